This is an optimization exercise on Yosys and OpenROAD, whose aim is small area, not a production implementation. Function was checked by simulation only, so behaviour that the tests miss may differ from the original. Order is by start time. A run may have started before the one above it ended, and the first run may already hold edits. The series may have gaps, and a smaller design here may also do less where the tests do not look.

File: run.sh
#!/bin/bash
# synth_recipe.tcl (not shown) runs the flow's synth.tcl, then flattens the netlist and writes it again
# the make line also repeats each setting of config.mk as NAME=value (left out here)
make -C /OpenROAD-flow-scripts/flow DESIGN_CONFIG=/design/flow/config.mk WORK_HOME=/design/flow/orfs CLKGATE_MAP_FILE= SYNTH_SCRIPT=/design/flow/synth_recipe.tcl finish
File: config.mk
export PLATFORM = sky130hd
export DESIGN_NAME = Top_FFT
export DESIGN_NICKNAME = Top_FFT
export VERILOG_FILES = /design/flow/design.v
export SDC_FILE = /design/flow/constraint.sdc
export NUM_CORES = 4
export LEC_CHECK = 0
export CAP_MARGIN = 20
export CORE_MARGIN = 2
export CORE_UTILIZATION = 40
export SLEW_MARGIN = 20
File: constraint.sdc
create_clock -name core_clock -period 12.0 [get_ports {clk}]
set_input_delay 2.4000 -clock core_clock [delete_from_list [all_inputs] [get_ports {clk}]]
set_output_delay 2.4000 -clock core_clock [all_outputs]
set_load 0.01 [all_outputs]
File: design.v
module delay_unit #(parameter DATA_WIDTH=32 )
(
input clk,
input reset,
input  [DATA_WIDTH-1:0] in_data,
output reg  [DATA_WIDTH-1:0] out_data
);
always @ (posedge clk, negedge reset )begin
  if(!reset) begin
    out_data<='b0;
  end
  else begin
    out_data<= in_data;
  end
end
endmodule
module Memory_Shifter 
#(parameter MEMORY_DEPTH=8 ,DATA_WIDTH=16)
 (input    [DATA_WIDTH-1:0]    data_in_r, data_in_i,
 input      clk,
 input      rst,
 output   [DATA_WIDTH-1:0] data_out_r, data_out_i
);
    genvar i ;
wire [DATA_WIDTH-1:0] out_data_r [0:MEMORY_DEPTH-1];
wire [DATA_WIDTH-1:0] out_data_i [0:MEMORY_DEPTH-1];
    generate 
        for(i=0;i<(MEMORY_DEPTH);i=i+1)begin :for_loop
            if(i==0) begin
               delay_unit #(.DATA_WIDTH(DATA_WIDTH)) u0_r   (.clk(clk),.reset(rst), .in_data(data_in_r), .out_data(out_data_r[i]) );
               delay_unit #(.DATA_WIDTH(DATA_WIDTH)) u0_i   (.clk(clk),.reset(rst), .in_data(data_in_i), .out_data(out_data_i[i]) );
            end
            else  begin
                delay_unit #(.DATA_WIDTH(DATA_WIDTH)) u1_r  (.clk(clk),.reset(rst), .in_data(out_data_r[i-1]), .out_data(out_data_r[i]) );
                delay_unit #(.DATA_WIDTH(DATA_WIDTH)) u1_i  (.clk(clk),.reset(rst), .in_data(out_data_i[i-1]), .out_data(out_data_i[i]) );
            end
        end
    endgenerate
    assign data_out_r = out_data_r[MEMORY_DEPTH-1];
    assign data_out_i = out_data_i[MEMORY_DEPTH-1];
endmodule
module Complex_MUX2x1 #(
    parameter DATA_WIDTH = 18
) (
    input       wire                          sel,
    input       wire      [DATA_WIDTH-1:0]    in0_r, in0_i,
    input       wire      [DATA_WIDTH-1:0]    in1_r, in1_i,
    output      wire      [DATA_WIDTH-1:0]    out_r, out_i
);
assign out_r = sel?in1_r:in0_r;
assign out_i = sel?in1_i:in0_i;
endmodule
module Butterfly #(
    parameter   DATA_WIDTH = 18
) (
    input   wire                                          en,  
    input   wire    signed        [DATA_WIDTH-1:0]        in1_r, in1_i,
    input   wire    signed        [DATA_WIDTH-1:0]        in2_r, in2_i,
    output  wire    signed        [DATA_WIDTH-1:0]        sum_out_r, sum_out_i,
    output  wire    signed        [DATA_WIDTH-1:0]        diff_out_r, diff_out_i
);
    assign sum_out_r = en? in1_r + in2_r:'b0;
    assign sum_out_i = en? in1_i + in2_i:'b0;
    assign diff_out_r = en? in1_r - in2_r:'b0;
    assign diff_out_i = en? in1_i - in2_i:'b0;
endmodule
module Multiplier #(
    parameter DATA_WIDTH = 16
) (
    input wire signed [DATA_WIDTH-1:0] in1, in2,
    output wire signed [2*DATA_WIDTH-1:0] out
);
  assign out = in1*in2;
endmodule
module Complex_Multiplier_fft #(
    parameter INTEGER_SIZE = 8,
                FRACT_SIZE = 8
) (
    input   wire                                             clk, rst,
    input   wire    signed  [INTEGER_SIZE+FRACT_SIZE-1:0]    in1_r,in1_i,
    input   wire    signed  [INTEGER_SIZE+FRACT_SIZE-1:0]    in2_r,in2_i,
    output  wire    signed  [INTEGER_SIZE+FRACT_SIZE-1:0]    out_r,out_i
);
localparam DATA_WIDTH = INTEGER_SIZE+FRACT_SIZE ;
wire signed [2*DATA_WIDTH-1:0] prod1, prod2, prod3, prod4;
wire signed [2*DATA_WIDTH-1:0] prod1_seq, prod2_seq, prod3_seq, prod4_seq;
wire signed [DATA_WIDTH-1:0]   temp1, temp2,temp3,temp4;
assign temp1=prod1_seq>>FRACT_SIZE;
assign temp2=prod2_seq>>FRACT_SIZE;
assign temp3=prod3_seq>>FRACT_SIZE;
assign temp4=prod4_seq>>FRACT_SIZE;
assign out_r = (temp1 - temp2);
assign out_i = (temp3 + temp4);
Multiplier #(.DATA_WIDTH(DATA_WIDTH)) M0 (.in1(in1_r), .in2(in2_r), .out(prod1));
Multiplier #(.DATA_WIDTH(DATA_WIDTH)) M1 (.in1(in1_i), .in2(in2_i), .out(prod2));
Multiplier #(.DATA_WIDTH(DATA_WIDTH)) M2 (.in1(in1_r), .in2(in2_i), .out(prod3));
Multiplier #(.DATA_WIDTH(DATA_WIDTH)) M3 (.in1(in2_r), .in2(in1_i), .out(prod4));
delay_unit #(.DATA_WIDTH(2*DATA_WIDTH)) D1 (.clk(clk), .reset(rst), .in_data(prod1), .out_data(prod1_seq));
delay_unit #(.DATA_WIDTH(2*DATA_WIDTH)) D2 (.clk(clk), .reset(rst), .in_data(prod2), .out_data(prod2_seq));
delay_unit #(.DATA_WIDTH(2*DATA_WIDTH)) D3 (.clk(clk), .reset(rst), .in_data(prod3), .out_data(prod3_seq));
delay_unit #(.DATA_WIDTH(2*DATA_WIDTH)) D4 (.clk(clk), .reset(rst), .in_data(prod4), .out_data(prod4_seq));
endmodule
module Constant_Multiplier_fft #(
    parameter INTEGER_SIZE = 6,
                FRACT_SIZE = 12,
                NFFT=64
) (
    input   wire            [5:0]               address,
    input   wire                                             clk, rst,
    input   wire    signed  [INTEGER_SIZE+FRACT_SIZE-1:0]    in1_r,in1_i,
    output  wire    signed  [INTEGER_SIZE+FRACT_SIZE-1:0]    out_r,out_i
);
localparam DATA_WIDTH = INTEGER_SIZE+FRACT_SIZE ;
reg signed  [INTEGER_SIZE+FRACT_SIZE-1:0]    in2_r,in2_i;
wire signed [2*DATA_WIDTH-1:0]               prod1, prod2, prod3, prod4;
wire signed [2*DATA_WIDTH-1:0]               prod1_seq, prod2_seq, prod3_seq, prod4_seq;
always @(*) begin
	case (address) 
	'd0 : begin
	in2_r= 'b000010000000000; 
	in2_i= 'b000000000000000;
	end
	'd1 : begin
	in2_r= 'b000001011010100; 
	in2_i= 'b111110100101100;
	end
	'd2 : begin
	in2_r= 'b000000000000000;
	in2_i= 'b111110000000000;
	end
	'd3 : begin
	in2_r= 'b111110100101100;
	in2_i= 'b111110100101100;
	end
	default:begin
	in2_r='b0;
	in2_i='b0;
	end
	endcase
end
wire signed [DATA_WIDTH-1:0]   temp1, temp2,temp3,temp4;
assign temp1=prod1_seq>>FRACT_SIZE;
assign temp2=prod2_seq>>FRACT_SIZE;
assign temp3=prod3_seq>>FRACT_SIZE;
assign temp4=prod4_seq>>FRACT_SIZE;
assign out_r = (temp1 - temp2);
assign out_i = (temp3 + temp4);
Multiplier #(.DATA_WIDTH(DATA_WIDTH)) M0 (.in1(in1_r), .in2(in2_r), .out(prod1));
Multiplier #(.DATA_WIDTH(DATA_WIDTH)) M1 (.in1(in1_i), .in2(in2_i), .out(prod2));
Multiplier #(.DATA_WIDTH(DATA_WIDTH)) M2 (.in1(in1_r), .in2(in2_i), .out(prod3));
Multiplier #(.DATA_WIDTH(DATA_WIDTH)) M3 (.in1(in2_r), .in2(in1_i), .out(prod4));
delay_unit #(.DATA_WIDTH(2*DATA_WIDTH)) D1 (.clk(clk), .reset(rst), .in_data(prod1), .out_data(prod1_seq));
delay_unit #(.DATA_WIDTH(2*DATA_WIDTH)) D2 (.clk(clk), .reset(rst), .in_data(prod2), .out_data(prod2_seq));
delay_unit #(.DATA_WIDTH(2*DATA_WIDTH)) D3 (.clk(clk), .reset(rst), .in_data(prod3), .out_data(prod3_seq));
delay_unit #(.DATA_WIDTH(2*DATA_WIDTH)) D4 (.clk(clk), .reset(rst), .in_data(prod4), .out_data(prod4_seq));
endmodule
module Trivial_multiplier_fft #( parameter INTEGER_SIZE = 6,FRACT_SIZE = 12, NFFT=64 )
(
    input   wire            [5:0]               address,
    input   wire                                             clk, rst,
    input   wire    signed  [INTEGER_SIZE+FRACT_SIZE-1:0]    in1_r,in1_i,
    output  wire    signed  [INTEGER_SIZE+FRACT_SIZE-1:0]    out_r,out_i
);
localparam DATA_WIDTH = INTEGER_SIZE+FRACT_SIZE ;
wire signed [DATA_WIDTH-1:0]   out_r_comb, out_i_comb;
assign out_r_comb = !address ? in1_r : in1_i;
assign out_i_comb = !address ? in1_i : -in1_r;
delay_unit #(.DATA_WIDTH(DATA_WIDTH)) D5_r (.clk(clk), .reset(rst), .in_data(out_r_comb), .out_data(out_r));
delay_unit #(.DATA_WIDTH(DATA_WIDTH)) D5_i (.clk(clk), .reset(rst), .in_data(out_i_comb), .out_data(out_i));
endmodule
module Twiddle_Factor_fft_3rd_stage # (parameter NFFT = 64, DATA_WIDTH = 18 )
(
    input   wire            [5:0]        address,
    output  reg    signed   [DATA_WIDTH-1:0  ]        data_real, data_imag 
);
reg signed  [DATA_WIDTH-1:0]    ROM_imag    [(NFFT/4) - 1:0];
reg signed  [DATA_WIDTH-1:0]    ROM_real    [(NFFT/4) - 1:0];
integer i;
always @(*) begin
    for ( i = 0 ; i < 16 ; i = i + 1 ) begin
        ROM_real [i] = 'b0;
        ROM_imag [i] = 'b0;
    end
		ROM_real[0]  =	 'b000010000000000;  
		ROM_real[1]  =	 'b000001111111011;  
		ROM_real[2]  =	 'b000001111101100;    
		ROM_real[3]  =	 'b000001111010011;    
		ROM_real[4]  =	 'b000001110110010;    
		ROM_real[5]  =	 'b000001110000111;    
		ROM_real[6]  =	 'b000001101010011;    
		ROM_real[7]  =	 'b000001100010111;    
		ROM_real[8]  =	 'b000001011010100;    
		ROM_real[9]  =	 'b000001010001001;    
		ROM_real[10]  =	 'b000001000111000;    
		ROM_real[11]  =	 'b000000111100010;    
		ROM_real[12]  =	 'b000000110000111;    
		ROM_real[13]  =	 'b000000100101001;    
		ROM_real[14]  =	 'b000000011000111;    
		ROM_real[15]  =	 'b000000001100100;    
		ROM_imag[0]      =  'b000000000000000;
		ROM_imag[1]	     =  'b111111110011011;	 
		ROM_imag[2]	     =  'b111111100111000; 		
		ROM_imag[3]	     =  'b111111011010110; 		
		ROM_imag[4]      =  'b111111001111000; 		
		ROM_imag[5]      =	'b111111000011101; 		
		ROM_imag[6]	     =  'b111110111000111; 		
		ROM_imag[7]	     =  'b111110101110110; 		
		ROM_imag[8]	     =	'b111110100101011; 		
		ROM_imag[9]	     =  'b111110011101000; 		
		ROM_imag[10]	 =	'b111110010101100; 		
		ROM_imag[11]	 =	'b111110001111000; 		
		ROM_imag[12]	 =	'b111110001001101; 		
		ROM_imag[13]     =  'b111110000101100; 		
		ROM_imag[14]	 =	'b111110000010011; 		
		ROM_imag[15]	 =	'b111110000000100; 	
	case(address)
        'd9,'d36,'d18: begin
		data_real = ROM_real[4];
		data_imag = ROM_imag[4];
		end 
        'd10,'d20: begin
		data_real = ROM_real[8];
		data_imag = ROM_imag[8];
		end
        'd11,'d22,'d26,'d52: begin
		data_real = ROM_real[12];
		data_imag = ROM_imag[12];
		end
        'd12: begin
		data_real = ROM_imag[0];
		data_imag = -ROM_real[0]; 
	      end
        'd13,'d44: begin
		data_real = ROM_imag[4];
		data_imag = -ROM_real[4];
		end
        'd14,'d28: begin
		data_real = ROM_imag[8];
		data_imag = -ROM_real[8];
		end
        'd15,'d60: begin
		data_real = ROM_imag[12];
		data_imag = -ROM_real[12];
		end
        'd17 , 'd34 : begin
		data_real = ROM_real[2];
		data_imag = ROM_imag[2];
		end
        'd19,'d38,'d25,'d50: begin
		data_real = ROM_real[6];
		data_imag = ROM_imag[6];
		end
        'd21,'d42: begin
		data_real = ROM_real[10];
		data_imag = ROM_imag[10];
		end
        'd23,'d58: begin
		data_real = ROM_real[14];
		data_imag = ROM_imag[14];
		end
        'd27 ,'d54: begin
		data_real = ROM_imag[2];
		data_imag = -ROM_real[2];
		end
        'd29,'d46: begin
		data_real = ROM_imag[14];
		data_imag = -ROM_real[14];
		end
        'd30: begin
		data_real = -ROM_real[4];   
		data_imag = -ROM_imag[4];
		end
        'd31,'d62: begin
		data_real = -ROM_real[10];  
		data_imag = -ROM_imag[10];
		end
        'd33: begin
		data_real = ROM_real[1];
		data_imag = ROM_imag[1];
		end
        'd35,'d49: begin
		data_real = ROM_real[3];
		data_imag = ROM_imag[3];
		end
        'd37,'d41: begin
		data_real = ROM_real[5];
		data_imag = ROM_imag[5];
		end
        'd39,'d57: begin
		data_real = ROM_real[7];
		data_imag = ROM_imag[7];
		end
        'd43,'d53: begin
		data_real = ROM_real[15];
		data_imag = ROM_imag[15];
		end
        'd45: begin
		data_real = ROM_imag[9];
		data_imag = -ROM_real[9];
		end
        'd47,'d61: begin
		data_real = -ROM_real[3];  
		data_imag = -ROM_imag[3];
		end
        'd51: begin
		data_real = ROM_real[9];
		data_imag = ROM_imag[9];
		end
        'd55,'d59:begin
		data_real =  ROM_imag[5];
		data_imag = -ROM_real[5];
		end
        'd63: begin
		data_real = -ROM_imag[1];
		data_imag =  ROM_real[1];
	      end
        default: begin
		data_real = ROM_real[0];
		data_imag = ROM_imag[0];
		end
      endcase
end
endmodule
module Address_gen_1st_fft #( parameter   STAGE_NO = 1,NFFT = 64 )
(
    input       wire                        clk, rst,
    input       wire                        Twiddle_active,
    output      reg [5:0]      Twiddle_address  
);
localparam  IDLE = 0,
            ADDRESS_GEN = 1;
reg [5:0] counter, counter_seq;
reg                  current_state, next_state;
always @(posedge clk or negedge rst) begin
    if(!rst) begin
        counter_seq <= 'b0;
        current_state <= IDLE;
    end
    else begin
        counter_seq <= counter;
        current_state <= next_state;
    end
end
always @(*) begin
       next_state = IDLE;
       Twiddle_address = 'b0;
       counter = 'b0;
       case (current_state)
           IDLE:begin
                Twiddle_address = 'b0;
                counter = 'b0;
                    if(Twiddle_active == 1'b1) begin
                        next_state = ADDRESS_GEN;
                    end
                    else begin
                        next_state = IDLE;
                    end
                end
           ADDRESS_GEN:begin
                    counter = counter_seq + 1'b1;
		            Twiddle_address=counter_seq[4]*counter_seq[5];  
                    if(counter_seq == NFFT-1)begin  
                    next_state = IDLE;
                    end
                    else begin
                    next_state = ADDRESS_GEN;
                    end
                        end
        endcase
end
endmodule
module Address_gen_2nd_fft #( parameter   STAGE_NO = 2,NFFT = 64 )
(
    input       wire                        clk, rst,
    input       wire                        Twiddle_active,
    output      reg  [5:0]     Twiddle_address  
);
localparam  IDLE = 0,
            ADDRESS_GEN = 1;
reg [5:0] counter, counter_seq     ;
reg                  current_state, next_state;
always @(posedge clk or negedge rst) begin
    if(!rst) begin
        counter_seq <= 'b0;
        current_state <= IDLE;
    end
    else begin
        counter_seq <= counter;
        current_state <= next_state;
    end
end
always @(*) begin
       next_state = IDLE;
       Twiddle_address = 'b0;
       counter = 'b0;
       case (current_state)
          IDLE:begin
                   Twiddle_address = 'b0;
                    counter = 'b0;
                    if(Twiddle_active == 1'b1) begin
                        next_state = ADDRESS_GEN;
                    end
                    else begin
                        next_state = IDLE;
                    end
                end
            ADDRESS_GEN:begin
                counter = counter_seq + 1'b1;
        		       Twiddle_address=counter_seq[3]*{counter_seq[4],counter_seq[5]};  
                        if(counter_seq == NFFT-1)begin  
                            next_state = IDLE;
                            end
                        else begin
                            next_state = ADDRESS_GEN;
                            end
                        end
        endcase
end
endmodule
module Address_gen_3rd_fft #( parameter  STAGE_NO = 3, NFFT = 64 )
(
    input       wire                        clk, rst,
    input       wire                        Twiddle_active,
    output      reg  [5:0]     Twiddle_address  
);
localparam  IDLE = 0,
            ADDRESS_GEN = 1;
reg [5:0] counter, counter_seq     ;
reg                    current_state, next_state;
always @(posedge clk or negedge rst) begin
    if(!rst) begin
        counter_seq <= 'b0;
        current_state <= IDLE;
    end
    else begin
        counter_seq <= counter;
        current_state <= next_state;
    end
end
always @(*) begin
    next_state = IDLE;
    Twiddle_address = 'b0;
    counter = 'b0;
    case (current_state)
        IDLE:begin
            Twiddle_address = 'b0;
            counter = 'b0;
            if(Twiddle_active == 1'b1) begin
                next_state = ADDRESS_GEN;
            end
            else begin
                next_state = IDLE;
            end
        end
        ADDRESS_GEN: begin
            counter = counter_seq + 1'b1;
            Twiddle_address = counter_seq;
            if(counter_seq == NFFT-1)begin  
                next_state = IDLE;
                end
            else begin
                next_state = ADDRESS_GEN;
                end
            end
    endcase
end
endmodule
module Address_gen_4th_fft #(parameter   STAGE_NO = 4, NFFT = 64 )
(
    input       wire                        clk, rst,
    input       wire                        Twiddle_active,
    output      reg  [5:0]     Twiddle_address   
);
localparam  IDLE = 0,
            ADDRESS_GEN = 1;
reg [5:0] counter, counter_seq     ;
reg                    current_state, next_state;
always @(posedge clk or negedge rst) begin
    if(!rst) begin
        counter_seq <= 'b0;
        current_state <= IDLE;
    end
    else begin
        counter_seq <= counter;
        current_state <= next_state;
    end
end
always @(*) begin
       next_state = IDLE;
       Twiddle_address = 'b0;
       counter = 'b0;
       case (current_state)
         IDLE:begin
            Twiddle_address = 'b0;
            counter = 'b0;
            if(Twiddle_active == 1'b1) begin
                next_state = ADDRESS_GEN;
            end
            else begin
                next_state = IDLE;
            end
        end
         ADDRESS_GEN:begin
                counter = counter_seq + 1'b1;
                Twiddle_address=counter_seq[1]*counter_seq[2];  
                if(counter_seq == NFFT-1)begin  
                    next_state = IDLE;
                    end
                else  begin
                      next_state = ADDRESS_GEN;
                      end
                    end
       endcase
end
endmodule
module Address_gen_5th_fft #(parameter   STAGE_NO = 5, NFFT = 64 )
(
    input       wire                        clk, rst,
    input       wire                        Twiddle_active,
    output      reg  [5:0]                  Twiddle_address
);
localparam  IDLE = 0,
            ADDRESS_GEN = 1;
reg [5:0] counter, counter_seq     ;
reg                    current_state, next_state;
always @(posedge clk or negedge rst) begin
    if(!rst) begin
        counter_seq <= 'b0;
        current_state <= IDLE;
    end
    else begin
        counter_seq <= counter;
        current_state <= next_state;
    end
end
always @(*) begin
       next_state = IDLE;
       Twiddle_address = 'b0;
       counter = 'b0;
       case (current_state)
            IDLE:begin
                Twiddle_address = 'b0;
                counter = 'b0;
                if(Twiddle_active == 1'b1) begin
                    next_state = ADDRESS_GEN;
                end
                else begin
                    next_state = IDLE;
                     end
                end
            ADDRESS_GEN: begin
                counter = counter_seq + 1'b1;
                Twiddle_address=counter_seq[0]*{counter_seq[1],counter_seq[2]};  
                if(counter_seq == NFFT-1)  
                    next_state = IDLE;
                else
                    next_state = ADDRESS_GEN;
            end
    endcase
end
endmodule
module MUX1_Control_unit #(parameter   NFFT = 64, STAGE_NO = 1 )
 (
    input   wire    clk, rst,
    input   wire    start_conv,
    output  reg     sel1   
);                
localparam  IDLE    = 0,
            INACTIVE = 1,
            ACTIVE = 2;
reg [$clog2(NFFT)-STAGE_NO:0] counter, counter_seq;      
reg [STAGE_NO:0]  end_control_counter;                   
reg [STAGE_NO:0]  end_control_counter_seq; 
reg end_control;                                         
reg [1:0] current_state, next_state;                    
always@(posedge clk or negedge rst) begin
    if(!rst) begin
        current_state <= 'b0;
        counter_seq <= 'b0;
        end_control_counter_seq <='b0;
    end
    else begin
        current_state <= next_state;
        counter_seq <= counter;
        end_control_counter_seq <= end_control_counter;
    end
end
always @(*) begin
    sel1         = 1'b0;
    end_control = 1'b1;
    counter     = 'b0;
    end_control_counter = 'b0;
    next_state  = IDLE;
    case (current_state)
        IDLE: begin
            sel1         = 1'b0;
            end_control = 1'b1;
            counter     = 'b0;
            end_control_counter = 'b0;
            if(start_conv) begin
                next_state = INACTIVE;
                end_control_counter = end_control_counter_seq + 1'b1;
                counter     = 'b0;
            end
            else begin
                next_state = IDLE;
                end_control_counter = end_control_counter_seq;
            end
        end
        INACTIVE: begin
            sel1         = 1'b0;
            end_control = 1'b0;
            if(counter_seq == 2**($clog2(NFFT)-STAGE_NO)-1) begin
                if(end_control_counter_seq == 2**(STAGE_NO-1)+1) begin
                    next_state = IDLE;
                    counter = 'b0;
                    end_control_counter = 'b0;
                end
                else begin
                    next_state  = ACTIVE;
                    sel1         = 1'b1;
                    counter = 'b0;
                    end_control_counter = end_control_counter_seq;
                end
            end
            else begin
                counter     = counter_seq + 1'b1;
                next_state  = INACTIVE;
                end_control_counter = end_control_counter_seq;
            end
        end
        ACTIVE: begin
            sel1         = 1'b1;
            end_control = 1'b0;
            if(counter_seq == 2**($clog2(NFFT)-STAGE_NO)-1) begin
                counter = 'b0;
                next_state = INACTIVE;
                sel1         = 1'b0;
                end_control_counter = end_control_counter_seq + 1'b1;
            end
            else begin
                counter     = counter_seq + 1'b1;
                next_state = ACTIVE;
                end_control_counter = end_control_counter_seq;
            end
        end
        default: begin
            sel1         = 1'b0;
            end_control = 1'b1;
            counter     = 'b0;
            end_control_counter = 'b0;
            next_state  = IDLE;
        end
    endcase
end
endmodule
module FFT_1st_stage #(
    parameter   INTEGER_SIZE = 6,
                FRACT_SIZE = 12,
                STAGE_NO = 1,
                NFFT = 64
) (
    input       wire                                             clk, rst,
    input       wire                                             start_conv,
    input       wire    signed  [INTEGER_SIZE+FRACT_SIZE-1:0]    serial_in_r, serial_in_i,
    output      wire    signed  [INTEGER_SIZE+FRACT_SIZE-1:0]    serial_out_r, serial_out_i
);
localparam DATA_WIDTH = INTEGER_SIZE+FRACT_SIZE ;
wire signed [DATA_WIDTH-1:0]        BUF_in_r, BUF_in_i;      
wire signed [DATA_WIDTH-1:0]        BUF_out_r, BUF_out_i;    
wire signed [DATA_WIDTH-1:0]        BFLY_out1_r, BFLY_out1_i;    
wire signed [DATA_WIDTH-1:0]        BFLY_out2_r, BFLY_out2_i;    
wire signed [DATA_WIDTH-1:0]        MUL_r_buf_in, MUL_r_buf_out;
wire signed [DATA_WIDTH-1:0]        MUL_i_buf_in, MUL_i_buf_out;
wire signed [DATA_WIDTH-1:0]        TF_r_buf_out, TF_i_buf_out;
wire signed [DATA_WIDTH-1:0]        MUX2_in0_r, MUX2_in0_i;
wire signed [DATA_WIDTH-1:0]        MUX2_in1_r, MUX2_in1_i;
wire                                sel1, sel2                 ;
wire        [5:0]      Twiddle_address;
Complex_MUX2x1 #(.DATA_WIDTH(DATA_WIDTH)) MUX1 (
    .sel(sel1),
    .in0_r(serial_in_r), 
    .in0_i(serial_in_i),
    .in1_r(BFLY_out2_r),
    .in1_i(BFLY_out2_i),
    .out_r(BUF_in_r),
    .out_i(BUF_in_i)
    );
Memory_Shifter #(   .DATA_WIDTH(DATA_WIDTH), 
                    .MEMORY_DEPTH(2**($clog2(NFFT)-STAGE_NO))) MS1 (  
    .clk(clk),
    .rst(rst),
    .data_in_r(BUF_in_r),
    .data_in_i(BUF_in_i),
    .data_out_r(BUF_out_r),
    .data_out_i(BUF_out_i)
);
Butterfly #(.DATA_WIDTH(DATA_WIDTH)) BF1 (
    .en(sel1),
    .in1_r(BUF_out_r),
    .in1_i(BUF_out_i),
    .in2_r(serial_in_r),
    .in2_i(serial_in_i),
    .sum_out_r(BFLY_out1_r),
    .sum_out_i(BFLY_out1_i),
    .diff_out_r(BFLY_out2_r),
    .diff_out_i(BFLY_out2_i)
);
delay_unit #(.DATA_WIDTH(1)) DU_SEL1_MUX2 (
    .clk(clk),
    .reset(rst),
    .in_data(sel1),
    .out_data(sel2)
);
Complex_MUX2x1 #(.DATA_WIDTH(DATA_WIDTH)) MUX2 (
    .sel(sel2),
    .in0_r(MUX2_in0_r),
    .in0_i(MUX2_in0_i),
    .in1_r(MUX2_in1_r),
    .in1_i(MUX2_in1_i),
    .out_r(MUL_r_buf_in),
    .out_i(MUL_i_buf_in)
);
delay_unit #(.DATA_WIDTH(DATA_WIDTH)) DU_MUX2_MUL_r (
    .clk(clk),
    .reset(rst),
    .in_data(MUL_r_buf_in),
    .out_data(MUL_r_buf_out)
);
delay_unit #(.DATA_WIDTH(DATA_WIDTH)) DU_MUX2_MUL_i (
    .clk(clk),
    .reset(rst),
    .in_data(MUL_i_buf_in),
    .out_data(MUL_i_buf_out)
);
MUX1_Control_unit #(.NFFT(NFFT), .STAGE_NO(STAGE_NO)) CU1 (
    .clk(clk),
    .rst(rst),
    .start_conv(start_conv),
    .sel1(sel1)
);
Address_gen_1st_fft #(.STAGE_NO(STAGE_NO), .NFFT(NFFT)) CU4 (
    .clk(clk),
    .rst(rst),
    .Twiddle_active(sel2),
    .Twiddle_address(Twiddle_address)
);
Trivial_multiplier_fft #(.INTEGER_SIZE(INTEGER_SIZE), .FRACT_SIZE(FRACT_SIZE)) MUL1 (
    .clk(clk),
    .rst(rst),
    .address(Twiddle_address),
    .in1_r(MUL_r_buf_out),
    .in1_i(MUL_i_buf_out),
    .out_r(serial_out_r),
    .out_i(serial_out_i)
);
delay_unit #(.DATA_WIDTH(DATA_WIDTH)) DU1_MS_r (
    .clk(clk),
    .reset(rst),
    .in_data(BUF_out_r),
    .out_data(MUX2_in0_r)
);
delay_unit #(.DATA_WIDTH(DATA_WIDTH)) DU1_MS_i (
    .clk(clk),
    .reset(rst),
    .in_data(BUF_out_i),
    .out_data(MUX2_in0_i)
);
delay_unit #(.DATA_WIDTH(DATA_WIDTH)) DU1_BF_r (
    .clk(clk),
    .reset(rst),
    .in_data(BFLY_out1_r),
    .out_data(MUX2_in1_r)
);
delay_unit #(.DATA_WIDTH(DATA_WIDTH)) DU1_BF_i (
    .clk(clk),
    .reset(rst),
    .in_data(BFLY_out1_i),
    .out_data(MUX2_in1_i)
);
endmodule
module FFT_2nd_stage #(
    parameter   INTEGER_SIZE = 6,
                FRACT_SIZE = 12,
                STAGE_NO = 1,
                NFFT = 64
) (
    input       wire                                             clk, rst,
    input       wire                                             start_conv,
    input       wire    signed  [INTEGER_SIZE+FRACT_SIZE-1:0]    serial_in_r, serial_in_i,
    output      wire    signed  [INTEGER_SIZE+FRACT_SIZE-1:0]    serial_out_r, serial_out_i
);
localparam DATA_WIDTH = INTEGER_SIZE+FRACT_SIZE ;
wire signed [DATA_WIDTH-1:0]        BUF_in_r, BUF_in_i;      
wire signed [DATA_WIDTH-1:0]        BUF_out_r, BUF_out_i;    
wire signed [DATA_WIDTH-1:0]        BFLY_out1_r, BFLY_out1_i;    
wire signed [DATA_WIDTH-1:0]        BFLY_out2_r, BFLY_out2_i;    
wire signed [DATA_WIDTH-1:0]        MUL_r_buf_in, MUL_r_buf_out;
wire signed [DATA_WIDTH-1:0]        MUL_i_buf_in, MUL_i_buf_out;
wire signed [DATA_WIDTH-1:0]        TF_r_buf_out, TF_i_buf_out;
wire signed [DATA_WIDTH-1:0]        MUX2_in0_r, MUX2_in0_i;
wire signed [DATA_WIDTH-1:0]        MUX2_in1_r, MUX2_in1_i;
wire                                sel1, sel2  ;
wire        [5:0]      Twiddle_address;
Complex_MUX2x1 #(.DATA_WIDTH(DATA_WIDTH)) MUX1 (
    .sel(sel1),
    .in0_r(serial_in_r), 
    .in0_i(serial_in_i),
    .in1_r(BFLY_out2_r),
    .in1_i(BFLY_out2_i),
    .out_r(BUF_in_r),
    .out_i(BUF_in_i)
    );
Memory_Shifter #(   .DATA_WIDTH(DATA_WIDTH), 
                    .MEMORY_DEPTH(2**($clog2(NFFT)-STAGE_NO))) MS1 (  
    .clk(clk),
    .rst(rst),
    .data_in_r(BUF_in_r),
    .data_in_i(BUF_in_i),
    .data_out_r(BUF_out_r),
    .data_out_i(BUF_out_i)
);
Butterfly #(.DATA_WIDTH(DATA_WIDTH)) BF1 (
    .en(sel1),
    .in1_r(BUF_out_r),
    .in1_i(BUF_out_i),
    .in2_r(serial_in_r),
    .in2_i(serial_in_i),
    .sum_out_r(BFLY_out1_r),
    .sum_out_i(BFLY_out1_i),
    .diff_out_r(BFLY_out2_r),
    .diff_out_i(BFLY_out2_i)
);
delay_unit #(.DATA_WIDTH(1)) DU_SEL1_MUX2 (
    .clk(clk),
    .reset(rst),
    .in_data(sel1),
    .out_data(sel2)
);
Complex_MUX2x1 #(.DATA_WIDTH(DATA_WIDTH)) MUX2 (
    .sel(sel2),
    .in0_r(MUX2_in0_r),
    .in0_i(MUX2_in0_i),
    .in1_r(MUX2_in1_r),
    .in1_i(MUX2_in1_i),
    .out_r(MUL_r_buf_in),
    .out_i(MUL_i_buf_in)
);
delay_unit #(.DATA_WIDTH(DATA_WIDTH)) DU_MUX2_MUL_r (
    .clk(clk),
    .reset(rst),
    .in_data(MUL_r_buf_in),
    .out_data(MUL_r_buf_out)
);
delay_unit #(.DATA_WIDTH(DATA_WIDTH)) DU_MUX2_MUL_i (
    .clk(clk),
    .reset(rst),
    .in_data(MUL_i_buf_in),
    .out_data(MUL_i_buf_out)
);
MUX1_Control_unit #(.NFFT(NFFT), .STAGE_NO(STAGE_NO)) CU1 (
    .clk(clk),
    .rst(rst),
    .start_conv(start_conv),
    .sel1(sel1)
);
Address_gen_2nd_fft #(.STAGE_NO(STAGE_NO), .NFFT(NFFT)) CU4 (
    .clk(clk),
    .rst(rst),
    .Twiddle_active(sel2),
    .Twiddle_address(Twiddle_address)
);
Constant_Multiplier_fft #(.INTEGER_SIZE(INTEGER_SIZE), .FRACT_SIZE(FRACT_SIZE)) MUL1 (
    .clk(clk),
    .rst(rst),
    .address(Twiddle_address),
    .in1_r(MUL_r_buf_out),
    .in1_i(MUL_i_buf_out),
    .out_r(serial_out_r),
    .out_i(serial_out_i)
);
delay_unit #(.DATA_WIDTH(DATA_WIDTH)) DU1_MS_r (
    .clk(clk),
    .reset(rst),
    .in_data(BUF_out_r),
    .out_data(MUX2_in0_r)
);
delay_unit #(.DATA_WIDTH(DATA_WIDTH)) DU1_MS_i (
    .clk(clk),
    .reset(rst),
    .in_data(BUF_out_i),
    .out_data(MUX2_in0_i)
);
delay_unit #(.DATA_WIDTH(DATA_WIDTH)) DU1_BF_r (
    .clk(clk),
    .reset(rst),
    .in_data(BFLY_out1_r),
    .out_data(MUX2_in1_r)
);
delay_unit #(.DATA_WIDTH(DATA_WIDTH)) DU1_BF_i (
    .clk(clk),
    .reset(rst),
    .in_data(BFLY_out1_i),
    .out_data(MUX2_in1_i)
);
endmodule
module FFT_3rd_stage #(
    parameter   INTEGER_SIZE = 6,
                FRACT_SIZE = 12,
                STAGE_NO = 1,
                NFFT = 64
) (
    input       wire                                             clk, rst,
    input       wire                                             start_conv,
    input       wire    signed  [INTEGER_SIZE+FRACT_SIZE-1:0]    serial_in_r, serial_in_i,
    output      wire    signed  [INTEGER_SIZE+FRACT_SIZE-1:0]    serial_out_r, serial_out_i
);
localparam DATA_WIDTH = INTEGER_SIZE+FRACT_SIZE ;
wire signed [DATA_WIDTH-1:0]        BUF_in_r, BUF_in_i;      
wire signed [DATA_WIDTH-1:0]        BUF_out_r, BUF_out_i;    
wire signed [DATA_WIDTH-1:0]        BFLY_out1_r, BFLY_out1_i;    
wire signed [DATA_WIDTH-1:0]        BFLY_out2_r, BFLY_out2_i;    
wire signed [DATA_WIDTH-1:0]        MUL_r_buf_in, MUL_r_buf_out;
wire signed [DATA_WIDTH-1:0]        MUL_i_buf_in, MUL_i_buf_out;
wire signed [DATA_WIDTH-1:0]        TF_r_buf_out, TF_i_buf_out;
wire signed [DATA_WIDTH-1:0]        MUX2_in0_r, MUX2_in0_i;
wire signed [DATA_WIDTH-1:0]        MUX2_in1_r, MUX2_in1_i;
wire                                sel1, sel2                  ;
wire        [5:0]      Twiddle_address;
Complex_MUX2x1 #(.DATA_WIDTH(DATA_WIDTH)) MUX1 (
    .sel(sel1),
    .in0_r(serial_in_r), 
    .in0_i(serial_in_i),
    .in1_r(BFLY_out2_r),
    .in1_i(BFLY_out2_i),
    .out_r(BUF_in_r),
    .out_i(BUF_in_i)
    );
Memory_Shifter #(   .DATA_WIDTH(DATA_WIDTH), 
                    .MEMORY_DEPTH(2**($clog2(NFFT)-STAGE_NO))) MS1 (  
    .clk(clk),
    .rst(rst),
    .data_in_r(BUF_in_r),
    .data_in_i(BUF_in_i),
    .data_out_r(BUF_out_r),
    .data_out_i(BUF_out_i)
);
Butterfly #(.DATA_WIDTH(DATA_WIDTH)) BF1 (
    .en(sel1),
    .in1_r(BUF_out_r),
    .in1_i(BUF_out_i),
    .in2_r(serial_in_r),
    .in2_i(serial_in_i),
    .sum_out_r(BFLY_out1_r),
    .sum_out_i(BFLY_out1_i),
    .diff_out_r(BFLY_out2_r),
    .diff_out_i(BFLY_out2_i)
);
delay_unit #(.DATA_WIDTH(1)) DU_SEL1_MUX2 (
    .clk(clk),
    .reset(rst),
    .in_data(sel1),
    .out_data(sel2)
);
Complex_MUX2x1 #(.DATA_WIDTH(DATA_WIDTH)) MUX2 (
    .sel(sel2),
    .in0_r(MUX2_in0_r),
    .in0_i(MUX2_in0_i),
    .in1_r(MUX2_in1_r),
    .in1_i(MUX2_in1_i),
    .out_r(MUL_r_buf_in),
    .out_i(MUL_i_buf_in)
);
delay_unit #(.DATA_WIDTH(DATA_WIDTH)) DU_MUX2_MUL_r (
    .clk(clk),
    .reset(rst),
    .in_data(MUL_r_buf_in),
    .out_data(MUL_r_buf_out)
);
delay_unit #(.DATA_WIDTH(DATA_WIDTH)) DU_MUX2_MUL_i (
    .clk(clk),
    .reset(rst),
    .in_data(MUL_i_buf_in),
    .out_data(MUL_i_buf_out)
);
MUX1_Control_unit #(.NFFT(NFFT), .STAGE_NO(STAGE_NO)) CU1 (
    .clk(clk),
    .rst(rst),
    .start_conv(start_conv),
    .sel1(sel1)
);
Address_gen_3rd_fft #(.STAGE_NO(STAGE_NO), .NFFT(NFFT)) CU4 (
    .clk(clk),
    .rst(rst),
    .Twiddle_active(sel2),
    .Twiddle_address(Twiddle_address)
);
Twiddle_Factor_fft_3rd_stage #(.NFFT(NFFT), .DATA_WIDTH(DATA_WIDTH)) TF1 (
    .address(Twiddle_address),
    .data_real(TF_r_buf_out),
    .data_imag(TF_i_buf_out)
);
Complex_Multiplier_fft #(.INTEGER_SIZE(INTEGER_SIZE), .FRACT_SIZE(FRACT_SIZE)) MUL1 (
    .clk(clk),
    .rst(rst),
    .in1_r(MUL_r_buf_out),
    .in1_i(MUL_i_buf_out),
    .in2_r(TF_r_buf_out),
    .in2_i(TF_i_buf_out),
    .out_r(serial_out_r),
    .out_i(serial_out_i)
);
delay_unit #(.DATA_WIDTH(DATA_WIDTH)) DU1_MS_r (
    .clk(clk),
    .reset(rst),
    .in_data(BUF_out_r),
    .out_data(MUX2_in0_r)
);
delay_unit #(.DATA_WIDTH(DATA_WIDTH)) DU1_MS_i (
    .clk(clk),
    .reset(rst),
    .in_data(BUF_out_i),
    .out_data(MUX2_in0_i)
);
delay_unit #(.DATA_WIDTH(DATA_WIDTH)) DU1_BF_r (
    .clk(clk),
    .reset(rst),
    .in_data(BFLY_out1_r),
    .out_data(MUX2_in1_r)
);
delay_unit #(.DATA_WIDTH(DATA_WIDTH)) DU1_BF_i (
    .clk(clk),
    .reset(rst),
    .in_data(BFLY_out1_i),
    .out_data(MUX2_in1_i)
);
endmodule
module FFT_4th_stage #(
    parameter   INTEGER_SIZE = 6,
                FRACT_SIZE = 12,
                STAGE_NO = 1,
                NFFT = 64
) (
    input       wire                                             clk, rst,
    input       wire                                             start_conv,
    input       wire    signed  [INTEGER_SIZE+FRACT_SIZE-1:0]    serial_in_r, serial_in_i,
    output      wire    signed  [INTEGER_SIZE+FRACT_SIZE-1:0]    serial_out_r, serial_out_i
);
localparam DATA_WIDTH = INTEGER_SIZE+FRACT_SIZE ;
wire signed [DATA_WIDTH-1:0]        BUF_in_r, BUF_in_i;      
wire signed [DATA_WIDTH-1:0]        BUF_out_r, BUF_out_i;    
wire signed [DATA_WIDTH-1:0]        BFLY_out1_r, BFLY_out1_i;    
wire signed [DATA_WIDTH-1:0]        BFLY_out2_r, BFLY_out2_i;    
wire signed [DATA_WIDTH-1:0]        MUL_r_buf_in, MUL_r_buf_out;
wire signed [DATA_WIDTH-1:0]        MUL_i_buf_in, MUL_i_buf_out;
wire signed [DATA_WIDTH-1:0]        TF_r_buf_out, TF_i_buf_out;
wire signed [DATA_WIDTH-1:0]        MUX2_in0_r, MUX2_in0_i;
wire signed [DATA_WIDTH-1:0]        MUX2_in1_r, MUX2_in1_i;
wire                                sel1, sel2  ;
wire        [5:0]      Twiddle_address;
Complex_MUX2x1 #(.DATA_WIDTH(DATA_WIDTH)) MUX1 (
    .sel(sel1),
    .in0_r(serial_in_r), 
    .in0_i(serial_in_i),
    .in1_r(BFLY_out2_r),
    .in1_i(BFLY_out2_i),
    .out_r(BUF_in_r),
    .out_i(BUF_in_i)
    );
Memory_Shifter #(   .DATA_WIDTH(DATA_WIDTH), 
                    .MEMORY_DEPTH(2**($clog2(NFFT)-STAGE_NO))) MS1 (  
    .clk(clk),
    .rst(rst),
    .data_in_r(BUF_in_r),
    .data_in_i(BUF_in_i),
    .data_out_r(BUF_out_r),
    .data_out_i(BUF_out_i)
);
Butterfly #(.DATA_WIDTH(DATA_WIDTH)) BF1 (
    .en(sel1),
    .in1_r(BUF_out_r),
    .in1_i(BUF_out_i),
    .in2_r(serial_in_r),
    .in2_i(serial_in_i),
    .sum_out_r(BFLY_out1_r),
    .sum_out_i(BFLY_out1_i),
    .diff_out_r(BFLY_out2_r),
    .diff_out_i(BFLY_out2_i)
);
delay_unit #(.DATA_WIDTH(1)) DU_SEL1_MUX2 (
    .clk(clk),
    .reset(rst),
    .in_data(sel1),
    .out_data(sel2)
);
Complex_MUX2x1 #(.DATA_WIDTH(DATA_WIDTH)) MUX2 (
    .sel(sel2),
    .in0_r(MUX2_in0_r),
    .in0_i(MUX2_in0_i),
    .in1_r(MUX2_in1_r),
    .in1_i(MUX2_in1_i),
    .out_r(MUL_r_buf_in),
    .out_i(MUL_i_buf_in)
);
delay_unit #(.DATA_WIDTH(DATA_WIDTH)) DU_MUX2_MUL_r (
    .clk(clk),
    .reset(rst),
    .in_data(MUL_r_buf_in),
    .out_data(MUL_r_buf_out)
);
delay_unit #(.DATA_WIDTH(DATA_WIDTH)) DU_MUX2_MUL_i (
    .clk(clk),
    .reset(rst),
    .in_data(MUL_i_buf_in),
    .out_data(MUL_i_buf_out)
);
MUX1_Control_unit #(.NFFT(NFFT), .STAGE_NO(STAGE_NO)) CU1 (
    .clk(clk),
    .rst(rst),
    .start_conv(start_conv),
    .sel1(sel1)
);
Address_gen_4th_fft #(.STAGE_NO(STAGE_NO), .NFFT(NFFT)) CU4 (
    .clk(clk),
    .rst(rst),
    .Twiddle_active(sel2),
    .Twiddle_address(Twiddle_address)
);
Trivial_multiplier_fft #(.INTEGER_SIZE(INTEGER_SIZE), .FRACT_SIZE(FRACT_SIZE)) MUL1 (
    .clk(clk),
    .rst(rst),
    .address(Twiddle_address),
    .in1_r(MUL_r_buf_out),
    .in1_i(MUL_i_buf_out),
    .out_r(serial_out_r),
    .out_i(serial_out_i)
);
delay_unit #(.DATA_WIDTH(DATA_WIDTH)) DU1_MS_r (
    .clk(clk),
    .reset(rst),
    .in_data(BUF_out_r),
    .out_data(MUX2_in0_r)
);
delay_unit #(.DATA_WIDTH(DATA_WIDTH)) DU1_MS_i (
    .clk(clk),
    .reset(rst),
    .in_data(BUF_out_i),
    .out_data(MUX2_in0_i)
);
delay_unit #(.DATA_WIDTH(DATA_WIDTH)) DU1_BF_r (
    .clk(clk),
    .reset(rst),
    .in_data(BFLY_out1_r),
    .out_data(MUX2_in1_r)
);
delay_unit #(.DATA_WIDTH(DATA_WIDTH)) DU1_BF_i (
    .clk(clk),
    .reset(rst),
    .in_data(BFLY_out1_i),
    .out_data(MUX2_in1_i)
);
endmodule
module FFT_5th_stage #(
    parameter   INTEGER_SIZE = 6,
                FRACT_SIZE = 12,
                STAGE_NO = 1,
                NFFT = 64
) (
    input       wire                                             clk, rst,
    input       wire                                             start_conv,
    input       wire    signed  [INTEGER_SIZE+FRACT_SIZE-1:0]    serial_in_r, serial_in_i,
    output      wire    signed  [INTEGER_SIZE+FRACT_SIZE-1:0]    serial_out_r, serial_out_i
);
localparam DATA_WIDTH = INTEGER_SIZE+FRACT_SIZE ;
wire signed [DATA_WIDTH-1:0]        BUF_in_r, BUF_in_i;      
wire signed [DATA_WIDTH-1:0]        BUF_out_r, BUF_out_i;    
wire signed [DATA_WIDTH-1:0]        BFLY_out1_r, BFLY_out1_i;    
wire signed [DATA_WIDTH-1:0]        BFLY_out2_r, BFLY_out2_i;    
wire signed [DATA_WIDTH-1:0]        MUL_r_buf_in, MUL_r_buf_out;
wire signed [DATA_WIDTH-1:0]        MUL_i_buf_in, MUL_i_buf_out;
wire signed [DATA_WIDTH-1:0]        TF_r_buf_out, TF_i_buf_out;
wire signed [DATA_WIDTH-1:0]        MUX2_in0_r, MUX2_in0_i;
wire signed [DATA_WIDTH-1:0]        MUX2_in1_r, MUX2_in1_i;
wire                                sel1, sel2  ;
wire        [5:0]      Twiddle_address;
Complex_MUX2x1 #(.DATA_WIDTH(DATA_WIDTH)) MUX1 (
    .sel(sel1),
    .in0_r(serial_in_r), 
    .in0_i(serial_in_i),
    .in1_r(BFLY_out2_r),
    .in1_i(BFLY_out2_i),
    .out_r(BUF_in_r),
    .out_i(BUF_in_i)
    );
Memory_Shifter #(   .DATA_WIDTH(DATA_WIDTH), 
                    .MEMORY_DEPTH(2**($clog2(NFFT)-STAGE_NO))) MS1 (  
    .clk(clk),
    .rst(rst),
    .data_in_r(BUF_in_r),
    .data_in_i(BUF_in_i),
    .data_out_r(BUF_out_r),
    .data_out_i(BUF_out_i)
);
Butterfly #(.DATA_WIDTH(DATA_WIDTH)) BF1 (
    .en(sel1),
    .in1_r(BUF_out_r),
    .in1_i(BUF_out_i),
    .in2_r(serial_in_r),
    .in2_i(serial_in_i),
    .sum_out_r(BFLY_out1_r),
    .sum_out_i(BFLY_out1_i),
    .diff_out_r(BFLY_out2_r),
    .diff_out_i(BFLY_out2_i)
);
delay_unit #(.DATA_WIDTH(1)) DU_SEL1_MUX2 (
    .clk(clk),
    .reset(rst),
    .in_data(sel1),
    .out_data(sel2)
);
Complex_MUX2x1 #(.DATA_WIDTH(DATA_WIDTH)) MUX2 (
    .sel(sel2),
    .in0_r(MUX2_in0_r),
    .in0_i(MUX2_in0_i),
    .in1_r(MUX2_in1_r),
    .in1_i(MUX2_in1_i),
    .out_r(MUL_r_buf_in),
    .out_i(MUL_i_buf_in)
);
delay_unit #(.DATA_WIDTH(DATA_WIDTH)) DU_MUX2_MUL_r (
    .clk(clk),
    .reset(rst),
    .in_data(MUL_r_buf_in),
    .out_data(MUL_r_buf_out)
);
delay_unit #(.DATA_WIDTH(DATA_WIDTH)) DU_MUX2_MUL_i (
    .clk(clk),
    .reset(rst),
    .in_data(MUL_i_buf_in),
    .out_data(MUL_i_buf_out)
);
MUX1_Control_unit #(.NFFT(NFFT), .STAGE_NO(STAGE_NO)) CU1 (
    .clk(clk),
    .rst(rst),
    .start_conv(start_conv),
    .sel1(sel1)
);
Address_gen_5th_fft #(.STAGE_NO(STAGE_NO), .NFFT(NFFT)) CU4 (
    .clk(clk),
    .rst(rst),
    .Twiddle_active(sel2),
    .Twiddle_address(Twiddle_address)
);
Constant_Multiplier_fft #(.INTEGER_SIZE(INTEGER_SIZE), .FRACT_SIZE(FRACT_SIZE)) MUL1 (
    .clk(clk),
    .rst(rst),
    .address(Twiddle_address),
    .in1_r(MUL_r_buf_out),
    .in1_i(MUL_i_buf_out),
    .out_r(serial_out_r),
    .out_i(serial_out_i)
);
delay_unit #(.DATA_WIDTH(DATA_WIDTH)) DU1_MS_r (
    .clk(clk),
    .reset(rst),
    .in_data(BUF_out_r),
    .out_data(MUX2_in0_r)
);
delay_unit #(.DATA_WIDTH(DATA_WIDTH)) DU1_MS_i (
    .clk(clk),
    .reset(rst),
    .in_data(BUF_out_i),
    .out_data(MUX2_in0_i)
);
delay_unit #(.DATA_WIDTH(DATA_WIDTH)) DU1_BF_r (
    .clk(clk),
    .reset(rst),
    .in_data(BFLY_out1_r),
    .out_data(MUX2_in1_r)
);
delay_unit #(.DATA_WIDTH(DATA_WIDTH)) DU1_BF_i (
    .clk(clk),
    .reset(rst),
    .in_data(BFLY_out1_i),
    .out_data(MUX2_in1_i)
);
endmodule
module FFT_6th_stage #(
    parameter   INTEGER_SIZE = 6,
                FRACT_SIZE = 12,
                STAGE_NO = 1,
                NFFT = 64
) (
    input       wire                                             clk, rst,
    input       wire                                             start_conv,
    input       wire    signed  [INTEGER_SIZE+FRACT_SIZE-1:0]    serial_in_r, serial_in_i,
    output      wire    signed  [INTEGER_SIZE+FRACT_SIZE-1:0]    serial_out_r, serial_out_i
);
localparam DATA_WIDTH = INTEGER_SIZE+FRACT_SIZE ;
wire signed [DATA_WIDTH-1:0]        BUF_in_r, BUF_in_i;      
wire signed [DATA_WIDTH-1:0]        BUF_out_r, BUF_out_i;    
wire signed [DATA_WIDTH-1:0]        BFLY_out1_r, BFLY_out1_i;    
wire signed [DATA_WIDTH-1:0]        BFLY_out2_r, BFLY_out2_i;    
wire signed [DATA_WIDTH-1:0]        MUL_r_buf_in, MUL_r_buf_out;
wire signed [DATA_WIDTH-1:0]        MUL_i_buf_in, MUL_i_buf_out;
wire signed [DATA_WIDTH-1:0]        TF_r_buf_out, TF_i_buf_out;
wire signed [DATA_WIDTH-1:0]        MUX2_in0_r, MUX2_in0_i;
wire signed [DATA_WIDTH-1:0]        MUX2_in1_r, MUX2_in1_i;
wire                                sel1, sel2               ;
Complex_MUX2x1 #(.DATA_WIDTH(DATA_WIDTH)) MUX1 (
    .sel(sel1),
    .in0_r(serial_in_r), 
    .in0_i(serial_in_i),
    .in1_r(BFLY_out2_r),
    .in1_i(BFLY_out2_i),
    .out_r(BUF_in_r),
    .out_i(BUF_in_i)
    );
Memory_Shifter #(   .DATA_WIDTH(DATA_WIDTH), 
                    .MEMORY_DEPTH(2**($clog2(NFFT)-STAGE_NO))) MS1 ( 
    .clk(clk),
    .rst(rst),
    .data_in_r(BUF_in_r),
    .data_in_i(BUF_in_i),
    .data_out_r(BUF_out_r),
    .data_out_i(BUF_out_i)
);
Butterfly #(.DATA_WIDTH(DATA_WIDTH)) BF1 (
    .en(sel1),
    .in1_r(BUF_out_r),
    .in1_i(BUF_out_i),
    .in2_r(serial_in_r), 
    .in2_i(serial_in_i), 
    .sum_out_r(BFLY_out1_r),
    .sum_out_i(BFLY_out1_i),
    .diff_out_r(BFLY_out2_r),
    .diff_out_i(BFLY_out2_i)
);
delay_unit #(.DATA_WIDTH(1)) DU_SEL1_MUX2 (
    .clk(clk),
    .reset(rst),
    .in_data(sel1),
    .out_data(sel2)
);
Complex_MUX2x1 #(.DATA_WIDTH(DATA_WIDTH)) MUX2 (
    .sel(sel2),
    .in0_r(MUX2_in0_r),
    .in0_i(MUX2_in0_i),
    .in1_r(MUX2_in1_r),
    .in1_i(MUX2_in1_i),
    .out_r(MUL_r_buf_in),
    .out_i(MUL_i_buf_in)
);
delay_unit #(.DATA_WIDTH(DATA_WIDTH)) DU_MUX2_MUL_r (
    .clk(clk),
    .reset(rst),
    .in_data(MUL_r_buf_in),
    .out_data(MUL_r_buf_out)  
);
delay_unit #(.DATA_WIDTH(DATA_WIDTH)) DU_MUX2_MUL_i (
    .clk(clk),
    .reset(rst),
    .in_data(MUL_i_buf_in),
    .out_data(MUL_i_buf_out)  
);
delay_unit #(.DATA_WIDTH(DATA_WIDTH)) last_delay_r (
    .clk(clk),
    .reset(rst),
    .in_data(MUL_r_buf_out),
    .out_data(serial_out_r)  
);
delay_unit #(.DATA_WIDTH(DATA_WIDTH)) last_delay_i (
    .clk(clk),
    .reset(rst),
    .in_data(MUL_i_buf_out),
    .out_data(serial_out_i)  
);
MUX1_Control_unit #(.NFFT(NFFT), .STAGE_NO(STAGE_NO)) CU1 (
    .clk(clk),
    .rst(rst),
    .start_conv(start_conv),
    .sel1(sel1)
);
delay_unit #(.DATA_WIDTH(DATA_WIDTH)) DU1_MS_r (
    .clk(clk),
    .reset(rst),
    .in_data(BUF_out_r),
    .out_data(MUX2_in0_r)
);
delay_unit #(.DATA_WIDTH(DATA_WIDTH)) DU1_MS_i (
    .clk(clk),
    .reset(rst),
    .in_data(BUF_out_i),
    .out_data(MUX2_in0_i)
);
delay_unit #(.DATA_WIDTH(DATA_WIDTH)) DU1_BF_r (
    .clk(clk),
    .reset(rst),
    .in_data(BFLY_out1_r),
    .out_data(MUX2_in1_r)
);
delay_unit #(.DATA_WIDTH(DATA_WIDTH)) DU1_BF_i (
    .clk(clk),
    .reset(rst),
    .in_data(BFLY_out1_i),
    .out_data(MUX2_in1_i)
);
endmodule
module Top_controller_fft #( parameter   NFFT = 64 )
(
    input   wire                    clk, rst,
    input   wire                    start_FFT,
    output  reg  [$clog2(NFFT)-1:0] start_stage,
    output  reg                     end_FFT, data_valid
);
    localparam  IDLE = 0,
                STAGE_OPERATION = 1,
                DATA_VALID = 3;
reg [$clog2(NFFT)-1:0] counter1, counter1_seq;   
reg [$clog2(NFFT)-1:0] counter_limit, counter_limit_seq;  
reg [$clog2(NFFT)-1:0] start_stage_seq;
reg [1:0]              current_state, next_state;
always @(posedge clk or negedge rst) begin
    if(!rst) begin
        counter1_seq <= 'b0;
        counter_limit_seq <= 'b0;
        current_state <= 2'b0;
        start_stage_seq <= 'b0;
    end
    else begin
        counter1_seq <= counter1;
        counter_limit_seq <= counter_limit;
        current_state <= next_state;
        start_stage_seq <= start_stage;
    end
end
always @(*) begin
    counter1 = 'b0;
    counter_limit = 'b0;
    next_state = IDLE;
    start_stage = 'b0;
    end_FFT = 1'b0;
    data_valid = 1'b0;
    case (current_state)
        IDLE: begin
            if(start_FFT) begin
                next_state = STAGE_OPERATION;
                start_stage = 'b1;
                counter1 = 'b0;
                counter_limit = NFFT>>1;
            end
            else begin
                next_state = IDLE;
                start_stage = 'b0;
                counter1 = 'b0;
                counter_limit = 'b0;
            end
        end 
        STAGE_OPERATION: begin
            counter_limit = counter_limit_seq;
            start_stage = start_stage_seq;
            if(counter1_seq == counter_limit_seq+2) begin
                if(start_stage[$clog2(NFFT)-1] == 1) begin  
                    next_state = DATA_VALID;
                    start_stage = 'b0;
                    counter1 = 'b0;
                    counter_limit = NFFT-1;
                    end_FFT = 1'b1;
                    data_valid = 1'b1;
                end
                else begin  
                    next_state = STAGE_OPERATION;
                    start_stage = start_stage_seq<<1;
                    counter1 = 'b0;
                    counter_limit = counter_limit_seq>>1;
                    end_FFT = 1'b0;
                end
            end
            else begin
                next_state = STAGE_OPERATION;
                counter1 = counter1_seq + 1'b1;
            end
        end
        DATA_VALID: begin
            counter_limit = counter_limit_seq;
            data_valid = 1'b1;
            if(counter1_seq == counter_limit_seq) begin  
                next_state = IDLE;
                counter1 = 'b0;
                data_valid = 1'b0;
            end
            else begin  
                next_state = DATA_VALID;
                counter1 = counter1_seq +1'b1;
            end
        end
    endcase
end
endmodule
module Top_FFT #(
    parameter   INTEGER_SIZE = 5,
                FRACT_SIZE = 10,
                NFFT = 64
) (
    input       wire                                             clk, rst,
    input       wire                                             start_FFT,
    input       wire    signed  [INTEGER_SIZE+FRACT_SIZE-1:0]    serial_in_r, serial_in_i,
    output      wire    signed  [INTEGER_SIZE+FRACT_SIZE-1:0]    serial_out_r, serial_out_i,
    output      wire                                             end_FFT, data_valid_FFT
);
localparam DATA_WIDTH = INTEGER_SIZE+FRACT_SIZE ;
wire    [$clog2(NFFT)-1:0]        start_stages;
wire    [DATA_WIDTH-1:0]        stage2_in_r, stage2_in_i;
wire    [DATA_WIDTH-1:0]        stage3_in_r, stage3_in_i;
wire    [DATA_WIDTH-1:0]        stage4_in_r, stage4_in_i;
wire    [DATA_WIDTH-1:0]        stage5_in_r, stage5_in_i;
wire    [DATA_WIDTH-1:0]        stage6_in_r, stage6_in_i;
wire    [DATA_WIDTH-1:0]        stage7_in_r, stage7_in_i;
FFT_1st_stage #(.INTEGER_SIZE(INTEGER_SIZE), .FRACT_SIZE(FRACT_SIZE), .STAGE_NO(1), .NFFT(NFFT)) ST1 (
    .clk(clk),
    .rst(rst),
    .start_conv(start_stages[0]),
    .serial_in_r(serial_in_r),
    .serial_in_i(serial_in_i),
    .serial_out_r(stage2_in_r),
    .serial_out_i(stage2_in_i)
);
FFT_2nd_stage #(.INTEGER_SIZE(INTEGER_SIZE), .FRACT_SIZE(FRACT_SIZE), .STAGE_NO(2), .NFFT(NFFT)) ST2 (
    .clk(clk),
    .rst(rst),
    .start_conv(start_stages[1]),
    .serial_in_r(stage2_in_r),
    .serial_in_i(stage2_in_i),
    .serial_out_r(stage3_in_r),
    .serial_out_i(stage3_in_i)
);
FFT_3rd_stage #(.INTEGER_SIZE(INTEGER_SIZE), .FRACT_SIZE(FRACT_SIZE), .STAGE_NO(3), .NFFT(NFFT)) ST3 (
    .clk(clk),
    .rst(rst),
    .start_conv(start_stages[2]),
    .serial_in_r(stage3_in_r),
    .serial_in_i(stage3_in_i),
    .serial_out_r(stage4_in_r),
    .serial_out_i(stage4_in_i)
);
FFT_4th_stage #(.INTEGER_SIZE(INTEGER_SIZE), .FRACT_SIZE(FRACT_SIZE), .STAGE_NO(4), .NFFT(NFFT)) ST4 (
    .clk(clk),
    .rst(rst),
    .start_conv(start_stages[3]),
    .serial_in_r(stage4_in_r),
    .serial_in_i(stage4_in_i),
    .serial_out_r(stage5_in_r),
    .serial_out_i(stage5_in_i)
);
FFT_5th_stage #(.INTEGER_SIZE(INTEGER_SIZE), .FRACT_SIZE(FRACT_SIZE), .STAGE_NO(5), .NFFT(NFFT)) ST5 (
    .clk(clk),
    .rst(rst),
    .start_conv(start_stages[4]),
    .serial_in_r(stage5_in_r),
    .serial_in_i(stage5_in_i),
    .serial_out_r(stage6_in_r),
    .serial_out_i(stage6_in_i)
);
FFT_6th_stage #(.INTEGER_SIZE(INTEGER_SIZE), .FRACT_SIZE(FRACT_SIZE), .STAGE_NO(6), .NFFT(NFFT)) ST6 (
    .clk(clk),
    .rst(rst),
    .start_conv(start_stages[5]),
    .serial_in_r(stage6_in_r),
    .serial_in_i(stage6_in_i),
    .serial_out_r(serial_out_r),
    .serial_out_i(serial_out_i)
);
Top_controller_fft #(.NFFT(NFFT)) TOP_CONT1 (
    .clk(clk),
    .rst(rst),
    .start_FFT(start_FFT),
    .start_stage(start_stages),
    .end_FFT(end_FFT),
    .data_valid(data_valid_FFT)
);
endmodule
==> results of run 1 <==
## worst min-delay path by stage
stage | endpoint | startpoint | depth (start not counted)
after detailed placement | ST1.MS1.for_loop[10].genblk1.u1_r.out_data[0]$_DFF_PN0_ | ST1.MS1.for_loop[9].genblk1.u1_r.out_data[0]$_DFF_PN0_ | 0
after floorplan | ST1.MS1.for_loop[10].genblk1.u1_i.out_data[0]$_DFF_PN0_ | ST1.MS1.for_loop[9].genblk1.u1_i.out_data[0]$_DFF_PN0_ | 0
after CTS | ST2.MS1.for_loop[3].genblk1.u1_i.out_data[0]$_DFF_PN0_ | ST2.MS1.for_loop[2].genblk1.u1_i.out_data[0]$_DFF_PN0_ | 0
after global placement | ST2.MS1.for_loop[11].genblk1.u1_i.out_data[2]$_DFF_PN0_ | ST2.MS1.for_loop[10].genblk1.u1_i.out_data[2]$_DFF_PN0_ | 0
after global routing | ST2.MS1.for_loop[3].genblk1.u1_i.out_data[0]$_DFF_PN0_ | ST2.MS1.for_loop[2].genblk1.u1_i.out_data[0]$_DFF_PN0_ | 0
final | ST2.MS1.for_loop[3].genblk1.u1_i.out_data[0]$_DFF_PN0_ | ST2.MS1.for_loop[2].genblk1.u1_i.out_data[0]$_DFF_PN0_ | 0
## area by class of cell
type                    instances  share of cell area, %
inverters                    2605                  5.417
repair buffers                181                 0.9490
diodes                          7               0.009705
multi-input cells            8082                  45.05
clock inverters               133                  1.086
flip-flops and latches       2820                  39.10
well taps                    5428                  3.763
clock buffers                 400                  4.631
## through the flow
step | std cells | setup WS (ns) | utilization [%] | hold WS [ns]
finish | 19660 | 3.167 | 44.48 | 0.3040
global route | 19650 | 2.521 | 44.48 | 0.3073
CTS | 19650 | 3.167 | 44.45 | 0.3017
detailed placement | 19110 | 3.224 | 41.91 | 0.3347
global placement | 19110 | 3.182 | 41.91 | 0.3313
floorplan | 13840 | 4.118 | - | 0.3312
## logic make-up (layout without fill, tap and decap cells)
| logic type | Yosys count | in the layout | synth area share [%] |
|---|---|---|---|
| AOI/OAI and AO/OA | 1329 | 1329 | 5.241 |
| xor gates and xnor gates | 695 | 695 | 3.740 |
| adders and majority gates | 3017 | 3017 | 30.65 |
| buffers and inverters | 2934 | 3319 | 6.825 |
| DFF | 2820 | 2820 | 43.31 |
| muxes | 249 | 249 | 1.705 |
| other | 2 | 11 | 0.004609 |
| and+or+nand+nor | 2788 | 2788 | 8.528 |
## routing by layer
metal | routed length, um | vias up | GRT usage, %
li1 | - | 43300 | -
met1 | 142400 | 46340 | 21.30
met2 | 167300 | 1279 | 29.26
met3 | 9536 | 536 | 1.693
met4 | 12440 | 0 | 5.563
met5 | 0 | - | 0
## cell usage in the layout, fill, tap and decap left out, types with 63 or more instances in the layout
master / n
and2_1: 429
inv_1: 2600
buf_4: 104
xnor2_1: 498
o21ai_0: 331
xor2_1: 196
clkbuf_16: 297
dfrtp_1: 2818
o21a_1: 71
a21oi_1: 361
nor2b_1: 273
o21bai_1: 85
ha_1: 1390
nor2_1: 552
nand3_1: 87
clkdlybuf4s50_1: 63
mux2_2: 228
nand2_1: 819
nor3_1: 171
nand2b_1: 129
a21o_1: 96
fa_1: 1624
## sequential cells by signal (all words and copies together) (netlist names), 45 cells and up
signal	cells
ST1.MS1.for_loop.genblk1.u1_r.out_data	465
ST4.MS1.for_loop.genblk1.u1_r.out_data	45
ST2.MS1.for_loop.genblk1.u1_i.out_data	225
ST2.MS1.for_loop.genblk1.u1_r.out_data	225
ST3.MS1.for_loop.genblk1.u1_r.out_data	105
ST4.MS1.for_loop.genblk1.u1_i.out_data	45
ST3.MS1.for_loop.genblk1.u1_i.out_data	105
ST1.MS1.for_loop.genblk1.u1_i.out_data	465
==> impl_metrics.json, run 1 <==
{
  "critPathMaxStageDelay_ns": 0.89,
  "cp_num_buf_inv": 7,
  "io_pins": 65,
  "insertion_delay_ns": 0.95,
  "regToRegSetupSlack_ns": 3.17,
  "synth_top_area_cell": "dfrtp_1",
  "cts_resized": 0,
  "drv_slew": 0,
  "regArea_sq_mm": 0.07057,
  "grt_max_degree": 200,
  "dr.pass1.iters": 5,
  "cts_max_path_buffers": 4,
  "rsz0062_at_grt": "no",
  "cap_violations": 0,
  "synthDistinctLibCells": 102,
  "final_nets": 17040,
  "yosysTopAreaCellShare_pct": 43.31,
  "grt_pass1_wl_um": 546100,
  "critPathTopFamily": "adder cells",
  "grt_overflow": 0,
  "synth_seq_area_share_pct": 43.31,
  "cp_max_fo": 40,
  "reg2reg_depth": 30,
  "synthTopCellsByArea": "dfrtp_1 (43%), fa_1 (20%), ha_1 (11%), inv_1 (6.0%), xnor2_1 (2.7%)",
  "ys_async_sr_fraction_pct": 100.0,
  "r2r_start": "ST3.CU4.counter_seq[3]$_DFF_PN0_",
  "start_util_pct": 40.15,
  "drcViolationCount": 0,
  "status": "complete, no violations",
  "synth_seq_cells": 2820,
  "postRouteAntennaNets": 0,
  "synth_edf_count": 0,
  "drive_gt1_share_pct": 6.575,
  "crit_path_frequent_cell": "fa_1",
  "yosys_warnings": 25,
  "cp.required_ns": 12.76,
  "area_growth_pct": 10.77,
  "tns_ns": 0,
  "skew_ns": 0.06218,
  "crit_path_top_delay_cell": "dfrtp_1",
  "io_buffers": 64,
  "rows": 234,
  "vias": 91460,
  "yosys_most_used_dff": "dfrtp_1",
  "num-fill-cells": 37470,
  "clock-sinks": 2820,
  "crit_type": "reg2reg",
  "netlist_instances": 13830,
  "crit_cells": 30,
  "fin_crit_sh_pct": 73.60,
  "critPathLaunch": "ST3.CU4.counter_seq[3]$_DFF_PN0_",
  "grtUsageTotal_pct": 16.58,
  "fin_area_sq_mm": 0.1805,
  "cts_root_buffer": "clkbuf_16",
  "yosysMostFrequentCell": "dfrtp_1",
  "place_congestion": 0.8601,
  "multi_input_area_sq_mm": 0.08131,
  "cts_tree": "built",
  "cts.clk_slew.worst_paths_ns": 0.06,
  "max_freq_mhz": 113.2,
  "holdBufCountCts": 0,
  "endpoint": "ST3.MUL1.D2.out_data[24]$_DFF_PN0_",
  "placed_area_sq_mm": 0.1701,
  "wl_um": 331600,
  "hold_viol_final": 0,
  "maxSlewHeadroom_pct": 28.02,
  "core_sq_mm": 0.4058,
  "endpoint_kind": "register",
  "vias_per_cell": 4.653,
  "period_needed_ns": 8.833,
  "dp_hpwl_um": 249000,
  "die_height_um": 642.2,
  "hp-class": "reg2reg",
  "avgSynthCellArea_sq_um": 11.78,
  "post-cts-setup-buffers": 0,
  "arrival_ns": 9.60,
  "htree_levels": 5,
  "die_w_um": 642.2,
  "drtIter0Drc": 4634,
  "rr_endpoint": "ST3.MUL1.D2.out_data[24]$_DFF_PN0_",
  "wl_per_cell_um": 16.87,
  "syn_area_sq_mm": 0.1629,
  "antenna_found_initial": 8,
  "cts_buffers": 297,
  "dieArea_sq_mm": 0.4125,
  "synth_common_cells": "dfrtp_1 (2820), inv_1 (2601), fa_1 (1624)",
  "startpoint_type": "register",
  "tightest_slew_ns": 1.080,
  "grt_pass1_vias": 98680,
  "setup-violations-final": 0
}
Power of run 1 is not shown: the default activity estimate is doubtful for this run.
## Run 2: large edit since run 1, in outline
design.v: 1581 -> 1625 lines; modules unchanged: 0
  delay_unit: edited, 16 -> 18 lines
  Butterfly: edited, 14 -> 22 lines
  rca: new, 17 lines
  rinc: new, 15 lines
  Complex_Multiplier_fft: edited, 28 -> 1355 lines, shown in part
  Constant_Multiplier_fft: edited, 54 -> 24 lines
  x181: new, 15 lines
  Trivial_multiplier_fft: edited, 14 -> 10 lines
  Twiddle_Factor_fft_3rd_stage: edited, 153 -> 73 lines
  Top_controller_fft: edited, 91 -> 15 lines
  Top_FFT: edited, 82 -> 61 lines, not shown
  removed: Memory_Shifter, Complex_MUX2x1, Multiplier, Address_gen_1st_fft, Address_gen_2nd_fft, Address_gen_3rd_fft, Address_gen_4th_fft, Address_gen_5th_fft, MUX1_Control_unit, FFT_1st_stage, FFT_2nd_stage, FFT_3rd_stage, FFT_4th_stage, FFT_5th_stage, FFT_6th_stage
==> module delay_unit as of run 2 <==
module delay_unit #(parameter W = 30, N = 1) (
    input  wire         clk,
    input  wire [W-1:0] d,
    output wire [W-1:0] q
);
generate
    if (N == 0) begin : g_wire
        assign q = d;
    end else begin : g_reg
        reg [W*N-1:0] sr;
        always @(posedge clk) begin
            if (N == 1) sr <= d;
            else        sr <= {sr, d};
        end
        assign q = sr[W*N-1 -: W];
    end
endgenerate
endmodule
==> module Butterfly as of run 2 <==
module Butterfly #(parameter D = 32) (
    input  wire        clk,
    input  wire        sel,
    input  wire [14:0] in_r, in_i,
    output wire [14:0] out_r, out_i
);
reg  [30*D-1:0] sr;
wire [14:0] f_r = sr[30*D-1 -: 15];
wire [14:0] f_i = sr[30*D-16 -: 15];
wire [14:0] sum_r, sum_i, diff_r, diff_i;
rca #(.W(15)) A_SR (.a(f_r), .b(in_r),  .ci(1'b0), .s(sum_r),  .co());
rca #(.W(15)) A_SI (.a(f_i), .b(in_i),  .ci(1'b0), .s(sum_i),  .co());
rca #(.W(15)) A_DR (.a(f_r), .b(~in_r), .ci(1'b1), .s(diff_r), .co());
rca #(.W(15)) A_DI (.a(f_i), .b(~in_i), .ci(1'b1), .s(diff_i), .co());
wire [29:0] fin = sel ? {diff_r, diff_i} : {in_r, in_i};
always @(posedge clk) begin
    if (D == 1) sr <= fin;
    else        sr <= {sr, fin};
end
assign out_r = sel ? sum_r : f_r;
assign out_i = sel ? sum_i : f_i;
endmodule
==> module rca as of run 2 <==
module rca #(parameter W = 15) (
    input  wire [W-1:0] a, b,
    input  wire         ci,
    output wire [W-1:0] s,
    output wire         co
);
wire [W:0] c;
assign c[0] = ci;
genvar k;
generate
    for (k = 0; k < W; k = k + 1) begin : g_bit
        assign s[k]   = a[k] ^ b[k] ^ c[k];
        assign c[k+1] = (a[k] & b[k]) | (a[k] & c[k]) | (b[k] & c[k]);
    end
endgenerate
assign co = c[W];
endmodule
==> module rinc as of run 2 <==
module rinc #(parameter W = 15) (
    input  wire [W-1:0] a,
    input  wire         ci,
    output wire [W-1:0] s
);
wire [W:0] c;
assign c[0] = ci;
genvar k;
generate
    for (k = 0; k < W; k = k + 1) begin : g_bit
        assign s[k]   = a[k] ^ c[k];
        assign c[k+1] = a[k] & c[k];
    end
endgenerate
endmodule
==> module Complex_Multiplier_fft, changes in run 2, first 32 of 1382 lines <==
@@ -1,28 +1,1355 @@
-module Complex_Multiplier_fft #(
-    parameter INTEGER_SIZE = 8,
-                FRACT_SIZE = 8
-) (
-    input   wire                                             clk, rst,
-    input   wire    signed  [INTEGER_SIZE+FRACT_SIZE-1:0]    in1_r,in1_i,
-    input   wire    signed  [INTEGER_SIZE+FRACT_SIZE-1:0]    in2_r,in2_i,
-    output  wire    signed  [INTEGER_SIZE+FRACT_SIZE-1:0]    out_r,out_i
+module Complex_Multiplier_fft (
+    input  wire [11:0] cr, ci,
+    input  wire [14:0] in_r, in_i,
+    output wire [14:0] out_r, out_i
 );
-localparam DATA_WIDTH = INTEGER_SIZE+FRACT_SIZE ;
-wire signed [2*DATA_WIDTH-1:0] prod1, prod2, prod3, prod4;
-wire signed [2*DATA_WIDTH-1:0] prod1_seq, prod2_seq, prod3_seq, prod4_seq;
-wire signed [DATA_WIDTH-1:0]   temp1, temp2,temp3,temp4;
-assign temp1=prod1_seq>>FRACT_SIZE;
-assign temp2=prod2_seq>>FRACT_SIZE;
-assign temp3=prod3_seq>>FRACT_SIZE;
-assign temp4=prod4_seq>>FRACT_SIZE;
-assign out_r = (temp1 - temp2);
-assign out_i = (temp3 + temp4);
-Multiplier #(.DATA_WIDTH(DATA_WIDTH)) M0 (.in1(in1_r), .in2(in2_r), .out(prod1));
-Multiplier #(.DATA_WIDTH(DATA_WIDTH)) M1 (.in1(in1_i), .in2(in2_i), .out(prod2));
-Multiplier #(.DATA_WIDTH(DATA_WIDTH)) M2 (.in1(in1_r), .in2(in2_i), .out(prod3));
-Multiplier #(.DATA_WIDTH(DATA_WIDTH)) M3 (.in1(in2_r), .in2(in1_i), .out(prod4));
-delay_unit #(.DATA_WIDTH(2*DATA_WIDTH)) D1 (.clk(clk), .reset(rst), .in_data(prod1), .out_data(prod1_seq));
-delay_unit #(.DATA_WIDTH(2*DATA_WIDTH)) D2 (.clk(clk), .reset(rst), .in_data(prod2), .out_data(prod2_seq));
-delay_unit #(.DATA_WIDTH(2*DATA_WIDTH)) D3 (.clk(clk), .reset(rst), .in_data(prod3), .out_data(prod3_seq));
-delay_unit #(.DATA_WIDTH(2*DATA_WIDTH)) D4 (.clk(clk), .reset(rst), .in_data(prod4), .out_data(prod4_seq));
==> module Constant_Multiplier_fft as of run 2 <==
module Constant_Multiplier_fft (
    input  wire [1:0]  addr,
    input  wire [14:0] in_r, in_i,
    output wire [14:0] out_r, out_i
);
wire [14:0] Pa, Pb, Na;
x181 MA (.x(in_r), .p(Pa));
x181 MB (.x(in_i), .p(Pb));
wire za = ~|in_r[7:0];
wire zb = ~|in_i[7:0];
rinc #(.W(15)) NA (.a(~Pa), .ci(za), .s(Na));
reg  [14:0] xr, yr, xi, yi;
reg         cr, ci;
always @(*) begin
    case (addr)
        2'd0:    begin xr = in_r; yr = 15'd0; cr = 1'b0; xi = in_i;  yi = 15'd0; ci = 1'b0; end
        2'd1:    begin xr = Pa;   yr = Pb;    cr = ~zb;  xi = Na;    yi = Pb;    ci = 1'b0; end
        2'd2:    begin xr = in_i; yr = 15'd0; cr = 1'b0; xi = ~in_r; yi = 15'd0; ci = 1'b1; end
        default: begin xr = Na;   yr = Pb;    cr = ~zb;  xi = Na;    yi = ~Pb;   ci = zb;   end
    endcase
end
rca #(.W(15)) AR (.a(xr), .b(yr), .ci(cr), .s(out_r), .co());
rca #(.W(15)) AI (.a(xi), .b(yi), .ci(ci), .s(out_i), .co());
endmodule
==> module x181 as of run 2 <==
module x181 (
    input  wire [14:0] x,
    output wire [14:0] p
);
wire [18:0] x9;      
wire [20:0] x45;     
wire [22:0] y;       
assign x9[2:0] = x[2:0];
rca #(.W(16)) A1 (.a({x[14], x[14:0]}), .b({{4{x[14]}}, x[14:3]}), .ci(1'b0), .s(x9[18:3]), .co());
assign x45[1:0] = x9[1:0];
rca #(.W(19)) A2 (.a(x9[18:0]), .b({{2{x9[18]}}, x9[18:2]}), .ci(1'b0), .s(x45[20:2]), .co());
assign y[1:0] = x[1:0];
rca #(.W(21)) A3 (.a(x45[20:0]), .b({{8{x[14]}}, x[14:2]}), .ci(1'b0), .s(y[22:2]), .co());
assign p = y[22:8];
endmodule
==> module Trivial_multiplier_fft as of run 2 <==
module Trivial_multiplier_fft (
    input  wire        rot,
    input  wire [14:0] in_r, in_i,
    output wire [14:0] out_r, out_i
);
wire [14:0] neg_r;
rinc #(.W(15)) NEG (.a(~in_r), .ci(1'b1), .s(neg_r));
assign out_r = rot ? in_i : in_r;
assign out_i = rot ? neg_r : in_i;
endmodule
==> module Twiddle_Factor_fft_3rd_stage as of run 2 <==
module Twiddle_Factor_fft_3rd_stage (
    input  wire [5:0]  addr,
    output reg  [11:0] tr, ti
);
always @(*) begin
    case (addr)
      6'd0: begin tr = 12'd1024; ti = 12'd0; end
      6'd1: begin tr = 12'd1024; ti = 12'd0; end
      6'd2: begin tr = 12'd1024; ti = 12'd0; end
      6'd3: begin tr = 12'd1024; ti = 12'd0; end
      6'd4: begin tr = 12'd1024; ti = 12'd0; end
      6'd5: begin tr = 12'd1024; ti = 12'd0; end
      6'd6: begin tr = 12'd1024; ti = 12'd0; end
      6'd7: begin tr = 12'd1024; ti = 12'd0; end
      6'd8: begin tr = 12'd1024; ti = 12'd0; end
      6'd9: begin tr = 12'd946; ti = 12'd3704; end
      6'd10: begin tr = 12'd724; ti = 12'd3371; end
      6'd11: begin tr = 12'd391; ti = 12'd3149; end
      6'd12: begin tr = 12'd0; ti = 12'd3072; end
      6'd13: begin tr = 12'd3704; ti = 12'd3150; end
      6'd14: begin tr = 12'd3371; ti = 12'd3372; end
      6'd15: begin tr = 12'd3149; ti = 12'd3705; end
      6'd16: begin tr = 12'd1024; ti = 12'd0; end
      6'd17: begin tr = 12'd1004; ti = 12'd3896; end
      6'd18: begin tr = 12'd946; ti = 12'd3704; end
      6'd19: begin tr = 12'd851; ti = 12'd3527; end
      6'd20: begin tr = 12'd724; ti = 12'd3371; end
      6'd21: begin tr = 12'd568; ti = 12'd3244; end
      6'd22: begin tr = 12'd391; ti = 12'd3149; end
      6'd23: begin tr = 12'd199; ti = 12'd3091; end
      6'd24: begin tr = 12'd1024; ti = 12'd0; end
      6'd25: begin tr = 12'd851; ti = 12'd3527; end
      6'd26: begin tr = 12'd391; ti = 12'd3149; end
      6'd27: begin tr = 12'd3896; ti = 12'd3092; end
      6'd28: begin tr = 12'd3371; ti = 12'd3372; end
      6'd29: begin tr = 12'd3091; ti = 12'd3897; end
      6'd30: begin tr = 12'd3150; ti = 12'd392; end
      6'd31: begin tr = 12'd3528; ti = 12'd852; end
      6'd32: begin tr = 12'd1024; ti = 12'd0; end
      6'd33: begin tr = 12'd1019; ti = 12'd3995; end
      6'd34: begin tr = 12'd1004; ti = 12'd3896; end
      6'd35: begin tr = 12'd979; ti = 12'd3798; end
      6'd36: begin tr = 12'd946; ti = 12'd3704; end
      6'd37: begin tr = 12'd903; ti = 12'd3613; end
      6'd38: begin tr = 12'd851; ti = 12'd3527; end
      6'd39: begin tr = 12'd791; ti = 12'd3446; end
      6'd40: begin tr = 12'd1024; ti = 12'd0; end
      6'd41: begin tr = 12'd903; ti = 12'd3613; end
      6'd42: begin tr = 12'd568; ti = 12'd3244; end
      6'd43: begin tr = 12'd100; ti = 12'd3076; end
      6'd44: begin tr = 12'd3704; ti = 12'd3150; end
      6'd45: begin tr = 12'd3304; ti = 12'd3447; end
      6'd46: begin tr = 12'd3091; ti = 12'd3897; end
      6'd47: begin tr = 12'd3117; ti = 12'd298; end
      6'd48: begin tr = 12'd1024; ti = 12'd0; end
      6'd49: begin tr = 12'd979; ti = 12'd3798; end
      6'd50: begin tr = 12'd851; ti = 12'd3527; end
      6'd51: begin tr = 12'd649; ti = 12'd3304; end
      6'd52: begin tr = 12'd391; ti = 12'd3149; end
      6'd53: begin tr = 12'd100; ti = 12'd3076; end
      6'd54: begin tr = 12'd3896; ti = 12'd3092; end
      6'd55: begin tr = 12'd3613; ti = 12'd3193; end
      6'd56: begin tr = 12'd1024; ti = 12'd0; end
      6'd57: begin tr = 12'd791; ti = 12'd3446; end
      6'd58: begin tr = 12'd199; ti = 12'd3091; end
      6'd59: begin tr = 12'd3613; ti = 12'd3193; end
      6'd60: begin tr = 12'd3149; ti = 12'd3705; end
      6'd61: begin tr = 12'd3117; ti = 12'd298; end
      6'd62: begin tr = 12'd3528; ti = 12'd852; end
      6'd63: begin tr = 12'd101; ti = 12'd1019; end
    endcase
end
endmodule
==> module Top_controller_fft as of run 2 <==
module Top_controller_fft (
    input  wire       clk, rst,
    input  wire       start_FFT,
    output reg  [7:0] t,
    output wire       end_FFT, data_valid
);
always @(posedge clk or negedge rst) begin
    if (!rst)                  t <= 8'd0;
    else if (t == 8'd0)        t <= {7'd0, start_FFT};
    else if (t == 8'd145)      t <= 8'd0;
    else                       t <= t + 8'd1;
end
assign end_FFT    = (t == 8'd81);
assign data_valid = (t >= 8'd81) && (t <= 8'd144);
endmodule
--- a/config.mk
+++ b/config.mk
@@ -8,4 +8,7 @@
 export CAP_MARGIN = 20
 export CORE_MARGIN = 2
-export CORE_UTILIZATION = 40
+export CORE_UTILIZATION = 60
+export CTS_CLUSTER_DIAMETER = 100
+export CTS_CLUSTER_SIZE = 30
+export PLACE_DENSITY = 0.72
 export SLEW_MARGIN = 20
==> impl_metrics.json, run 2 <==
{
  "status": "complete, no violations",
  "post-cts-setup-buffers": 0,
  "synth_seq_area_share_pct": 52.25,
  "cp_num_buf_inv": 3,
  "critPathLaunch": "R5A.g_reg.sr[15]$_DFF_P_",
  "syn_area_sq_mm": 0.09436,
  "final_common_cell": "dfxtp_1",
  "tns_ns": 0,
  "grt_pass1_wl_um": 310700,
  "cts.clk_slew.worst_paths_ns": 0.12,
  "synth_top_area_cell": "dfxtp_1",
  "dp_hpwl_um": 136300,
  "vias_per_cell": 5.557,
  "io_pins": 65,
  "die_w_um": 400.6,
  "synth_edf_count": 0,
  "crit_type": "reg2reg",
  "dr.pass1.iters": 9,
  "skew_ns": 0.1024,
  "dieArea_sq_mm": 0.1605,
  "grtUsageTotal_pct": 24.53,
  "crit_path_frequent_cell": "fa_1",
  "grt_pass1_vias": 55580,
  "critPathMaxStageDelay_ns": 0.55,
  "yosysMostFrequentCell": "dfxtp_1",
  "drtIter0Drc": 4872,
  "rsz0062_at_grt": "no",
  "clock-sinks": 2461,
  "area_growth_pct": 4.792,
  "wl_um": 195900,
  "insertion_delay_ns": 0.81,
  "final_nets": 8932,
  "yosys_most_used_dff": "dfxtp_1",
  "cts_max_path_buffers": 3,
  "netlist_instances": 8175,
  "hp-class": "reg2reg",
  "core_sq_mm": 0.1562,
  "min-delay-start": "R3B.g_reg.sr[17]$_DFF_P_",
  "reg.largest.list": "ST1.sr: 960 flops, ST2.sr: 480 flops, ST3.sr: 240 flops",
  "grt_overflow": 0,
  "antennaDiodeCount": 0,
  "synth_common_cells": "dfxtp_1 (2453), fa_1 (809), inv_1 (770)",
  "vias": 55240,
  "synth_seq_cells": 2461,
  "cp_max_fo": 5,
  "yosys_warnings": 13,
  "drcViolationCount": 0,
  "r2r_start": "R5A.g_reg.sr[15]$_DFF_P_",
  "maxSlewHeadroom_pct": 23.50,
  "drive_gt1_share_pct": 5.873,
  "cts_tree": "built",
  "wl_met2_um": 92280,
  "start_util_pct": 60.41,
  "num-fill-cells": 11970,
  "largest_reg_flops": 960,
  "top_register": "ST1.sr",
  "grt_max_degree": 102,
  "tightest_slew_ns": 1.142,
  "hold_viol_final": 0,
  "cts_resized": 0,
  "place_congestion": 0.9053,
  "htree_levels": 3,
  "fin_crit_sh_pct": 88.99,
  "rows": 145,
  "synthDistinctLibCells": 78,
  "yosysTopAreaCellShare_pct": 52.04,
  "synthTopCellsByArea": "dfxtp_1 (52%), fa_1 (17%), inv_1 (3.1%), ha_1 (2.9%), a21oi_1 (2.3%)",
  "arrival_ns": 11.36,
  "cts_buffers": 94,
  "period_needed_ns": 10.68,
  "drv_slew": 0,
  "ys_async_sr_fraction_pct": 0.3251,
  "setup-violations-final": 0,
  "max_freq_mhz": 93.65,
  "startpoint_type": "register",
  "antenna_found_initial": 7,
  "cap_violations": 0,
  "postRouteAntennaNets": 0,
  "endpoint_kind": "register",
  "cts_root_buffer": "clkbuf_16",
  "wl_per_cell_um": 19.70,
  "critPathTopFamily": "adder cells",
  "final_cell_mix": "dfxtp_1 (2432), fa_1 (809), inv_1 (769)",
  "die_height_um": 400.6,
  "wl_met3_um": 13830,
  "cp.required_ns": 12.68,
  "io_buffers": 64,
  "highest_layer": "met5",
  "holdBufCountCts": 0,
  "crit_path_top_delay_cell": "fa_1",
  "avgSynthCellArea_sq_um": 11.54,
  "wirelength_met1_um": 82260
}
==> run 2: cell types whose count changed in the layout (fill, tap and decap cells not counted), moves of 166 or more <==
cell       previous run  this run
dfrtp_1            2818         5
dfxtp_1               0      2432
inv_1              2600       769
ha_1               1390       217
fa_1               1624       809
and2_1              429        24
xnor2_1             498       108
nand2_1             819       544
clkbuf_16           297        94
nor2b_1             273        94
o22ai_1              14       180
==> run 2: metal layers <==
| layer | track usage (%) | up-vias |
|---|---|---|
| met5 | 0 | - |
| met4 | 8.905 | 6 |
| met3 | 4.016 | 469 |
| met2 | 40.45 | 1981 |
| met1 | 32.83 | 26920 |
| li1 | - | 25860 |
==> run 2: worst paths after layout <==
path / endpoint / slack (ns) / depth (start not counted)
setup / recovery: R5B.g_reg.sr[29]$_DFF_P_ / 1.32 / 27
hold / removal: R3B.g_reg.sr[47]$_DFF_P_ / 0.27 / 0
setup reg to reg: R5B.g_reg.sr[29]$_DFF_P_ / 1.32 / 27
hold reg to reg: R3B.g_reg.sr[47]$_DFF_P_ / 0.27 / 0
max in group asynchronous: CTRL.t[5]$_DFF_PN0_ / 9.75 / 1
min in group asynchronous: CTRL.t[1]$_DFF_PN0_ / 1.96 / 1
==> run 2: kinds of logic (layout without fill, tap and decap cells) <==
logic type | Yosys count | count (layout) | synth area share (%)
buf+inv | 1349 | 1058 | 5.557
flops | 2461 | 2461 | 52.25
compound gates | 1471 | 1471 | 9.664
simple gates | 1249 | 1249 | 5.719
xor+xnor | 179 | 179 | 1.689
fa+ha+maj | 1175 | 1175 | 21.64
mux | 291 | 291 | 3.474
==> run 2: final cells by class <==
class                           instances  area, sq um  share of cell area [%]
Tap cell                             2058         2575                   2.604
Timing Repair Buffer                  172         1451                   1.468
Inverter                              775         2909                   2.942
Clock inverter                         14        317.8                  0.3214
Clock buffer                           97         2384                   2.410
Multi-Input combinational cell       4365        39900                   40.35
Sequential cell                      2461        49350                   49.91
==> run 2: worst register-to-register path, delay by kind of cell, from the launching register on <==
kind / cells / cell delay [ns]
fa+ha+maj: 21 / 9.16
mux: 1 / 0.50
flops: 1 / 0.44
xor+xnor: 2 / 0.32
buf+inv: 3 / 0.17
==> run 2: metrics by stage <==
step	hold slack (ns)	area [sq um]	setup slack [ns]	cells	utilization (%)
floorplan	0.3096	94360	1.782	8175	-
global placement	0.3095	96170	1.453	9831	61.57
detailed placement	0.3121	96170	1.314	9831	61.57
CTS	0.2545	98880	1.234	9942	63.30
global route	0.2657	98880	0.8637	9942	63.30
finish	0.2676	98880	1.322	9942	63.30
Power of run 2 is not shown: the default activity estimate is doubtful for this run.
==> inputs of run 3 (changes only) <==
--- a/config.mk
+++ b/config.mk
@@ -8,7 +8,4 @@
 export CAP_MARGIN = 20
 export CORE_MARGIN = 2
-export CORE_UTILIZATION = 60
-export CTS_CLUSTER_DIAMETER = 100
-export CTS_CLUSTER_SIZE = 30
-export PLACE_DENSITY = 0.72
+export CORE_UTILIZATION = 40
 export SLEW_MARGIN = 20
==> impl_metrics.json, run 3 <==
{
  "cts_resized": 0,
  "yosys_most_used_dff": "dfxtp_1",
  "dr.pass1.iters": 7,
  "startpoint_type": "register",
  "io_pins": 65,
  "skew_ns": 0.1053,
  "r2r_start": "R5A.g_reg.sr[15]$_DFF_P_",
  "synth_top_area_cell": "dfxtp_1",
  "vias_per_cell": 4.874,
  "reg.largest.list": "ST1.sr: 960 flops, ST2.sr: 480 flops, ST3.sr: 240 flops",
  "cts.clk_slew.worst_paths_ns": 0.07,
  "min-delay-start": "ST2.sr[214]$_DFF_P_",
  "cts_buffers": 213,
  "critPathTopFamily": "adder cells",
  "core_sq_mm": 0.2350,
  "multi_input_area_sq_mm": 0.03990,
  "syn_area_sq_mm": 0.09436,
  "endpoint": "R5B.g_reg.sr[29]$_DFF_P_",
  "timing.hold.ws_ns": 0.2697,
  "post-cts-setup-buffers": 0,
  "top_register": "ST1.sr",
  "grt_overflow": 0,
  "max_freq_mhz": 94.89,
  "crit_path_frequent_cell": "fa_1",
  "cp_max_fo": 5,
  "place_congestion": 0.8747,
  "wl_per_cell_um": 17.44,
  "start_util_pct": 40.16,
  "io_buffers": 64,
  "regArea_sq_mm": 0.04934,
  "synth_common_cells": "dfxtp_1 (2453), fa_1 (809), inv_1 (770)",
  "cts_tree": "built",
  "fin_area_sq_mm": 0.1053,
  "grt_pass1_wl_um": 316800,
  "num-fill-cells": 21320,
  "netlist_instances": 8175,
  "drive_gt1_share_pct": 8.872,
  "rr_endpoint": "R5B.g_reg.sr[29]$_DFF_P_",
  "grtUsageTotal_pct": 16.61,
  "cap_violations": 0,
  "final_nets": 9066,
  "setup-violations-final": 0,
  "tightest_slew_ns": 1.020,
  "grt_max_degree": 103,
  "place_ws_ns": 1.403,
  "hold_viol_final": 0,
  "rows": 178,
  "status": "complete, no violations",
  "clock-sinks": 2461,
  "synthDistinctLibCells": 78,
  "fin_crit_sh_pct": 87.82,
  "synth_seq_cells": 2461,
  "antenna_found_initial": 3,
  "hold_depth": 0,
  "hp-class": "reg2reg",
  "regToRegSetupSlack_ns": 1.46,
  "dp_hpwl_um": 135500,
  "cp_num_buf_inv": 3,
  "maxSlewHeadroom_pct": 31.72,
  "synth_edf_count": 0,
  "dieArea_sq_mm": 0.2398,
  "area_growth_pct": 11.62,
  "synth_seq_area_share_pct": 52.25,
  "holdBufCountCts": 0,
  "die_w_um": 489.7,
  "final_common_cell": "dfxtp_1",
  "final_cell_mix": "dfxtp_1 (2436), fa_1 (809), inv_1 (769)",
  "yosysTopAreaCellShare_pct": 52.04,
  "arrival_ns": 11.28,
  "die_height_um": 489.7,
  "drv_slew": 0,
  "vias": 55240,
  "endpoint_kind": "register",
  "critPathMaxStageDelay_ns": 0.57,
  "setup_ws_ns": 1.462,
  "yosysMostFrequentCell": "dfxtp_1",
  "placed_area_sq_mm": 0.09766,
  "yosys_warnings": 13,
  "period_needed_ns": 10.54,
  "wl_um": 197700,
  "crit_type": "reg2reg",
  "reg2reg_depth": 27,
  "rsz0062_at_grt": "no",
  "drtIter0Drc": 3596,
  "htree_levels": 4,
  "largest_reg_flops": 960,
  "insertion_delay_ns": 0.88,
  "critPathLaunch": "R5A.g_reg.sr[15]$_DFF_P_",
  "synthTopCellsByArea": "dfxtp_1 (52%), fa_1 (17%), inv_1 (3.1%), ha_1 (2.9%), a21oi_1 (2.3%)",
  "cts_max_path_buffers": 3,
  "postRouteAntennaNets": 0,
  "crit_cells": 27,
  "drcViolationCount": 0,
  "grt_pass1_vias": 56610,
  "ys_async_sr_fraction_pct": 0.3251,
  "crit_path_top_delay_cell": "fa_1",
  "cp.required_ns": 12.74,
  "cts_root_buffer": "clkbuf_16",
  "tns_ns": 0,
  "avgSynthCellArea_sq_um": 11.54
}
[run 3: final cells by class]
cell class,count,area share [%]
Clock inverter,111,1.582
Sequential cell,2461,46.85
Tap cell,3150,3.742
Antenna cell,2,0.004752
Multi-Input combinational cell,4365,37.89
Timing Repair Buffer,187,1.485
Inverter,775,2.762
Clock buffer,284,5.685
[run 3: how the worst min path moves through the flow]
stage / endpoint / slack, ns
5_1_grt: ST3.sr[113]$_DFF_P_ / 0.28
3_5_place_dp: ST1.sr[100]$_DFF_P_ / 0.31
2_1_floorplan: R3B.g_reg.sr[30]$_DFF_P_ / 0.31
4_1_cts: ST2.sr[244]$_DFF_P_ / 0.27
6_report: ST2.sr[244]$_DFF_P_ / 0.27
3_3_place_gp: ST4.sr[32]$_DFF_P_ / 0.31
[run 3: cells by family (layout without fill, tap and decap cells)]
kind of cell,count (synthesis),after routing,share of synthesized area (%)
flip-flops,2461,2461,52.25
adder cells (fa/ha/maj),1175,1175,21.64
AND/OR/NAND/NOR,1249,1249,5.719
XOR/XNOR,179,179,1.689
multiplexers,291,291,3.474
buffers and inverters,1349,1357,5.557
AO/OA/AOI/OAI,1471,1471,9.664
other,0,2,0
[run 3: layer usage]
layer,vias to the layer above,global-route usage [%],share of wire [%]
met3,383,2.525,5.3
met4,4,6.115,3.0
li1,26280,-,-
met5,-,0,0.0096
met1,27040,21.85,44
met2,1534,27.69,47
[run 3: worst register-to-register path: cells and delay by family (launching register included)]
kind       cells  cell delay (ns)
xor+xnor       2             0.33
fa+ha+maj     21             9.04
buf+inv        3             0.17
flops          1             0.42
mux            1             0.48
[run 3: stage by stage]
stage               std cells  util (%)
floorplan                8175         -
CTS                     11330     44.82
global placement        10940     41.57
detailed placement      10940     41.57
global route            11330     44.82
finish                  11340     44.82
Power of run 3 is not shown: the default activity estimate is doubtful for this run.
==> inputs of run 4 (changes only) <==
--- a/design.v
+++ b/design.v
@@ -27,6 +27,6 @@
 wire [14:0] f_i = sr[30*D-16 -: 15];
 wire [14:0] sum_r, sum_i, diff_r, diff_i;
-rca #(.W(15)) A_SR (.a(f_r), .b(in_r),  .ci(1'b0), .s(sum_r),  .co());
-rca #(.W(15)) A_SI (.a(f_i), .b(in_i),  .ci(1'b0), .s(sum_i),  .co());
+rca #(.W(15)) A_SR (.a(f_r), .b(in_r & {15{sel}}), .ci(1'b0), .s(sum_r), .co());
+rca #(.W(15)) A_SI (.a(f_i), .b(in_i & {15{sel}}), .ci(1'b0), .s(sum_i), .co());
 rca #(.W(15)) A_DR (.a(f_r), .b(~in_r), .ci(1'b1), .s(diff_r), .co());
 rca #(.W(15)) A_DI (.a(f_i), .b(~in_i), .ci(1'b1), .s(diff_i), .co());
@@ -36,6 +36,6 @@
     else        sr <= {sr, fin};
 end
-assign out_r = sel ? sum_r : f_r;
-assign out_i = sel ? sum_i : f_i;
+assign out_r = sum_r;
+assign out_i = sum_i;
 endmodule
 module rca #(parameter W = 15) (
--- a/config.mk
+++ b/config.mk
@@ -6,6 +6,10 @@
 export NUM_CORES = 4
 export LEC_CHECK = 0
+export ABC_AREA = 1
 export CAP_MARGIN = 20
 export CORE_MARGIN = 2
-export CORE_UTILIZATION = 40
+export CORE_UTILIZATION = 60
+export CTS_CLUSTER_DIAMETER = 100
+export CTS_CLUSTER_SIZE = 30
+export PLACE_DENSITY = 0.72
 export SLEW_MARGIN = 20
==> impl_metrics.json, run 4 <==
{
  "status": "complete, no violations",
  "core_sq_mm": 0.1452,
  "yosys_warnings": 13,
  "timing.hold.ws_ns": 0.2689,
  "final_nets": 8417,
  "synth_seq_cells": 2461,
  "yosys_most_used_dff": "dfxtp_1",
  "antennaDiodeCount": 0,
  "ys_async_sr_fraction_pct": 0.3251,
  "cts_resized": 0,
  "reg.largest.list": "ST1.sr: 960 flops, ST2.sr: 480 flops, ST3.sr: 240 flops",
  "rows": 140,
  "startpoint_type": "register",
  "place_congestion": 0.9586,
  "crit_type": "reg2reg",
  "crit_path_top_delay_cell": "fa_1",
  "final_cell_mix": "dfxtp_1 (2452), inv_1 (1057), fa_1 (809)",
  "rsz0062_at_grt": "no",
  "dieArea_sq_mm": 0.1488,
  "drv_slew": 0,
  "cts_buffers": 93,
  "post-cts-setup-buffers": 0,
  "critPathMaxStageDelay_ns": 0.56,
  "top_register": "ST1.sr",
  "synthDistinctLibCells": 55,
  "postRouteAntennaNets": 0,
  "skew_ns": 0.07903,
  "antenna_found_initial": 3,
  "clock-sinks": 2461,
  "arrival_ns": 11.05,
  "grt_overflow": 0,
  "wl_um": 179400,
  "drtIter0Drc": 3546,
  "final_common_cell": "dfxtp_1",
  "drcViolationCount": 0,
  "synth_seq_area_share_pct": 56.38,
  "tightest_slew_ns": 1.192,
  "cts_tree": "built",
  "cts.clk_slew.worst_paths_ns": 0.11,
  "netlist_instances": 7410,
  "die_height_um": 385.8,
  "fin_crit_sh_pct": 86.62,
  "area_growth_pct": 5.679,
  "num-fill-cells": 11040,
  "yosysTopAreaCellShare_pct": 56.15,
  "cp.required_ns": 12.65,
  "grt_pass1_vias": 49870,
  "fin_util_pct": 63.65,
  "synthTopCellsByArea": "dfxtp_1 (56%), fa_1 (19%), inv_1 (4.5%), xor2_1 (3.5%), nand2_1 (3.2%)",
  "wl_per_cell_um": 19.32,
  "dpl.cell_count": 9176,
  "cts_root_buffer": "clkbuf_16",
  "drive_gt1_share_pct": 3.447,
  "holdBufCountCts": 0,
  "avgSynthCellArea_sq_um": 11.80,
  "synth_common_cells": "dfxtp_1 (2453), inv_1 (1057), fa_1 (809)",
  "maxSlewHeadroom_pct": 20.20,
  "die_w_um": 385.8,
  "synth_top_area_cell": "dfxtp_1",
  "max_freq_mhz": 96.21,
  "insertion_delay_ns": 0.78,
  "tns_ns": 0,
  "yosysMostFrequentCell": "dfxtp_1",
  "endpoint_kind": "register",
  "grt_pass1_wl_um": 282600,
  "dr.pass1.iters": 6,
  "largest_reg_flops": 960,
  "io_buffers": 64,
  "cap_violations": 0,
  "hp-class": "reg2reg",
  "setup-violations-final": 0,
  "cts_max_path_buffers": 3,
  "vias": 48280,
  "syn_area_sq_mm": 0.08746,
  "io_pins": 65,
  "period_needed_ns": 10.39,
  "start_util_pct": 60.23,
  "grt_max_degree": 72,
  "dp_hpwl_um": 127300,
  "vias_per_cell": 5.200,
  "fin_cells": 9285,
  "synth_edf_count": 0,
  "crit_path_frequent_cell": "fa_1",
  "htree_levels": 3,
  "cp_max_fo": 5,
  "grtUsageTotal_pct": 24.68,
  "hold_viol_final": 0
}
==> run 4: cell count changes in the layout (fill, tap and decap cells not counted), moves of 62 or more <==
| cell | change |
|---|---|
| mux2_2 | -152 |
| nor2b_1 | -95 |
| a22oi_1 | -122 |
| nor2_1 | -106 |
| clkbuf_16 | -120 |
| inv_1 | +288 |
| o22ai_1 | +132 |
| maj3_1 | -137 |
| a221oi_1 | -73 |
| mux2i_1 | -125 |
| a21oi_1 | -331 |
| xor2_1 | +280 |
| xnor2_1 | -62 |
| nand2_1 | +193 |
==> run 4: logic make-up after synthesis <==
logic type | after synthesis | synth area share, %
buffers and inverters | 1387 | 6.270
DFF | 2461 | 56.38
xor gates and xnor gates | 392 | 3.934
AOI/OAI and AO/OA | 947 | 6.259
adders and majority gates | 1030 | 21.68
and+or+nand+nor | 1193 | 5.479
==> run 4: area by class of cell <==
class	instances	area, sq um	area share, %
clock inverter	14	275.3	0.2978
sequential	2461	49310	53.35
multi-input combinational	3562	32730	35.41
clock buffer	95	2335	2.526
inverter	1084	4074	4.408
timing repair buffer	152	1301	1.408
tap	1917	2399	2.595
==> run 4: per-layer routing <==
metal	GRT usage (%)	part of all wire, %	up-vias
met4	10.66	4.7	0
li1	-	-	22680
met1	33.90	43	23500
met2	39.12	46	1630
met5	0	0	-
met3	3.865	6.5	475
==> run 4: final timing paths <==
path / from / end / slack [ns] / depth (start not counted)
max in group asynchronous: rst / CTRL.t[0]$_DFF_PN0_ / 9.74 / 1
setup reg to reg: R2A.g_reg.sr[18]$_DFF_P_ / R2B.g_reg.sr[29]$_DFF_P_ / 1.61 / 30
hold / removal: ST2.sr[328]$_DFF_P_ / ST2.sr[358]$_DFF_P_ / 0.27 / 0
hold reg to reg: ST2.sr[328]$_DFF_P_ / ST2.sr[358]$_DFF_P_ / 0.27 / 0
min in group asynchronous: rst / CTRL.t[6]$_DFF_PN0_ / 1.96 / 1
setup / recovery: R2A.g_reg.sr[18]$_DFF_P_ / R2B.g_reg.sr[29]$_DFF_P_ / 1.61 / 30
==> run 4: worst max-delay path: cells and delay by family, from the launching register on <==
kind / cells / cell delay (ns)
compound gates: 1 / 0.15
fa+ha+maj: 21 / 9.03
buf+inv: 4 / 0.23
flops: 1 / 0.43
simple gates: 4 / 0.46
==> run 4: stage by stage <==
step / area, sq um / setup WS [ns]
floorplan: 87460 / 1.984
global placement: 89820 / 1.533
detailed placement: 89820 / 1.539
CTS: 92430 / 1.500
global route: 92430 / 1.129
finish: 92430 / 1.606
Power of run 4 is not shown: the default activity estimate is doubtful for this run.
--- run 5: outline of the changes from run 4 ---
design.v: 1625 -> 1632 lines; modules unchanged: 9
  Complex_Multiplier_fft: edited, 1355 -> 1365 lines, shown in part
  Top_FFT: edited, 61 -> 58 lines
==> module Complex_Multiplier_fft as of run 5, first 29 of 1365 lines <==
module Complex_Multiplier_fft (
    input  wire [11:0] cr, ci,
    input  wire [14:0] in_r, in_i,
    output wire [14:0] out_r, out_i
);
wire [14:0] in_r_n = ~in_r;
wire [14:0] in_i_n = ~in_i;
wire ncr_o0 = ((~cr[0]) & ~(~cr[1]) & ~1'b1) | (~(~cr[0]) & ~(~cr[1]) & 1'b1);
wire ncr_t0 = (~(~cr[0]) & (~cr[1]) & ~1'b1) | ((~cr[0]) & ~(~cr[1]) & 1'b1);
wire ncr_m0 = ((~cr[0]) & (~cr[1]) & ~1'b1) | (~(~cr[0]) & (~cr[1]) & 1'b1);
wire ncr_c0 = (~cr[1]) & ((~cr[0]) | 1'b1);
wire ncr_o1 = ((~cr[2]) & ~(~cr[3]) & ~ncr_c0) | (~(~cr[2]) & ~(~cr[3]) & ncr_c0);
wire ncr_t1 = (~(~cr[2]) & (~cr[3]) & ~ncr_c0) | ((~cr[2]) & ~(~cr[3]) & ncr_c0);
wire ncr_m1 = ((~cr[2]) & (~cr[3]) & ~ncr_c0) | (~(~cr[2]) & (~cr[3]) & ncr_c0);
wire ncr_c1 = (~cr[3]) & ((~cr[2]) | ncr_c0);
wire ncr_o2 = ((~cr[4]) & ~(~cr[5]) & ~ncr_c1) | (~(~cr[4]) & ~(~cr[5]) & ncr_c1);
wire ncr_t2 = (~(~cr[4]) & (~cr[5]) & ~ncr_c1) | ((~cr[4]) & ~(~cr[5]) & ncr_c1);
wire ncr_m2 = ((~cr[4]) & (~cr[5]) & ~ncr_c1) | (~(~cr[4]) & (~cr[5]) & ncr_c1);
wire ncr_c2 = (~cr[5]) & ((~cr[4]) | ncr_c1);
wire ncr_o3 = ((~cr[6]) & ~(~cr[7]) & ~ncr_c2) | (~(~cr[6]) & ~(~cr[7]) & ncr_c2);
wire ncr_t3 = (~(~cr[6]) & (~cr[7]) & ~ncr_c2) | ((~cr[6]) & ~(~cr[7]) & ncr_c2);
wire ncr_m3 = ((~cr[6]) & (~cr[7]) & ~ncr_c2) | (~(~cr[6]) & (~cr[7]) & ncr_c2);
wire ncr_c3 = (~cr[7]) & ((~cr[6]) | ncr_c2);
wire ncr_o4 = ((~cr[8]) & ~(~cr[9]) & ~ncr_c3) | (~(~cr[8]) & ~(~cr[9]) & ncr_c3);
wire ncr_t4 = (~(~cr[8]) & (~cr[9]) & ~ncr_c3) | ((~cr[8]) & ~(~cr[9]) & ncr_c3);
wire ncr_m4 = ((~cr[8]) & (~cr[9]) & ~ncr_c3) | (~(~cr[8]) & (~cr[9]) & ncr_c3);
wire ncr_c4 = (~cr[9]) & ((~cr[8]) | ncr_c3);
wire ncr_o5 = ((~cr[10]) & ~(~cr[11]) & ~ncr_c4) | (~(~cr[10]) & ~(~cr[11]) & ncr_c4);
wire ncr_t5 = (~cr[10]) & ~(~cr[11]) & ncr_c4;
==> module Top_FFT, changes in run 5 <==
@@ -38,11 +38,8 @@
 delay_unit #(.W(30), .N(1)) R3A (.clk(clk), .d({s3o_r, s3o_i}), .q({e_r, e_i}));
 wire [7:0]  p3n = t - 8'd60;
-wire [11:0] twn_r, twn_i;
-reg  [11:0] tw_r, tw_i;
-Twiddle_Factor_fft_3rd_stage TW (.addr(p3n[5:0]), .tr(twn_r), .ti(twn_i));
-always @(posedge clk) begin
-    tw_r <= twn_r;
-    tw_i <= twn_i;
-end
+reg  [5:0]  p3;
+wire [11:0] tw_r, tw_i;
+always @(posedge clk) p3 <= p3n[5:0];
+Twiddle_Factor_fft_3rd_stage TW (.addr(p3), .tr(tw_r), .ti(tw_i));
 Complex_Multiplier_fft M3 (.cr(tw_r), .ci(tw_i), .in_r(e_r), .in_i(e_i), .out_r(g_r), .out_i(g_i));
 delay_unit #(.W(30), .N(2)) R3B (.clk(clk), .d({g_r, g_i}), .q({s4i_r, s4i_i}));
--- a/config.mk
+++ b/config.mk
@@ -9,7 +9,7 @@
 export CAP_MARGIN = 20
 export CORE_MARGIN = 2
-export CORE_UTILIZATION = 60
+export CORE_UTILIZATION = 68
 export CTS_CLUSTER_DIAMETER = 100
 export CTS_CLUSTER_SIZE = 30
-export PLACE_DENSITY = 0.72
+export PLACE_DENSITY = 0.78
 export SLEW_MARGIN = 20
==> impl_metrics.json, run 5 <==
{
  "grt_overflow": 0,
  "cts_resized": 0,
  "met2_usage_pct": 48.86,
  "startpoint_type": "register",
  "grt_max_degree": 83,
  "drv_slew": 0,
  "setup-violations-final": 0,
  "synth_edf_count": 0,
  "max_freq_mhz": 96.13,
  "use_met3_pct": 6.199,
  "avgSynthCellArea_sq_um": 11.68,
  "wl_um": 194100,
  "grt_pass1_wl_um": 303500,
  "yosys_most_used_dff": "dfxtp_1",
  "cts_max_path_buffers": 3,
  "endpoint_kind": "register",
  "critPathMaxStageDelay_ns": 0.55,
  "antenna_found_initial": 6,
  "cp.required_ns": 12.66,
  "arrival_ns": 11.06,
  "skew_ns": 0.09985,
  "post-cts-setup-buffers": 0,
  "area_growth_pct": 5.334,
  "cp_max_fo": 5,
  "final_cell_mix": "dfxtp_1 (2453), inv_1 (1120), fa_1 (814)",
  "cts_root_buffer": "clkbuf_16",
  "final_nets": 8441,
  "dp_hpwl_um": 136400,
  "cap_violations": 0,
  "core_sq_mm": 0.1272,
  "use_met1_pct": 40.30,
  "grt_pass1_vias": 52560,
  "crit_type": "reg2reg",
  "reg2reg_depth": 28,
  "dr.pass1.iters": 8,
  "status": "complete, no violations",
  "synth_seq_cells": 2461,
  "period_needed_ns": 10.40,
  "hp-class": "reg2reg",
  "yosysMostFrequentCell": "dfxtp_1",
  "clock-sinks": 2461,
  "vias_per_cell": 5.528,
  "insertion_delay_ns": 0.80,
  "rows": 131,
  "synth_top_area_cell": "dfxtp_1",
  "tns_ns": 0,
  "drcViolationCount": 0,
  "final_common_cell": "dfxtp_1",
  "drive_gt1_share_pct": 2.880,
  "reg.largest.list": "ST1.sr: 960 flops, ST2.sr: 480 flops, ST3.sr: 240 flops",
  "tightest_slew_ns": 1.213,
  "rsz0062_at_grt": "no",
  "synth_seq_area_share_pct": 56.78,
  "dieArea_sq_mm": 0.1306,
  "fin_crit_sh_pct": 86.69,
  "hold_viol_final": 0,
  "drtIter0Drc": 5150,
  "yosysTopAreaCellShare_pct": 56.55,
  "largest_reg_flops": 960,
  "die_w_um": 361.3,
  "postRouteAntennaNets": 0,
  "top_register": "ST1.sr",
  "htree_levels": 3,
  "hold_depth": 0,
  "die_height_um": 361.3,
  "io_pins": 65,
  "io_buffers": 64,
  "ys_async_sr_fraction_pct": 0.3251,
  "start_util_pct": 68.27,
  "yosys_warnings": 13,
  "grtUsageTotal_pct": 30.53,
  "place_congestion": 0.9651,
  "crit_path_frequent_cell": "fa_1",
  "cts.clk_slew.worst_paths_ns": 0.11,
  "syn_area_sq_mm": 0.08683,
  "synth_common_cells": "dfxtp_1 (2453), inv_1 (1121), fa_1 (814), nand2_1 (814), o21ai_0 (413)",
  "cts_buffers": 94,
  "crit_path_top_delay_cell": "fa_1",
  "wl_per_cell_um": 21.51,
  "grt-busiest-layer": "met2",
  "holdBufCountCts": 0,
  "fin_area_sq_mm": 0.09147,
  "placed_area_sq_mm": 0.08878,
  "cts_tree": "built",
  "netlist_instances": 7433,
  "maxSlewHeadroom_pct": 19.07,
  "synthDistinctLibCells": 48,
  "vias": 49900,
  "synthTopCellsByArea": "dfxtp_1 (57%), fa_1 (19%), inv_1 (4.8%), ha_1 (3.5%), nand2_1 (3.5%)"
}
-- run 5: worst max-delay path: cells and delay by family (launching register included) --
family	cells	cell delay [ns]
DFF	1	0.43
xor gates and xnor gates	2	0.32
buffers and inverters	4	0.25
adders and majority gates	21	9.14
AOI/OAI and AO/OA	1	0.17
-- run 5: final cells by class --
type	count	area, sq um
Fill cell	8294	35730
Tap cell	1662	2079
Clock inverter	12	311.5
Sequential cell	2461	49310
Clock buffer	96	2360
Inverter	1142	4287
Multi-Input combinational cell	3518	31960
Timing Repair Buffer	132	1155
Antenna cell	3	7.507
-- run 5: metrics by stage --
step | setup WS (ns) | utilization [%] | instances | hold slack (ns)
after global placement | 1.709 | 69.79 | 8914 | 0.3095
after global routing | 1.095 | 71.91 | 9024 | 0.2546
after detailed placement | 1.595 | 69.80 | 8915 | 0.3121
final | 1.598 | 71.91 | 9026 | 0.2645
after CTS | 1.573 | 71.90 | 9023 | 0.2543
after floorplan | 2.008 | - | 7433 | 0.3096
-- run 5: cell families (layout without fill, tap and decap cells) --
kind of cell	after synthesis	in the layout	share of synthesized area, %
flops	2461	2461	56.78
buf+inv	1454	1382	6.478
simple gates	1223	1223	5.522
compound gates	1136	1136	7.911
fa+ha+maj	1059	1059	22.30
xor+xnor	100	100	1.009
other cells	0	3	0
-- run 5: routing by layer --
metal | share of wire [%] | vias up
li1 | - | 22930
met1 | 41 | 24420
met2 | 47 | 2003
met3 | 7.3 | 541
met4 | 5.4 | 4
met5 | 0.014 | -
-- run 5: final timing paths --
check | slack, ns | to | from
max | 1.60 | R5B.g_reg.sr[29]$_DFF_P_ | R5A.g_reg.sr[18]$_DFF_P_
min | 0.26 | ST3.sr[69]$_DFF_P_ | ST3.sr[39]$_DFF_P_
max reg2reg | 1.60 | R5B.g_reg.sr[29]$_DFF_P_ | R5A.g_reg.sr[18]$_DFF_P_
min reg2reg | 0.26 | ST3.sr[69]$_DFF_P_ | ST3.sr[39]$_DFF_P_
max in group asynchronous | 9.78 | CTRL.t[0]$_DFF_PN0_ | rst
min in group asynchronous | 1.92 | CTRL.t[6]$_DFF_PN0_ | rst
Power of run 5 is not shown: the default activity estimate is doubtful for this run.
==> run 6: too many edits to list; what changed since run 5 <==
design.v: 1632 -> 13972 lines; modules unchanged: 0
  Top_FFT: edited, 58 -> 13936 lines, shown in part
  fa1: new, 24 lines
  ha1: new, 12 lines
  removed: delay_unit, Butterfly, rca, rinc, Complex_Multiplier_fft, Constant_Multiplier_fft, x181, Trivial_multiplier_fft, Twiddle_Factor_fft_3rd_stage, Top_controller_fft
==> module Top_FFT as of run 6, first 71 of 13936 lines <==
module Top_FFT(clk, rst, start_FFT, serial_in_r, serial_in_i, serial_out_r, serial_out_i, end_FFT, data_valid_FFT);
  input clk;
  wire clk;
  input rst;
  wire rst;
  input start_FFT;
  wire start_FFT;
  input [14:0] serial_in_r;
  wire [14:0] serial_in_r;
  input [14:0] serial_in_i;
  wire [14:0] serial_in_i;
  output [14:0] serial_out_r;
  wire [14:0] serial_out_r;
  output [14:0] serial_out_i;
  wire [14:0] serial_out_i;
  output end_FFT;
  wire end_FFT;
  output data_valid_FFT;
  wire data_valid_FFT;
  wire \CTRL.clk ;
  wire \CTRL.data_valid ;
  wire \CTRL.end_FFT ;
  wire \CTRL.rst ;
  wire \CTRL.start_FFT ;
  reg [7:0] \CTRL.t ;
  wire [14:0] \M1.NEG.a ;
  wire [15:0] \M1.NEG.c ;
  wire \M1.NEG.ci ;
  wire [14:0] \M1.NEG.s ;
  wire [14:0] \M1.in_i ;
  wire [14:0] \M1.in_r ;
  wire [14:0] \M1.neg_r ;
  wire [14:0] \M1.out_i ;
  wire [14:0] \M1.out_r ;
  wire \M1.rot ;
  wire [14:0] \M2.AI.a ;
  wire [14:0] \M2.AI.b ;
  wire [15:0] \M2.AI.c ;
  wire \M2.AI.ci ;
  wire \M2.AI.co ;
  wire [14:0] \M2.AI.s ;
  wire [14:0] \M2.AR.a ;
  wire [14:0] \M2.AR.b ;
  wire [15:0] \M2.AR.c ;
  wire \M2.AR.ci ;
  wire \M2.AR.co ;
  wire [14:0] \M2.AR.s ;
  wire [15:0] \M2.MA.A1.a ;
  wire [15:0] \M2.MA.A1.b ;
  wire [16:0] \M2.MA.A1.c ;
  wire \M2.MA.A1.ci ;
  wire \M2.MA.A1.co ;
  wire [15:0] \M2.MA.A1.s ;
  wire [18:0] \M2.MA.A2.a ;
  wire [18:0] \M2.MA.A2.b ;
  wire [19:0] \M2.MA.A2.c ;
  wire \M2.MA.A2.ci ;
  wire \M2.MA.A2.co ;
  wire [18:0] \M2.MA.A2.s ;
  wire [14:0] \M2.MA.A3.a ;
  wire [14:0] \M2.MA.A3.b ;
  wire [15:0] \M2.MA.A3.c ;
  wire \M2.MA.A3.ci ;
  wire \M2.MA.A3.co ;
  wire [14:0] \M2.MA.A3.s ;
  wire [20:0] \M2.MA.a3 ;
  wire [20:0] \M2.MA.b3 ;
  wire [6:0] \M2.MA.c3 ;
  wire [14:0] \M2.MA.p ;
  wire [14:0] \M2.MA.x ;
  wire [20:0] \M2.MA.x45 ;
==> module fa1 as of run 6 <==
module fa1(a, b, c, s, co);
  input a;
  wire a;
  input b;
  wire b;
  input c;
  wire c;
  output s;
  wire s;
  output co;
  wire co;
  wire fw_0;
  wire fw_1;
  wire fw_2;
  wire fw_3;
  wire fw_4;
  assign s = fw_4 ^ c;
  assign fw_4 = a ^ b;
  assign co = fw_0 | fw_3;
  assign fw_3 = b & c;
  assign fw_0 = fw_2 | fw_1;
  assign fw_1 = a & c;
  assign fw_2 = a & b;
endmodule
==> module ha1 as of run 6 <==
module ha1(a, b, s, co);
  input a;
  wire a;
  input b;
  wire b;
  output s;
  wire s;
  output co;
  wire co;
  assign co = a & b;
  assign s = a ^ b;
endmodule
--- a/config.mk
+++ b/config.mk
@@ -9,7 +9,9 @@
 export CAP_MARGIN = 20
 export CORE_MARGIN = 2
-export CORE_UTILIZATION = 68
+export CORE_UTILIZATION = 60
 export CTS_CLUSTER_DIAMETER = 100
 export CTS_CLUSTER_SIZE = 30
-export PLACE_DENSITY = 0.78
+export PLACE_DENSITY = 0.72
 export SLEW_MARGIN = 20
+export SYNTH_HIERARCHICAL = 1
+export SYNTH_MINIMUM_KEEP_SIZE = 0
==> impl_metrics.json, run 6 <==
{
  "status": "complete, no violations",
  "regArea_sq_mm": 0.04897,
  "netlist_instances": 6841,
  "final_common_cell": "dfxtp_1",
  "antenna_found_initial": 4,
  "use_met3_pct": 5.527,
  "drive_gt1_share_pct": 3.386,
  "synth_seq_area_share_pct": 58.28,
  "avgSynthCellArea_sq_um": 12.28,
  "cts_max_path_buffers": 3,
  "drcViolationCount": 0,
  "tns_ns": 0,
  "cp_max_fo": 6,
  "grt_pass1_vias": 47300,
  "reg.largest.list": "ST1.sr: 960 flops, ST2.sr: 480 flops, ST3.sr: 240 flops",
  "cts_buffers": 95,
  "synth_edf_count": 0,
  "fin_crit_sh_pct": 83.63,
  "yosys.area_share.simple_pct": 6.730,
  "r2r_start": "R2A.g_reg.sr[18]$_DFF_P_",
  "syn_area_sq_mm": 0.08402,
  "synthMuxAreaShare_pct": 0.02681,
  "vias": 45730,
  "cts_resized": 0,
  "synthAdderAreaFrac_pct": 23.46,
  "largest_reg_flops": 960,
  "cap_violations": 0,
  "htree_levels": 3,
  "placed_area_sq_mm": 0.08636,
  "drtIter0Drc": 4297,
  "yosys_warnings": 7,
  "start_util_pct": 60.36,
  "cts.clk_slew.worst_paths_ns": 0.10,
  "rows": 137,
  "num-fill-cells": 10440,
  "final_nets": 7864,
  "synth-compound-area-share_pct": 7.065,
  "fin_area_sq_mm": 0.08916,
  "area_growth_pct": 6.116,
  "synthXorXnorAreaFrac_pct": 0.3753,
  "endpoint_kind": "register",
  "dp_hpwl_um": 121500,
  "synth_seq_cells": 2444,
  "dieArea_sq_mm": 0.1430,
  "place_congestion": 0.9969,
  "grt-busiest-layer": "met2",
  "tightest_slew_ns": 1.152,
  "synth_top_area_cell": "dfxtp_1",
  "insertion_delay_ns": 0.74,
  "die_height_um": 378.2,
  "synth_common_cells": "dfxtp_1 (2436), fa_1 (867), nand2_1 (740)",
  "rr_endpoint": "R2B.g_reg.sr[29]$_DFF_P_",
  "synthTopCellsByArea": "dfxtp_1 (58%), fa_1 (21%), nand2_1 (3.3%), ha_1 (2.8%), inv_1 (2.4%)",
  "endpoint": "R2B.g_reg.sr[29]$_DFF_P_",
  "synth_top_family_by_area": "adder cells",
  "grt_overflow": 0,
  "hold_viol_final": 0,
  "final_cell_mix": "dfxtp_1 (2436), fa_1 (867), nand2_1 (740)",
  "grt_pass1_wl_um": 266900,
  "setup-violations-final": 0,
  "wl_um": 169200,
  "drv_slew": 0,
  "ys_async_sr_fraction_pct": 0.3273,
  "regToRegSetupSlack_ns": 1.96,
  "post-cts-setup-buffers": 0,
  "maxSlewHeadroom_pct": 22.70,
  "hp-class": "reg2reg",
  "clock-sinks": 2444,
  "synthDistinctLibCells": 47,
  "period_needed_ns": 10.04,
  "top_register": "ST1.sr",
  "arrival_ns": 10.67,
  "cts_root_buffer": "clkbuf_16",
  "cts_tree": "built",
  "skew_ns": 0.04615,
  "postRouteAntennaNets": 0,
  "io_pins": 65,
  "core_sq_mm": 0.1392,
  "reg2reg_depth": 26,
  "dr.pass1.iters": 7,
  "grtUsageTotal_pct": 24.41,
  "die_w_um": 378.2,
  "met2_usage_pct": 39.26,
  "crit_type": "reg2reg",
  "yosysMostFrequentCell": "dfxtp_1",
  "yosys_most_used_dff": "dfxtp_1",
  "holdBufCountCts": 0,
  "fin_util_pct": 64.05,
  "startpoint_type": "register",
  "dpl.cell_count": 8553,
  "yosysTopAreaCellShare_pct": 58.04,
  "grt_max_degree": 77,
  "wl_per_cell_um": 19.51,
  "vias_per_cell": 5.275,
  "fin_cells": 8669,
  "use_met1_pct": 32.39,
  "cp.required_ns": 12.63,
  "multi_input_area_sq_mm": 0.03173,
  "rsz0062_at_grt": "no",
  "io_buffers": 64,
  "max_freq_mhz": 99.64,
  "critPathLaunch": "R2A.g_reg.sr[18]$_DFF_P_"
}
==> run 6: changes by cell type after synthesis, moves of 57 or more <==
| cell | previous run | this run |
|---|---|---|
| ha_1 | 245 | 188 |
| a21oi_1 | 258 | 363 |
| inv_1 | 1121 | 537 |
| nand2_1 | 814 | 740 |
| o21ai_0 | 413 | 341 |
| o221ai_1 | 161 | 27 |
| nor2_1 | 298 | 508 |
==> run 6: worst min-delay path by stage <==
stage / endpoint / start / depth (start not counted) / slack, ns
global route: ST2.sr[459]$_DFF_P_ / ST2.sr[429]$_DFF_P_ / 0 / 0.31
floorplan: R3B.g_reg.sr[30]$_DFF_P_ / R3B.g_reg.sr[0]$_DFF_P_ / 0 / 0.31
global placement: ST1.sr[291]$_DFF_P_ / ST1.sr[261]$_DFF_P_ / 0 / 0.31
detailed placement: ST1.sr[223]$_DFF_P_ / ST1.sr[193]$_DFF_P_ / 0 / 0.31
finish: ST2.sr[459]$_DFF_P_ / ST2.sr[429]$_DFF_P_ / 0 / 0.30
CTS: ST2.sr[459]$_DFF_P_ / ST2.sr[429]$_DFF_P_ / 0 / 0.30
==> run 6: metal layers <==
metal	part of all wire (%)	up-vias
met2	46	1567
met5	0.0077	-
met1	42	22270
met4	4.1	2
li1	-	21460
met3	7.8	432
==> run 6: critical path: stages (launching register included) <==
cell     delay (ns)
dfxtp_1        0.53
ha_1           0.35
fa_1           0.43
fa_1           0.39
fa_1           0.40
fa_1           0.39
fa_1           0.47
fa_1           0.59
inv_1          0.05
ha_1           0.29
nand2_1        0.08
o22ai_1        0.09
a221o_1        0.32
fa_1           0.46
fa_1           0.39
fa_1           0.41
fa_1           0.40
fa_1           0.39
fa_1           0.38
fa_1           0.39
fa_1           0.38
fa_1           0.38
fa_1           0.38
fa_1           0.38
fa_1           0.39
fa_1           0.38
fa_1           0.44
==> run 6: cell type report <==
cell class / count / area share (%)
Sequential cell: 2444 / 54.93
Clock buffer: 99 / 2.707
Antenna cell: 1 / 0.002807
Inverter: 562 / 2.366
Clock inverter: 14 / 0.3957
Timing Repair Buffer: 141 / 1.380
Tap cell: 1876 / 2.633
Multi-Input combinational cell: 3532 / 35.59
==> run 6: metrics by stage <==
step	setup slack [ns]	hold slack [ns]
2_1_floorplan	2.447	0.3096
5_1_grt	1.504	0.3127
3_5_place_dp	1.905	0.3121
3_3_place_gp	1.905	0.3095
6_report	1.964	0.3023
4_1_cts	1.897	0.3002
==> run 6: logic make-up after synthesis <==
| logic type | Yosys count |
|---|---|
| AOI/OAI and AO/OA | 1034 |
| xor gates and xnor gates | 36 |
| adders and majority gates | 1055 |
| buffers and inverters | 865 |
| DFF | 2444 |
| muxes | 2 |
| and+or+nand+nor | 1405 |
==> run 6: modules after synthesis, one instance, submodules excluded <==
module	area (sq um)	cells	times used	flip-flops and latches
fa1	20.02	1	865	0
ha1	12.51	1	129	0
Top_FFT	65090	5847	1	2444
Power of run 6 is not shown: the default activity estimate is doubtful for this run.
==> inputs of run 7 (changes only) <==
--- a/design.v
+++ b/design.v
@@ -343,7 +343,49 @@
   wire \M3.ncr_t5 ;
   wire [14:0] \M3.out_i ;
+  wire \M3.out_i_c8 ;
+  wire [6:0] \M3.out_i_h0.a ;
+  wire [6:0] \M3.out_i_h0.b ;
+  wire [7:0] \M3.out_i_h0.c ;
+  wire \M3.out_i_h0.ci ;
+  wire \M3.out_i_h0.co ;
+  wire [6:0] \M3.out_i_h0.s ;
+  wire [6:0] \M3.out_i_h1.a ;
+  wire [6:0] \M3.out_i_h1.b ;
+  wire [7:0] \M3.out_i_h1.c ;
+  wire \M3.out_i_h1.ci ;
+  wire \M3.out_i_h1.co ;
+  wire [6:0] \M3.out_i_h1.s ;
+  wire [7:0] \M3.out_i_lo.a ;
+  wire [7:0] \M3.out_i_lo.b ;
+  wire [8:0] \M3.out_i_lo.c ;
+  wire \M3.out_i_lo.ci ;
+  wire \M3.out_i_lo.co ;
+  wire [7:0] \M3.out_i_lo.s ;
+  wire [14:0] \M3.out_i_s0 ;
+  wire [14:0] \M3.out_i_s1 ;
   wire [14:0] \M3.out_i_x ;
   wire [14:0] \M3.out_i_y ;
   wire [14:0] \M3.out_r ;
+  wire \M3.out_r_c8 ;
+  wire [6:0] \M3.out_r_h0.a ;
+  wire [6:0] \M3.out_r_h0.b ;
+  wire [7:0] \M3.out_r_h0.c ;
+  wire \M3.out_r_h0.ci ;
+  wire \M3.out_r_h0.co ;
+  wire [6:0] \M3.out_r_h0.s ;
+  wire [6:0] \M3.out_r_h1.a ;
+  wire [6:0] \M3.out_r_h1.b ;
+  wire [7:0] \M3.out_r_h1.c ;
+  wire \M3.out_r_h1.ci ;
+  wire \M3.out_r_h1.co ;
+  wire [6:0] \M3.out_r_h1.s ;
+  wire [7:0] \M3.out_r_lo.a ;
+  wire [7:0] \M3.out_r_lo.b ;
+  wire [8:0] \M3.out_r_lo.c ;
+  wire \M3.out_r_lo.ci ;
+  wire \M3.out_r_lo.co ;
+  wire [7:0] \M3.out_r_lo.s ;
+  wire [14:0] \M3.out_r_s0 ;
+  wire [14:0] \M3.out_r_s1 ;
   wire [14:0] \M3.out_r_x ;
   wire [14:0] \M3.out_r_y ;
@@ -2799,17 +2841,17 @@
   wire fw_1940;
   wire fw_1941;
-  wire [14:0] fw_1942;
-  wire [14:0] fw_1943;
+  wire fw_1942;
+  wire fw_1943;
   wire [14:0] fw_1944;
-  wire fw_1945;
-  wire fw_1946;
+  wire [14:0] fw_1945;
+  wire [14:0] fw_1946;
   wire fw_1947;
-  wire [14:0] fw_1948;
+  wire fw_1948;
   wire fw_1949;
   wire fw_195;
   wire [14:0] fw_1950;
-  wire [14:0] fw_1951;
-  wire fw_1952;
-  wire fw_1953;
+  wire fw_1951;
+  wire [14:0] fw_1952;
+  wire [14:0] fw_1953;
   wire fw_1954;
   wire fw_1955;
@@ -2831,11 +2873,11 @@
   wire fw_197;
   wire fw_1970;
-  wire [14:0] fw_1971;
+  wire fw_1971;
   wire fw_1972;
   wire [14:0] fw_1973;
-  wire [14:0] fw_1974;
+  wire fw_1974;
   wire [14:0] fw_1975;
-  wire fw_1976;
-  wire fw_1977;
+  wire [14:0] fw_1976;
+  wire [14:0] fw_1977;
   wire fw_1978;
   wire fw_1979;
@@ -2855,20 +2897,20 @@
   wire fw_1991;
   wire fw_1992;
-  wire [14:0] fw_1993;
-  wire [14:0] fw_1994;
-  wire fw_1995;
+  wire fw_1993;
+  wire fw_1994;
+  wire [14:0] fw_1995;
   wire [14:0] fw_1996;
   wire fw_1997;
-  wire fw_1998;
+  wire [14:0] fw_1998;
   wire fw_1999;
   wire fw_2;
   wire fw_20;
   wire fw_200;
-  wire [14:0] fw_2000;
+  wire fw_2000;
   wire fw_2001;
   wire [14:0] fw_2002;
-  wire [14:0] fw_2003;
-  wire fw_2004;
-  wire fw_2005;
+  wire fw_2003;
+  wire [14:0] fw_2004;
+  wire [14:0] fw_2005;
   wire fw_2006;
   wire fw_2007;
@@ -2924,12 +2966,14 @@
   wire fw_2052;
   wire fw_2053;
-  wire [7:0] fw_2054;
+  wire fw_2054;
   wire fw_2055;
-  wire fw_2056;
-  wire [7:0] fw_2057;
+  wire [7:0] fw_2056;
+  wire fw_2057;
   wire fw_2058;
-  wire fw_2059;
+  wire [7:0] fw_2059;
   wire fw_206;
-  wire [7:0] fw_2060;
+  wire fw_2060;
+  wire fw_2061;
+  wire [7:0] fw_2062;
   wire fw_207;
   wire fw_208;
@@ -4936,4 +4980,294 @@
     .s(\M2.NA.s [0])
   );
+  fa1 \M3.out_i_h0.g_bit[1].U  (
+    .a(\M3.t868c ),
+    .b(\M3.t869s ),
+    .c(\M3.out_i_h0.c [1]),
+    .co(\M3.out_i_h0.c [2]),
+    .s(\M3.out_i_h0.s [1])
+  );
+  fa1 \M3.out_i_h0.g_bit[2].U  (
+    .a(\M3.t869c ),
+    .b(\M3.t870s ),
+    .c(\M3.out_i_h0.c [2]),
+    .co(\M3.out_i_h0.c [3]),
+    .s(\M3.out_i_h0.s [2])
+  );
+  fa1 \M3.out_i_h0.g_bit[3].U  (
+    .a(\M3.t870c ),
+    .b(\M3.t871s ),
+    .c(\M3.out_i_h0.c [3]),
+    .co(\M3.out_i_h0.c [4]),
+    .s(\M3.out_i_h0.s [3])
+  );
+  fa1 \M3.out_i_h0.g_bit[4].U  (
+    .a(\M3.t871c ),
+    .b(\M3.t872s ),
+    .c(\M3.out_i_h0.c [4]),
+    .co(\M3.out_i_h0.c [5]),
+    .s(\M3.out_i_h0.s [4])
+  );
+  fa1 \M3.out_i_h0.g_bit[5].U  (
+    .a(\M3.t872c ),
+    .b(\M3.t873s ),
+    .c(\M3.out_i_h0.c [5]),
+    .co(\M3.out_i_h0.c [6]),
+    .s(\M3.out_i_h0.s [5])
+  );
+  fa1 \M3.out_i_h0.g_bit[6].U  (
+    .a(\M3.t873c ),
+    .b(\M3.t874s ),
+    .c(\M3.out_i_h0.c [6]),
+    .co(\M3.out_i_h0.co ),
+    .s(\M3.out_i_h0.s [6])
+  );
+  ha1 \M3.out_i_h0.g_c0.U0  (
+    .a(\M3.t867c ),
+    .b(\M3.t868s ),
+    .co(\M3.out_i_h0.c [1]),
+    .s(\M3.out_i_h0.s [0])
+  );
+  fa1 \M3.out_i_h1.g_bit[1].U  (
+    .a(\M3.t868c ),
+    .b(\M3.t869s ),
+    .c(\M3.out_i_h1.c [1]),
+    .co(\M3.out_i_h1.c [2]),
+    .s(\M3.out_i_h1.s [1])
+  );
+  fa1 \M3.out_i_h1.g_bit[2].U  (
+    .a(\M3.t869c ),
+    .b(\M3.t870s ),
+    .c(\M3.out_i_h1.c [2]),
+    .co(\M3.out_i_h1.c [3]),
+    .s(\M3.out_i_h1.s [2])
+  );
+  fa1 \M3.out_i_h1.g_bit[3].U  (
+    .a(\M3.t870c ),
+    .b(\M3.t871s ),
+    .c(\M3.out_i_h1.c [3]),
+    .co(\M3.out_i_h1.c [4]),
+    .s(\M3.out_i_h1.s [3])
+  );
+  fa1 \M3.out_i_h1.g_bit[4].U  (
+    .a(\M3.t871c ),
+    .b(\M3.t872s ),
+    .c(\M3.out_i_h1.c [4]),
+    .co(\M3.out_i_h1.c [5]),
+    .s(\M3.out_i_h1.s [4])
+  );
+  fa1 \M3.out_i_h1.g_bit[5].U  (
+    .a(\M3.t872c ),
+    .b(\M3.t873s ),
+    .c(\M3.out_i_h1.c [5]),
+    .co(\M3.out_i_h1.c [6]),
+    .s(\M3.out_i_h1.s [5])
+  );
+  fa1 \M3.out_i_h1.g_bit[6].U  (
+    .a(\M3.t873c ),
+    .b(\M3.t874s ),
+    .c(\M3.out_i_h1.c [6]),
+    .co(\M3.out_i_h1.co ),
+    .s(\M3.out_i_h1.s [6])
+  );
+  fa1 \M3.out_i_lo.g_bit[1].U  (
+    .a(\M3.h860c ),
+    .b(\M3.t861s ),
+    .c(\M3.out_i_lo.c [1]),
+    .co(\M3.out_i_lo.c [2]),
+    .s(\M3.out_i_lo.s [1])
+  );
+  fa1 \M3.out_i_lo.g_bit[2].U  (
+    .a(\M3.t861c ),
+    .b(\M3.t862s ),
+    .c(\M3.out_i_lo.c [2]),
+    .co(\M3.out_i_lo.c [3]),
+    .s(\M3.out_i_lo.s [2])
+  );
+  fa1 \M3.out_i_lo.g_bit[3].U  (
+    .a(\M3.t862c ),
+    .b(\M3.t863s ),
+    .c(\M3.out_i_lo.c [3]),
+    .co(\M3.out_i_lo.c [4]),
+    .s(\M3.out_i_lo.s [3])
+  );
+  fa1 \M3.out_i_lo.g_bit[4].U  (
+    .a(\M3.t863c ),
+    .b(\M3.t864s ),
+    .c(\M3.out_i_lo.c [4]),
+    .co(\M3.out_i_lo.c [5]),
+    .s(\M3.out_i_lo.s [4])
+  );
+  fa1 \M3.out_i_lo.g_bit[5].U  (
+    .a(\M3.t864c ),
+    .b(\M3.t865s ),
+    .c(\M3.out_i_lo.c [5]),
+    .co(\M3.out_i_lo.c [6]),
+    .s(\M3.out_i_lo.s [5])
+  );
+  fa1 \M3.out_i_lo.g_bit[6].U  (
+    .a(\M3.t865c ),
+    .b(\M3.t866s ),
+    .c(\M3.out_i_lo.c [6]),
+    .co(\M3.out_i_lo.c [7]),
+    .s(\M3.out_i_lo.s [6])
+  );
+  fa1 \M3.out_i_lo.g_bit[7].U  (
+    .a(\M3.t866c ),
+    .b(\M3.t867s ),
+    .c(\M3.out_i_lo.c [7]),
+    .co(\M3.out_i_c8 ),
+    .s(\M3.out_i_lo.s [7])
+  );
+  ha1 \M3.out_i_lo.g_c0.U0  (
+    .a(\M3.h860s ),
+    .b(\M3.g744 ),
+    .co(\M3.out_i_lo.c [1]),
+    .s(\M3.out_i_lo.s [0])
+  );
+  fa1 \M3.out_r_h0.g_bit[1].U  (
+    .a(\M3.t437c ),
+    .b(\M3.t438s ),
+    .c(\M3.out_r_h0.c [1]),
+    .co(\M3.out_r_h0.c [2]),
+    .s(\M3.out_r_h0.s [1])
+  );
+  fa1 \M3.out_r_h0.g_bit[2].U  (
+    .a(\M3.t438c ),
+    .b(\M3.t439s ),
+    .c(\M3.out_r_h0.c [2]),
+    .co(\M3.out_r_h0.c [3]),
+    .s(\M3.out_r_h0.s [2])
+  );
+  fa1 \M3.out_r_h0.g_bit[3].U  (
+    .a(\M3.t439c ),
+    .b(\M3.t440s ),
+    .c(\M3.out_r_h0.c [3]),
+    .co(\M3.out_r_h0.c [4]),
+    .s(\M3.out_r_h0.s [3])
+  );
+  fa1 \M3.out_r_h0.g_bit[4].U  (
+    .a(\M3.t440c ),
+    .b(\M3.t441s ),
+    .c(\M3.out_r_h0.c [4]),
+    .co(\M3.out_r_h0.c [5]),
+    .s(\M3.out_r_h0.s [4])
+  );
+  fa1 \M3.out_r_h0.g_bit[5].U  (
+    .a(\M3.t441c ),
+    .b(\M3.t442s ),
+    .c(\M3.out_r_h0.c [5]),
+    .co(\M3.out_r_h0.c [6]),
+    .s(\M3.out_r_h0.s [5])
+  );
+  fa1 \M3.out_r_h0.g_bit[6].U  (
+    .a(\M3.t442c ),
+    .b(\M3.t443s ),
+    .c(\M3.out_r_h0.c [6]),
+    .co(\M3.out_r_h0.co ),
+    .s(\M3.out_r_h0.s [6])
+  );
+  ha1 \M3.out_r_h0.g_c0.U0  (
+    .a(\M3.t436c ),
+    .b(\M3.t437s ),
+    .co(\M3.out_r_h0.c [1]),
+    .s(\M3.out_r_h0.s [0])
+  );
+  fa1 \M3.out_r_h1.g_bit[1].U  (
+    .a(\M3.t437c ),
+    .b(\M3.t438s ),
+    .c(\M3.out_r_h1.c [1]),
+    .co(\M3.out_r_h1.c [2]),
+    .s(\M3.out_r_h1.s [1])
+  );
+  fa1 \M3.out_r_h1.g_bit[2].U  (
+    .a(\M3.t438c ),
+    .b(\M3.t439s ),
+    .c(\M3.out_r_h1.c [2]),
+    .co(\M3.out_r_h1.c [3]),
+    .s(\M3.out_r_h1.s [2])
+  );
+  fa1 \M3.out_r_h1.g_bit[3].U  (
+    .a(\M3.t439c ),
+    .b(\M3.t440s ),
+    .c(\M3.out_r_h1.c [3]),
+    .co(\M3.out_r_h1.c [4]),
+    .s(\M3.out_r_h1.s [3])
+  );
+  fa1 \M3.out_r_h1.g_bit[4].U  (
+    .a(\M3.t440c ),
+    .b(\M3.t441s ),
+    .c(\M3.out_r_h1.c [4]),
+    .co(\M3.out_r_h1.c [5]),
+    .s(\M3.out_r_h1.s [4])
+  );
+  fa1 \M3.out_r_h1.g_bit[5].U  (
+    .a(\M3.t441c ),
+    .b(\M3.t442s ),
+    .c(\M3.out_r_h1.c [5]),
+    .co(\M3.out_r_h1.c [6]),
+    .s(\M3.out_r_h1.s [5])
+  );
+  fa1 \M3.out_r_h1.g_bit[6].U  (
+    .a(\M3.t442c ),
+    .b(\M3.t443s ),
+    .c(\M3.out_r_h1.c [6]),
+    .co(\M3.out_r_h1.co ),
+    .s(\M3.out_r_h1.s [6])
+  );
+  fa1 \M3.out_r_lo.g_bit[1].U  (
+    .a(\M3.h429c ),
+    .b(\M3.t430s ),
+    .c(\M3.out_r_lo.c [1]),
+    .co(\M3.out_r_lo.c [2]),
+    .s(\M3.out_r_lo.s [1])
+  );
+  fa1 \M3.out_r_lo.g_bit[2].U  (
+    .a(\M3.t430c ),
+    .b(\M3.t431s ),
+    .c(\M3.out_r_lo.c [2]),
+    .co(\M3.out_r_lo.c [3]),
+    .s(\M3.out_r_lo.s [2])
+  );
+  fa1 \M3.out_r_lo.g_bit[3].U  (
+    .a(\M3.t431c ),
+    .b(\M3.t432s ),
+    .c(\M3.out_r_lo.c [3]),
+    .co(\M3.out_r_lo.c [4]),
+    .s(\M3.out_r_lo.s [3])
+  );
+  fa1 \M3.out_r_lo.g_bit[4].U  (
+    .a(\M3.t432c ),
+    .b(\M3.t433s ),
+    .c(\M3.out_r_lo.c [4]),
+    .co(\M3.out_r_lo.c [5]),
+    .s(\M3.out_r_lo.s [4])
+  );
+  fa1 \M3.out_r_lo.g_bit[5].U  (
+    .a(\M3.t433c ),
+    .b(\M3.t434s ),
+    .c(\M3.out_r_lo.c [5]),
+    .co(\M3.out_r_lo.c [6]),
+    .s(\M3.out_r_lo.s [5])
+  );
+  fa1 \M3.out_r_lo.g_bit[6].U  (
+    .a(\M3.t434c ),
+    .b(\M3.t435s ),
+    .c(\M3.out_r_lo.c [6]),
+    .co(\M3.out_r_lo.c [7]),
+    .s(\M3.out_r_lo.s [6])
+  );
+  fa1 \M3.out_r_lo.g_bit[7].U  (
+    .a(\M3.t435c ),
+    .b(\M3.t436s ),
+    .c(\M3.out_r_lo.c [7]),
+    .co(\M3.out_r_c8 ),
+    .s(\M3.out_r_lo.s [7])
+  );
+  ha1 \M3.out_r_lo.g_c0.U0  (
+    .a(\M3.h429s ),
+    .b(\M3.g313 ),
+    .co(\M3.out_r_lo.c [1]),
+    .s(\M3.out_r_lo.s [0])
+  );
   ha1 \M3.uh101  (
     .a(\M3.v52 ),
@@ -10686,105 +11020,105 @@
   );
   assign \ST6.A_DR.c [1] = \ST6.sr [15] | \ST6.A_DR.b [0];
-  assign \ST6.diff_r [0] = ~ fw_2050;
+  assign \ST6.diff_r [0] = ~ fw_2052;
   assign \ST6.A_DI.c [1] = \ST6.sr [0] | \ST6.A_DI.b [0];
-  assign \ST6.diff_i [0] = ~ fw_2048;
-  assign fw_2001 = | \R5A.g_reg.sr [22:15];
-  assign \M5.NA.ci  = ! fw_2001;
-  assign fw_1977 = | \R5A.g_reg.sr [7:0];
-  assign \M5.zb  = ! fw_1977;
+  assign \ST6.diff_i [0] = ~ fw_2050;
+  assign fw_2003 = | \R5A.g_reg.sr [22:15];
+  assign \M5.NA.ci  = ! fw_2003;
+  assign fw_1979 = | \R5A.g_reg.sr [7:0];
+  assign \M5.zb  = ! fw_1979;
   assign \M5.NA.a  = ~ \M5.MA.A3.s ;
-  assign fw_1952 = ! \M5.addr ;
-  assign fw_1974 = ~ \R5A.g_reg.sr [29:15];
-  assign fw_1953 = \M5.addr  == 2'h1;
-  assign fw_1971 = ~ \M5.MB.A3.s ;
-  assign fw_1970 = \M5.addr  == 2'h2;
-  assign \M5.AI.ci  = fw_1938 ? fw_1940 : fw_1939;
-  assign fw_1969 = \M5.addr  == 2'h1;
-  assign fw_1968 = ! \M5.addr ;
-  assign fw_1967 = \M5.addr  == 2'h2;
-  assign \M5.AI.b  = fw_1941 ? fw_1943 : fw_1942;
-  assign fw_1966 = \M5.addr  == 2'h1;
+  assign fw_1954 = ! \M5.addr ;
+  assign fw_1976 = ~ \R5A.g_reg.sr [29:15];
+  assign fw_1955 = \M5.addr  == 2'h1;
+  assign fw_1973 = ~ \M5.MB.A3.s ;
+  assign fw_1972 = \M5.addr  == 2'h2;
+  assign \M5.AI.ci  = fw_1940 ? fw_1942 : fw_1941;
+  assign fw_1971 = \M5.addr  == 2'h1;
+  assign fw_1970 = ! \M5.addr ;
+  assign fw_1969 = \M5.addr  == 2'h2;
+  assign \M5.AI.b  = fw_1943 ? fw_1945 : fw_1944;
+  assign fw_1968 = \M5.addr  == 2'h1;
+  assign fw_1967 = ! \M5.addr ;
+  assign fw_1966 = \M5.addr  == 2'h2;
+  assign \M5.AI.a  = fw_1966 ? fw_1976 : fw_1946;
   assign fw_1965 = ! \M5.addr ;
   assign fw_1964 = \M5.addr  == 2'h2;
-  assign \M5.AI.a  = fw_1964 ? fw_1974 : fw_1944;
-  assign fw_1963 = ! \M5.addr ;
-  assign fw_1962 = \M5.addr  == 2'h2;
-  assign \M5.AR.ci  = fw_1945 ? fw_1947 : fw_1946;
-  assign fw_1961 = \M5.addr  == 2'h1;
-  assign fw_1959 = ! \M5.addr ;
-  assign fw_1957 = \M5.addr  == 2'h2;
-  assign \M5.AR.b  = fw_1957 ? 15'h0000 : fw_1948;
-  assign fw_1955 = ! \M5.addr ;
-  assign fw_1954 = \M5.addr  == 2'h2;
-  assign \M5.AR.a  = fw_1949 ? fw_1951 : fw_1950;
-  assign fw_1951 = fw_1954 ? \R5A.g_reg.sr [14:0] : \M5.MA.A3.s ;
-  assign fw_1950 = fw_1952 ? \R5A.g_reg.sr [29:15] : \M5.NA.s ;
-  assign fw_1949 = fw_1953 | fw_1954;
-  assign fw_1948 = fw_1955 ? 15'h0000 : \M5.MB.A3.s ;
-  assign fw_1947 = fw_1962 ? 1'h0 : fw_1977;
-  assign fw_1946 = fw_1959 ? 1'h0 : fw_1977;
-  assign fw_1945 = fw_1961 | fw_1962;
-  assign fw_1944 = fw_1963 ? \R5A.g_reg.sr [14:0] : \M5.NA.s ;
-  assign fw_1943 = fw_1967 ? 15'h0000 : \M5.MB.A3.s ;
-  assign fw_1942 = fw_1965 ? 15'h0000 : fw_1971;
-  assign fw_1941 = fw_1966 | fw_1967;
-  assign fw_1940 = fw_1970 ? 1'h1 : 1'h0;
-  assign fw_1939 = fw_1968 ? 1'h0 : \M5.zb ;
-  assign fw_1938 = fw_1969 | fw_1970;
-  assign fw_1934 = \M5.MA.A2.s [3] & \R5A.g_reg.sr [22];
-  assign \M5.MA.c3 [5] = fw_1932 | fw_1933;
-  assign fw_1933 = \R5A.g_reg.sr [21] & \M5.MA.c3 [4];
-  assign fw_1932 = fw_1930 | fw_1931;
-  assign fw_1931 = \M5.MA.A2.s [2] & \M5.MA.c3 [4];
-  assign fw_1930 = \M5.MA.A2.s [2] & \R5A.g_reg.sr [21];
-  assign \M5.MA.c3 [4] = fw_1928 | fw_1929;
-  assign fw_1929 = \R5A.g_reg.sr [20] & \M5.MA.c3 [3];
-  assign fw_1928 = fw_1926 | fw_1927;
-  assign fw_1927 = \M5.MA.A2.s [1] & \M5.MA.c3 [3];
-  assign fw_1926 = \M5.MA.A2.s [1] & \R5A.g_reg.sr [20];
-  assign \M5.MA.c3 [3] = fw_1924 | fw_1925;
-  assign fw_1925 = \R5A.g_reg.sr [19] & \M5.MA.c3 [2];
-  assign fw_1924 = fw_1922 | fw_1923;
-  assign fw_1923 = \M5.MA.A2.s [0] & \M5.MA.c3 [2];
-  assign fw_1922 = \M5.MA.A2.s [0] & \R5A.g_reg.sr [19];
-  assign \M5.MA.c3 [2] = fw_1920 | fw_1921;
-  assign fw_1921 = \R5A.g_reg.sr [18] & \M5.MA.c3 [1];
-  assign fw_1920 = fw_1918 | fw_1919;
-  assign fw_1919 = \R5A.g_reg.sr [16] & \M5.MA.c3 [1];
-  assign fw_1918 = \R5A.g_reg.sr [16] & \R5A.g_reg.sr [18];
-  assign fw_1935 = \M5.MA.A2.s [3] & \M5.MA.c3 [5];
-  assign fw_1936 = fw_1934 | fw_1935;
-  assign fw_1937 = \R5A.g_reg.sr [22] & \M5.MA.c3 [5];
-  assign \M5.MA.A3.ci  = fw_1936 | fw_1937;
+  assign \M5.AR.ci  = fw_1947 ? fw_1949 : fw_1948;
+  assign fw_1963 = \M5.addr  == 2'h1;
+  assign fw_1961 = ! \M5.addr ;
+  assign fw_1959 = \M5.addr  == 2'h2;
+  assign \M5.AR.b  = fw_1959 ? 15'h0000 : fw_1950;
+  assign fw_1957 = ! \M5.addr ;
+  assign fw_1956 = \M5.addr  == 2'h2;
+  assign \M5.AR.a  = fw_1951 ? fw_1953 : fw_1952;
+  assign fw_1953 = fw_1956 ? \R5A.g_reg.sr [14:0] : \M5.MA.A3.s ;
+  assign fw_1952 = fw_1954 ? \R5A.g_reg.sr [29:15] : \M5.NA.s ;
+  assign fw_1951 = fw_1955 | fw_1956;
+  assign fw_1950 = fw_1957 ? 15'h0000 : \M5.MB.A3.s ;
+  assign fw_1949 = fw_1964 ? 1'h0 : fw_1979;
+  assign fw_1948 = fw_1961 ? 1'h0 : fw_1979;
+  assign fw_1947 = fw_1963 | fw_1964;
+  assign fw_1946 = fw_1965 ? \R5A.g_reg.sr [14:0] : \M5.NA.s ;
+  assign fw_1945 = fw_1969 ? 15'h0000 : \M5.MB.A3.s ;
+  assign fw_1944 = fw_1967 ? 15'h0000 : fw_1973;
+  assign fw_1943 = fw_1968 | fw_1969;
+  assign fw_1942 = fw_1972 ? 1'h1 : 1'h0;
+  assign fw_1941 = fw_1970 ? 1'h0 : \M5.zb ;
+  assign fw_1940 = fw_1971 | fw_1972;
+  assign fw_1936 = \M5.MA.A2.s [3] & \R5A.g_reg.sr [22];
+  assign \M5.MA.c3 [5] = fw_1934 | fw_1935;
+  assign fw_1935 = \R5A.g_reg.sr [21] & \M5.MA.c3 [4];
+  assign fw_1934 = fw_1932 | fw_1933;
+  assign fw_1933 = \M5.MA.A2.s [2] & \M5.MA.c3 [4];
+  assign fw_1932 = \M5.MA.A2.s [2] & \R5A.g_reg.sr [21];
+  assign \M5.MA.c3 [4] = fw_1930 | fw_1931;
+  assign fw_1931 = \R5A.g_reg.sr [20] & \M5.MA.c3 [3];
+  assign fw_1930 = fw_1928 | fw_1929;
+  assign fw_1929 = \M5.MA.A2.s [1] & \M5.MA.c3 [3];
+  assign fw_1928 = \M5.MA.A2.s [1] & \R5A.g_reg.sr [20];
+  assign \M5.MA.c3 [3] = fw_1926 | fw_1927;
+  assign fw_1927 = \R5A.g_reg.sr [19] & \M5.MA.c3 [2];
+  assign fw_1926 = fw_1924 | fw_1925;
+  assign fw_1925 = \M5.MA.A2.s [0] & \M5.MA.c3 [2];
+  assign fw_1924 = \M5.MA.A2.s [0] & \R5A.g_reg.sr [19];
+  assign \M5.MA.c3 [2] = fw_1922 | fw_1923;
+  assign fw_1923 = \R5A.g_reg.sr [18] & \M5.MA.c3 [1];
+  assign fw_1922 = fw_1920 | fw_1921;
+  assign fw_1921 = \R5A.g_reg.sr [16] & \M5.MA.c3 [1];
+  assign fw_1920 = \R5A.g_reg.sr [16] & \R5A.g_reg.sr [18];
+  assign fw_1937 = \M5.MA.A2.s [3] & \M5.MA.c3 [5];
+  assign fw_1938 = fw_1936 | fw_1937;
+  assign fw_1939 = \R5A.g_reg.sr [22] & \M5.MA.c3 [5];
+  assign \M5.MA.A3.ci  = fw_1938 | fw_1939;
   assign \M5.MA.c3 [1] = \R5A.g_reg.sr [15] & \R5A.g_reg.sr [17];
-  assign fw_1914 = \M5.MB.A2.s [3] & \R5A.g_reg.sr [7];
-  assign \M5.MB.c3 [5] = fw_1912 | fw_1913;
-  assign fw_1913 = \R5A.g_reg.sr [6] & \M5.MB.c3 [4];
-  assign fw_1912 = fw_1910 | fw_1911;
-  assign fw_1911 = \M5.MB.A2.s [2] & \M5.MB.c3 [4];
-  assign fw_1910 = \M5.MB.A2.s [2] & \R5A.g_reg.sr [6];
-  assign \M5.MB.c3 [4] = fw_1908 | fw_1909;
-  assign fw_1909 = \R5A.g_reg.sr [5] & \M5.MB.c3 [3];
-  assign fw_1908 = fw_1906 | fw_1907;
-  assign fw_1907 = \M5.MB.A2.s [1] & \M5.MB.c3 [3];
-  assign fw_1906 = \M5.MB.A2.s [1] & \R5A.g_reg.sr [5];
-  assign \M5.MB.c3 [3] = fw_1904 | fw_1905;
-  assign fw_1905 = \R5A.g_reg.sr [4] & \M5.MB.c3 [2];
-  assign fw_1904 = fw_1902 | fw_1903;
-  assign fw_1903 = \M5.MB.A2.s [0] & \M5.MB.c3 [2];
-  assign fw_1902 = \M5.MB.A2.s [0] & \R5A.g_reg.sr [4];
-  assign \M5.MB.c3 [2] = fw_1900 | fw_1901;
-  assign fw_1901 = \R5A.g_reg.sr [3] & \M5.MB.c3 [1];
-  assign fw_1900 = fw_1898 | fw_1899;
-  assign fw_1899 = \R5A.g_reg.sr [1] & \M5.MB.c3 [1];
-  assign fw_1898 = \R5A.g_reg.sr [1] & \R5A.g_reg.sr [3];
-  assign fw_1915 = \M5.MB.A2.s [3] & \M5.MB.c3 [5];
-  assign fw_1916 = fw_1914 | fw_1915;
-  assign fw_1917 = \R5A.g_reg.sr [7] & \M5.MB.c3 [5];
-  assign \M5.MB.A3.ci  = fw_1916 | fw_1917;
+  assign fw_1916 = \M5.MB.A2.s [3] & \R5A.g_reg.sr [7];
+  assign \M5.MB.c3 [5] = fw_1914 | fw_1915;
+  assign fw_1915 = \R5A.g_reg.sr [6] & \M5.MB.c3 [4];
+  assign fw_1914 = fw_1912 | fw_1913;
+  assign fw_1913 = \M5.MB.A2.s [2] & \M5.MB.c3 [4];
+  assign fw_1912 = \M5.MB.A2.s [2] & \R5A.g_reg.sr [6];
+  assign \M5.MB.c3 [4] = fw_1910 | fw_1911;
+  assign fw_1911 = \R5A.g_reg.sr [5] & \M5.MB.c3 [3];
+  assign fw_1910 = fw_1908 | fw_1909;
+  assign fw_1909 = \M5.MB.A2.s [1] & \M5.MB.c3 [3];
+  assign fw_1908 = \M5.MB.A2.s [1] & \R5A.g_reg.sr [5];
+  assign \M5.MB.c3 [3] = fw_1906 | fw_1907;
+  assign fw_1907 = \R5A.g_reg.sr [4] & \M5.MB.c3 [2];
+  assign fw_1906 = fw_1904 | fw_1905;
+  assign fw_1905 = \M5.MB.A2.s [0] & \M5.MB.c3 [2];
+  assign fw_1904 = \M5.MB.A2.s [0] & \R5A.g_reg.sr [4];
+  assign \M5.MB.c3 [2] = fw_1902 | fw_1903;
+  assign fw_1903 = \R5A.g_reg.sr [3] & \M5.MB.c3 [1];
+  assign fw_1902 = fw_1900 | fw_1901;
+  assign fw_1901 = \R5A.g_reg.sr [1] & \M5.MB.c3 [1];
+  assign fw_1900 = \R5A.g_reg.sr [1] & \R5A.g_reg.sr [3];
+  assign fw_1917 = \M5.MB.A2.s [3] & \M5.MB.c3 [5];
+  assign fw_1918 = fw_1916 | fw_1917;
+  assign fw_1919 = \R5A.g_reg.sr [7] & \M5.MB.c3 [5];
+  assign \M5.MB.A3.ci  = fw_1918 | fw_1919;
   assign \M5.MB.c3 [1] = \R5A.g_reg.sr [0] & \R5A.g_reg.sr [2];
   assign \ST5.A_SR.b  = \R4B.g_reg.sr [29:15] & { q5[1], q5[1], q5[1], q5[1], q5[1], q5[1], q5[1], q5[1], q5[1], q5[1], q5[1], q5[1], q5[1], q5[1], q5[1] };
   assign \ST5.A_SI.b  = \R4B.g_reg.sr [14:0] & { q5[1], q5[1], q5[1], q5[1], q5[1], q5[1], q5[1], q5[1], q5[1], q5[1], q5[1], q5[1], q5[1], q5[1], q5[1] };
-  assign fw_1886 = \ST5.sr [45] ^ \ST5.A_DR.b [0];
+  assign fw_1888 = \ST5.sr [45] ^ \ST5.A_DR.b [0];
   assign \ST5.A_DR.b  = ~ \R4B.g_reg.sr [29:15];
   assign fw_1882 = \ST5.sr [30] ^ \ST5.A_DI.b [0];
@@ -10794,5 +11128,5 @@
     \ST5.sr  <= { \ST5.sr [29:0], \ST5.fin  };
   assign \ST5.A_DR.c [1] = \ST5.sr [45] | \ST5.A_DR.b [0];
-  assign \ST5.diff_r [0] = ~ fw_1886;
+  assign \ST5.diff_r [0] = ~ fw_1888;
   assign \ST5.A_DI.c [1] = \ST5.sr [30] | \ST5.A_DI.b [0];
   assign \ST5.diff_i [0] = ~ fw_1882;
@@ -10802,7 +11136,7 @@
   assign \ST4.A_SR.b  = \R3B.g_reg.sr [59:45] & { q4[2], q4[2], q4[2], q4[2], q4[2], q4[2], q4[2], q4[2], q4[2], q4[2], q4[2], q4[2], q4[2], q4[2], q4[2] };
   assign \ST4.A_SI.b  = \R3B.g_reg.sr [44:30] & { q4[2], q4[2], q4[2], q4[2], q4[2], q4[2], q4[2], q4[2], q4[2], q4[2], q4[2], q4[2], q4[2], q4[2], q4[2] };
-  assign fw_1648 = \ST4.sr [105] ^ \ST4.A_DR.b [0];
+  assign fw_1666 = \ST4.sr [105] ^ \ST4.A_DR.b [0];
   assign \ST4.A_DR.b  = ~ \R3B.g_reg.sr [59:45];
-  assign fw_1603 = \ST4.sr [90] ^ \ST4.A_DI.b [0];
+  assign fw_1623 = \ST4.sr [90] ^ \ST4.A_DI.b [0];
   assign \ST4.A_DI.b  = ~ \R3B.g_reg.sr [44:30];
   assign \ST4.fin  = q4[2] ? { \ST4.A_DR.s [14:1], \ST4.diff_r [0], \ST4.A_DI.s [14:1], \ST4.diff_i [0] } : \R3B.g_reg.sr [59:30];
@@ -10810,7 +11144,7 @@
     \ST4.sr  <= { \ST4.sr [89:0], \ST4.fin  };
   assign \ST4.A_DR.c [1] = \ST4.sr [105] | \ST4.A_DR.b [0];
-  assign \ST4.diff_r [0] = ~ fw_1648;
+  assign \ST4.diff_r [0] = ~ fw_1666;
   assign \ST4.A_DI.c [1] = \ST4.sr [90] | \ST4.A_DI.b [0];
-  assign \ST4.diff_i [0] = ~ fw_1603;
+  assign \ST4.diff_i [0] = ~ fw_1623;
   assign \M3.in_i_n  = ~ \R3A.g_reg.sr [14:0];
   assign fw_0 = \M3.ncr_o0  & \R3A.g_reg.sr [15];
@@ -11391,5 +11725,5 @@
   assign \M3.p133  = \M3.t114c  | \M3.t115s ;
   assign \M3.g134  = \M3.v2  & \M3.g116 ;
-  assign \M3.out_i  = { \M3.t873c , \M3.t872c , \M3.t871c , \M3.t870c , \M3.t869c , \M3.t868c , \M3.t867c , \M3.t866c , \M3.t865c , \M3.t864c , \M3.t863c , \M3.t862c , \M3.t861c , \M3.h860c , \M3.h860s  } + { \M3.t874s , \M3.t873s , \M3.t872s , \M3.t871s , \M3.t870s , \M3.t869s , \M3.t868s , \M3.t867s , \M3.t866s , \M3.t865s , \M3.t864s , \M3.t863s , \M3.t862s , \M3.t861s , \M3.g744  };
+  assign \R3B.d [14:8] = \M3.out_i_c8  ? { \M3.out_i_h1.s [6:1], \M3.out_i_s1 [8] } : \M3.out_i_h0.s ;
   assign fw_464 = \M3.p121  & \M3.g118 ;
   assign \M3.g136  = \M3.g120  | fw_464;
@@ -11966,4 +12300,5 @@
   assign fw_921 = fw_919 | fw_920;
   assign \M3.v246  = ~ fw_921;
+  assign fw_1898 = \M3.t867c  ^ \M3.t868s ;
   assign fw_922 = \M3.v158  ^ \M3.v172 ;
   assign \M3.t251s  = ~ fw_922;
@@ -12034,5 +12369,6 @@
   assign \M3.t412s  = ~ fw_943;
   assign \M3.t412c  = \M3.v231  | \M3.v245 ;
-  assign \M3.out_r  = { \M3.t442c , \M3.t441c , \M3.t440c , \M3.t439c , \M3.t438c , \M3.t437c , \M3.t436c , \M3.t435c , \M3.t434c , \M3.t433c , \M3.t432c , \M3.t431c , \M3.t430c , \M3.h429c , \M3.h429s  } + { \M3.t443s , \M3.t442s , \M3.t441s , \M3.t440s , \M3.t439s , \M3.t438s , \M3.t437s , \M3.t436s , \M3.t435s , \M3.t434s , \M3.t433s , \M3.t432s , \M3.t431s , \M3.t430s , \M3.g313  };
+  assign fw_1899 = \M3.t436c  ^ \M3.t437s ;
+  assign \R3B.d [29:23] = \M3.out_r_c8  ? { \M3.out_r_h1.s [6:1], \M3.out_r_s1 [8] } : \M3.out_r_h0.s ;
   assign fw_944 = \M3.nci_o0  & \R3A.g_reg.sr [15];
   assign fw_945 = \M3.nci_m0  & \M3.in_r_n [0];
@@ -12859,28 +13195,28 @@
   assign fw_1602 = fw_1600 | fw_1601;
   assign \M3.v633  = ~ fw_1602;
-  assign fw_1604 = \M3.ncr_o2  & \R3A.g_reg.sr [7];
-  assign fw_1605 = \M3.ncr_m2  & \M3.in_i_n [7];
-  assign fw_1606 = fw_1604 | fw_1605;
-  assign fw_1607 = \M3.ncr_t2  & \R3A.g_reg.sr [6];
-  assign fw_1608 = fw_1606 | fw_1607;
-  assign \M3.v634  = ~ fw_1608;
-  assign fw_1609 = \M3.ncr_o2  & \R3A.g_reg.sr [8];
-  assign fw_1610 = \M3.ncr_m2  & \M3.in_i_n [8];
-  assign fw_1611 = fw_1609 | fw_1610;
-  assign fw_1612 = \M3.ncr_t2  & \R3A.g_reg.sr [7];
-  assign fw_1613 = fw_1611 | fw_1612;
-  assign \M3.v635  = ~ fw_1613;
-  assign fw_1614 = \M3.ncr_o2  & \R3A.g_reg.sr [9];
-  assign fw_1615 = \M3.ncr_m2  & \M3.in_i_n [9];
-  assign fw_1616 = fw_1614 | fw_1615;
-  assign fw_1617 = \M3.ncr_t2  & \R3A.g_reg.sr [8];
-  assign fw_1618 = fw_1616 | fw_1617;
-  assign \M3.v636  = ~ fw_1618;
-  assign fw_1619 = \M3.ncr_o2  & \R3A.g_reg.sr [10];
-  assign fw_1620 = \M3.ncr_m2  & \M3.in_i_n [10];
-  assign fw_1621 = fw_1619 | fw_1620;
-  assign fw_1622 = \M3.ncr_t2  & \R3A.g_reg.sr [9];
-  assign fw_1623 = fw_1621 | fw_1622;
-  assign \M3.v637  = ~ fw_1623;
+  assign fw_1603 = \M3.ncr_o2  & \R3A.g_reg.sr [7];
+  assign fw_1604 = \M3.ncr_m2  & \M3.in_i_n [7];
+  assign fw_1605 = fw_1603 | fw_1604;
+  assign fw_1606 = \M3.ncr_t2  & \R3A.g_reg.sr [6];
+  assign fw_1607 = fw_1605 | fw_1606;
+  assign \M3.v634  = ~ fw_1607;
+  assign fw_1608 = \M3.ncr_o2  & \R3A.g_reg.sr [8];
+  assign fw_1609 = \M3.ncr_m2  & \M3.in_i_n [8];
+  assign fw_1610 = fw_1608 | fw_1609;
+  assign fw_1611 = \M3.ncr_t2  & \R3A.g_reg.sr [7];
+  assign fw_1612 = fw_1610 | fw_1611;
+  assign \M3.v635  = ~ fw_1612;
+  assign fw_1613 = \M3.ncr_o2  & \R3A.g_reg.sr [9];
+  assign fw_1614 = \M3.ncr_m2  & \M3.in_i_n [9];
+  assign fw_1615 = fw_1613 | fw_1614;
+  assign fw_1616 = \M3.ncr_t2  & \R3A.g_reg.sr [8];
+  assign fw_1617 = fw_1615 | fw_1616;
+  assign \M3.v636  = ~ fw_1617;
+  assign fw_1618 = \M3.ncr_o2  & \R3A.g_reg.sr [10];
+  assign fw_1619 = \M3.ncr_m2  & \M3.in_i_n [10];
+  assign fw_1620 = fw_1618 | fw_1619;
+  assign fw_1621 = \M3.ncr_t2  & \R3A.g_reg.sr [9];
+  assign fw_1622 = fw_1620 | fw_1621;
+  assign \M3.v637  = ~ fw_1622;
   assign fw_1624 = \M3.ncr_o2  & \R3A.g_reg.sr [11];
   assign fw_1625 = \M3.ncr_m2  & \M3.in_i_n [11];
@@ -12912,26 +13248,26 @@
   assign fw_1647 = \M3.ncr_t2  & \R3A.g_reg.sr [14];
   assign \M3.v642  = fw_1646 | fw_1647;
-  assign fw_1649 = \M3.ncr_o3  & \R3A.g_reg.sr [0];
-  assign fw_1650 = \M3.ncr_m3  & \M3.in_i_n [0];
-  assign fw_1651 = fw_1649 | fw_1650;
-  assign \M3.v643  = ~ fw_1651;
-  assign fw_1652 = \M3.ncr_o3  & \R3A.g_reg.sr [1];
-  assign fw_1653 = \M3.ncr_m3  & \M3.in_i_n [1];
-  assign fw_1654 = fw_1652 | fw_1653;
-  assign fw_1655 = \M3.ncr_t3  & \R3A.g_reg.sr [0];
-  assign fw_1656 = fw_1654 | fw_1655;
-  assign \M3.v644  = ~ fw_1656;
-  assign fw_1657 = \M3.ncr_o3  & \R3A.g_reg.sr [2];
-  assign fw_1658 = \M3.ncr_m3  & \M3.in_i_n [2];
-  assign fw_1659 = fw_1657 | fw_1658;
-  assign fw_1660 = \M3.ncr_t3  & \R3A.g_reg.sr [1];
-  assign fw_1661 = fw_1659 | fw_1660;
-  assign \M3.v645  = ~ fw_1661;
-  assign fw_1662 = \M3.ncr_o3  & \R3A.g_reg.sr [3];
-  assign fw_1663 = \M3.ncr_m3  & \M3.in_i_n [3];
-  assign fw_1664 = fw_1662 | fw_1663;
-  assign fw_1665 = \M3.ncr_t3  & \R3A.g_reg.sr [2];
-  assign fw_1666 = fw_1664 | fw_1665;
-  assign \M3.v646  = ~ fw_1666;
+  assign fw_1648 = \M3.ncr_o3  & \R3A.g_reg.sr [0];
+  assign fw_1649 = \M3.ncr_m3  & \M3.in_i_n [0];
+  assign fw_1650 = fw_1648 | fw_1649;
+  assign \M3.v643  = ~ fw_1650;
+  assign fw_1651 = \M3.ncr_o3  & \R3A.g_reg.sr [1];
+  assign fw_1652 = \M3.ncr_m3  & \M3.in_i_n [1];
+  assign fw_1653 = fw_1651 | fw_1652;
+  assign fw_1654 = \M3.ncr_t3  & \R3A.g_reg.sr [0];
+  assign fw_1655 = fw_1653 | fw_1654;
+  assign \M3.v644  = ~ fw_1655;
+  assign fw_1656 = \M3.ncr_o3  & \R3A.g_reg.sr [2];
+  assign fw_1657 = \M3.ncr_m3  & \M3.in_i_n [2];
+  assign fw_1658 = fw_1656 | fw_1657;
+  assign fw_1659 = \M3.ncr_t3  & \R3A.g_reg.sr [1];
+  assign fw_1660 = fw_1658 | fw_1659;
+  assign \M3.v645  = ~ fw_1660;
+  assign fw_1661 = \M3.ncr_o3  & \R3A.g_reg.sr [3];
+  assign fw_1662 = \M3.ncr_m3  & \M3.in_i_n [3];
+  assign fw_1663 = fw_1661 | fw_1662;
+  assign fw_1664 = \M3.ncr_t3  & \R3A.g_reg.sr [2];
+  assign fw_1665 = fw_1663 | fw_1664;
+  assign \M3.v646  = ~ fw_1665;
   assign fw_1667 = \M3.ncr_o3  & \R3A.g_reg.sr [4];
   assign fw_1668 = \M3.ncr_m3  & \M3.in_i_n [4];
@@ -13219,9 +13555,9 @@
   assign \M3.g734  = \M3.g722  | fw_1885;
   assign \M3.p735  = \M3.p723  & \M3.p721 ;
-  assign fw_1887 = \M3.p727  & \M3.g724 ;
-  assign \M3.g736  = \M3.g726  | fw_1887;
+  assign fw_1886 = \M3.p727  & \M3.g724 ;
+  assign \M3.g736  = \M3.g726  | fw_1886;
   assign \M3.p737  = \M3.p727  & \M3.p725 ;
-  assign fw_1888 = \M3.p731  & \M3.g728 ;
-  assign \M3.g738  = \M3.g730  | fw_1888;
+  assign fw_1887 = \M3.p731  & \M3.g728 ;
+  assign \M3.g738  = \M3.g730  | fw_1887;
   assign fw_1889 = \M3.p735  & \M3.g732 ;
   assign \M3.g740  = \M3.g734  | fw_1889;
@@ -13246,4 +13582,8 @@
   assign \M3.t843s  = ~ fw_1897;
   assign \M3.t843c  = \M3.v523  | \M3.v537 ;
+  assign \M3.out_i_h1.c [1] = \M3.t867c  | \M3.t868s ;
+  assign \M3.out_i_s1 [8] = ~ fw_1898;
+  assign \M3.out_r_h1.c [1] = \M3.t436c  | \M3.t437s ;
+  assign \M3.out_r_s1 [8] = ~ fw_1899;
   assign \M3.nci_m0  = | { 3'h0, \TW.hit [60:59], 3'h0, \TW.hit [55], 2'h0, \TW.hit [52], 5'h00, \TW.hit [46], 4'h0, \TW.hit [41], 3'h0, \TW.hit [37], 7'h00, \TW.hit [29], 2'h0, \TW.hit [26], 3'h0, \TW.hit [22], 6'h00, \TW.hit [15], 3'h0, \TW.hit [11], 11'h000 };
   assign \TW.hit [62] = p3 == 6'h3e;
@@ -13362,7 +13702,7 @@
   assign \ST3.A_SR.b  = \R2B.g_reg.sr [29:15] & { q3[3], q3[3], q3[3], q3[3], q3[3], q3[3], q3[3], q3[3], q3[3], q3[3], q3[3], q3[3], q3[3], q3[3], q3[3] };
   assign \ST3.A_SI.b  = \R2B.g_reg.sr [14:0] & { q3[3], q3[3], q3[3], q3[3], q3[3], q3[3], q3[3], q3[3], q3[3], q3[3], q3[3], q3[3], q3[3], q3[3], q3[3] };
-  assign fw_1956 = \ST3.sr [225] ^ \ST3.A_DR.b [0];
+  assign fw_1958 = \ST3.sr [225] ^ \ST3.A_DR.b [0];
   assign \ST3.A_DR.b  = ~ \R2B.g_reg.sr [29:15];
-  assign fw_1958 = \ST3.sr [210] ^ \ST3.A_DI.b [0];
+  assign fw_1960 = \ST3.sr [210] ^ \ST3.A_DI.b [0];
   assign \ST3.A_DI.b  = ~ \R2B.g_reg.sr [14:0];
   assign \ST3.fin  = q3[3] ? { \ST3.A_DR.s [14:1], \ST3.diff_r [0], \ST3.A_DI.s [14:1], \ST3.diff_i [0] } : \R2B.g_reg.sr ;
@@ -13370,116 +13710,116 @@
     \ST3.sr  <= { \ST3.sr [209:0], \ST3.fin  };
   assign \ST3.A_DR.c [1] = \ST3.sr [225] | \ST3.A_DR.b [0];
-  assign \ST3.diff_r [0] = ~ fw_1956;
+  assign \ST3.diff_r [0] = ~ fw_1958;
   assign \ST3.A_DI.c [1] = \ST3.sr [210] | \ST3.A_DI.b [0];
-  assign \ST3.diff_i [0] = ~ fw_1958;
-  assign fw_1960 = | \R2A.g_reg.sr [22:15];
-  assign \M2.NA.ci  = ! fw_1960;
-  assign fw_1972 = | \R2A.g_reg.sr [7:0];
-  assign \M2.zb  = ! fw_1972;
+  assign \ST3.diff_i [0] = ~ fw_1960;
+  assign fw_1962 = | \R2A.g_reg.sr [22:15];
+  assign \M2.NA.ci  = ! fw_1962;
+  assign fw_1974 = | \R2A.g_reg.sr [7:0];
+  assign \M2.zb  = ! fw_1974;
   assign \M2.NA.a  = ~ \M2.MA.A3.s ;
-  assign fw_1992 = ! \M2.addr ;
-  assign fw_1973 = ~ \R2A.g_reg.sr [29:15];
-  assign fw_1991 = \M2.addr  == 2'h1;
-  assign fw_1975 = ~ \M2.MB.A3.s ;
-  assign fw_1976 = \M2.addr  == 2'h2;
-  assign \M2.AI.ci  = fw_2007 ? fw_2005 : fw_2006;
-  assign fw_1978 = \M2.addr  == 2'h1;
-  assign fw_1979 = ! \M2.addr ;
-  assign fw_1980 = \M2.addr  == 2'h2;
-  assign \M2.AI.b  = fw_2004 ? fw_2002 : fw_2003;
-  assign fw_1981 = \M2.addr  == 2'h1;
-  assign fw_1982 = ! \M2.addr ;
-  assign fw_1983 = \M2.addr  == 2'h2;
-  assign \M2.AI.a  = fw_1983 ? fw_1973 : fw_2000;
+  assign fw_1994 = ! \M2.addr ;
+  assign fw_1975 = ~ \R2A.g_reg.sr [29:15];
+  assign fw_1993 = \M2.addr  == 2'h1;
+  assign fw_1977 = ~ \M2.MB.A3.s ;
+  assign fw_1978 = \M2.addr  == 2'h2;
+  assign \M2.AI.ci  = fw_2009 ? fw_2007 : fw_2008;
+  assign fw_1980 = \M2.addr  == 2'h1;
+  assign fw_1981 = ! \M2.addr ;
+  assign fw_1982 = \M2.addr  == 2'h2;
+  assign \M2.AI.b  = fw_2006 ? fw_2004 : fw_2005;
+  assign fw_1983 = \M2.addr  == 2'h1;
   assign fw_1984 = ! \M2.addr ;
   assign fw_1985 = \M2.addr  == 2'h2;
-  assign \M2.AR.ci  = fw_1999 ? fw_1997 : fw_1998;
-  assign fw_1986 = \M2.addr  == 2'h1;
-  assign fw_1987 = ! \M2.addr ;
-  assign fw_1988 = \M2.addr  == 2'h2;
-  assign \M2.AR.b  = fw_1988 ? 15'h0000 : fw_1996;
+  assign \M2.AI.a  = fw_1985 ? fw_1975 : fw_2002;
+  assign fw_1986 = ! \M2.addr ;
+  assign fw_1987 = \M2.addr  == 2'h2;
+  assign \M2.AR.ci  = fw_2001 ? fw_1999 : fw_2000;
+  assign fw_1988 = \M2.addr  == 2'h1;
   assign fw_1989 = ! \M2.addr ;
   assign fw_1990 = \M2.addr  == 2'h2;
-  assign \M2.AR.a  = fw_1995 ? fw_1993 : fw_1994;
-  assign fw_1993 = fw_1990 ? \R2A.g_reg.sr [14:0] : \M2.MA.A3.s ;
-  assign fw_1994 = fw_1992 ? \R2A.g_reg.sr [29:15] : \M2.NA.s ;
-  assign fw_1995 = fw_1991 | fw_1990;
+  assign \M2.AR.b  = fw_1990 ? 15'h0000 : fw_1998;
+  assign fw_1991 = ! \M2.addr ;
+  assign fw_1992 = \M2.addr  == 2'h2;
+  assign \M2.AR.a  = fw_1997 ? fw_1995 : fw_1996;
+  assign fw_1995 = fw_1992 ? \R2A.g_reg.sr [14:0] : \M2.MA.A3.s ;
+  assign fw_1996 = fw_1994 ? \R2A.g_reg.sr [29:15] : \M2.NA.s ;
+  assign fw_1997 = fw_1993 | fw_1992;
   always @(posedge clk)
     \ST6.sr  <= \ST6.fin ;
-  assign fw_1996 = fw_1989 ? 15'h0000 : \M2.MB.A3.s ;
+  assign fw_1998 = fw_1991 ? 15'h0000 : \M2.MB.A3.s ;
   assign \ST6.fin  = q6[0] ? { \ST6.A_DR.s [14:1], \ST6.diff_r [0], \ST6.A_DI.s [14:1], \ST6.diff_i [0] } : \R5B.g_reg.sr ;
   assign \ST6.A_DI.b  = ~ \R5B.g_reg.sr [14:0];
-  assign fw_1997 = fw_1985 ? 1'h0 : fw_1972;
-  assign fw_1998 = fw_1987 ? 1'h0 : fw_1972;
-  assign fw_1999 = fw_1986 | fw_1985;
-  assign fw_2048 = \ST6.sr [0] ^ \ST6.A_DI.b [0];
+  assign fw_1999 = fw_1987 ? 1'h0 : fw_1974;
+  assign fw_2000 = fw_1989 ? 1'h0 : fw_1974;
+  assign fw_2001 = fw_1988 | fw_1987;
+  assign fw_2050 = \ST6.sr [0] ^ \ST6.A_DI.b [0];
   assign \ST6.A_DR.b  = ~ \R5B.g_reg.sr [29:15];
-  assign fw_2000 = fw_1984 ? \R2A.g_reg.sr [14:0] : \M2.NA.s ;
-  assign fw_2050 = \ST6.sr [15] ^ \ST6.A_DR.b [0];
+  assign fw_2002 = fw_1986 ? \R2A.g_reg.sr [14:0] : \M2.NA.s ;
+  assign fw_2052 = \ST6.sr [15] ^ \ST6.A_DR.b [0];
   assign \ST6.A_SI.b  = \R5B.g_reg.sr [14:0] & { q6[0], q6[0], q6[0], q6[0], q6[0], q6[0], q6[0], q6[0], q6[0], q6[0], q6[0], q6[0], q6[0], q6[0], q6[0] };
-  assign fw_2002 = fw_1980 ? 15'h0000 : \M2.MB.A3.s ;
-  assign fw_2003 = fw_1982 ? 15'h0000 : fw_1975;
-  assign fw_2004 = fw_1981 | fw_1980;
+  assign fw_2004 = fw_1982 ? 15'h0000 : \M2.MB.A3.s ;
+  assign fw_2005 = fw_1984 ? 15'h0000 : fw_1977;
+  assign fw_2006 = fw_1983 | fw_1982;
   assign \ST6.A_SR.b  = \R5B.g_reg.sr [29:15] & { q6[0], q6[0], q6[0], q6[0], q6[0], q6[0], q6[0], q6[0], q6[0], q6[0], q6[0], q6[0], q6[0], q6[0], q6[0] };
-  assign fw_2005 = fw_1976 ? 1'h1 : 1'h0;
-  assign fw_2006 = fw_1979 ? 1'h0 : \M2.zb ;
-  assign fw_2007 = fw_1978 | fw_1976;
-  assign fw_2011 = \M2.MA.A2.s [3] & \R2A.g_reg.sr [22];
-  assign \M2.MA.c3 [5] = fw_2013 | fw_2012;
-  assign fw_2012 = \R2A.g_reg.sr [21] & \M2.MA.c3 [4];
-  assign fw_2013 = fw_2015 | fw_2014;
-  assign fw_2014 = \M2.MA.A2.s [2] & \M2.MA.c3 [4];
-  assign fw_2015 = \M2.MA.A2.s [2] & \R2A.g_reg.sr [21];
-  assign \M2.MA.c3 [4] = fw_2017 | fw_2016;
-  assign fw_2016 = \R2A.g_reg.sr [20] & \M2.MA.c3 [3];
-  assign fw_2017 = fw_2019 | fw_2018;
-  assign fw_2018 = \M2.MA.A2.s [1] & \M2.MA.c3 [3];
-  assign fw_2019 = \M2.MA.A2.s [1] & \R2A.g_reg.sr [20];
-  assign \M2.MA.c3 [3] = fw_2021 | fw_2020;
-  assign fw_2020 = \R2A.g_reg.sr [19] & \M2.MA.c3 [2];
-  assign fw_2021 = fw_2023 | fw_2022;
-  assign fw_2022 = \M2.MA.A2.s [0] & \M2.MA.c3 [2];
-  assign fw_2023 = \M2.MA.A2.s [0] & \R2A.g_reg.sr [19];
-  assign \M2.MA.c3 [2] = fw_2025 | fw_2024;
-  assign fw_2024 = \R2A.g_reg.sr [18] & \M2.MA.c3 [1];
-  assign fw_2025 = fw_2027 | fw_2026;
-  assign fw_2026 = \R2A.g_reg.sr [16] & \M2.MA.c3 [1];
-  assign fw_2027 = \R2A.g_reg.sr [16] & \R2A.g_reg.sr [18];
-  assign fw_2010 = \M2.MA.A2.s [3] & \M2.MA.c3 [5];
-  assign fw_2009 = fw_2011 | fw_2010;
-  assign fw_2008 = \R2A.g_reg.sr [22] & \M2.MA.c3 [5];
-  assign \M2.MA.A3.ci  = fw_2009 | fw_2008;
+  assign fw_2007 = fw_1978 ? 1'h1 : 1'h0;
+  assign fw_2008 = fw_1981 ? 1'h0 : \M2.zb ;
+  assign fw_2009 = fw_1980 | fw_1978;
+  assign fw_2013 = \M2.MA.A2.s [3] & \R2A.g_reg.sr [22];
+  assign \M2.MA.c3 [5] = fw_2015 | fw_2014;
+  assign fw_2014 = \R2A.g_reg.sr [21] & \M2.MA.c3 [4];
+  assign fw_2015 = fw_2017 | fw_2016;
+  assign fw_2016 = \M2.MA.A2.s [2] & \M2.MA.c3 [4];
+  assign fw_2017 = \M2.MA.A2.s [2] & \R2A.g_reg.sr [21];
+  assign \M2.MA.c3 [4] = fw_2019 | fw_2018;
+  assign fw_2018 = \R2A.g_reg.sr [20] & \M2.MA.c3 [3];
+  assign fw_2019 = fw_2021 | fw_2020;
+  assign fw_2020 = \M2.MA.A2.s [1] & \M2.MA.c3 [3];
+  assign fw_2021 = \M2.MA.A2.s [1] & \R2A.g_reg.sr [20];
+  assign \M2.MA.c3 [3] = fw_2023 | fw_2022;
+  assign fw_2022 = \R2A.g_reg.sr [19] & \M2.MA.c3 [2];
+  assign fw_2023 = fw_2025 | fw_2024;
+  assign fw_2024 = \M2.MA.A2.s [0] & \M2.MA.c3 [2];
+  assign fw_2025 = \M2.MA.A2.s [0] & \R2A.g_reg.sr [19];
+  assign \M2.MA.c3 [2] = fw_2027 | fw_2026;
+  assign fw_2026 = \R2A.g_reg.sr [18] & \M2.MA.c3 [1];
+  assign fw_2027 = fw_2029 | fw_2028;
+  assign fw_2028 = \R2A.g_reg.sr [16] & \M2.MA.c3 [1];
+  assign fw_2029 = \R2A.g_reg.sr [16] & \R2A.g_reg.sr [18];
+  assign fw_2012 = \M2.MA.A2.s [3] & \M2.MA.c3 [5];
+  assign fw_2011 = fw_2013 | fw_2012;
+  assign fw_2010 = \R2A.g_reg.sr [22] & \M2.MA.c3 [5];
+  assign \M2.MA.A3.ci  = fw_2011 | fw_2010;
   assign \M2.MA.c3 [1] = \R2A.g_reg.sr [15] & \R2A.g_reg.sr [17];
-  assign fw_2031 = \M2.MB.A2.s [3] & \R2A.g_reg.sr [7];
-  assign \M2.MB.c3 [5] = fw_2033 | fw_2032;
-  assign fw_2032 = \R2A.g_reg.sr [6] & \M2.MB.c3 [4];
-  assign fw_2033 = fw_2035 | fw_2034;
-  assign fw_2034 = \M2.MB.A2.s [2] & \M2.MB.c3 [4];
-  assign fw_2035 = \M2.MB.A2.s [2] & \R2A.g_reg.sr [6];
-  assign \M2.MB.c3 [4] = fw_2037 | fw_2036;
-  assign fw_2036 = \R2A.g_reg.sr [5] & \M2.MB.c3 [3];
-  assign fw_2037 = fw_2039 | fw_2038;
-  assign fw_2038 = \M2.MB.A2.s [1] & \M2.MB.c3 [3];
-  assign fw_2039 = \M2.MB.A2.s [1] & \R2A.g_reg.sr [5];
-  assign \M2.MB.c3 [3] = fw_2041 | fw_2040;
-  assign fw_2040 = \R2A.g_reg.sr [4] & \M2.MB.c3 [2];
-  assign fw_2041 = fw_2043 | fw_2042;
-  assign fw_2042 = \M2.MB.A2.s [0] & \M2.MB.c3 [2];
-  assign fw_2043 = \M2.MB.A2.s [0] & \R2A.g_reg.sr [4];
-  assign \M2.MB.c3 [2] = fw_2045 | fw_2044;
-  assign fw_2044 = \R2A.g_reg.sr [3] & \M2.MB.c3 [1];
-  assign fw_2045 = fw_2047 | fw_2046;
-  assign fw_2046 = \R2A.g_reg.sr [1] & \M2.MB.c3 [1];
-  assign fw_2047 = \R2A.g_reg.sr [1] & \R2A.g_reg.sr [3];
-  assign fw_2030 = \M2.MB.A2.s [3] & \M2.MB.c3 [5];
-  assign fw_2029 = fw_2031 | fw_2030;
-  assign fw_2028 = \R2A.g_reg.sr [7] & \M2.MB.c3 [5];
-  assign \M2.MB.A3.ci  = fw_2029 | fw_2028;
+  assign fw_2033 = \M2.MB.A2.s [3] & \R2A.g_reg.sr [7];
+  assign \M2.MB.c3 [5] = fw_2035 | fw_2034;
+  assign fw_2034 = \R2A.g_reg.sr [6] & \M2.MB.c3 [4];
+  assign fw_2035 = fw_2037 | fw_2036;
+  assign fw_2036 = \M2.MB.A2.s [2] & \M2.MB.c3 [4];
+  assign fw_2037 = \M2.MB.A2.s [2] & \R2A.g_reg.sr [6];
+  assign \M2.MB.c3 [4] = fw_2039 | fw_2038;
+  assign fw_2038 = \R2A.g_reg.sr [5] & \M2.MB.c3 [3];
+  assign fw_2039 = fw_2041 | fw_2040;
+  assign fw_2040 = \M2.MB.A2.s [1] & \M2.MB.c3 [3];
+  assign fw_2041 = \M2.MB.A2.s [1] & \R2A.g_reg.sr [5];
+  assign \M2.MB.c3 [3] = fw_2043 | fw_2042;
+  assign fw_2042 = \R2A.g_reg.sr [4] & \M2.MB.c3 [2];
+  assign fw_2043 = fw_2045 | fw_2044;
+  assign fw_2044 = \M2.MB.A2.s [0] & \M2.MB.c3 [2];
+  assign fw_2045 = \M2.MB.A2.s [0] & \R2A.g_reg.sr [4];
+  assign \M2.MB.c3 [2] = fw_2047 | fw_2046;
+  assign fw_2046 = \R2A.g_reg.sr [3] & \M2.MB.c3 [1];
+  assign fw_2047 = fw_2049 | fw_2048;
+  assign fw_2048 = \R2A.g_reg.sr [1] & \M2.MB.c3 [1];
+  assign fw_2049 = \R2A.g_reg.sr [1] & \R2A.g_reg.sr [3];
+  assign fw_2032 = \M2.MB.A2.s [3] & \M2.MB.c3 [5];
+  assign fw_2031 = fw_2033 | fw_2032;
+  assign fw_2030 = \R2A.g_reg.sr [7] & \M2.MB.c3 [5];
+  assign \M2.MB.A3.ci  = fw_2031 | fw_2030;
   assign \M2.MB.c3 [1] = \R2A.g_reg.sr [0] & \R2A.g_reg.sr [2];
   assign \ST2.A_SR.b  = \R1B.g_reg.sr [29:15] & { q2[4], q2[4], q2[4], q2[4], q2[4], q2[4], q2[4], q2[4], q2[4], q2[4], q2[4], q2[4], q2[4], q2[4], q2[4] };
   assign \ST2.A_SI.b  = \R1B.g_reg.sr [14:0] & { q2[4], q2[4], q2[4], q2[4], q2[4], q2[4], q2[4], q2[4], q2[4], q2[4], q2[4], q2[4], q2[4], q2[4], q2[4] };
-  assign fw_2049 = \ST2.sr [465] ^ \ST2.A_DR.b [0];
+  assign fw_2051 = \ST2.sr [465] ^ \ST2.A_DR.b [0];
   assign \ST2.A_DR.b  = ~ \R1B.g_reg.sr [29:15];
-  assign fw_2051 = \ST2.sr [450] ^ \ST2.A_DI.b [0];
+  assign fw_2053 = \ST2.sr [450] ^ \ST2.A_DI.b [0];
   assign \ST2.A_DI.b  = ~ \R1B.g_reg.sr [14:0];
   assign \ST2.fin  = q2[4] ? { \ST2.A_DR.s [14:1], \ST2.diff_r [0], \ST2.A_DI.s [14:1], \ST2.diff_i [0] } : \R1B.g_reg.sr ;
@@ -13487,7 +13827,7 @@
     \ST2.sr  <= { \ST2.sr [449:0], \ST2.fin  };
   assign \ST2.A_DR.c [1] = \ST2.sr [465] | \ST2.A_DR.b [0];
-  assign \ST2.diff_r [0] = ~ fw_2049;
+  assign \ST2.diff_r [0] = ~ fw_2051;
   assign \ST2.A_DI.c [1] = \ST2.sr [450] | \ST2.A_DI.b [0];
-  assign \ST2.diff_i [0] = ~ fw_2051;
+  assign \ST2.diff_i [0] = ~ fw_2053;
   assign \M1.NEG.a  = ~ \R1A.g_reg.sr [29:15];
   assign \M1.out_r  = \M1.rot  ? \R1A.g_reg.sr [14:0] : \R1A.g_reg.sr [29:15];
@@ -13495,7 +13835,7 @@
   assign \ST1.A_SR.b  = serial_in_r & { \CTRL.t [5], \CTRL.t [5], \CTRL.t [5], \CTRL.t [5], \CTRL.t [5], \CTRL.t [5], \CTRL.t [5], \CTRL.t [5], \CTRL.t [5], \CTRL.t [5], \CTRL.t [5], \CTRL.t [5], \CTRL.t [5], \CTRL.t [5], \CTRL.t [5] };
   assign \ST1.A_SI.b  = serial_in_i & { \CTRL.t [5], \CTRL.t [5], \CTRL.t [5], \CTRL.t [5], \CTRL.t [5], \CTRL.t [5], \CTRL.t [5], \CTRL.t [5], \CTRL.t [5], \CTRL.t [5], \CTRL.t [5], \CTRL.t [5], \CTRL.t [5], \CTRL.t [5], \CTRL.t [5] };
-  assign fw_2052 = \ST1.sr [945] ^ \ST1.A_DR.b [0];
+  assign fw_2054 = \ST1.sr [945] ^ \ST1.A_DR.b [0];
   assign \ST1.A_DR.b  = ~ serial_in_r;
-  assign fw_2053 = \ST1.sr [930] ^ \ST1.A_DI.b [0];
+  assign fw_2055 = \ST1.sr [930] ^ \ST1.A_DI.b [0];
   assign \ST1.A_DI.b  = ~ serial_in_i;
   assign \ST1.fin  = \CTRL.t [5] ? { \ST1.A_DR.s [14:1], \ST1.diff_r [0], \ST1.A_DI.s [14:1], \ST1.diff_i [0] } : { serial_in_r, serial_in_i };
@@ -13503,19 +13843,19 @@
     \ST1.sr  <= { \ST1.sr [929:0], \ST1.fin  };
   assign \ST1.A_DR.c [1] = \ST1.sr [945] | \ST1.A_DR.b [0];
-  assign \ST1.diff_r [0] = ~ fw_2052;
+  assign \ST1.diff_r [0] = ~ fw_2054;
   assign \ST1.A_DI.c [1] = \ST1.sr [930] | \ST1.A_DI.b [0];
-  assign \ST1.diff_i [0] = ~ fw_2053;
-  assign fw_2055 = ! \CTRL.t ;
-  assign fw_2056 = \CTRL.t  == 8'h91;
-  assign fw_2057 = \CTRL.t  + 8'h01;
+  assign \ST1.diff_i [0] = ~ fw_2055;
+  assign fw_2057 = ! \CTRL.t ;
+  assign fw_2058 = \CTRL.t  == 8'h91;
+  assign fw_2059 = \CTRL.t  + 8'h01;
   assign end_FFT = \CTRL.t  == 8'h51;
-  assign fw_2058 = \CTRL.t  >= 8'h51;
-  assign fw_2059 = \CTRL.t  <= 8'h90;
-  assign data_valid_FFT = fw_2058 && fw_2059;
-  assign fw_2060 = fw_2056 ? 8'h00 : fw_2057;
-  assign fw_2054 = fw_2055 ? { 7'h00, start_FFT } : fw_2060;
+  assign fw_2060 = \CTRL.t  >= 8'h51;
+  assign fw_2061 = \CTRL.t  <= 8'h90;
+  assign data_valid_FFT = fw_2060 && fw_2061;
+  assign fw_2062 = fw_2058 ? 8'h00 : fw_2059;
+  assign fw_2056 = fw_2057 ? { 7'h00, start_FFT } : fw_2062;
   always @(posedge clk, negedge rst)
     if (!rst) \CTRL.t  <= 8'h00;
-    else \CTRL.t  <= fw_2054;
+    else \CTRL.t  <= fw_2056;
   always @(posedge clk)
     p3 <= p3n[5:0];
@@ -13534,5 +13874,5 @@
     \R4A.g_reg.sr  <= \R4A.d ;
   always @(posedge clk)
-    \R3B.g_reg.sr  <= { \R3B.g_reg.sr [29:0], \M3.out_r , \M3.out_i  };
+    \R3B.g_reg.sr  <= { \R3B.g_reg.sr [29:0], \R3B.d [29:23], \M3.out_r_lo.s , \R3B.d [14:8], \M3.out_i_lo.s  };
   assign \M3.in_r_n  = ~ \R3A.g_reg.sr [29:15];
   assign \TW.hit [63] = p3 == 6'h3f;
@@ -13562,14 +13902,20 @@
   assign \M3.out_r_x  = { \M3.t442c , \M3.t441c , \M3.t440c , \M3.t439c , \M3.t438c , \M3.t437c , \M3.t436c , \M3.t435c , \M3.t434c , \M3.t433c , \M3.t432c , \M3.t431c , \M3.t430c , \M3.h429c , \M3.h429s  };
   assign \M3.out_r_y  = { \M3.t443s , \M3.t442s , \M3.t441s , \M3.t440s , \M3.t439s , \M3.t438s , \M3.t437s , \M3.t436s , \M3.t435s , \M3.t434s , \M3.t433s , \M3.t432s , \M3.t431s , \M3.t430s , \M3.g313  };
+  assign \M3.out_r_s0 [14:8] = \M3.out_r_h0.s ;
+  assign \M3.out_r_s1 [14:9] = \M3.out_r_h1.s [6:1];
   assign \M3.out_i_x  = { \M3.t873c , \M3.t872c , \M3.t871c , \M3.t870c , \M3.t869c , \M3.t868c , \M3.t867c , \M3.t866c , \M3.t865c , \M3.t864c , \M3.t863c , \M3.t862c , \M3.t861c , \M3.h860c , \M3.h860s  };
   assign \M3.out_i_y  = { \M3.t874s , \M3.t873s , \M3.t872s , \M3.t871s , \M3.t870s , \M3.t869s , \M3.t868s , \M3.t867s , \M3.t866s , \M3.t865s , \M3.t864s , \M3.t863s , \M3.t862s , \M3.t861s , \M3.g744  };
+  assign \M3.out_i_s0 [14:8] = \M3.out_i_h0.s ;
+  assign \M3.out_i_s1 [14:9] = \M3.out_i_h1.s [6:1];
   assign \M3.pci_t5  = 1'h0;
   assign \M3.ncr_t5  = 1'h0;
   assign \M3.nci_t5  = 1'h0;
+  assign \M3.out_i  = { \R3B.d [14:8], \M3.out_i_lo.s  };
+  assign \M3.out_r  = { \R3B.d [29:23], \M3.out_r_lo.s  };
   assign \M3.in_i  = \R3A.g_reg.sr [14:0];
   assign \M3.in_r  = \R3A.g_reg.sr [29:15];
   assign \M3.dg  = { 1'h0, \M3.pci_t4 , \M3.pci_t3 , \M3.pci_t2 , \M3.pci_t1 , \M3.pci_t0 , \M3.pci_o5 , \M3.pci_o4 , \M3.pci_o3 , \M3.pci_o2 , \M3.pci_o1 , \M3.pci_o0 , \M3.pci_m5 , \M3.pci_m4 , \M3.pci_m3 , \M3.pci_m2 , \M3.pci_m1 , \M3.pci_m0 , 1'h0, \M3.ncr_t4 , \M3.ncr_t3 , \M3.ncr_t2 , \M3.ncr_t1 , \M3.ncr_t0 , \M3.ncr_o5 , \M3.ncr_o4 , \M3.ncr_o3 , \M3.ncr_o2 , \M3.ncr_o1 , \M3.ncr_o0 , \M3.ncr_m5 , \M3.ncr_m4 , \M3.ncr_m3 , \M3.ncr_m2 , \M3.ncr_m1 , \M3.ncr_m0 , 1'h0, \M3.nci_t4 , \M3.nci_t3 , \M3.nci_t2 , \M3.nci_t1 , \M3.nci_t0 , \M3.nci_o5 , \M3.nci_o4 , \M3.nci_o3 , \M3.nci_o2 , \M3.nci_o1 , \M3.nci_o0 , \M3.nci_m5 , \M3.nci_m4 , \M3.nci_m3 , \M3.nci_m2 , \M3.nci_m1 , \M3.nci_m0  };
   assign \R3B.q  = \R3B.g_reg.sr [59:30];
-  assign \R3B.d  = { \M3.out_r , \M3.out_i  };
+  assign { \R3B.d [22:15], \R3B.d [7:0] } = { \M3.out_r_lo.s , \M3.out_i_lo.s  };
   assign \R3B.clk  = clk;
   assign \ST4.A_DI.a  = \ST4.sr [104:90];
@@ -13628,4 +13974,32 @@
   assign \ST5.A_SR.s  = \R5A.d [29:15];
   assign \ST5.A_SR.c [15] = \ST5.A_SR.co ;
+  assign \M3.out_i_h1.c [7] = \M3.out_i_h1.co ;
+  assign \M3.out_i_h1.s [0] = \M3.out_i_s1 [8];
+  assign \M3.out_i_h1.ci  = 1'h1;
+  assign \M3.out_i_h1.b  = { \M3.t874s , \M3.t873s , \M3.t872s , \M3.t871s , \M3.t870s , \M3.t869s , \M3.t868s  };
+  assign \M3.out_i_h1.a  = { \M3.t873c , \M3.t872c , \M3.t871c , \M3.t870c , \M3.t869c , \M3.t868c , \M3.t867c  };
+  assign \M3.out_i_h0.c [7] = \M3.out_i_h0.co ;
+  assign \M3.out_i_h0.ci  = 1'h0;
+  assign \M3.out_i_h0.b  = { \M3.t874s , \M3.t873s , \M3.t872s , \M3.t871s , \M3.t870s , \M3.t869s , \M3.t868s  };
+  assign \M3.out_i_h0.a  = { \M3.t873c , \M3.t872c , \M3.t871c , \M3.t870c , \M3.t869c , \M3.t868c , \M3.t867c  };
+  assign \M3.out_i_lo.c [8] = \M3.out_i_c8 ;
+  assign \M3.out_i_lo.co  = \M3.out_i_c8 ;
+  assign \M3.out_i_lo.ci  = 1'h0;
+  assign \M3.out_i_lo.b  = { \M3.t867s , \M3.t866s , \M3.t865s , \M3.t864s , \M3.t863s , \M3.t862s , \M3.t861s , \M3.g744  };
+  assign \M3.out_i_lo.a  = { \M3.t866c , \M3.t865c , \M3.t864c , \M3.t863c , \M3.t862c , \M3.t861c , \M3.h860c , \M3.h860s  };
+  assign \M3.out_r_lo.c [8] = \M3.out_r_c8 ;
+  assign \M3.out_r_lo.co  = \M3.out_r_c8 ;
+  assign \M3.out_r_lo.ci  = 1'h0;
+  assign \M3.out_r_lo.b  = { \M3.t436s , \M3.t435s , \M3.t434s , \M3.t433s , \M3.t432s , \M3.t431s , \M3.t430s , \M3.g313  };
+  assign \M3.out_r_lo.a  = { \M3.t435c , \M3.t434c , \M3.t433c , \M3.t432c , \M3.t431c , \M3.t430c , \M3.h429c , \M3.h429s  };
+  assign \M3.out_r_h0.c [7] = \M3.out_r_h0.co ;
+  assign \M3.out_r_h0.ci  = 1'h0;
+  assign \M3.out_r_h0.b  = { \M3.t443s , \M3.t442s , \M3.t441s , \M3.t440s , \M3.t439s , \M3.t438s , \M3.t437s  };
+  assign \M3.out_r_h0.a  = { \M3.t442c , \M3.t441c , \M3.t440c , \M3.t439c , \M3.t438c , \M3.t437c , \M3.t436c  };
+  assign \M3.out_r_h1.c [7] = \M3.out_r_h1.co ;
+  assign \M3.out_r_h1.s [0] = \M3.out_r_s1 [8];
+  assign \M3.out_r_h1.ci  = 1'h1;
+  assign \M3.out_r_h1.b  = { \M3.t443s , \M3.t442s , \M3.t441s , \M3.t440s , \M3.t439s , \M3.t438s , \M3.t437s  };
+  assign \M3.out_r_h1.a  = { \M3.t442c , \M3.t441c , \M3.t440c , \M3.t439c , \M3.t438c , \M3.t437c , \M3.t436c  };
   assign \TW.addr  = p3;
   assign \TW.dg  = { 1'h0, \M3.pci_t4 , \M3.pci_t3 , \M3.pci_t2 , \M3.pci_t1 , \M3.pci_t0 , \M3.pci_o5 , \M3.pci_o4 , \M3.pci_o3 , \M3.pci_o2 , \M3.pci_o1 , \M3.pci_o0 , \M3.pci_m5 , \M3.pci_m4 , \M3.pci_m3 , \M3.pci_m2 , \M3.pci_m1 , \M3.pci_m0 , 1'h0, \M3.ncr_t4 , \M3.ncr_t3 , \M3.ncr_t2 , \M3.ncr_t1 , \M3.ncr_t0 , \M3.ncr_o5 , \M3.ncr_o4 , \M3.ncr_o3 , \M3.ncr_o2 , \M3.ncr_o1 , \M3.ncr_o0 , \M3.ncr_m5 , \M3.ncr_m4 , \M3.ncr_m3 , \M3.ncr_m2 , \M3.ncr_m1 , \M3.ncr_m0 , 1'h0, \M3.nci_t4 , \M3.nci_t3 , \M3.nci_t2 , \M3.nci_t1 , \M3.nci_t0 , \M3.nci_o5 , \M3.nci_o4 , \M3.nci_o3 , \M3.nci_o2 , \M3.nci_o1 , \M3.nci_o0 , \M3.nci_m5 , \M3.nci_m4 , \M3.nci_m3 , \M3.nci_m2 , \M3.nci_m1 , \M3.nci_m0  };
@@ -13897,6 +14271,6 @@
   assign h_r = \R4A.g_reg.sr [29:15];
   assign tw_dg = { 1'h0, \M3.pci_t4 , \M3.pci_t3 , \M3.pci_t2 , \M3.pci_t1 , \M3.pci_t0 , \M3.pci_o5 , \M3.pci_o4 , \M3.pci_o3 , \M3.pci_o2 , \M3.pci_o1 , \M3.pci_o0 , \M3.pci_m5 , \M3.pci_m4 , \M3.pci_m3 , \M3.pci_m2 , \M3.pci_m1 , \M3.pci_m0 , 1'h0, \M3.ncr_t4 , \M3.ncr_t3 , \M3.ncr_t2 , \M3.ncr_t1 , \M3.ncr_t0 , \M3.ncr_o5 , \M3.ncr_o4 , \M3.ncr_o3 , \M3.ncr_o2 , \M3.ncr_o1 , \M3.ncr_o0 , \M3.ncr_m5 , \M3.ncr_m4 , \M3.ncr_m3 , \M3.ncr_m2 , \M3.ncr_m1 , \M3.ncr_m0 , 1'h0, \M3.nci_t4 , \M3.nci_t3 , \M3.nci_t2 , \M3.nci_t1 , \M3.nci_t0 , \M3.nci_o5 , \M3.nci_o4 , \M3.nci_o3 , \M3.nci_o2 , \M3.nci_o1 , \M3.nci_o0 , \M3.nci_m5 , \M3.nci_m4 , \M3.nci_m3 , \M3.nci_m2 , \M3.nci_m1 , \M3.nci_m0  };
-  assign g_i = \M3.out_i ;
-  assign g_r = \M3.out_r ;
+  assign g_i = { \R3B.d [14:8], \M3.out_i_lo.s  };
+  assign g_r = { \R3B.d [29:23], \M3.out_r_lo.s  };
   assign e_i = \R3A.g_reg.sr [14:0];
   assign e_r = \R3A.g_reg.sr [29:15];
==> impl_metrics.json, run 7 <==
{
  "status": "complete, no violations",
  "clock-sinks": 2444,
  "fin_crit_sh_pct": 84.32,
  "timing.hold.ws_ns": 0.2975,
  "top_register": "ST1.sr",
  "endpoint_kind": "register",
  "dp_hpwl_um": 121900,
  "drv_slew": 0,
  "io_buffers": 64,
  "fin_cells": 8570,
  "grt_pass1_vias": 46830,
  "start_util_pct": 60.28,
  "cts_resized": 0,
  "drtIter0Drc": 4498,
  "cap_violations": 0,
  "synth_seq_cells": 2444,
  "maxSlewHeadroom_pct": 21.20,
  "yosys_warnings": 7,
  "crit_type": "reg2reg",
  "die_height_um": 377.7,
  "period_needed_ns": 10.12,
  "avgSynthCellArea_sq_um": 12.44,
  "wl_per_cell_um": 19.83,
  "cts_tree": "built",
  "critPathLaunch": "R2A.g_reg.sr[18]$_DFF_P_",
  "synth_seq_area_share_pct": 58.43,
  "wl_um": 169900,
  "drcViolationCount": 0,
  "postRouteAntennaNets": 0,
  "syn_area_sq_mm": 0.08380,
  "hold_viol_final": 0,
  "ys_async_sr_fraction_pct": 0.3273,
  "grtUsageTotal_pct": 24.47,
  "tns_ns": 0,
  "final_common_cell": "dfxtp_1",
  "core_sq_mm": 0.1390,
  "tightest_slew_ns": 1.179,
  "vias": 45510,
  "synthDistinctLibCells": 48,
  "synthTopCellsByArea": "dfxtp_1 (58%), fa_1 (22%), nand2_1 (3.1%), ha_1 (2.5%), inv_1 (2.4%)",
  "rows": 137,
  "hp-class": "reg2reg",
  "final_cell_mix": "dfxtp_1 (2436), fa_1 (903), nand2_1 (696)",
  "cts_root_buffer": "clkbuf_16",
  "cts_buffers": 95,
  "rsz0062_at_grt": "no",
  "largest_reg_flops": 960,
  "max_freq_mhz": 98.84,
  "dr.pass1.iters": 9,
  "synth_edf_count": 0,
  "antenna_found_initial": 7,
  "cts_max_path_buffers": 3,
  "holdBufCountCts": 0,
  "area_growth_pct": 6.038,
  "setup-violations-final": 0,
  "skew_ns": 0.08820,
  "grt_pass1_wl_um": 266000,
  "final_nets": 7777,
  "yosys_most_used_dff": "dfxtp_1",
  "grt_overflow": 0,
  "synth_common_cells": "dfxtp_1 (2436), fa_1 (903), nand2_1 (696)",
  "yosysTopAreaCellShare_pct": 58.19,
  "grt_max_degree": 86,
  "dieArea_sq_mm": 0.1427,
  "reg.largest.list": "ST1.sr: 960 flops, ST2.sr: 480 flops, ST3.sr: 240 flops",
  "die_w_um": 377.7,
  "htree_levels": 3,
  "io_pins": 65,
  "netlist_instances": 6738,
  "dpl.cell_count": 8454,
  "synth_top_area_cell": "dfxtp_1",
  "vias_per_cell": 5.310,
  "place_congestion": 0.9484,
  "min-delay-start": "ST3.sr[170]$_DFF_P_",
  "cts.clk_slew.worst_paths_ns": 0.11,
  "arrival_ns": 10.77,
  "cp.required_ns": 12.65,
  "post-cts-setup-buffers": 0,
  "r2r_start": "R2A.g_reg.sr[18]$_DFF_P_",
  "yosysMostFrequentCell": "dfxtp_1",
  "insertion_delay_ns": 0.77,
  "startpoint_type": "register",
  "cp_max_fo": 6,
  "drive_gt1_share_pct": 3.483
}
==> run 7: worst max-delay path, stage by stage, from the launching register on <==
cell      delay, ns
dfxtp_1        0.41
ha_1           0.22
fa_1           0.39
fa_1           0.39
fa_1           0.40
fa_1           0.40
fa_1           0.40
fa_1           0.40
fa_1           0.40
fa_1           0.39
fa_1           0.39
fa_1           0.39
fa_1           0.39
fa_1           0.39
fa_1           0.38
fa_1           0.39
fa_1           0.66
fa_1           0.49
fa_1           0.46
fa_1           0.39
fa_1           0.51
inv_1          0.06
ha_1           0.29
nand2_1        0.09
nor2_1         0.05
a221oi_1       0.21
o21ai_0        0.17
fa_1           0.50
==> run 7: cell families after synthesis <==
logic type | synth area share, %
DFF | 58.43
adders and majority gates | 24.05
xor gates and xnor gates | 0.06271
and+or+nand+nor | 6.190
muxes | 0.02687
AOI/OAI and AO/OA | 7.140
buffers and inverters | 4.098
==> run 7: per-layer routing <==
metal | vias up | global-route usage (%) | share of wire [%]
met5 | - | 0.1029 | 0.015
met4 | 4 | 10.35 | 5.0
met3 | 452 | 5.290 | 7.6
met2 | 1738 | 38.19 | 45
met1 | 22200 | 33.30 | 42
li1 | 21110 | - | -
==> run 7: cell type report <==
class | count | area, sq um
fill | 10320 | 50160
antenna | 4 | 10.01
inverter | 557 | 2091
sequential | 2444 | 48970
clock buffer | 97 | 2385
tap | 1876 | 2347
multi-input combinational | 3434 | 31480
timing repair buffer | 143 | 1234
clock inverter | 15 | 344.1
==> run 7: worst paths after layout <==
check / to / slack [ns] / cells past startpoint
max: R2B.g_reg.sr[29]$_DFF_P_ / 1.88 / 27
min: ST3.sr[200]$_DFF_P_ / 0.30 / 0
max reg2reg: R2B.g_reg.sr[29]$_DFF_P_ / 1.88 / 27
min reg2reg: ST3.sr[200]$_DFF_P_ / 0.30 / 0
max in group asynchronous: CTRL.t[5]$_DFF_PN0_ / 9.72 / 1
min in group asynchronous: CTRL.t[7]$_DFF_PN0_ / 1.94 / 1
==> run 7: Yosys stat by module, one instance, submodules excluded <==
module / cells inside / flip-flops and latches / area [sq um]
Top_FFT: 5702 / 2444 / 64060
fa1: 1 / 0 / 20.02
ha1: 1 / 0 / 12.51
==> run 7: metrics by stage <==
| step | cell area (sq um) | utilization, % | setup slack [ns] |
|---|---|---|---|
| 6_report | 88860 | 63.92 | 1.882 |
| 5_1_grt | 88860 | 63.92 | 1.491 |
| 4_1_cts | 88850 | 63.91 | 1.875 |
| 3_5_place_dp | 86120 | 61.95 | 1.904 |
| 3_3_place_gp | 86120 | 61.95 | 1.940 |
| 2_1_floorplan | 83800 | - | 2.346 |
Power of run 7 is not shown: the default activity estimate is doubtful for this run.
--- run 8: outline of the changes from run 7 ---
design.v: 14346 -> 14226 lines; modules unchanged: 2
  Top_FFT: edited, 14310 -> 14190 lines, shown in part
==> module Top_FFT, changes in run 8, first 74 of 4599 lines <==
@@ -24,11 +24,6 @@
   wire \CTRL.start_FFT ;
   reg [7:0] \CTRL.t ;
-  wire [14:0] \M1.NEG.a ;
-  wire [15:0] \M1.NEG.c ;
-  wire \M1.NEG.ci ;
-  wire [14:0] \M1.NEG.s ;
   wire [14:0] \M1.in_i ;
   wire [14:0] \M1.in_r ;
-  wire [14:0] \M1.neg_r ;
   wire [14:0] \M1.out_i ;
   wire [14:0] \M1.out_r ;
@@ -1415,11 +1410,6 @@
   wire \M3.v94 ;
   wire \M3.v95 ;
-  wire [14:0] \M4.NEG.a ;
-  wire [15:0] \M4.NEG.c ;
-  wire \M4.NEG.ci ;
-  wire [14:0] \M4.NEG.s ;
   wire [14:0] \M4.in_i ;
   wire [14:0] \M4.in_r ;
-  wire [14:0] \M4.neg_r ;
   wire [14:0] \M4.out_i ;
   wire [14:0] \M4.out_r ;
@@ -1507,12 +1497,8 @@
   wire \M5.za ;
   wire \M5.zb ;
-  wire \R1A.clk ;
-  wire [29:0] \R1A.d ;
-  reg [29:0] \R1A.g_reg.sr ;
-  wire [29:0] \R1A.q ;
-  wire \R1B.clk ;
-  wire [29:0] \R1B.d ;
-  reg [29:0] \R1B.g_reg.sr ;
-  wire [29:0] \R1B.q ;
+  wire \R1.clk ;
+  wire [30:0] \R1.d ;
+  reg [30:0] \R1.g_reg.sr ;
+  wire [30:0] \R1.q ;
   wire \R2A.clk ;
   wire [29:0] \R2A.d ;
@@ -1529,14 +1515,10 @@
   wire \R3B.clk ;
   wire [29:0] \R3B.d ;
-  reg [59:0] \R3B.g_reg.sr ;
+  reg [29:0] \R3B.g_reg.sr ;
   wire [29:0] \R3B.q ;
-  wire \R4A.clk ;
-  wire [29:0] \R4A.d ;
-  reg [29:0] \R4A.g_reg.sr ;
-  wire [29:0] \R4A.q ;
-  wire \R4B.clk ;
-  wire [29:0] \R4B.d ;
-  reg [29:0] \R4B.g_reg.sr ;
-  wire [29:0] \R4B.q ;
+  wire \R4.clk ;
+  wire [30:0] \R4.d ;
+  reg [30:0] \R4.g_reg.sr ;
+  wire [30:0] \R4.q ;
   wire \R5A.clk ;
   wire [29:0] \R5A.d ;
@@ -1547,14 +1529,4 @@
   reg [29:0] \R5B.g_reg.sr ;
   wire [29:0] \R5B.q ;
-  wire \R6.clk ;
-  wire [29:0] \R6.d ;
-  reg [209:0] \R6.g_reg.sr ;
-  wire [29:0] \R6.q ;
-  wire [14:0] \ST1.A_DI.a ;
-  wire [14:0] \ST1.A_DI.b ;
-  wire [15:0] \ST1.A_DI.c ;
-  wire \ST1.A_DI.ci ;
-  wire \ST1.A_DI.co ;
-  wire [14:0] \ST1.A_DI.s ;
==> impl_metrics.json, run 8 <==
{
  "dr.pass1.iters": 8,
  "vias_per_cell": 5.388,
  "synth_edf_count": 0,
  "cp.required_ns": 12.58,
  "avgSynthCellArea_sq_um": 12.03,
  "synthDistinctLibCells": 51,
  "wl_per_cell_um": 20.34,
  "multi_input_area_sq_mm": 0.03179,
  "synthTopCellsByArea": "dfxtp_1 (55%), fa_1 (23%), nand2_1 (3.6%), inv_1 (2.5%), o21ai_0 (2.4%)",
  "final_nets": 7479,
  "area_growth_pct": 5.777,
  "drive_gt1_share_pct": 3.832,
  "maxSlewHeadroom_pct": 12.56,
  "cp_max_fo": 6,
  "startpoint_type": "register",
  "largest_reg_flops": 960,
  "synth_seq_cells": 2146,
  "skew_ns": 0.07125,
  "endpoint_kind": "register",
  "crit_type": "reg2reg",
  "start_util_pct": 60.44,
  "setup-violations-final": 0,
  "netlist_instances": 6496,
  "place_congestion": 0.9604,
  "yosys_most_used_dff": "dfxtp_1",
  "num-fill-cells": 9805,
  "cts_tree": "built",
  "final_cell_mix": "dfxtp_1 (2137), fa_1 (907), nand2_1 (750)",
  "yosys_warnings": 7,
  "tns_ns": 0,
  "clock-sinks": 2146,
  "post-cts-setup-buffers": 0,
  "r2r_start": "R2A.g_reg.sr[18]$_DFF_P_",
  "io_buffers": 64,
  "fin_util_pct": 63.94,
  "setup_ws_ns": 2.087,
  "synth_top_area_cell": "dfxtp_1",
  "rsz0062_at_grt": "no",
  "grt_max_degree": 64,
  "antenna_found_initial": 10,
  "vias": 43990,
  "synth_common_cells": "dfxtp_1 (2138), fa_1 (907), nand2_1 (751)",
  "grt_pass1_vias": 45370,
  "ys_async_sr_fraction_pct": 0.3728,
  "regToRegSetupSlack_ns": 2.09,
  "whs_endpoint": "ST2.sr[61]$_DFF_P_",
  "dieArea_sq_mm": 0.1332,
  "io_pins": 65,
  "hold_depth": 0,
  "cts.clk_slew.worst_paths_ns": 0.11,
  "min-delay-start": "ST2.sr[31]$_DFF_P_",
  "cts_buffers": 83,
  "grt_pass1_wl_um": 261600,
  "reg2reg_depth": 26,
  "use_met1_pct": 35.67,
  "yosysMostFrequentCell": "dfxtp_1",
  "core_sq_mm": 0.1293,
  "drcViolationCount": 0,
  "dp_hpwl_um": 122100,
  "hold_viol_final": 0,
  "die_w_um": 364.9,
  "yosysTopAreaCellShare_pct": 54.76,
  "fin_crit_sh_pct": 82.61,
  "drv_slew": 0,
  "top_register": "ST1.sr",
  "period_needed_ns": 9.913,
  "drtIter0Drc": 3719,
  "rows": 132,
  "cts_resized": 0,
  "final_common_cell": "dfxtp_1",
  "postRouteAntennaNets": 0,
  "status": "complete, no violations",
  "grtUsageTotal_pct": 25.86,
  "met2_usage_pct": 41.46,
  "reg.largest.list": "ST1.sr: 960 flops, ST2.sr: 480 flops, ST3.sr: 240 flops",
  "tightest_slew_ns": 1.300,
  "syn_area_sq_mm": 0.07816,
  "grt_overflow": 0,
  "place_ws_ns": 2.073,
  "hp-class": "reg2reg",
  "die_height_um": 364.9,
  "htree_levels": 3,
  "insertion_delay_ns": 0.74,
  "arrival_ns": 10.49,
  "cts_root_buffer": "clkbuf_16",
  "use_met3_pct": 4.206,
  "grt-busiest-layer": "met2",
  "synth_seq_area_share_pct": 55.01,
  "wl_um": 166000,
  "max_freq_mhz": 100.9,
  "rr_endpoint": "R2B.g_reg.sr[29]$_DFF_P_",
  "cts_max_path_buffers": 3,
  "cap_violations": 0,
  "holdBufCountCts": 0,
  "regArea_sq_mm": 0.04301
}
## run 8: cell count changes after synthesis, moves of 20 or more
cell      delta
o21ai_0     +55
a221oi_1    +35
o211ai_1    +20
ha_1        -35
o22ai_1     -45
nand2_1     +55
dfxtp_1    -298
xnor2_1     +30
a21oi_1     -94
## run 8: final cells by class
class / instances / share of cell area, %
repair buffers: 142 / 1.488
clock inverters: 12 / 0.3405
flip-flops and latches: 2146 / 52.01
multi-input cells: 3474 / 38.45
diodes: 2 / 0.006053
clock buffers: 85 / 2.521
well taps: 1742 / 2.636
inverters: 561 / 2.547
## run 8: per-module statistics from Yosys (local to each module, per instance)
module   copies in the design  cells  cell area [sq um]
fa1                       907      1              20.02
Top_FFT                     1   5486              58720
ha1                       103      1              12.51
## run 8: worst max-delay path by stage
stage / start / endpoint / slack, ns / cells past startpoint
detailed placement: R2A.g_reg.sr[18]$_DFF_P_ / R2B.g_reg.sr[29]$_DFF_P_ / 2.07 / 26
global route: CTRL.t[0]$_DFF_PN0_ / R5B.g_reg.sr[14]$_DFF_P_ / 1.40 / 25
global placement: R2A.g_reg.sr[18]$_DFF_P_ / R2B.g_reg.sr[29]$_DFF_P_ / 2.17 / 26
floorplan: R2A.g_reg.sr[18]$_DFF_P_ / R2B.g_reg.sr[29]$_DFF_P_ / 2.45 / 26
CTS: R2A.g_reg.sr[18]$_DFF_P_ / R2B.g_reg.sr[29]$_DFF_P_ / 2.00 / 26
finish: R2A.g_reg.sr[18]$_DFF_P_ / R2B.g_reg.sr[29]$_DFF_P_ / 2.09 / 26
## run 8: critical path, stage by stage (launching register included)
cell     delay (ns)
dfxtp_1        0.48
ha_1           0.22
fa_1           0.49
fa_1           0.43
fa_1           0.39
fa_1           0.39
fa_1           0.47
fa_1           0.44
fa_1           0.38
fa_1           0.38
fa_1           0.38
fa_1           0.39
fa_1           0.39
fa_1           0.38
fa_1           0.53
inv_1          0.06
ha_1           0.29
nand2_1        0.08
o22ai_1        0.06
a221o_1        0.30
fa_1           0.44
fa_1           0.39
fa_1           0.39
fa_1           0.38
fa_1           0.39
fa_1           0.39
fa_1           0.43
## run 8: cell families after synthesis
kind of cell    synth area share (%)
mux                           0.2161
flops                          55.01
compound gates                 7.591
buf+inv                        4.444
simple gates                   6.995
fa+ha+maj                      25.33
xor+xnor                      0.4146
## run 8: metrics by stage
stage               hold WS, ns  std cells  area, sq um
floorplan                0.3096       6496        78170
global placement         0.3095       8064        80290
detailed placement       0.3121       8064        80290
CTS                      0.2948       8161        82660
global route             0.3020       8162        82680
finish                   0.2977       8164        82680
## run 8: layer usage
layer | part of all wire [%] | up-vias
met4 | 4.3 | 6
met3 | 6.5 | 450
met5 | 0.025 | -
li1 | - | 20300
met2 | 46 | 1564
met1 | 43 | 21670
Power of run 8 is not shown: the default activity estimate is doubtful for this run.
==> inputs of run 9 (changes only) <==
--- a/design.v
+++ b/design.v
@@ -1497,8 +1497,4 @@
   wire \M5.za ;
   wire \M5.zb ;
-  wire \R1.clk ;
-  wire [30:0] \R1.d ;
-  reg [30:0] \R1.g_reg.sr ;
-  wire [30:0] \R1.q ;
   wire \R2A.clk ;
   wire [29:0] \R2A.d ;
@@ -1517,8 +1513,4 @@
   reg [29:0] \R3B.g_reg.sr ;
   wire [29:0] \R3B.q ;
-  wire \R4.clk ;
-  wire [30:0] \R4.d ;
-  reg [30:0] \R4.g_reg.sr ;
-  wire [30:0] \R4.q ;
   wire \R5A.clk ;
   wire [29:0] \R5A.d ;
@@ -2801,9 +2793,9 @@
   wire fw_1887;
   wire fw_1888;
-  wire fw_1889;
+  wire [14:0] fw_1889;
   wire fw_189;
-  wire [14:0] fw_1890;
-  wire fw_1891;
-  wire [14:0] fw_1892;
+  wire fw_1890;
+  wire [14:0] fw_1891;
+  wire fw_1892;
   wire fw_1893;
   wire fw_1894;
@@ -9264,5 +9256,5 @@
     .a(\ST2.sr [450]),
     .b(\ST2.g_neg.A_SI.b [0]),
-    .c(\R1.g_reg.sr [30]),
+    .c(\M1.rot ),
     .co(\ST2.g_neg.A_SI.c [1]),
     .s(\R2A.d [0])
@@ -10484,5 +10476,5 @@
     .a(\ST5.sr [30]),
     .b(\ST5.g_neg.A_SI.b [0]),
-    .c(\R4.g_reg.sr [30]),
+    .c(\M4.rot ),
     .co(\ST5.g_neg.A_SI.c [1]),
     .s(\R5A.d [0])
@@ -10914,8 +10906,8 @@
   assign \M5.AI.a  = fw_1967 ? fw_1975 : fw_1947;
   assign fw_1966 = ! \M5.addr ;
-  assign fw_1965 = \M5.addr  == 2'h2;
+  assign fw_1964 = \M5.addr  == 2'h2;
   assign \M5.AR.ci  = fw_1948 ? fw_1950 : fw_1949;
   assign fw_1962 = \M5.addr  == 2'h1;
-  assign fw_1961 = ! \M5.addr ;
+  assign fw_1960 = ! \M5.addr ;
   assign fw_1959 = \M5.addr  == 2'h2;
   assign \M5.AR.b  = fw_1959 ? 15'h0000 : fw_1951;
@@ -10927,7 +10919,7 @@
   assign fw_1952 = fw_1956 | fw_1957;
   assign fw_1951 = fw_1958 ? 15'h0000 : \M5.MB.A3.s ;
-  assign fw_1950 = fw_1965 ? 1'h0 : fw_1976;
-  assign fw_1949 = fw_1961 ? 1'h0 : fw_1976;
-  assign fw_1948 = fw_1962 | fw_1965;
+  assign fw_1950 = fw_1964 ? 1'h0 : fw_1976;
+  assign fw_1949 = fw_1960 ? 1'h0 : fw_1976;
+  assign fw_1948 = fw_1962 | fw_1964;
   assign fw_1947 = fw_1966 ? \R5A.g_reg.sr [14:0] : \M5.NA.s ;
   assign \ST6.diff_r [0] = ~ fw_2055;
@@ -10991,31 +10983,31 @@
   assign \M5.MB.A3.ci  = fw_1919 | fw_1920;
   assign \M5.MB.c3 [1] = \R5A.g_reg.sr [0] & \R5A.g_reg.sr [2];
-  assign \ST5.A_SR.b  = \R4.g_reg.sr [29:15] & { q5[1], q5[1], q5[1], q5[1], q5[1], q5[1], q5[1], q5[1], q5[1], q5[1], q5[1], q5[1], q5[1], q5[1], q5[1] };
+  assign \ST5.A_SR.b  = \ST5.in_r  & { q5[1], q5[1], q5[1], q5[1], q5[1], q5[1], q5[1], q5[1], q5[1], q5[1], q5[1], q5[1], q5[1], q5[1], q5[1] };
   assign fw_1883 = \ST5.sr [45] ^ \ST5.A_DR.b [0];
-  assign \ST5.A_DR.b  = ~ \R4.g_reg.sr [29:15];
-  assign \ST5.fin  = q5[1] ? { \ST5.A_DR.s [14:1], \ST5.diff_r [0], \ST5.diff_i  } : \R4.g_reg.sr [29:0];
-  assign fw_1892 = \R4.g_reg.sr [14:0] ^ { \R4.g_reg.sr [30], \R4.g_reg.sr [30], \R4.g_reg.sr [30], \R4.g_reg.sr [30], \R4.g_reg.sr [30], \R4.g_reg.sr [30], \R4.g_reg.sr [30], \R4.g_reg.sr [30], \R4.g_reg.sr [30], \R4.g_reg.sr [30], \R4.g_reg.sr [30], \R4.g_reg.sr [30], \R4.g_reg.sr [30], \R4.g_reg.sr [30], \R4.g_reg.sr [30] };
-  assign \ST5.g_neg.A_SI.b  = fw_1892 & { q5[1], q5[1], q5[1], q5[1], q5[1], q5[1], q5[1], q5[1], q5[1], q5[1], q5[1], q5[1], q5[1], q5[1], q5[1] };
-  assign fw_1890 = \R4.g_reg.sr [14:0] ^ { \R4.g_reg.sr [30], \R4.g_reg.sr [30], \R4.g_reg.sr [30], \R4.g_reg.sr [30], \R4.g_reg.sr [30], \R4.g_reg.sr [30], \R4.g_reg.sr [30], \R4.g_reg.sr [30], \R4.g_reg.sr [30], \R4.g_reg.sr [30], \R4.g_reg.sr [30], \R4.g_reg.sr [30], \R4.g_reg.sr [30], \R4.g_reg.sr [30], \R4.g_reg.sr [30] };
-  assign \ST5.g_neg.A_DI.b  = ~ fw_1890;
-  assign \ST5.g_neg.A_DI.ci  = ~ \R4.g_reg.sr [30];
+  assign \ST5.A_DR.b  = ~ \ST5.in_r ;
+  assign \ST5.fin  = q5[1] ? { \ST5.A_DR.s [14:1], \ST5.diff_r [0], \ST5.diff_i  } : { \ST5.in_r , \ST5.in_i  };
+  assign fw_1891 = \ST5.in_i  ^ { \M4.rot , \M4.rot , \M4.rot , \M4.rot , \M4.rot , \M4.rot , \M4.rot , \M4.rot , \M4.rot , \M4.rot , \M4.rot , \M4.rot , \M4.rot , \M4.rot , \M4.rot  };
+  assign \ST5.g_neg.A_SI.b  = fw_1891 & { q5[1], q5[1], q5[1], q5[1], q5[1], q5[1], q5[1], q5[1], q5[1], q5[1], q5[1], q5[1], q5[1], q5[1], q5[1] };
+  assign fw_1889 = \ST5.in_i  ^ { \M4.rot , \M4.rot , \M4.rot , \M4.rot , \M4.rot , \M4.rot , \M4.rot , \M4.rot , \M4.rot , \M4.rot , \M4.rot , \M4.rot , \M4.rot , \M4.rot , \M4.rot  };
+  assign \ST5.g_neg.A_DI.b  = ~ fw_1889;
+  assign \ST5.g_neg.A_DI.ci  = ~ \M4.rot ;
   always @(posedge clk)
     \ST5.sr  <= { \ST5.sr [29:0], \ST5.fin  };
   assign \ST5.A_DR.c [1] = \ST5.sr [45] | \ST5.A_DR.b [0];
   assign \ST5.diff_r [0] = ~ fw_1883;
-  assign \M4.out_i  = \M4.rot  ? \M4.in_r  : \M4.in_i ;
+  assign \ST5.in_i  = \M4.rot  ? \M4.in_r  : \M4.in_i ;
   assign \ST4.A_SR.b  = \R3B.g_reg.sr [29:15] & { q4[2], q4[2], q4[2], q4[2], q4[2], q4[2], q4[2], q4[2], q4[2], q4[2], q4[2], q4[2], q4[2], q4[2], q4[2] };
-  assign fw_1671 = \ST4.sr [105] ^ \ST4.A_DR.b [0];
+  assign fw_1691 = \ST4.sr [105] ^ \ST4.A_DR.b [0];
   assign \ST4.A_DR.b  = ~ \R3B.g_reg.sr [29:15];
   assign \ST4.fin  = q4[2] ? { \ST4.A_DR.s [14:1], \ST4.diff_r [0], \ST4.diff_i  } : \R3B.g_reg.sr ;
   assign \ST4.g_pos.A_SI.b  = \R3B.g_reg.sr [14:0] & { q4[2], q4[2], q4[2], q4[2], q4[2], q4[2], q4[2], q4[2], q4[2], q4[2], q4[2], q4[2], q4[2], q4[2], q4[2] };
-  assign fw_1598 = \ST4.sr [90] ^ \ST4.g_pos.A_DI.b [0];
+  assign fw_1618 = \ST4.sr [90] ^ \ST4.g_pos.A_DI.b [0];
   assign \ST4.g_pos.A_DI.b  = ~ \R3B.g_reg.sr [14:0];
   always @(posedge clk)
     \ST4.sr  <= { \ST4.sr [89:0], \ST4.fin  };
   assign \ST4.A_DR.c [1] = \ST4.sr [105] | \ST4.A_DR.b [0];
-  assign \ST4.diff_r [0] = ~ fw_1671;
+  assign \ST4.diff_r [0] = ~ fw_1691;
   assign \ST4.g_pos.A_DI.c [1] = \ST4.sr [90] | \ST4.g_pos.A_DI.b [0];
-  assign \ST4.diff_i [0] = ~ fw_1598;
+  assign \ST4.diff_i [0] = ~ fw_1618;
   assign \M3.in_i_n  = ~ \R3A.g_reg.sr [14:0];
   assign fw_0 = \M3.ncr_o0  & \R3A.g_reg.sr [15];
@@ -13060,28 +13052,28 @@
   assign fw_1597 = fw_1595 | fw_1596;
   assign \M3.v632  = ~ fw_1597;
-  assign fw_1599 = \M3.ncr_o2  & \R3A.g_reg.sr [6];
-  assign fw_1600 = \M3.ncr_m2  & \M3.in_i_n [6];
-  assign fw_1601 = fw_1599 | fw_1600;
-  assign fw_1602 = \M3.ncr_t2  & \R3A.g_reg.sr [5];
-  assign fw_1603 = fw_1601 | fw_1602;
-  assign \M3.v633  = ~ fw_1603;
-  assign fw_1604 = \M3.ncr_o2  & \R3A.g_reg.sr [7];
-  assign fw_1605 = \M3.ncr_m2  & \M3.in_i_n [7];
-  assign fw_1606 = fw_1604 | fw_1605;
-  assign fw_1607 = \M3.ncr_t2  & \R3A.g_reg.sr [6];
-  assign fw_1608 = fw_1606 | fw_1607;
-  assign \M3.v634  = ~ fw_1608;
-  assign fw_1609 = \M3.ncr_o2  & \R3A.g_reg.sr [8];
-  assign fw_1610 = \M3.ncr_m2  & \M3.in_i_n [8];
-  assign fw_1611 = fw_1609 | fw_1610;
-  assign fw_1612 = \M3.ncr_t2  & \R3A.g_reg.sr [7];
-  assign fw_1613 = fw_1611 | fw_1612;
-  assign \M3.v635  = ~ fw_1613;
-  assign fw_1614 = \M3.ncr_o2  & \R3A.g_reg.sr [9];
-  assign fw_1615 = \M3.ncr_m2  & \M3.in_i_n [9];
-  assign fw_1616 = fw_1614 | fw_1615;
-  assign fw_1617 = \M3.ncr_t2  & \R3A.g_reg.sr [8];
-  assign fw_1618 = fw_1616 | fw_1617;
-  assign \M3.v636  = ~ fw_1618;
+  assign fw_1598 = \M3.ncr_o2  & \R3A.g_reg.sr [6];
+  assign fw_1599 = \M3.ncr_m2  & \M3.in_i_n [6];
+  assign fw_1600 = fw_1598 | fw_1599;
+  assign fw_1601 = \M3.ncr_t2  & \R3A.g_reg.sr [5];
+  assign fw_1602 = fw_1600 | fw_1601;
+  assign \M3.v633  = ~ fw_1602;
+  assign fw_1603 = \M3.ncr_o2  & \R3A.g_reg.sr [7];
+  assign fw_1604 = \M3.ncr_m2  & \M3.in_i_n [7];
+  assign fw_1605 = fw_1603 | fw_1604;
+  assign fw_1606 = \M3.ncr_t2  & \R3A.g_reg.sr [6];
+  assign fw_1607 = fw_1605 | fw_1606;
+  assign \M3.v634  = ~ fw_1607;
+  assign fw_1608 = \M3.ncr_o2  & \R3A.g_reg.sr [8];
+  assign fw_1609 = \M3.ncr_m2  & \M3.in_i_n [8];
+  assign fw_1610 = fw_1608 | fw_1609;
+  assign fw_1611 = \M3.ncr_t2  & \R3A.g_reg.sr [7];
+  assign fw_1612 = fw_1610 | fw_1611;
+  assign \M3.v635  = ~ fw_1612;
+  assign fw_1613 = \M3.ncr_o2  & \R3A.g_reg.sr [9];
+  assign fw_1614 = \M3.ncr_m2  & \M3.in_i_n [9];
+  assign fw_1615 = fw_1613 | fw_1614;
+  assign fw_1616 = \M3.ncr_t2  & \R3A.g_reg.sr [8];
+  assign fw_1617 = fw_1615 | fw_1616;
+  assign \M3.v636  = ~ fw_1617;
   assign fw_1619 = \M3.ncr_o2  & \R3A.g_reg.sr [10];
   assign fw_1620 = \M3.ncr_m2  & \M3.in_i_n [10];
@@ -13147,28 +13139,28 @@
   assign fw_1670 = fw_1668 | fw_1669;
   assign \M3.v647  = ~ fw_1670;
-  assign fw_1672 = \M3.ncr_o3  & \R3A.g_reg.sr [5];
-  assign fw_1673 = \M3.ncr_m3  & \M3.in_i_n [5];
-  assign fw_1674 = fw_1672 | fw_1673;
-  assign fw_1675 = \M3.ncr_t3  & \R3A.g_reg.sr [4];
-  assign fw_1676 = fw_1674 | fw_1675;
-  assign \M3.v648  = ~ fw_1676;
-  assign fw_1677 = \M3.ncr_o3  & \R3A.g_reg.sr [6];
-  assign fw_1678 = \M3.ncr_m3  & \M3.in_i_n [6];
-  assign fw_1679 = fw_1677 | fw_1678;
-  assign fw_1680 = \M3.ncr_t3  & \R3A.g_reg.sr [5];
-  assign fw_1681 = fw_1679 | fw_1680;
-  assign \M3.v649  = ~ fw_1681;
-  assign fw_1682 = \M3.ncr_o3  & \R3A.g_reg.sr [7];
-  assign fw_1683 = \M3.ncr_m3  & \M3.in_i_n [7];
-  assign fw_1684 = fw_1682 | fw_1683;
-  assign fw_1685 = \M3.ncr_t3  & \R3A.g_reg.sr [6];
-  assign fw_1686 = fw_1684 | fw_1685;
-  assign \M3.v650  = ~ fw_1686;
-  assign fw_1687 = \M3.ncr_o3  & \R3A.g_reg.sr [8];
-  assign fw_1688 = \M3.ncr_m3  & \M3.in_i_n [8];
-  assign fw_1689 = fw_1687 | fw_1688;
-  assign fw_1690 = \M3.ncr_t3  & \R3A.g_reg.sr [7];
-  assign fw_1691 = fw_1689 | fw_1690;
-  assign \M3.v651  = ~ fw_1691;
+  assign fw_1671 = \M3.ncr_o3  & \R3A.g_reg.sr [5];
+  assign fw_1672 = \M3.ncr_m3  & \M3.in_i_n [5];
+  assign fw_1673 = fw_1671 | fw_1672;
+  assign fw_1674 = \M3.ncr_t3  & \R3A.g_reg.sr [4];
+  assign fw_1675 = fw_1673 | fw_1674;
+  assign \M3.v648  = ~ fw_1675;
+  assign fw_1676 = \M3.ncr_o3  & \R3A.g_reg.sr [6];
+  assign fw_1677 = \M3.ncr_m3  & \M3.in_i_n [6];
+  assign fw_1678 = fw_1676 | fw_1677;
+  assign fw_1679 = \M3.ncr_t3  & \R3A.g_reg.sr [5];
+  assign fw_1680 = fw_1678 | fw_1679;
+  assign \M3.v649  = ~ fw_1680;
+  assign fw_1681 = \M3.ncr_o3  & \R3A.g_reg.sr [7];
+  assign fw_1682 = \M3.ncr_m3  & \M3.in_i_n [7];
+  assign fw_1683 = fw_1681 | fw_1682;
+  assign fw_1684 = \M3.ncr_t3  & \R3A.g_reg.sr [6];
+  assign fw_1685 = fw_1683 | fw_1684;
+  assign \M3.v650  = ~ fw_1685;
+  assign fw_1686 = \M3.ncr_o3  & \R3A.g_reg.sr [8];
+  assign fw_1687 = \M3.ncr_m3  & \M3.in_i_n [8];
+  assign fw_1688 = fw_1686 | fw_1687;
+  assign fw_1689 = \M3.ncr_t3  & \R3A.g_reg.sr [7];
+  assign fw_1690 = fw_1688 | fw_1689;
+  assign \M3.v651  = ~ fw_1690;
   assign fw_1692 = \M3.ncr_o3  & \R3A.g_reg.sr [9];
   assign fw_1693 = \M3.ncr_m3  & \M3.in_i_n [9];
@@ -13434,8 +13426,8 @@
   assign \M3.g740  = \M3.g734  | fw_1888;
   assign \M3.p741  = \M3.p735  & \M3.p733 ;
-  assign fw_1889 = \M3.p741  & \M3.g738 ;
-  assign \M3.g742  = \M3.g740  | fw_1889;
-  assign fw_1891 = \M3.p737  & \M3.g742 ;
-  assign \M3.g744  = \M3.g736  | fw_1891;
+  assign fw_1890 = \M3.p741  & \M3.g738 ;
+  assign \M3.g742  = \M3.g740  | fw_1890;
+  assign fw_1892 = \M3.p737  & \M3.g742 ;
+  assign \M3.g744  = \M3.g736  | fw_1892;
   assign fw_1893 = ~ \M3.nci_m5 ;
   assign fw_1894 = ~ \M3.ncr_m5 ;
@@ -13572,5 +13564,5 @@
   assign \TW.hit [6] = p3 == 6'h06;
   assign \ST3.A_SR.b  = \R2B.g_reg.sr [29:15] & { q3[3], q3[3], q3[3], q3[3], q3[3], q3[3], q3[3], q3[3], q3[3], q3[3], q3[3], q3[3], q3[3], q3[3], q3[3] };
-  assign fw_1960 = \ST3.sr [225] ^ \ST3.A_DR.b [0];
+  assign fw_1961 = \ST3.sr [225] ^ \ST3.A_DR.b [0];
   assign \ST3.A_DR.b  = ~ \R2B.g_reg.sr [29:15];
   assign \ST3.fin  = q3[3] ? { \ST3.A_DR.s [14:1], \ST3.diff_r [0], \ST3.diff_i  } : \R2B.g_reg.sr ;
@@ -13581,9 +13573,9 @@
     \ST3.sr  <= { \ST3.sr [209:0], \ST3.fin  };
   assign \ST3.A_DR.c [1] = \ST3.sr [225] | \ST3.A_DR.b [0];
-  assign \ST3.diff_r [0] = ~ fw_1960;
+  assign \ST3.diff_r [0] = ~ fw_1961;
   assign \ST3.g_pos.A_DI.c [1] = \ST3.sr [210] | \ST3.g_pos.A_DI.b [0];
   assign \ST3.diff_i [0] = ~ fw_1963;
-  assign fw_1964 = | \R2A.g_reg.sr [22:15];
-  assign \M2.NA.ci  = ! fw_1964;
+  assign fw_1965 = | \R2A.g_reg.sr [22:15];
+  assign \M2.NA.ci  = ! fw_1965;
   assign fw_1977 = | \R2A.g_reg.sr [7:0];
   assign \M2.zb  = ! fw_1977;
@@ -13687,18 +13679,18 @@
   assign \M2.MB.A3.ci  = fw_2032 | fw_2031;
   assign \M2.MB.c3 [1] = \R2A.g_reg.sr [0] & \R2A.g_reg.sr [2];
-  assign \ST2.A_SR.b  = \R1.g_reg.sr [29:15] & { q2[4], q2[4], q2[4], q2[4], q2[4], q2[4], q2[4], q2[4], q2[4], q2[4], q2[4], q2[4], q2[4], q2[4], q2[4] };
+  assign \ST2.A_SR.b  = \ST2.in_r  & { q2[4], q2[4], q2[4], q2[4], q2[4], q2[4], q2[4], q2[4], q2[4], q2[4], q2[4], q2[4], q2[4], q2[4], q2[4] };
   assign fw_2054 = \ST2.sr [465] ^ \ST2.A_DR.b [0];
-  assign \ST2.A_DR.b  = ~ \R1.g_reg.sr [29:15];
-  assign \ST2.fin  = q2[4] ? { \ST2.A_DR.s [14:1], \ST2.diff_r [0], \ST2.diff_i  } : \R1.g_reg.sr [29:0];
-  assign fw_2052 = \R1.g_reg.sr [14:0] ^ { \R1.g_reg.sr [30], \R1.g_reg.sr [30], \R1.g_reg.sr [30], \R1.g_reg.sr [30], \R1.g_reg.sr [30], \R1.g_reg.sr [30], \R1.g_reg.sr [30], \R1.g_reg.sr [30], \R1.g_reg.sr [30], \R1.g_reg.sr [30], \R1.g_reg.sr [30], \R1.g_reg.sr [30], \R1.g_reg.sr [30], \R1.g_reg.sr [30], \R1.g_reg.sr [30] };
+  assign \ST2.A_DR.b  = ~ \ST2.in_r ;
+  assign \ST2.fin  = q2[4] ? { \ST2.A_DR.s [14:1], \ST2.diff_r [0], \ST2.diff_i  } : { \ST2.in_r , \ST2.in_i  };
+  assign fw_2052 = \ST2.in_i  ^ { \M1.rot , \M1.rot , \M1.rot , \M1.rot , \M1.rot , \M1.rot , \M1.rot , \M1.rot , \M1.rot , \M1.rot , \M1.rot , \M1.rot , \M1.rot , \M1.rot , \M1.rot  };
   assign \ST2.g_neg.A_SI.b  = fw_2052 & { q2[4], q2[4], q2[4], q2[4], q2[4], q2[4], q2[4], q2[4], q2[4], q2[4], q2[4], q2[4], q2[4], q2[4], q2[4] };
-  assign fw_2053 = \R1.g_reg.sr [14:0] ^ { \R1.g_reg.sr [30], \R1.g_reg.sr [30], \R1.g_reg.sr [30], \R1.g_reg.sr [30], \R1.g_reg.sr [30], \R1.g_reg.sr [30], \R1.g_reg.sr [30], \R1.g_reg.sr [30], \R1.g_reg.sr [30], \R1.g_reg.sr [30], \R1.g_reg.sr [30], \R1.g_reg.sr [30], \R1.g_reg.sr [30], \R1.g_reg.sr [30], \R1.g_reg.sr [30] };
+  assign fw_2053 = \ST2.in_i  ^ { \M1.rot , \M1.rot , \M1.rot , \M1.rot , \M1.rot , \M1.rot , \M1.rot , \M1.rot , \M1.rot , \M1.rot , \M1.rot , \M1.rot , \M1.rot , \M1.rot , \M1.rot  };
   assign \ST2.g_neg.A_DI.b  = ~ fw_2053;
-  assign \ST2.g_neg.A_DI.ci  = ~ \R1.g_reg.sr [30];
+  assign \ST2.g_neg.A_DI.ci  = ~ \M1.rot ;
   always @(posedge clk)
     \ST2.sr  <= { \ST2.sr [449:0], \ST2.fin  };
   assign \ST2.A_DR.c [1] = \ST2.sr [465] | \ST2.A_DR.b [0];
   assign \ST2.diff_r [0] = ~ fw_2054;
-  assign \M1.out_i  = \M1.rot  ? \M1.in_r  : \M1.in_i ;
+  assign \ST2.in_i  = \M1.rot  ? \M1.in_r  : \M1.in_i ;
   assign \ST1.A_SR.b  = serial_in_r & { \ST1.sel , \ST1.sel , \ST1.sel , \ST1.sel , \ST1.sel , \ST1.sel , \ST1.sel , \ST1.sel , \ST1.sel , \ST1.sel , \ST1.sel , \ST1.sel , \ST1.sel , \ST1.sel , \ST1.sel  };
   assign fw_2056 = \ST1.sr [945] ^ \ST1.A_DR.b [0];
@@ -13734,7 +13726,5 @@
   always @(posedge clk)
     \R5A.g_reg.sr  <= \R5A.d ;
-  always @(posedge clk)
-    \R4.g_reg.sr  <= { \M4.rot , \M4.out_r , \M4.out_i  };
-  assign \M4.out_r  = \M4.rot  ? \M4.in_i  : \M4.in_r ;
+  assign \ST5.in_r  = \M4.rot  ? \M4.in_i  : \M4.in_r ;
   assign \M4.rot  = p4[1] & p4[2];
   always @(posedge clk)
@@ -13742,5 +13732,5 @@
   assign \M3.in_r_n  = ~ \R3A.g_reg.sr [29:15];
   assign \TW.hit [63] = p3 == 6'h3f;
-  assign p3n = \CTRL.t  - 8'h3b;
+  assign p3n = \CTRL.t  - 8'h3a;
   always @(posedge clk)
     \R3A.g_reg.sr  <= \R3A.d ;
@@ -13750,19 +13740,17 @@
   always @(posedge clk)
     \R2A.g_reg.sr  <= \R2A.d ;
-  always @(posedge clk)
-    \R1.g_reg.sr  <= { \M1.rot , \M1.out_r , \M1.out_i  };
-  assign \M1.out_r  = \M1.rot  ? \M1.in_i  : \M1.in_r ;
+  assign \ST2.in_r  = \M1.rot  ? \M1.in_i  : \M1.in_r ;
   assign \M1.rot  = p1[4] & p1[5];
   assign \ST1.ext  = ~ lo64;
   assign \ST1.sel  = \CTRL.t [5] & lo64;
-  assign p5 = \CTRL.t  - 8'h45;
-  assign p4 = \CTRL.t  - 8'h41;
-  assign p2 = \CTRL.t  - 8'h32;
+  assign p5 = \CTRL.t  - 8'h43;
+  assign p4 = \CTRL.t  - 8'h40;
+  assign p2 = \CTRL.t  - 8'h31;
   assign p1 = \CTRL.t  - 8'h20;
-  assign q6 = \CTRL.t  - 8'h46;
-  assign q5 = \CTRL.t  - 8'h42;
-  assign q4 = \CTRL.t  - 8'h3d;
-  assign q3 = \CTRL.t  - 8'h33;
-  assign q2 = \CTRL.t  - 8'h21;
+  assign q6 = \CTRL.t  - 8'h44;
+  assign q5 = \CTRL.t  - 8'h40;
+  assign q4 = \CTRL.t  - 8'h3c;
+  assign q3 = \CTRL.t  - 8'h32;
+  assign q2 = \CTRL.t  - 8'h20;
   assign lo64 = ! \CTRL.t [7:6];
   assign \ST6.A_SR.b  = \R5B.g_reg.sr [29:15] & { q6[0], q6[0], q6[0], q6[0], q6[0], q6[0], q6[0], q6[0], q6[0], q6[0], q6[0], q6[0], q6[0], q6[0], q6[0] };
@@ -13820,12 +13808,11 @@
   assign \ST4.sel  = q4[2];
   assign \ST4.clk  = clk;
-  assign \R4.q  = \R4.g_reg.sr ;
-  assign \R4.d  = { \M4.rot , \M4.out_r , \M4.out_i  };
-  assign \R4.clk  = clk;
+  assign \M4.out_i  = \ST5.in_i ;
+  assign \M4.out_r  = \ST5.in_r ;
   assign \ST5.g_neg.A_DI.a  = \ST5.sr [44:30];
   assign \ST5.g_neg.A_DI.s  = \ST5.diff_i ;
   assign \ST5.g_neg.A_DI.c [15] = \ST5.g_neg.A_DI.co ;
   assign \ST5.g_neg.A_SI.a  = \ST5.sr [44:30];
-  assign \ST5.g_neg.A_SI.ci  = \R4.g_reg.sr [30];
+  assign \ST5.g_neg.A_SI.ci  = \M4.rot ;
   assign \ST5.g_neg.A_SI.s  = \R5A.d [14:0];
   assign \ST5.g_neg.A_SI.c [15] = \ST5.g_neg.A_SI.co ;
@@ -13838,5 +13825,5 @@
   assign \ST5.A_SR.s  = \R5A.d [29:15];
   assign \ST5.A_SR.c [15] = \ST5.A_SR.co ;
-  assign \ST5.g_neg.ngv  = { \R4.g_reg.sr [30], \R4.g_reg.sr [30], \R4.g_reg.sr [30], \R4.g_reg.sr [30], \R4.g_reg.sr [30], \R4.g_reg.sr [30], \R4.g_reg.sr [30], \R4.g_reg.sr [30], \R4.g_reg.sr [30], \R4.g_reg.sr [30], \R4.g_reg.sr [30], \R4.g_reg.sr [30], \R4.g_reg.sr [30], \R4.g_reg.sr [30], \R4.g_reg.sr [30] };
+  assign \ST5.g_neg.ngv  = { \M4.rot , \M4.rot , \M4.rot , \M4.rot , \M4.rot , \M4.rot , \M4.rot , \M4.rot , \M4.rot , \M4.rot , \M4.rot , \M4.rot , \M4.rot , \M4.rot , \M4.rot  };
   assign \ST5.fin0  = \ST5.fin ;
   assign \ST5.diff_r [14:1] = \ST5.A_DR.s [14:1];
@@ -13869,4 +13856,5 @@
   assign \M3.out_r_h0.a  = { \M3.t442c , \M3.t441c , \M3.t440c , \M3.t439c , \M3.t438c , \M3.t437c , \M3.t436c  };
   assign \ST5.tap_i  = \ST5.sr [14:0];
+  assign \ST5.tap_r  = \ST5.sr [29:15];
   assign \M3.out_r_h1.c [7] = \M3.out_r_h1.co ;
   assign \M3.out_r_h1.s [0] = \M3.out_r_s1 [8];
@@ -13876,13 +13864,10 @@
   assign \TW.addr  = p3;
   assign \TW.dg  = { 1'h0, \M3.pci_t4 , \M3.pci_t3 , \M3.pci_t2 , \M3.pci_t1 , \M3.pci_t0 , \M3.pci_o5 , \M3.pci_o4 , \M3.pci_o3 , \M3.pci_o2 , \M3.pci_o1 , \M3.pci_o0 , \M3.pci_m5 , \M3.pci_m4 , \M3.pci_m3 , \M3.pci_m2 , \M3.pci_m1 , \M3.pci_m0 , 1'h0, \M3.ncr_t4 , \M3.ncr_t3 , \M3.ncr_t2 , \M3.ncr_t1 , \M3.ncr_t0 , \M3.ncr_o5 , \M3.ncr_o4 , \M3.ncr_o3 , \M3.ncr_o2 , \M3.ncr_o1 , \M3.ncr_o0 , \M3.ncr_m5 , \M3.ncr_m4 , \M3.ncr_m3 , \M3.ncr_m2 , \M3.ncr_m1 , \M3.ncr_m0 , 1'h0, \M3.nci_t4 , \M3.nci_t3 , \M3.nci_t2 , \M3.nci_t1 , \M3.nci_t0 , \M3.nci_o5 , \M3.nci_o4 , \M3.nci_o3 , \M3.nci_o2 , \M3.nci_o1 , \M3.nci_o0 , \M3.nci_m5 , \M3.nci_m4 , \M3.nci_m3 , \M3.nci_m2 , \M3.nci_m1 , \M3.nci_m0  };
-  assign \ST5.tap_r  = \ST5.sr [29:15];
   assign \ST5.out_i  = \R5A.d [14:0];
   assign \ST5.out_r  = \R5A.d [29:15];
   assign \ST5.ext_i  = 15'h0000;
   assign \ST5.ext_r  = 15'h0000;
-  assign \ST5.in_i  = \R4.g_reg.sr [14:0];
-  assign \ST5.in_r  = \R4.g_reg.sr [29:15];
   assign \ST5.ext  = 1'h0;
-  assign \ST5.ng  = \R4.g_reg.sr [30];
+  assign \ST5.ng  = \M4.rot ;
   assign \ST5.sel  = q5[1];
   assign \ST5.clk  = clk;
@@ -13987,4 +13972,5 @@
   assign \M5.xr  = \M5.AR.a ;
   assign \M5.za  = \M5.NA.ci ;
+  assign \M5.Na  = \M5.NA.s ;
   assign \M2.MA.A3.a  = \M2.MA.A2.s [18:4];
   assign \M2.MA.A3.b  = { \R2A.g_reg.sr [29], \R2A.g_reg.sr [29], \R2A.g_reg.sr [29], \R2A.g_reg.sr [29], \R2A.g_reg.sr [29], \R2A.g_reg.sr [29], \R2A.g_reg.sr [29], \R2A.g_reg.sr [29], \R2A.g_reg.sr [29:23] };
@@ -13998,5 +13984,4 @@
   assign \M2.MA.A1.ci  = 1'h0;
   assign \M2.MA.A1.c [16] = \M2.MA.A1.co ;
-  assign \M5.Na  = \M5.NA.s ;
   assign \M5.Pb  = \M5.MB.A3.s ;
   assign \M5.Pa  = \M5.MA.A3.s ;
@@ -14005,4 +13990,5 @@
   assign \M5.in_i  = \R5A.g_reg.sr [14:0];
   assign \M5.in_r  = \R5A.g_reg.sr [29:15];
+  assign \R5B.q  = \R5B.g_reg.sr ;
   assign { \M2.MA.c3 [6], \M2.MA.c3 [0] } = { \M2.MA.A3.ci , 1'h0 };
   assign \M2.MA.b3  = { \R2A.g_reg.sr [29], \R2A.g_reg.sr [29], \R2A.g_reg.sr [29], \R2A.g_reg.sr [29], \R2A.g_reg.sr [29], \R2A.g_reg.sr [29], \R2A.g_reg.sr [29], \R2A.g_reg.sr [29], \R2A.g_reg.sr [29:17] };
@@ -14023,5 +14009,4 @@
   assign \M2.MB.A1.ci  = 1'h0;
   assign \M2.MB.A1.c [16] = \M2.MB.A1.co ;
-  assign \R5B.q  = \R5B.g_reg.sr ;
   assign \R5B.d  = { \M5.AR.s , \M5.AI.s  };
   assign \R5B.clk  = clk;
@@ -14043,8 +14028,6 @@
   assign \ST2.clk  = clk;
   assign \ST2.sel  = q2[4];
-  assign \ST2.ng  = \R1.g_reg.sr [30];
+  assign \ST2.ng  = \M1.rot ;
   assign \ST2.ext  = 1'h0;
-  assign \ST2.in_r  = \R1.g_reg.sr [29:15];
-  assign \ST2.in_i  = \R1.g_reg.sr [14:0];
   assign \ST2.ext_r  = 15'h0000;
   assign \ST2.ext_i  = 15'h0000;
@@ -14059,14 +14042,15 @@
   assign \ST2.diff_r [14:1] = \ST2.A_DR.s [14:1];
   assign \ST2.fin0  = \ST2.fin ;
-  assign \ST2.g_neg.ngv  = { \R1.g_reg.sr [30], \R1.g_reg.sr [30], \R1.g_reg.sr [30], \R1.g_reg.sr [30], \R1.g_reg.sr [30], \R1.g_reg.sr [30], \R1.g_reg.sr [30], \R1.g_reg.sr [30], \R1.g_reg.sr [30], \R1.g_reg.sr [30], \R1.g_reg.sr [30], \R1.g_reg.sr [30], \R1.g_reg.sr [30], \R1.g_reg.sr [30], \R1.g_reg.sr [30] };
+  assign \ST2.g_neg.ngv  = { \M1.rot , \M1.rot , \M1.rot , \M1.rot , \M1.rot , \M1.rot , \M1.rot , \M1.rot , \M1.rot , \M1.rot , \M1.rot , \M1.rot , \M1.rot , \M1.rot , \M1.rot  };
   assign \ST6.g_pos.A_SI.a  = \ST6.sr [14:0];
   assign \ST6.g_pos.A_SI.ci  = 1'h0;
   assign \ST6.g_pos.A_SI.s  = \ST1.ext_i ;
   assign \ST6.g_pos.A_SI.c [15] = \ST6.g_pos.A_SI.co ;
+  assign \ST6.A_DR.a  = \ST6.sr [29:15];
   assign \ST2.A_SR.c [15] = \ST2.A_SR.co ;
   assign \ST2.A_SR.s  = \R2A.d [29:15];
   assign \ST2.A_SR.ci  = 1'h0;
   assign \ST2.A_SR.a  = \ST2.sr [479:465];
-  assign \ST6.A_DR.a  = \ST6.sr [29:15];
+  assign \ST6.A_DR.ci  = 1'h1;
   assign \ST2.A_DR.c [15] = \ST2.A_DR.co ;
   assign \ST2.A_DR.s [0] = \ST2.diff_r [0];
@@ -14075,13 +14059,11 @@
   assign \ST2.g_neg.A_SI.c [15] = \ST2.g_neg.A_SI.co ;
   assign \ST2.g_neg.A_SI.s  = \R2A.d [14:0];
-  assign \ST2.g_neg.A_SI.ci  = \R1.g_reg.sr [30];
+  assign \ST2.g_neg.A_SI.ci  = \M1.rot ;
   assign \ST2.g_neg.A_SI.a  = \ST2.sr [464:450];
   assign \ST2.g_neg.A_DI.c [15] = \ST2.g_neg.A_DI.co ;
   assign \ST2.g_neg.A_DI.s  = \ST2.diff_i ;
   assign \ST2.g_neg.A_DI.a  = \ST2.sr [464:450];
-  assign \R1.clk  = clk;
-  assign \R1.d  = { \M1.rot , \M1.out_r , \M1.out_i  };
-  assign \R1.q  = \R1.g_reg.sr ;
-  assign \ST6.A_DR.ci  = 1'h1;
+  assign \M1.out_r  = \ST2.in_r ;
+  assign \M1.out_i  = \ST2.in_i ;
   assign \ST6.A_DR.s [0] = \ST6.diff_r [0];
   assign \ST1.clk  = clk;
@@ -14091,6 +14073,6 @@
   assign \ST1.out_r  = \M1.in_r ;
   assign \ST1.out_i  = \M1.in_i ;
-  assign \ST1.tap_r  = \ST1.sr [299:285];
-  assign \ST1.tap_i  = \ST1.sr [284:270];
+  assign \ST1.tap_r  = \ST1.sr [359:345];
+  assign \ST1.tap_i  = \ST1.sr [344:330];
   assign \ST1.f_r  = \ST1.sr [959:945];
   assign \ST1.f_i  = \ST1.sr [944:930];
@@ -14157,10 +14139,10 @@
   assign c_r = \R2A.g_reg.sr [29:15];
   assign rot1 = \M1.rot ;
-  assign ng5 = \R4.g_reg.sr [30];
-  assign ng2 = \R1.g_reg.sr [30];
-  assign k_i = \M4.out_i ;
-  assign k_r = \M4.out_r ;
-  assign b_i = \M1.out_i ;
-  assign b_r = \M1.out_r ;
+  assign ng5 = \M4.rot ;
+  assign ng2 = \M1.rot ;
+  assign k_i = \ST5.in_i ;
+  assign k_r = \ST5.in_r ;
+  assign b_i = \ST2.in_i ;
+  assign b_r = \ST2.in_r ;
   assign s6o_i = \ST1.ext_i ;
   assign s6o_r = \ST1.ext_r ;
@@ -14169,6 +14151,6 @@
   assign s5o_i = \R5A.d [14:0];
   assign s5o_r = \R5A.d [29:15];
-  assign s5i_i = \R4.g_reg.sr [14:0];
-  assign s5i_r = \R4.g_reg.sr [29:15];
+  assign s5i_i = \ST5.in_i ;
+  assign s5i_r = \ST5.in_r ;
   assign s4o_i = \M4.in_i ;
   assign s4o_r = \M4.in_r ;
@@ -14181,11 +14163,11 @@
   assign s2o_i = \R2A.d [14:0];
   assign s2o_r = \R2A.d [29:15];
-  assign s2i_i = \R1.g_reg.sr [14:0];
-  assign s2i_r = \R1.g_reg.sr [29:15];
+  assign s2i_i = \ST2.in_i ;
+  assign s2i_r = \ST2.in_r ;
   assign s1o_i = \M1.in_i ;
   assign s1o_r = \M1.in_r ;
   assign t = \CTRL.t ;
-  assign serial_out_i = \ST1.sr [284:270];
-  assign serial_out_r = \ST1.sr [299:285];
+  assign serial_out_i = \ST1.sr [344:330];
+  assign serial_out_r = \ST1.sr [359:345];
 endmodule
 module fa1(a, b, c, s, co);
==> impl_metrics.json, run 9 <==
{
  "htree_levels": 3,
  "period_needed_ns": 10.08,
  "drtIter0Drc": 4289,
  "drive_gt1_share_pct": 4.115,
  "rows": 131,
  "synth_common_cells": "dfxtp_1 (2076), fa_1 (907), nand2_1 (726)",
  "synth_edf_count": 0,
  "max_freq_mhz": 99.24,
  "yosysMostFrequentCell": "dfxtp_1",
  "crit_path_top_delay_cell": "fa_1",
  "dpl.cell_count": 7807,
  "crit_type": "reg2reg",
  "hp-class": "reg2reg",
  "cts_buffers": 81,
  "yosysTopAreaCellShare_pct": 54.30,
  "place_congestion": 0.9782,
  "rsz0062_at_grt": "no",
  "area_growth_pct": 5.658,
  "cts_tree": "built",
  "start_util_pct": 60.25,
  "dp_hpwl_um": 121500,
  "reg.largest.list": "ST1.sr: 960 flops, ST2.sr: 480 flops, ST3.sr: 240 flops",
  "grt_pass1_wl_um": 257400,
  "drcViolationCount": 0,
  "maxSlewHeadroom_pct": 24.49,
  "reg2reg_depth": 27,
  "critPathMaxStageDelay_ns": 0.55,
  "cp_max_fo": 6,
  "startpoint_type": "register",
  "grtUsageTotal_pct": 25.88,
  "holdBufCountCts": 0,
  "cts.clk_slew.worst_paths_ns": 0.12,
  "arrival_ns": 10.71,
  "synth_seq_cells": 2084,
  "ys_async_sr_fraction_pct": 0.3839,
  "grt_max_degree": 92,
  "cts_root_buffer": "clkbuf_16",
  "final_common_cell": "dfxtp_1",
  "drv_slew": 0,
  "skew_ns": 0.09859,
  "wl_um": 164500,
  "cap_violations": 0,
  "cts_max_path_buffers": 3,
  "io_buffers": 64,
  "tightest_slew_ns": 1.131,
  "netlist_instances": 6309,
  "dieArea_sq_mm": 0.1304,
  "endpoint_kind": "register",
  "cp.required_ns": 12.63,
  "largest_reg_flops": 960,
  "grt_overflow": 0,
  "fin_util_pct": 63.66,
  "avgSynthCellArea_sq_um": 12.13,
  "vias_per_cell": 5.494,
  "grt_pass1_vias": 44760,
  "yosys_most_used_dff": "dfxtp_1",
  "die_w_um": 361.2,
  "wl_per_cell_um": 20.80,
  "synthDistinctLibCells": 51,
  "synth_seq_area_share_pct": 54.56,
  "top_register": "ST1.sr",
  "hold_depth": 0,
  "num-fill-cells": 9547,
  "hold_viol_final": 0,
  "die_height_um": 361.2,
  "io_pins": 65,
  "synthTopCellsByArea": "dfxtp_1 (54%), fa_1 (24%), nand2_1 (3.6%), o21ai_0 (2.3%), inv_1 (2.3%)",
  "clock-sinks": 2084,
  "postRouteAntennaNets": 0,
  "status": "complete, no violations",
  "cts_resized": 0,
  "tns_ns": 0,
  "crit_path_frequent_cell": "fa_1",
  "setup-violations-final": 0,
  "fin_cells": 7909,
  "vias": 43450,
  "post-cts-setup-buffers": 0,
  "synth_top_area_cell": "dfxtp_1",
  "fin_crit_sh_pct": 83.97,
  "final_cell_mix": "dfxtp_1 (2076), fa_1 (907), nand2_1 (724)",
  "syn_area_sq_mm": 0.07654,
  "dr.pass1.iters": 6,
  "insertion_delay_ns": 0.75,
  "antenna_found_initial": 15,
  "core_sq_mm": 0.1270,
  "timing.hold.ws_ns": 0.2807,
  "yosys_warnings": 7,
  "final_nets": 7304
}
run 9: through the flow:
| stage | worst slack (ns) | instance area (sq um) |
|---|---|---|
| after floorplan | 2.371 | 76540 |
| after CTS | 1.883 | 80860 |
| after detailed placement | 1.886 | 78530 |
| after global placement | 1.998 | 78530 |
| final | 1.923 | 80870 |
| after global routing | 1.563 | 80860 |
run 9: kinds of logic (layout without fill, tap and decap cells):
family                     Yosys count  in the layout  synth area share (%)
xor gates and xnor gates            10             10                0.1144
DFF                               2084           2084                 54.56
and+or+nand+nor                   1315           1315                 7.080
buffers and inverters              803            739                 4.257
muxes                               14             14                0.1831
adders and majority gates         1043           1043                 25.95
AOI/OAI and AO/OA                 1040           1040                 7.855
other                                0              2                     0
run 9: routing by layer:
metal | vias to the layer above | wire length [um] | global-route usage [%]
met5 | - | 79 | 0
met4 | 12 | 5981 | 8.713
met3 | 399 | 13970 | 5.453
met2 | 1808 | 74380 | 40.54
met1 | 21390 | 70060 | 36.17
li1 | 19850 | - | -
run 9: final timing paths:
kind | startpoint | endpoint | slack [ns]
max in group asynchronous | rst | CTRL.t[5]$_DFF_PN0_ | 9.76
worst max register to register | R5A.g_reg.sr[18]$_DFF_P_ | R5B.g_reg.sr[14]$_DFF_P_ | 1.92
worst max-delay path | R5A.g_reg.sr[18]$_DFF_P_ | R5B.g_reg.sr[14]$_DFF_P_ | 1.92
worst min register to register | ST3.sr[14]$_DFF_P_ | ST3.sr[44]$_DFF_P_ | 0.28
min in group asynchronous | rst | CTRL.t[3]$_DFF_PN0_ | 1.93
worst min-delay path | ST3.sr[14]$_DFF_P_ | ST3.sr[44]$_DFF_P_ | 0.28
run 9: worst max-delay path, delay by kind of cell, from the launching register on:
kind | cells | cell delay, ns
compound gates | 2 | 0.28
buf+inv | 1 | 0.06
flops | 1 | 0.51
fa+ha+maj | 22 | 8.91
simple gates | 2 | 0.17
run 9: per-module statistics from Yosys (local to each module, per instance):
module / flip-flops and latches / copies in the design / cells / area [sq um]
Top_FFT: 2084 / 1 / 5299 / 57090
fa1: 0 / 907 / 1 / 20.02
ha1: 0 / 103 / 1 / 12.51
run 9: cell type report:
class / count / area, sq um / area share (%)
Sequential cell: 2084 / 41760 / 51.64
Multi-Input combinational cell: 3422 / 31600 / 39.07
Tap cell: 1662 / 2079 / 2.572
Clock buffer: 87 / 2049 / 2.534
Inverter: 499 / 1873 / 2.316
Timing Repair Buffer: 140 / 1224 / 1.513
Clock inverter: 13 / 276.5 / 0.3419
Antenna cell: 2 / 5.005 / 0.006189
Power of run 9 is not shown: the default activity estimate is doubtful for this run.
==> inputs of run 10 (changes only) <==
--- a/config.mk
+++ b/config.mk
@@ -12,4 +12,5 @@
 export CTS_CLUSTER_DIAMETER = 100
 export CTS_CLUSTER_SIZE = 30
+export GPL_TIMING_DRIVEN = 0
 export PLACE_DENSITY = 0.72
 export SLEW_MARGIN = 20
==> impl_metrics.json, run 10 <==
{
  "rows": 131,
  "area_growth_pct": 6.580,
  "die_w_um": 361.2,
  "grt_max_degree": 32,
  "drive_gt1_share_pct": 3.988,
  "vias": 45090,
  "io_pins": 65,
  "grt_pass1_wl_um": 297400,
  "clock-sinks": 2084,
  "yosysMostFrequentCell": "dfxtp_1",
  "rsz0062_at_grt": "no",
  "tns_ns": 0,
  "grt_overflow": 0,
  "synth_edf_count": 0,
  "start_util_pct": 60.25,
  "final_common_cell": "dfxtp_1",
  "hp-class": "reg2reg",
  "synthTopCellsByArea": "dfxtp_1 (54%), fa_1 (24%), nand2_1 (3.6%), o21ai_0 (2.3%), inv_1 (2.3%)",
  "maxSlewHeadroom_pct": 17.88,
  "max_freq_mhz": 87.52,
  "avgSynthCellArea_sq_um": 12.13,
  "cp_max_fo": 14,
  "grtUsageTotal_pct": 31.05,
  "cp.required_ns": 12.63,
  "yosys_warnings": 7,
  "final_cell_mix": "dfxtp_1 (2072), fa_1 (907), nand2_1 (726)",
  "synthDistinctLibCells": 51,
  "drv_slew": 0,
  "io_buffers": 64,
  "startpoint_type": "register",
  "setup_ws_ns": 0.5742,
  "syn_area_sq_mm": 0.07654,
  "crit_path_top_delay_cell": "clkbuf_1",
  "dr.pass1.iters": 8,
  "period_needed_ns": 11.43,
  "synth_seq_cells": 2084,
  "crit_type": "reg2reg",
  "ys_async_sr_fraction_pct": 0.3839,
  "wl_per_cell_um": 24.20,
  "die_height_um": 361.2,
  "fin_crit_sh_pct": 95.21,
  "core_sq_mm": 0.1270,
  "cts_max_path_buffers": 3,
  "arrival_ns": 12.06,
  "insertion_delay_ns": 0.74,
  "timing.hold.ws_ns": 0.3219,
  "yosys_most_used_dff": "dfxtp_1",
  "final_nets": 7531,
  "wl_um": 196800,
  "hold_viol_final": 0,
  "endpoint_kind": "register",
  "drtIter0Drc": 4573,
  "drcViolationCount": 0,
  "dp_hpwl_um": 150600,
  "netlist_instances": 6309,
  "cts_resized": 0,
  "num-fill-cells": 9430,
  "status": "complete, no violations",
  "critPathMaxStageDelay_ns": 0.79,
  "holdBufCountCts": 0,
  "synth_common_cells": "dfxtp_1 (2076), fa_1 (907), nand2_1 (726)",
  "cts_root_buffer": "clkbuf_16",
  "antenna_found_initial": 10,
  "reg.largest.list": "ST1.sr: 960 flops, ST2.sr: 480 flops, ST3.sr: 240 flops",
  "synth_seq_area_share_pct": 54.56,
  "place_congestion": 0.9898,
  "crit_path_frequent_cell": "fa_1",
  "vias_per_cell": 5.544,
  "htree_levels": 3,
  "cts.clk_slew.worst_paths_ns": 0.11,
  "top_register": "ST1.sr",
  "place_ws_ns": 0.7401,
  "setup-violations-final": 0,
  "grt_pass1_vias": 46570,
  "dieArea_sq_mm": 0.1304,
  "post-cts-setup-buffers": 0,
  "synth_top_area_cell": "dfxtp_1",
  "cap_violations": 0,
  "largest_reg_flops": 960,
  "tightest_slew_ns": 1.219,
  "skew_ns": 0.03674,
  "cts_tree": "built",
  "cts_buffers": 80,
  "postRouteAntennaNets": 0,
  "yosysTopAreaCellShare_pct": 54.30
}
run 10: kinds of logic (layout without fill, tap and decap cells):
group,after synthesis,after routing,share of synthesized area [%]
buffers and inverters,803,963,4.257
xor gates and xnor gates,10,10,0.1144
AOI/OAI and AO/OA,1040,1040,7.855
adders and majority gates,1043,1043,25.95
and+or+nand+nor,1315,1315,7.080
muxes,14,14,0.1831
other,0,2,0
DFF,2084,2084,54.56
run 10: metal layers:
metal	vias to the layer above	GRT usage, %	wire length, um
met3	320	6.022	15320
met2	1726	48.37	89170
met5	-	0.1850	64
met4	10	10.42	7100
met1	22720	43.99	85130
li1	20310	-	-
run 10: Yosys stat by module, one instance, submodules excluded:
module	flops+latches	copies in the design	area, sq um
Top_FFT	2084	1	57090
fa1	0	907	20.02
ha1	0	103	12.51
run 10: metrics by stage:
step,util (%),area (sq um),std cells
final,64.22,81570,8133
after CTS,64.20,81550,8131
after global placement,62.39,79260,8035
after global routing,64.21,81570,8131
after floorplan,-,76540,6309
after detailed placement,62.40,79260,8035
run 10: worst paths after layout:
path,startpoint,endpoint,slack (ns),cells past startpoint
min in group asynchronous,rst,CTRL.t[7]$_DFF_PN0_,1.96,1
setup / recovery,CTRL.t[1]$_DFF_PN0_,R2B.g_reg.sr[29]$_DFF_P_,0.57,29
hold / removal,ST2.sr[84]$_DFF_P_,ST2.sr[114]$_DFF_P_,0.32,0
hold reg to reg,ST2.sr[84]$_DFF_P_,ST2.sr[114]$_DFF_P_,0.32,0
max in group asynchronous,rst,CTRL.t[5]$_DFF_PN0_,9.72,1
setup reg to reg,CTRL.t[1]$_DFF_PN0_,R2B.g_reg.sr[29]$_DFF_P_,0.57,29
run 10: area by class of cell:
type                       count  area (sq um)  area share (%)
inverter                     499          1873           2.296
tap                         1662          2079           2.549
antenna                        2         5.005        0.006135
sequential                  2084         41770           51.20
clock inverter                10         241.5          0.2960
multi-input combinational   3422         31540           38.66
buffer                       304          1385           1.698
timing repair buffer          64         640.6          0.7853
clock buffer                  86          2046           2.508
run 10: worst max-delay path, delay by kind of cell, from the launching register on:
kind                       cells  cell delay, ns
xor gates and xnor gates       1            0.14
adders and majority gates     17            6.75
buffers and inverters          7            2.73
DFF                            1            0.48
and+or+nand+nor                4            1.21
Power of run 10 is not shown: the default activity estimate is doubtful for this run.
==> inputs of run 11 (changes only) <==
--- a/config.mk
+++ b/config.mk
@@ -7,12 +7,11 @@
 export LEC_CHECK = 0
 export ABC_AREA = 1
-export CAP_MARGIN = 20
+export CAP_MARGIN = 5
 export CORE_MARGIN = 2
 export CORE_UTILIZATION = 60
 export CTS_CLUSTER_DIAMETER = 100
 export CTS_CLUSTER_SIZE = 30
-export GPL_TIMING_DRIVEN = 0
 export PLACE_DENSITY = 0.72
-export SLEW_MARGIN = 20
+export SLEW_MARGIN = 5
 export SYNTH_HIERARCHICAL = 1
 export SYNTH_MINIMUM_KEEP_SIZE = 0
==> impl_metrics.json, run 11 <==
{
  "io_buffers": 64,
  "postRouteAntennaNets": 0,
  "cp_max_fo": 6,
  "netlist_instances": 6309,
  "place_congestion": 0.9782,
  "post-cts-setup-buffers": 0,
  "dieArea_sq_mm": 0.1304,
  "fin_crit_sh_pct": 83.99,
  "yosys_most_used_dff": "dfxtp_1",
  "endpoint_kind": "register",
  "ys_async_sr_fraction_pct": 0.3839,
  "rsz0062_at_grt": "no",
  "max_freq_mhz": 99.22,
  "avgSynthCellArea_sq_um": 12.13,
  "cts_resized": 0,
  "tightest_slew_ns": 1.219,
  "cap_violations": 0,
  "final_cell_mix": "dfxtp_1 (2076), fa_1 (907), nand2_1 (724)",
  "wl_um": 164400,
  "synth_seq_area_share_pct": 54.56,
  "cts_buffers": 81,
  "synth_top_area_cell": "dfxtp_1",
  "antenna_found_initial": 15,
  "dr.pass1.iters": 8,
  "start_util_pct": 60.25,
  "syn_area_sq_mm": 0.07654,
  "status": "complete, no violations",
  "regToRegSetupSlack_ns": 1.92,
  "crit_type": "reg2reg",
  "grt_pass1_wl_um": 257400,
  "dp_hpwl_um": 121500,
  "vias_per_cell": 5.494,
  "cts_root_buffer": "clkbuf_16",
  "htree_levels": 3,
  "insertion_delay_ns": 0.75,
  "synthTopCellsByArea": "dfxtp_1 (54%), fa_1 (24%), nand2_1 (3.6%), o21ai_0 (2.3%), inv_1 (2.3%)",
  "drcViolationCount": 0,
  "hold_viol_final": 0,
  "yosys_warnings": 7,
  "cts_max_path_buffers": 3,
  "final_common_cell": "dfxtp_1",
  "clock-sinks": 2084,
  "holdBufCountCts": 0,
  "rows": 131,
  "io_pins": 65,
  "period_needed_ns": 10.08,
  "grt_overflow": 0,
  "drive_gt1_share_pct": 4.083,
  "arrival_ns": 10.71,
  "synth_common_cells": "dfxtp_1 (2076), fa_1 (907), nand2_1 (726)",
  "yosysMostFrequentCell": "dfxtp_1",
  "grt_max_degree": 92,
  "drv_slew": 0,
  "tns_ns": 0,
  "final_nets": 7304,
  "synth_seq_cells": 2084,
  "maxSlewHeadroom_pct": 18.43,
  "yosysTopAreaCellShare_pct": 54.30,
  "cts.clk_slew.worst_paths_ns": 0.11,
  "skew_ns": 0.09891,
  "reg.largest.list": "ST1.sr: 960 flops, ST2.sr: 480 flops, ST3.sr: 240 flops",
  "setup-violations-final": 0,
  "core_sq_mm": 0.1270,
  "die_w_um": 361.2,
  "grt_pass1_vias": 44760,
  "vias": 43440,
  "top_register": "ST1.sr",
  "hp-class": "reg2reg",
  "cp.required_ns": 12.63,
  "grtUsageTotal_pct": 25.88,
  "synth_edf_count": 0,
  "drtIter0Drc": 4516,
  "area_growth_pct": 5.648,
  "wl_per_cell_um": 20.79,
  "largest_reg_flops": 960,
  "cts_tree": "built",
  "startpoint_type": "register",
  "synthDistinctLibCells": 51,
  "die_height_um": 361.2
}
run 11: path summary, 6_finish.rpt:
path | start | end | cells after the start
max | R5A.g_reg.sr[18]$_DFF_P_ | R5B.g_reg.sr[29]$_DFF_P_ | 26
min | ST3.sr[74]$_DFF_P_ | ST3.sr[104]$_DFF_P_ | 0
max reg2reg | R5A.g_reg.sr[18]$_DFF_P_ | R5B.g_reg.sr[29]$_DFF_P_ | 26
min reg2reg | ST3.sr[74]$_DFF_P_ | ST3.sr[104]$_DFF_P_ | 0
max in group asynchronous | rst | CTRL.t[5]$_DFF_PN0_ | 1
min in group asynchronous | rst | CTRL.t[3]$_DFF_PN0_ | 1
run 11: per-layer routing:
layer / routed length, um / track usage (%) / vias up
met1: 70250 / 36.17 / 21370
met5: 79 / 0 / -
li1: - / - / 19850
met3: 13640 / 5.453 / 396
met4: 6002 / 8.713 / 12
met2: 74460 / 40.54 / 1819
run 11: through the flow:
step	setup slack, ns	util (%)	hold WS [ns]	instances	cell area, sq um
after detailed placement	1.886	61.82	0.3121	7807	78530
after global placement	1.998	61.82	0.3095	7807	78530
after CTS	1.883	63.65	0.2741	7907	80860
final	1.922	63.65	0.2819	7908	80860
after floorplan	2.371	-	0.3096	6309	76540
after global routing	1.345	63.65	0.2777	7907	80860
run 11: final cells by class:
class,count,area [sq um]
antenna,1,2.502
clock buffer,87,2049
clock inverter,13,276.5
fill,9547,46170
inverter,499,1873
multi-input combinational,3422,31590
sequential,2084,41760
tap,1662,2079
timing repair buffer,140,1224
run 11: Yosys stat by module, one instance, submodules excluded:
module,copies in the design,cells,flops+latches
ha1,103,1,0
fa1,907,1,0
Top_FFT,1,5299,2084
run 11: logic make-up after synthesis:
| family | share of synthesized area [%] |
|---|---|
| XOR/XNOR | 0.1144 |
| AO/OA/AOI/OAI | 7.855 |
| buffers and inverters | 4.257 |
| adder cells (fa/ha/maj) | 25.95 |
| flip-flops | 54.56 |
| AND/OR/NAND/NOR | 7.080 |
| multiplexers | 0.1831 |
run 11: critical path, cell delays in order, from the launching register on:
cell     delay [ns]
dfxtp_1        0.51
ha_1           0.35
fa_1           0.45
fa_1           0.39
fa_1           0.39
fa_1           0.40
fa_1           0.39
fa_1           0.39
fa_1           0.40
fa_1           0.39
fa_1           0.40
fa_1           0.40
fa_1           0.40
fa_1           0.40
fa_1           0.47
fa_1           0.45
fa_1           0.39
fa_1           0.39
fa_1           0.39
fa_1           0.52
inv_1          0.05
ha_1           0.28
nand2_1        0.09
o22ai_1        0.10
a221o_1        0.32
fa_1           0.44
fa_1           0.43
Power of run 11 is not shown: the default activity estimate is doubtful for this run.
==> inputs of run 12 (changes only) <==
--- a/design.v
+++ b/design.v
@@ -1517,8 +1517,4 @@
   reg [29:0] \R5A.g_reg.sr ;
   wire [29:0] \R5A.q ;
-  wire \R5B.clk ;
-  wire [29:0] \R5B.d ;
-  reg [29:0] \R5B.g_reg.sr ;
-  wire [29:0] \R5B.q ;
   wire [14:0] \ST1.A_DR.a ;
   wire [14:0] \ST1.A_DR.b ;
@@ -2793,13 +2789,13 @@
   wire fw_1887;
   wire fw_1888;
-  wire [14:0] fw_1889;
+  wire fw_1889;
   wire fw_189;
   wire fw_1890;
-  wire [14:0] fw_1891;
+  wire fw_1891;
   wire fw_1892;
   wire fw_1893;
   wire fw_1894;
-  wire fw_1895;
-  wire fw_1896;
+  wire [14:0] fw_1895;
+  wire [14:0] fw_1896;
   wire fw_1897;
   wire fw_1898;
@@ -2892,9 +2888,9 @@
   wire fw_1976;
   wire fw_1977;
-  wire [14:0] fw_1978;
-  wire [14:0] fw_1979;
+  wire fw_1978;
+  wire fw_1979;
   wire fw_198;
   wire fw_1980;
-  wire fw_1981;
+  wire [14:0] fw_1981;
   wire fw_1982;
   wire fw_1983;
@@ -2902,5 +2898,5 @@
   wire fw_1985;
   wire fw_1986;
-  wire fw_1987;
+  wire [14:0] fw_1987;
   wire fw_1988;
   wire fw_1989;
@@ -2922,8 +2918,8 @@
   wire fw_2001;
   wire fw_2002;
-  wire fw_2003;
+  wire [14:0] fw_2003;
   wire [14:0] fw_2004;
   wire [14:0] fw_2005;
-  wire [14:0] fw_2006;
+  wire fw_2006;
   wire fw_2007;
   wire fw_2008;
@@ -3913,8 +3909,8 @@
   wire [14:0] s6i_i;
   wire [14:0] s6i_r;
-  wire [14:0] s6o_i;
-  wire [14:0] s6o_r;
   wire [7:0] t;
   wire [53:0] tw_dg;
+  wire [14:0] w6_i;
+  wire [14:0] w6_r;
   fa1 \M2.AI.g_bit[10].U  (
     .a(\M2.AI.a [10]),
@@ -6687,6 +6683,6 @@
   fa1 \M3.ut750  (
     .a(\M3.v675 ),
-    .b(fw_1893),
-    .c(fw_1894),
+    .b(fw_1891),
+    .c(fw_1892),
     .co(\M3.t750c ),
     .s(\M3.t750s )
@@ -10583,5 +10579,5 @@
     .c(\ST6.A_SR.c [10]),
     .co(\ST6.A_SR.c [11]),
-    .s(\ST1.ext_r [10])
+    .s(\ST6.A_SR.s [10])
   );
   fa1 \ST6.A_SR.g_bit[11].U  (
@@ -10590,5 +10586,5 @@
     .c(\ST6.A_SR.c [11]),
     .co(\ST6.A_SR.c [12]),
-    .s(\ST1.ext_r [11])
+    .s(\ST6.A_SR.s [11])
   );
   fa1 \ST6.A_SR.g_bit[12].U  (
@@ -10597,5 +10593,5 @@
     .c(\ST6.A_SR.c [12]),
     .co(\ST6.A_SR.c [13]),
-    .s(\ST1.ext_r [12])
+    .s(\ST6.A_SR.s [12])
   );
   fa1 \ST6.A_SR.g_bit[13].U  (
@@ -10604,5 +10600,5 @@
     .c(\ST6.A_SR.c [13]),
     .co(\ST6.A_SR.c [14]),
-    .s(\ST1.ext_r [13])
+    .s(\ST6.A_SR.s [13])
   );
   fa1 \ST6.A_SR.g_bit[14].U  (
@@ -10611,5 +10607,5 @@
     .c(\ST6.A_SR.c [14]),
     .co(\ST6.A_SR.co ),
-    .s(\ST1.ext_r [14])
+    .s(\ST6.A_SR.s [14])
   );
   fa1 \ST6.A_SR.g_bit[1].U  (
@@ -10618,5 +10614,5 @@
     .c(\ST6.A_SR.c [1]),
     .co(\ST6.A_SR.c [2]),
-    .s(\ST1.ext_r [1])
+    .s(\ST6.A_SR.s [1])
   );
   fa1 \ST6.A_SR.g_bit[2].U  (
@@ -10625,5 +10621,5 @@
     .c(\ST6.A_SR.c [2]),
     .co(\ST6.A_SR.c [3]),
-    .s(\ST1.ext_r [2])
+    .s(\ST6.A_SR.s [2])
   );
   fa1 \ST6.A_SR.g_bit[3].U  (
@@ -10632,5 +10628,5 @@
     .c(\ST6.A_SR.c [3]),
     .co(\ST6.A_SR.c [4]),
-    .s(\ST1.ext_r [3])
+    .s(\ST6.A_SR.s [3])
   );
   fa1 \ST6.A_SR.g_bit[4].U  (
@@ -10639,5 +10635,5 @@
     .c(\ST6.A_SR.c [4]),
     .co(\ST6.A_SR.c [5]),
-    .s(\ST1.ext_r [4])
+    .s(\ST6.A_SR.s [4])
   );
   fa1 \ST6.A_SR.g_bit[5].U  (
@@ -10646,5 +10642,5 @@
     .c(\ST6.A_SR.c [5]),
     .co(\ST6.A_SR.c [6]),
-    .s(\ST1.ext_r [5])
+    .s(\ST6.A_SR.s [5])
   );
   fa1 \ST6.A_SR.g_bit[6].U  (
@@ -10653,5 +10649,5 @@
     .c(\ST6.A_SR.c [6]),
     .co(\ST6.A_SR.c [7]),
-    .s(\ST1.ext_r [6])
+    .s(\ST6.A_SR.s [6])
   );
   fa1 \ST6.A_SR.g_bit[7].U  (
@@ -10660,5 +10656,5 @@
     .c(\ST6.A_SR.c [7]),
     .co(\ST6.A_SR.c [8]),
-    .s(\ST1.ext_r [7])
+    .s(\ST6.A_SR.s [7])
   );
   fa1 \ST6.A_SR.g_bit[8].U  (
@@ -10667,5 +10663,5 @@
     .c(\ST6.A_SR.c [8]),
     .co(\ST6.A_SR.c [9]),
-    .s(\ST1.ext_r [8])
+    .s(\ST6.A_SR.s [8])
   );
   fa1 \ST6.A_SR.g_bit[9].U  (
@@ -10674,5 +10670,5 @@
     .c(\ST6.A_SR.c [9]),
     .co(\ST6.A_SR.c [10]),
-    .s(\ST1.ext_r [9])
+    .s(\ST6.A_SR.s [9])
   );
   ha1 \ST6.A_SR.g_c0.U0  (
@@ -10680,5 +10676,5 @@
     .b(\ST6.A_SR.b [0]),
     .co(\ST6.A_SR.c [1]),
-    .s(\ST1.ext_r [0])
+    .s(\ST6.A_SR.s [0])
   );
   fa1 \ST6.g_pos.A_DI.g_bit[10].U  (
@@ -10785,5 +10781,5 @@
     .c(\ST6.g_pos.A_SI.c [10]),
     .co(\ST6.g_pos.A_SI.c [11]),
-    .s(\ST1.ext_i [10])
+    .s(\ST6.g_pos.A_SI.s [10])
   );
   fa1 \ST6.g_pos.A_SI.g_bit[11].U  (
@@ -10792,5 +10788,5 @@
     .c(\ST6.g_pos.A_SI.c [11]),
     .co(\ST6.g_pos.A_SI.c [12]),
-    .s(\ST1.ext_i [11])
+    .s(\ST6.g_pos.A_SI.s [11])
   );
   fa1 \ST6.g_pos.A_SI.g_bit[12].U  (
@@ -10799,5 +10795,5 @@
     .c(\ST6.g_pos.A_SI.c [12]),
     .co(\ST6.g_pos.A_SI.c [13]),
-    .s(\ST1.ext_i [12])
+    .s(\ST6.g_pos.A_SI.s [12])
   );
   fa1 \ST6.g_pos.A_SI.g_bit[13].U  (
@@ -10806,5 +10802,5 @@
     .c(\ST6.g_pos.A_SI.c [13]),
     .co(\ST6.g_pos.A_SI.c [14]),
-    .s(\ST1.ext_i [13])
+    .s(\ST6.g_pos.A_SI.s [13])
   );
   fa1 \ST6.g_pos.A_SI.g_bit[14].U  (
@@ -10813,5 +10809,5 @@
     .c(\ST6.g_pos.A_SI.c [14]),
     .co(\ST6.g_pos.A_SI.co ),
-    .s(\ST1.ext_i [14])
+    .s(\ST6.g_pos.A_SI.s [14])
   );
   fa1 \ST6.g_pos.A_SI.g_bit[1].U  (
@@ -10820,5 +10816,5 @@
     .c(\ST6.g_pos.A_SI.c [1]),
     .co(\ST6.g_pos.A_SI.c [2]),
-    .s(\ST1.ext_i [1])
+    .s(\ST6.g_pos.A_SI.s [1])
   );
   fa1 \ST6.g_pos.A_SI.g_bit[2].U  (
@@ -10827,5 +10823,5 @@
     .c(\ST6.g_pos.A_SI.c [2]),
     .co(\ST6.g_pos.A_SI.c [3]),
-    .s(\ST1.ext_i [2])
+    .s(\ST6.g_pos.A_SI.s [2])
   );
   fa1 \ST6.g_pos.A_SI.g_bit[3].U  (
@@ -10834,5 +10830,5 @@
     .c(\ST6.g_pos.A_SI.c [3]),
     .co(\ST6.g_pos.A_SI.c [4]),
-    .s(\ST1.ext_i [3])
+    .s(\ST6.g_pos.A_SI.s [3])
   );
   fa1 \ST6.g_pos.A_SI.g_bit[4].U  (
@@ -10841,5 +10837,5 @@
     .c(\ST6.g_pos.A_SI.c [4]),
     .co(\ST6.g_pos.A_SI.c [5]),
-    .s(\ST1.ext_i [4])
+    .s(\ST6.g_pos.A_SI.s [4])
   );
   fa1 \ST6.g_pos.A_SI.g_bit[5].U  (
@@ -10848,5 +10844,5 @@
     .c(\ST6.g_pos.A_SI.c [5]),
     .co(\ST6.g_pos.A_SI.c [6]),
-    .s(\ST1.ext_i [5])
+    .s(\ST6.g_pos.A_SI.s [5])
   );
   fa1 \ST6.g_pos.A_SI.g_bit[6].U  (
@@ -10855,5 +10851,5 @@
     .c(\ST6.g_pos.A_SI.c [6]),
     .co(\ST6.g_pos.A_SI.c [7]),
-    .s(\ST1.ext_i [6])
+    .s(\ST6.g_pos.A_SI.s [6])
   );
   fa1 \ST6.g_pos.A_SI.g_bit[7].U  (
@@ -10862,5 +10858,5 @@
     .c(\ST6.g_pos.A_SI.c [7]),
     .co(\ST6.g_pos.A_SI.c [8]),
-    .s(\ST1.ext_i [7])
+    .s(\ST6.g_pos.A_SI.s [7])
   );
   fa1 \ST6.g_pos.A_SI.g_bit[8].U  (
@@ -10869,5 +10865,5 @@
     .c(\ST6.g_pos.A_SI.c [8]),
     .co(\ST6.g_pos.A_SI.c [9]),
-    .s(\ST1.ext_i [8])
+    .s(\ST6.g_pos.A_SI.s [8])
   );
   fa1 \ST6.g_pos.A_SI.g_bit[9].U  (
@@ -10876,5 +10872,5 @@
     .c(\ST6.g_pos.A_SI.c [9]),
     .co(\ST6.g_pos.A_SI.c [10]),
-    .s(\ST1.ext_i [9])
+    .s(\ST6.g_pos.A_SI.s [9])
   );
   ha1 \ST6.g_pos.A_SI.g_c0.U0  (
@@ -10882,18 +10878,18 @@
     .b(\ST6.g_pos.A_SI.b [0]),
     .co(\ST6.g_pos.A_SI.c [1]),
-    .s(\ST1.ext_i [0])
+    .s(\ST6.g_pos.A_SI.s [0])
   );
   assign \ST6.g_pos.A_DI.c [1] = \ST6.sr [0] | \ST6.g_pos.A_DI.b [0];
   assign \ST6.diff_i [0] = ~ fw_2051;
-  assign fw_2003 = | \R5A.g_reg.sr [22:15];
-  assign \M5.NA.ci  = ! fw_2003;
-  assign fw_1976 = | \R5A.g_reg.sr [7:0];
-  assign \M5.zb  = ! fw_1976;
+  assign fw_2007 = | \R5A.g_reg.sr [22:15];
+  assign \M5.NA.ci  = ! fw_2007;
+  assign fw_1991 = | \R5A.g_reg.sr [7:0];
+  assign \M5.zb  = ! fw_1991;
   assign \M5.NA.a  = ~ \M5.MA.A3.s ;
   assign fw_1955 = ! \M5.addr ;
-  assign fw_1975 = ~ \R5A.g_reg.sr [29:15];
-  assign fw_1956 = \M5.addr  == 2'h1;
-  assign fw_1974 = ~ \M5.MB.A3.s ;
-  assign fw_1973 = \M5.addr  == 2'h2;
+  assign fw_1987 = ~ \R5A.g_reg.sr [29:15];
+  assign fw_1957 = \M5.addr  == 2'h1;
+  assign fw_1981 = ~ \M5.MB.A3.s ;
+  assign fw_1977 = \M5.addr  == 2'h2;
   assign \M5.AI.ci  = fw_1941 ? fw_1943 : fw_1942;
   assign fw_1972 = \M5.addr  == 2'h1;
@@ -10904,31 +10900,31 @@
   assign fw_1968 = ! \M5.addr ;
   assign fw_1967 = \M5.addr  == 2'h2;
-  assign \M5.AI.a  = fw_1967 ? fw_1975 : fw_1947;
+  assign \M5.AI.a  = fw_1967 ? fw_1987 : fw_1947;
   assign fw_1966 = ! \M5.addr ;
-  assign fw_1964 = \M5.addr  == 2'h2;
+  assign fw_1965 = \M5.addr  == 2'h2;
   assign \M5.AR.ci  = fw_1948 ? fw_1950 : fw_1949;
-  assign fw_1962 = \M5.addr  == 2'h1;
-  assign fw_1960 = ! \M5.addr ;
+  assign fw_1964 = \M5.addr  == 2'h1;
+  assign fw_1963 = ! \M5.addr ;
+  assign fw_1962 = \M5.addr  == 2'h2;
+  assign \M5.AR.b  = fw_1962 ? 15'h0000 : fw_1951;
+  assign fw_1961 = ! \M5.addr ;
   assign fw_1959 = \M5.addr  == 2'h2;
-  assign \M5.AR.b  = fw_1959 ? 15'h0000 : fw_1951;
-  assign fw_1958 = ! \M5.addr ;
-  assign fw_1957 = \M5.addr  == 2'h2;
   assign \M5.AR.a  = fw_1952 ? fw_1954 : fw_1953;
-  assign fw_1954 = fw_1957 ? \R5A.g_reg.sr [14:0] : \M5.MA.A3.s ;
+  assign fw_1954 = fw_1959 ? \R5A.g_reg.sr [14:0] : \M5.MA.A3.s ;
   assign fw_1953 = fw_1955 ? \R5A.g_reg.sr [29:15] : \M5.NA.s ;
-  assign fw_1952 = fw_1956 | fw_1957;
-  assign fw_1951 = fw_1958 ? 15'h0000 : \M5.MB.A3.s ;
-  assign fw_1950 = fw_1964 ? 1'h0 : fw_1976;
-  assign fw_1949 = fw_1960 ? 1'h0 : fw_1976;
-  assign fw_1948 = fw_1962 | fw_1964;
+  assign fw_1952 = fw_1957 | fw_1959;
+  assign fw_1951 = fw_1961 ? 15'h0000 : \M5.MB.A3.s ;
+  assign fw_1950 = fw_1965 ? 1'h0 : fw_1991;
+  assign fw_1949 = fw_1963 ? 1'h0 : fw_1991;
+  assign fw_1948 = fw_1964 | fw_1965;
   assign fw_1947 = fw_1966 ? \R5A.g_reg.sr [14:0] : \M5.NA.s ;
   assign \ST6.diff_r [0] = ~ fw_2055;
   assign fw_1946 = fw_1970 ? 15'h0000 : \M5.MB.A3.s ;
-  assign fw_1945 = fw_1968 ? 15'h0000 : fw_1974;
+  assign fw_1945 = fw_1968 ? 15'h0000 : fw_1981;
   assign fw_1944 = fw_1969 | fw_1970;
   assign \ST6.A_DR.c [1] = \ST6.sr [15] | \ST6.A_DR.b [0];
-  assign fw_1943 = fw_1973 ? 1'h1 : 1'h0;
+  assign fw_1943 = fw_1977 ? 1'h1 : 1'h0;
   assign fw_1942 = fw_1971 ? 1'h0 : \M5.zb ;
-  assign fw_1941 = fw_1972 | fw_1973;
+  assign fw_1941 = fw_1972 | fw_1977;
   assign fw_1937 = \M5.MA.A2.s [3] & \R5A.g_reg.sr [22];
   assign \M5.MA.c3 [5] = fw_1935 | fw_1936;
@@ -10984,30 +10980,30 @@
   assign \M5.MB.c3 [1] = \R5A.g_reg.sr [0] & \R5A.g_reg.sr [2];
   assign \ST5.A_SR.b  = \ST5.in_r  & { q5[1], q5[1], q5[1], q5[1], q5[1], q5[1], q5[1], q5[1], q5[1], q5[1], q5[1], q5[1], q5[1], q5[1], q5[1] };
-  assign fw_1883 = \ST5.sr [45] ^ \ST5.A_DR.b [0];
+  assign fw_1886 = \ST5.sr [45] ^ \ST5.A_DR.b [0];
   assign \ST5.A_DR.b  = ~ \ST5.in_r ;
   assign \ST5.fin  = q5[1] ? { \ST5.A_DR.s [14:1], \ST5.diff_r [0], \ST5.diff_i  } : { \ST5.in_r , \ST5.in_i  };
-  assign fw_1891 = \ST5.in_i  ^ { \M4.rot , \M4.rot , \M4.rot , \M4.rot , \M4.rot , \M4.rot , \M4.rot , \M4.rot , \M4.rot , \M4.rot , \M4.rot , \M4.rot , \M4.rot , \M4.rot , \M4.rot  };
-  assign \ST5.g_neg.A_SI.b  = fw_1891 & { q5[1], q5[1], q5[1], q5[1], q5[1], q5[1], q5[1], q5[1], q5[1], q5[1], q5[1], q5[1], q5[1], q5[1], q5[1] };
-  assign fw_1889 = \ST5.in_i  ^ { \M4.rot , \M4.rot , \M4.rot , \M4.rot , \M4.rot , \M4.rot , \M4.rot , \M4.rot , \M4.rot , \M4.rot , \M4.rot , \M4.rot , \M4.rot , \M4.rot , \M4.rot  };
-  assign \ST5.g_neg.A_DI.b  = ~ fw_1889;
+  assign fw_1896 = \ST5.in_i  ^ { \M4.rot , \M4.rot , \M4.rot , \M4.rot , \M4.rot , \M4.rot , \M4.rot , \M4.rot , \M4.rot , \M4.rot , \M4.rot , \M4.rot , \M4.rot , \M4.rot , \M4.rot  };
+  assign \ST5.g_neg.A_SI.b  = fw_1896 & { q5[1], q5[1], q5[1], q5[1], q5[1], q5[1], q5[1], q5[1], q5[1], q5[1], q5[1], q5[1], q5[1], q5[1], q5[1] };
+  assign fw_1895 = \ST5.in_i  ^ { \M4.rot , \M4.rot , \M4.rot , \M4.rot , \M4.rot , \M4.rot , \M4.rot , \M4.rot , \M4.rot , \M4.rot , \M4.rot , \M4.rot , \M4.rot , \M4.rot , \M4.rot  };
+  assign \ST5.g_neg.A_DI.b  = ~ fw_1895;
   assign \ST5.g_neg.A_DI.ci  = ~ \M4.rot ;
   always @(posedge clk)
     \ST5.sr  <= { \ST5.sr [29:0], \ST5.fin  };
   assign \ST5.A_DR.c [1] = \ST5.sr [45] | \ST5.A_DR.b [0];
-  assign \ST5.diff_r [0] = ~ fw_1883;
+  assign \ST5.diff_r [0] = ~ fw_1886;
   assign \ST5.in_i  = \M4.rot  ? \M4.in_r  : \M4.in_i ;
   assign \ST4.A_SR.b  = \R3B.g_reg.sr [29:15] & { q4[2], q4[2], q4[2], q4[2], q4[2], q4[2], q4[2], q4[2], q4[2], q4[2], q4[2], q4[2], q4[2], q4[2], q4[2] };
-  assign fw_1691 = \ST4.sr [105] ^ \ST4.A_DR.b [0];
+  assign fw_1725 = \ST4.sr [105] ^ \ST4.A_DR.b [0];
   assign \ST4.A_DR.b  = ~ \R3B.g_reg.sr [29:15];
   assign \ST4.fin  = q4[2] ? { \ST4.A_DR.s [14:1], \ST4.diff_r [0], \ST4.diff_i  } : \R3B.g_reg.sr ;
   assign \ST4.g_pos.A_SI.b  = \R3B.g_reg.sr [14:0] & { q4[2], q4[2], q4[2], q4[2], q4[2], q4[2], q4[2], q4[2], q4[2], q4[2], q4[2], q4[2], q4[2], q4[2], q4[2] };
-  assign fw_1618 = \ST4.sr [90] ^ \ST4.g_pos.A_DI.b [0];
+  assign fw_1650 = \ST4.sr [90] ^ \ST4.g_pos.A_DI.b [0];
   assign \ST4.g_pos.A_DI.b  = ~ \R3B.g_reg.sr [14:0];
   always @(posedge clk)
     \ST4.sr  <= { \ST4.sr [89:0], \ST4.fin  };
   assign \ST4.A_DR.c [1] = \ST4.sr [105] | \ST4.A_DR.b [0];
-  assign \ST4.diff_r [0] = ~ fw_1691;
+  assign \ST4.diff_r [0] = ~ fw_1725;
   assign \ST4.g_pos.A_DI.c [1] = \ST4.sr [90] | \ST4.g_pos.A_DI.b [0];
-  assign \ST4.diff_i [0] = ~ fw_1618;
+  assign \ST4.diff_i [0] = ~ fw_1650;
   assign \M3.in_i_n  = ~ \R3A.g_reg.sr [14:0];
   assign fw_0 = \M3.ncr_o0  & \R3A.g_reg.sr [15];
@@ -13076,43 +13072,43 @@
   assign fw_1617 = fw_1615 | fw_1616;
   assign \M3.v636  = ~ fw_1617;
-  assign fw_1619 = \M3.ncr_o2  & \R3A.g_reg.sr [10];
-  assign fw_1620 = \M3.ncr_m2  & \M3.in_i_n [10];
-  assign fw_1621 = fw_1619 | fw_1620;
-  assign fw_1622 = \M3.ncr_t2  & \R3A.g_reg.sr [9];
-  assign fw_1623 = fw_1621 | fw_1622;
-  assign \M3.v637  = ~ fw_1623;
-  assign fw_1624 = \M3.ncr_o2  & \R3A.g_reg.sr [11];
-  assign fw_1625 = \M3.ncr_m2  & \M3.in_i_n [11];
-  assign fw_1626 = fw_1624 | fw_1625;
-  assign fw_1627 = \M3.ncr_t2  & \R3A.g_reg.sr [10];
-  assign fw_1628 = fw_1626 | fw_1627;
-  assign \M3.v638  = ~ fw_1628;
-  assign fw_1629 = \M3.ncr_o2  & \R3A.g_reg.sr [12];
-  assign fw_1630 = \M3.ncr_m2  & \M3.in_i_n [12];
-  assign fw_1631 = fw_1629 | fw_1630;
-  assign fw_1632 = \M3.ncr_t2  & \R3A.g_reg.sr [11];
-  assign fw_1633 = fw_1631 | fw_1632;
-  assign \M3.v639  = ~ fw_1633;
-  assign fw_1634 = \M3.ncr_o2  & \R3A.g_reg.sr [13];
-  assign fw_1635 = \M3.ncr_m2  & \M3.in_i_n [13];
-  assign fw_1636 = fw_1634 | fw_1635;
-  assign fw_1637 = \M3.ncr_t2  & \R3A.g_reg.sr [12];
-  assign fw_1638 = fw_1636 | fw_1637;
-  assign \M3.v640  = ~ fw_1638;
-  assign fw_1639 = \M3.ncr_o2  & \R3A.g_reg.sr [14];
-  assign fw_1640 = \M3.ncr_m2  & \M3.in_i_n [14];
-  assign fw_1641 = fw_1639 | fw_1640;
-  assign fw_1642 = \M3.ncr_t2  & \R3A.g_reg.sr [13];
-  assign fw_1643 = fw_1641 | fw_1642;
-  assign \M3.v641  = ~ fw_1643;
-  assign fw_1644 = \M3.ncr_o2  & \R3A.g_reg.sr [14];
-  assign fw_1645 = \M3.ncr_m2  & \M3.in_i_n [14];
-  assign fw_1646 = fw_1644 | fw_1645;
-  assign fw_1647 = \M3.ncr_t2  & \R3A.g_reg.sr [14];
-  assign \M3.v642  = fw_1646 | fw_1647;
-  assign fw_1648 = \M3.ncr_o3  & \R3A.g_reg.sr [0];
-  assign fw_1649 = \M3.ncr_m3  & \M3.in_i_n [0];
-  assign fw_1650 = fw_1648 | fw_1649;
-  assign \M3.v643  = ~ fw_1650;
+  assign fw_1618 = \M3.ncr_o2  & \R3A.g_reg.sr [10];
+  assign fw_1619 = \M3.ncr_m2  & \M3.in_i_n [10];
+  assign fw_1620 = fw_1618 | fw_1619;
+  assign fw_1621 = \M3.ncr_t2  & \R3A.g_reg.sr [9];
+  assign fw_1622 = fw_1620 | fw_1621;
+  assign \M3.v637  = ~ fw_1622;
+  assign fw_1623 = \M3.ncr_o2  & \R3A.g_reg.sr [11];
+  assign fw_1624 = \M3.ncr_m2  & \M3.in_i_n [11];
+  assign fw_1625 = fw_1623 | fw_1624;
+  assign fw_1626 = \M3.ncr_t2  & \R3A.g_reg.sr [10];
+  assign fw_1627 = fw_1625 | fw_1626;
+  assign \M3.v638  = ~ fw_1627;
+  assign fw_1628 = \M3.ncr_o2  & \R3A.g_reg.sr [12];
+  assign fw_1629 = \M3.ncr_m2  & \M3.in_i_n [12];
+  assign fw_1630 = fw_1628 | fw_1629;
+  assign fw_1631 = \M3.ncr_t2  & \R3A.g_reg.sr [11];
+  assign fw_1632 = fw_1630 | fw_1631;
+  assign \M3.v639  = ~ fw_1632;
+  assign fw_1633 = \M3.ncr_o2  & \R3A.g_reg.sr [13];
+  assign fw_1634 = \M3.ncr_m2  & \M3.in_i_n [13];
+  assign fw_1635 = fw_1633 | fw_1634;
+  assign fw_1636 = \M3.ncr_t2  & \R3A.g_reg.sr [12];
+  assign fw_1637 = fw_1635 | fw_1636;
+  assign \M3.v640  = ~ fw_1637;
+  assign fw_1638 = \M3.ncr_o2  & \R3A.g_reg.sr [14];
+  assign fw_1639 = \M3.ncr_m2  & \M3.in_i_n [14];
+  assign fw_1640 = fw_1638 | fw_1639;
+  assign fw_1641 = \M3.ncr_t2  & \R3A.g_reg.sr [13];
+  assign fw_1642 = fw_1640 | fw_1641;
+  assign \M3.v641  = ~ fw_1642;
+  assign fw_1643 = \M3.ncr_o2  & \R3A.g_reg.sr [14];
+  assign fw_1644 = \M3.ncr_m2  & \M3.in_i_n [14];
+  assign fw_1645 = fw_1643 | fw_1644;
+  assign fw_1646 = \M3.ncr_t2  & \R3A.g_reg.sr [14];
+  assign \M3.v642  = fw_1645 | fw_1646;
+  assign fw_1647 = \M3.ncr_o3  & \R3A.g_reg.sr [0];
+  assign fw_1648 = \M3.ncr_m3  & \M3.in_i_n [0];
+  assign fw_1649 = fw_1647 | fw_1648;
+  assign \M3.v643  = ~ fw_1649;
   assign fw_1651 = \M3.ncr_o3  & \R3A.g_reg.sr [1];
   assign fw_1652 = \M3.ncr_m3  & \M3.in_i_n [1];
@@ -13163,45 +13159,45 @@
   assign fw_1690 = fw_1688 | fw_1689;
   assign \M3.v651  = ~ fw_1690;
-  assign fw_1692 = \M3.ncr_o3  & \R3A.g_reg.sr [9];
-  assign fw_1693 = \M3.ncr_m3  & \M3.in_i_n [9];
-  assign fw_1694 = fw_1692 | fw_1693;
-  assign fw_1695 = \M3.ncr_t3  & \R3A.g_reg.sr [8];
-  assign fw_1696 = fw_1694 | fw_1695;
-  assign \M3.v652  = ~ fw_1696;
-  assign fw_1697 = \M3.ncr_o3  & \R3A.g_reg.sr [10];
-  assign fw_1698 = \M3.ncr_m3  & \M3.in_i_n [10];
-  assign fw_1699 = fw_1697 | fw_1698;
-  assign fw_1700 = \M3.ncr_t3  & \R3A.g_reg.sr [9];
-  assign fw_1701 = fw_1699 | fw_1700;
-  assign \M3.v653  = ~ fw_1701;
-  assign fw_1702 = \M3.ncr_o3  & \R3A.g_reg.sr [11];
-  assign fw_1703 = \M3.ncr_m3  & \M3.in_i_n [11];
-  assign fw_1704 = fw_1702 | fw_1703;
-  assign fw_1705 = \M3.ncr_t3  & \R3A.g_reg.sr [10];
-  assign fw_1706 = fw_1704 | fw_1705;
-  assign \M3.v654  = ~ fw_1706;
-  assign fw_1707 = \M3.ncr_o3  & \R3A.g_reg.sr [12];
-  assign fw_1708 = \M3.ncr_m3  & \M3.in_i_n [12];
-  assign fw_1709 = fw_1707 | fw_1708;
-  assign fw_1710 = \M3.ncr_t3  & \R3A.g_reg.sr [11];
-  assign fw_1711 = fw_1709 | fw_1710;
-  assign \M3.v655  = ~ fw_1711;
-  assign fw_1712 = \M3.ncr_o3  & \R3A.g_reg.sr [13];
-  assign fw_1713 = \M3.ncr_m3  & \M3.in_i_n [13];
-  assign fw_1714 = fw_1712 | fw_1713;
-  assign fw_1715 = \M3.ncr_t3  & \R3A.g_reg.sr [12];
-  assign fw_1716 = fw_1714 | fw_1715;
-  assign \M3.v656  = ~ fw_1716;
-  assign fw_1717 = \M3.ncr_o3  & \R3A.g_reg.sr [14];
-  assign fw_1718 = \M3.ncr_m3  & \M3.in_i_n [14];
-  assign fw_1719 = fw_1717 | fw_1718;
-  assign fw_1720 = \M3.ncr_t3  & \R3A.g_reg.sr [13];
-  assign fw_1721 = fw_1719 | fw_1720;
-  assign \M3.v657  = ~ fw_1721;
-  assign fw_1722 = \M3.ncr_o3  & \R3A.g_reg.sr [14];
-  assign fw_1723 = \M3.ncr_m3  & \M3.in_i_n [14];
-  assign fw_1724 = fw_1722 | fw_1723;
-  assign fw_1725 = \M3.ncr_t3  & \R3A.g_reg.sr [14];
-  assign \M3.v658  = fw_1724 | fw_1725;
+  assign fw_1691 = \M3.ncr_o3  & \R3A.g_reg.sr [9];
+  assign fw_1692 = \M3.ncr_m3  & \M3.in_i_n [9];
+  assign fw_1693 = fw_1691 | fw_1692;
+  assign fw_1694 = \M3.ncr_t3  & \R3A.g_reg.sr [8];
+  assign fw_1695 = fw_1693 | fw_1694;
+  assign \M3.v652  = ~ fw_1695;
+  assign fw_1696 = \M3.ncr_o3  & \R3A.g_reg.sr [10];
+  assign fw_1697 = \M3.ncr_m3  & \M3.in_i_n [10];
+  assign fw_1698 = fw_1696 | fw_1697;
+  assign fw_1699 = \M3.ncr_t3  & \R3A.g_reg.sr [9];
+  assign fw_1700 = fw_1698 | fw_1699;
+  assign \M3.v653  = ~ fw_1700;
+  assign fw_1701 = \M3.ncr_o3  & \R3A.g_reg.sr [11];
+  assign fw_1702 = \M3.ncr_m3  & \M3.in_i_n [11];
+  assign fw_1703 = fw_1701 | fw_1702;
+  assign fw_1704 = \M3.ncr_t3  & \R3A.g_reg.sr [10];
+  assign fw_1705 = fw_1703 | fw_1704;
+  assign \M3.v654  = ~ fw_1705;
+  assign fw_1706 = \M3.ncr_o3  & \R3A.g_reg.sr [12];
+  assign fw_1707 = \M3.ncr_m3  & \M3.in_i_n [12];
+  assign fw_1708 = fw_1706 | fw_1707;
+  assign fw_1709 = \M3.ncr_t3  & \R3A.g_reg.sr [11];
+  assign fw_1710 = fw_1708 | fw_1709;
+  assign \M3.v655  = ~ fw_1710;
+  assign fw_1711 = \M3.ncr_o3  & \R3A.g_reg.sr [13];
+  assign fw_1712 = \M3.ncr_m3  & \M3.in_i_n [13];
+  assign fw_1713 = fw_1711 | fw_1712;
+  assign fw_1714 = \M3.ncr_t3  & \R3A.g_reg.sr [12];
+  assign fw_1715 = fw_1713 | fw_1714;
+  assign \M3.v656  = ~ fw_1715;
+  assign fw_1716 = \M3.ncr_o3  & \R3A.g_reg.sr [14];
+  assign fw_1717 = \M3.ncr_m3  & \M3.in_i_n [14];
+  assign fw_1718 = fw_1716 | fw_1717;
+  assign fw_1719 = \M3.ncr_t3  & \R3A.g_reg.sr [13];
+  assign fw_1720 = fw_1718 | fw_1719;
+  assign \M3.v657  = ~ fw_1720;
+  assign fw_1721 = \M3.ncr_o3  & \R3A.g_reg.sr [14];
+  assign fw_1722 = \M3.ncr_m3  & \M3.in_i_n [14];
+  assign fw_1723 = fw_1721 | fw_1722;
+  assign fw_1724 = \M3.ncr_t3  & \R3A.g_reg.sr [14];
+  assign \M3.v658  = fw_1723 | fw_1724;
   assign fw_1726 = \M3.ncr_o4  & \R3A.g_reg.sr [0];
   assign fw_1727 = \M3.ncr_m4  & \M3.in_i_n [0];
@@ -13412,12 +13408,12 @@
   assign \M3.g730  = \M3.g714  | fw_1882;
   assign \M3.p731  = \M3.p715  & \M3.p713 ;
-  assign fw_1884 = \M3.p719  & \M3.g716 ;
-  assign \M3.g732  = \M3.g718  | fw_1884;
+  assign fw_1883 = \M3.p719  & \M3.g716 ;
+  assign \M3.g732  = \M3.g718  | fw_1883;
   assign \M3.p733  = \M3.p719  & \M3.p717 ;
-  assign fw_1885 = \M3.p723  & \M3.g720 ;
-  assign \M3.g734  = \M3.g722  | fw_1885;
+  assign fw_1884 = \M3.p723  & \M3.g720 ;
+  assign \M3.g734  = \M3.g722  | fw_1884;
   assign \M3.p735  = \M3.p723  & \M3.p721 ;
-  assign fw_1886 = \M3.p727  & \M3.g724 ;
-  assign \M3.g736  = \M3.g726  | fw_1886;
+  assign fw_1885 = \M3.p727  & \M3.g724 ;
+  assign \M3.g736  = \M3.g726  | fw_1885;
   assign \M3.p737  = \M3.p727  & \M3.p725 ;
   assign fw_1887 = \M3.p731  & \M3.g728 ;
@@ -13426,15 +13422,15 @@
   assign \M3.g740  = \M3.g734  | fw_1888;
   assign \M3.p741  = \M3.p735  & \M3.p733 ;
-  assign fw_1890 = \M3.p741  & \M3.g738 ;
-  assign \M3.g742  = \M3.g740  | fw_1890;
-  assign fw_1892 = \M3.p737  & \M3.g742 ;
-  assign \M3.g744  = \M3.g736  | fw_1892;
-  assign fw_1893 = ~ \M3.nci_m5 ;
-  assign fw_1894 = ~ \M3.ncr_m5 ;
-  assign fw_1895 = \M3.v474  ^ \M3.v488 ;
-  assign \M3.t777s  = ~ fw_1895;
+  assign fw_1889 = \M3.p741  & \M3.g738 ;
+  assign \M3.g742  = \M3.g740  | fw_1889;
+  assign fw_1890 = \M3.p737  & \M3.g742 ;
+  assign \M3.g744  = \M3.g736  | fw_1890;
+  assign fw_1891 = ~ \M3.nci_m5 ;
+  assign fw_1892 = ~ \M3.ncr_m5 ;
+  assign fw_1893 = \M3.v474  ^ \M3.v488 ;
+  assign \M3.t777s  = ~ fw_1893;
   assign \M3.t777c  = \M3.v474  | \M3.v488 ;
-  assign fw_1896 = \M3.v475  ^ \M3.v489 ;
-  assign \M3.t780s  = ~ fw_1896;
+  assign fw_1894 = \M3.v475  ^ \M3.v489 ;
+  assign \M3.t780s  = ~ fw_1894;
   assign \M3.t780c  = \M3.v475  | \M3.v489 ;
   assign \M3.h784s  = ~ \M3.v491 ;
@@ -13564,42 +13560,42 @@
   assign \TW.hit [6] = p3 == 6'h06;
   assign \ST3.A_SR.b  = \R2B.g_reg.sr [29:15] & { q3[3], q3[3], q3[3], q3[3], q3[3], q3[3], q3[3], q3[3], q3[3], q3[3], q3[3], q3[3], q3[3], q3[3], q3[3] };
-  assign fw_1961 = \ST3.sr [225] ^ \ST3.A_DR.b [0];
+  assign fw_1956 = \ST3.sr [225] ^ \ST3.A_DR.b [0];
   assign \ST3.A_DR.b  = ~ \R2B.g_reg.sr [29:15];
   assign \ST3.fin  = q3[3] ? { \ST3.A_DR.s [14:1], \ST3.diff_r [0], \ST3.diff_i  } : \R2B.g_reg.sr ;
   assign \ST3.g_pos.A_SI.b  = \R2B.g_reg.sr [14:0] & { q3[3], q3[3], q3[3], q3[3], q3[3], q3[3], q3[3], q3[3], q3[3], q3[3], q3[3], q3[3], q3[3], q3[3], q3[3] };
-  assign fw_1963 = \ST3.sr [210] ^ \ST3.g_pos.A_DI.b [0];
+  assign fw_1958 = \ST3.sr [210] ^ \ST3.g_pos.A_DI.b [0];
   assign \ST3.g_pos.A_DI.b  = ~ \R2B.g_reg.sr [14:0];
   always @(posedge clk)
     \ST3.sr  <= { \ST3.sr [209:0], \ST3.fin  };
   assign \ST3.A_DR.c [1] = \ST3.sr [225] | \ST3.A_DR.b [0];
-  assign \ST3.diff_r [0] = ~ fw_1961;
+  assign \ST3.diff_r [0] = ~ fw_1956;
   assign \ST3.g_pos.A_DI.c [1] = \ST3.sr [210] | \ST3.g_pos.A_DI.b [0];
-  assign \ST3.diff_i [0] = ~ fw_1963;
-  assign fw_1965 = | \R2A.g_reg.sr [22:15];
-  assign \M2.NA.ci  = ! fw_1965;
-  assign fw_1977 = | \R2A.g_reg.sr [7:0];
-  assign \M2.zb  = ! fw_1977;
+  assign \ST3.diff_i [0] = ~ fw_1958;
+  assign fw_1960 = | \R2A.g_reg.sr [22:15];
+  assign \M2.NA.ci  = ! fw_1960;
+  assign fw_1973 = | \R2A.g_reg.sr [7:0];
+  assign \M2.zb  = ! fw_1973;
   assign \M2.NA.a  = ~ \M2.MA.A3.s ;
   assign fw_1995 = ! \M2.addr ;
-  assign fw_1978 = ~ \R2A.g_reg.sr [29:15];
+  assign fw_1974 = ~ \R2A.g_reg.sr [29:15];
   assign fw_1994 = \M2.addr  == 2'h1;
-  assign fw_1979 = ~ \M2.MB.A3.s ;
-  assign fw_1980 = \M2.addr  == 2'h2;
+  assign fw_1975 = ~ \M2.MB.A3.s ;
+  assign fw_1976 = \M2.addr  == 2'h2;
   assign \M2.AI.ci  = fw_2010 ? fw_2008 : fw_2009;
-  assign fw_1981 = \M2.addr  == 2'h1;
-  assign fw_1982 = ! \M2.addr ;
-  assign fw_1983 = \M2.addr  == 2'h2;
-  assign \M2.AI.b  = fw_2007 ? fw_2005 : fw_2006;
-  assign fw_1984 = \M2.addr  == 2'h1;
+  assign fw_1978 = \M2.addr  == 2'h1;
+  assign fw_1979 = ! \M2.addr ;
+  assign fw_1980 = \M2.addr  == 2'h2;
+  assign \M2.AI.b  = fw_2006 ? fw_2004 : fw_2005;
+  assign fw_1982 = \M2.addr  == 2'h1;
+  assign fw_1983 = ! \M2.addr ;
+  assign fw_1984 = \M2.addr  == 2'h2;
+  assign \M2.AI.a  = fw_1984 ? fw_1974 : fw_2003;
   assign fw_1985 = ! \M2.addr ;
   assign fw_1986 = \M2.addr  == 2'h2;
-  assign \M2.AI.a  = fw_1986 ? fw_1978 : fw_2004;
-  assign fw_1987 = ! \M2.addr ;
-  assign fw_1988 = \M2.addr  == 2'h2;
   assign \M2.AR.ci  = fw_2002 ? fw_2000 : fw_2001;
-  assign fw_1989 = \M2.addr  == 2'h1;
-  assign fw_1990 = ! \M2.addr ;
-  assign fw_1991 = \M2.addr  == 2'h2;
-  assign \M2.AR.b  = fw_1991 ? 15'h0000 : fw_1999;
+  assign fw_1988 = \M2.addr  == 2'h1;
+  assign fw_1989 = ! \M2.addr ;
+  assign fw_1990 = \M2.addr  == 2'h2;
+  assign \M2.AR.b  = fw_1990 ? 15'h0000 : fw_1999;
   assign fw_1992 = ! \M2.addr ;
   assign fw_1993 = \M2.addr  == 2'h2;
@@ -13611,20 +13607,20 @@
   always @(posedge clk)
     \ST6.sr  <= \ST6.fin ;
-  assign \ST6.g_pos.A_DI.b  = ~ \R5B.g_reg.sr [14:0];
-  assign fw_2000 = fw_1988 ? 1'h0 : fw_1977;
-  assign fw_2001 = fw_1990 ? 1'h0 : fw_1977;
-  assign fw_2002 = fw_1989 | fw_1988;
+  assign \ST6.g_pos.A_DI.b  = ~ \ST1.sr [374:360];
+  assign fw_2000 = fw_1986 ? 1'h0 : fw_1973;
+  assign fw_2001 = fw_1989 ? 1'h0 : fw_1973;
+  assign fw_2002 = fw_1988 | fw_1986;
   assign fw_2051 = \ST6.sr [0] ^ \ST6.g_pos.A_DI.b [0];
-  assign \ST6.g_pos.A_SI.b  = \R5B.g_reg.sr [14:0] & { q6[0], q6[0], q6[0], q6[0], q6[0], q6[0], q6[0], q6[0], q6[0], q6[0], q6[0], q6[0], q6[0], q6[0], q6[0] };
-  assign fw_2004 = fw_1987 ? \R2A.g_reg.sr [14:0] : \M2.NA.s ;
-  assign \ST6.fin  = q6[0] ? { \ST6.A_DR.s [14:1], \ST6.diff_r [0], \ST6.diff_i  } : \R5B.g_reg.sr ;
-  assign fw_2005 = fw_1983 ? 15'h0000 : \M2.MB.A3.s ;
-  assign fw_2006 = fw_1985 ? 15'h0000 : fw_1979;
-  assign fw_2007 = fw_1984 | fw_1983;
-  assign \ST6.A_DR.b  = ~ \R5B.g_reg.sr [29:15];
+  assign \ST6.g_pos.A_SI.b  = \ST1.sr [374:360] & { q6[0], q6[0], q6[0], q6[0], q6[0], q6[0], q6[0], q6[0], q6[0], q6[0], q6[0], q6[0], q6[0], q6[0], q6[0] };
+  assign fw_2003 = fw_1985 ? \R2A.g_reg.sr [14:0] : \M2.NA.s ;
+  assign \ST6.fin  = q6[0] ? { \ST6.A_DR.s [14:1], \ST6.diff_r [0], \ST6.diff_i  } : \ST1.sr [389:360];
+  assign fw_2004 = fw_1980 ? 15'h0000 : \M2.MB.A3.s ;
+  assign fw_2005 = fw_1983 ? 15'h0000 : fw_1975;
+  assign fw_2006 = fw_1982 | fw_1980;
+  assign \ST6.A_DR.b  = ~ \ST1.sr [389:375];
   assign fw_2055 = \ST6.sr [15] ^ \ST6.A_DR.b [0];
-  assign fw_2008 = fw_1980 ? 1'h1 : 1'h0;
-  assign fw_2009 = fw_1982 ? 1'h0 : \M2.zb ;
-  assign fw_2010 = fw_1981 | fw_1980;
+  assign fw_2008 = fw_1976 ? 1'h1 : 1'h0;
+  assign fw_2009 = fw_1979 ? 1'h0 : \M2.zb ;
+  assign fw_2010 = fw_1978 | fw_1976;
   assign fw_2014 = \M2.MA.A2.s [3] & \R2A.g_reg.sr [22];
   assign \M2.MA.c3 [5] = fw_2016 | fw_2015;
@@ -13700,5 +13696,5 @@
   assign fw_2057 = \ST1.sr [930] ^ \ST1.g_pos.A_DI.b [0];
   assign \ST1.g_pos.A_DI.b  = ~ serial_in_i;
-  assign \ST1.fin  = \ST1.ext  ? { \ST1.ext_r , \ST1.ext_i  } : \ST1.fin0 ;
+  assign \ST1.fin  = \ST1.ext  ? { \M5.AR.s , \M5.AI.s  } : \ST1.fin0 ;
   always @(posedge clk)
     \ST1.sr  <= { \ST1.sr [929:0], \ST1.fin  };
@@ -13721,6 +13717,4 @@
   always @(posedge clk)
     p3 <= p3n[5:0];
-  always @(posedge clk)
-    \R5B.g_reg.sr  <= { \M5.AR.s , \M5.AI.s  };
   assign \M5.addr  = p5[0] ? { p5[1], p5[2] } : 2'h0;
   always @(posedge clk)
@@ -13748,5 +13742,5 @@
   assign p2 = \CTRL.t  - 8'h31;
   assign p1 = \CTRL.t  - 8'h20;
-  assign q6 = \CTRL.t  - 8'h44;
+  assign q6 = \CTRL.t  - 8'h50;
   assign q5 = \CTRL.t  - 8'h40;
   assign q4 = \CTRL.t  - 8'h3c;
@@ -13754,5 +13748,5 @@
   assign q2 = \CTRL.t  - 8'h20;
   assign lo64 = ! \CTRL.t [7:6];
-  assign \ST6.A_SR.b  = \R5B.g_reg.sr [29:15] & { q6[0], q6[0], q6[0], q6[0], q6[0], q6[0], q6[0], q6[0], q6[0], q6[0], q6[0], q6[0], q6[0], q6[0], q6[0] };
+  assign \ST6.A_SR.b  = \ST1.sr [389:375] & { q6[0], q6[0], q6[0], q6[0], q6[0], q6[0], q6[0], q6[0], q6[0], q6[0], q6[0], q6[0], q6[0], q6[0], q6[0] };
   assign \M3.out_r_x  = { \M3.t442c , \M3.t441c , \M3.t440c , \M3.t439c , \M3.t438c , \M3.t437c , \M3.t436c , \M3.t435c , \M3.t434c , \M3.t433c , \M3.t432c , \M3.t431c , \M3.t430c , \M3.h429c , \M3.h429s  };
   assign \M3.out_r_y  = { \M3.t443s , \M3.t442s , \M3.t441s , \M3.t440s , \M3.t439s , \M3.t438s , \M3.t437s , \M3.t436s , \M3.t435s , \M3.t434s , \M3.t433s , \M3.t432s , \M3.t431s , \M3.t430s , \M3.g313  };
@@ -13827,9 +13821,4 @@
   assign \ST5.g_neg.ngv  = { \M4.rot , \M4.rot , \M4.rot , \M4.rot , \M4.rot , \M4.rot , \M4.rot , \M4.rot , \M4.rot , \M4.rot , \M4.rot , \M4.rot , \M4.rot , \M4.rot , \M4.rot  };
   assign \ST5.fin0  = \ST5.fin ;
-  assign \ST5.diff_r [14:1] = \ST5.A_DR.s [14:1];
-  assign \ST5.sum_i  = \R5A.d [14:0];
-  assign \ST5.sum_r  = \R5A.d [29:15];
-  assign \ST5.f_i  = \ST5.sr [44:30];
-  assign \ST5.f_r  = \ST5.sr [59:45];
   assign \M3.out_i_h1.c [7] = \M3.out_i_h1.co ;
   assign \M3.out_i_h1.s [0] = \M3.out_i_s1 [8];
@@ -13855,6 +13844,5 @@
   assign \M3.out_r_h0.b  = { \M3.t443s , \M3.t442s , \M3.t441s , \M3.t440s , \M3.t439s , \M3.t438s , \M3.t437s  };
   assign \M3.out_r_h0.a  = { \M3.t442c , \M3.t441c , \M3.t440c , \M3.t439c , \M3.t438c , \M3.t437c , \M3.t436c  };
-  assign \ST5.tap_i  = \ST5.sr [14:0];
-  assign \ST5.tap_r  = \ST5.sr [29:15];
+  assign \ST5.diff_r [14:1] = \ST5.A_DR.s [14:1];
   assign \M3.out_r_h1.c [7] = \M3.out_r_h1.co ;
   assign \M3.out_r_h1.s [0] = \M3.out_r_s1 [8];
@@ -13864,4 +13852,10 @@
   assign \TW.addr  = p3;
   assign \TW.dg  = { 1'h0, \M3.pci_t4 , \M3.pci_t3 , \M3.pci_t2 , \M3.pci_t1 , \M3.pci_t0 , \M3.pci_o5 , \M3.pci_o4 , \M3.pci_o3 , \M3.pci_o2 , \M3.pci_o1 , \M3.pci_o0 , \M3.pci_m5 , \M3.pci_m4 , \M3.pci_m3 , \M3.pci_m2 , \M3.pci_m1 , \M3.pci_m0 , 1'h0, \M3.ncr_t4 , \M3.ncr_t3 , \M3.ncr_t2 , \M3.ncr_t1 , \M3.ncr_t0 , \M3.ncr_o5 , \M3.ncr_o4 , \M3.ncr_o3 , \M3.ncr_o2 , \M3.ncr_o1 , \M3.ncr_o0 , \M3.ncr_m5 , \M3.ncr_m4 , \M3.ncr_m3 , \M3.ncr_m2 , \M3.ncr_m1 , \M3.ncr_m0 , 1'h0, \M3.nci_t4 , \M3.nci_t3 , \M3.nci_t2 , \M3.nci_t1 , \M3.nci_t0 , \M3.nci_o5 , \M3.nci_o4 , \M3.nci_o3 , \M3.nci_o2 , \M3.nci_o1 , \M3.nci_o0 , \M3.nci_m5 , \M3.nci_m4 , \M3.nci_m3 , \M3.nci_m2 , \M3.nci_m1 , \M3.nci_m0  };
+  assign \ST5.sum_i  = \R5A.d [14:0];
+  assign \ST5.sum_r  = \R5A.d [29:15];
+  assign \ST5.f_i  = \ST5.sr [44:30];
+  assign \ST5.f_r  = \ST5.sr [59:45];
+  assign \ST5.tap_i  = \ST5.sr [14:0];
+  assign \ST5.tap_r  = \ST5.sr [29:15];
   assign \ST5.out_i  = \R5A.d [14:0];
   assign \ST5.out_r  = \R5A.d [29:15];
@@ -13967,10 +13961,4 @@
   assign \M5.ci  = \M5.AI.ci ;
   assign \M5.cr  = \M5.AR.ci ;
-  assign \M5.yi  = \M5.AI.b ;
-  assign \M5.xi  = \M5.AI.a ;
-  assign \M5.yr  = \M5.AR.b ;
-  assign \M5.xr  = \M5.AR.a ;
-  assign \M5.za  = \M5.NA.ci ;
-  assign \M5.Na  = \M5.NA.s ;
   assign \M2.MA.A3.a  = \M2.MA.A2.s [18:4];
   assign \M2.MA.A3.b  = { \R2A.g_reg.sr [29], \R2A.g_reg.sr [29], \R2A.g_reg.sr [29], \R2A.g_reg.sr [29], \R2A.g_reg.sr [29], \R2A.g_reg.sr [29], \R2A.g_reg.sr [29], \R2A.g_reg.sr [29], \R2A.g_reg.sr [29:23] };
@@ -13984,11 +13972,13 @@
   assign \M2.MA.A1.ci  = 1'h0;
   assign \M2.MA.A1.c [16] = \M2.MA.A1.co ;
+  assign \M5.yi  = \M5.AI.b ;
+  assign \M5.xi  = \M5.AI.a ;
+  assign \M5.yr  = \M5.AR.b ;
+  assign \M5.xr  = \M5.AR.a ;
+  assign \M5.za  = \M5.NA.ci ;
+  assign \M5.Na  = \M5.NA.s ;
   assign \M5.Pb  = \M5.MB.A3.s ;
   assign \M5.Pa  = \M5.MA.A3.s ;
   assign \M5.out_i  = \M5.AI.s ;
-  assign \M5.out_r  = \M5.AR.s ;
-  assign \M5.in_i  = \R5A.g_reg.sr [14:0];
-  assign \M5.in_r  = \R5A.g_reg.sr [29:15];
-  assign \R5B.q  = \R5B.g_reg.sr ;
   assign { \M2.MA.c3 [6], \M2.MA.c3 [0] } = { \M2.MA.A3.ci , 1'h0 };
   assign \M2.MA.b3  = { \R2A.g_reg.sr [29], \R2A.g_reg.sr [29], \R2A.g_reg.sr [29], \R2A.g_reg.sr [29], \R2A.g_reg.sr [29], \R2A.g_reg.sr [29], \R2A.g_reg.sr [29], \R2A.g_reg.sr [29], \R2A.g_reg.sr [29:17] };
@@ -14009,6 +13999,7 @@
   assign \M2.MB.A1.ci  = 1'h0;
   assign \M2.MB.A1.c [16] = \M2.MB.A1.co ;
-  assign \R5B.d  = { \M5.AR.s , \M5.AI.s  };
-  assign \R5B.clk  = clk;
+  assign \M5.out_r  = \M5.AR.s ;
+  assign \M5.in_i  = \R5A.g_reg.sr [14:0];
+  assign \M5.in_r  = \R5A.g_reg.sr [29:15];
   assign \ST6.g_pos.A_DI.a  = \ST6.sr [14:0];
   assign \ST6.g_pos.A_DI.ci  = 1'h1;
@@ -14045,12 +14036,10 @@
   assign \ST6.g_pos.A_SI.a  = \ST6.sr [14:0];
   assign \ST6.g_pos.A_SI.ci  = 1'h0;
-  assign \ST6.g_pos.A_SI.s  = \ST1.ext_i ;
-  assign \ST6.g_pos.A_SI.c [15] = \ST6.g_pos.A_SI.co ;
-  assign \ST6.A_DR.a  = \ST6.sr [29:15];
   assign \ST2.A_SR.c [15] = \ST2.A_SR.co ;
   assign \ST2.A_SR.s  = \R2A.d [29:15];
   assign \ST2.A_SR.ci  = 1'h0;
   assign \ST2.A_SR.a  = \ST2.sr [479:465];
-  assign \ST6.A_DR.ci  = 1'h1;
+  assign \ST6.g_pos.A_SI.c [15] = \ST6.g_pos.A_SI.co ;
+  assign \ST6.A_DR.a  = \ST6.sr [29:15];
   assign \ST2.A_DR.c [15] = \ST2.A_DR.co ;
   assign \ST2.A_DR.s [0] = \ST2.diff_r [0];
@@ -14066,13 +14055,15 @@
   assign \M1.out_r  = \ST2.in_r ;
   assign \M1.out_i  = \ST2.in_i ;
-  assign \ST6.A_DR.s [0] = \ST6.diff_r [0];
+  assign \ST6.A_DR.ci  = 1'h1;
   assign \ST1.clk  = clk;
   assign \ST1.ng  = 1'h0;
   assign \ST1.in_r  = serial_in_r;
   assign \ST1.in_i  = serial_in_i;
+  assign \ST1.ext_r  = \M5.AR.s ;
+  assign \ST1.ext_i  = \M5.AI.s ;
   assign \ST1.out_r  = \M1.in_r ;
   assign \ST1.out_i  = \M1.in_i ;
-  assign \ST1.tap_r  = \ST1.sr [359:345];
-  assign \ST1.tap_i  = \ST1.sr [344:330];
+  assign \ST1.tap_r  = \ST1.sr [389:375];
+  assign \ST1.tap_i  = \ST1.sr [374:360];
   assign \ST1.f_r  = \ST1.sr [959:945];
   assign \ST1.f_i  = \ST1.sr [944:930];
@@ -14080,12 +14071,12 @@
   assign \ST1.sum_i  = \M1.in_i ;
   assign \ST1.diff_r [14:1] = \ST1.A_DR.s [14:1];
+  assign \ST6.A_DR.s [0] = \ST6.diff_r [0];
   assign \ST6.A_DR.c [15] = \ST6.A_DR.co ;
   assign \ST6.A_SR.a  = \ST6.sr [29:15];
-  assign \ST6.A_SR.ci  = 1'h0;
   assign \ST1.A_SR.c [15] = \ST1.A_SR.co ;
   assign \ST1.A_SR.s  = \M1.in_r ;
   assign \ST1.A_SR.ci  = 1'h0;
   assign \ST1.A_SR.a  = \ST1.sr [959:945];
-  assign \ST6.A_SR.s  = \ST1.ext_r ;
+  assign \ST6.A_SR.ci  = 1'h0;
   assign \ST1.A_DR.c [15] = \ST1.A_DR.co ;
   assign \ST1.A_DR.s [0] = \ST1.diff_r [0];
@@ -14096,5 +14087,4 @@
   assign \ST1.g_pos.A_SI.ci  = 1'h0;
   assign \ST1.g_pos.A_SI.a  = \ST1.sr [944:930];
-  assign \ST6.A_SR.c [15] = \ST6.A_SR.co ;
   assign \ST1.g_pos.A_DI.c [15] = \ST1.g_pos.A_DI.co ;
   assign \ST1.g_pos.A_DI.s  = \ST1.diff_i ;
@@ -14106,24 +14096,21 @@
   assign \CTRL.end_FFT  = end_FFT;
   assign \CTRL.data_valid  = data_valid_FFT;
+  assign \ST6.A_SR.c [15] = \ST6.A_SR.co ;
   assign \ST6.fin0  = \ST6.fin ;
   assign \ST6.diff_r [14:1] = \ST6.A_DR.s [14:1];
-  assign \ST6.sum_i  = \ST1.ext_i ;
-  assign \ST6.sum_r  = \ST1.ext_r ;
+  assign \ST6.sum_i  = \ST6.g_pos.A_SI.s ;
+  assign \ST6.sum_r  = \ST6.A_SR.s ;
   assign \ST6.f_i  = \ST6.sr [14:0];
   assign \ST6.f_r  = \ST6.sr [29:15];
   assign \ST6.tap_i  = \ST6.sr [14:0];
   assign \ST6.tap_r  = \ST6.sr [29:15];
-  assign \ST6.out_i  = \ST1.ext_i ;
-  assign \ST6.out_r  = \ST1.ext_r ;
+  assign \ST6.out_i  = \ST6.g_pos.A_SI.s ;
+  assign \ST6.out_r  = \ST6.A_SR.s ;
   assign \ST6.ext_i  = 15'h0000;
   assign \ST6.ext_r  = 15'h0000;
-  assign \ST6.in_i  = \R5B.g_reg.sr [14:0];
-  assign \ST6.in_r  = \R5B.g_reg.sr [29:15];
+  assign \ST6.in_i  = \ST1.sr [374:360];
+  assign \ST6.in_r  = \ST1.sr [389:375];
   assign \ST6.ext  = 1'h0;
   assign \ST6.ng  = 1'h0;
-  assign \ST6.sel  = q6[0];
-  assign \ST6.clk  = clk;
-  assign n_i = \M5.AI.s ;
-  assign n_r = \M5.AR.s ;
   assign m_i = \R5A.g_reg.sr [14:0];
   assign m_r = \R5A.g_reg.sr [29:15];
@@ -14139,4 +14126,8 @@
   assign c_r = \R2A.g_reg.sr [29:15];
   assign rot1 = \M1.rot ;
+  assign w6_i = \ST1.sr [374:360];
+  assign w6_r = \ST1.sr [389:375];
+  assign n_i = \M5.AI.s ;
+  assign n_r = \M5.AR.s ;
   assign ng5 = \M4.rot ;
   assign ng2 = \M1.rot ;
@@ -14145,8 +14136,8 @@
   assign b_i = \ST2.in_i ;
   assign b_r = \ST2.in_r ;
-  assign s6o_i = \ST1.ext_i ;
-  assign s6o_r = \ST1.ext_r ;
-  assign s6i_i = \R5B.g_reg.sr [14:0];
-  assign s6i_r = \R5B.g_reg.sr [29:15];
+  assign \ST6.sel  = q6[0];
+  assign \ST6.clk  = clk;
+  assign s6i_i = \ST1.sr [374:360];
+  assign s6i_r = \ST1.sr [389:375];
   assign s5o_i = \R5A.d [14:0];
   assign s5o_r = \R5A.d [29:15];
@@ -14168,6 +14159,6 @@
   assign s1o_r = \M1.in_r ;
   assign t = \CTRL.t ;
-  assign serial_out_i = \ST1.sr [344:330];
-  assign serial_out_r = \ST1.sr [359:345];
+  assign serial_out_i = \ST6.g_pos.A_SI.s ;
+  assign serial_out_r = \ST6.A_SR.s ;
 endmodule
 module fa1(a, b, c, s, co);
--- a/config.mk
+++ b/config.mk
@@ -7,5 +7,5 @@
 export LEC_CHECK = 0
 export ABC_AREA = 1
-export CAP_MARGIN = 5
+export CAP_MARGIN = 20
 export CORE_MARGIN = 2
 export CORE_UTILIZATION = 60
@@ -13,5 +13,5 @@
 export CTS_CLUSTER_SIZE = 30
 export PLACE_DENSITY = 0.72
-export SLEW_MARGIN = 5
+export SLEW_MARGIN = 20
 export SYNTH_HIERARCHICAL = 1
 export SYNTH_MINIMUM_KEEP_SIZE = 0
==> impl_metrics.json, run 12 <==
{
  "status": "complete, no violations",
  "io_pins": 65,
  "critPathLaunch": "CTRL.t[0]$_DFF_PN0_",
  "r2r_start": "R5A.g_reg.sr[18]$_DFF_P_",
  "drtIter0Drc": 4877,
  "dr.pass1.iters": 9,
  "cts_resized": 0,
  "crit_type": "reg2out",
  "postRouteAntennaNets": 0,
  "synth_seq_cells": 2054,
  "tightest_slew_ns": 1.104,
  "core_sq_mm": 0.1254,
  "dieArea_sq_mm": 0.1290,
  "fin_util_pct": 64.00,
  "drv_slew": 0,
  "cts_buffers": 81,
  "die_height_um": 359.2,
  "yosys_most_used_dff": "dfxtp_1",
  "skew_ns": 0.06296,
  "endpoint_kind": "output port",
  "dp_hpwl_um": 121600,
  "wirelength_met1_um": 71420,
  "regToRegSetupSlack_ns": 1.75,
  "synth_top_area_cell": "dfxtp_1",
  "fin_crit_sh_pct": 88.33,
  "synth_edf_count": 0,
  "rsz0062_at_grt": "no",
  "wl_per_cell_um": 20.81,
  "hold_viol_final": 0,
  "final_common_cell": "dfxtp_1",
  "cp_max_fo": 45,
  "min-delay-start": "ST1.sr[73]$_DFF_P_",
  "cts_max_path_buffers": 3,
  "cts.clk_slew.worst_paths_ns": 0.11,
  "cts_root_buffer": "clkbuf_16",
  "vias": 43170,
  "startpoint_type": "register",
  "highest_layer": "met5",
  "cts_tree": "built",
  "cp.required_ns": 9.60,
  "netlist_instances": 6249,
  "area_growth_pct": 6.004,
  "final_nets": 7272,
  "synthTopCellsByArea": "dfxtp_1 (54%), fa_1 (24%), nand2_1 (3.6%), o21ai_0 (2.4%), inv_1 (2.3%)",
  "max_freq_mhz": 94.34,
  "yosysMostFrequentCell": "dfxtp_1",
  "yosysTopAreaCellShare_pct": 54.10,
  "ys_async_sr_fraction_pct": 0.3895,
  "vias_per_cell": 5.491,
  "grt_max_degree": 67,
  "start_util_pct": 60.37,
  "final_cell_mix": "dfxtp_1 (2046), fa_1 (907), nand2_1 (726)",
  "hp-class": "reg2reg",
  "yosys_warnings": 7,
  "cap_violations": 0,
  "rows": 130,
  "grtUsageTotal_pct": 26.03,
  "htree_levels": 3,
  "synth_seq_area_share_pct": 54.36,
  "wl_um": 163600,
  "drive_gt1_share_pct": 4.074,
  "holdBufCountCts": 0,
  "setup-violations-final": 0,
  "top_register": "ST1.sr",
  "period_needed_ns": 10.60,
  "wl_met2_um": 72270,
  "avgSynthCellArea_sq_um": 12.12,
  "synth_common_cells": "dfxtp_1 (2046), fa_1 (907), nand2_1 (726)",
  "wl_met3_um": 14410,
  "clock-sinks": 2054,
  "antenna_found_initial": 14,
  "reg.largest.list": "ST1.sr: 960 flops, ST2.sr: 480 flops, ST3.sr: 240 flops",
  "arrival_ns": 8.20,
  "largest_reg_flops": 960,
  "die_w_um": 359.2,
  "io_buffers": 64,
  "grt_pass1_wl_um": 257100,
  "synthDistinctLibCells": 51,
  "grt_overflow": 0,
  "insertion_delay_ns": 0.75,
  "drcViolationCount": 0,
  "grt_pass1_vias": 44170,
  "place_congestion": 0.9352,
  "maxSlewHeadroom_pct": 26.31,
  "post-cts-setup-buffers": 0,
  "syn_area_sq_mm": 0.07571,
  "tns_ns": 0
}
[run 12: cell types whose count changed in the layout (fill, tap and decap cells not counted), moves of 2 or more]
cell / previous run / this run
dfxtp_1: 2076 / 2046
buf_4: 75 / 73
inv_8: 0 / 2
clkinv_8: 0 / 2
clkbuf_1: 6 / 3
nand2_1: 724 / 726
nand2_2: 19 / 17
diode_2: 1 / 3
[run 12: logic make-up (layout without fill, tap and decap cells)]
group,after synthesis,in the layout,synth area share (%)
flops,2054,2054,54.36
simple gates,1315,1315,7.157
mux,14,14,0.1851
xor+xnor,10,10,0.1157
other cells,0,3,0
fa+ha+maj,1043,1043,26.23
buf+inv,773,734,4.006
compound gates,1040,1040,7.941
[run 12: path summary, 6_finish.rpt]
path | cells past startpoint | to
max reg2reg | 28 | ST1.sr[29]$_DFF_P_
min | 0 | ST1.sr[103]$_DFF_P_
min in group asynchronous | 1 | CTRL.t[7]$_DFF_PN0_
min reg2reg | 0 | ST1.sr[103]$_DFF_P_
max | 19 | serial_out_i[14]
max in group asynchronous | 1 | CTRL.t[0]$_DFF_PN0_
[run 12: layout make-up]
class	instances	area (sq um)
multi-input combinational	3422	31590
fill	9439	45150
clock buffer	84	2038
timing repair buffer	138	1204
antenna	3	7.507
clock inverter	13	315.3
tap	1650	2064
inverter	499	1873
sequential	2054	41170
[run 12: layer usage]
metal | up-vias | track usage (%)
met5 | - | 0
met4 | 16 | 7.736
met3 | 397 | 5.856
met2 | 1861 | 39.35
met1 | 21160 | 37.87
li1 | 19740 | -
[run 12: critical path, stage by stage (launching register included)]
cell	delay, ns
dfrtp_4	0.62
buf_4	0.31
nand2_1	0.10
inv_1	0.05
ha_1	0.19
fa_1	0.38
fa_1	0.38
fa_1	0.39
fa_1	0.42
fa_1	0.40
fa_1	0.40
fa_1	0.41
fa_1	0.42
fa_1	0.40
fa_1	0.39
fa_1	0.39
fa_1	0.38
fa_1	0.39
fa_1	0.49
clkdlybuf4s50_1	0.54
[run 12: Yosys stat by module, one instance, submodules excluded]
module	cells inside	flip-flops and latches
ha1	1	0
Top_FFT	5239	2054
fa1	1	0
[run 12: metrics by stage]
| step | instances | setup WS (ns) | hold WS, ns | cell area [sq um] |
|---|---|---|---|---|
| after detailed placement | 7762 | 1.690 | 0.3121 | 77870 |
| after CTS | 7859 | 1.376 | 0.2905 | 80230 |
| after global placement | 7762 | 1.823 | 0.3095 | 77870 |
| after floorplan | 6249 | 2.192 | 0.3096 | 75710 |
| final | 7863 | 1.400 | 0.2906 | 80260 |
| after global routing | 7860 | 1.136 | 0.2869 | 80250 |
Power of run 12 is not shown: the default activity estimate is doubtful for this run.
--- run 13: outline of the changes from run 12 ---
design.v: 14199 -> 14256 lines; modules unchanged: 2
  Top_FFT: edited, 14163 -> 14220 lines, shown in part
==> module Top_FFT, changes in run 13, first 69 of 1792 lines <==
@@ -1513,8 +1513,4 @@
   reg [29:0] \R3B.g_reg.sr ;
   wire [29:0] \R3B.q ;
-  wire \R5A.clk ;
-  wire [29:0] \R5A.d ;
-  reg [29:0] \R5A.g_reg.sr ;
-  wire [29:0] \R5A.q ;
   wire [14:0] \ST1.A_DR.a ;
   wire [14:0] \ST1.A_DR.b ;
@@ -1553,4 +1549,7 @@
   wire [14:0] \ST1.in_i ;
   wire [14:0] \ST1.in_r ;
+  wire \ST1.inj ;
+  wire [14:0] \ST1.inj_i ;
+  wire [14:0] \ST1.inj_r ;
   wire \ST1.ng ;
   wire [14:0] \ST1.out_i ;
@@ -1560,4 +1559,6 @@
   wire [14:0] \ST1.sum_i ;
   wire [14:0] \ST1.sum_r ;
+  wire [14:0] \ST1.tap0_i ;
+  wire [14:0] \ST1.tap0_r ;
   wire [14:0] \ST1.tap_i ;
   wire [14:0] \ST1.tap_r ;
@@ -1599,4 +1600,7 @@
   wire [14:0] \ST2.in_i ;
   wire [14:0] \ST2.in_r ;
+  wire \ST2.inj ;
+  wire [14:0] \ST2.inj_i ;
+  wire [14:0] \ST2.inj_r ;
   wire \ST2.ng ;
   wire [14:0] \ST2.out_i ;
@@ -1606,4 +1610,6 @@
   wire [14:0] \ST2.sum_i ;
   wire [14:0] \ST2.sum_r ;
+  wire [14:0] \ST2.tap0_i ;
+  wire [14:0] \ST2.tap0_r ;
   wire [14:0] \ST2.tap_i ;
   wire [14:0] \ST2.tap_r ;
@@ -1644,4 +1650,7 @@
   wire [14:0] \ST3.in_i ;
   wire [14:0] \ST3.in_r ;
+  wire \ST3.inj ;
+  wire [14:0] \ST3.inj_i ;
+  wire [14:0] \ST3.inj_r ;
   wire \ST3.ng ;
   wire [14:0] \ST3.out_i ;
@@ -1651,4 +1660,6 @@
   wire [14:0] \ST3.sum_i ;
   wire [14:0] \ST3.sum_r ;
+  wire [14:0] \ST3.tap0_i ;
+  wire [14:0] \ST3.tap0_r ;
   wire [14:0] \ST3.tap_i ;
   wire [14:0] \ST3.tap_r ;
@@ -1689,4 +1700,7 @@
   wire [14:0] \ST4.in_i ;
   wire [14:0] \ST4.in_r ;
+  wire \ST4.inj ;
+  wire [14:0] \ST4.inj_i ;
+  wire [14:0] \ST4.inj_r ;
   wire \ST4.ng ;
   wire [14:0] \ST4.out_i ;
@@ -1696,4 +1710,6 @@
   wire [14:0] \ST4.sum_i ;
   wire [14:0] \ST4.sum_r ;
+  wire [14:0] \ST4.tap0_i ;
+  wire [14:0] \ST4.tap0_r ;
   wire [14:0] \ST4.tap_i ;
   wire [14:0] \ST4.tap_r ;
==> impl_metrics.json, run 13 <==
{
  "die_height_um": 358.6,
  "tns_ns": 0,
  "rows": 130,
  "synth_common_cells": "dfxtp_1 (2016), fa_1 (907), nand2_1 (647)",
  "fin_crit_sh_pct": 87.46,
  "io_buffers": 64,
  "critPathTopFamily": "adder cells",
  "cap_violations": 0,
  "cp_num_buf_inv": 2,
  "dp_hpwl_um": 122400,
  "vias_per_cell": 5.476,
  "crit_path_frequent_cell": "fa_1",
  "yosys_warnings": 7,
  "arrival_ns": 8.10,
  "synthTopCellsByArea": "dfxtp_1 (53%), fa_1 (24%), nand2_1 (3.2%), o21ai_0 (2.4%), inv_1 (2.4%)",
  "drv_slew": 0,
  "avgSynthCellArea_sq_um": 12.07,
  "cts_tree": "built",
  "place_congestion": 0.9389,
  "wl_um": 164200,
  "antenna_found_initial": 4,
  "io_pins": 65,
  "endpoint": "serial_out_r[14]",
  "synthDistinctLibCells": 56,
  "startpoint_type": "register",
  "drtIter0Drc": 4060,
  "ys_async_sr_fraction_pct": 0.3953,
  "syn_area_sq_mm": 0.07545,
  "cts_resized": 0,
  "hp-class": "reg2reg",
  "wl_per_cell_um": 20.87,
  "final_common_cell": "dfxtp_1",
  "synth_seq_area_share_pct": 53.76,
  "cp_cell_sequence": "nand2_1, inv_1, ha_1, fa_1, fa_1, fa_1, fa_1, fa_1, fa_1, fa_1, fa_1, fa_1, fa_1, fa_1, fa_1, fa_1, fa_1, clkdlybuf4s50_1",
  "cts.clk_slew.worst_paths_ns": 0.11,
  "cts_root_buffer": "clkbuf_16",
  "cts_max_path_buffers": 3,
  "synth_seq_cells": 2024,
  "area_growth_pct": 5.887,
  "rr_endpoint": "ST1.sr[59]$_DFF_P_",
  "final_cell_mix": "dfxtp_1 (2016), fa_1 (907), nand2_1 (646)",
  "r2r_start": "ST1.sr[15]$_DFF_P_",
  "insertion_delay_ns": 0.70,
  "grtUsageTotal_pct": 26.29,
  "drcViolationCount": 0,
  "yosys_most_used_dff": "dfxtp_1",
  "rsz0062_at_grt": "no",
  "synth_edf_count": 0,
  "clock-sinks": 2024,
  "endpoint_kind": "output port",
  "num-fill-cells": 9617,
  "holdBufCountCts": 0,
  "grt_max_degree": 68,
  "postRouteAntennaNets": 0,
  "crit_type": "reg2out",
  "timing.hold.ws_ns": 0.3198,
  "critPathLaunch": "CTRL.t[0]$_DFF_PN0_",
  "critPathMaxStageDelay_ns": 0.71,
  "synth_top_area_cell": "dfxtp_1",
  "post-cts-setup-buffers": 0,
  "regToRegSetupSlack_ns": 1.82,
  "setup-violations-final": 0,
  "maxSlewHeadroom_pct": 21.89,
  "hold_viol_final": 0,
  "cp_max_fo": 55,
  "netlist_instances": 6253,
  "crit_path_top_delay_cell": "dfrtp_4",
  "cp.required_ns": 9.60,
  "dr.pass1.iters": 8,
  "yosysTopAreaCellShare_pct": 53.49,
  "drive_gt1_share_pct": 4.826,
  "yosysMostFrequentCell": "dfxtp_1",
  "start_util_pct": 60.24,
  "reg.largest.list": "ST1.sr: 960 flops, ST2.sr: 480 flops, ST3.sr: 240 flops",
  "largest_reg_flops": 960,
  "period_needed_ns": 10.50,
  "final_nets": 7279,
  "reg2reg_depth": 27,
  "die_w_um": 358.6,
  "crit_cells": 18,
  "grt_pass1_vias": 43740,
  "vias": 43090,
  "htree_levels": 3,
  "max_freq_mhz": 95.28,
  "dieArea_sq_mm": 0.1286,
  "status": "complete, no violations",
  "skew_ns": 0.03120,
  "grt_overflow": 0,
  "cts_buffers": 79,
  "top_register": "ST1.sr",
  "grt_pass1_wl_um": 254500,
  "tightest_slew_ns": 1.170,
  "core_sq_mm": 0.1252
}
## run 13: per-stage QoR
step                      std cells  cell area (sq um)  util, %  worst slack, ns
after global placement         7771              77670    62.01            1.860
after floorplan                6253              75450        -            2.202
after global routing           7867              79880    63.78            1.248
final                          7869              79890    63.79            1.504
after CTS                      7866              79880    63.78            1.353
after detailed placement       7771              77670    62.01            1.776
## run 13: area by class of cell
class	instances	area, sq um	area share [%]
repair buffers	151	1294	1.619
clock buffers	83	2034	2.547
well taps	1650	2064	2.584
flip-flops and latches	2024	40570	50.78
inverters	511	1918	2.401
multi-input cells	3435	31830	39.84
diodes	3	7.507	0.009397
clock inverters	12	180.2	0.2255
## run 13: logic make-up (layout without fill, tap and decap cells)
family,Yosys count,after routing,synth area share (%)
DFF,2024,2024,53.76
and+or+nand+nor,1257,1257,6.808
AOI/OAI and AO/OA,1099,1099,8.491
adders and majority gates,1044,1044,26.34
buffers and inverters,794,757,4.139
muxes,25,25,0.3499
xor gates and xnor gates,10,10,0.1161
other,0,3,0
## run 13: worst reg2reg max path: stages (launching register included)
cell	delay, ns
dfxtp_1	0.48
ha_1	0.34
fa_1	0.42
fa_1	0.39
fa_1	0.39
fa_1	0.39
fa_1	0.47
fa_1	0.45
fa_1	0.53
inv_1	0.06
ha_1	0.28
nand2_1	0.09
o22ai_1	0.06
a221o_1	0.30
fa_1	0.44
fa_1	0.40
fa_1	0.39
fa_1	0.38
fa_1	0.38
fa_1	0.38
fa_1	0.40
fa_1	0.40
fa_1	0.38
fa_1	0.39
fa_1	0.39
fa_1	0.39
fa_1	0.44
mux2_2	0.26
## run 13: how the worst min path moves through the flow
stage / endpoint / slack [ns] / from / cells after the start
final: ST1.sr[749]$_DFF_P_ / 0.32 / ST1.sr[719]$_DFF_P_ / 0
after global routing: ST1.sr[672]$_DFF_P_ / 0.33 / ST1.sr[642]$_DFF_P_ / 0
after detailed placement: ST4.sr[90]$_DFF_P_ / 0.31 / ST4.sr[60]$_DFF_P_ / 0
after CTS: ST1.sr[922]$_DFF_P_ / 0.32 / ST1.sr[892]$_DFF_P_ / 0
after global placement: ST1.sr[561]$_DFF_P_ / 0.31 / ST1.sr[531]$_DFF_P_ / 0
after floorplan: ST1.sr[100]$_DFF_P_ / 0.31 / ST1.sr[70]$_DFF_P_ / 0
## run 13: Yosys stat by module (local to each module, per instance)
module   area (sq um)  flops+latches  times used  cells inside
Top_FFT         56000           2024           1          5243
fa1             20.02              0         907             1
ha1             12.51              0         103             1
## run 13: per-layer routing
metal,wire [um],GRT usage (%),part of all wire [%],vias up
met5,10,0,0.0061,-
met1,70030,36.93,43,21150
met2,74910,41.17,46,1774
met4,5562,8.100,3.4,2
li1,-,-,-,19840
met3,13720,5.782,8.4,326
Power of run 13 is not shown: the default activity estimate is doubtful for this run.
==> run 14: too many edits to list; what changed since run 13 <==
design.v: 14256 -> 14261 lines; modules unchanged: 2
  Top_FFT: edited, 14220 -> 14225 lines, shown in part
==> module Top_FFT, changes in run 14, first 68 of 1923 lines <==
@@ -1550,4 +1550,6 @@
   wire [14:0] \ST1.in_r ;
   wire \ST1.inj ;
+  wire \ST1.inj2 ;
+  wire [29:0] \ST1.inj2_d ;
   wire [14:0] \ST1.inj_i ;
   wire [14:0] \ST1.inj_r ;
@@ -1561,4 +1563,5 @@
   wire [14:0] \ST1.tap0_i ;
   wire [14:0] \ST1.tap0_r ;
+  wire [29:0] \ST1.tap2_d ;
   wire [14:0] \ST1.tap_i ;
   wire [14:0] \ST1.tap_r ;
@@ -1601,4 +1604,6 @@
   wire [14:0] \ST2.in_r ;
   wire \ST2.inj ;
+  wire \ST2.inj2 ;
+  wire [29:0] \ST2.inj2_d ;
   wire [14:0] \ST2.inj_i ;
   wire [14:0] \ST2.inj_r ;
@@ -1612,4 +1617,5 @@
   wire [14:0] \ST2.tap0_i ;
   wire [14:0] \ST2.tap0_r ;
+  wire [29:0] \ST2.tap2_d ;
   wire [14:0] \ST2.tap_i ;
   wire [14:0] \ST2.tap_r ;
@@ -1651,4 +1657,6 @@
   wire [14:0] \ST3.in_r ;
   wire \ST3.inj ;
+  wire \ST3.inj2 ;
+  wire [29:0] \ST3.inj2_d ;
   wire [14:0] \ST3.inj_i ;
   wire [14:0] \ST3.inj_r ;
@@ -1662,4 +1670,5 @@
   wire [14:0] \ST3.tap0_i ;
   wire [14:0] \ST3.tap0_r ;
+  wire [29:0] \ST3.tap2_d ;
   wire [14:0] \ST3.tap_i ;
   wire [14:0] \ST3.tap_r ;
@@ -1701,4 +1710,6 @@
   wire [14:0] \ST4.in_r ;
   wire \ST4.inj ;
+  wire \ST4.inj2 ;
+  wire [29:0] \ST4.inj2_d ;
   wire [14:0] \ST4.inj_i ;
   wire [14:0] \ST4.inj_r ;
@@ -1712,4 +1723,5 @@
   wire [14:0] \ST4.tap0_i ;
   wire [14:0] \ST4.tap0_r ;
+  wire [29:0] \ST4.tap2_d ;
   wire [14:0] \ST4.tap_i ;
   wire [14:0] \ST4.tap_r ;
@@ -1752,4 +1764,6 @@
   wire [14:0] \ST5.in_r ;
   wire \ST5.inj ;
+  wire \ST5.inj2 ;
+  wire [29:0] \ST5.inj2_d ;
   wire [14:0] \ST5.inj_i ;
   wire [14:0] \ST5.inj_r ;
@@ -1763,6 +1777,13 @@
   wire [14:0] \ST5.tap0_i ;
   wire [14:0] \ST5.tap0_r ;
+  wire [29:0] \ST5.tap2_d ;
   wire [14:0] \ST5.tap_i ;
   wire [14:0] \ST5.tap_r ;
+  wire [14:0] \ST6.A_DI.a ;
+  wire [14:0] \ST6.A_DI.b ;
+  wire [15:0] \ST6.A_DI.c ;
==> impl_metrics.json, run 14 <==
{
  "status": "complete, no violations",
  "arrival_ns": 7.93,
  "grtUsageTotal_pct": 26.97,
  "yosysMostFrequentCell": "dfxtp_1",
  "cts_root_buffer": "clkbuf_16",
  "cts_tree": "built",
  "vias": 43600,
  "dieArea_sq_mm": 0.1276,
  "place_ws_ns": 1.725,
  "rows": 129,
  "htree_levels": 3,
  "place_congestion": 0.9505,
  "cts_resized": 0,
  "core_sq_mm": 0.1238,
  "startpoint_type": "register",
  "holdBufCountCts": 0,
  "drtIter0Drc": 4771,
  "hold_viol_final": 0,
  "crit_path_top_delay_cell": "dfrtp_2",
  "netlist_instances": 6236,
  "crit_cells": 18,
  "synth_seq_cells": 1994,
  "synthTopCellsByArea": "dfxtp_1 (53%), fa_1 (24%), nand2_1 (3.3%), a21oi_1 (2.4%), inv_1 (2.4%)",
  "wl_um": 168000,
  "wirelength_met1_um": 72510,
  "min-delay-start": "ST3.sr[29]$_DFF_P_",
  "postRouteAntennaNets": 0,
  "critPathLaunch": "CTRL.t[0]$_DFF_PN0_",
  "crit_type": "reg2out",
  "final_cell_mix": "dfxtp_1 (1986), fa_1 (907), nand2_1 (649)",
  "cts_max_path_buffers": 3,
  "period_needed_ns": 10.33,
  "fin_area_sq_mm": 0.07923,
  "grt_pass1_wl_um": 260200,
  "maxSlewHeadroom_pct": 22.45,
  "critPathMaxStageDelay_ns": 0.59,
  "endpoint_kind": "output port",
  "area_growth_pct": 5.810,
  "wl_met3_um": 15280,
  "fin_util_pct": 64.00,
  "grt_max_degree": 66,
  "fin_crit_sh_pct": 86.09,
  "hp-class": "reg2reg",
  "insertion_delay_ns": 0.68,
  "highest_layer": "met5",
  "yosys_most_used_dff": "dfxtp_1",
  "synth_common_cells": "dfxtp_1 (1986), fa_1 (907), nand2_1 (650)",
  "cp.required_ns": 9.60,
  "start_util_pct": 60.48,
  "cts.clk_slew.worst_paths_ns": 0.11,
  "tns_ns": 0,
  "max_freq_mhz": 96.80,
  "tightest_slew_ns": 1.162,
  "crit_path_frequent_cell": "fa_1",
  "io_pins": 65,
  "skew_ns": 0.01904,
  "clock-sinks": 1994,
  "io_buffers": 64,
  "placed_area_sq_mm": 0.07703,
  "ys_async_sr_fraction_pct": 0.4012,
  "cp_num_buf_inv": 2,
  "drcViolationCount": 0,
  "vias_per_cell": 5.570,
  "cp_max_fo": 15,
  "synth_seq_area_share_pct": 53.37,
  "multi_input_area_sq_mm": 0.03189,
  "critPathTopFamily": "adder cells",
  "wl_met2_um": 74840,
  "dp_hpwl_um": 123900,
  "regArea_sq_mm": 0.03996,
  "r2r_start": "ST1.sr[15]$_DFF_P_",
  "rsz0062_at_grt": "no",
  "final_nets": 7256,
  "wl_per_cell_um": 21.46,
  "reg2reg_depth": 27,
  "dr.pass1.iters": 23,
  "yosysTopAreaCellShare_pct": 53.10,
  "largest_reg_flops": 960,
  "syn_area_sq_mm": 0.07488,
  "setup_ws_ns": 1.669,
  "top_register": "ST1.sr",
  "grt_overflow": 0,
  "cap_violations": 0,
  "avgSynthCellArea_sq_um": 12.01,
  "post-cts-setup-buffers": 0,
  "die_w_um": 357.3,
  "antenna_found_initial": 3,
  "drive_gt1_share_pct": 4.491,
  "cp_cell_sequence": "nand2_1, inv_1, ha_1, fa_1, fa_1, fa_1, fa_1, fa_1, fa_1, fa_1, fa_1, fa_1, fa_1, fa_1, fa_1, fa_1, fa_1, clkdlybuf4s50_1",
  "synthDistinctLibCells": 53,
  "final_common_cell": "dfxtp_1",
  "cts_buffers": 79,
  "grt_pass1_vias": 44380,
  "reg.largest.list": "ST1.sr: 960 flops, ST2.sr: 480 flops, ST3.sr: 240 flops",
  "setup-violations-final": 0,
  "hold_depth": 0,
  "drv_slew": 0,
  "die_height_um": 357.3,
  "synth_top_area_cell": "dfxtp_1",
  "yosys_warnings": 7,
  "synth_edf_count": 0,
  "num-fill-cells": 9250
}
==> run 14: cell types whose count changed after synthesis, moves of 12 or more <==
cell / delta
a21oi_1: +47
a221oi_1: +12
a22oi_1: -18
clkbuf_1: +13
dfxtp_1: -30
nor2_1: +32
o21ai_0: -42
o22ai_1: -22
==> run 14: path summary, 6_finish.rpt <==
check,slack (ns),end
min,0.32,ST3.sr[59]$_DFF_P_
max reg2reg,1.76,ST1.sr[59]$_DFF_P_
min reg2reg,0.32,ST3.sr[59]$_DFF_P_
max in group asynchronous,9.68,CTRL.t[5]$_DFF_PN0_
min in group asynchronous,2.00,CTRL.t[3]$_DFF_PN0_
max,1.67,serial_out_r[14]
==> run 14: cell type report <==
class                           count  area share (%)
Antenna cell                        1        0.003159
Timing Repair Buffer              141           1.538
Multi-Input combinational cell   3453           40.26
Sequential cell                  1994           50.44
Clock inverter                     11          0.2006
Inverter                          509           2.412
Clock buffer                       82           2.563
Tap cell                         1637           2.585
==> run 14: cells by family (layout without fill, tap and decap cells) <==
group	Yosys count	in the layout	synth area share, %
simple gates	1296	1296	7.099
other cells	0	1	0
buf+inv	789	743	4.117
flops	1994	1994	53.37
mux	23	23	0.3225
xor+xnor	9	9	0.1053
fa+ha+maj	1045	1045	26.56
compound gates	1080	1080	8.434
==> run 14: modules after synthesis, one instance, submodules excluded <==
module / flip-flops and latches / cells / area, sq um
Top_FFT: 1994 / 5226 / 55430
fa1: 0 / 1 / 20.02
ha1: 0 / 1 / 12.51
==> run 14: worst reg2reg max path: cells and delay by family (launching register included) <==
family	cells	cell delay [ns]
muxes	1	0.27
and+or+nand+nor	1	0.08
AOI/OAI and AO/OA	2	0.38
DFF	1	0.38
adders and majority gates	22	8.98
buffers and inverters	1	0.05
==> run 14: metrics by stage <==
stage | hold slack [ns] | instances
2_1_floorplan | 0.3096 | 6236
3_3_place_gp | 0.3096 | 7734
3_5_place_dp | 0.3121 | 7734
4_1_cts | 0.3201 | 7827
5_1_grt | 0.3286 | 7827
6_report | 0.3213 | 7828
==> run 14: metal layers <==
layer / vias to the layer above / GRT usage (%)
met5: - / 0
met4: 4 / 7.353
met3: 397 / 6.602
met2: 1896 / 41.04
met1: 21540 / 38.86
li1: 19770 / -
Power of run 14 is not shown: the default activity estimate is doubtful for this run.
==> run 15: too many edits to list; what changed since run 14 <==
design.v: 14261 -> 14249 lines; modules unchanged: 2
  Top_FFT: edited, 14225 -> 14213 lines, shown in part
==> module Top_FFT, changes in run 15, first 68 of 2785 lines <==
@@ -1552,4 +1552,6 @@
   wire \ST1.inj2 ;
   wire [29:0] \ST1.inj2_d ;
+  wire \ST1.inj3 ;
+  wire [29:0] \ST1.inj3_d ;
   wire [14:0] \ST1.inj_i ;
   wire [14:0] \ST1.inj_r ;
@@ -1564,4 +1566,5 @@
   wire [14:0] \ST1.tap0_r ;
   wire [29:0] \ST1.tap2_d ;
+  wire [29:0] \ST1.tap3_d ;
   wire [14:0] \ST1.tap_i ;
   wire [14:0] \ST1.tap_r ;
@@ -1606,4 +1609,6 @@
   wire \ST2.inj2 ;
   wire [29:0] \ST2.inj2_d ;
+  wire \ST2.inj3 ;
+  wire [29:0] \ST2.inj3_d ;
   wire [14:0] \ST2.inj_i ;
   wire [14:0] \ST2.inj_r ;
@@ -1618,4 +1623,5 @@
   wire [14:0] \ST2.tap0_r ;
   wire [29:0] \ST2.tap2_d ;
+  wire [29:0] \ST2.tap3_d ;
   wire [14:0] \ST2.tap_i ;
   wire [14:0] \ST2.tap_r ;
@@ -1659,4 +1665,6 @@
   wire \ST3.inj2 ;
   wire [29:0] \ST3.inj2_d ;
+  wire \ST3.inj3 ;
+  wire [29:0] \ST3.inj3_d ;
   wire [14:0] \ST3.inj_i ;
   wire [14:0] \ST3.inj_r ;
@@ -1671,4 +1679,5 @@
   wire [14:0] \ST3.tap0_r ;
   wire [29:0] \ST3.tap2_d ;
+  wire [29:0] \ST3.tap3_d ;
   wire [14:0] \ST3.tap_i ;
   wire [14:0] \ST3.tap_r ;
@@ -1712,4 +1721,6 @@
   wire \ST4.inj2 ;
   wire [29:0] \ST4.inj2_d ;
+  wire \ST4.inj3 ;
+  wire [29:0] \ST4.inj3_d ;
   wire [14:0] \ST4.inj_i ;
   wire [14:0] \ST4.inj_r ;
@@ -1724,4 +1735,5 @@
   wire [14:0] \ST4.tap0_r ;
   wire [29:0] \ST4.tap2_d ;
+  wire [29:0] \ST4.tap3_d ;
   wire [14:0] \ST4.tap_i ;
   wire [14:0] \ST4.tap_r ;
@@ -1738,14 +1750,10 @@
   wire \ST5.A_SR.co ;
   wire [14:0] \ST5.A_SR.s ;
-  wire \ST5.clk ;
   wire [14:0] \ST5.diff_i ;
   wire [14:0] \ST5.diff_r ;
-  wire \ST5.ext ;
-  wire [14:0] \ST5.ext_i ;
-  wire [14:0] \ST5.ext_r ;
+  wire [29:0] \ST5.f ;
   wire [14:0] \ST5.f_i ;
   wire [14:0] \ST5.f_r ;
   wire [29:0] \ST5.fin ;
-  wire [29:0] \ST5.fin0 ;
   wire [14:0] \ST5.g_neg.A_DI.a ;
   wire [14:0] \ST5.g_neg.A_DI.b ;
==> impl_metrics.json, run 15 <==
{
  "synth_common_cells": "dfxtp_1 (1926), fa_1 (907), nand2_1 (656)",
  "wirelength_met1_um": 69180,
  "fin_crit_sh_pct": 86.45,
  "max_freq_mhz": 96.40,
  "place_congestion": 0.9384,
  "drcViolationCount": 0,
  "start_util_pct": 60.66,
  "r2r_start": "ST1.sr[78]$_DFF_P_",
  "yosys_warnings": 7,
  "area_growth_pct": 5.731,
  "arrival_ns": 7.97,
  "cp_max_fo": 14,
  "yosysMostFrequentCell": "dfxtp_1",
  "yosys_most_used_dff": "dfxtp_1",
  "skew_ns": 0.03125,
  "dpl.cell_count": 7698,
  "io_buffers": 64,
  "reg2reg_depth": 27,
  "critPathTopFamily": "adder cells",
  "insertion_delay_ns": 0.68,
  "fin_area_sq_mm": 0.07827,
  "cts_max_path_buffers": 3,
  "crit_path_top_delay_cell": "dfrtp_2",
  "synth_top_family_by_area": "adder cells",
  "synthDistinctLibCells": 57,
  "grtUsageTotal_pct": 26.96,
  "cp_cell_sequence": "nand2_1, inv_1, ha_1, fa_1, fa_1, fa_1, fa_1, fa_1, fa_1, fa_1, fa_1, fa_1, fa_1, fa_1, fa_1, fa_1, fa_1, clkdlybuf4s50_1",
  "wl_per_cell_um": 21.36,
  "crit_path_frequent_cell": "fa_1",
  "status": "complete, no violations",
  "io_pins": 65,
  "tns_ns": 0,
  "vias": 43410,
  "reg.largest.list": "ST1.sr: 960 flops, ST2.sr: 480 flops, ST3.sr: 240 flops",
  "startpoint_type": "register",
  "postRouteAntennaNets": 0,
  "syn_area_sq_mm": 0.07403,
  "largest_reg_flops": 960,
  "regToRegSetupSlack_ns": 1.73,
  "crit_cells": 18,
  "rsz0062_at_grt": "no",
  "crit_type": "reg2out",
  "yosys.area_share.simple_pct": 7.327,
  "cp_num_buf_inv": 2,
  "synthTopCellsByArea": "dfxtp_1 (52%), fa_1 (25%), nand2_1 (3.3%), nor2_1 (2.5%), o21ai_0 (2.5%)",
  "grt_overflow": 0,
  "cts_root_buffer": "clkbuf_16",
  "avgSynthCellArea_sq_um": 11.91,
  "top_register": "ST1.sr",
  "synth_seq_area_share_pct": 52.35,
  "dr.pass1.iters": 9,
  "dieArea_sq_mm": 0.1262,
  "clock-sinks": 1934,
  "critPathLaunch": "CTRL.t[0]$_DFF_PN0_",
  "highest_layer": "met5",
  "cts_buffers": 75,
  "synth-compound-area-share_pct": 8.493,
  "cp.required_ns": 9.60,
  "yosysTopAreaCellShare_pct": 52.08,
  "drv_slew": 0,
  "grt_max_degree": 62,
  "ys_async_sr_fraction_pct": 0.4137,
  "synthAdderAreaFrac_pct": 26.84,
  "final_cell_mix": "dfxtp_1 (1926), fa_1 (907), nand2_1 (655)",
  "netlist_instances": 6217,
  "wl_met2_um": 75030,
  "hold_viol_final": 0,
  "regArea_sq_mm": 0.03876,
  "grt_pass1_vias": 44570,
  "htree_levels": 3,
  "placed_area_sq_mm": 0.07618,
  "period_needed_ns": 10.37,
  "grt_pass1_wl_um": 259200,
  "cts_tree": "built",
  "antenna_found_initial": 5,
  "synthMuxAreaShare_pct": 0.7842,
  "fin_cells": 7790,
  "cap_violations": 0,
  "wl_met3_um": 16630,
  "rows": 128,
  "cts_resized": 0,
  "synth_edf_count": 0,
  "holdBufCountCts": 0,
  "drive_gt1_share_pct": 4.737,
  "vias_per_cell": 5.572,
  "critPathMaxStageDelay_ns": 0.58,
  "endpoint_kind": "output port",
  "die_w_um": 355.3,
  "tightest_slew_ns": 1.139,
  "post-cts-setup-buffers": 0,
  "cts.clk_slew.worst_paths_ns": 0.11,
  "final_nets": 7228,
  "dp_hpwl_um": 123300,
  "maxSlewHeadroom_pct": 23.45,
  "final_common_cell": "dfxtp_1",
  "multi_input_area_sq_mm": 0.03231,
  "endpoint": "serial_out_i[14]",
  "synth_top_area_cell": "dfxtp_1",
  "rr_endpoint": "ST1.sr[119]$_DFF_P_",
  "core_sq_mm": 0.1220,
  "setup-violations-final": 0,
  "wl_um": 166400,
  "die_height_um": 355.3,
  "synthXorXnorAreaFrac_pct": 0.07099,
  "drtIter0Drc": 5004,
  "synth_seq_cells": 1934,
  "num-fill-cells": 9334,
  "hp-class": "reg2reg"
}
## run 15: changes by cell type in the layout (fill, tap and decap cells not counted), sizes merged, moves of 23 or more
cell,change
a21oi,-33
a221oi,+23
dfxtp,-60
inv,-34
mux2,+31
o21ai,+50
## run 15: metrics by stage
| step | utilization, % | setup slack [ns] | hold slack, ns |
|---|---|---|---|
| 2_1_floorplan | - | 2.203 | 0.3096 |
| 3_3_place_gp | 62.42 | 1.947 | 0.3095 |
| 3_5_place_dp | 62.42 | 1.766 | 0.3121 |
| 4_1_cts | 64.13 | 1.534 | 0.3145 |
| 5_1_grt | 64.14 | 1.387 | 0.3184 |
| 6_report | 64.14 | 1.626 | 0.3120 |
## run 15: cell type report
| cell class | instances | area share, % |
|---|---|---|
| diodes | 1 | 0.003197 |
| clock inverters | 8 | 0.1455 |
| inverters | 487 | 2.335 |
| clock buffers | 82 | 2.513 |
| repair buffers | 146 | 1.605 |
| well taps | 1625 | 2.598 |
| multi-input cells | 3507 | 41.28 |
| flip-flops and latches | 1934 | 49.52 |
## run 15: cell families after synthesis
group	Yosys count
compound gates	1084
xor+xnor	6
simple gates	1320
buf+inv	776
fa+ha+maj	1044
flops	1934
mux	53
## run 15: modules after synthesis (local to each module, per instance)
| module | cell area, sq um | cells inside | flops+latches | copies in the design |
|---|---|---|---|---|
| fa1 | 20.02 | 1 | 0 | 907 |
| ha1 | 12.51 | 1 | 0 | 103 |
| Top_FFT | 54580 | 5207 | 1934 | 1 |
## run 15: metal layers
layer / vias to the layer above / track usage (%)
li1: 19740 / -
met1: 21340 / 37.75
met2: 1973 / 41.61
met3: 352 / 6.815
met4: 2 / 8.212
met5: - / 0.9057
## run 15: worst min-delay path by stage
stage                              startpoint             endpoint  slack [ns]  depth (start not counted)
after floorplan            ST1.sr[90]$_DFF_P_  ST1.sr[120]$_DFF_P_        0.31                          0
after global placement    ST1.sr[394]$_DFF_P_  ST1.sr[424]$_DFF_P_        0.31                          0
after detailed placement  ST1.sr[324]$_DFF_P_  ST1.sr[354]$_DFF_P_        0.31                          0
after CTS                 ST3.sr[147]$_DFF_P_  ST3.sr[177]$_DFF_P_        0.31                          0
after global routing       ST4.sr[60]$_DFF_P_   ST4.sr[90]$_DFF_P_        0.32                          0
final                     ST3.sr[147]$_DFF_P_  ST3.sr[177]$_DFF_P_        0.31                          0
Power of run 15 is not shown: the default activity estimate is doubtful for this run.

-- separate check: timing with driven ports --
No port has a modelled driver above. Below, the same layouts with a new extraction and two added sets of constraints. Step 1 assumes that a clkbuf_16 drives the clock port and a buf_2 every other input. Step 2 moves the port delays by t, midway between the first and last clock arrival at a register: inputs arrive t later, outputs are due t later. That takes back most of the time a late clock gives input paths. a / b / c = ideal / step 1 / step 2; a / b = the first two.
run	t, ns	slack for setup (ns)	hold slack, ns	clock arrival spread, ns	worst data-port slew with drivers (ns)
run 1	1.018	3.167 / 3.167 / 3.167	0.304 / 0.304 / 0.304	0.096 / 0.096	0.11
run 2	0.835	1.321 / 1.321 / 1.321	0.268 / 0.268 / 0.268	0.107 / 0.108	0.10
run 3	0.912	1.462 / 1.462 / 1.462	0.270 / 0.270 / 0.270	0.117 / 0.117	0.13
run 4	0.819	1.606 / 1.606 / 1.606	0.269 / 0.269 / 0.269	0.087 / 0.087	0.18
run 5	0.821	1.598 / 1.598 / 1.598	0.265 / 0.265 / 0.265	0.112 / 0.112	0.09
run 6	0.806	1.964 / 1.964 / 1.964	0.302 / 0.302 / 0.302	0.064 / 0.064	0.14
run 7	0.797	1.882 / 1.882 / 1.882	0.297 / 0.297 / 0.297	0.096 / 0.096	0.17
run 8	0.786	2.087 / 2.087 / 2.087	0.298 / 0.298 / 0.298	0.080 / 0.079	0.18
run 9	0.778	1.923 / 1.923 / 1.923	0.281 / 0.281 / 0.281	0.107 / 0.108	0.15
run 10	0.805	0.574 / 0.574 / 0.574	0.322 / 0.322 / 0.322	0.041 / 0.041	0.19
run 11	0.778	1.922 / 1.922 / 1.922	0.282 / 0.282 / 0.282	0.108 / 0.108	0.14
run 12	0.792	1.400 / 1.321 / 1.751	0.291 / 0.291 / 0.291	0.079 / 0.079	0.18
run 13	0.760	1.504 / 1.427 / 1.825	0.320 / 0.320 / 0.320	0.035 / 0.035	0.15
run 14	0.748	1.669 / 1.592 / 1.760	0.321 / 0.321 / 0.321	0.022 / 0.022	0.15
run 15	0.740	1.626 / 1.545 / 1.734	0.312 / 0.312 / 0.312	0.036 / 0.036	0.14
After both steps setup and hold are still met in every run listed.
